Source: an optimization exercise on an open RTL-to-GDS flow (aim: a short achievable clock period and few clock cycles). Production flows keep margins and buffers that such runs may drop.
Where RTL was checked, it was by simulation tests only, not by an equivalence proof against the original.
Order is by start time. A run may have started before the one above it ended, and the first run may already hold edits.
The series may have gaps, and a smaller design here may also do less where the tests do not look.
For runs 2 to 8, 10 to 13, 21 to 24, 26, 29 and 30, only the layout was checked, not whether the RTL still works.
Power is estimated from default activity; no workload was simulated.

File: flow/design.v
module SignExtension(
  In, 
  Out
);
input signed [15:0] In; 
output signed [31:0] Out;
assign Out = In;
endmodule  
module SevenSeg(OUT,IN);
input  [3:0] IN;
output [6:0] OUT;
assign OUT =
  (IN == 4'h0) ? 7'b1000000 :
  (IN == 4'h1) ? 7'b1111001 :
  (IN == 4'h2) ? 7'b0100100 :
  (IN == 4'h3) ? 7'b0110000 :
  (IN == 4'h4) ? 7'b0011001 :
  (IN == 4'h5) ? 7'b0010010 :
  (IN == 4'h6) ? 7'b0000010 :
  (IN == 4'h7) ? 7'b1111000 :
  (IN == 4'h8) ? 7'b0000000 :
  (IN == 4'h9) ? 7'b0010000 :
  (IN == 4'hA) ? 7'b0001000 :
  (IN == 4'hb) ? 7'b0000011 :
  (IN == 4'hc) ? 7'b1000110 :
  (IN == 4'hd) ? 7'b0100001 :
  (IN == 4'he) ? 7'b0000110 :
    7'b0001110 ;
endmodule
module Fetch(
  I_CLOCK,
  I_LOCK,
  I_BranchPC,
  I_BranchAddrSelect,
  I_BranchStallSignal,
  I_DepStallSignal,
  O_LOCK,
  O_PC,
  O_IR,
  O_FetchStall,
  O_IMemAddr,
  I_IMemData
);
input I_CLOCK;
input I_LOCK;
input [16-1:0] I_BranchPC;  
input[1:0] I_BranchAddrSelect;  
input I_BranchStallSignal;  
input I_DepStallSignal;  
output reg O_LOCK;
output reg [16-1:0] O_PC;
output reg [32-1:0] O_IR;
output reg O_FetchStall; 
output [9:0] O_IMemAddr;
input [32-1:0] I_IMemData;
reg[16-1:0] PC;  
reg branchwait;
assign O_IMemAddr = (I_LOCK == 1 && I_BranchAddrSelect == 1 && branchwait == 1) ?
  I_BranchPC[11:2] : PC[11:2];
always @(negedge I_CLOCK)
begin      
   O_LOCK <= I_LOCK;
   if (I_LOCK == 0)
   begin
      PC <= 0;
      branchwait <= 0;
      O_FetchStall <= 0;
      O_IR <= I_IMemData;
      O_PC <= 16'h4;
   end 
	else  
   begin
		  if(I_BranchAddrSelect == 1 && branchwait == 1) 
        begin
            O_FetchStall <= 0;
            PC <= I_BranchPC + 16'h4;
            O_IR <= I_IMemData;
            O_PC <= I_BranchPC;
            branchwait <= 0;
        end 
		  else if(I_BranchAddrSelect == 0 && branchwait == 1)  
        begin
            O_FetchStall <= 0;
            O_IR <= I_IMemData;
				PC <= PC + 16'h4;
            O_PC <= PC;
				branchwait <= 0;
        end 
		  else if(branchwait == 1)  
        begin
            O_FetchStall <= 1;  
        end 
		  else if(I_BranchStallSignal == 1'b1)  
        begin
            O_FetchStall <= 1;  
            branchwait <= 1;
        end 
		  else if(I_DepStallSignal == 1'b1)  
		  begin
        end 
		  else  
        begin
            O_FetchStall <= 0;
            O_IR <= I_IMemData;
            PC <= PC + 16'h4;
            O_PC <= PC;
        end
   end  
end  
endmodule  
module Decode(
  I_CLOCK,
  I_LOCK,
  I_PC,
  I_IR,
  I_FetchStall,
  I_WriteBackEnable,
  I_WriteBackRegIdx,
  I_WriteBackData,
  O_LOCK,
  O_PC,
  O_Opcode,
  O_Src1Value,
  O_Src2Value,
  O_DestRegIdx,
  O_DestValue,
  O_Imm,
  O_FetchStall,
  O_DepStall,
  O_BranchStallSignal,
  O_DepStallSignal
);
input I_CLOCK;
input I_LOCK;
input [16-1:0] I_PC;
input [32-1:0] I_IR;
input I_FetchStall;
input I_WriteBackEnable;
input [3:0] I_WriteBackRegIdx;
input [16-1:0] I_WriteBackData;
output reg O_LOCK;
output reg [16-1:0] O_PC;
output reg [8-1:0] O_Opcode;
output reg [16-1:0] O_Src1Value;
output reg [16-1:0] O_Src2Value;
output reg [3:0] O_DestRegIdx;
output reg [16-1:0] O_DestValue;
output reg [16-1:0] O_Imm;
output reg O_FetchStall;
output reg O_DepStall;  
output O_DepStallSignal;
output O_BranchStallSignal;
reg [16-1:0] RF[0:16-1];  
reg RF_VALID[0:16-1];  
wire [16-1:0] Imm32;  
reg [2:0] ConditionalCode;  
reg [3:0] counter; 
integer trav;
wire __DepStallSignal;
function RegBusy;
  input [3:0] idx;
  RegBusy = (RF_VALID[idx] != 1) && !((I_WriteBackEnable == 1) && (I_WriteBackRegIdx == idx));
endfunction
assign __DepStallSignal = 
  (I_LOCK == 1'b1) ? 
   ( (I_IR[31:24] == 8'b00000001    ) ? ((I_WriteBackEnable == 1) ? ((I_WriteBackRegIdx == I_IR[19:16]) ? (1'b0) : (RF_VALID[I_IR[19:16]] != 1)) : (RF_VALID[I_IR[19:16]] != 1)) || RegBusy(I_IR[23:20]) : 
	  (I_IR[31:24] == 8'b00001001    ) ? ((I_WriteBackEnable == 1) ? ((I_WriteBackRegIdx == I_IR[19:16]) ? (1'b0) : (RF_VALID[I_IR[19:16]] != 1)) : (RF_VALID[I_IR[19:16]] != 1)) || RegBusy(I_IR[23:20]) : 
     (I_IR[31:24] == 8'b00010000       ) ? (RegBusy(I_IR[11:8]) || RegBusy(I_IR[19:16])) : 
	  (I_IR[31:24] == 8'b00010001    ) ? (RegBusy(I_IR[19:16])) : 
	  (I_IR[31:24] == 8'b00000000     ) ? ((RF_VALID[I_IR[19:16]] == 1 && RF_VALID[I_IR[11:8]] == 1) ? (1'b0) : (1'b1)) || RegBusy(I_IR[23:20]) :
	  (I_IR[31:24] == 8'b00001000     ) ? ((RF_VALID[I_IR[19:16]] == 1 && RF_VALID[I_IR[11:8]] == 1) ? (1'b0) : (1'b1)) || RegBusy(I_IR[23:20]) :
     (I_IR[31:24] == 8'b11011100       ) ? (ConditionalCode != 3'b100) : 
	  (I_IR[31:24] == 8'b11011010       ) ? (ConditionalCode != 3'b010) : 
	  (I_IR[31:24] == 8'b11011001       ) ? (ConditionalCode != 3'b001) : 
	  (I_IR[31:24] == 8'b11011110      ) ? (ConditionalCode != 3'b110) : 
	  (I_IR[31:24] == 8'b11011101      ) ? (ConditionalCode != 3'b101) : 
	  (I_IR[31:24] == 8'b11011011      ) ? (ConditionalCode != 3'b011) : 
	  (I_IR[31:24] == 8'b11011111     ) ? (ConditionalCode != 3'b111) : 
	  (I_IR[31:24] == 8'b00101010       ) ? ((I_WriteBackEnable == 1) ? ((I_WriteBackRegIdx == I_IR[23:20]) ? (1'b0) : (RF_VALID[I_IR[23:20]] != 1)) : (RF_VALID[I_IR[23:20]] != 1)) || RegBusy(I_IR[19:16]) :
	  (I_IR[31:24] == 8'b00110010       ) ? ((RF_VALID[I_IR[19:16]] == 1 && RF_VALID[I_IR[23:20]] == 1) ? (1'b0) : (1'b1)) :
	  (I_IR[31:24] == 8'b11100000       ) ? ((I_WriteBackEnable == 1) ? ((I_WriteBackRegIdx == I_IR[19:16]) ? (1'b0) : (RF_VALID[I_IR[19:16]] != 1)) : (RF_VALID[I_IR[19:16]] != 1)) :
	  (I_IR[31:24] == 8'b11110000       ) ? (1'b0) :
	  (I_IR[31:24] == 8'b11111000      ) ? ((I_WriteBackEnable == 1) ? ((I_WriteBackRegIdx == I_IR[19:16]) ? (1'b0) : (RF_VALID[I_IR[19:16]] != 1)) : (RF_VALID[I_IR[19:16]] != 1)) :
     (1'b0)
    ) : (1'b0);
assign O_DepStallSignal = (__DepStallSignal);
wire IsJump = (I_IR[31:24] == 8'b11100000 || I_IR[31:24] == 8'b11110000 || I_IR[31:24] == 8'b11111000);
wire IsBranchOrJump = (I_IR[31:27] == 5'b11011) || IsJump;
assign O_BranchStallSignal = 
  (I_LOCK == 1'b1) ? 
    ((I_IR[31:24] == 8'b11011100  ) ? (1'b1) : 
     (I_IR[31:24] == 8'b11011010  ) ? (1'b1) : 
     (I_IR[31:24] == 8'b11011001  ) ? (1'b1) : 
     (I_IR[31:24] == 8'b11011110 ) ? (1'b1) : 
     (I_IR[31:24] == 8'b11011101 ) ? (1'b1) : 
     (I_IR[31:24] == 8'b11011011 ) ? (1'b1) : 
     (I_IR[31:24] == 8'b11011111) ? (1'b1) : 
     (I_IR[31:24] == 8'b11100000  ) ? (1'b1) : 
     (I_IR[31:24] == 8'b11110000  ) ? (1'b1) : 
     (I_IR[31:24] == 8'b11111000 ) ? (1'b1) : 
     (1'b0)
    ) : (1'b0);
always @(posedge I_CLOCK)
begin
  if (I_LOCK == 1'b1)
  begin
	 if(I_WriteBackEnable == 1)
	 begin
		RF[I_WriteBackRegIdx] <= I_WriteBackData;
		if($signed(I_WriteBackData) > 0)
		begin
			ConditionalCode <= 3'b001;
		end else
		if($signed(I_WriteBackData) == 0)
		begin
			ConditionalCode <= 3'b010;
		end else
		if($signed(I_WriteBackData) < 0)
		begin
			ConditionalCode <= 3'b100;
		end
	 end
  end  
  else
  begin
    for (trav = 0; trav < 16; trav = trav + 1)
      RF[trav] <= 0;
    ConditionalCode <= 0;
  end
end  
always @(negedge I_CLOCK)
begin
  O_LOCK <= I_LOCK;
  O_FetchStall <= I_FetchStall;
  O_DepStall <= I_LOCK;  
  if(counter == 0)
  begin
	O_PC <= I_PC;
  end
  else
  begin
  O_PC <= I_PC;
  end
  if (I_LOCK == 1'b1)
  begin
	  if(I_WriteBackEnable == 1)
	  begin
		RF_VALID[I_WriteBackRegIdx] <= 1'b1;
	  end
	  if(IsBranchOrJump || counter >= 1)
	  begin
		counter <= counter + 1'b1;
	  end
	  else
	  begin
		counter <= 0;
	  end
	  if(I_FetchStall && counter <= 2 && !((I_IR[31:24] == 8'b11100000 || I_IR[31:24] == 8'b11110000 || I_IR[31:24] == 8'b11111000) && !__DepStallSignal))
		  begin 
		  end
     else if((counter >= 4'b0100 && IsBranchOrJump && !(IsJump && __DepStallSignal)) || (!IsBranchOrJump && !__DepStallSignal))
     begin
	   O_Opcode <= I_IR[31:24];
	   counter <= 0;
		O_FetchStall <= 0;
		O_DepStall <= 0;
			 case(I_IR[31:24]) 
					8'b00000001:
						 begin
							  O_DestRegIdx <= I_IR[23:20];
							  O_DestValue <= RF[I_IR[23:20]];
							  RF_VALID[I_IR[23:20]] <= 1'b0;
							  O_Src1Value <= RF[I_IR[19:16]];
							  O_Imm <= Imm32;
						 end
					8'b00000000:
						 begin
							  O_DestRegIdx <= I_IR[23:20];
							  O_DestValue <= RF[I_IR[23:20]];
							  RF_VALID[I_IR[23:20]] <= 1'b0;
							  O_Src1Value <= RF[I_IR[19:16]];
							  O_Src2Value <= RF[I_IR[11:8]];
						 end
					8'b00001000:
						 begin
							  O_DestRegIdx <= I_IR[23:20];
							  O_DestValue <= RF[I_IR[23:20]];
							  RF_VALID[I_IR[23:20]] <= 1'b0;
							  O_Src1Value <= RF[I_IR[19:16]];
							  O_Src2Value <= RF[I_IR[11:8]];
						 end
					8'b00001001:
						 begin
							  O_DestRegIdx <= I_IR[23:20];
							  O_DestValue <= RF[I_IR[23:20]];
							  RF_VALID[I_IR[23:20]] <= 1'b0;
							  O_Src1Value <= RF[I_IR[19:16]];
							  O_Imm <= Imm32;
						 end
					8'b00010001:
						 begin
							  O_DestRegIdx <= I_IR[19:16];
							  O_Src1Value <= RF[I_IR[19:16]];
							  RF_VALID[I_IR[19:16]] <= 1'b0;
							  O_Imm <= Imm32;
						 end
					8'b00010000:
						 begin
							  O_DestRegIdx <= I_IR[19:16];
							  O_Src1Value <= RF[I_IR[19:16]];
							  RF_VALID[I_IR[19:16]] <= 1'b0;
							  O_Src2Value <= RF[I_IR[11:8]];
						 end
					8'b00101010:
						 begin
							  O_DestRegIdx <= I_IR[23:20];
							  O_DestValue <= RF[I_IR[23:20]];
							  RF_VALID[I_IR[23:20]] <= 1'b0;
							  O_Src1Value <= RF[I_IR[19:16]];
							  O_Imm <= Imm32;
						 end
					8'b00110010:
						 begin
							  O_DestValue <= RF[I_IR[23:20]];
							  O_Src1Value <= RF[I_IR[19:16]];
							  O_Imm <= Imm32;
						 end
					8'b11100000:
						 begin
							  O_Src1Value <= RF[I_IR[19:16]];
						 end
					8'b11110000:
						 begin
							  O_Imm <= Imm32;
						 end
					8'b11111000:
						 begin
							  O_DestRegIdx <= I_IR[19:16];
							  O_Src1Value <= RF[I_IR[19:16]];
						 end 
						 8'b11011100:
						 begin
							  O_Imm <= I_IR[15:0];
							  O_DestValue <= ConditionalCode;
						 end 
					8'b11011010:
						 begin
							  O_Imm <= I_IR[15:0];
							  O_DestValue <= ConditionalCode;
						 end
					8'b11011001:
						 begin
							  O_Imm <= I_IR[15:0];
							  O_DestValue <= ConditionalCode;
						 end
					8'b11011110:
						 begin
							  O_Imm <= I_IR[15:0];
							  O_DestValue <= ConditionalCode;
						 end
					8'b11011101:
						 begin
							  O_Imm <= I_IR[15:0];
							  O_DestValue <= ConditionalCode;
						 end
					8'b11011011:
						 begin
							  O_Imm <= I_IR[15:0];
							  O_DestValue <= ConditionalCode;
						 end
					8'b11011111:
						 begin
							  O_Imm <= I_IR[15:0];
							  O_DestValue <= ConditionalCode;
						 end
			  endcase
		  end    
  end  
  else
  begin
    for (trav = 0; trav < 16; trav = trav + 1)
      RF_VALID[trav] <= 1'b1;
    counter <= 0;
    O_Opcode <= 0;
  end
end  
SignExtension SE0(.In(I_IR[15:0]), .Out(Imm32));
endmodule  
module Execute(
  I_CLOCK,
  I_LOCK,
  I_PC,
  I_Opcode,
  I_Src1Value,
  I_Src2Value,
  I_DestRegIdx,
  I_Imm,
  I_DestValue,
  I_FetchStall,
  I_DepStall,
  O_LOCK,
  O_ALUOut,
  O_Opcode,
  O_DestRegIdx,
  O_DestValue,
  O_FetchStall,
  O_DepStall
);
input I_CLOCK;
input I_LOCK;
input [16-1:0] I_PC;
input [8-1:0] I_Opcode;
input [3:0] I_DestRegIdx;
input [16-1:0] I_Src1Value;
input [16-1:0] I_Src2Value;
input [16-1:0] I_Imm;
input [16-1:0] I_DestValue;
input I_FetchStall;
input I_DepStall;
output reg O_LOCK;
output reg [16-1:0] O_ALUOut;
output reg [8-1:0] O_Opcode;
output reg [3:0] O_DestRegIdx;
output reg [16-1:0] O_DestValue;
output reg O_FetchStall;
output reg O_DepStall;
always @(negedge I_CLOCK)
begin
  O_LOCK <= I_LOCK;
  if(I_LOCK == 1'b1) 
  begin
	  O_FetchStall <= I_FetchStall;
	  O_DepStall <= I_DepStall;
	  if(I_DepStall || I_FetchStall)
	  begin
	  end
	  else
	  begin
	  O_DestRegIdx <= I_DestRegIdx;
	  O_DestValue <= I_DestValue;
	  O_Opcode <= I_Opcode;
		case(I_Opcode)
			8'b00000000: O_ALUOut <= I_Src1Value + I_Src2Value;
			8'b00000001: O_ALUOut <= I_Src1Value + I_Imm;
			8'b00001000: O_ALUOut <= I_Src1Value & I_Src2Value;
			8'b00001001: O_ALUOut <= I_Src1Value & I_Imm;
			8'b00010000: O_ALUOut <= I_Src2Value;
			8'b00010001: O_ALUOut <= I_Imm;
			8'b00101010: O_ALUOut <= I_Src1Value + I_Imm;
			8'b00110010: O_ALUOut <= I_Src1Value + I_Imm;
			8'b11011100: O_ALUOut <=   I_PC + (I_Imm<<2) + 16'h4;
			8'b11011010: O_ALUOut <=   I_PC + (I_Imm<<2) + 16'h4;
			8'b11011001: O_ALUOut <=   I_PC + (I_Imm<<2) + 16'h4;
			8'b11011110: O_ALUOut <=  I_PC + (I_Imm<<2) + 16'h4;
			8'b11011101: O_ALUOut <=  I_PC + (I_Imm<<2) + 16'h4;
			8'b11011011: O_ALUOut <=  I_PC + (I_Imm<<2) + 16'h4;
			8'b11011111: O_ALUOut <= I_PC + (I_Imm<<2) + 16'h4;
			8'b11100000: O_ALUOut <= I_Src1Value;
			8'b11110000: 
			 begin
				O_DestValue <= (I_PC + 16'h4);
				O_ALUOut <= I_PC + (I_Imm<<2) + 16'h4;	
			 end
			8'b11111000: 
			 begin
				O_DestValue <= (I_PC + 16'h4);
				O_ALUOut <= I_PC + (I_Src1Value<<2) + 16'h4;
			 end
		 endcase
	  end
  end  
  else
  begin
    O_ALUOut <= 0;  
  end
end  
endmodule  
module Memory(
  I_CLOCK,
  I_LOCK,
  I_ALUOut,
  I_Opcode,
  I_DestRegIdx,
  I_DestValue,
  I_FetchStall,
  I_DepStall,
  O_LOCK,
  O_ALUOut,
  O_Opcode,
  O_MemOut,
  O_DestRegIdx,
  O_BranchPC,
  O_BranchAddrSelect,
  O_FetchStall,
  O_DepStall,
  O_LEDR,
  O_LEDG,
  O_HEX0,
  O_HEX1,
  O_HEX2,
  O_HEX3,
  O_DMemAddr,
  O_DMemWE,
  O_DMemWData,
  I_DMemRData
);
input I_CLOCK;
input I_LOCK;
input [16-1:0] I_ALUOut;
input [8-1:0] I_Opcode;
input [3:0] I_DestRegIdx;
input [16-1:0] I_DestValue;
input I_FetchStall;
input I_DepStall;
output reg O_LOCK;
output reg [16-1:0] O_ALUOut;
output reg [8-1:0] O_Opcode;
output reg [3:0] O_DestRegIdx;
output reg [16-1:0] O_MemOut;
output reg O_FetchStall;
output reg O_DepStall;
output reg [16-1:0] O_BranchPC;
output reg [1:0] O_BranchAddrSelect;
output [9:0] O_LEDR;
output [7:0] O_LEDG;
output [6:0] O_HEX0, O_HEX1, O_HEX2, O_HEX3;
output [9:0] O_DMemAddr;
output O_DMemWE;
output [16-1:0] O_DMemWData;
input [16-1:0] I_DMemRData;
assign O_DMemAddr = I_ALUOut[9:0];
assign O_DMemWE = (I_LOCK == 1'b1) && (I_FetchStall == 1'b0) && (I_DepStall == 1'b0) && (I_Opcode == 8'b00110010);
assign O_DMemWData = I_DestValue;
always @(negedge I_CLOCK)
begin
  O_LOCK <= I_LOCK;
  O_BranchAddrSelect <=2'b10;
  O_FetchStall <= I_FetchStall;
  O_DepStall <= I_DepStall;
  if (I_LOCK == 1'b1)
  begin
	 if(I_FetchStall || I_DepStall)
	 begin 
	 end
	 else
	 begin
	 O_ALUOut <= I_ALUOut;
	 O_Opcode <= I_Opcode;
	 O_DestRegIdx <= I_DestRegIdx;
		case(I_Opcode)
			8'b00101010:
				begin
					O_MemOut <= I_DMemRData;
				end
			8'b00110010:   
				begin
				end
			8'b11011100: 
				begin
					if(I_DestValue[2:0] == 3'b100)
					begin
						O_BranchAddrSelect <= 1'b1;
					end
					else
					begin
						O_BranchAddrSelect <= 1'b0;
					end
					O_BranchPC <= I_ALUOut;
				end
			8'b11011010: 
				begin
					if(I_DestValue[2:0] == 3'b010)
					begin
						O_BranchAddrSelect <= 1'b1;
					end
					else
					begin
						O_BranchAddrSelect <= 1'b0;
					end
					O_BranchPC <= I_ALUOut;
				end
			8'b11011001: 
				begin
					if(I_DestValue[2:0] == 3'b001)
					begin
						O_BranchAddrSelect <= 1'b1;
					end
					else
					begin
						O_BranchAddrSelect <= 1'b0;
					end
					O_BranchPC <= I_ALUOut;
				end
			8'b11011110: 
				begin
					if(I_DestValue[2:0] == 3'b100 || I_DestValue[2:0] == 3'b010)
					begin
						O_BranchAddrSelect <= 1'b1;
					end
					else
					begin
						O_BranchAddrSelect <= 1'b0;
					end
					O_BranchPC <= I_ALUOut;
				end
			8'b11011101: 
				begin
					if(I_DestValue[2:0] == 3'b100 || I_DestValue[2:0] == 3'b001)
					begin
						O_BranchAddrSelect <= 1'b1;
					end
					else
					begin
						O_BranchAddrSelect <= 1'b0;
					end
					O_BranchPC <= I_ALUOut;
				end
			8'b11011011: 
				begin
					if(I_DestValue[2:0] == 3'b010 || I_DestValue[2:0] == 3'b001)
					begin
						O_BranchAddrSelect <= 1'b1;
					end
					else
					begin
						O_BranchAddrSelect <= 1'b0;
					end
					O_BranchPC <= I_ALUOut;
				end	
			8'b11011111: 
				begin
					if(I_DestValue[2:0] == 3'b100 || I_DestValue[2:0] == 3'b010 || I_DestValue[2:0] == 3'b001)
					begin
						O_BranchAddrSelect <= 1'b1;
					end
					else
					begin
						O_BranchAddrSelect <= 1'b0;
					end
					O_BranchPC <= I_ALUOut;
				end	
			8'b11100000: 
				begin
					O_BranchAddrSelect <= 1'b1;
					O_BranchPC <= I_ALUOut;
				end	
			8'b11110000: 
				begin
					O_BranchAddrSelect <= 1'b1;
					O_BranchPC <= I_ALUOut;
					O_ALUOut <= I_DestValue;
				end	
			8'b11111000: 
				begin
					O_BranchAddrSelect <= 1'b1;
					O_BranchPC <= I_ALUOut;
					O_ALUOut <= I_DestValue;
				end	
		endcase
	end
  end 
  else  
  begin
    O_BranchAddrSelect <= 1'b0;
  end  
end  
reg [15:0] HexOut;
reg [9:0] LedROut;
reg [7:0] LedGOut;
always @(negedge I_CLOCK)
begin
	if (I_LOCK == 0) begin
		HexOut <= 16'hDEAD;
      LedGOut <= 8'b11111111;
      LedROut <= 10'b1111111111;
   end else begin  
		if ((I_FetchStall == 1'b0) && (I_DepStall == 1'b0)) begin
			if (I_Opcode == 8'b00110010) begin
				if (I_ALUOut[9:0] == 1022)
					HexOut <= I_DestValue;
				else if (I_ALUOut[9:0] == 1020)
					LedROut <= I_DestValue;
				else if (I_ALUOut[9:0] == 1021)
					LedGOut <= I_DestValue;
			end  
		end  
	end  
end  
SevenSeg sseg0(.OUT(O_HEX3), .IN(HexOut[15:12]));
SevenSeg sseg1(.OUT(O_HEX2), .IN(HexOut[11:8]));
SevenSeg sseg2(.OUT(O_HEX1), .IN(HexOut[7:4]));
SevenSeg sseg3(.OUT(O_HEX0), .IN(HexOut[3:0]));
assign O_LEDR = LedROut;
assign O_LEDG = LedGOut;
endmodule  
module Writeback(
  I_CLOCK,
  I_LOCK,
  I_Opcode,
  I_ALUOut,
  I_MemOut,
  I_DestRegIdx,
  I_FetchStall,
  I_DepStall,
  O_WriteBackEnable,
  O_WriteBackRegIdx,
  O_WriteBackData
);
input I_CLOCK;
input I_LOCK;
input I_FetchStall;
input [8-1:0] I_Opcode;
input [3:0] I_DestRegIdx;
input [16-1:0] I_ALUOut;
input [16-1:0] I_MemOut;
input I_DepStall;
output O_WriteBackEnable;
output [3:0] O_WriteBackRegIdx;
output [16-1:0] O_WriteBackData;
assign O_WriteBackEnable = 
  ((I_LOCK == 1'b1) && (I_FetchStall == 1'b0)) ? 
    ((I_DepStall == 1'b0) ?
      ((I_Opcode == 8'b00000000 ) ? (1'b1) :
       (I_Opcode == 8'b00000001) ? (1'b1) :
       (I_Opcode == 8'b00010001) ? (1'b1) :
		 (I_Opcode == 8'b00001000)  ? (1'b1) :
		 (I_Opcode == 8'b00001001) ? (1'b1) :
		 (I_Opcode == 8'b00010000)    ? (1'b1) :
       (I_Opcode == 8'b11111000  ) ? (1'b1) :   
		 (I_Opcode == 8'b11110000  )  ? (1'b1) :
		 (I_Opcode == 8'b00101010  )  ? (1'b1) : 	 
       (1'b0)
      ) : (1'b0)
    ) : (1'b0);
assign O_WriteBackRegIdx = 
  ((I_LOCK == 1'b1) && (I_FetchStall == 1'b0)) ? 
    ((I_DepStall == 1'b0) ?
      ((I_Opcode == 8'b00000000 ) ? (I_DestRegIdx) :
       (I_Opcode == 8'b00000001) ? (I_DestRegIdx) :
       (I_Opcode == 8'b00010001) ? (I_DestRegIdx) :
		 (I_Opcode == 8'b00001000)  ? (I_DestRegIdx) :
		 (I_Opcode == 8'b00001001) ? (I_DestRegIdx) :
		 (I_Opcode == 8'b00010000)    ? (I_DestRegIdx) :
		 (I_Opcode == 8'b00101010)    ? (I_DestRegIdx) : 
		 (I_Opcode == 8'b11111000)   ?(7) : 
		 (I_Opcode == 8'b11110000)    ? (7) : 
       (4'h0)
      ) : (1'b0)
    ) : (1'b0);
assign O_WriteBackData = 
  ((I_LOCK == 1'b1) && (I_FetchStall == 1'b0)) ? 
    ((I_DepStall == 1'b0) ?
      ((I_Opcode == 8'b00000000 ) ? (I_ALUOut) :
       (I_Opcode == 8'b00000001) ? (I_ALUOut) :
       (I_Opcode == 8'b00010001) ? (I_ALUOut) :
		 (I_Opcode == 8'b00001000)  ? (I_ALUOut) :
		 (I_Opcode == 8'b00001001) ? (I_ALUOut) :
		 (I_Opcode == 8'b00010000)    ? (I_ALUOut) :
		 (I_Opcode == 8'b11111000)   ? (I_ALUOut) :
		 (I_Opcode == 8'b11110000)    ? (I_ALUOut) :
		 (I_Opcode == 8'b00101010)    ? (I_MemOut) : 
       (16'h0000)
      ) : (1'b0)
    ) : (1'b0);
endmodule  
module hw5_cpu(
  clk,
  rst_n,
  imem_addr,
  imem_data,
  dmem_addr,
  dmem_we,
  dmem_wdata,
  dmem_rdata,
  LEDR, LEDG,
  HEX0, HEX1, HEX2, HEX3
);
input clk;
input rst_n;
output [9:0] imem_addr;
input [32-1:0] imem_data;
output [9:0] dmem_addr;
output dmem_we;
output [16-1:0] dmem_wdata;
input [16-1:0] dmem_rdata;
output [9:0] LEDR;
output [7:0] LEDG;
output [6:0] HEX0, HEX1, HEX2, HEX3;
wire LOCK_FD;
wire [16-1:0] PC_FD;
wire [32-1:0] IR_FD;
wire [16-1:0] BranchPC_FM;
wire [1:0] BranchAddrSelect_FM;
wire DepStallSignal_FD;
wire BranchStallSignal_FD;
wire FetchStall_FD;
Fetch Fetch0(
  .I_CLOCK(clk),
  .I_LOCK(rst_n),
  .I_BranchPC(BranchPC_FM),
  .I_BranchAddrSelect(BranchAddrSelect_FM),
  .I_BranchStallSignal(BranchStallSignal_FD),
  .I_DepStallSignal(DepStallSignal_FD),
  .O_LOCK(LOCK_FD),
  .O_FetchStall(FetchStall_FD),
  .O_PC(PC_FD),
  .O_IR(IR_FD),
  .O_IMemAddr(imem_addr),
  .I_IMemData(imem_data)
);
wire WritebackEnable_WD;
wire [3:0] WriteBackRegIdx_WD;
wire [16-1:0] WritebackData_WD;
wire LOCK_DE;
wire [16-1:0] PC_DE;
wire [8-1:0] Opcode_DE;
wire [16-1:0] Src1Value_DE;
wire [16-1:0] Src2Value_DE;
wire [3:0] DestRegIdx_DE;
wire [16-1:0] DestValue_DE;
wire [16-1:0] Imm_DE;
wire FetchStall_DE;
wire DepStall_DE;
Decode Decode0(
  .I_CLOCK(clk),
  .I_LOCK(LOCK_FD),
  .I_FetchStall(FetchStall_FD),
  .I_PC(PC_FD),
  .I_IR(IR_FD),
  .I_WriteBackEnable(WritebackEnable_WD),
  .I_WriteBackRegIdx(WriteBackRegIdx_WD),
  .I_WriteBackData(WritebackData_WD),
  .O_DepStallSignal(DepStallSignal_FD),
  .O_BranchStallSignal(BranchStallSignal_FD),
  .O_LOCK(LOCK_DE),
  .O_FetchStall(FetchStall_DE),
  .O_PC(PC_DE),
  .O_Opcode(Opcode_DE),
  .O_DepStall(DepStall_DE),
  .O_Src1Value(Src1Value_DE),
  .O_Src2Value(Src2Value_DE),
  .O_DestRegIdx(DestRegIdx_DE),
  .O_DestValue(DestValue_DE),
  .O_Imm(Imm_DE)
);
wire LOCK_EM;
wire [16-1:0] ALUOut_EM;
wire [8-1:0] Opcode_EM;
wire [3:0] DestRegIdx_EM;
wire [16-1:0] DestValue_EM;
wire FetchStall_EM;
wire DepStall_EM;
Execute Execute0(
  .I_CLOCK(clk),
  .I_LOCK(LOCK_DE),
  .I_FetchStall(FetchStall_DE),
  .I_PC(PC_DE),
  .I_Opcode(Opcode_DE),
  .I_Src1Value(Src1Value_DE),
  .I_Src2Value(Src2Value_DE),
  .I_DestRegIdx(DestRegIdx_DE),
  .I_DestValue(DestValue_DE),
  .I_Imm(Imm_DE),
  .I_DepStall(DepStall_DE),
  .O_LOCK(LOCK_EM),
  .O_FetchStall(FetchStall_EM),
  .O_ALUOut(ALUOut_EM),
  .O_Opcode(Opcode_EM),
  .O_DestRegIdx(DestRegIdx_EM),
  .O_DestValue(DestValue_EM),
  .O_DepStall(DepStall_EM)
);
wire LOCK_MW;
wire [16-1:0] ALUOut_MW;
wire [8-1:0] Opcode_MW;
wire [16-1:0] MemOut_MW;
wire [3:0] DestRegIdx_MW;
wire FetchStall_MW;
wire DepStall_MW;
Memory Memory0(
  .I_CLOCK(clk),
  .I_LOCK(LOCK_EM),
  .I_FetchStall(FetchStall_EM),
  .I_ALUOut(ALUOut_EM),
  .I_Opcode(Opcode_EM),
  .I_DestRegIdx(DestRegIdx_EM),
  .I_DestValue(DestValue_EM),
  .I_DepStall(DepStall_EM),
  .O_BranchPC(BranchPC_FM),
  .O_BranchAddrSelect(BranchAddrSelect_FM),
  .O_LOCK(LOCK_MW),
  .O_FetchStall(FetchStall_MW),
  .O_ALUOut(ALUOut_MW),
  .O_Opcode(Opcode_MW),
  .O_MemOut(MemOut_MW),
  .O_DestRegIdx(DestRegIdx_MW),
  .O_DepStall(DepStall_MW),
  .O_LEDR(LEDR),
  .O_LEDG(LEDG),
  .O_HEX0(HEX0),
  .O_HEX1(HEX1),
  .O_HEX2(HEX2),
  .O_HEX3(HEX3),
  .O_DMemAddr(dmem_addr),
  .O_DMemWE(dmem_we),
  .O_DMemWData(dmem_wdata),
  .I_DMemRData(dmem_rdata)
);
Writeback Writeback0(
  .I_CLOCK(clk),
  .I_LOCK(LOCK_MW),
  .I_FetchStall(FetchStall_MW),
  .I_ALUOut(ALUOut_MW),
  .I_Opcode(Opcode_MW),
  .I_MemOut(MemOut_MW),
  .I_DestRegIdx(DestRegIdx_MW),
  .I_DepStall(DepStall_MW),
  .O_WriteBackEnable(WritebackEnable_WD),
  .O_WriteBackRegIdx(WriteBackRegIdx_WD),
  .O_WriteBackData(WritebackData_WD)
);
endmodule  
File: flow/run.sh
#!/bin/bash
# synth_recipe.tcl (not shown) runs the flow's synth.tcl, then flattens the netlist and writes it again
# the make line also repeats each setting of config.mk as NAME=value (left out here)
make -C /OpenROAD-flow-scripts/flow DESIGN_CONFIG=/design/flow/config.mk WORK_HOME=/design/flow/orfs CLKGATE_MAP_FILE= SYNTH_SCRIPT=/design/flow/synth_recipe.tcl finish
File: flow/config.mk
export PLATFORM = sky130hd
export DESIGN_NAME = hw5_cpu
export DESIGN_NICKNAME = hw5_cpu
export VERILOG_FILES = /design/flow/design.v
export SDC_FILE = /design/flow/constraint.sdc
export NUM_CORES = 4
export LEC_CHECK = 0
export CAP_MARGIN = 20
export CORE_MARGIN = 2
export CORE_UTILIZATION = 40
export SLEW_MARGIN = 20
File: flow/constraint.sdc
create_clock -name core_clock -period 12.0 [get_ports {clk}]
set_input_delay 2.4000 -clock core_clock [delete_from_list [all_inputs] [get_ports {clk}]]
set_output_delay 2.4000 -clock core_clock [all_outputs]
set_load 0.01 [all_outputs]
==> results of run 1 <==
==> Yosys cell counts (6+ instances only) <==
| library cell | instances | share of area, % |
|---|---|---|
| buf_4 | 11 | 0.25 |
| buf_2 | 9 | 0.14 |
| o21bai_1 | 9 | 0.21 |
| edfxtp_1 | 190 | 18 |
| inv_1 | 51 | 0.59 |
| o31ai_1 | 17 | 0.39 |
| ha_1 | 70 | 2.7 |
| and3_1 | 18 | 0.35 |
| nand3_1 | 92 | 1.4 |
| buf_1 | 27 | 0.31 |
| and2_1 | 7 | 0.14 |
| xnor2_1 | 31 | 0.84 |
| mux2_2 | 67 | 2.3 |
| a221o_1 | 7 | 0.22 |
| o2111ai_1 | 9 | 0.24 |
| clkbuf_1 | 183 | 2.1 |
| xor2_1 | 33 | 0.89 |
| a21oi_1 | 270 | 4.2 |
| a21boi_0 | 14 | 0.32 |
| nand2_1 | 482 | 5.6 |
| or3_1 | 10 | 0.19 |
| nor3_1 | 39 | 0.60 |
| a21o_1 | 24 | 0.56 |
| a22oi_1 | 11 | 0.25 |
| nor4_1 | 14 | 0.27 |
| nand2b_1 | 32 | 0.62 |
| nor2_1 | 268 | 3.1 |
| nor3b_1 | 12 | 0.28 |
| mux4_2 | 254 | 18 |
| nor2b_1 | 31 | 0.60 |
| o21ai_0 | 77 | 1.2 |
| o211ai_1 | 13 | 0.30 |
| dfxtp_1 | 409 | 25 |
| a211oi_1 | 39 | 0.90 |
| nand4_1 | 9 | 0.17 |
| mux2i_1 | 102 | 3.2 |
| o22ai_1 | 15 | 0.29 |
| a31oi_1 | 27 | 0.52 |
| a221oi_1 | 11 | 0.30 |
| or2_2 | 11 | 0.21 |
| or3b_2 | 6 | 0.16 |
==> worst reg2reg max path: cells and delay by family (launching register included) <==
kind	cells	cell delay, ps
AO/OA/AOI/OAI	1	120
buffers and inverters	1	380
flip-flops	1	410
AND/OR/NAND/NOR	9	3210
==> worst min path at each step <==
| stage | from | end |
|---|---|---|
| finish | Fetch0.O_PC[1]$_SDFFE_NN0P_ | Decode0.O_PC[1]$_DFF_N_ |
| CTS | Fetch0.O_PC[1]$_SDFFE_NN0P_ | Decode0.O_PC[1]$_DFF_N_ |
| global placement | Fetch0.O_PC[9]$_SDFFE_NN0P_ | Decode0.O_PC[9]$_DFF_N_ |
| detailed placement | Fetch0.O_PC[1]$_SDFFE_NN0P_ | Decode0.O_PC[1]$_DFF_N_ |
| global route | Fetch0.O_PC[10]$_SDFFE_NN0P_ | Decode0.O_PC[10]$_DFF_N_ |
| floorplan | Fetch0.O_LOCK$_DFF_N_ | Decode0.O_LOCK$_DFF_N_ |
==> cells by family after synthesis <==
family | Yosys count
xor gates and xnor gates | 64
and+or+nand+nor | 1053
buffers and inverters | 284
muxes | 425
AOI/OAI and AO/OA | 600
adders and majority gates | 73
DFF | 599
==> layout make-up <==
type | instances | area (µm²)
tap | 1060 | 1330
inverter | 51 | 199
antenna | 2 | 5.00
fill | 7430 | 41800
sequential | 599 | 13900
timing repair buffer | 213 | 1950
clock buffer | 86 | 2000
clock inverter | 383 | 1770
multi-input combinational | 2215 | 17400
==> metrics by stage <==
stage / hold slack, ps / utilization, % / power [W]
3_5_place_dp: 338 / 43.2 / 0.00276
4_1_cts: 336 / 47.9 / 0.00537
6_report: 334 / 48.0 / 0.00533
2_1_floorplan: 329 / - / 0.00262
3_3_place_gp: 334 / 43.2 / 0.00276
5_1_grt: 342 / 48.0 / 0.00557
==> per-layer routing <==
| metal | GRT usage [%] | up-vias | share of wire [%] |
|---|---|---|---|
| li1 | - | 12270 | - |
| met1 | 32.9 | 13061 | 41 |
| met2 | 40.5 | 1349 | 47 |
| met3 | 5.66 | 283 | 8.5 |
| met4 | 11.8 | 2 | 4.4 |
| met5 | 0 | - | 0.011 |
==> power by group through the flow <==
stage,Combinational (W),Clock (W),Sequential (W)
finish,0.000359,0.00277,0.00220
detailed placement,0.000353,0.000170,0.00224
floorplan,0.000245,0.000170,0.00220
global route,0.000382,0.00299,0.00220
CTS,0.000355,0.00281,0.00220
global placement,0.000353,0.000170,0.00224
==> results.txt, run 1 <==
flop-to-flop setup slack 1710 ps; Critical Path AT 8680 ps; Clk pin slew, worst setup/hold paths 50 ps; CP Cell Sequence nor2b_1 -> and2_1 -> nand2_1 -> mux2_2 -> clkdlybuf4s50_1; CP Launch Type flip-flop; Int Power 0.00385 W; CTS Buffer Depth 3; hold buffers post-CTS 0; Starting Density 40.3%; Hold Path Class flip-flop to flip-flop; Post-Synth Adder-Cell Area 2.89%; IO Count 133; Leakage 15.0 nW; largest family of logic cells by synthesized area multiplexers; WP data required 9600 ps; EDFF count, synth 190; worst-path fanout max 11; Root Driver clkbuf_16; Synth cell types 85; Ys Warns 5; status no timing/DRC/antenna violations; clock sinks 599; Critical Path Start Fetch0.branchwait$_SDFF_NP0_; grt ovf 0; Comb pwr share 6.7%; Max Transition Viols Final 0; worst-margin pin slew 1180 ps; Die Wd 289 µm; die area 83300 µm²; via count 26965; sw frac 27.8%; Critical R2R Launch Memory0.O_Opcode[2]$_DFFE_NP_; cts bufs inserted 70; hold path depth 0; asr flop ratio synth 0%; Port Buffers 132; flops & latches, synth 599; Top reg by flops Decode0.RF; FF-to-FF path depth 11; drt first pass iters 8; Setup violations, final 0; post-route design area 38600 µm²; Row Count 104; sequential-to-total area share from yosys stat 42.9%; setup TNS 0 ps; detailed router's first-iteration violation count 2806; vias in the first global route 26028; maxcap violations 0; Regs by FF count Decode0.RF x256, Fetch0.O_IR x32; first-pass GRT wire length 160000 µm; H-tree levels 3; initial antenna violation count 4; post-synthesis mux area share 23.2%; Reg power frac 41.3%; Antenna Nets Post-Route 0; Critical path buffers and inverters 1; placed cells 4138; Layout Cells excl Fill 4609; Psw 0.00148 W; Clock Skews 65.5 ps; Mapped Cells 3098; Total GRT Usage 25.4%; Clock Latency Late Sink 670 ps; CTS tree done; pin count of the biggest net entering global routing 120; fraction of the mapped netlist area in simple logic gates 14.3%; Power per Cell Area 138 nW/µm²; slew margin rel. 20.9%; commonest non-fill, non-tap cell in the layout nand2_1; area share of xor/xnor cells in the synthesized design 1.73%; Post-CTS Setup Bufs 0; Fin. Hold Viols 0; CORE AREA 80400 µm²; Max IR drop VDD 0.0926 mV; routed wire length 108000 µm; unrepaired setup endpoints after global routing no; DRC Markers 0; Critical Path End imem_addr[5]; most frequent cells in the layout nand2_1 (481), dfxtp_1 (409), inv_1 (396); number of cells on the critical path 5; DP HPWL 70400 µm; CP Capture Type output pin; Clk pwr share 52.0%; Final #Nets 3613; pre-CTS setup slack 1600 ps; CP top delay family simple AND/OR/NAND/NOR gates; vias per inst 5.85; proportion of layout cells with a drive suffix above 1 15.9%; Die Height 289 µm; placer congestion estimate 0.918; dpl cell area 34800 µm²; compound-cell area share of the yosys netlist 11.5%; post-CTS sizing 0; Crit Path Category flip-flop to output pin; wire length per cell 23.3 µm; R2R Path End Decode0.ConditionalCode[1]$_SDFFE_PN0P_; Post-synth top flop dfxtp_1; Post-Synthesis Cell Area 32400 µm²; area delta synth->final 19.1%; Synth Area per Inst 10.5 µm²; CP max-delay cell clkdlybuf4s50_1; Largest register FFs 256; largest stage delay on the critical path 530 ps; PnR worst setup slack 923 ps
Testbench counts, summed over its fixed seeds: cycles 43,176.
==> inputs of run 2 (changes only) <==
==> flow/design.v (replaced) <==
module SignExtension(
  In, 
  Out
);
input signed [15:0] In; 
output signed [31:0] Out;
assign Out = In;
endmodule  
module SevenSeg(OUT,IN);
input  [3:0] IN;
output [6:0] OUT;
assign OUT =
  (IN == 4'h0) ? 7'b1000000 :
  (IN == 4'h1) ? 7'b1111001 :
  (IN == 4'h2) ? 7'b0100100 :
  (IN == 4'h3) ? 7'b0110000 :
  (IN == 4'h4) ? 7'b0011001 :
  (IN == 4'h5) ? 7'b0010010 :
  (IN == 4'h6) ? 7'b0000010 :
  (IN == 4'h7) ? 7'b1111000 :
  (IN == 4'h8) ? 7'b0000000 :
  (IN == 4'h9) ? 7'b0010000 :
  (IN == 4'hA) ? 7'b0001000 :
  (IN == 4'hb) ? 7'b0000011 :
  (IN == 4'hc) ? 7'b1000110 :
  (IN == 4'hd) ? 7'b0100001 :
  (IN == 4'he) ? 7'b0000110 :
    7'b0001110 ;
endmodule
module hw5_cpu(
  clk,
  rst_n,
  imem_addr,
  imem_data,
  dmem_addr,
  dmem_we,
  dmem_wdata,
  dmem_rdata,
  LEDR, LEDG,
  HEX0, HEX1, HEX2, HEX3
);
input clk;
input rst_n;
output [9:0] imem_addr;
input [32-1:0] imem_data;
output [9:0] dmem_addr;
output dmem_we;
output [16-1:0] dmem_wdata;
input [16-1:0] dmem_rdata;
output [9:0] LEDR;
output [7:0] LEDG;
output [6:0] HEX0, HEX1, HEX2, HEX3;
reg rst_q;
always @(posedge clk)
  rst_q <= rst_n;
reg [15:0] pc_f;
reg        x_v;
reg [31:0] x_ir;
reg [15:0] x_pc;
reg        m_wreg;
reg        m_load;
reg        m_we;
reg [3:0]  m_rd;
reg [15:0] m_res;
reg [15:0] m_sdata;
reg        w_wreg;
reg [3:0]  w_rd;
reg [15:0] w_res;
reg [15:0] rf [0:15];
reg [2:0]  cc;
reg [9:0]  ledr_q;
reg [7:0]  ledg_q;
reg [6:0]  hex0_q, hex1_q, hex2_q, hex3_q;
assign imem_addr  = pc_f[11:2];
assign dmem_addr  = m_res[9:0];
assign dmem_we    = m_we;
assign dmem_wdata = m_sdata;
assign LEDR = ledr_q;
assign LEDG = ledg_q;
assign HEX0 = hex0_q;
assign HEX1 = hex1_q;
assign HEX2 = hex2_q;
assign HEX3 = hex3_q;
wire [7:0]  op  = x_ir[31:24];
wire [3:0]  ra  = x_ir[23:20];
wire [3:0]  rb  = x_ir[19:16];
wire [3:0]  rc  = x_ir[11:8];
wire [15:0] imm = x_ir[15:0];
wire is_add  = (op == 8'b00000000);
wire is_addi = (op == 8'b00000001);
wire is_and  = (op == 8'b00001000);
wire is_andi = (op == 8'b00001001);
wire is_mov  = (op == 8'b00010000);
wire is_movi = (op == 8'b00010001);
wire is_ldw  = (op == 8'b00101010);
wire is_stw  = (op == 8'b00110010);
wire is_br   = (op[7:3] == 5'b11011);
wire is_jmp  = (op == 8'b11100000);
wire is_jsr  = (op == 8'b11110000);
wire is_jsrr = (op == 8'b11111000);
wire uses_b = is_add | is_addi | is_and | is_andi | is_ldw | is_stw | is_jmp | is_jsrr;
wire uses_c = is_add | is_and | is_mov;
wire wreg   = is_add | is_addi | is_and | is_andi | is_mov | is_movi | is_ldw | is_jsr | is_jsrr;
wire [3:0] rd = (is_mov | is_movi) ? rb : (is_jsr | is_jsrr) ? 4'd7 : ra;
wire hit_m_b = m_wreg && (m_rd == rb);
wire hit_m_c = m_wreg && (m_rd == rc);
wire hit_m_a = m_wreg && (m_rd == ra);
wire hit_w_b = w_wreg && (w_rd == rb);
wire hit_w_c = w_wreg && (w_rd == rc);
wire hit_w_a = w_wreg && (w_rd == ra);
wire [15:0] fb = hit_m_b ? m_res : hit_w_b ? w_res : rf[rb];
wire [15:0] fc = hit_m_c ? m_res : hit_w_c ? w_res : rf[rc];
wire [15:0] fa = hit_m_a ? m_res : hit_w_a ? w_res : rf[ra];
wire stall = x_v && m_load &&
  ((uses_b && m_rd == rb) || (uses_c && m_rd == rc) || (is_stw && m_rd == ra) || is_br);
wire [15:0] pc4 = x_pc + 16'h4;
wire [15:0] opb = (is_addi | is_andi | is_ldw | is_stw) ? imm : fc;
wire [15:0] sum = fb + opb;
wire [15:0] res = (is_and | is_andi) ? (fb & opb) :
                  is_mov ? fc :
                  is_movi ? imm :
                  (is_jsr | is_jsrr) ? pc4 :
                  sum;
function [2:0] ccof;
  input [15:0] v;
  ccof = v[15] ? 3'b100 : (v == 16'h0) ? 3'b010 : 3'b001;
endfunction
wire [2:0] cc_now = m_wreg ? ccof(m_res) : w_wreg ? ccof(w_res) : cc;
wire br_taken = is_br && ((op[2:0] & cc_now) != 3'b000);
wire redirect = x_v && !stall && (is_jmp || is_jsr || is_jsrr || br_taken);
wire [15:0] target = is_jmp ? fb : pc4 + {(is_jsrr ? fb[13:0] : imm[13:0]), 2'b00};
wire go = x_v && !stall;
always @(posedge clk)
begin
  if (!rst_n) begin
    pc_f <= 16'h0;
    x_v  <= 1'b0;
  end else if (redirect) begin
    pc_f <= target;
    x_v  <= 1'b0;
  end else if (!stall) begin
    pc_f <= pc_f + 16'h4;
    x_v  <= 1'b1;
    x_ir <= imem_data;
    x_pc <= pc_f;
  end
end
always @(posedge clk)
begin
  if (!rst_q) begin
    m_wreg <= 1'b0;
    m_load <= 1'b0;
    m_we   <= 1'b0;
    m_res  <= 16'h0;
  end else begin
    m_wreg <= go && wreg;
    m_load <= go && is_ldw;
    m_we   <= go && is_stw;
    m_res  <= res;
  end
  m_rd    <= rd;
  m_sdata <= fa;
end
always @(posedge clk)
begin
  if (!rst_q)
    w_wreg <= 1'b0;
  else
    w_wreg <= m_wreg;
  w_rd  <= m_rd;
  w_res <= m_load ? dmem_rdata : m_res;
end
integer i;
always @(posedge clk)
begin
  if (!rst_q) begin
    for (i = 0; i < 16; i = i + 1)
      rf[i] <= 16'h0;
    cc <= 3'b000;
  end else if (w_wreg) begin
    rf[w_rd] <= w_res;
    cc <= ccof(w_res);
  end
end
wire [6:0] seg0, seg1, seg2, seg3;
SevenSeg sseg0(.OUT(seg3), .IN(m_sdata[15:12]));
SevenSeg sseg1(.OUT(seg2), .IN(m_sdata[11:8]));
SevenSeg sseg2(.OUT(seg1), .IN(m_sdata[7:4]));
SevenSeg sseg3(.OUT(seg0), .IN(m_sdata[3:0]));
always @(posedge clk)
begin
  if (!rst_q) begin
    ledr_q <= 10'h3FF;
    ledg_q <= 8'hFF;
    hex3_q <= 7'b0100001;  
    hex2_q <= 7'b0000110;  
    hex1_q <= 7'b0001000;  
    hex0_q <= 7'b0100001;  
  end else if (m_we) begin
    if (m_res[9:0] == 1020)
      ledr_q <= m_sdata[9:0];
    if (m_res[9:0] == 1021)
      ledg_q <= m_sdata[7:0];
    if (m_res[9:0] == 1022) begin
      hex3_q <= seg3;
      hex2_q <= seg2;
      hex1_q <= seg1;
      hex0_q <= seg0;
    end
  end
end
endmodule  
==> results.txt, run 2 <==
fraction of the mapped netlist area in simple logic gates 14.8% (was 14.3%); post-CTS sizing 0 (unchanged); FMAX 0.170 GHz; Post-CTS Setup Bufs 0 (unchanged); flop-to-flop setup slack 6120 ps (was 1710 ps); EDFF count, synth 304 (was 190); Root Driver clkbuf_16 (unchanged); sequential-to-total area share from yosys stat 44.8% (was 42.9%); Clock Skews 26.9 ps (was 65.5 ps); Hold Path Class flip-flop to flip-flop (unchanged); first-pass GRT wire length 128000 µm (was 160000 µm); Hold Path Origin m_rd[0]$_DFF_P_ (was Fetch0.O_PC[1]$_SDFFE_NN0P_); IO Count 133 (unchanged); grt ovf 0 (unchanged); die area 68500 µm² (was 83300 µm²); vias in the first global route 18889 (was 26028); Fillers 5831 (was 7430); drt first pass iters 5 (was 8); Post-synth top flop edfxtp_1 (was dfxtp_1); commonest non-fill, non-tap cell in the layout edfxtp_1 (was nand2_1); Max Transition Viols Final 0 (unchanged); post-synth top area share 34.4% (was 25.3%); Starting Density 40.4% (was 40.3%); worst-margin pin slew 1250 ps (was 1180 ps); vias per inst 6.16 (was 5.85); via count 19154 (was 26965); Max IR drop VDD 0.112 mV (was 0.0926 mV); largest family of logic cells by synthesized area multiplexers (unchanged); Layout Cells excl Fill 3110 (was 4609); area delta synth->final 13.5% (was 19.1%); R2R Path End m_res[15]$_SDFF_PN0_ (was Decode0.ConditionalCode[1]$_SDFFE_PN0P_); Comb pwr share 18.1% (was 6.7%); Total GRT Usage 25.7% (was 25.4%); Post-Synth Adder-Cell Area 1.61% (was 2.89%); Mapped Cells 2187 (was 3098); CP Capture Type flip-flop (was output pin); hold buffers post-CTS 0 (unchanged); worst-path fanout max 43 (was 11); setup TNS 0 ps (unchanged); Leakage 10.9 nW (was 15.0 nW); Core Util, Final 45.9% (was 48.0%); Final #Nets 2290 (was 3613); Synth Area per Inst 12.1 µm² (was 10.5 µm²); CORE AREA 65700 µm² (was 80400 µm²); clock sinks 443 (was 599); Ys Warns 1 (was 5); CP Launch Type flip-flop (unchanged); Clk pin slew, worst setup/hold paths 70 ps (was 50 ps); Row Count 94 (was 104); Die Height 262 µm (was 289 µm); sw frac 30.1% (was 27.8%); compound-cell area share of the yosys netlist 7.55% (was 11.5%); DRC Markers 0 (unchanged); hold endpoint w_rd[0]$_DFF_P_ (was Decode0.O_PC[1]$_DFF_N_); placed cells 3018 (was 4138); detailed router's first-iteration violation count 1984 (was 2806); maxcap violations 0 (unchanged); Regs by FF count rf x256, x_ir x32 (was Decode0.RF x256, Fetch0.O_IR x32); FF-to-FF path depth 16 (was 11); Largest register FFs 256 (unchanged); wire length per cell 28.3 µm (was 23.3 µm); CTS Buffer Depth 3 (unchanged); pin count of the biggest net entering global routing 72 (was 120); Post-synth top cells edfxtp_1 (304), and2_1 (250), mux4_2 (238), nand2_1 (162), clkbuf_1 (141) (was nand2_1 (482), dfxtp_1 (409), a21oi_1 (270), nor2_1 (268), mux4_2 (254)); WP data required 12510 ps (was 9600 ps); Post-Synthesis Cell Area 26600 µm² (was 32400 µm²); leading post-synthesis cells by cell area edfxtp_1 (34%), mux4_2 (20%), dfxtp_1 (10%) (was dfxtp_1 (25%), mux4_2 (18%), edfxtp_1 (18%)); post-synthesis mux area share 25.2% (was 23.2%); Int Power 0.00306 W (was 0.00385 W); Hold WS 441 ps (was 334 ps); Clk pwr share 37.0% (was 52.0%); asr flop ratio synth 0% (unchanged); proportion of layout cells with a drive suffix above 1 20.4% (was 15.9%); CTS tree done (unchanged); initial antenna violation count 2 (was 4); top-count cell post-synth edfxtp_1 (was nand2_1); placer congestion estimate 0.958 (was 0.918); cts bufs inserted 50 (was 70); Power per Cell Area 145 nW/µm² (was 138 nW/µm²); Psw 0.00132 W (was 0.00148 W); Reg power frac 45.0% (was 41.3%); hold path depth 0 (unchanged); routed wire length 88100 µm (was 108000 µm); Tmin final 5880 ps; Fin. Hold Viols 0 (unchanged); post-synth top area cell edfxtp_1 (was dfxtp_1); Power Total 0.00438 W (was 0.00533 W); most frequent cells in the layout edfxtp_1 (304), and2_1 (250), mux4_2 (238) (was nand2_1 (481), dfxtp_1 (409), inv_1 (396)); flops & latches, synth 443 (was 599); Setup violations, final 0 (unchanged); unrepaired setup endpoints after global routing no (unchanged); Synth cell types 85 (unchanged); Clock Latency Late Sink 620 ps (was 670 ps); Port Buffers 132 (unchanged); Critical Path AT 6390 ps (was 8680 ps); Antenna Nets Post-Route 0 (unchanged); # diodes 0 (was 2); Die Wd 262 µm (was 289 µm); DP HPWL 58600 µm (was 70400 µm); Top reg by flops rf (was Decode0.RF); area share of xor/xnor cells in the synthesized design 2.04% (was 1.73%); final clock period utilization by the worst path 49.0%; slew margin rel. 16.8% (was 20.9%); H-tree levels 2 (was 3); Crit Path Category flip-flop to flip-flop (was flip-flop to output pin); status no timing/DRC/antenna violations (unchanged)
## run 2: how the worst max path moves through the flow
stage	from	endpoint	slack, ps	depth (start not counted)
final	flip-flop	m_res[15]$_SDFF_PN0_	6120	16
after global routing	flip-flop	m_res[15]$_SDFF_PN0_	5800	16
after CTS	flip-flop	m_res[15]$_SDFF_PN0_	6090	16
after detailed placement	flip-flop	m_res[15]$_SDFF_PN0_	6100	16
after global placement	flip-flop	m_res[15]$_SDFF_PN0_	6060	16
after floorplan	flip-flop	m_res[15]$_SDFF_PN0_	7210	18
## run 2: cell families (layout without fill, tap and decap cells)
kind of cell             count (synthesis)  after routing
XOR/XNOR                                62             62
flip-flops                             443            443
AO/OA/AOI/OAI                          313            313
multiplexers                           360            360
buffers and inverters                  230            289
AND/OR/NAND/NOR                        746            746
adder cells (fa/ha/maj)                 33             33
## run 2: through the flow
step | setup slack, ps | area [µm²]
floorplan | 7210 | 26600
global placement | 6060 | 28400
detailed placement | 6100 | 28400
CTS | 6090 | 30100
global route | 5800 | 30100
finish | 6120 | 30100
## run 2: per-layer routing
| metal | GRT usage, % | vias to the layer above | part of all wire (%) |
|---|---|---|---|
| met4 | 11.8 | 2 | 4.8 |
| li1 | - | 8320 | - |
| met2 | 42.3 | 943 | 48 |
| met3 | 4.21 | 226 | 8.5 |
| met5 | 0 | - | 0.012 |
| met1 | 33.3 | 9663 | 39 |
## run 2: power by group through the flow
stage / Sequential, W / Clock (W) / Combinational [W]
after floorplan: 0.00181 / 0 / 0.000640
after global placement: 0.00199 / 0 / 0.000776
after detailed placement: 0.00199 / 0 / 0.000778
after CTS: 0.00196 / 0.00164 / 0.000782
after global routing: 0.00199 / 0.00169 / 0.000841
final: 0.00197 / 0.00162 / 0.000791
## run 2: area by class of cell
class / instances / area (µm²) / share of cell area [%]
clock inverter: 23 / 236 / 0.784
multi-input combinational: 1514 / 13700 / 45.3
sequential: 443 / 11900 / 39.6
clock buffer: 68 / 1490 / 4.93
inverter: 18 / 67.6 / 0.224
timing repair buffer: 180 / 1690 / 5.59
tap: 864 / 1080 / 3.59
## run 2: critical path: stages, from the launching register on
cell and delay, ps:
dfxtp_4 640, buf_4 820, mux4_2 600, mux4_2 480
nor2b_1 150, a211oi_1 330, nor2_1 90, mux2_2 270
ha_1 240, or2_1 260, a21o_1 160, or4_4 520
a41oi_2 230, a211o_1 190, o21ai_1 100, or4_1 400
a32o_1 260
==> inputs of run 3 (changes only) <==
==> flow/flow/run.sh (new file) <==
#!/bin/bash
# The standard layout, with timing repair aimed below the design's period.
set -euo pipefail
bash standard.sh SETUP_SLACK_MARGIN=9 finish > flow.log 2>&1
==> flow/standard.sh (new file) <==
#!/bin/bash
# synth_recipe.tcl (not shown) runs the flow's synth.tcl, then flattens the netlist and writes it again
# the make line also repeats each setting of config.mk as NAME=value (left out here)
make -C /OpenROAD-flow-scripts/flow DESIGN_CONFIG=/design/flow/config.mk WORK_HOME=/design/flow/orfs CLKGATE_MAP_FILE= SYNTH_SCRIPT=/design/flow/synth_recipe.tcl "${@:-finish}"
removed: flow/run.sh
==> results.txt, run 3 <==
WP data required 12530 ps (was 12510 ps); CORE AREA 65700 µm² (unchanged); Starting Density 40.4% (unchanged); Power Total 0.00461 W (was 0.00438 W); worst-path fanout max 5 (was 43); CP Cell Sequence buf_12 -> buf_12 -> buf_16 -> mux4_2 -> mux4_2 -> mux2i_1 -> a21oi_1 -> mux2_4 -> ha_4 -> a21oi_4 -> and4b_1 -> or4_4 -> a41oi_2 -> a211o_1 -> o21ai_1 -> or4_1 -> a32o_1 (was buf_4 -> mux4_2 -> mux4_2 -> nor2b_1 -> a211oi_1 -> nor2_1 -> mux2_2 -> ha_1 -> or2_1 -> a21o_1 -> or4_4 -> a41oi_2 -> a211o_1 -> o21ai_1 -> or4_1 -> a32o_1); Regs by FF count rf x256, x_ir x32 (unchanged); setup TNS 0 ps (unchanged); die area 68500 µm² (unchanged); pin count of the biggest net entering global routing 65 (was 72); FMAX 0.212 GHz (was 0.170 GHz); Setup violations, final 0 (unchanged); Max Transition Viols Final 0 (unchanged); Crit Path Category flip-flop to flip-flop (unchanged); area of the multi-input gates 14600 µm² (was 13700 µm²); DP HPWL 59100 µm (was 58600 µm); Max Used Layer met4 (was met5); commonest non-fill, non-tap cell in the layout edfxtp_1 (unchanged); Row Count 94 (unchanged); Ys Warns 1 (unchanged); Fillers 5498 (was 5831); Clock Skews 38.5 ps (was 26.9 ps); asr flop ratio synth 0% (unchanged); EDFF count, synth 304 (unchanged); Hold Path Class flip-flop to flip-flop (unchanged); flops & latches, synth 443 (unchanged); drt first pass iters 6 (was 5); Top reg by flops rf (unchanged); first-pass GRT wire length 136000 µm (was 128000 µm); proportion of layout cells with a drive suffix above 1 38.9% (was 20.4%); Root Driver clkbuf_16 (unchanged); Power per Cell Area 138 nW/µm² (was 145 nW/µm²); CTS Buffer Depth 3 (unchanged); Max IR drop VDD 0.0965 mV (was 0.112 mV); CTS tree done (unchanged); Post-Synthesis Cell Area 26600 µm² (unchanged); flop-to-flop setup slack 7280 ps (was 6120 ps); via count 20457 (was 19154); met2 WL 46300 µm (was 42100 µm); worst-margin pin slew 1080 ps (was 1250 ps); Die Wd 262 µm (unchanged); initial antenna violation count 3 (was 2); status no timing/DRC/antenna violations (unchanged); IO Count 133 (unchanged); wire length per cell 28.8 µm (was 28.3 µm); vias in the first global route 19945 (was 18889); Port Buffers 132 (unchanged); Total GRT Usage 27.3% (was 25.7%); Clock Latency Late Sink 630 ps (was 620 ps); unrepaired setup endpoints after global routing yes (was no); Post-synth top cells edfxtp_1 (304), and2_1 (250), mux4_2 (238), nand2_1 (162), clkbuf_1 (141) (unchanged); Tmin final 4720 ps (was 5880 ps); Sequential Area 12100 µm² (was 11900 µm²); CP Launch Type flip-flop (unchanged); sequential-to-total area share from yosys stat 44.8% (unchanged); area delta synth->final 26.2% (was 13.5%); Clk pin slew, worst setup/hold paths 70 ps (about the same); post-synth top area cell edfxtp_1 (unchanged); routed wire length 95300 µm (was 88100 µm); Die Height 262 µm (unchanged); Antenna Nets Post-Route 0 (unchanged); Critical Path End m_res[15]$_SDFF_PN0_ (unchanged); maxcap violations 0 (unchanged); grt ovf 0 (unchanged); cts bufs inserted 50 (unchanged); placer congestion estimate 0.947 (was 0.958); Synth Area per Inst 12.1 µm² (unchanged); slew margin rel. 27.8% (was 16.8%); most frequent cells in the layout edfxtp_1 (304), and2_1 (249), mux4_2 (238) (was edfxtp_1 (304), and2_1 (250), mux4_2 (238)); Leakage 12.5 nW (was 10.9 nW); Largest register FFs 256 (unchanged); Synth cell types 85 (unchanged); Fin. Hold Viols 0 (unchanged); largest stage delay on the critical path 540 ps (was 820 ps); vias per inst 6.20 (was 6.16); FF-to-FF path depth 17 (was 16); met1 wire length 36800 µm (was 34300 µm); post-synth top area share 34.4% (unchanged); DRC Markers 0 (unchanged); leading post-synthesis cells by cell area edfxtp_1 (34%), mux4_2 (20%), dfxtp_1 (10%) (unchanged); CP Capture Type flip-flop (unchanged); detailed router's first-iteration violation count 2479 (was 1984); clock sinks 443 (unchanged); Final #Nets 2477 (was 2290); H-tree levels 2 (unchanged); final clock period utilization by the worst path 39.3% (was 49.0%); met3 wire length 7410 µm (was 7530 µm); top-count cell post-synth edfxtp_1 (unchanged); Critical Path AT 5240 ps (was 6390 ps); R2R Path End m_res[15]$_SDFF_PN0_ (unchanged); Mapped Cells 2187 (unchanged); Post-synth top flop edfxtp_1 (unchanged); CP max-delay cell or4_4 (was buf_4); Core Util, Final 51.0% (was 45.9%)
-- run 3: timing repair --
| action | 4_1_cts | 5_1_grt |
|---|---|---|
| hold endpoints to repair | 0 | 0 |
| hold buffers | 0 | 0 |
| pin swaps | 51 | 33 |
| gates resized for setup | 716 | 64 |
| buffers inserted | 125 | 46 |
| setup endpoints to repair | 297 | 222 |
| gates cloned | 15 | 4 |
-- run 3: worst min path at each step --
stage	start	end	slack, ps	depth (start not counted)
floorplan	m_rd[0]$_DFF_P_	w_rd[0]$_DFF_P_	400	0
finish	m_rd[0]$_DFF_P_	w_rd[0]$_DFF_P_	430	0
CTS	m_rd[1]$_DFF_P_	w_rd[1]$_DFF_P_	420	0
global placement	pc_f[0]$_SDFFE_PN0P_	x_pc[0]$_DFFE_PP_	410	0
global route	m_rd[0]$_DFF_P_	w_rd[0]$_DFF_P_	440	0
detailed placement	pc_f[0]$_SDFFE_PN0P_	x_pc[0]$_DFFE_PP_	420	0
-- run 3: final cells by class --
type,instances,share of cell area (%)
flip-flops and latches,443,36.2
clock buffers,62,3.99
inverters,18,0.209
diodes,3,0.0224
well taps,864,3.22
repair buffers,365,11.9
clock inverters,31,0.791
multi-input cells,1516,43.7
-- run 3: power by group --
part | internal, W | total [W] | switching, W
combinational | 0.000578 | 0.00114 | 0.000559
clock | 0.000875 | 0.00154 | 0.000664
sequential | 0.00173 | 0.00194 | 0.000205
-- run 3: metal layers --
metal  track usage (%)  vias up
li1                  -     8728
met1              34.2    10421
met2              45.6     1059
met3              5.76      249
met4              11.8        0
met5                 0        -
-- run 3: worst max-delay path, delay by kind of cell, from the launching register on --
| family | cells | cell delay, ps |
|---|---|---|
| buffers and inverters | 3 | 370 |
| adder cells (fa/ha/maj) | 1 | 180 |
| multiplexers | 4 | 1470 |
| AND/OR/NAND/NOR | 3 | 1190 |
| flip-flops | 1 | 430 |
| AO/OA/AOI/OAI | 6 | 950 |
-- run 3: cell families after synthesis --
group                      Yosys count  synth area share (%)
and+or+nand+nor                    746                  14.8
DFF                                443                  44.8
muxes                              360                  25.2
AOI/OAI and AO/OA                  313                  7.55
buffers and inverters              230                  3.97
xor gates and xnor gates            62                  2.04
adders and majority gates           33                  1.61
-- run 3: through the flow --
step / std cells / hold WS, ps / area (µm²) / setup slack [ps]
floorplan: 2187 / 395 / 26900 / 7590
global placement: 3016 / 410 / 28600 / 6320
detailed placement: 3016 / 417 / 28600 / 6250
CTS: 3249 / 419 / 32800 / 7330
global route: 3301 / 436 / 33500 / 7180
finish: 3302 / 428 / 33500 / 7280
==> inputs of run 4 (changes only) <==
==> flow/design.v (replaced) <==
module SignExtension(
  In, 
  Out
);
input signed [15:0] In; 
output signed [31:0] Out;
assign Out = In;
endmodule  
module SevenSeg(OUT,IN);
input  [3:0] IN;
output [6:0] OUT;
assign OUT =
  (IN == 4'h0) ? 7'b1000000 :
  (IN == 4'h1) ? 7'b1111001 :
  (IN == 4'h2) ? 7'b0100100 :
  (IN == 4'h3) ? 7'b0110000 :
  (IN == 4'h4) ? 7'b0011001 :
  (IN == 4'h5) ? 7'b0010010 :
  (IN == 4'h6) ? 7'b0000010 :
  (IN == 4'h7) ? 7'b1111000 :
  (IN == 4'h8) ? 7'b0000000 :
  (IN == 4'h9) ? 7'b0010000 :
  (IN == 4'hA) ? 7'b0001000 :
  (IN == 4'hb) ? 7'b0000011 :
  (IN == 4'hc) ? 7'b1000110 :
  (IN == 4'hd) ? 7'b0100001 :
  (IN == 4'he) ? 7'b0000110 :
    7'b0001110 ;
endmodule
module hw5_cpu(
  clk,
  rst_n,
  imem_addr,
  imem_data,
  dmem_addr,
  dmem_we,
  dmem_wdata,
  dmem_rdata,
  LEDR, LEDG,
  HEX0, HEX1, HEX2, HEX3
);
input clk;
input rst_n;
output [9:0] imem_addr;
input [32-1:0] imem_data;
output [9:0] dmem_addr;
output dmem_we;
output [16-1:0] dmem_wdata;
input [16-1:0] dmem_rdata;
output [9:0] LEDR;
output [7:0] LEDG;
output [6:0] HEX0, HEX1, HEX2, HEX3;
reg rst_q;
always @(posedge clk)
  rst_q <= rst_n;
reg [15:0] pc_f;
reg        x_v;
reg [15:0] x_pc4;                   
reg [15:0] x_tgt;                   
reg        x_sum, x_and, x_link;    
reg        x_wreg, x_load, x_store;
reg        x_br, x_jmp, x_jsr, x_jsrr;
reg [2:0]  x_nzp;
reg [3:0]  x_rd;
reg [15:0] x_b, x_c, x_a;           
reg        x_bm, x_bw, x_bv, x_bn;  
reg        x_cm, x_cw, x_cv, x_cn;
reg        x_am, x_aw, x_av, x_an;
reg        m_wreg;
reg        m_load;
reg        m_we;
reg [3:0]  m_rd;
reg [15:0] m_res;
reg [15:0] m_sdata;
reg        w_wreg;
reg [3:0]  w_rd;
reg [15:0] w_res;
reg        v_wreg;
reg [3:0]  v_rd;
reg [15:0] v_res;
reg [15:0] rf [0:15];
reg [2:0]  cc;
reg [9:0]  ledr_q;
reg [7:0]  ledg_q;
reg [6:0]  hex0_q, hex1_q, hex2_q, hex3_q;
assign imem_addr  = pc_f[11:2];
assign dmem_addr  = m_res[9:0];
assign dmem_we    = m_we;
assign dmem_wdata = m_sdata;
assign LEDR = ledr_q;
assign LEDG = ledg_q;
assign HEX0 = hex0_q;
assign HEX1 = hex1_q;
assign HEX2 = hex2_q;
assign HEX3 = hex3_q;
wire [7:0]  f_op  = imem_data[31:24];
wire [3:0]  f_ra  = imem_data[23:20];
wire [3:0]  f_rb  = imem_data[19:16];
wire [3:0]  f_rc  = imem_data[11:8];
wire [15:0] f_imm = imem_data[15:0];
wire f_add  = (f_op == 8'b00000000);
wire f_addi = (f_op == 8'b00000001);
wire f_and  = (f_op == 8'b00001000);
wire f_andi = (f_op == 8'b00001001);
wire f_mov  = (f_op == 8'b00010000);
wire f_movi = (f_op == 8'b00010001);
wire f_ldw  = (f_op == 8'b00101010);
wire f_stw  = (f_op == 8'b00110010);
wire f_br   = (f_op[7:3] == 5'b11011);
wire f_jmp  = (f_op == 8'b11100000);
wire f_jsr  = (f_op == 8'b11110000);
wire f_jsrr = (f_op == 8'b11111000);
wire f_immt   = f_addi | f_andi | f_ldw | f_stw | f_movi;
wire f_uses_b = f_add | f_addi | f_and | f_andi | f_ldw | f_stw | f_jmp | f_jsrr;
wire f_uses_c = f_add | f_and | f_mov;
wire f_wreg   = f_add | f_addi | f_and | f_andi | f_mov | f_movi | f_ldw | f_jsr | f_jsrr;
wire [3:0] f_rd = (f_mov | f_movi) ? f_rb : (f_jsr | f_jsrr) ? 4'd7 : f_ra;
wire xw = x_v && x_wreg;
wire b_m = xw     && (x_rd == f_rb);
wire b_w = m_wreg && (m_rd == f_rb);
wire b_v = w_wreg && (w_rd == f_rb);
wire c_m = xw     && (x_rd == f_rc);
wire c_w = m_wreg && (m_rd == f_rc);
wire c_v = w_wreg && (w_rd == f_rc);
wire a_m = xw     && (x_rd == f_ra);
wire a_w = m_wreg && (m_rd == f_ra);
wire a_v = w_wreg && (w_rd == f_ra);
wire f_stall = x_v && x_load &&
  ((f_uses_b && x_rd == f_rb) || (f_uses_c && x_rd == f_rc) || (f_stw && x_rd == f_ra) || f_br);
wire [15:0] pc4_f = pc_f + 16'h4;
wire [15:0] tgt_f = pc4_f + {f_imm[13:0], 2'b00};
wire [15:0] fb = ({16{x_bm}} & m_res) | ({16{x_bw}} & w_res) | ({16{x_bv}} & v_res) | ({16{x_bn}} & x_b);
wire [15:0] fc = ({16{x_cm}} & m_res) | ({16{x_cw}} & w_res) | ({16{x_cv}} & v_res) | ({16{x_cn}} & x_c);
wire [15:0] fa = ({16{x_am}} & m_res) | ({16{x_aw}} & w_res) | ({16{x_av}} & v_res) | ({16{x_an}} & x_a);
wire [15:0] sum = fb + fc;
wire [15:0] res = x_sum ? sum :
                  x_and ? (fb & fc) :
                  x_link ? x_pc4 :
                  fc;
function [2:0] ccof;
  input [15:0] v;
  ccof = v[15] ? 3'b100 : (v == 16'h0) ? 3'b010 : 3'b001;
endfunction
wire [2:0] cc_now = m_wreg ? ccof(m_res) : w_wreg ? ccof(w_res) : cc;
wire br_taken = x_br && ((x_nzp & cc_now) != 3'b000);
wire redirect = x_v && (x_jmp || x_jsr || x_jsrr || br_taken);
wire [15:0] target = x_jmp ? fb : x_jsrr ? (x_pc4 + {fb[13:0], 2'b00}) : x_tgt;
always @(posedge clk)
begin
  if (!rst_n) begin
    pc_f <= 16'h0;
    x_v  <= 1'b0;
  end else if (redirect) begin
    pc_f <= target;
    x_v  <= 1'b0;
  end else if (f_stall) begin
    x_v  <= 1'b0;
  end else begin
    pc_f <= pc4_f;
    x_v  <= 1'b1;
  end
  x_pc4   <= pc4_f;
  x_tgt   <= tgt_f;
  x_sum   <= f_add | f_addi | f_ldw | f_stw;
  x_and   <= f_and | f_andi;
  x_link  <= f_jsr | f_jsrr;
  x_wreg  <= f_wreg;
  x_load  <= f_ldw;
  x_store <= f_stw;
  x_br    <= f_br;
  x_jmp   <= f_jmp;
  x_jsr   <= f_jsr;
  x_jsrr  <= f_jsrr;
  x_nzp   <= f_op[2:0];
  x_rd    <= f_rd;
  x_b  <= rf[f_rb];
  x_bm <= b_m;
  x_bw <= !b_m && b_w;
  x_bv <= !b_m && !b_w && b_v;
  x_bn <= !b_m && !b_w && !b_v;
  x_c  <= f_immt ? f_imm : rf[f_rc];
  x_cm <= !f_immt && c_m;
  x_cw <= !f_immt && !c_m && c_w;
  x_cv <= !f_immt && !c_m && !c_w && c_v;
  x_cn <= f_immt || (!c_m && !c_w && !c_v);
  x_a  <= rf[f_ra];
  x_am <= a_m;
  x_aw <= !a_m && a_w;
  x_av <= !a_m && !a_w && a_v;
  x_an <= !a_m && !a_w && !a_v;
end
always @(posedge clk)
begin
  if (!rst_q) begin
    m_wreg <= 1'b0;
    m_load <= 1'b0;
    m_we   <= 1'b0;
    m_res  <= 16'h0;
  end else begin
    m_wreg <= x_v && x_wreg;
    m_load <= x_v && x_load;
    m_we   <= x_v && x_store;
    m_res  <= res;
  end
  m_rd    <= x_rd;
  m_sdata <= fa;
end
always @(posedge clk)
begin
  if (!rst_q) begin
    w_wreg <= 1'b0;
    v_wreg <= 1'b0;
  end else begin
    w_wreg <= m_wreg;
    v_wreg <= w_wreg;
  end
  w_rd  <= m_rd;
  w_res <= m_load ? dmem_rdata : m_res;
  v_rd  <= w_rd;
  v_res <= w_res;
end
integer i;
always @(posedge clk)
begin
  if (!rst_q) begin
    for (i = 0; i < 16; i = i + 1)
      rf[i] <= 16'h0;
    cc <= 3'b000;
  end else if (w_wreg) begin
    rf[w_rd] <= w_res;
    cc <= ccof(w_res);
  end
end
wire [6:0] seg0, seg1, seg2, seg3;
SevenSeg sseg0(.OUT(seg3), .IN(m_sdata[15:12]));
SevenSeg sseg1(.OUT(seg2), .IN(m_sdata[11:8]));
SevenSeg sseg2(.OUT(seg1), .IN(m_sdata[7:4]));
SevenSeg sseg3(.OUT(seg0), .IN(m_sdata[3:0]));
always @(posedge clk)
begin
  if (!rst_q) begin
    ledr_q <= 10'h3FF;
    ledg_q <= 8'hFF;
    hex3_q <= 7'b0100001;  
    hex2_q <= 7'b0000110;  
    hex1_q <= 7'b0001000;  
    hex0_q <= 7'b0100001;  
  end else if (m_we) begin
    if (m_res[9:0] == 1020)
      ledr_q <= m_sdata[9:0];
    if (m_res[9:0] == 1021)
      ledg_q <= m_sdata[7:0];
    if (m_res[9:0] == 1022) begin
      hex3_q <= seg3;
      hex2_q <= seg2;
      hex1_q <= seg1;
      hex0_q <= seg0;
    end
  end
end
endmodule  
==> flow/run.sh (new file) <==
#!/bin/bash
# synth_recipe.tcl (not shown) runs the flow's synth.tcl, then flattens the netlist and writes it again
# the make line also repeats each setting of config.mk as NAME=value (left out here)
make -C /OpenROAD-flow-scripts/flow DESIGN_CONFIG=/design/flow/config.mk WORK_HOME=/design/flow/orfs CLKGATE_MAP_FILE= SYNTH_SCRIPT=/design/flow/synth_recipe.tcl finish
removed: flow/flow/run.sh
removed: flow/standard.sh
==> results.txt, run 4 <==
initial antenna violation count 5 (was 3); CP top delay family simple AND/OR/NAND/NOR gates (was multiplexers); IO Count 133 (unchanged); via count 20049 (was 20457); grt ovf 0 (unchanged); Critical Path AT 5810 ps (was 5240 ps); most frequent cells in the layout and2_1 (265), edfxtp_1 (256), dfxtp_1 (249) (was edfxtp_1 (304), and2_1 (249), mux4_2 (238)); placer congestion estimate 0.891 (was 0.947); Setup violations, final 0 (unchanged); CTS Buffer Depth 3 (unchanged); Max Transition Viols Final 0 (unchanged); Post-synth top cells and2_1 (265), edfxtp_1 (256), dfxtp_1 (250), mux4_2 (238), nand2_1 (180) (was edfxtp_1 (304), and2_1 (250), mux4_2 (238), nand2_1 (162), clkbuf_1 (141)); WP data required 12500 ps (was 12530 ps); EDFF count, synth 256 (was 304); post-CTS sizing 0 (was 716); proportion of layout cells with a drive suffix above 1 20.1% (was 38.9%); CTS tree done (unchanged); Post-synth top flop edfxtp_1 (unchanged); asr flop ratio synth 0% (unchanged); Synth cell types 79 (was 85); setup TNS 0 ps (unchanged); Tmin final 5310 ps (was 4720 ps); Critical path buffers and inverters 2 (was 3); met2 WL 42000 µm (was 46300 µm); commonest non-fill, non-tap cell in the layout and2_1 (was edfxtp_1); wire length per cell 27.3 µm (was 28.8 µm); worst-path fanout max 23 (was 5); Largest register FFs 256 (unchanged); Max IR drop VDD 0.0993 mV (was 0.0965 mV); pin count of the biggest net entering global routing 74 (was 65); first-pass GRT wire length 132000 µm (was 136000 µm); Die Wd 268 µm (was 262 µm); slew margin rel. 21.1% (was 27.8%); met3 wire length 8680 µm (was 7410 µm); Clk pin slew, worst setup/hold paths 60 ps (was 70 ps); vias per inst 6.08 (was 6.20); Root Driver clkbuf_16 (unchanged); CP dominant cell by count o211ai_1; CP Launch Type input pin (was flip-flop); final clock period utilization by the worst path 44.2% (was 39.3%); clock sinks 506 (was 443); Port Buffers 132 (unchanged); Die Height 268 µm (was 262 µm); Crit Path Category input pin to flip-flop (was flip-flop to flip-flop); Clock Skews 18.4 ps (was 38.5 ps); drt first pass iters 6 (unchanged); CORE AREA 68700 µm² (was 65700 µm²); detailed router's first-iteration violation count 2393 (was 2479); CP max-delay cell nor2_2 (was or4_4); DP HPWL 59000 µm (was 59100 µm); worst-margin pin slew 1180 ps (was 1080 ps); post-synth top area share 27.6% (was 34.4%); unrepaired setup endpoints after global routing no (was yes); top-count cell post-synth and2_1 (was edfxtp_1); FMAX 0.188 GHz (was 0.212 GHz); maxcap violations 0 (unchanged); post-synth top area cell edfxtp_1 (unchanged); Leakage 11.9 nW (was 12.5 nW); Starting Density 40.5% (was 40.4%); CP Cell Sequence clkdlybuf4s50_1 -> buf_4 -> xor2_1 -> nor4_1 -> o211ai_1 -> nand2_1 -> o211ai_1 -> nor2_2 -> or4b_4 -> a41oi_2 (was buf_12 -> buf_12 -> buf_16 -> mux4_2 -> mux4_2 -> mux2i_1 -> a21oi_1 -> mux2_4 -> ha_4 -> a21oi_4 -> and4b_1 -> or4_4 -> a41oi_2 -> a211o_1 -> o21ai_1 -> or4_1 -> a32o_1); routed wire length 90100 µm (was 95300 µm); leading post-synthesis cells by cell area edfxtp_1 (28%), mux4_2 (19%), dfxtp_1 (18%) (was edfxtp_1 (34%), mux4_2 (20%), dfxtp_1 (10%)); dpl cell area 29800 µm² (was 28600 µm²); DRC Markers 0 (unchanged); hold buffers post-CTS 0 (unchanged); Synth Area per Inst 12.0 µm² (was 12.1 µm²); area delta synth->final 14.4% (was 26.2%); H-tree levels 2 (unchanged); CP Capture Type flip-flop (unchanged); Ys Warns 1 (unchanged); Clock Latency Late Sink 630 ps (about the same); Total GRT Usage 25.2% (was 27.3%); Antenna Nets Post-Route 0 (unchanged); Hold Path Class flip-flop to flip-flop (unchanged); largest stage delay on the critical path 810 ps (was 540 ps); Row Count 96 (was 94); Max Used Layer met5 (was met4); status no timing/DRC/antenna violations (unchanged); die area 71600 µm² (was 68500 µm²); vias in the first global route 19725 (was 19945); post-route design area 31800 µm² (was 33500 µm²); sequential-to-total area share from yosys stat 45.6% (was 44.8%); Final #Nets 2417 (was 2477); flops & latches, synth 506 (was 443); Post-Synthesis Cell Area 27800 µm² (was 26600 µm²); Fin. Hold Viols 0 (unchanged); Top reg by flops rf (unchanged); cts bufs inserted 55 (was 50); Power per Cell Area 139 nW/µm² (was 138 nW/µm²); met1 wire length 35400 µm (was 36800 µm); Post-CTS Setup Bufs 0 (was 125); Mapped Cells 2311 (was 2187)
[run 4: cell count changes after synthesis, moves of 12 or more]
cell / change
mux2i_1: -41
a21oi_1: -44
nand2_1: +18
clkbuf_1: +18
and2_1: +15
ha_1: +13
xor2_1: +15
edfxtp_1: -48
a22oi_1: +96
nor2_1: -43
buf_1: +12
o211a_1: +19
dfxtp_1: +111
[run 4: layout make-up]
class                   instances  area [µm²]
multi-input cells            1557       14300
clock inverters                29         335
fillers                      6112       36900
diodes                          2        5.00
clock buffers                  75        1620
repair buffers                174        1610
well taps                     931        1160
flip-flops and latches        506       12700
inverters                      26        97.6
[run 4: cell families after synthesis]
family / after synthesis / share of synthesized area [%]
simple gates: 740 / 14.4
flops: 506 / 45.6
compound gates: 379 / 9.41
mux: 304 / 21.8
buf+inv: 248 / 3.76
xor+xnor: 87 / 2.74
fa+ha+maj: 47 / 2.20
[run 4: final timing paths]
check / cells past startpoint / to / slack (ps) / start
setup reg to reg: 12 / m_res[13]$_SDFF_PN0_ / 7630 / w_res[1]$_DFF_P_
hold / removal: 0 / x_tgt[1]$_DFF_P_ / 360 / pc_f[1]$_SDFFE_PN0P_
hold reg to reg: 0 / x_tgt[1]$_DFF_P_ / 360 / pc_f[1]$_SDFFE_PN0P_
setup / recovery: 10 / pc_f[15]$_SDFFE_PN0P_ / 6690 / imem_data[22]
[run 4: through the flow]
stage	cells	power (W)	worst slack, ps	hold slack [ps]	utilization (%)
2_1_floorplan	2311	0.00241	7510	331	-
3_3_place_gp	3194	0.00261	6150	337	43.4
3_5_place_dp	3194	0.00263	6060	346	43.4
4_1_cts	3298	0.00443	6730	361	46.3
5_1_grt	3299	0.00455	6510	379	46.3
6_report	3300	0.00442	6690	359	46.3
[run 4: layer usage]
layer  GRT usage, %  up-vias
li1               -     8714
met1           33.0     9999
met2           40.1     1119
met3           6.05      215
met4           10.3        2
met5              0        -
[run 4: report_power, final]
group / internal (W) / total (W) / switching (W)
clock: 0.00108 / 0.00182 / 0.000743
combinational: 0.000271 / 0.000579 / 0.000308
sequential: 0.00190 / 0.00202 / 0.000125
==> inputs of run 5 (changes only) <==
--- a/flow/design.v
+++ b/flow/design.v
@@ -56,11 +56,11 @@
 reg [15:0] pc_f;
 reg        x_v;
 reg [15:0] x_pc4;                   
-reg [15:0] x_tgt;                   
 reg        x_sum, x_and, x_link;    
 reg        x_wreg, x_load, x_store;
-reg        x_br, x_jmp, x_jsr, x_jsrr;
-reg [2:0]  x_nzp;
+reg        x_jmp, x_jsrr, x_movi;
+reg        x_pv;                    
+reg [15:0] x_pval;                  
 reg [3:0]  x_rd;
 reg [15:0] x_b, x_c, x_a;           
 reg        x_bm, x_bw, x_bv, x_bn;  
@@ -78,6 +78,7 @@
 reg        v_wreg;
 reg [3:0]  v_rd;
 reg [15:0] v_res;
+reg [15:0] lr;                      
 reg [15:0] rf [0:15];
 reg [2:0]  cc;
 reg [9:0]  ledr_q;
@@ -129,22 +130,32 @@
   ((f_uses_b && x_rd == f_rb) || (f_uses_c && x_rd == f_rc) || (f_stw && x_rd == f_ra) || f_br);
 wire [15:0] pc4_f = pc_f + 16'h4;
 wire [15:0] tgt_f = pc4_f + {f_imm[13:0], 2'b00};
+wire movi_hit = x_v && x_movi && (x_rd == f_rb);
+wire [15:0] jmp_pval = movi_hit ? x_c : (f_rb == 4'd7) ? lr : pc4_f;
+wire [15:0] jsrr_pf  = pc4_f + {x_c[13:0], 2'b00};
 wire [15:0] fb = ({16{x_bm}} & m_res) | ({16{x_bw}} & w_res) | ({16{x_bv}} & v_res) | ({16{x_bn}} & x_b);
 wire [15:0] fc = ({16{x_cm}} & m_res) | ({16{x_cw}} & w_res) | ({16{x_cv}} & v_res) | ({16{x_cn}} & x_c);
 wire [15:0] fa = ({16{x_am}} & m_res) | ({16{x_aw}} & w_res) | ({16{x_av}} & v_res) | ({16{x_an}} & x_a);
 wire [15:0] sum = fb + fc;
 wire [15:0] res = x_sum ? sum :
-                  x_and ? (fb & fc) :
+                  x_and ? andv :
                   x_link ? x_pc4 :
                   fc;
 function [2:0] ccof;
   input [15:0] v;
   ccof = v[15] ? 3'b100 : (v == 16'h0) ? 3'b010 : 3'b001;
 endfunction
-wire [2:0] cc_now = m_wreg ? ccof(m_res) : w_wreg ? ccof(w_res) : cc;
-wire br_taken = x_br && ((x_nzp & cc_now) != 3'b000);
-wire redirect = x_v && (x_jmp || x_jsr || x_jsrr || br_taken);
-wire [15:0] target = x_jmp ? fb : x_jsrr ? (x_pc4 + {fb[13:0], 2'b00}) : x_tgt;
+wire [15:0] andv = fb & fc;
+wire sum_zero = ((fb ^ fc) == {fb[14:0] | fc[14:0], 1'b0});
+wire [2:0] cc_sum = sum[15] ? 3'b100 : sum_zero ? 3'b010 : 3'b001;
+wire [2:0] cc_x = x_sum ? cc_sum : x_and ? ccof(andv) : x_link ? ccof(x_pc4) : ccof(fc);
+wire [2:0] cc_m = m_load ? ccof(dmem_rdata) : ccof(m_res);
+wire [2:0] cc_now = m_wreg ? cc_m : w_wreg ? ccof(w_res) : cc;
+wire [2:0] cc_live = (x_v && x_wreg) ? cc_x : cc_now;
+wire f_take = f_jsr || (f_br && ((f_op[2:0] & cc_live) != 3'b000));
+wire pred_ok = x_pv && (fb == x_pval);
+wire redirect = x_v && (x_jmp || x_jsrr) && !pred_ok;
+wire [15:0] target = x_jmp ? fb : (x_pc4 + {fb[13:0], 2'b00});
 always @(posedge clk)
 begin
   if (!rst_n) begin
@@ -156,22 +167,32 @@
   end else if (f_stall) begin
     x_v  <= 1'b0;
   end else begin
-    pc_f <= pc4_f;
+    if (f_take)
+      pc_f <= tgt_f;
+    else if (f_jmp)
+      pc_f <= jmp_pval;
+    else if (f_jsrr && movi_hit)
+      pc_f <= jsrr_pf;
+    else
+      pc_f <= pc4_f;
     x_v  <= 1'b1;
   end
+  if (!rst_q)
+    lr <= 16'h0;
+  else if (!redirect && !f_stall && (f_jsr || f_jsrr))
+    lr <= pc4_f;
   x_pc4   <= pc4_f;
-  x_tgt   <= tgt_f;
   x_sum   <= f_add | f_addi | f_ldw | f_stw;
   x_and   <= f_and | f_andi;
   x_link  <= f_jsr | f_jsrr;
   x_wreg  <= f_wreg;
   x_load  <= f_ldw;
   x_store <= f_stw;
-  x_br    <= f_br;
   x_jmp   <= f_jmp;
-  x_jsr   <= f_jsr;
   x_jsrr  <= f_jsrr;
-  x_nzp   <= f_op[2:0];
+  x_movi  <= f_movi;
+  x_pv    <= f_jmp || movi_hit;
+  x_pval  <= f_jmp ? jmp_pval : x_c;
   x_rd    <= f_rd;
   x_b  <= rf[f_rb];
   x_bm <= b_m;
==> flow/flow/run.sh (new file) <==
#!/bin/bash
# The standard layout, with timing repair aimed below the design's period.
set -euo pipefail
bash standard.sh SETUP_SLACK_MARGIN=9 finish > flow.log 2>&1
==> flow/standard.sh (new file) <==
#!/bin/bash
# synth_recipe.tcl (not shown) runs the flow's synth.tcl, then flattens the netlist and writes it again
# the make line also repeats each setting of config.mk as NAME=value (left out here)
make -C /OpenROAD-flow-scripts/flow DESIGN_CONFIG=/design/flow/config.mk WORK_HOME=/design/flow/orfs CLKGATE_MAP_FILE= SYNTH_SCRIPT=/design/flow/synth_recipe.tcl "${@:-finish}"
removed: flow/run.sh
==> results.txt, run 5 <==
status no timing/DRC/antenna violations (unchanged); final clock period utilization by the worst path 36.1% (was 44.2%); FMAX 0.231 GHz (was 0.188 GHz); Starting Density 40.3% (was 40.5%); Die Height 280 µm (was 268 µm); top-count cell post-synth dfxtp_1 (was and2_1); flops & latches, synth 521 (was 506); DRC Markers 0 (unchanged); IO Count 133 (unchanged); area delta synth->final 33.0% (was 14.4%); clock sinks 521 (was 506); Synth cell types 80 (was 79); hold buffers post-CTS 0 (unchanged); leading post-synthesis cells by cell area edfxtp_1 (25%), dfxtp_1 (17%), mux4_2 (14%) (was edfxtp_1 (28%), mux4_2 (19%), dfxtp_1 (18%)); Mapped Cells 2804 (was 2311); setup TNS 0 ps (unchanged); Leakage 15.8 nW (was 11.9 nW); pin count of the biggest net entering global routing 49 (was 74); wire length per cell 31.4 µm (was 27.3 µm); die area 78600 µm² (was 71600 µm²); Clock Latency Late Sink 680 ps (was 630 ps); Critical Path AT 4870 ps (was 5810 ps); Top reg by flops rf (unchanged); Crit Path Category input pin to flip-flop (unchanged); post-synth top area share 25.1% (was 27.6%); CP Launch Type input pin (unchanged); WP data required 12530 ps (was 12500 ps); vias per inst 6.44 (was 6.08); proportion of layout cells with a drive suffix above 1 37.7% (was 20.1%); Clk pin slew, worst setup/hold paths 60 ps (about the same); Hold WS 436 ps (was 359 ps); Root Driver clkbuf_16 (unchanged); most frequent cells in the layout edfxtp_1 (256), and2_1 (250), buf_4 (192) (was and2_1 (265), edfxtp_1 (256), dfxtp_1 (249)); CTS tree done (unchanged); worst-path fanout max 3 (was 23); Fillers 6215 (was 6112); first-pass GRT wire length 184000 µm (was 132000 µm); routed wire length 129000 µm (was 90100 µm); sequential-to-total area share from yosys stat 42.5% (was 45.6%); Row Count 101 (was 96); slew margin rel. 15.1% (was 21.1%); met3 usage 6.93% (was 6.05%); grt ovf 0 (unchanged); initial antenna violation count 7 (was 5); Fin. Hold Viols 0 (unchanged); placer congestion estimate 0.966 (was 0.891); Port Buffers 132 (unchanged); Max Transition Viols Final 0 (unchanged); CTS Buffer Depth 3 (unchanged); DP HPWL 75700 µm (was 59000 µm); drt first pass iters 6 (unchanged); Ys Warns 1 (unchanged); Tmin final 4340 ps (was 5310 ps); asr flop ratio synth 0% (unchanged); CP Capture Type flip-flop (unchanged); EDFF count, synth 256 (unchanged); detailed router's first-iteration violation count 3678 (was 2393); Die Wd 280 µm (was 268 µm); Setup violations, final 0 (unchanged); Max IR drop VDD 0.146 mV (was 0.0993 mV); Layout Cells excl Fill 4120 (was 3300); cts bufs inserted 60 (was 55); Power per Cell Area 125 nW/µm² (was 139 nW/µm²); CORE AREA 75800 µm² (was 68700 µm²); vias in the first global route 26091 (was 19725); H-tree levels 2 (unchanged); GR Util met1 39.0% (was 33.0%); Largest register FFs 256 (unchanged); Total GRT Usage 32.4% (was 25.2%); Clock Skews 42.8 ps (was 18.4 ps); Post-synth top cells dfxtp_1 (265), edfxtp_1 (256), and2_1 (252), nand2_1 (199), mux4_2 (190) (was and2_1 (265), edfxtp_1 (256), dfxtp_1 (250), mux4_2 (238), nand2_1 (180)); post-synth top area cell edfxtp_1 (unchanged); via count 26532 (was 20049); Post-synth top flop dfxtp_1 (was edfxtp_1); Hold Path Class flip-flop to flip-flop (unchanged); commonest non-fill, non-tap cell in the layout edfxtp_1 (was and2_1); met2 usage 50.9% (was 40.1%); unrepaired setup endpoints after global routing yes (was no); Final #Nets 3216 (was 2417); Antenna Nets Post-Route 0 (unchanged); Synth Area per Inst 10.9 µm² (was 12.0 µm²); Post-Synthesis Cell Area 30600 µm² (was 27800 µm²); GR peak layer met2 (unchanged); placed cells 3715 (was 3194); maxcap violations 0 (unchanged); worst-margin pin slew 1270 ps (was 1180 ps)
run 5: logic make-up after synthesis:
group	share of synthesized area, %
adder cells (fa/ha/maj)	3.17
AO/OA/AOI/OAI	11.9
buffers and inverters	4.38
AND/OR/NAND/NOR	14.5
flip-flops	42.5
XOR/XNOR	3.70
multiplexers	19.8
run 5: stage by stage:
step | util [%] | power [W] | cell area (µm²) | worst slack [ps]
detailed placement | 43.4 | 0.00290 | 32900 | 5620
CTS | 52.4 | 0.00501 | 39800 | 7680
global placement | 43.3 | 0.00289 | 32800 | 5680
finish | 53.6 | 0.00509 | 40700 | 7660
floorplan | - | 0.00261 | 31500 | 7520
global route | 53.6 | 0.00521 | 40700 | 7560
run 5: metal layers:
layer	vias up	routed length (µm)
li1	11040	-
met1	12944	45900
met2	1968	58500
met3	578	13300
met4	2	11700
met5	-	12
run 5: area by class of cell:
class | instances | area [µm²] | area share [%]
multi-input combinational | 1974 | 18000 | 44.2
sequential | 521 | 13200 | 32.5
timing repair buffer | 471 | 5920 | 14.6
clock buffer | 68 | 1530 | 3.77
tap | 978 | 1220 | 3.01
clock inverter | 43 | 492 | 1.21
inverter | 61 | 246 | 0.606
timing repair inverter | 2 | 25.0 | 0.0616
antenna | 2 | 5.00 | 0.0123
run 5: worst paths after layout:
path	start	endpoint	slack (ps)	cells past startpoint
worst max register to register	w_res[3]$_DFF_P_	pc_f[6]$_SDFFE_PN0P_	7930	18
worst min register to register	m_rd[0]$_DFF_P_	w_rd[0]$_DFF_P_	440	0
worst max-delay path	imem_data[3]	pc_f[15]$_SDFFE_PN0P_	7660	11
worst min-delay path	m_rd[0]$_DFF_P_	w_rd[0]$_DFF_P_	440	0
run 5: worst max-delay path: stages:
cell and delay [ps]:
clkdlybuf4s50_1 550, ha_4 240, o21ai_2 80, o21ai_1 100, a31oi_2 230, nor2b_1 70, o21a_1 210, o41ai_4 370
buf_4 200, o211ai_1 140, o2111a_1 290
run 5: what timing repair did:
item,in CTS,in global routing
setup buffers,196,43
setup endpoints to repair,299,223
gates resized for setup,1094,126
cloned,50,3
pin swaps,104,55
run 5: where the power goes:
part / internal [W] / leakage (nW) / switching, W
registers: 0.00195 / 4.85 / 0.000142
clock network: 0.00110 / 0.969 / 0.000823
logic: 0.000503 / 9.93 / 0.000569
total: 0.00355 / 15.8 / 0.00153
==> inputs of run 6 (changes only) <==
--- a/flow/design.v
+++ b/flow/design.v
@@ -27,6 +27,50 @@
   (IN == 4'he) ? 7'b0000110 :
     7'b0001110 ;
 endmodule
+module Add16(
+  A,
+  B,
+  S
+);
+input  [15:0] A;
+input  [15:0] B;
+output [15:0] S;
+wire [15:0] p0 = A ^ B;
+wire [15:0] g0 = A & B;
+wire [15:0] g1, p1, g2, p2, g3, p3, g4;
+genvar i;
+generate
+  for (i = 0; i < 16; i = i + 1) begin : lv
+    if (i >= 1) begin : l1
+      assign g1[i] = g0[i] | (p0[i] & g0[i-1]);
+      assign p1[i] = p0[i] & p0[i-1];
+    end else begin : l1n
+      assign g1[i] = g0[i];
+      assign p1[i] = p0[i];
+    end
+    if (i >= 2) begin : l2
+      assign g2[i] = g1[i] | (p1[i] & g1[i-2]);
+      assign p2[i] = p1[i] & p1[i-2];
+    end else begin : l2n
+      assign g2[i] = g1[i];
+      assign p2[i] = p1[i];
+    end
+    if (i >= 4) begin : l3
+      assign g3[i] = g2[i] | (p2[i] & g2[i-4]);
+      assign p3[i] = p2[i] & p2[i-4];
+    end else begin : l3n
+      assign g3[i] = g2[i];
+      assign p3[i] = p2[i];
+    end
+    if (i >= 8) begin : l4
+      assign g4[i] = g3[i] | (p3[i] & g3[i-8]);
+    end else begin : l4n
+      assign g4[i] = g3[i];
+    end
+  end
+endgenerate
+assign S = p0 ^ {g4[14:0], 1'b0};
+endmodule  
 module hw5_cpu(
   clk,
   rst_n,
@@ -129,14 +173,17 @@
 wire f_stall = x_v && x_load &&
   ((f_uses_b && x_rd == f_rb) || (f_uses_c && x_rd == f_rc) || (f_stw && x_rd == f_ra) || f_br);
 wire [15:0] pc4_f = pc_f + 16'h4;
-wire [15:0] tgt_f = pc4_f + {f_imm[13:0], 2'b00};
+wire [15:0] tgt_f;
+Add16 add_tgt(.A(pc4_f), .B({f_imm[13:0], 2'b00}), .S(tgt_f));
 wire movi_hit = x_v && x_movi && (x_rd == f_rb);
 wire [15:0] jmp_pval = movi_hit ? x_c : (f_rb == 4'd7) ? lr : pc4_f;
-wire [15:0] jsrr_pf  = pc4_f + {x_c[13:0], 2'b00};
+wire [15:0] jsrr_pf;
+Add16 add_jsrr(.A(pc4_f), .B({x_c[13:0], 2'b00}), .S(jsrr_pf));
 wire [15:0] fb = ({16{x_bm}} & m_res) | ({16{x_bw}} & w_res) | ({16{x_bv}} & v_res) | ({16{x_bn}} & x_b);
 wire [15:0] fc = ({16{x_cm}} & m_res) | ({16{x_cw}} & w_res) | ({16{x_cv}} & v_res) | ({16{x_cn}} & x_c);
 wire [15:0] fa = ({16{x_am}} & m_res) | ({16{x_aw}} & w_res) | ({16{x_av}} & v_res) | ({16{x_an}} & x_a);
-wire [15:0] sum = fb + fc;
+wire [15:0] sum;
+Add16 add_alu(.A(fb), .B(fc), .S(sum));
 wire [15:0] res = x_sum ? sum :
                   x_and ? andv :
                   x_link ? x_pc4 :
@@ -155,7 +202,9 @@
 wire f_take = f_jsr || (f_br && ((f_op[2:0] & cc_live) != 3'b000));
 wire pred_ok = x_pv && (fb == x_pval);
 wire redirect = x_v && (x_jmp || x_jsrr) && !pred_ok;
-wire [15:0] target = x_jmp ? fb : (x_pc4 + {fb[13:0], 2'b00});
+wire [15:0] jsrr_x;
+Add16 add_jsrx(.A(x_pc4), .B({fb[13:0], 2'b00}), .S(jsrr_x));
+wire [15:0] target = x_jmp ? fb : jsrr_x;
 always @(posedge clk)
 begin
   if (!rst_n) begin
==> results.txt, run 6 <==
Post-Synth Adder-Cell Area 3.21% (was 3.17%); Max Transition Viols Final 0 (unchanged); top-count cell post-synth and2_1 (was dfxtp_1); Root Driver clkbuf_16 (unchanged); detailed router's first-iteration violation count 3161 (was 3678); Row Count 100 (was 101); CTS tree done (unchanged); wire length per cell 30.7 µm (was 31.4 µm); final clock period utilization by the worst path 38.3% (was 36.1%); Top reg by flops rf (unchanged); vias in the first global route 24563 (was 26091); post-synth top area cell edfxtp_1 (unchanged); Ys Warns 1 (unchanged); placed cells 3555 (was 3715); Critical Path AT 5120 ps (was 4870 ps); FMAX 0.218 GHz (was 0.231 GHz); initial antenna violation count 6 (was 7); vias per inst 6.34 (was 6.44); Die Wd 279 µm (was 280 µm); worst-margin pin slew 1110 ps (was 1270 ps); drt first pass iters 6 (unchanged); placer congestion estimate 0.927 (was 0.966); die area 77700 µm² (was 78600 µm²); compound-cell area share of the yosys netlist 10.3% (was 11.9%); Clock Skews 26.3 ps (was 42.8 ps); worst-path fanout max 7 (was 3); Crit Path Category input pin to flip-flop (unchanged); proportion of layout cells with a drive suffix above 1 36.2% (was 37.7%); via count 24772 (was 26532); Fin. Hold Viols 0 (unchanged); post-synth top area share 25.5% (was 25.1%); Port Buffers 132 (unchanged); Clock Latency Late Sink 640 ps (was 680 ps); Largest register FFs 256 (unchanged); Post-synth top cells and2_1 (272), dfxtp_1 (265), edfxtp_1 (256), mux4_2 (238), nand2_1 (186) (was dfxtp_1 (265), edfxtp_1 (256), and2_1 (252), nand2_1 (199), mux4_2 (190)); first-pass GRT wire length 171000 µm (was 184000 µm); Die Height 279 µm (was 280 µm); Power per Cell Area 126 nW/µm² (was 125 nW/µm²); Synth cell types 79 (was 80); CORE AREA 74600 µm² (was 75800 µm²); fraction of the mapped netlist area in simple logic gates 13.8% (was 14.5%); CP Capture Type flip-flop (unchanged); asr flop ratio synth 0% (unchanged); Synth Area per Inst 11.4 µm² (was 10.9 µm²); DP HPWL 71900 µm (was 75700 µm); hold buffers post-CTS 0 (unchanged); area share of xor/xnor cells in the synthesized design 3.66% (was 3.70%); grt ovf 0 (unchanged); pin count of the biggest net entering global routing 54 (was 49); Starting Density 40.5% (was 40.3%); Final #Nets 3010 (was 3216); Max IR drop VDD 0.109 mV (was 0.146 mV); Hold Path Class flip-flop to flip-flop (unchanged); Layout Cells excl Fill 3907 (was 4120); unrepaired setup endpoints after global routing yes (unchanged); maxcap violations 0 (unchanged); CP Launch Type input pin (unchanged); cts bufs inserted 58 (was 60); most frequent cells in the layout and2_1 (269), edfxtp_1 (256), mux4_2 (238) (was edfxtp_1 (256), and2_1 (250), buf_4 (192)); Post-synth top flop dfxtp_1 (unchanged); Post-Synthesis Cell Area 30200 µm² (was 30600 µm²); Antenna Nets Post-Route 0 (unchanged); clock sinks 521 (unchanged); Clk pin slew, worst setup/hold paths 60 ps (about the same); Tmin final 4590 ps (was 4340 ps); CTS Buffer Depth 3 (unchanged); largest family of logic cells by synthesized area multiplexers (unchanged); EDFF count, synth 256 (unchanged); slew margin rel. 25.6% (was 15.1%); flop-to-flop setup slack 8000 ps (was 7930 ps); status no timing/DRC/antenna violations (unchanged); post-synthesis mux area share 21.9% (was 19.8%); setup TNS 0 ps (unchanged); area delta synth->final 29.7% (was 33.0%); IO Count 133 (unchanged); H-tree levels 2 (unchanged); leading post-synthesis cells by cell area edfxtp_1 (25%), mux4_2 (18%), dfxtp_1 (18%) (was edfxtp_1 (25%), dfxtp_1 (17%), mux4_2 (14%)); routed wire length 120000 µm (was 129000 µm); Mapped Cells 2645 (was 2804); Setup violations, final 0 (unchanged); sequential-to-total area share from yosys stat 43.0% (was 42.5%); WP data required 12520 ps (was 12530 ps); DRC Markers 0 (unchanged); flops & latches, synth 521 (unchanged); Leakage 15.2 nW (was 15.8 nW); Total GRT Usage 30.4% (was 32.4%); commonest non-fill, non-tap cell in the layout and2_1 (was edfxtp_1)
[run 6: cell types whose count changed in the layout (fill, tap and decap cells not counted), sizes merged, moves of 12 or more]
| cell | before | now |
|---|---|---|
| mux2 | 49 | 36 |
| mux2i | 123 | 85 |
| mux4 | 190 | 238 |
| and2 | 252 | 272 |
| nor3 | 66 | 49 |
| clkbuf | 74 | 86 |
| buf | 438 | 373 |
| a221oi | 28 | 7 |
| nand2 | 204 | 188 |
| nand3 | 42 | 20 |
| o21ai | 137 | 118 |
[run 6: final cells by class]
| type | count | area (µm²) |
|---|---|---|
| antenna | 4 | 10.0 |
| clock buffer | 79 | 1670 |
| clock inverter | 30 | 348 |
| fill | 6174 | 35400 |
| inverter | 63 | 272 |
| multi-input combinational | 1833 | 17200 |
| sequential | 521 | 13200 |
| tap | 969 | 1210 |
| timing repair buffer | 405 | 5210 |
| timing repair inverter | 3 | 38.8 |
[run 6: what timing repair did]
action                                  CTS  global route
pin swaps                                63            49
buffers inserted                        149            39
gates resized for setup                 966           110
cloned                                   47             4
endpoints found under the setup margin  365           236
[run 6: layer usage]
metal,track usage (%),vias up,part of all wire [%]
met1,36.0,12169,35
met5,0,-,0.033
met3,6.89,522,10
met4,22.7,6,9.0
met2,48.5,1661,46
li1,-,10414,-
[run 6: critical path, cell delays in order]
cell and delay (ps):
buf_6 90, or4_4 540, o41ai_4 460, a21boi_1 160, o31ai_2 310, mux2i_1 130, mux2i_1 270, a221oi_4 80
buf_6 160, buf_16 140, mux2i_2 150, a32o_1 230
[run 6: path summary, 6_finish.rpt]
check / from / endpoint / cells past startpoint
max: dmem_rdata[7] / pc_f[13]$_SDFFE_PN0P_ / 12
min: m_rd[1]$_DFF_P_ / w_rd[1]$_DFF_P_ / 0
min reg2reg: m_rd[1]$_DFF_P_ / w_rd[1]$_DFF_P_ / 0
max reg2reg: pc_f[3]$_SDFFE_PN0P_ / pc_f[15]$_SDFFE_PN0P_ / 13
[run 6: metrics by stage]
step	util (%)	total power, W	instance area, µm²	setup WS, ps	hold slack [ps]
6_report	52.5	0.00495	39200	7410	428
5_1_grt	52.5	0.00509	39200	7380	440
4_1_cts	51.4	0.00489	38300	7440	418
3_5_place_dp	43.5	0.00286	32400	5820	407
3_3_place_gp	43.4	0.00285	32400	5930	416
2_1_floorplan	-	0.00258	30900	7230	349
[run 6: kinds of logic (layout without fill, tap and decap cells)]
kind of cell             count (synthesis)  after routing
multiplexers                           359            359
other                                    0              4
adder cells (fa/ha/maj)                 75             75
AO/OA/AOI/OAI                          457            458
XOR/XNOR                               126            126
flip-flops                             521            521
buffers and inverters                  294            580
AND/OR/NAND/NOR                        813            815
[run 6: power breakdown]
| group | switching (W) | leakage [nW] | internal (W) |
|---|---|---|---|
| Clock | 0.000766 | 0.993 | 0.00113 |
| Sequential | 0.000140 | 4.85 | 0.00195 |
| Combinational | 0.000508 | 9.31 | 0.000458 |
==> inputs of run 7 (changes only) <==
--- a/flow/design.v
+++ b/flow/design.v
@@ -27,50 +27,6 @@
   (IN == 4'he) ? 7'b0000110 :
     7'b0001110 ;
 endmodule
-module Add16(
-  A,
-  B,
-  S
-);
-input  [15:0] A;
-input  [15:0] B;
-output [15:0] S;
-wire [15:0] p0 = A ^ B;
-wire [15:0] g0 = A & B;
-wire [15:0] g1, p1, g2, p2, g3, p3, g4;
-genvar i;
-generate
-  for (i = 0; i < 16; i = i + 1) begin : lv
-    if (i >= 1) begin : l1
-      assign g1[i] = g0[i] | (p0[i] & g0[i-1]);
-      assign p1[i] = p0[i] & p0[i-1];
-    end else begin : l1n
-      assign g1[i] = g0[i];
-      assign p1[i] = p0[i];
-    end
-    if (i >= 2) begin : l2
-      assign g2[i] = g1[i] | (p1[i] & g1[i-2]);
-      assign p2[i] = p1[i] & p1[i-2];
-    end else begin : l2n
-      assign g2[i] = g1[i];
-      assign p2[i] = p1[i];
-    end
-    if (i >= 4) begin : l3
-      assign g3[i] = g2[i] | (p2[i] & g2[i-4]);
-      assign p3[i] = p2[i] & p2[i-4];
-    end else begin : l3n
-      assign g3[i] = g2[i];
-      assign p3[i] = p2[i];
-    end
-    if (i >= 8) begin : l4
-      assign g4[i] = g3[i] | (p3[i] & g3[i-8]);
-    end else begin : l4n
-      assign g4[i] = g3[i];
-    end
-  end
-endgenerate
-assign S = p0 ^ {g4[14:0], 1'b0};
-endmodule  
 module hw5_cpu(
   clk,
   rst_n,
@@ -107,9 +63,7 @@
 reg [15:0] x_pval;                  
 reg [3:0]  x_rd;
 reg [15:0] x_b, x_c, x_a;           
-reg        x_bm, x_bw, x_bv, x_bn;  
-reg        x_cm, x_cw, x_cv, x_cn;
-reg        x_am, x_aw, x_av, x_an;
+reg        x_bm, x_cm, x_am;        
 reg        m_wreg;
 reg        m_load;
 reg        m_we;
@@ -119,9 +73,6 @@
 reg        w_wreg;
 reg [3:0]  w_rd;
 reg [15:0] w_res;
-reg        v_wreg;
-reg [3:0]  v_rd;
-reg [15:0] v_res;
 reg [15:0] lr;                      
 reg [15:0] rf [0:15];
 reg [2:0]  cc;
@@ -170,20 +121,22 @@
 wire a_m = xw     && (x_rd == f_ra);
 wire a_w = m_wreg && (m_rd == f_ra);
 wire a_v = w_wreg && (w_rd == f_ra);
-wire f_stall = x_v && x_load &&
-  ((f_uses_b && x_rd == f_rb) || (f_uses_c && x_rd == f_rc) || (f_stw && x_rd == f_ra) || f_br);
+wire [15:0] w_next = m_load ? dmem_rdata : m_res;
+wire [15:0] f_bval = b_w ? w_next : b_v ? w_res : rf[f_rb];
+wire [15:0] f_cval = c_w ? w_next : c_v ? w_res : rf[f_rc];
+wire [15:0] f_aval = a_w ? w_next : a_v ? w_res : rf[f_ra];
+wire f_stall = (x_v && x_load &&
+  ((f_uses_b && x_rd == f_rb) || (f_uses_c && x_rd == f_rc) || (f_stw && x_rd == f_ra) || f_br)) ||
+  (f_br && !xw && m_load);
 wire [15:0] pc4_f = pc_f + 16'h4;
-wire [15:0] tgt_f;
-Add16 add_tgt(.A(pc4_f), .B({f_imm[13:0], 2'b00}), .S(tgt_f));
+wire [15:0] tgt_f = pc4_f + {f_imm[13:0], 2'b00};
 wire movi_hit = x_v && x_movi && (x_rd == f_rb);
 wire [15:0] jmp_pval = movi_hit ? x_c : (f_rb == 4'd7) ? lr : pc4_f;
-wire [15:0] jsrr_pf;
-Add16 add_jsrr(.A(pc4_f), .B({x_c[13:0], 2'b00}), .S(jsrr_pf));
-wire [15:0] fb = ({16{x_bm}} & m_res) | ({16{x_bw}} & w_res) | ({16{x_bv}} & v_res) | ({16{x_bn}} & x_b);
-wire [15:0] fc = ({16{x_cm}} & m_res) | ({16{x_cw}} & w_res) | ({16{x_cv}} & v_res) | ({16{x_cn}} & x_c);
-wire [15:0] fa = ({16{x_am}} & m_res) | ({16{x_aw}} & w_res) | ({16{x_av}} & v_res) | ({16{x_an}} & x_a);
-wire [15:0] sum;
-Add16 add_alu(.A(fb), .B(fc), .S(sum));
+wire [15:0] jsrr_pf  = pc4_f + {x_c[13:0], 2'b00};
+wire [15:0] fb = x_bm ? m_res : x_b;
+wire [15:0] fc = x_cm ? m_res : x_c;
+wire [15:0] fa = x_am ? m_res : x_a;
+wire [15:0] sum = fb + fc;
 wire [15:0] res = x_sum ? sum :
                   x_and ? andv :
                   x_link ? x_pc4 :
@@ -196,14 +149,12 @@
 wire sum_zero = ((fb ^ fc) == {fb[14:0] | fc[14:0], 1'b0});
 wire [2:0] cc_sum = sum[15] ? 3'b100 : sum_zero ? 3'b010 : 3'b001;
 wire [2:0] cc_x = x_sum ? cc_sum : x_and ? ccof(andv) : x_link ? ccof(x_pc4) : ccof(fc);
-wire [2:0] cc_m = m_load ? ccof(dmem_rdata) : ccof(m_res);
-wire [2:0] cc_now = m_wreg ? cc_m : w_wreg ? ccof(w_res) : cc;
+wire [2:0] cc_now = m_wreg ? ccof(m_res) : w_wreg ? ccof(w_res) : cc;
 wire [2:0] cc_live = (x_v && x_wreg) ? cc_x : cc_now;
 wire f_take = f_jsr || (f_br && ((f_op[2:0] & cc_live) != 3'b000));
 wire pred_ok = x_pv && (fb == x_pval);
 wire redirect = x_v && (x_jmp || x_jsrr) && !pred_ok;
-wire [15:0] jsrr_x;
-Add16 add_jsrx(.A(x_pc4), .B({fb[13:0], 2'b00}), .S(jsrr_x));
+wire [15:0] jsrr_x = x_pc4 + {fb[13:0], 2'b00};
 wire [15:0] target = x_jmp ? fb : jsrr_x;
 always @(posedge clk)
 begin
@@ -243,21 +194,12 @@
   x_pv    <= f_jmp || movi_hit;
   x_pval  <= f_jmp ? jmp_pval : x_c;
   x_rd    <= f_rd;
-  x_b  <= rf[f_rb];
+  x_b  <= f_bval;
   x_bm <= b_m;
-  x_bw <= !b_m && b_w;
-  x_bv <= !b_m && !b_w && b_v;
-  x_bn <= !b_m && !b_w && !b_v;
-  x_c  <= f_immt ? f_imm : rf[f_rc];
+  x_c  <= f_immt ? f_imm : f_cval;
   x_cm <= !f_immt && c_m;
-  x_cw <= !f_immt && !c_m && c_w;
-  x_cv <= !f_immt && !c_m && !c_w && c_v;
-  x_cn <= f_immt || (!c_m && !c_w && !c_v);
-  x_a  <= rf[f_ra];
+  x_a  <= f_aval;
   x_am <= a_m;
-  x_aw <= !a_m && a_w;
-  x_av <= !a_m && !a_w && a_v;
-  x_an <= !a_m && !a_w && !a_v;
 end
 always @(posedge clk)
 begin
@@ -277,17 +219,12 @@
 end
 always @(posedge clk)
 begin
-  if (!rst_q) begin
+  if (!rst_q)
     w_wreg <= 1'b0;
-    v_wreg <= 1'b0;
-  end else begin
+  else
     w_wreg <= m_wreg;
-    v_wreg <= w_wreg;
-  end
   w_rd  <= m_rd;
-  w_res <= m_load ? dmem_rdata : m_res;
-  v_rd  <= w_rd;
-  v_res <= w_res;
+  w_res <= w_next;
 end
 integer i;
 always @(posedge clk)
==> results.txt, run 7 <==
CP dominant cell by count o21ai_2; detailed router's first-iteration violation count 3079 (was 3161); Clock Skews 25.5 ps (was 26.3 ps); Max IR drop VDD 0.110 mV (was 0.109 mV); Clk pwr share 37.5% (was 38.2%); CP max-delay cell fa_2 (was or4_4); CTS Buffer Depth 3 (unchanged); initial antenna violation count 8 (was 6); FMAX 0.247 GHz (was 0.218 GHz); Fin. Hold Viols 0 (unchanged); Clock Latency Late Sink 640 ps (about the same); hold buffers post-CTS 0 (unchanged); post-synth top area share 25.5% (about the same); vias per inst 6.28 (was 6.34); Total GRT Usage 30.2% (was 30.4%); Critical Path AT 4590 ps (was 5120 ps); die area 77600 µm² (was 77700 µm²); Reg power frac 41.3% (was 42.3%); top-count cell post-synth and2_1 (unchanged); Die Height 279 µm (about the same); Hold Path Class flip-flop to flip-flop (unchanged); Crit Path Category input pin to flip-flop (unchanged); setup TNS 0 ps (unchanged); proportion of layout cells with a drive suffix above 1 38.7% (was 36.2%); Power per Cell Area 121 nW/µm² (was 126 nW/µm²); Synth Area per Inst 11.2 µm² (was 11.4 µm²); CORE AREA 74600 µm² (unchanged); most frequent cells in the layout and2_1 (259), edfxtp_1 (256), mux4_2 (240) (was and2_1 (269), edfxtp_1 (256), mux4_2 (238)); first-pass GRT wire length 170000 µm (was 171000 µm); Setup violations, final 0 (unchanged); Top reg by flops rf (unchanged); DRC Markers 0 (unchanged); Port Buffers 132 (unchanged); Leakage 15.0 nW (was 15.2 nW); Row Count 100 (unchanged); sw frac 29.4% (was 28.6%); Int Power 0.00341 W (was 0.00354 W); final clock period utilization by the worst path 33.8% (was 38.3%); Ys Warns 1 (unchanged); Post-synth top cells and2_1 (260), edfxtp_1 (256), dfxtp_1 (240), mux4_2 (240), nand2_1 (191) (was and2_1 (272), dfxtp_1 (265), edfxtp_1 (256), mux4_2 (238), nand2_1 (186)); clock sinks 496 (was 521); Post-Synthesis Cell Area 30100 µm² (was 30200 µm²); Die Wd 279 µm (about the same); Max Transition Viols Final 0 (unchanged); Clk pin slew, worst setup/hold paths 60 ps (about the same); Power Total 0.00483 W (was 0.00495 W); Post-synth top flop edfxtp_1 (was dfxtp_1); post-synth top area cell edfxtp_1 (unchanged); via count 25095 (was 24772); CP Cell Sequence buf_8 -> ha_4 -> fa_2 -> a21o_1 -> a21oi_2 -> o21ai_2 -> a31oi_2 -> nor2b_1 -> o21ai_2 -> nor2b_4 -> xnor2_2 -> mux2i_1 -> o22ai_1 (was buf_6 -> or4_4 -> o41ai_4 -> a21boi_1 -> o31ai_2 -> mux2i_1 -> mux2i_1 -> a221oi_4 -> buf_6 -> buf_16 -> mux2i_2 -> a32o_1); Fillers 6238 (was 6174); IO Count 133 (unchanged); pin count of the biggest net entering global routing 49 (was 54); CP Launch Type input pin (unchanged); Final #Nets 3103 (was 3010); placer congestion estimate 0.948 (was 0.927); sequential-to-total area share from yosys stat 41.4% (was 43.0%); Core Util, Final 53.4% (was 52.5%); Antenna Nets Post-Route 0 (unchanged); Mapped Cells 2696 (was 2645); EDFF count, synth 256 (unchanged); H-tree levels 2 (unchanged); leading post-synthesis cells by cell area edfxtp_1 (26%), mux4_2 (18%), dfxtp_1 (16%) (was edfxtp_1 (25%), mux4_2 (18%), dfxtp_1 (18%)); Synth cell types 78 (was 79); slew margin rel. 21.3% (was 25.6%); Root Driver clkbuf_16 (unchanged); wire length per cell 30.3 µm (was 30.7 µm); Psw 0.00142 W (was 0.00141 W); drt first pass iters 5 (was 6); commonest non-fill, non-tap cell in the layout and2_1 (unchanged); routed wire length 121000 µm (was 120000 µm); asr flop ratio synth 0% (unchanged); vias in the first global route 24367 (was 24563); unrepaired setup endpoints after global routing yes (unchanged); area delta synth->final 32.0% (was 29.7%); CP Capture Type flip-flop (unchanged); worst-margin pin slew 1180 ps (was 1110 ps); Starting Density 40.4% (was 40.5%); cts bufs inserted 55 (was 58); flops & latches, synth 496 (was 521); WP data required 12540 ps (was 12520 ps); Largest register FFs 256 (unchanged); Tmin final 4050 ps (was 4590 ps); largest stage delay on the critical path 350 ps (was 540 ps); Comb pwr share 21.2% (was 19.5%); worst-path fanout max 2 (was 7); DP HPWL 73700 µm (was 71900 µm); status no timing/DRC/antenna violations (unchanged); CTS tree done (unchanged); grt ovf 0 (unchanged); maxcap violations 0 (unchanged)
## run 7: cell count changes after synthesis, moves of 19 or more
cell,before,now
dfxtp_1,265,240
a211oi_1,31,50
a21oi_1,81,113
a22oi_1,87,9
nand3_1,19,44
nor2_1,164,185
## run 7: cells by family after synthesis
logic type	Yosys count	synth area share (%)
and+or+nand+nor	865	14.8
DFF	496	41.4
AOI/OAI and AO/OA	436	9.12
muxes	397	23.4
buffers and inverters	299	4.23
xor gates and xnor gates	128	3.72
adders and majority gates	75	3.21
## run 7: power groups by stage
stage	clock (W)	sequential (W)	combinational, W
3_5_place_dp	0	0.00204	0.000766
5_1_grt	0.00188	0.00200	0.00107
3_3_place_gp	0	0.00203	0.000763
2_1_floorplan	0	0.00195	0.000572
4_1_cts	0.00182	0.00198	0.000961
6_report	0.00181	0.00199	0.00103
## run 7: worst paths after layout
| path | from | end | slack (ps) | cells past startpoint |
|---|---|---|---|---|
| worst max-delay path | imem_data[0] | pc_f[12]$_SDFFE_PN0P_ | 7950 | 13 |
| worst min-delay path | x_rd[0]$_DFF_P_ | m_rd[0]$_DFF_P_ | 420 | 0 |
| worst max register to register | pc_f[2]$_SDFFE_PN0P_ | pc_f[15]$_SDFFE_PN0P_ | 8090 | 14 |
| worst min register to register | x_rd[0]$_DFF_P_ | m_rd[0]$_DFF_P_ | 420 | 0 |
## run 7: area by class of cell
| cell class | count | area, µm² | share of cell area [%] |
|---|---|---|---|
| inverters | 63 | 265 | 0.666 |
| diodes | 4 | 10.0 | 0.0251 |
| clock buffers | 74 | 1560 | 3.92 |
| repair inverters | 1 | 16.3 | 0.0409 |
| repair buffers | 456 | 5800 | 14.6 |
| flip-flops and latches | 496 | 12700 | 31.9 |
| well taps | 969 | 1210 | 3.05 |
| multi-input cells | 1905 | 17900 | 45.0 |
| clock inverters | 27 | 332 | 0.833 |
## run 7: routing by layer
layer  global-route usage, %  up-vias  share of wire (%)
met5                   0.750        -               0.10
met4                    14.8        8                5.9
met3                    7.26      394                 10
met2                    48.0     1565                 46
met1                    38.5    12530                 38
li1                        -    10598                  -
## run 7: what timing repair did
action	in CTS	in global routing
pin swaps	93	75
gates cloned	46	6
endpoints found under the setup margin	255	214
buffers inserted	159	73
resized for setup	984	141
## run 7: through the flow
stage	hold slack (ps)	instance area, µm²	instances	setup WS [ps]
floorplan	364	30700	2696	7650
global placement	396	32300	3606	6060
detailed placement	407	32300	3606	6020
CTS	412	38500	3912	7960
global route	424	39800	3994	7870
finish	420	39800	3995	7950
## run 7: critical path: cells and delay by family
kind	cells	cell delay, ps
buffers and inverters	1	100
adder cells (fa/ha/maj)	2	500
multiplexers	1	120
XOR/XNOR	1	150
AO/OA/AOI/OAI	6	1040
AND/OR/NAND/NOR	2	280
==> inputs of run 8 (changes only) <==
--- a/flow/design.v
+++ b/flow/design.v
@@ -27,6 +27,50 @@
   (IN == 4'he) ? 7'b0000110 :
     7'b0001110 ;
 endmodule
+module Add16(
+  A,
+  B,
+  S
+);
+input  [15:0] A;
+input  [15:0] B;
+output [15:0] S;
+wire [15:0] p0 = A ^ B;
+wire [15:0] g0 = A & B;
+wire [15:0] g1, p1, g2, p2, g3, p3, g4;
+genvar i;
+generate
+  for (i = 0; i < 16; i = i + 1) begin : lv
+    if (i >= 1) begin : l1
+      assign g1[i] = g0[i] | (p0[i] & g0[i-1]);
+      assign p1[i] = p0[i] & p0[i-1];
+    end else begin : l1n
+      assign g1[i] = g0[i];
+      assign p1[i] = p0[i];
+    end
+    if (i >= 2) begin : l2
+      assign g2[i] = g1[i] | (p1[i] & g1[i-2]);
+      assign p2[i] = p1[i] & p1[i-2];
+    end else begin : l2n
+      assign g2[i] = g1[i];
+      assign p2[i] = p1[i];
+    end
+    if (i >= 4) begin : l3
+      assign g3[i] = g2[i] | (p2[i] & g2[i-4]);
+      assign p3[i] = p2[i] & p2[i-4];
+    end else begin : l3n
+      assign g3[i] = g2[i];
+      assign p3[i] = p2[i];
+    end
+    if (i >= 8) begin : l4
+      assign g4[i] = g3[i] | (p3[i] & g3[i-8]);
+    end else begin : l4n
+      assign g4[i] = g3[i];
+    end
+  end
+endgenerate
+assign S = p0 ^ {g4[14:0], 1'b0};
+endmodule  
 module hw5_cpu(
   clk,
   rst_n,
@@ -129,14 +173,17 @@
   ((f_uses_b && x_rd == f_rb) || (f_uses_c && x_rd == f_rc) || (f_stw && x_rd == f_ra) || f_br)) ||
   (f_br && !xw && m_load);
 wire [15:0] pc4_f = pc_f + 16'h4;
-wire [15:0] tgt_f = pc4_f + {f_imm[13:0], 2'b00};
+wire [15:0] tgt_f;
+Add16 add_tgt(.A(pc4_f), .B({f_imm[13:0], 2'b00}), .S(tgt_f));
 wire movi_hit = x_v && x_movi && (x_rd == f_rb);
 wire [15:0] jmp_pval = movi_hit ? x_c : (f_rb == 4'd7) ? lr : pc4_f;
-wire [15:0] jsrr_pf  = pc4_f + {x_c[13:0], 2'b00};
+wire [15:0] jsrr_pf;
+Add16 add_jsrr(.A(pc4_f), .B({x_c[13:0], 2'b00}), .S(jsrr_pf));
 wire [15:0] fb = x_bm ? m_res : x_b;
 wire [15:0] fc = x_cm ? m_res : x_c;
 wire [15:0] fa = x_am ? m_res : x_a;
-wire [15:0] sum = fb + fc;
+wire [15:0] sum;
+Add16 add_alu(.A(fb), .B(fc), .S(sum));
 wire [15:0] res = x_sum ? sum :
                   x_and ? andv :
                   x_link ? x_pc4 :
@@ -154,7 +201,8 @@
 wire f_take = f_jsr || (f_br && ((f_op[2:0] & cc_live) != 3'b000));
 wire pred_ok = x_pv && (fb == x_pval);
 wire redirect = x_v && (x_jmp || x_jsrr) && !pred_ok;
-wire [15:0] jsrr_x = x_pc4 + {fb[13:0], 2'b00};
+wire [15:0] jsrr_x;
+Add16 add_jsrx(.A(x_pc4), .B({fb[13:0], 2'b00}), .S(jsrr_x));
 wire [15:0] target = x_jmp ? fb : jsrr_x;
 always @(posedge clk)
 begin
==> results.txt, run 8 <==
worst-margin pin slew 1200 ps (was 1180 ps); Row Count 100 (unchanged); Top reg by flops rf (unchanged); initial antenna violation count 6 (was 8); Clk pin slew, worst setup/hold paths 60 ps (about the same); WP data required 12560 ps (was 12540 ps); Core Util, Final 53.6% (was 53.4%); FF-to-FF path depth 15 (was 14); Setup violations, final 0 (unchanged); area delta synth->final 32.7% (was 32.0%); most frequent cells in the layout and2_1 (262), edfxtp_1 (256), mux4_2 (241) (was and2_1 (259), edfxtp_1 (256), mux4_2 (240)); flops & latches, synth 496 (unchanged); CTS tree done (unchanged); Mapped Cells 2690 (was 2696); Fillers 6179 (was 6238); Synth cell types 76 (was 78); Hold Path Class flip-flop to flip-flop (unchanged); status no timing/DRC/antenna violations (unchanged); CTS Buffer Depth 3 (unchanged); number of cells on the critical path 13 (unchanged); slew margin rel. 20.1% (was 21.3%); setup TNS 0 ps (unchanged); via count 24633 (was 25095); top-count cell post-synth and2_1 (unchanged); proportion of layout cells with a drive suffix above 1 39.0% (was 38.7%); vias per inst 6.15 (was 6.28); routed wire length 119000 µm (was 121000 µm); Post-Synthesis Cell Area 30100 µm² (about the same); Critical Path End pc_f[14]$_SDFFE_PN0P_ (was pc_f[12]$_SDFFE_PN0P_); asr flop ratio synth 0% (unchanged); IO Count 133 (unchanged); Post-synth top flop edfxtp_1 (unchanged); DP HPWL 71900 µm (was 73700 µm); Port Buffers 132 (unchanged); detailed router's first-iteration violation count 3010 (was 3079); placer congestion estimate 0.953 (was 0.948); Starting Density 40.4% (about the same); Critical path buffers and inverters 1 (unchanged); H-tree levels 2 (unchanged); first-pass GRT wire length 169000 µm (was 170000 µm); CP max-delay cell fa_2 (unchanged); hold buffers post-CTS 0 (unchanged); post-synth top area share 25.6% (was 25.5%); Ys Warns 1 (unchanged); Leakage 15.2 nW (was 15.0 nW); die area 77400 µm² (was 77600 µm²); Die Height 278 µm (was 279 µm); cts bufs inserted 56 (was 55); Clock Latency Late Sink 630 ps (was 640 ps); Fin. Hold Viols 0 (unchanged); Die Wd 278 µm (was 279 µm); Power per Cell Area 121 nW/µm² (about the same); unrepaired setup endpoints after global routing yes (unchanged); wire length per cell 29.8 µm (was 30.3 µm); Critical Path Start imem_data[0] (unchanged); final clock period utilization by the worst path 34.9% (was 33.8%); Final #Nets 3106 (was 3103); area of the multi-input gates 18000 µm² (was 17900 µm²); Antenna Nets Post-Route 0 (unchanged); Crit Path Category input pin to flip-flop (unchanged); post-synth top area cell edfxtp_1 (unchanged); CP Launch Type input pin (unchanged); worst-path fanout max 2 (unchanged); CP Cell Sequence buf_8 -> ha_4 -> fa_2 -> a21o_1 -> a21oi_2 -> o21bai_1 -> a21o_1 -> a21oi_2 -> o21ai_2 -> o41ai_2 -> xnor2_1 -> mux2i_1 -> o2bb2ai_1 (was buf_8 -> ha_4 -> fa_2 -> a21o_1 -> a21oi_2 -> o21ai_2 -> a31oi_2 -> nor2b_1 -> o21ai_2 -> nor2b_4 -> xnor2_2 -> mux2i_1 -> o22ai_1); Post-synth top cells and2_1 (265), edfxtp_1 (256), mux4_2 (241), dfxtp_1 (240), nand2_1 (190) (was and2_1 (260), edfxtp_1 (256), dfxtp_1 (240), mux4_2 (240), nand2_1 (191)); Clock Skews 20.7 ps (was 25.5 ps); flop-to-flop setup slack 8070 ps (was 8090 ps); CP top delay family compound AO/OA/AOI/OAI gates (unchanged); Sequential Area 12700 µm² (about the same); vias in the first global route 24340 (was 24367); Total GRT Usage 30.0% (was 30.2%); CORE AREA 74400 µm² (was 74600 µm²); EDFF count, synth 256 (unchanged); Tmin final 4190 ps (was 4050 ps); drt first pass iters 5 (unchanged); pin count of the biggest net entering global routing 49 (unchanged); maxcap violations 0 (unchanged); Critical R2R Launch pc_f[2]$_SDFFE_PN0P_ (unchanged); commonest non-fill, non-tap cell in the layout and2_1 (unchanged); clock sinks 496 (unchanged); CP Capture Type flip-flop (unchanged); grt ovf 0 (unchanged); sequential-to-total area share from yosys stat 41.5% (was 41.4%); Root Driver clkbuf_16 (unchanged); DRC Markers 0 (unchanged); R2R Path End pc_f[15]$_SDFFE_PN0P_ (unchanged); FMAX 0.239 GHz (was 0.247 GHz); largest stage delay on the critical path 360 ps (was 350 ps); Synth Area per Inst 11.2 µm² (about the same); leading post-synthesis cells by cell area edfxtp_1 (26%), mux4_2 (18%), dfxtp_1 (16%) (unchanged); Largest register FFs 256 (unchanged); Critical Path AT 4750 ps (was 4590 ps); Max Transition Viols Final 0 (unchanged); Max IR drop VDD 0.103 mV (was 0.110 mV)
[run 8: cell types whose count changed after synthesis, moves of 6 or more]
cell,delta
mux2i_1,+26
o21ai_0,+15
a22oi_1,-9
nand3_1,-9
o221ai_1,-9
xor2_1,+9
a21oi_1,-8
xnor2_1,-8
a211oi_2,-7
a21o_1,+6
nor3_1,+6
[run 8: layout make-up]
class,count,share of cell area (%)
Multi-Input combinational cell,1905,45.1
Clock buffer,67,3.90
Tap cell,969,3.04
Sequential cell,496,31.8
Timing Repair Buffer,459,14.5
Inverter,61,0.624
Timing Repair inverter,2,0.0627
Antenna cell,6,0.0376
Clock inverter,39,0.940
[run 8: per-layer routing]
layer  vias to the layer above  global-route usage (%)  wire (µm)
li1                      10573                       -          -
met1                     12044                    35.5      42200
met2                      1543                    49.1      56200
met3                       473                    5.58      10700
met4                         0                    21.7      10300
met5                         -                       0          0
[run 8: worst min path at each step]
stage,from,endpoint,slack (ps),depth (start not counted)
final,pc_f[0]$_SDFFE_PN0P_,x_pc4[0]$_DFF_P_,410,0
after global routing,pc_f[0]$_SDFFE_PN0P_,x_pc4[0]$_DFF_P_,420,0
after CTS,pc_f[1]$_SDFFE_PN0P_,x_pc4[1]$_DFF_P_,400,0
after detailed placement,pc_f[1]$_SDFFE_PN0P_,x_pc4[1]$_DFF_P_,390,0
after global placement,pc_f[0]$_SDFFE_PN0P_,x_pc4[0]$_DFF_P_,380,0
after floorplan,pc_f[0]$_SDFFE_PN0P_,x_pc4[0]$_DFF_P_,360,0
[run 8: logic make-up after synthesis]
kind of cell / count (synthesis) / share of synthesized area, %
AO/OA/AOI/OAI: 422 / 8.75
buffers and inverters: 297 / 4.12
flip-flops: 496 / 41.5
XOR/XNOR: 129 / 3.76
multiplexers: 415 / 24.0
adder cells (fa/ha/maj): 75 / 3.22
AND/OR/NAND/NOR: 856 / 14.6
[run 8: where the power goes]
part	internal [W]	switching [W]
combinational	0.000492	0.000536
clock	0.00105	0.000753
sequential	0.00186	0.000119
total	0.00341	0.00141
[run 8: metrics by stage]
| step | power, W | instance area [µm²] | std cells | worst slack, ps | hold WS, ps |
|---|---|---|---|---|---|
| 6_report | 0.00482 | 39900 | 4004 | 7810 | 412 |
| 5_1_grt | 0.00495 | 39900 | 4001 | 7680 | 417 |
| 4_1_cts | 0.00476 | 38800 | 3927 | 7880 | 401 |
| 3_5_place_dp | 0.00279 | 32400 | 3607 | 6060 | 388 |
| 3_3_place_gp | 0.00278 | 32400 | 3606 | 6090 | 384 |
| 2_1_floorplan | 0.00251 | 30900 | 2690 | 7570 | 363 |
[run 8: worst register-to-register path: cells and delay by family (launching register included)]
| kind | cells | cell delay, ps |
|---|---|---|
| simple gates | 3 | 260 |
| xor+xnor | 3 | 890 |
| compound gates | 6 | 1290 |
| fa+ha+maj | 2 | 680 |
| buf+inv | 1 | 360 |
| flops | 1 | 360 |
[run 8: what timing repair did]
action | CTS | global route
buffers inserted | 166 | 65
pin swaps | 85 | 69
resized for setup | 972 | 125
gates cloned | 48 | 5
endpoints found under the setup margin | 247 | 311
==> inputs of run 9 (changes only) <==
--- a/flow/design.v
+++ b/flow/design.v
@@ -27,49 +27,37 @@
   (IN == 4'he) ? 7'b0000110 :
     7'b0001110 ;
 endmodule
-module Add16(
+module AddKS(
   A,
   B,
+  CI,
   S
 );
-input  [15:0] A;
-input  [15:0] B;
-output [15:0] S;
-wire [15:0] p0 = A ^ B;
-wire [15:0] g0 = A & B;
-wire [15:0] g1, p1, g2, p2, g3, p3, g4;
-genvar i;
+parameter W = 16;
+input  [W-1:0] A;
+input  [W-1:0] B;
+input          CI;
+output [W-1:0] S;
+wire [W-1:0] p = A ^ B;
+wire [6*W-1:0] g;
+wire [6*W-1:0] t;
+assign g[W-1:0] = (A & B) | {{(W-1){1'b0}}, p[0] & CI};
+assign t[W-1:0] = p;
+genvar l, i;
 generate
-  for (i = 0; i < 16; i = i + 1) begin : lv
-    if (i >= 1) begin : l1
-      assign g1[i] = g0[i] | (p0[i] & g0[i-1]);
-      assign p1[i] = p0[i] & p0[i-1];
-    end else begin : l1n
-      assign g1[i] = g0[i];
-      assign p1[i] = p0[i];
-    end
-    if (i >= 2) begin : l2
-      assign g2[i] = g1[i] | (p1[i] & g1[i-2]);
-      assign p2[i] = p1[i] & p1[i-2];
-    end else begin : l2n
-      assign g2[i] = g1[i];
-      assign p2[i] = p1[i];
-    end
-    if (i >= 4) begin : l3
-      assign g3[i] = g2[i] | (p2[i] & g2[i-4]);
-      assign p3[i] = p2[i] & p2[i-4];
-    end else begin : l3n
-      assign g3[i] = g2[i];
-      assign p3[i] = p2[i];
-    end
-    if (i >= 8) begin : l4
-      assign g4[i] = g3[i] | (p3[i] & g3[i-8]);
-    end else begin : l4n
-      assign g4[i] = g3[i];
+  for (l = 0; l < 5; l = l + 1) begin : lvl
+    for (i = 0; i < W; i = i + 1) begin : pos
+      if (i >= (1 << l)) begin : comb
+        assign g[(l+1)*W+i] = g[l*W+i] | (t[l*W+i] & g[l*W+i-(1<<l)]);
+        assign t[(l+1)*W+i] = t[l*W+i] & t[l*W+i-(1<<l)];
+      end else begin : pass
+        assign g[(l+1)*W+i] = g[l*W+i];
+        assign t[(l+1)*W+i] = t[l*W+i];
+      end
     end
   end
 endgenerate
-assign S = p0 ^ {g4[14:0], 1'b0};
+assign S = p ^ {g[5*W +: W-1], CI};
 endmodule  
 module hw5_cpu(
   clk,
@@ -173,17 +161,19 @@
   ((f_uses_b && x_rd == f_rb) || (f_uses_c && x_rd == f_rc) || (f_stw && x_rd == f_ra) || f_br)) ||
   (f_br && !xw && m_load);
 wire [15:0] pc4_f = pc_f + 16'h4;
-wire [15:0] tgt_f;
-Add16 add_tgt(.A(pc4_f), .B({f_imm[13:0], 2'b00}), .S(tgt_f));
+wire [13:0] tgt_hi;
+AddKS #(.W(14)) add_tgt(.A(pc_f[15:2]), .B(f_imm[13:0]), .CI(1'b1), .S(tgt_hi));
+wire [15:0] tgt_f = {tgt_hi, pc_f[1:0]};
 wire movi_hit = x_v && x_movi && (x_rd == f_rb);
 wire [15:0] jmp_pval = movi_hit ? x_c : (f_rb == 4'd7) ? lr : pc4_f;
-wire [15:0] jsrr_pf;
-Add16 add_jsrr(.A(pc4_f), .B({x_c[13:0], 2'b00}), .S(jsrr_pf));
+wire [13:0] jsrr_hi;
+AddKS #(.W(14)) add_jsrr(.A(pc_f[15:2]), .B(x_c[13:0]), .CI(1'b1), .S(jsrr_hi));
+wire [15:0] jsrr_pf  = {jsrr_hi, pc_f[1:0]};
 wire [15:0] fb = x_bm ? m_res : x_b;
 wire [15:0] fc = x_cm ? m_res : x_c;
 wire [15:0] fa = x_am ? m_res : x_a;
 wire [15:0] sum;
-Add16 add_alu(.A(fb), .B(fc), .S(sum));
+AddKS #(.W(16)) add_alu(.A(fb), .B(fc), .CI(1'b0), .S(sum));
 wire [15:0] res = x_sum ? sum :
                   x_and ? andv :
                   x_link ? x_pc4 :
@@ -201,8 +191,9 @@
 wire f_take = f_jsr || (f_br && ((f_op[2:0] & cc_live) != 3'b000));
 wire pred_ok = x_pv && (fb == x_pval);
 wire redirect = x_v && (x_jmp || x_jsrr) && !pred_ok;
-wire [15:0] jsrr_x;
-Add16 add_jsrx(.A(x_pc4), .B({fb[13:0], 2'b00}), .S(jsrr_x));
+wire [13:0] jsrx_hi;
+AddKS #(.W(14)) add_jsrx(.A(x_pc4[15:2]), .B(fb[13:0]), .CI(1'b0), .S(jsrx_hi));
+wire [15:0] jsrr_x = {jsrx_hi, x_pc4[1:0]};
 wire [15:0] target = x_jmp ? fb : jsrr_x;
 always @(posedge clk)
 begin
@@ -227,7 +218,7 @@
   end
   if (!rst_q)
     lr <= 16'h0;
-  else if (!redirect && !f_stall && (f_jsr || f_jsrr))
+  else if (f_jsr || f_jsrr)
     lr <= pc4_f;
   x_pc4   <= pc4_f;
   x_sum   <= f_add | f_addi | f_ldw | f_stw;
@@ -274,12 +265,12 @@
   w_rd  <= m_rd;
   w_res <= w_next;
 end
-integer i;
+integer k;
 always @(posedge clk)
 begin
   if (!rst_q) begin
-    for (i = 0; i < 16; i = i + 1)
-      rf[i] <= 16'h0;
+    for (k = 0; k < 16; k = k + 1)
+      rf[k] <= 16'h0;
     cc <= 3'b000;
   end else if (w_wreg) begin
     rf[w_rd] <= w_res;
==> results.txt, run 9 <==
# diodes 0 (was 6); Critical Path Start imem_data[8] (was imem_data[0]); routed wire length 121000 µm (was 119000 µm); initial antenna violation count 4 (was 6); Tmin final 4030 ps (was 4190 ps); detailed router's first-iteration violation count 2899 (was 3010); Ys Warns 1 (unchanged); Total GRT Usage 30.2% (was 30.0%); first-pass GRT wire length 172000 µm (was 169000 µm); Top reg by flops rf (unchanged); worst-path fanout max 8 (was 2); vias in the first global route 24907 (was 24340); FF-to-FF path depth 13 (was 15); FMAX 0.248 GHz (was 0.239 GHz); H-tree levels 2 (unchanged); sequential-to-total area share from yosys stat 41.4% (was 41.5%); placer congestion estimate 0.949 (was 0.953); worst-margin pin slew 1200 ps (about the same); CTS tree done (unchanged); Fillers 6171 (was 6179); Row Count 100 (unchanged); CTS Buffer Depth 3 (unchanged); Sequential Area 12700 µm² (about the same); Critical R2R Launch x_c[5]$_DFF_P_ (was pc_f[2]$_SDFFE_PN0P_); wire length per cell 29.9 µm (was 29.8 µm); Post-synth top flop edfxtp_1 (unchanged); DP HPWL 71700 µm (was 71900 µm); Synth Area per Inst 11.0 µm² (was 11.2 µm²); Clock Skews 31.8 ps (was 20.7 ps); CP max-delay cell o41a_4 (was fa_2); Post-Synthesis Cell Area 30200 µm² (was 30100 µm²); Crit Path Category input pin to flip-flop (unchanged); Die Height 279 µm (was 278 µm); cts bufs inserted 56 (unchanged); pin count of the biggest net entering global routing 49 (unchanged); CP Capture Type flip-flop (unchanged); maxcap violations 0 (unchanged); Antenna Nets Post-Route 0 (unchanged); proportion of layout cells with a drive suffix above 1 37.3% (was 39.0%); post-route design area 39900 µm² (about the same); drt first pass iters 6 (was 5); clock sinks 496 (unchanged); dpl cell area 32400 µm² (about the same); most frequent cells in the layout edfxtp_1 (256), and2_1 (250), mux4_2 (240) (was and2_1 (262), edfxtp_1 (256), mux4_2 (241)); flop-to-flop setup slack 8100 ps (was 8070 ps); flops & latches, synth 496 (unchanged); Die Wd 279 µm (was 278 µm); largest stage delay on the critical path 570 ps (was 360 ps); Leakage 15.2 nW (about the same); Root Driver clkbuf_16 (unchanged); Critical Path End pc_f[14]$_SDFFE_PN0N_ (was pc_f[14]$_SDFFE_PN0P_); Mapped Cells 2735 (was 2690); grt ovf 0 (unchanged); status no timing/DRC/antenna violations (unchanged); via count 25299 (was 24633); asr flop ratio synth 0% (unchanged); Starting Density 40.5% (was 40.4%); post-synth top area cell edfxtp_1 (unchanged); Port Buffers 132 (unchanged); Largest register FFs 256 (unchanged); vias per inst 6.26 (was 6.15); Clock Latency Late Sink 640 ps (was 630 ps); commonest non-fill, non-tap cell in the layout edfxtp_1 (was and2_1); CP Launch Type input pin (unchanged); Max Transition Viols Final 0 (unchanged); Hold Path Class flip-flop to flip-flop (unchanged); EDFF count, synth 256 (unchanged); CORE AREA 74600 µm² (was 74400 µm²); Clk pin slew, worst setup/hold paths 60 ps (about the same); Post-synth top cells edfxtp_1 (256), and2_1 (250), dfxtp_1 (240), mux4_2 (240), nand2_1 (206) (was and2_1 (265), edfxtp_1 (256), mux4_2 (241), dfxtp_1 (240), nand2_1 (190)); CP dominant cell by count buf_16; setup TNS 0 ps (unchanged); Fin. Hold Viols 0 (unchanged); Critical Path AT 4550 ps (was 4750 ps); Synth cell types 84 (was 76); post-synth top area share 25.5% (was 25.6%); final clock period utilization by the worst path 33.6% (was 34.9%); Setup violations, final 0 (unchanged); area of the multi-input gates 17800 µm² (was 18000 µm²); Final #Nets 3151 (was 3106); IO Count 133 (unchanged); top-count cell post-synth edfxtp_1 (was and2_1); CP Cell Sequence buf_16 -> buf_16 -> buf_12 -> xnor2_4 -> nand4_1 -> nor3_2 -> o41a_4 -> nor2_4 -> nand2_4 -> nand4bb_1 -> o311ai_1 (was buf_8 -> ha_4 -> fa_2 -> a21o_1 -> a21oi_2 -> o21bai_1 -> a21o_1 -> a21oi_2 -> o21ai_2 -> o41ai_2 -> xnor2_1 -> mux2i_1 -> o2bb2ai_1); leading post-synthesis cells by cell area edfxtp_1 (25%), mux4_2 (18%), dfxtp_1 (16%) (was edfxtp_1 (26%), mux4_2 (18%), dfxtp_1 (16%)); R2R Path End pc_f[15]$_SDFFE_PN0N_ (was pc_f[15]$_SDFFE_PN0P_); DRC Markers 0 (unchanged); area delta synth->final 32.1% (was 32.7%); WP data required 12520 ps (was 12560 ps); unrepaired setup endpoints after global routing yes (unchanged); Power per Cell Area 121 nW/µm² (about the same); Max IR drop VDD 0.107 mV (was 0.103 mV); slew margin rel. 20.1% (about the same); die area 77700 µm² (was 77400 µm²)
-- run 9: changes by cell type after synthesis, sizes merged, moves of 14 or more --
cell / before / now
nand2: 191 / 207
nor3: 44 / 60
and2: 265 / 250
clkbuf: 168 / 183
mux2i: 125 / 111
xnor2: 75 / 61
-- run 9: worst min path at each step --
stage	end	startpoint	depth (start not counted)
final	x_pc4[1]$_DFF_P_	pc_f[1]$_SDFFE_PN0P_	0
after global routing	x_pc4[1]$_DFF_P_	pc_f[1]$_SDFFE_PN0P_	0
after CTS	x_pc4[1]$_DFF_P_	pc_f[1]$_SDFFE_PN0P_	0
after floorplan	x_pc4[0]$_DFF_P_	pc_f[0]$_SDFFE_PN0P_	0
after global placement	x_pc4[1]$_DFF_P_	pc_f[1]$_SDFFE_PN0P_	0
after detailed placement	x_pc4[1]$_DFF_P_	pc_f[1]$_SDFFE_PN0P_	0
-- run 9: power by group --
| group | switching (W) | internal (W) |
|---|---|---|
| Clock | 0.000754 | 0.00107 |
| Combinational | 0.000533 | 0.000471 |
| Sequential | 0.000133 | 0.00187 |
-- run 9: cell families after synthesis --
logic type / after synthesis / synth area share, %
AO/OA/AOI/OAI: 446 / 9.31
adder cells (fa/ha/maj): 75 / 3.21
XOR/XNOR: 125 / 3.62
flip-flops: 496 / 41.4
multiplexers: 400 / 23.4
AND/OR/NAND/NOR: 879 / 14.8
buffers and inverters: 314 / 4.30
-- run 9: critical path: cells and delay by family --
family / cells / cell delay, ps
AND/OR/NAND/NOR: 5 / 950
XOR/XNOR: 1 / 120
buffers and inverters: 3 / 410
AO/OA/AOI/OAI: 2 / 660
-- run 9: metal layers --
layer	GRT usage, %	vias to the layer above	share of wire, %
met4	19.2	6	7.9
met5	0	-	0.035
met2	50.1	1537	47
met1	36.5	12543	36
li1	-	10752	-
met3	5.17	461	8.8
-- run 9: cell type report --
| class | count | area share (%) |
|---|---|---|
| Clock buffer | 66 | 3.68 |
| Clock inverter | 39 | 1.16 |
| Inverter | 73 | 0.740 |
| Multi-Input combinational cell | 1931 | 44.6 |
| Sequential cell | 496 | 31.8 |
| Tap cell | 969 | 3.04 |
| Timing Repair Buffer | 468 | 15.0 |
-- run 9: timing repair --
item / in CTS / in global routing
endpoints found under the setup margin: 252 / 196
resized for setup: 982 / 105
buffers inserted: 180 / 58
gates cloned: 44 / 7
pin swaps: 88 / 59
hold buffers: 0 / 0
-- run 9: stage by stage --
stage | power, W | cells | util, % | hold WS [ps] | worst slack, ps
global route | 0.00496 | 4042 | 53.5 | 395 | 7890
global placement | 0.00279 | 3648 | 43.4 | 385 | 6140
detailed placement | 0.00280 | 3648 | 43.4 | 387 | 6100
CTS | 0.00477 | 3977 | 52.0 | 388 | 7950
floorplan | 0.00252 | 2735 | - | 363 | 7730
finish | 0.00483 | 4042 | 53.5 | 400 | 7970
Testbench counts for the RTL of run 9, summed over its fixed seeds: cycles 19,565.
==> inputs of run 10 (changes only) <==
--- a/flow/design.v
+++ b/flow/design.v
@@ -87,7 +87,11 @@
   rst_q <= rst_n;
 reg [15:0] pc_f;
 reg        x_v;
+reg [15:0] x_pc;                    
 reg [15:0] x_pc4;                   
+reg        x_rp;                    
+reg        x_lt;                    
+reg [2:0]  x_lcc;                   
 reg        x_sum, x_and, x_link;    
 reg        x_wreg, x_load, x_store;
 reg        x_jmp, x_jsrr, x_movi;
@@ -101,10 +105,8 @@
 reg        m_we;
 reg [3:0]  m_rd;
 reg [15:0] m_res;
-reg [15:0] m_sdata;
-reg        w_wreg;
-reg [3:0]  w_rd;
-reg [15:0] w_res;
+reg [9:0]  m_addr;                  
+reg [15:0] m_sdata;                 
 reg [15:0] lr;                      
 reg [15:0] rf [0:15];
 reg [2:0]  cc;
@@ -112,7 +114,7 @@
 reg [7:0]  ledg_q;
 reg [6:0]  hex0_q, hex1_q, hex2_q, hex3_q;
 assign imem_addr  = pc_f[11:2];
-assign dmem_addr  = m_res[9:0];
+assign dmem_addr  = m_addr;
 assign dmem_we    = m_we;
 assign dmem_wdata = m_sdata;
 assign LEDR = ledr_q;
@@ -121,6 +123,10 @@
 assign HEX1 = hex1_q;
 assign HEX2 = hex2_q;
 assign HEX3 = hex3_q;
+function [2:0] ccof;
+  input [15:0] v;
+  ccof = v[15] ? 3'b100 : (v == 16'h0) ? 3'b010 : 3'b001;
+endfunction
 wire [7:0]  f_op  = imem_data[31:24];
 wire [3:0]  f_ra  = imem_data[23:20];
 wire [3:0]  f_rb  = imem_data[19:16];
@@ -138,7 +144,7 @@
 wire f_jmp  = (f_op == 8'b11100000);
 wire f_jsr  = (f_op == 8'b11110000);
 wire f_jsrr = (f_op == 8'b11111000);
-wire f_immt   = f_addi | f_andi | f_ldw | f_stw | f_movi;
+wire f_immt   = f_addi | f_andi | f_ldw | f_stw | f_movi | f_br | f_jsr;
 wire f_uses_b = f_add | f_addi | f_and | f_andi | f_ldw | f_stw | f_jmp | f_jsrr;
 wire f_uses_c = f_add | f_and | f_mov;
 wire f_wreg   = f_add | f_addi | f_and | f_andi | f_mov | f_movi | f_ldw | f_jsr | f_jsrr;
@@ -146,24 +152,29 @@
 wire xw = x_v && x_wreg;
 wire b_m = xw     && (x_rd == f_rb);
 wire b_w = m_wreg && (m_rd == f_rb);
-wire b_v = w_wreg && (w_rd == f_rb);
 wire c_m = xw     && (x_rd == f_rc);
 wire c_w = m_wreg && (m_rd == f_rc);
-wire c_v = w_wreg && (w_rd == f_rc);
 wire a_m = xw     && (x_rd == f_ra);
 wire a_w = m_wreg && (m_rd == f_ra);
-wire a_v = w_wreg && (w_rd == f_ra);
-wire [15:0] w_next = m_load ? dmem_rdata : m_res;
-wire [15:0] f_bval = b_w ? w_next : b_v ? w_res : rf[f_rb];
-wire [15:0] f_cval = c_w ? w_next : c_v ? w_res : rf[f_rc];
-wire [15:0] f_aval = a_w ? w_next : a_v ? w_res : rf[f_ra];
-wire f_stall = (x_v && x_load &&
-  ((f_uses_b && x_rd == f_rb) || (f_uses_c && x_rd == f_rc) || (f_stw && x_rd == f_ra) || f_br)) ||
-  (f_br && !xw && m_load);
+wire [15:0] m_val = m_load ? dmem_rdata : m_res;
+wire [15:0] f_bval = b_w ? m_val : rf[f_rb];
+wire [15:0] f_cval = c_w ? m_val : rf[f_rc];
+wire [15:0] f_aval = a_w ? m_val : rf[f_ra];
+wire f_ldep = x_v && x_load &&
+  ((f_uses_b && x_rd == f_rb) || (f_uses_c && x_rd == f_rc) || (f_stw && x_rd == f_ra));
+wire f_stall = f_br && ((x_v && x_load) || (!xw && m_load));
 wire [15:0] pc4_f = pc_f + 16'h4;
-wire [13:0] tgt_hi;
-AddKS #(.W(14)) add_tgt(.A(pc_f[15:2]), .B(f_imm[13:0]), .CI(1'b1), .S(tgt_hi));
-wire [15:0] tgt_f = {tgt_hi, pc_f[1:0]};
+wire [4:0] tgt_lo = {1'b0, pc_f[5:2]} + {1'b0, f_imm[3:0]} + 5'd1;
+wire imm_pos = (f_imm[13:4] == 10'h000);
+wire imm_neg = (f_imm[13:4] == 10'h3FF);
+wire f_short = imm_pos || imm_neg;
+wire [9:0] pch_inc = pc_f[15:6] + 10'd1;
+wire [9:0] pch_dec = pc_f[15:6] - 10'd1;
+wire hi_inc = imm_pos && tgt_lo[4];
+wire hi_dec = imm_neg && !tgt_lo[4];
+wire [9:0] tgt_hi = ({10{hi_inc}} & pch_inc) | ({10{hi_dec}} & pch_dec) |
+                    ({10{!hi_inc && !hi_dec}} & pc_f[15:6]);
+wire [15:0] tgt_f = {tgt_hi, tgt_lo[3:0], pc_f[1:0]};
 wire movi_hit = x_v && x_movi && (x_rd == f_rb);
 wire [15:0] jmp_pval = movi_hit ? x_c : (f_rb == 4'd7) ? lr : pc4_f;
 wire [13:0] jsrr_hi;
@@ -174,53 +185,80 @@
 wire [15:0] fa = x_am ? m_res : x_a;
 wire [15:0] sum;
 AddKS #(.W(16)) add_alu(.A(fb), .B(fc), .CI(1'b0), .S(sum));
+wire [15:0] andv = fb & fc;
 wire [15:0] res = x_sum ? sum :
                   x_and ? andv :
                   x_link ? x_pc4 :
                   fc;
-function [2:0] ccof;
-  input [15:0] v;
-  ccof = v[15] ? 3'b100 : (v == 16'h0) ? 3'b010 : 3'b001;
+function zsum;    
+  input [15:0] a;
+  input [15:0] b;
+  zsum = ((a ^ b) == {a[14:0] | b[14:0], 1'b0});
 endfunction
-wire [15:0] andv = fb & fc;
-wire sum_zero = ((fb ^ fc) == {fb[14:0] | fc[14:0], 1'b0});
-wire [2:0] cc_sum = sum[15] ? 3'b100 : sum_zero ? 3'b010 : 3'b001;
-wire [2:0] cc_x = x_sum ? cc_sum : x_and ? ccof(andv) : x_link ? ccof(x_pc4) : ccof(fc);
-wire [2:0] cc_now = m_wreg ? ccof(m_res) : w_wreg ? ccof(w_res) : cc;
-wire [2:0] cc_live = (x_v && x_wreg) ? cc_x : cc_now;
+wire [15:0] s_bc, s_bm, s_mc, s_mm;
+AddKS #(.W(16)) add_sbc(.A(x_b),   .B(x_c),   .CI(1'b0), .S(s_bc));
+AddKS #(.W(16)) add_sbm(.A(x_b),   .B(m_res), .CI(1'b0), .S(s_bm));
+AddKS #(.W(16)) add_smc(.A(m_res), .B(x_c),   .CI(1'b0), .S(s_mc));
+AddKS #(.W(16)) add_smm(.A(m_res), .B(m_res), .CI(1'b0), .S(s_mm));
+wire n_sum = (x_bm && x_cm && s_mm[15]) || (x_bm && !x_cm && s_mc[15]) ||
+             (!x_bm && x_cm && s_bm[15]) || (!x_bm && !x_cm && s_bc[15]);
+wire z_sum = x_bm ? (x_cm ? zsum(m_res, m_res) : zsum(m_res, x_c)) :
+                    (x_cm ? zsum(x_b, m_res)   : zsum(x_b, x_c));
+wire n_and = fb[15] & fc[15];
+wire z_and = x_bm ? (x_cm ? (m_res == 16'h0) : ((m_res & x_c) == 16'h0)) :
+                    (x_cm ? ((x_b & m_res) == 16'h0) : ((x_b & x_c) == 16'h0));
+wire n_pass = fc[15];
+wire z_pass = x_cm ? (m_res == 16'h0) : (x_c == 16'h0);
+wire n_x = x_sum ? n_sum : x_and ? n_and : x_link ? x_lcc[2] : n_pass;
+wire z_x = x_sum ? z_sum : x_and ? z_and : x_link ? x_lcc[1] : z_pass;
+wire [2:0] cc_x = {n_x, !n_x && z_x, !n_x && !z_x};
+wire [2:0] cc_now = m_wreg ? ccof(m_res) : cc;
+wire [2:0] cc_live = xw ? cc_x : cc_now;
 wire f_take = f_jsr || (f_br && ((f_op[2:0] & cc_live) != 3'b000));
-wire pred_ok = x_pv && (fb == x_pval);
-wire redirect = x_v && (x_jmp || x_jsrr) && !pred_ok;
-wire [13:0] jsrx_hi;
-AddKS #(.W(14)) add_jsrx(.A(x_pc4[15:2]), .B(fb[13:0]), .CI(1'b0), .S(jsrx_hi));
-wire [15:0] jsrr_x = {jsrx_hi, x_pc4[1:0]};
-wire [15:0] target = x_jmp ? fb : jsrr_x;
+wire pred_ok = x_pv && (x_bm ? (m_res == x_pval) : (x_b == x_pval));
+wire redirect = x_v && (x_rp || x_lt || ((x_jmp || x_jsrr) && !pred_ok));
+wire go = x_v && !x_rp;
+wire [13:0] jsrb_hi, jsrm_hi, far_hi;
+AddKS #(.W(14)) add_jsrb(.A(x_pc4[15:2]), .B(x_b[13:0]),   .CI(1'b0), .S(jsrb_hi));
+AddKS #(.W(14)) add_jsrm(.A(x_pc4[15:2]), .B(m_res[13:0]), .CI(1'b0), .S(jsrm_hi));
+AddKS #(.W(14)) add_far(.A(x_pc4[15:2]),  .B(x_c[13:0]),   .CI(1'b0), .S(far_hi));
+wire t_rp  = x_rp;
+wire t_far = !x_rp && x_lt;
+wire t_jmp = !x_rp && !x_lt && x_jmp;
+wire t_jrb = !x_rp && !x_lt && !x_jmp && !x_bm;
+wire t_jrm = !x_rp && !x_lt && !x_jmp && x_bm;
+wire [15:0] target = ({16{t_rp}} & x_pc) | ({16{t_jmp}} & fb) |
+                     ({16{t_far}} & {far_hi, x_pc4[1:0]}) |
+                     ({16{t_jrb}} & {jsrb_hi, x_pc4[1:0]}) |
+                     ({16{t_jrm}} & {jsrm_hi, x_pc4[1:0]});
+wire p_red  = redirect;
+wire p_hold = !redirect && f_stall;
+wire p_go   = !redirect && !f_stall;
+wire p_tgt  = p_go && f_take && f_short;
+wire p_jmp  = p_go && f_jmp;
+wire p_jsrr = p_go && f_jsrr && movi_hit;
+wire p_seq  = p_go && !(f_take && f_short) && !f_jmp && !(f_jsrr && movi_hit);
+wire [15:0] pc_next = ({16{p_red}} & target) | ({16{p_hold}} & pc_f) |
+                      ({16{p_tgt}} & tgt_f) | ({16{p_jmp}} & jmp_pval) |
+                      ({16{p_jsrr}} & jsrr_pf) | ({16{p_seq}} & pc4_f);
 always @(posedge clk)
 begin
   if (!rst_n) begin
     pc_f <= 16'h0;
     x_v  <= 1'b0;
-  end else if (redirect) begin
-    pc_f <= target;
-    x_v  <= 1'b0;
-  end else if (f_stall) begin
-    x_v  <= 1'b0;
   end else begin
-    if (f_take)
-      pc_f <= tgt_f;
-    else if (f_jmp)
-      pc_f <= jmp_pval;
-    else if (f_jsrr && movi_hit)
-      pc_f <= jsrr_pf;
-    else
-      pc_f <= pc4_f;
-    x_v  <= 1'b1;
+    pc_f <= pc_next;
+    x_v  <= !redirect && !f_stall;
   end
   if (!rst_q)
     lr <= 16'h0;
   else if (f_jsr || f_jsrr)
     lr <= pc4_f;
+  x_pc    <= pc_f;
   x_pc4   <= pc4_f;
+  x_rp    <= f_ldep;
+  x_lt    <= f_take && !f_short;
+  x_lcc   <= ccof(pc4_f);
   x_sum   <= f_add | f_addi | f_ldw | f_stw;
   x_and   <= f_and | f_andi;
   x_link  <= f_jsr | f_jsrr;
@@ -247,23 +285,18 @@
     m_load <= 1'b0;
     m_we   <= 1'b0;
     m_res  <= 16'h0;
+    m_addr <= 10'h0;
   end else begin
-    m_wreg <= x_v && x_wreg;
-    m_load <= x_v && x_load;
-    m_we   <= x_v && x_store;
+    m_wreg <= go && x_wreg;
+    m_load <= go && x_load;
+    m_we   <= go && x_store;
     m_res  <= res;
+    if (go && (x_load || x_store))
+      m_addr <= sum[9:0];
   end
   m_rd    <= x_rd;
-  m_sdata <= fa;
-end
-always @(posedge clk)
-begin
-  if (!rst_q)
-    w_wreg <= 1'b0;
-  else
-    w_wreg <= m_wreg;
-  w_rd  <= m_rd;
-  w_res <= w_next;
+  if (go && x_store)
+    m_sdata <= fa;
 end
 integer k;
 always @(posedge clk)
@@ -272,9 +305,9 @@
     for (k = 0; k < 16; k = k + 1)
       rf[k] <= 16'h0;
     cc <= 3'b000;
-  end else if (w_wreg) begin
-    rf[w_rd] <= w_res;
-    cc <= ccof(w_res);
+  end else if (m_wreg) begin
+    rf[m_rd] <= m_val;
+    cc <= ccof(m_val);
   end
 end
 wire [6:0] seg0, seg1, seg2, seg3;
@@ -292,11 +325,11 @@
     hex1_q <= 7'b0001000;  
     hex0_q <= 7'b0100001;  
   end else if (m_we) begin
-    if (m_res[9:0] == 1020)
+    if (m_addr == 1020)
       ledr_q <= m_sdata[9:0];
-    if (m_res[9:0] == 1021)
+    if (m_addr == 1021)
       ledg_q <= m_sdata[7:0];
-    if (m_res[9:0] == 1022) begin
+    if (m_addr == 1022) begin
       hex3_q <= seg3;
       hex2_q <= seg2;
       hex1_q <= seg1;
==> results.txt, run 10 <==
status no timing/DRC/antenna violations (unchanged); pin count of the biggest net entering global routing 56 (was 49); Tmin final 4130 ps (was 4030 ps); Max IR drop VDD 0.131 mV (was 0.107 mV); worst-path fanout max 3 (was 8); CTS tree done (unchanged); vias per inst 6.47 (was 6.26); post-synth top area cell edfxtp_1 (unchanged); Total GRT Usage 33.4% (was 30.2%); setup TNS 0 ps (unchanged); Critical Path AT 4650 ps (was 4550 ps); grt ovf 0 (unchanged); Final #Nets 3632 (was 3151); area delta synth->final 33.4% (was 32.1%); unrepaired setup endpoints after global routing yes (unchanged); die area 83300 µm² (was 77700 µm²); Synth Area per Inst 10.6 µm² (was 11.0 µm²); flops & latches, synth 503 (was 496); Port Buffers 132 (unchanged); Root Driver clkbuf_16 (unchanged); Ys Warns 1 (unchanged); hold path depth 0 (unchanged); Comb pwr share 23.5% (was 20.8%); Antenna Nets Post-Route 0 (unchanged); CORE AREA 80400 µm² (was 74600 µm²); Clk pin slew, worst setup/hold paths 70 ps (was 60 ps); first-pass GRT wire length 199000 µm (was 172000 µm); pre-CTS setup slack 6000 ps (was 6100 ps); placer congestion estimate 0.957 (was 0.949); H-tree levels 2 (unchanged); most frequent cells in the layout nor2_1 (432), edfxtp_1 (272), mux4_2 (240) (was edfxtp_1 (256), and2_1 (250), mux4_2 (240)); Row Count 104 (was 100); Starting Density 40.3% (was 40.5%); DP HPWL 83000 µm (was 71700 µm); Post-synth top cells nor2_1 (453), edfxtp_1 (272), mux4_2 (240), nand2_1 (240), dfxtp_1 (231) (was edfxtp_1 (256), and2_1 (250), dfxtp_1 (240), mux4_2 (240), nand2_1 (206)); sequential-to-total area share from yosys stat 39.5% (was 41.4%); EDFF count, synth 272 (was 256); CTS Buffer Depth 3 (unchanged); post-route design area 43200 µm² (was 39900 µm²); cts bufs inserted 56 (unchanged); FMAX 0.242 GHz (was 0.248 GHz); Clk pwr share 36.4% (was 37.8%); Int Power 0.00346 W (was 0.00341 W); # diodes 0 (unchanged); PnR worst setup slack 7870 ps (was 7970 ps); Top reg by flops rf (unchanged); Die Wd 289 µm (was 279 µm); proportion of layout cells with a drive suffix above 1 36.3% (was 37.3%); vias in the first global route 28309 (was 24907); maxcap violations 0 (unchanged); Power per Cell Area 116 nW/µm² (was 121 nW/µm²); CP Capture Type flip-flop (unchanged); Hold Path Class flip-flop to flip-flop (unchanged); Post-Synthesis Cell Area 32400 µm² (was 30200 µm²); Layout Cells excl Fill 4514 (was 4042); detailed router's first-iteration violation count 3925 (was 2899); Psw 0.00156 W (was 0.00142 W); Crit Path Category input pin to flip-flop (unchanged); placed cells 4091 (was 3648); Post-synth top flop edfxtp_1 (unchanged); Die Height 289 µm (was 279 µm); worst-margin pin slew 955 ps (was 1200 ps); Clock Skews 51.6 ps (was 31.8 ps); drt first pass iters 8 (was 6); leading post-synthesis cells by cell area edfxtp_1 (25%), mux4_2 (17%), dfxtp_1 (14%) (was edfxtp_1 (25%), mux4_2 (18%), dfxtp_1 (16%)); slew margin rel. 36.2% (was 20.1%); sw frac 31.1% (was 29.4%); Reg power frac 40.1% (was 41.4%); IO Count 133 (unchanged); post-synth top area share 25.2% (was 25.5%); routed wire length 143000 µm (was 121000 µm); DRC Markers 0 (unchanged); final clock period utilization by the worst path 34.4% (was 33.6%); Mapped Cells 3057 (was 2735); Max Transition Viols Final 0 (unchanged); FF-to-FF path depth 12 (was 13); Fillers 6837 (was 6171); Leakage 16.9 nW (was 15.2 nW); wire length per cell 31.6 µm (was 29.9 µm); clock sinks 503 (was 496); via count 29184 (was 25299); WP data required 12520 ps (about the same); Fin. Hold Viols 0 (unchanged); commonest non-fill, non-tap cell in the layout nor2_1 (was edfxtp_1); Clock Latency Late Sink 680 ps (was 640 ps); top-count cell post-synth nor2_1 (was edfxtp_1); CP Launch Type input pin (unchanged); Synth cell types 85 (was 84); initial antenna violation count 3 (was 4); asr flop ratio synth 0% (unchanged); Largest register FFs 256 (unchanged); dpl cell area 35100 µm² (was 32400 µm²); Setup violations, final 0 (unchanged)
## run 10: cell types whose count changed in the layout (fill, tap and decap cells not counted), sizes merged, moves of 18 or more
cell / change
o21a: +21
nor2: +268
nand4: +23
buf: +56
xnor2: +34
and3: +18
clkdlybuf4s50: -19
and2: -235
nand2: +30
a21oi: +20
ha: +98
inv: +35
mux2i: -31
## run 10: cell type report
cell class              instances  area [µm²]  area share, %
multi-input cells            2219       19900           46.1
flip-flops and latches        503       13000           30.0
repair buffers                516        6610           15.3
clock buffers                  68        1450           3.35
well taps                    1060        1330           3.07
inverters                     109         469           1.09
clock inverters                37         463           1.07
repair inverters                2        36.3         0.0839
## run 10: per-stage QoR
step / total power [W] / util, % / hold WS (ps)
6_report: 0.00503 / 53.7 / 405
5_1_grt: 0.00514 / 53.7 / 415
4_1_cts: 0.00491 / 52.3 / 398
3_5_place_dp: 0.00294 / 43.6 / 387
3_3_place_gp: 0.00294 / 43.6 / 385
2_1_floorplan: 0.00264 / - / 354
## run 10: critical path, cell delays in order
cell and delay, ps:
buf_6 70, nand4_1 430, nor3_4 440, and3_4 280, nand4_1 130, or3_1 330, o21ai_1 100, xor2_1 90
nand2_1 90, mux2i_1 60, o31a_1 230
## run 10: power by group through the flow
stage / Sequential, W / Clock, W / Combinational (W)
after floorplan: 0.00197 / 0 / 0.000671
after global placement: 0.00204 / 0 / 0.000899
after detailed placement: 0.00204 / 0 / 0.000900
after CTS: 0.00200 / 0.00181 / 0.00109
after global routing: 0.00201 / 0.00189 / 0.00123
final: 0.00202 / 0.00183 / 0.00118
## run 10: routing by layer
metal  share of wire, %  up-vias  global-route usage, %
li1                   -    12057                      -
met1                 34    14140                   40.1
met2                 45     2246                   51.3
met3                 12      735                   9.68
met4                9.0        6                   24.2
met5              0.030        -                      0
## run 10: logic make-up (layout without fill, tap and decap cells)
family	count (synthesis)	in the layout	synth area share, %
and+or+nand+nor	992	993	13.6
muxes	382	382	21.3
AOI/OAI and AO/OA	501	501	9.98
adders and majority gates	175	175	6.89
DFF	503	503	39.5
xor gates and xnor gates	168	168	4.54
buffers and inverters	336	732	4.17
## run 10: repair_timing
| item | CTS | global route |
|---|---|---|
| hold buffers | 0 | 0 |
| hold endpoints to repair | 0 | 0 |
| resized for setup | 1096 | 169 |
| gates cloned | 60 | 2 |
| endpoints found under the setup margin | 582 | 323 |
| setup buffers | 199 | 57 |
| pin swaps | 90 | 97 |
## run 10: final timing paths
kind                  startpoint  slack [ps]                   to
max                imem_data[13]        7870  pc_f[14]$_SDFF_PN0_
min           pc_f[1]$_SDFF_PN0_         410     x_pc4[1]$_DFF_P_
max reg2reg  m_res[0]$_SDFF_PN0_        8150  pc_f[14]$_SDFF_PN0_
min reg2reg   pc_f[1]$_SDFF_PN0_         410     x_pc4[1]$_DFF_P_
==> inputs of run 11 (changes only) <==
--- a/flow/design.v
+++ b/flow/design.v
@@ -163,13 +163,16 @@
 wire f_ldep = x_v && x_load &&
   ((f_uses_b && x_rd == f_rb) || (f_uses_c && x_rd == f_rc) || (f_stw && x_rd == f_ra));
 wire f_stall = f_br && ((x_v && x_load) || (!xw && m_load));
-wire [15:0] pc4_f = pc_f + 16'h4;
+wire [13:0] pc4_hi;
+AddKS #(.W(14)) add_pc4(.A(pc_f[15:2]), .B(14'h0), .CI(1'b1), .S(pc4_hi));
+wire [15:0] pc4_f = {pc4_hi, pc_f[1:0]};
 wire [4:0] tgt_lo = {1'b0, pc_f[5:2]} + {1'b0, f_imm[3:0]} + 5'd1;
 wire imm_pos = (f_imm[13:4] == 10'h000);
 wire imm_neg = (f_imm[13:4] == 10'h3FF);
 wire f_short = imm_pos || imm_neg;
-wire [9:0] pch_inc = pc_f[15:6] + 10'd1;
-wire [9:0] pch_dec = pc_f[15:6] - 10'd1;
+wire [9:0] pch_inc, pch_dec;
+AddKS #(.W(10)) add_pinc(.A(pc_f[15:6]), .B(10'h000), .CI(1'b1), .S(pch_inc));
+AddKS #(.W(10)) add_pdec(.A(pc_f[15:6]), .B(10'h3FF), .CI(1'b0), .S(pch_dec));
 wire hi_inc = imm_pos && tgt_lo[4];
 wire hi_dec = imm_neg && !tgt_lo[4];
 wire [9:0] tgt_hi = ({10{hi_inc}} & pch_inc) | ({10{hi_dec}} & pch_dec) |
==> results.txt, run 11 <==
area delta synth->final 31.8% (was 33.4%); Starting Density 40.3% (about the same); Hold WS 453 ps (was 405 ps); IO Count 133 (unchanged); grt ovf 0 (unchanged); Total GRT Usage 32.7% (was 33.4%); wire length per cell 31.0 µm (was 31.6 µm); Hold Path Class flip-flop to flip-flop (unchanged); Leakage 16.5 nW (was 16.9 nW); CP dominant cell by count buf_4 (was nand4_1); drt first pass iters 7 (was 8); status no timing/DRC/antenna violations (unchanged); WP data required 12530 ps (was 12520 ps); Die Height 289 µm (about the same); Row Count 104 (unchanged); Comb pwr share 22.7% (was 23.5%); placer congestion estimate 0.982 (was 0.957); Clock Latency Late Sink 700 ps (was 680 ps); slew margin rel. 32.4% (was 36.2%); sw frac 30.7% (was 31.1%); proportion of layout cells with a drive suffix above 1 35.1% (was 36.3%); CP Capture Type flip-flop (unchanged); pre-CTS setup slack 6360 ps (was 6000 ps); Reg power frac 39.6% (was 40.1%); vias per inst 6.46 (was 6.47); Synth cell types 78 (was 85); detailed router's first-iteration violation count 3864 (was 3925); Ys Warns 1 (unchanged); post-synth top area share 25.2% (about the same); CORE AREA 80400 µm² (unchanged); first-pass GRT wire length 197000 µm (was 199000 µm); DRC Markers 0 (unchanged); Fillers 6770 (was 6837); Critical Path AT 4690 ps (was 4650 ps); Clk pin slew, worst setup/hold paths 60 ps (was 70 ps); unrepaired setup endpoints after global routing yes (unchanged); cts bufs inserted 57 (was 56); initial antenna violation count 2 (was 3); leading post-synthesis cells by cell area edfxtp_1 (25%), mux4_2 (17%), dfxtp_1 (14%) (unchanged); Clock Skews 80.3 ps (was 51.6 ps); Max Transition Viols Final 0 (unchanged); clock sinks 503 (unchanged); vias in the first global route 28643 (was 28309); Die Wd 289 µm (about the same); Mapped Cells 3048 (was 3057); Power Total 0.00510 W (was 0.00503 W); CP max-delay cell nor4_4 (was nor3_4); most frequent cells in the layout nor2_1 (413), edfxtp_1 (272), mux4_2 (240) (was nor2_1 (432), edfxtp_1 (272), mux4_2 (240)); CP Launch Type input pin (unchanged); Post-synth top cells nor2_1 (430), edfxtp_1 (272), mux4_2 (240), nand2_1 (236), dfxtp_1 (231) (was nor2_1 (453), edfxtp_1 (272), mux4_2 (240), nand2_1 (240), dfxtp_1 (231)); FMAX 0.241 GHz (was 0.242 GHz); worst-path fanout max 4 (was 3); top-count cell post-synth nor2_1 (unchanged); largest stage delay on the critical path 450 ps (was 440 ps); die area 83400 µm² (was 83300 µm²); Max IR drop VDD 0.112 mV (was 0.131 mV); CTS Buffer Depth 3 (unchanged); final clock period utilization by the worst path 34.6% (was 34.4%); CP Cell Sequence buf_8 -> buf_4 -> nor4_4 -> buf_4 -> nand3_2 -> buf_6 -> a21oi_4 -> nor2b_4 -> buf_4 -> a21oi_2 -> xor2_1 -> nor4_2 -> a311o_1 (was buf_6 -> nand4_1 -> nor3_4 -> and3_4 -> nand4_1 -> or3_1 -> o21ai_1 -> xor2_1 -> nand2_1 -> mux2i_1 -> o31a_1); Setup violations, final 0 (unchanged); Post-synth top flop edfxtp_1 (unchanged); worst-margin pin slew 1010 ps (was 955 ps); H-tree levels 2 (unchanged); pin count of the biggest net entering global routing 54 (was 56); commonest non-fill, non-tap cell in the layout nor2_1 (unchanged); via count 28909 (was 29184); PnR worst setup slack 7840 ps (was 7870 ps); Psw 0.00156 W (about the same); Power per Cell Area 119 nW/µm² (was 116 nW/µm²); sequential-to-total area share from yosys stat 39.5% (about the same); Int Power 0.00354 W (was 0.00346 W); DP HPWL 86600 µm (was 83000 µm); Top reg by flops rf (unchanged); asr flop ratio synth 0% (unchanged); Tmin final 4160 ps (was 4130 ps); post-synth top area cell edfxtp_1 (unchanged); Clk pwr share 37.7% (was 36.4%); Synth Area per Inst 10.6 µm² (about the same); EDFF count, synth 272 (unchanged); Post-Synthesis Cell Area 32400 µm² (about the same); Antenna Nets Post-Route 0 (unchanged); Root Driver clkbuf_16 (unchanged); CTS tree done (unchanged); setup TNS 0 ps (unchanged); # diodes 0 (unchanged); Port Buffers 132 (unchanged); maxcap violations 0 (unchanged); flops & latches, synth 503 (unchanged); Largest register FFs 256 (unchanged); Final #Nets 3595 (was 3632); routed wire length 139000 µm (was 143000 µm); Fin. Hold Viols 0 (unchanged); Crit Path Category input pin to flip-flop (unchanged)
[run 11: cell types whose count changed in the layout (fill, tap and decap cells not counted), sizes merged, moves of 7 or more]
cell / change
a221o: -10
a21o: +8
a221oi: +7
o211ai: +7
xor2: +17
and3: -7
a211oi: +13
nor2: -22
o21ai: -14
o22ai: +7
nand3: +10
xnor2: -19
buf: -25
[run 11: worst max-delay path: cells and delay by family]
family	cells	cell delay, ps
and+or+nand+nor	4	770
buffers and inverters	5	740
AOI/OAI and AO/OA	3	560
xor gates and xnor gates	1	200
[run 11: power groups by stage]
stage	Combinational [W]	Clock (W)	Sequential (W)
detailed placement	0.000929	0	0.00205
floorplan	0.000676	0	0.00197
global route	0.00121	0.00200	0.00202
finish	0.00116	0.00192	0.00202
global placement	0.000912	0	0.00204
CTS	0.00109	0.00192	0.00201
[run 11: layout make-up]
| class | instances | area [µm²] | area share [%] |
|---|---|---|---|
| Clock buffer | 66 | 1480 | 3.47 |
| Clock inverter | 41 | 562 | 1.32 |
| Timing Repair Buffer | 483 | 5910 | 13.8 |
| Sequential cell | 503 | 13000 | 30.3 |
| Timing Repair inverter | 2 | 28.8 | 0.0674 |
| Tap cell | 1060 | 1330 | 3.10 |
| Multi-Input combinational cell | 2213 | 19900 | 46.7 |
| Inverter | 110 | 498 | 1.17 |
[run 11: repair_timing]
action / CTS / global route
setup endpoints to repair: 477 / 232
resized for setup: 1070 / 116
endpoints found under the hold margin: 0 / 0
pin swaps: 80 / 67
gates cloned: 48 / 2
hold buffers: 0 / 0
setup buffers: 191 / 42
[run 11: layer usage]
metal	GRT usage [%]	routed length, µm
met1	39.7	49000
met4	20.3	10100
met2	52.2	64300
met5	0	26
met3	8.25	15500
[run 11: cells by family (layout without fill, tap and decap cells)]
group           Yosys count  in the layout  share of synthesized area, %
simple gates            966            969                          13.3
compound gates          524            524                          10.6
flops                   503            503                          39.5
mux                     379            379                          21.2
buf+inv                 335            702                          4.12
fa+ha+maj               175            175                          6.89
xor+xnor                166            166                          4.48
[run 11: worst paths after layout]
check / from / end / slack (ps) / cells after the start
max: imem_data[6] / pc_f[9]$_SDFF_PN0_ / 7840 / 13
min: x_rp$_DFF_P_ / m_wreg$_SDFF_PN0_ / 450 / 1
max reg2reg: x_c[13]$_DFF_P_ / pc_f[8]$_SDFF_PN0_ / 8160 / 13
min reg2reg: x_rp$_DFF_P_ / m_wreg$_SDFF_PN0_ / 450 / 1
[run 11: stage by stage]
step / instances / area [µm²] / utilization [%]
after floorplan: 3048 / 33700 / -
after global placement: 4082 / 35100 / 43.6
after detailed placement: 4087 / 35200 / 43.8
after CTS: 4433 / 41900 / 52.1
after global routing: 4478 / 42700 / 53.1
final: 4478 / 42700 / 53.1
==> inputs of run 12 (changes only) <==
--- a/flow/config.mk
+++ b/flow/config.mk
@@ -9,3 +9,4 @@
 export CORE_MARGIN = 2
 export CORE_UTILIZATION = 40
 export SLEW_MARGIN = 20
+export SYNTH_HIERARCHICAL = 1
==> results.txt, run 12 <==
placer congestion estimate 0.933 (was 0.982); Final #Nets 3926 (was 3595); drt first pass iters 5 (was 7); cts bufs inserted 56 (was 57); die area 91200 µm² (was 83400 µm²); Critical Path AT 4580 ps (was 4690 ps); CORE AREA 88200 µm² (was 80400 µm²); Crit Path Category input pin to flip-flop (unchanged); area of the multi-input gates 23000 µm² (was 19900 µm²); hold endpoint m_rd[0]$_DFF_P_ (was m_wreg$_SDFF_PN0_); Post-Synthesis Cell Area 35500 µm² (was 32400 µm²); H-tree levels 2 (unchanged); slew margin rel. 29.1% (was 32.4%); Clock Skews 73.6 ps (was 80.3 ps); pin count of the biggest net entering global routing 69 (was 54); Tmin final 4070 ps (was 4160 ps); Psw 0.00244 W (was 0.00156 W); Critical R2R Launch x_c[7]$_DFF_P_ (was x_c[13]$_DFF_P_); PnR worst setup slack 7930 ps (was 7840 ps); CTS tree done (unchanged); final clock period utilization by the worst path 34.0% (was 34.6%); vias in the first global route 29218 (was 28643); clock sinks 503 (unchanged); detailed router's first-iteration violation count 3872 (was 3864); DP HPWL 87000 µm (was 86600 µm); Max IR drop VDD 0.166 mV (was 0.112 mV); sw frac 37.2% (was 30.7%); initial antenna violation count 4 (was 2); CTS Buffer Depth 3 (unchanged); CP Capture Type flip-flop (unchanged); first-pass GRT wire length 200000 µm (was 197000 µm); Row Count 109 (was 104); Comb pwr share 38.6% (was 22.7%); flop-to-flop setup slack 7940 ps (was 8160 ps); FF-to-FF path depth 15 (was 13); commonest non-fill, non-tap cell in the layout nor2_1 (unchanged); maxcap violations 0 (unchanged); proportion of layout cells with a drive suffix above 1 32.8% (was 35.1%); R2R Path End pc_f[14]$_SDFF_PN0_ (was pc_f[8]$_SDFF_PN0_); wire length per cell 29.1 µm (was 31.0 µm); Die Height 302 µm (was 289 µm); WP data required 12500 ps (was 12530 ps); Clock Latency Late Sink 680 ps (was 700 ps); Largest register FFs 256 (unchanged); grt ovf 0 (unchanged); DRC Markers 0 (unchanged); Power per Cell Area 145 nW/µm² (was 119 nW/µm²); Port Buffers 132 (unchanged); Hold Path Origin x_rd[0]$_DFF_P_ (was x_rp$_DFF_P_); status no timing/DRC/antenna violations (unchanged); Total GRT Usage 30.2% (was 32.7%); Fin. Hold Viols 0 (unchanged); Starting Density 40.2% (was 40.3%); Sequential Area 13000 µm² (about the same); Reg power frac 33.1% (was 39.6%); CP Launch Type input pin (unchanged); Critical Path Start imem_data[19] (was imem_data[6]); Layout Cells excl Fill 4827 (was 4478); Die Wd 302 µm (was 289 µm); setup TNS 0 ps (unchanged); most frequent cells in the layout nor2_1 (356), nand2_1 (275), edfxtp_1 (272) (was nor2_1 (413), edfxtp_1 (272), mux4_2 (240)); Hold WS 440 ps (was 453 ps); Top reg by flops rf (unchanged); pre-CTS setup slack 5750 ps (was 6360 ps); Fillers 7680 (was 6770); Clk pwr share 28.3% (was 37.7%); worst-path fanout max 14 (was 4); Ys Warns 7 (was 1); Setup violations, final 0 (unchanged); hold buffers post-CTS 0 (unchanged); Leakage 17.9 nW (was 16.5 nW); IO Count 133 (unchanged); Clk pin slew, worst setup/hold paths 60 ps (about the same); Root Driver clkbuf_16 (unchanged); unrepaired setup endpoints after global routing yes (unchanged); hold path depth 0 (was 1); Antenna Nets Post-Route 0 (unchanged); Synth Area per Inst 10.8 µm² (was 10.6 µm²); Mapped Cells 3288 (was 3048); routed wire length 141000 µm (was 139000 µm); Int Power 0.00413 W (was 0.00354 W); worst-margin pin slew 1060 ps (was 1010 ps); vias per inst 6.28 (was 6.46); Hold Path Class flip-flop to flip-flop (unchanged); area delta synth->final 27.7% (was 31.8%); placed cells 4469 (was 4087); Max Transition Viols Final 0 (unchanged); FMAX 0.245 GHz (was 0.241 GHz); via count 30330 (was 28909)
[run 12: power by group through the flow]
stage | registers [W] | logic, W | clock network (W)
after floorplan | 0.00210 | 0.00163 | 0
after global placement | 0.00222 | 0.00215 | 0
after detailed placement | 0.00222 | 0.00215 | 0
after CTS | 0.00217 | 0.00242 | 0.00187
after global routing | 0.00218 | 0.00273 | 0.00193
final | 0.00218 | 0.00254 | 0.00186
[run 12: cell type report]
class                      instances  share of cell area (%)
clock inverter                    38                    1.05
sequential                       503                    28.7
tap                             1165                    3.21
timing repair buffer             457                    12.2
inverter                          83                   0.770
clock buffer                      68                    3.28
antenna                            2                  0.0110
multi-input combinational       2511                    50.7
[run 12: metal layers]
metal	vias up	wire [µm]	GRT usage [%]
met5	-	92	0.569
met4	4	10400	18.9
met3	529	16200	7.05
met2	2056	62900	47.0
met1	14747	51000	37.9
li1	12994	-	-
[run 12: timing repair]
item                       CTS  global route
pin swaps                   39            26
setup buffers              169            37
resized for setup          999           126
setup endpoints to repair  487           237
cloned                      40             3
[run 12: worst max-delay path by stage]
stage | to | slack, ps | depth (start not counted)
6_report | pc_f[8]$_SDFF_PN0_ | 7930 | 12
5_1_grt | pc_f[14]$_SDFF_PN0_ | 7830 | 14
4_1_cts | pc_f[14]$_SDFF_PN0_ | 8040 | 14
3_5_place_dp | pc_f[11]$_SDFF_PN0_ | 5750 | 10
3_3_place_gp | pc_f[13]$_SDFF_PN0_ | 5760 | 10
2_1_floorplan | pc_f[13]$_SDFF_PN0_ | 7830 | 9
[run 12: critical path, stage by stage]
cell and delay, ps:
buf_8 100, buf_12 130, xor2_4 180, nor4_4 430, nand3_4 190, buf_12 190, nor3_4 170, nor2_1 70
nand3_1 140, a31oi_4 50, buf_12 160, a221o_1 340
[run 12: through the flow]
stage / instance area, µm² / power, W / util [%]
final: 45300 / 0.00657 / 51.4
after global routing: 45300 / 0.00684 / 51.4
after CTS: 44400 / 0.00645 / 50.4
after detailed placement: 38300 / 0.00437 / 43.4
after global placement: 38200 / 0.00437 / 43.3
after floorplan: 36900 / 0.00373 / -
==> inputs of run 13 (changes only) <==
--- a/flow/design.v
+++ b/flow/design.v
@@ -90,7 +90,6 @@
 reg [15:0] x_pc;                    
 reg [15:0] x_pc4;                   
 reg        x_rp;                    
-reg        x_lt;                    
 reg [2:0]  x_lcc;                   
 reg        x_sum, x_and, x_link;    
 reg        x_wreg, x_load, x_store;
@@ -107,6 +106,9 @@
 reg [15:0] m_res;
 reg [9:0]  m_addr;                  
 reg [15:0] m_sdata;                 
+reg        w_wreg;
+reg [3:0]  w_rd;
+reg [15:0] w_res;
 reg [15:0] lr;                      
 reg [15:0] rf [0:15];
 reg [2:0]  cc;
@@ -123,10 +125,6 @@
 assign HEX1 = hex1_q;
 assign HEX2 = hex2_q;
 assign HEX3 = hex3_q;
-function [2:0] ccof;
-  input [15:0] v;
-  ccof = v[15] ? 3'b100 : (v == 16'h0) ? 3'b010 : 3'b001;
-endfunction
 wire [7:0]  f_op  = imem_data[31:24];
 wire [3:0]  f_ra  = imem_data[23:20];
 wire [3:0]  f_rb  = imem_data[19:16];
@@ -144,7 +142,7 @@
 wire f_jmp  = (f_op == 8'b11100000);
 wire f_jsr  = (f_op == 8'b11110000);
 wire f_jsrr = (f_op == 8'b11111000);
-wire f_immt   = f_addi | f_andi | f_ldw | f_stw | f_movi | f_br | f_jsr;
+wire f_immt   = f_addi | f_andi | f_ldw | f_stw | f_movi;
 wire f_uses_b = f_add | f_addi | f_and | f_andi | f_ldw | f_stw | f_jmp | f_jsrr;
 wire f_uses_c = f_add | f_and | f_mov;
 wire f_wreg   = f_add | f_addi | f_and | f_andi | f_mov | f_movi | f_ldw | f_jsr | f_jsrr;
@@ -152,32 +150,24 @@
 wire xw = x_v && x_wreg;
 wire b_m = xw     && (x_rd == f_rb);
 wire b_w = m_wreg && (m_rd == f_rb);
+wire b_v = w_wreg && (w_rd == f_rb);
 wire c_m = xw     && (x_rd == f_rc);
 wire c_w = m_wreg && (m_rd == f_rc);
+wire c_v = w_wreg && (w_rd == f_rc);
 wire a_m = xw     && (x_rd == f_ra);
 wire a_w = m_wreg && (m_rd == f_ra);
-wire [15:0] m_val = m_load ? dmem_rdata : m_res;
-wire [15:0] f_bval = b_w ? m_val : rf[f_rb];
-wire [15:0] f_cval = c_w ? m_val : rf[f_rc];
-wire [15:0] f_aval = a_w ? m_val : rf[f_ra];
+wire a_v = w_wreg && (w_rd == f_ra);
+wire [15:0] w_next = m_load ? dmem_rdata : m_res;
+wire [15:0] f_bval = b_w ? w_next : b_v ? w_res : rf[f_rb];
+wire [15:0] f_cval = c_w ? w_next : c_v ? w_res : rf[f_rc];
+wire [15:0] f_aval = a_w ? w_next : a_v ? w_res : rf[f_ra];
 wire f_ldep = x_v && x_load &&
   ((f_uses_b && x_rd == f_rb) || (f_uses_c && x_rd == f_rc) || (f_stw && x_rd == f_ra));
 wire f_stall = f_br && ((x_v && x_load) || (!xw && m_load));
-wire [13:0] pc4_hi;
-AddKS #(.W(14)) add_pc4(.A(pc_f[15:2]), .B(14'h0), .CI(1'b1), .S(pc4_hi));
-wire [15:0] pc4_f = {pc4_hi, pc_f[1:0]};
-wire [4:0] tgt_lo = {1'b0, pc_f[5:2]} + {1'b0, f_imm[3:0]} + 5'd1;
-wire imm_pos = (f_imm[13:4] == 10'h000);
-wire imm_neg = (f_imm[13:4] == 10'h3FF);
-wire f_short = imm_pos || imm_neg;
-wire [9:0] pch_inc, pch_dec;
-AddKS #(.W(10)) add_pinc(.A(pc_f[15:6]), .B(10'h000), .CI(1'b1), .S(pch_inc));
-AddKS #(.W(10)) add_pdec(.A(pc_f[15:6]), .B(10'h3FF), .CI(1'b0), .S(pch_dec));
-wire hi_inc = imm_pos && tgt_lo[4];
-wire hi_dec = imm_neg && !tgt_lo[4];
-wire [9:0] tgt_hi = ({10{hi_inc}} & pch_inc) | ({10{hi_dec}} & pch_dec) |
-                    ({10{!hi_inc && !hi_dec}} & pc_f[15:6]);
-wire [15:0] tgt_f = {tgt_hi, tgt_lo[3:0], pc_f[1:0]};
+wire [15:0] pc4_f = pc_f + 16'h4;
+wire [13:0] tgt_hi;
+AddKS #(.W(14)) add_tgt(.A(pc_f[15:2]), .B(f_imm[13:0]), .CI(1'b1), .S(tgt_hi));
+wire [15:0] tgt_f = {tgt_hi, pc_f[1:0]};
 wire movi_hit = x_v && x_movi && (x_rd == f_rb);
 wire [15:0] jmp_pval = movi_hit ? x_c : (f_rb == 4'd7) ? lr : pc4_f;
 wire [13:0] jsrr_hi;
@@ -188,11 +178,14 @@
 wire [15:0] fa = x_am ? m_res : x_a;
 wire [15:0] sum;
 AddKS #(.W(16)) add_alu(.A(fb), .B(fc), .CI(1'b0), .S(sum));
-wire [15:0] andv = fb & fc;
 wire [15:0] res = x_sum ? sum :
                   x_and ? andv :
                   x_link ? x_pc4 :
                   fc;
+function [2:0] ccof;
+  input [15:0] v;
+  ccof = v[15] ? 3'b100 : (v == 16'h0) ? 3'b010 : 3'b001;
+endfunction
 function zsum;    
   input [15:0] a;
   input [15:0] b;
@@ -203,8 +196,7 @@
 AddKS #(.W(16)) add_sbm(.A(x_b),   .B(m_res), .CI(1'b0), .S(s_bm));
 AddKS #(.W(16)) add_smc(.A(m_res), .B(x_c),   .CI(1'b0), .S(s_mc));
 AddKS #(.W(16)) add_smm(.A(m_res), .B(m_res), .CI(1'b0), .S(s_mm));
-wire n_sum = (x_bm && x_cm && s_mm[15]) || (x_bm && !x_cm && s_mc[15]) ||
-             (!x_bm && x_cm && s_bm[15]) || (!x_bm && !x_cm && s_bc[15]);
+wire n_sum = x_bm ? (x_cm ? s_mm[15] : s_mc[15]) : (x_cm ? s_bm[15] : s_bc[15]);
 wire z_sum = x_bm ? (x_cm ? zsum(m_res, m_res) : zsum(m_res, x_c)) :
                     (x_cm ? zsum(x_b, m_res)   : zsum(x_b, x_c));
 wire n_and = fb[15] & fc[15];
@@ -215,43 +207,37 @@
 wire n_x = x_sum ? n_sum : x_and ? n_and : x_link ? x_lcc[2] : n_pass;
 wire z_x = x_sum ? z_sum : x_and ? z_and : x_link ? x_lcc[1] : z_pass;
 wire [2:0] cc_x = {n_x, !n_x && z_x, !n_x && !z_x};
-wire [2:0] cc_now = m_wreg ? ccof(m_res) : cc;
-wire [2:0] cc_live = xw ? cc_x : cc_now;
+wire [15:0] andv = fb & fc;
+wire [2:0] cc_now = m_wreg ? ccof(m_res) : w_wreg ? ccof(w_res) : cc;
+wire [2:0] cc_live = (x_v && x_wreg) ? cc_x : cc_now;
 wire f_take = f_jsr || (f_br && ((f_op[2:0] & cc_live) != 3'b000));
-wire pred_ok = x_pv && (x_bm ? (m_res == x_pval) : (x_b == x_pval));
-wire redirect = x_v && (x_rp || x_lt || ((x_jmp || x_jsrr) && !pred_ok));
+wire pred_ok = x_pv && (fb == x_pval);
+wire redirect = x_v && (x_rp || ((x_jmp || x_jsrr) && !pred_ok));
 wire go = x_v && !x_rp;
-wire [13:0] jsrb_hi, jsrm_hi, far_hi;
-AddKS #(.W(14)) add_jsrb(.A(x_pc4[15:2]), .B(x_b[13:0]),   .CI(1'b0), .S(jsrb_hi));
-AddKS #(.W(14)) add_jsrm(.A(x_pc4[15:2]), .B(m_res[13:0]), .CI(1'b0), .S(jsrm_hi));
-AddKS #(.W(14)) add_far(.A(x_pc4[15:2]),  .B(x_c[13:0]),   .CI(1'b0), .S(far_hi));
-wire t_rp  = x_rp;
-wire t_far = !x_rp && x_lt;
-wire t_jmp = !x_rp && !x_lt && x_jmp;
-wire t_jrb = !x_rp && !x_lt && !x_jmp && !x_bm;
-wire t_jrm = !x_rp && !x_lt && !x_jmp && x_bm;
-wire [15:0] target = ({16{t_rp}} & x_pc) | ({16{t_jmp}} & fb) |
-                     ({16{t_far}} & {far_hi, x_pc4[1:0]}) |
-                     ({16{t_jrb}} & {jsrb_hi, x_pc4[1:0]}) |
-                     ({16{t_jrm}} & {jsrm_hi, x_pc4[1:0]});
-wire p_red  = redirect;
-wire p_hold = !redirect && f_stall;
-wire p_go   = !redirect && !f_stall;
-wire p_tgt  = p_go && f_take && f_short;
-wire p_jmp  = p_go && f_jmp;
-wire p_jsrr = p_go && f_jsrr && movi_hit;
-wire p_seq  = p_go && !(f_take && f_short) && !f_jmp && !(f_jsrr && movi_hit);
-wire [15:0] pc_next = ({16{p_red}} & target) | ({16{p_hold}} & pc_f) |
-                      ({16{p_tgt}} & tgt_f) | ({16{p_jmp}} & jmp_pval) |
-                      ({16{p_jsrr}} & jsrr_pf) | ({16{p_seq}} & pc4_f);
+wire [13:0] jsrx_hi;
+AddKS #(.W(14)) add_jsrx(.A(x_pc4[15:2]), .B(fb[13:0]), .CI(1'b0), .S(jsrx_hi));
+wire [15:0] jsrr_x = {jsrx_hi, x_pc4[1:0]};
+wire [15:0] target = x_rp ? x_pc : x_jmp ? fb : jsrr_x;
 always @(posedge clk)
 begin
   if (!rst_n) begin
     pc_f <= 16'h0;
     x_v  <= 1'b0;
+  end else if (redirect) begin
+    pc_f <= target;
+    x_v  <= 1'b0;
+  end else if (f_stall) begin
+    x_v  <= 1'b0;
   end else begin
-    pc_f <= pc_next;
-    x_v  <= !redirect && !f_stall;
+    if (f_take)
+      pc_f <= tgt_f;
+    else if (f_jmp)
+      pc_f <= jmp_pval;
+    else if (f_jsrr && movi_hit)
+      pc_f <= jsrr_pf;
+    else
+      pc_f <= pc4_f;
+    x_v  <= 1'b1;
   end
   if (!rst_q)
     lr <= 16'h0;
@@ -260,7 +246,6 @@
   x_pc    <= pc_f;
   x_pc4   <= pc4_f;
   x_rp    <= f_ldep;
-  x_lt    <= f_take && !f_short;
   x_lcc   <= ccof(pc4_f);
   x_sum   <= f_add | f_addi | f_ldw | f_stw;
   x_and   <= f_and | f_andi;
@@ -301,6 +286,15 @@
   if (go && x_store)
     m_sdata <= fa;
 end
+always @(posedge clk)
+begin
+  if (!rst_q)
+    w_wreg <= 1'b0;
+  else
+    w_wreg <= m_wreg;
+  w_rd  <= m_rd;
+  w_res <= w_next;
+end
 integer k;
 always @(posedge clk)
 begin
@@ -308,9 +302,9 @@
     for (k = 0; k < 16; k = k + 1)
       rf[k] <= 16'h0;
     cc <= 3'b000;
-  end else if (m_wreg) begin
-    rf[m_rd] <= m_val;
-    cc <= ccof(m_val);
+  end else if (w_wreg) begin
+    rf[w_rd] <= w_res;
+    cc <= ccof(w_res);
   end
 end
 wire [6:0] seg0, seg1, seg2, seg3;
--- a/flow/config.mk
+++ b/flow/config.mk
@@ -9,4 +9,3 @@
 export CORE_MARGIN = 2
 export CORE_UTILIZATION = 40
 export SLEW_MARGIN = 20
-export SYNTH_HIERARCHICAL = 1
==> results.txt, run 13 <==
status no timing/DRC/antenna violations (unchanged); Core Util, Final 52.1% (was 51.4%); drt first pass iters 6 (was 5); leading post-synthesis cells by cell area edfxtp_1 (25%), mux4_2 (17%), dfxtp_1 (15%); proportion of layout cells with a drive suffix above 1 33.7% (was 32.8%); Clock Latency Late Sink 670 ps (was 680 ps); sw frac 29.9% (was 37.2%); CORE AREA 80800 µm² (was 88200 µm²); Top reg by flops rf (unchanged); vias per inst 6.23 (was 6.28); hold path depth 0 (unchanged); FMAX 0.244 GHz (was 0.245 GHz); Critical R2R Launch x_bm$_DFF_P_ (was x_c[7]$_DFF_P_); Clk pin slew, worst setup/hold paths 70 ps (was 60 ps); DRC Markers 0 (unchanged); CTS Buffer Depth 3 (unchanged); CP Capture Type flip-flop (unchanged); detailed router's first-iteration violation count 3443 (was 3872); Mapped Cells 2990 (was 3288); Hold Path Origin m_rd[0]$_DFF_P_ (was x_rd[0]$_DFF_P_); post-synth top area share 25.0%; Hold WS 437 ps (was 440 ps); post-synth top area cell edfxtp_1; Total GRT Usage 30.2% (about the same); pin count of the biggest net entering global routing 52 (was 69); Psw 0.00151 W (was 0.00244 W); first-pass GRT wire length 187000 µm (was 200000 µm); asr flop ratio synth 0%; Row Count 104 (was 109); EDFF count, synth 272; Critical Path AT 4630 ps (was 4580 ps); Reg power frac 41.3% (was 33.1%); H-tree levels 2 (unchanged); DP HPWL 83000 µm (was 87000 µm); Ys Warns 1 (was 7); vias in the first global route 26850 (was 29218); Post-Synthesis Cell Area 32700 µm² (was 35500 µm²); Int Power 0.00354 W (was 0.00413 W); Synth Area per Inst 10.9 µm² (was 10.8 µm²); FF-to-FF path depth 16 (was 15); grt ovf 0 (unchanged); area delta synth->final 28.8% (was 27.7%); placer congestion estimate 0.967 (was 0.933); cts bufs inserted 60 (was 56); Synth cell types 85; Die Wd 290 µm (was 302 µm); Power per Cell Area 120 nW/µm² (was 145 nW/µm²); Final #Nets 3474 (was 3926); worst-path fanout max 4 (was 14); flop-to-flop setup slack 8110 ps (was 7940 ps); Setup violations, final 0 (unchanged); IO Count 133 (unchanged); Max Transition Viols Final 0 (unchanged); Die Height 290 µm (was 302 µm); R2R Path End pc_f[14]$_SDFFE_PN0N_ (was pc_f[14]$_SDFF_PN0_); routed wire length 131000 µm (was 141000 µm); via count 27296 (was 30330); Leakage 16.2 nW (was 17.9 nW); final clock period utilization by the worst path 34.1% (was 34.0%); top-count cell post-synth edfxtp_1; clock sinks 523 (was 503); slew margin rel. 16.5% (was 29.1%); Port Buffers 132 (unchanged); Post-synth top cells edfxtp_1 (272), and2_1 (264), dfxtp_1 (251), mux4_2 (240), nand2_1 (221); Root Driver clkbuf_16 (unchanged); most frequent cells in the layout edfxtp_1 (272), and2_1 (264), mux4_2 (240) (was nor2_1 (356), nand2_1 (275), edfxtp_1 (272)); Comb pwr share 21.2% (was 38.6%); Hold Path Class flip-flop to flip-flop (unchanged); Crit Path Category input pin to flip-flop (unchanged); maxcap violations 0 (unchanged); worst-margin pin slew 1250 ps (was 1060 ps); flops & latches, synth 523; die area 84100 µm² (was 91200 µm²); Clock Skews 40.6 ps (was 73.6 ps); initial antenna violation count 3 (was 4); commonest non-fill, non-tap cell in the layout edfxtp_1 (was nor2_1); hold endpoint w_rd[0]$_DFF_P_ (was m_rd[0]$_DFF_P_); Clk pwr share 37.5% (was 28.3%); Largest register FFs 256 (unchanged); Tmin final 4090 ps (was 4070 ps); Max IR drop VDD 0.0947 mV (was 0.166 mV); WP data required 12540 ps (was 12500 ps); placed cells 4019 (was 4469); Layout Cells excl Fill 4379 (was 4827); sequential-to-total area share from yosys stat 40.3%; Antenna Nets Post-Route 0 (unchanged); Starting Density 40.5% (was 40.2%); CTS tree done (unchanged); CP Launch Type input pin (unchanged); Fin. Hold Viols 0 (unchanged); unrepaired setup endpoints after global routing yes (unchanged); wire length per cell 30.0 µm (was 29.1 µm); setup TNS 0 ps (unchanged); Post-synth top flop edfxtp_1
run 13: stage by stage:
| step | cell area (µm²) | total power [W] | setup slack (ps) |
|---|---|---|---|
| final | 42100 | 0.00505 | 7910 |
| after global routing | 42100 | 0.00518 | 7760 |
| after CTS | 41000 | 0.00499 | 7800 |
| after floorplan | 33600 | 0.00266 | 7540 |
| after detailed placement | 35400 | 0.00298 | 5780 |
| after global placement | 35400 | 0.00297 | 5790 |
run 13: timing repair:
action | 4_1_cts | 5_1_grt
gates cloned | 38 | 9
resized for setup | 852 | 129
pin swaps | 67 | 66
setup endpoints to repair | 255 | 229
hold buffers | 0 | 0
setup buffers | 160 | 42
run 13: metal layers:
layer,routed length [µm],vias to the layer above,GRT usage (%)
li1,-,11667,-
met1,49100,13516,38.1
met2,61300,1691,48.9
met3,12200,422,5.23
met4,8780,0,17.8
met5,0,-,0
run 13: worst max-delay path by stage:
| stage | end | slack (ps) | startpoint | cells after the start |
|---|---|---|---|---|
| after global routing | pc_f[14]$_SDFFE_PN0N_ | 7760 | imem_data[0] | 15 |
| after detailed placement | pc_f[3]$_SDFFE_PN0N_ | 5780 | imem_data[18] | 10 |
| final | pc_f[13]$_SDFFE_PN0N_ | 7910 | imem_data[6] | 10 |
| after floorplan | pc_f[14]$_SDFFE_PN0N_ | 7540 | imem_data[0] | 14 |
| after CTS | pc_f[15]$_SDFFE_PN0N_ | 7800 | imem_data[5] | 10 |
| after global placement | pc_f[3]$_SDFFE_PN0N_ | 5790 | imem_data[18] | 10 |
run 13: logic make-up (layout without fill, tap and decap cells):
logic type | after synthesis | in the layout | synth area share (%)
simple gates | 954 | 959 | 14.8
xor+xnor | 154 | 154 | 4.12
fa+ha+maj | 154 | 154 | 5.98
other cells | 0 | 3 | 0
buf+inv | 321 | 642 | 3.96
compound gates | 504 | 504 | 9.80
flops | 523 | 523 | 40.3
mux | 380 | 380 | 21.0
run 13: worst max-delay path: stages:
cell	delay [ps]
clkdlybuf4s50_1	440
ha_1	240
and2_1	170
o21ai_0	330
o21ai_4	130
o41ai_2	210
buf_4	200
xor2_4	170
a211oi_1	80
a211o_1	250
run 13: power by group through the flow:
stage	sequential (W)	combinational, W	clock (W)
after floorplan	0.00204	0.000613	0
after global placement	0.00211	0.000859	0
after detailed placement	0.00212	0.000867	0
after CTS	0.00208	0.00102	0.00190
after global routing	0.00209	0.00113	0.00196
final	0.00208	0.00107	0.00189
run 13: final cells by class:
type,count,area (µm²)
fill,6910,38700
multi-input combinational,2151,19700
sequential,523,13300
timing repair buffer,433,5250
clock buffer,78,1620
tap,1060,1330
inverter,99,463
clock inverter,30,350
timing repair inverter,2,36.3
antenna,3,7.51
==> inputs of run 14 (changes only) <==
==> flow/design.v: back to that of run 9 <==
--- a/flow/config.mk
+++ b/flow/config.mk
@@ -9,3 +9,4 @@
 export CORE_MARGIN = 2
 export CORE_UTILIZATION = 40
 export SLEW_MARGIN = 20
+export TNS_END_PERCENT = 10
==> results.txt, run 14 <==
status no timing/DRC/antenna violations (unchanged); Power Total 0.00479 W (was 0.00505 W); post-synth top area share 25.5% (was 25.0%); Fin. Hold Viols 0 (unchanged); Clk pwr share 38.6% (was 37.5%); Comb pwr share 19.3% (was 21.2%); hold path depth 0 (unchanged); EDFF count, synth 256 (was 272); routed wire length 119000 µm (was 131000 µm); worst-margin pin slew 1240 ps (was 1250 ps); Largest register FFs 256 (unchanged); Post-synth top flop edfxtp_1 (unchanged); Critical R2R Launch rst_q$_DFF_P_ (was x_bm$_DFF_P_); proportion of layout cells with a drive suffix above 1 28.4% (was 33.7%); Leakage 14.3 nW (was 16.2 nW); Layout Cells excl Fill 3931 (was 4379); vias per inst 6.24 (was 6.23); drt first pass iters 7 (was 6); pre-CTS setup slack 5830 ps (was 5780 ps); Final #Nets 3036 (was 3474); FMAX 0.250 GHz (was 0.244 GHz); area delta synth->final 25.1% (was 28.8%); FF-to-FF path depth 5 (was 16); Total GRT Usage 30.2% (about the same); hold endpoint x_pc4[1]$_DFF_P_ (was w_rd[0]$_DFF_P_); placed cells 3644 (was 4019); commonest non-fill, non-tap cell in the layout edfxtp_1 (unchanged); clock sinks 496 (was 523); sequential-to-total area share from yosys stat 41.4% (was 40.3%); vias in the first global route 24324 (was 26850); IO Count 133 (unchanged); wire length per cell 30.3 µm (was 30.0 µm); post-synth top area cell edfxtp_1 (unchanged); Port Buffers 132 (unchanged); worst-path fanout max 3 (was 4); Mapped Cells 2735 (was 2990); die area 77700 µm² (was 84100 µm²); final clock period utilization by the worst path 33.3% (was 34.1%); Int Power 0.00337 W (was 0.00354 W); Antenna Nets Post-Route 0 (unchanged); setup TNS 0 ps (unchanged); Max Transition Viols Final 0 (unchanged); DRC Markers 0 (unchanged); pin count of the biggest net entering global routing 40 (was 52); DP HPWL 74200 µm (was 83000 µm); Synth cell types 84 (was 85); Die Height 279 µm (was 290 µm); slew margin rel. 17.4% (was 16.5%); Max IR drop VDD 0.113 mV (was 0.0947 mV); CTS tree done (unchanged); CTS Buffer Depth 3 (unchanged); post-route design area 37800 µm² (was 42100 µm²); flops & latches, synth 496 (was 523); CP Capture Type flip-flop (unchanged); Synth Area per Inst 11.0 µm² (was 10.9 µm²); leading post-synthesis cells by cell area edfxtp_1 (25%), mux4_2 (18%), dfxtp_1 (16%) (was edfxtp_1 (25%), mux4_2 (17%), dfxtp_1 (15%)); Hold Path Origin pc_f[1]$_SDFFE_PN0P_ (was m_rd[0]$_DFF_P_); Top reg by flops rf (unchanged); initial antenna violation count 7 (was 3); asr flop ratio synth 0% (unchanged); Tmin final 4000 ps (was 4090 ps); dpl cell area 32400 µm² (was 35400 µm²); Die Wd 279 µm (was 290 µm); unrepaired setup endpoints after global routing yes (unchanged); Ys Warns 1 (unchanged); Critical Path AT 4540 ps (was 4630 ps); first-pass GRT wire length 171000 µm (was 187000 µm); Psw 0.00142 W (was 0.00151 W); maxcap violations 0 (unchanged); Power per Cell Area 127 nW/µm² (was 120 nW/µm²); Setup violations, final 0 (unchanged); Clk pin slew, worst setup/hold paths 60 ps (was 70 ps); R2R Path End rf[0][10]$_SDFFCE_PN0P_ (was pc_f[14]$_SDFFE_PN0N_); Post-Synthesis Cell Area 30200 µm² (was 32700 µm²); WP data required 12540 ps (about the same); Root Driver clkbuf_16 (unchanged); Crit Path Category input pin to flip-flop (unchanged); H-tree levels 2 (unchanged); top-count cell post-synth edfxtp_1 (unchanged); PnR worst setup slack 8000 ps (was 7910 ps); via count 24511 (was 27296); Hold Path Class flip-flop to flip-flop (unchanged); Reg power frac 42.1% (was 41.3%); Critical Path Start imem_data[0] (was imem_data[6]); Clock Skews 32.6 ps (was 40.6 ps); Post-synth top cells edfxtp_1 (256), and2_1 (250), dfxtp_1 (240), mux4_2 (240), nand2_1 (206) (was edfxtp_1 (272), and2_1 (264), dfxtp_1 (251), mux4_2 (240), nand2_1 (221)); Row Count 100 (was 104); Clock Latency Late Sink 660 ps (was 670 ps); detailed router's first-iteration violation count 2788 (was 3443); CORE AREA 74600 µm² (was 80800 µm²); most frequent cells in the layout edfxtp_1 (256), and2_1 (250), mux4_2 (240) (was edfxtp_1 (272), and2_1 (264), mux4_2 (240)); flop-to-flop setup slack 8040 ps (was 8110 ps); Starting Density 40.5% (about the same); grt ovf 0 (unchanged); sw frac 29.7% (was 29.9%); cts bufs inserted 55 (was 60); CP Launch Type input pin (unchanged); placer congestion estimate 0.945 (was 0.967)
[run 14: changes by cell type after synthesis, moves of 11 or more]
cell / change
a21oi_1: -31
and2_1: -14
dfxtp_1: -11
edfxtp_1: -16
ha_1: -79
inv_1: -21
mux2_2: +16
nand2_1: -15
nand4_1: -19
nor2_1: -31
o21ai_0: -26
xor2_1: -23
[run 14: metal layers]
metal	vias up	track usage [%]	wire, µm	share of wire [%]
li1	10539	-	-	-
met1	12156	35.8	43000	36
met2	1388	50.4	57700	48
met3	426	5.25	9220	7.7
met4	2	20.4	9230	7.7
met5	-	0	12	0.010
[run 14: power by group through the flow]
stage	sequential, W	clock [W]	combinational, W
after floorplan	0.00195	0	0.000566
after global placement	0.00204	0	0.000763
after detailed placement	0.00204	0	0.000769
after CTS	0.00201	0.00186	0.000883
after global routing	0.00202	0.00193	0.000973
final	0.00201	0.00185	0.000923
[run 14: kinds of logic (layout without fill, tap and decap cells)]
family	Yosys count	after routing	synth area share (%)
and+or+nand+nor	879	883	14.8
DFF	496	496	41.4
AOI/OAI and AO/OA	446	446	9.31
muxes	400	400	23.4
buffers and inverters	314	533	4.30
xor gates and xnor gates	125	125	3.62
adders and majority gates	75	75	3.21
other	0	4	0
[run 14: final cells by class]
type	count	area, µm²
Inverter	73	293
Antenna cell	4	10.0
Clock inverter	39	480
Sequential cell	496	12600
Timing Repair inverter	1	5.00
Timing Repair Buffer	355	4270
Clock buffer	65	1460
Multi-Input combinational cell	1929	17400
Tap cell	969	1210
Fill cell	6386	36800
[run 14: how the worst max path moves through the flow]
stage	end	slack [ps]	depth (start not counted)
CTS	pc_f[12]$_SDFFE_PN0N_	7940	14
global route	pc_f[12]$_SDFFE_PN0N_	7920	14
detailed placement	pc_f[13]$_SDFFE_PN0N_	5830	10
finish	pc_f[12]$_SDFFE_PN0N_	8000	14
floorplan	pc_f[12]$_SDFFE_PN0N_	7730	13
global placement	pc_f[13]$_SDFFE_PN0N_	5940	10
[run 14: stage by stage]
stage | util (%) | hold slack [ps]
finish | 50.7 | 404
global route | 50.7 | 418
CTS | 49.8 | 402
detailed placement | 43.4 | 389
global placement | 43.4 | 384
floorplan | - | 363
[run 14: repair_timing]
item	4_1_cts	5_1_grt
gates cloned	33	1
pin swaps	46	22
buffers inserted	98	47
endpoints found under the setup margin	386	492
hold buffers	0	0
gates resized for setup	386	132
[run 14: critical path, stage by stage]
cell and delay (ps):
buf_12 110, inv_12 40, ha_4 120, inv_2 40, fa_2 350, a21o_1 180, a21oi_2 190, o21bai_1 80
a21o_1 190, a21oi_4 190, o21bai_1 110, a21oi_2 190, xnor2_2 100, a311oi_1 240
Testbench counts for the RTL of run 14, summed over its fixed seeds: cycles 19,565.
==> inputs of run 15 (changes only) <==
==> flow/flow/run.sh (replaced) <==
#!/bin/bash
# The standard layout, with timing repair aimed below the design's period.
set -euo pipefail
bash standard.sh SETUP_SLACK_MARGIN=8.5 finish > flow.log 2>&1
==> results.txt, run 15 <==
status no timing/DRC/antenna violations (unchanged); Die Wd 279 µm (unchanged); EDFF count, synth 256 (unchanged); Fin. Hold Viols 0 (unchanged); Max Transition Viols Final 0 (unchanged); H-tree levels 2 (unchanged); Starting Density 40.5% (unchanged); detailed router's first-iteration violation count 2540 (was 2788); Power Total 0.00483 W (was 0.00479 W); leading post-synthesis cells by cell area edfxtp_1 (25%), mux4_2 (18%), dfxtp_1 (16%) (unchanged); via count 23987 (was 24511); compound-cell area share of the yosys netlist 9.31% (unchanged); Tmin final 3950 ps (was 4000 ps); worst-path fanout max 3 (unchanged); Synth cell types 84 (unchanged); post-synth top area share 25.5% (unchanged); setup TNS 0 ps (unchanged); routed wire length 115000 µm (was 119000 µm); CP Launch Type input pin (unchanged); die area 77700 µm² (unchanged); Crit Path Category input pin to flip-flop (unchanged); pin count of the biggest net entering global routing 52 (was 40); Post-Synth Adder-Cell Area 3.21% (unchanged); fraction of the mapped netlist area in simple logic gates 14.8% (unchanged); Psw 0.00140 W (was 0.00142 W); area share of xor/xnor cells in the synthesized design 3.62% (unchanged); unrepaired setup endpoints after global routing yes (unchanged); Clock Latency Late Sink 660 ps (about the same); post-synthesis mux area share 23.4% (unchanged); CORE AREA 74600 µm² (unchanged); Root Driver clkbuf_16 (unchanged); CP Capture Type flip-flop (unchanged); CP top delay family compound AO/OA/AOI/OAI gates (unchanged); CP Cell Sequence buf_12 -> inv_12 -> ha_4 -> inv_2 -> fa_2 -> a21o_1 -> a21oi_2 -> o21bai_1 -> a21o_1 -> a21oi_4 -> o21bai_1 -> a21oi_1 -> xnor2_1 -> a311oi_1 (was buf_12 -> inv_12 -> ha_4 -> inv_2 -> fa_2 -> a21o_1 -> a21oi_2 -> o21bai_1 -> a21o_1 -> a21oi_4 -> o21bai_1 -> a21oi_2 -> xnor2_2 -> a311oi_1); CTS tree done (unchanged); Leakage 13.9 nW (was 14.3 nW); placer congestion estimate 0.957 (was 0.945); CP max-delay cell fa_2 (unchanged); FF-to-FF path depth 15 (was 5); most frequent cells in the layout edfxtp_1 (256), and2_1 (250), mux4_2 (240) (unchanged); Post-Synthesis Cell Area 30200 µm² (unchanged); FMAX 0.253 GHz (was 0.250 GHz); sequential-to-total area share from yosys stat 41.4% (unchanged); clock sinks 496 (unchanged); Ys Warns 1 (unchanged); final clock period utilization by the worst path 32.9% (was 33.3%); worst-margin pin slew 1210 ps (was 1240 ps); CTS Buffer Depth 3 (unchanged); asr flop ratio synth 0% (unchanged); Post-synth top cells edfxtp_1 (256), and2_1 (250), dfxtp_1 (240), mux4_2 (240), nand2_1 (206) (unchanged); Clk pwr share 40.4% (was 38.6%); Post-synth top flop edfxtp_1 (unchanged); Port Buffers 132 (unchanged); drt first pass iters 6 (was 7); slew margin rel. 19.1% (was 17.4%); Clk pin slew, worst setup/hold paths 60 ps (about the same); Int Power 0.00344 W (was 0.00337 W); WP data required 12500 ps (was 12540 ps); Max IR drop VDD 0.115 mV (was 0.113 mV); IO Count 133 (unchanged); DP HPWL 73400 µm (was 74200 µm); flops & latches, synth 496 (unchanged); Total GRT Usage 29.3% (was 30.2%); number of cells on the critical path 14 (unchanged); Critical path buffers and inverters 3 (unchanged); wire length per cell 29.6 µm (was 30.3 µm); Die Height 279 µm (unchanged); grt ovf 0 (unchanged); top-count cell post-synth edfxtp_1 (unchanged); Setup violations, final 0 (unchanged); maxcap violations 0 (unchanged); Clock Skews 37.6 ps (was 32.6 ps); Row Count 100 (unchanged); vias per inst 6.19 (was 6.24); Antenna Nets Post-Route 0 (unchanged); area delta synth->final 22.3% (was 25.1%); hold buffers post-CTS 0 (unchanged); Synth Area per Inst 11.0 µm² (unchanged); Top reg by flops rf (unchanged); Hold Path Class flip-flop to flip-flop (unchanged); cts bufs inserted 56 (was 55); largest family of logic cells by synthesized area multiplexers (unchanged); post-synth top area cell edfxtp_1 (unchanged); commonest non-fill, non-tap cell in the layout edfxtp_1 (unchanged); Reg power frac 41.7% (was 42.1%); initial antenna violation count 10 (was 7); DRC Markers 0 (unchanged); vias in the first global route 24082 (was 24324); Final #Nets 2974 (was 3036); Critical Path AT 4450 ps (was 4540 ps); Mapped Cells 2735 (unchanged); proportion of layout cells with a drive suffix above 1 26.0% (was 28.4%); first-pass GRT wire length 167000 µm (was 171000 µm); Power per Cell Area 131 nW/µm² (was 127 nW/µm²); hold path depth 0 (unchanged); sw frac 28.9% (was 29.7%); Largest register FFs 256 (unchanged); Comb pwr share 17.9% (was 19.3%); largest stage delay on the critical path 330 ps (was 350 ps); Core Util, Final 49.5% (was 50.7%)
## run 15: cell count changes in the layout (fill, tap and decap cells not counted), moves of 11 or more
cell and delta:
buf_4 -39, dlygate4sd2_1 +31, buf_6 -22, o21ai_0 +15
clkdlybuf4s50_1 -13, mux2i_1 +13, mux2i_4 -11, o21ai_1 -11
## run 15: cells by family (layout without fill, tap and decap cells)
family,count (synthesis),count (layout)
AO/OA/AOI/OAI,446,446
XOR/XNOR,125,125
adder cells (fa/ha/maj),75,75
buffers and inverters,314,472
flip-flops,496,496
multiplexers,400,400
other,0,7
AND/OR/NAND/NOR,879,883
## run 15: final cells by class
type	instances	area, µm²
antenna	7	17.5
inverter	73	295
sequential	496	12600
clock buffer	70	1540
tap	969	1210
multi-input combinational	1929	17200
timing repair buffer	293	3470
clock inverter	36	572
fill	6471	37600
## run 15: timing repair
item                                    CTS  global route
setup buffers                            81             7
pin swaps                                52            17
resized for setup                       388            33
cloned                                   24             0
endpoints found under the setup margin  217           197
## run 15: path summary, 6_finish.rpt
path	slack, ps	from	to
worst max register to register	8220	x_bm$_DFF_P_	pc_f[14]$_SDFFE_PN0N_
worst min-delay path	400	pc_f[1]$_SDFFE_PN0P_	x_pc4[1]$_DFF_P_
worst min register to register	400	pc_f[1]$_SDFFE_PN0P_	x_pc4[1]$_DFF_P_
worst max-delay path	8050	imem_data[0]	pc_f[12]$_SDFFE_PN0N_
## run 15: routing by layer
| metal | vias up | GRT usage [%] | wire [µm] |
|---|---|---|---|
| met2 | 1260 | 49.0 | 55100 |
| met5 | - | 0 | 61 |
| met4 | 10 | 18.9 | 8380 |
| met1 | 11911 | 34.4 | 41900 |
| li1 | 10380 | - | - |
| met3 | 426 | 6.28 | 9270 |
## run 15: power by group through the flow
stage | clock, W | combinational, W | sequential (W)
floorplan | 0 | 0.000562 | 0.00195
global placement | 0 | 0.000754 | 0.00204
detailed placement | 0 | 0.000760 | 0.00205
CTS | 0.00197 | 0.000844 | 0.00201
global route | 0.00203 | 0.000916 | 0.00203
finish | 0.00195 | 0.000865 | 0.00202
## run 15: through the flow
stage                     setup slack (ps)  area (µm²)  instances  hold WS [ps]
after floorplan                       7730       30600       2735           363
after global placement                5900       32400       3648           384
after detailed placement              5860       32400       3648           388
after CTS                             8030       36800       3859           399
after global routing                  7970       36900       3870           414
final                                 8050       36900       3873           401
==> inputs of run 16 (changes only) <==
--- a/flow/design.v
+++ b/flow/design.v
@@ -101,7 +101,8 @@
 reg        m_we;
 reg [3:0]  m_rd;
 reg [15:0] m_res;
-reg [15:0] m_sdata;
+reg [9:0]  m_addr;                  
+reg [15:0] m_sdata;                 
 reg        w_wreg;
 reg [3:0]  w_rd;
 reg [15:0] w_res;
@@ -112,7 +113,7 @@
 reg [7:0]  ledg_q;
 reg [6:0]  hex0_q, hex1_q, hex2_q, hex3_q;
 assign imem_addr  = pc_f[11:2];
-assign dmem_addr  = m_res[9:0];
+assign dmem_addr  = m_addr;
 assign dmem_we    = m_we;
 assign dmem_wdata = m_sdata;
 assign LEDR = ledr_q;
@@ -164,8 +165,8 @@
 wire [13:0] tgt_hi;
 AddKS #(.W(14)) add_tgt(.A(pc_f[15:2]), .B(f_imm[13:0]), .CI(1'b1), .S(tgt_hi));
 wire [15:0] tgt_f = {tgt_hi, pc_f[1:0]};
-wire movi_hit = x_v && x_movi && (x_rd == f_rb);
-wire [15:0] jmp_pval = movi_hit ? x_c : (f_rb == 4'd7) ? lr : pc4_f;
+wire movi_hit = x_v && x_movi;
+wire [15:0] jmp_pval = (f_rb == 4'd7) ? lr : movi_hit ? x_c : pc4_f;
 wire [13:0] jsrr_hi;
 AddKS #(.W(14)) add_jsrr(.A(pc_f[15:2]), .B(x_c[13:0]), .CI(1'b1), .S(jsrr_hi));
 wire [15:0] jsrr_pf  = {jsrr_hi, pc_f[1:0]};
@@ -247,14 +248,17 @@
     m_load <= 1'b0;
     m_we   <= 1'b0;
     m_res  <= 16'h0;
+    m_addr <= 10'h0;
+    m_sdata <= 16'h0;
   end else begin
     m_wreg <= x_v && x_wreg;
     m_load <= x_v && x_load;
     m_we   <= x_v && x_store;
     m_res  <= res;
+    m_addr <= (x_v && (x_load || x_store)) ? sum[9:0] : 10'h0;
+    m_sdata <= (x_v && x_store) ? fa : 16'h0;
   end
   m_rd    <= x_rd;
-  m_sdata <= fa;
 end
 always @(posedge clk)
 begin
@@ -282,6 +286,9 @@
 SevenSeg sseg1(.OUT(seg2), .IN(m_sdata[11:8]));
 SevenSeg sseg2(.OUT(seg1), .IN(m_sdata[7:4]));
 SevenSeg sseg3(.OUT(seg0), .IN(m_sdata[3:0]));
+wire ld_r = m_we && (m_addr == 1020);
+wire ld_g = m_we && (m_addr == 1021);
+wire ld_h = m_we && (m_addr == 1022);
 always @(posedge clk)
 begin
   if (!rst_q) begin
@@ -291,17 +298,13 @@
     hex2_q <= 7'b0000110;  
     hex1_q <= 7'b0001000;  
     hex0_q <= 7'b0100001;  
-  end else if (m_we) begin
-    if (m_res[9:0] == 1020)
-      ledr_q <= m_sdata[9:0];
-    if (m_res[9:0] == 1021)
-      ledg_q <= m_sdata[7:0];
-    if (m_res[9:0] == 1022) begin
-      hex3_q <= seg3;
-      hex2_q <= seg2;
-      hex1_q <= seg1;
-      hex0_q <= seg0;
-    end
+  end else begin
+    ledr_q <= ({10{ld_r}} & m_sdata[9:0]) | ({10{!ld_r}} & ledr_q);
+    ledg_q <= ({8{ld_g}} & m_sdata[7:0]) | ({8{!ld_g}} & ledg_q);
+    hex3_q <= ({7{ld_h}} & seg3) | ({7{!ld_h}} & hex3_q);
+    hex2_q <= ({7{ld_h}} & seg2) | ({7{!ld_h}} & hex2_q);
+    hex1_q <= ({7{ld_h}} & seg1) | ({7{!ld_h}} & hex1_q);
+    hex0_q <= ({7{ld_h}} & seg0) | ({7{!ld_h}} & hex0_q);
   end
 end
 endmodule  
==> results.txt, run 16 <==
status no timing/DRC/antenna violations (unchanged); worst-path fanout max 3 (unchanged); Port Buffers 132 (unchanged); most frequent cells in the layout and2_1 (261), edfxtp_1 (256), mux4_2 (240) (was edfxtp_1 (256), and2_1 (250), mux4_2 (240)); CP max-delay cell fa_2 (unchanged); CP Launch Type input pin (unchanged); sequential-to-total area share from yosys stat 41.8% (was 41.4%); Die Wd 280 µm (was 279 µm); grt ovf 0 (unchanged); met1 wire length 44800 µm (was 41900 µm); DP HPWL 75900 µm (was 73400 µm); CP dominant cell by count o211ai_1; largest family of logic cells by synthesized area multiplexers (unchanged); drt first pass iters 7 (was 6); H-tree levels 2 (unchanged); Critical Path AT 4670 ps (was 4450 ps); FMAX 0.241 GHz (was 0.253 GHz); Clock Skews 25.4 ps (was 37.6 ps); placer congestion estimate 0.979 (was 0.957); maxcap violations 0 (unchanged); Ys Warns 1 (unchanged); IO Count 133 (unchanged); Top reg by flops rf (unchanged); Post-synth top flop edfxtp_1 (unchanged); flops & latches, synth 506 (was 496); Reg power frac 43.2% (was 41.7%); pin count of the biggest net entering global routing 47 (was 52); Mapped Cells 2719 (was 2735); largest stage delay on the critical path 360 ps (was 330 ps); Psw 0.00132 W (was 0.00140 W); Int Power 0.00332 W (was 0.00344 W); vias per inst 6.20 (was 6.19); slew margin rel. 23.3% (was 19.1%); cts bufs inserted 58 (was 56); sw frac 28.4% (was 28.9%); Starting Density 40.2% (was 40.5%); FF-to-FF path depth 13 (was 15); Tmin final 4150 ps (was 3950 ps); Post-synth top cells and2_1 (262), edfxtp_1 (256), dfxtp_1 (250), mux4_2 (240), nor2_1 (215) (was edfxtp_1 (256), and2_1 (250), dfxtp_1 (240), mux4_2 (240), nand2_1 (206)); Comb pwr share 17.1% (was 17.9%); compound-cell area share of the yosys netlist 8.93% (was 9.31%); Clock Latency Late Sink 630 ps (was 660 ps); Hold Path Class flip-flop to flip-flop (unchanged); CORE AREA 75600 µm² (was 74600 µm²); clock sinks 506 (was 496); Post-Synth Adder-Cell Area 3.19% (was 3.21%); first-pass GRT wire length 162000 µm (was 167000 µm); final clock period utilization by the worst path 34.6% (was 32.9%); post-synth top area share 25.3% (was 25.5%); Largest register FFs 256 (unchanged); met3 wire length 10600 µm (was 9270 µm); Power per Cell Area 127 nW/µm² (was 131 nW/µm²); CP Cell Sequence buf_6 -> inv_4 -> ha_4 -> inv_2 -> fa_2 -> a21oi_4 -> o211ai_1 -> a31oi_1 -> nor2b_1 -> o21a_1 -> o41ai_4 -> xnor2_2 -> o211ai_1 -> o311ai_1 (was buf_12 -> inv_12 -> ha_4 -> inv_2 -> fa_2 -> a21o_1 -> a21oi_2 -> o21bai_1 -> a21o_1 -> a21oi_4 -> o21bai_1 -> a21oi_1 -> xnor2_1 -> a311oi_1); leading post-synthesis cells by cell area edfxtp_1 (25%), mux4_2 (18%), dfxtp_1 (16%) (unchanged); WP data required 12520 ps (was 12500 ps); Layout Cells excl Fill 3867 (was 3873); Critical R2R Launch x_bm$_DFF_P_ (unchanged); Post-Synthesis Cell Area 30400 µm² (was 30200 µm²); met2 WL 52900 µm (was 55100 µm); routed wire length 115000 µm (about the same); hold buffers post-CTS 0 (unchanged); Row Count 101 (was 100); CP Capture Type flip-flop (unchanged); EDFF count, synth 256 (unchanged); Max Transition Viols Final 0 (unchanged); Synth Area per Inst 11.2 µm² (was 11.0 µm²); area share of xor/xnor cells in the synthesized design 3.72% (was 3.62%); CTS tree done (unchanged); top-count cell post-synth and2_1 (was edfxtp_1); Clk pwr share 39.7% (was 40.4%); unrepaired setup endpoints after global routing yes (unchanged); post-synth top area cell edfxtp_1 (unchanged); placed cells 3650 (was 3648); area delta synth->final 20.6% (was 22.3%); worst-margin pin slew 1150 ps (was 1210 ps); Total GRT Usage 28.4% (was 29.3%); commonest non-fill, non-tap cell in the layout and2_1 (was edfxtp_1); Leakage 13.4 nW (was 13.9 nW); flop-to-flop setup slack 7960 ps (was 8220 ps); via count 23988 (was 23987); Crit Path Category input pin to flip-flop (unchanged); setup TNS 0 ps (unchanged); R2R Path End pc_f[12]$_SDFFE_PN0N_ (was pc_f[14]$_SDFFE_PN0N_); post-synthesis mux area share 23.7% (was 23.4%); die area 78200 µm² (was 77700 µm²); Hold Path Origin pc_f[1]$_SDFFE_PN0P_ (unchanged); Setup violations, final 0 (unchanged); Root Driver clkbuf_16 (unchanged); detailed router's first-iteration violation count 2722 (was 2540); Synth cell types 75 (was 84); Fin. Hold Viols 0 (unchanged); initial antenna violation count 4 (was 10); hold path depth 0 (unchanged); proportion of layout cells with a drive suffix above 1 24.7% (was 26.0%); CTS Buffer Depth 3 (unchanged); hold endpoint x_pc4[1]$_DFF_P_ (unchanged); Clk pin slew, worst setup/hold paths 60 ps (about the same); asr flop ratio synth 0% (unchanged); Max Used Layer met5 (unchanged); Final #Nets 2967 (was 2974); # diodes 0 (was 7); Antenna Nets Post-Route 0 (unchanged); Max IR drop VDD 0.114 mV (was 0.115 mV); vias in the first global route 23467 (was 24082); DRC Markers 0 (unchanged); fraction of the mapped netlist area in simple logic gates 14.8% (about the same); wire length per cell 29.7 µm (was 29.6 µm); Die Height 280 µm (was 279 µm)
==> run 16: area by class of cell <==
cell class                 instances  area, µm²
multi-input combinational       1925      17200
clock buffer                      72       1620
fill                            6661      38900
inverter                          68        268
sequential                       506      12800
timing repair buffer             281       3260
tap                              978       1220
timing repair inverter             2       10.0
clock inverter                    35        344
==> run 16: routing by layer <==
layer  GRT usage [%]  vias up
li1                -    10356
met1            37.0    11947
met2            45.4     1383
met3            5.99      300
met4            13.5        2
met5               0        -
==> run 16: kinds of logic (layout without fill, tap and decap cells) <==
group                    count (synthesis)  after routing
adder cells (fa/ha/maj)                 75             75
multiplexers                           409            409
AND/OR/NAND/NOR                        889            889
XOR/XNOR                               129            129
flip-flops                             506            506
buffers and inverters                  288            458
AO/OA/AOI/OAI                          423            423
==> run 16: how the worst max path moves through the flow <==
stage                  start                     to  slack (ps)
2_1_floorplan  imem_data[30]   pc_f[9]$_SDFFE_PN0N_        7570
3_3_place_gp   imem_data[24]   pc_f[9]$_SDFFE_PN0N_        5900
3_5_place_dp   imem_data[24]   pc_f[9]$_SDFFE_PN0N_        5850
4_1_cts         imem_data[0]  pc_f[14]$_SDFFE_PN0N_        7830
5_1_grt         imem_data[0]  pc_f[14]$_SDFFE_PN0N_        7780
6_report        imem_data[0]  pc_f[14]$_SDFFE_PN0N_        7850
==> run 16: power by group through the flow <==
| stage | clock network, W | registers (W) | logic (W) |
|---|---|---|---|
| floorplan | 0 | 0.00196 | 0.000501 |
| global placement | 0 | 0.00203 | 0.000696 |
| detailed placement | 0 | 0.00204 | 0.000701 |
| CTS | 0.00186 | 0.00200 | 0.000755 |
| global route | 0.00193 | 0.00201 | 0.000834 |
| finish | 0.00184 | 0.00201 | 0.000794 |
==> run 16: timing repair <==
item	4_1_cts	5_1_grt
setup endpoints to repair	230	226
cloned	12	11
gates resized for setup	237	94
pin swaps	34	15
setup buffers	47	40
==> run 16: worst max-delay path, delay by kind of cell <==
kind | cells | cell delay, ps
adder cells (fa/ha/maj) | 2 | 490
buffers and inverters | 3 | 190
AND/OR/NAND/NOR | 1 | 100
AO/OA/AOI/OAI | 7 | 1290
XOR/XNOR | 1 | 200
==> run 16: stage by stage <==
stage	instance area, µm²	hold slack, ps	utilization [%]	worst slack [ps]	power [W]
floorplan	30600	364	-	7570	0.00247
global placement	32500	394	43.0	5900	0.00273
detailed placement	32600	374	43.1	5850	0.00274
CTS	35900	396	47.5	7830	0.00461
global route	36600	407	48.5	7780	0.00478
finish	36600	403	48.5	7850	0.00464
Testbench counts for the RTL of run 16, summed over its fixed seeds: cycles 19,565.
==> inputs of run 17 (changes only) <==
==> flow/design.v: back to that of run 9 <==
--- a/flow/config.mk
+++ b/flow/config.mk
@@ -7,6 +7,6 @@
 export LEC_CHECK = 0
 export CAP_MARGIN = 20
 export CORE_MARGIN = 2
-export CORE_UTILIZATION = 40
+export CORE_UTILIZATION = 50
 export SLEW_MARGIN = 20
 export TNS_END_PERCENT = 10
==> results.txt, run 17 <==
Mapped Cells 2735 (was 2719); placed cells 3454 (was 3650); Power per Cell Area 128 nW/µm² (was 127 nW/µm²); Largest register FFs 256 (unchanged); CP top delay family buffers and inverters (was compound AO/OA/AOI/OAI gates); Synth Area per Inst 11.0 µm² (was 11.2 µm²); Max IR drop VDD 0.114 mV (about the same); Fillers 4754 (was 6661); CTS Buffer Depth 3 (unchanged); asr flop ratio synth 0% (unchanged); dpl cell area 32100 µm² (was 32600 µm²); Post-Synthesis Cell Area 30200 µm² (was 30400 µm²); Row Count 90 (was 101); Critical path buffers and inverters 1 (was 3); slew margin rel. 17.4% (was 23.3%); WP data required 9600 ps (was 12520 ps); routed wire length 113000 µm (was 115000 µm); Hold Path Class flip-flop to flip-flop (unchanged); unrepaired setup endpoints after global routing yes (unchanged); IO Count 133 (unchanged); Starting Density 50.3% (was 40.2%); status no timing/DRC/antenna violations (unchanged); initial antenna violation count 5 (was 4); hold buffers post-CTS 0 (unchanged); Fin. Hold Viols 0 (unchanged); CP max-delay cell clkdlybuf4s50_1 (was fa_2); Setup violations, final 0 (unchanged); drt first pass iters 6 (was 7); leading post-synthesis cells by cell area edfxtp_1 (25%), mux4_2 (18%), dfxtp_1 (16%) (unchanged); Post-synth top cells edfxtp_1 (256), and2_1 (250), dfxtp_1 (240), mux4_2 (240), nand2_1 (206) (was and2_1 (262), edfxtp_1 (256), dfxtp_1 (250), mux4_2 (240), nor2_1 (215)); worst-margin pin slew 1240 ps (was 1150 ps); first-pass GRT wire length 164000 µm (was 162000 µm); largest stage delay on the critical path 580 ps (was 360 ps); post-synth top area share 25.5% (was 25.3%); setup TNS 0 ps (unchanged); vias per inst 6.52 (was 6.20); pin count of the biggest net entering global routing 48 (was 47); detailed router's first-iteration violation count 3131 (was 2722); post-route design area 36900 µm² (was 36600 µm²); clock sinks 496 (was 506); most frequent cells in the layout edfxtp_1 (256), and2_1 (250), mux4_2 (240) (was and2_1 (261), edfxtp_1 (256), mux4_2 (240)); sequential-to-total area share from yosys stat 41.4% (was 41.8%); Critical Path AT 1670 ps (was 4670 ps); Max Transition Viols Final 0 (unchanged); worst-path fanout max 6 (was 3); Port Buffers 132 (unchanged); H-tree levels 2 (unchanged); Synth cell types 84 (was 75); Root Driver clkbuf_16 (unchanged); maxcap violations 0 (unchanged); CORE AREA 60000 µm² (was 75600 µm²); commonest non-fill, non-tap cell in the layout edfxtp_1 (was and2_1); Clock Latency Late Sink 640 ps (was 630 ps); Hold WS 395 ps (was 403 ps); Top reg by flops rf (unchanged); Clk pin slew, worst setup/hold paths 70 ps (was 60 ps); DRC Markers 0 (unchanged); CP Capture Type output pin (was flip-flop); wire length per cell 30.6 µm (was 29.7 µm); Antenna Nets Post-Route 0 (unchanged); die area 62400 µm² (was 78200 µm²); Total GRT Usage 36.1% (was 28.4%); DP HPWL 70300 µm (was 75900 µm); flops & latches, synth 496 (was 506); Leakage 13.9 nW (was 13.4 nW); final clock period utilization by the worst path 33.9% (was 34.6%); Layout Cells excl Fill 3699 (was 3867); CTS tree done (unchanged); grt ovf 0 (unchanged); CP Cell Sequence clkdlybuf4s50_1 (was buf_6 -> inv_4 -> ha_4 -> inv_2 -> fa_2 -> a21oi_4 -> o211ai_1 -> a31oi_1 -> nor2b_1 -> o21a_1 -> o41ai_4 -> xnor2_2 -> o211ai_1 -> o311ai_1); Crit Path Category flip-flop to output pin (was input pin to flip-flop); via count 24131 (was 23988); cts bufs inserted 56 (was 58); Power Total 0.00472 W (was 0.00464 W); Post-synth top flop edfxtp_1 (unchanged); Final #Nets 2995 (was 2967); post-synth top area cell edfxtp_1 (unchanged); Ys Warns 1 (unchanged); Tmin final 4070 ps (was 4150 ps); vias in the first global route 23642 (was 23467); Clock Skews 27.7 ps (was 25.4 ps); area delta synth->final 22.0% (was 20.6%); CP Launch Type flip-flop (was input pin); EDFF count, synth 256 (unchanged); top-count cell post-synth edfxtp_1 (was and2_1); proportion of layout cells with a drive suffix above 1 26.8% (was 24.7%); Die Wd 250 µm (was 280 µm); placer congestion estimate 0.960 (was 0.979); FMAX 0.246 GHz (was 0.241 GHz); Die Height 250 µm (was 280 µm)
-- run 17: cell count changes in the layout (fill, tap and decap cells not counted), sizes merged, moves of 9 or more --
cell,previous run,this run
nor2,217,185
o21ai,133,146
xnor2,89,61
and2,263,250
clkbuf,80,68
buf,158,196
a21oi,85,94
xor2,40,64
clkdlybuf4s50,96,87
nand2,194,209
a31oi,7,16
nand3,29,44
dfxtp,250,240
-- run 17: where the power goes --
group	internal (W)	switching, W	leakage [nW]
logic	0.000409	0.000478	8.29
registers	0.00187	0.000150	4.64
clock network	0.00106	0.000761	0.928
-- run 17: kinds of logic (layout without fill, tap and decap cells) --
kind of cell             after synthesis  after routing  synth area share (%)
other                                  0              1                     0
XOR/XNOR                             125            125                  3.62
flip-flops                           496            496                  41.4
multiplexers                         400            400                  23.4
buffers and inverters                314            489                  4.30
AND/OR/NAND/NOR                      879            885                  14.8
AO/OA/AOI/OAI                        446            446                  9.31
adder cells (fa/ha/maj)               75             75                  3.21
-- run 17: cell type report --
cell class | instances | area (µm²) | share of cell area, %
Clock inverter | 39 | 442 | 1.20
Tap cell | 782 | 978 | 2.65
Clock buffer | 65 | 1480 | 4.01
Antenna cell | 1 | 2.50 | 0.00679
Timing Repair Buffer | 312 | 3700 | 10.0
Inverter | 73 | 293 | 0.794
Sequential cell | 496 | 12600 | 34.2
Multi-Input combinational cell | 1931 | 17400 | 47.1
-- run 17: metal layers --
layer | GRT usage (%) | wire length (µm) | vias up
li1 | - | - | 10447
met1 | 46.1 | 42400 | 11921
met2 | 57.5 | 53100 | 1396
met3 | 6.81 | 10500 | 367
met4 | 21.2 | 7330 | 0
met5 | 0 | 0 | -
-- run 17: worst paths after layout --
path | depth (start not counted) | to | slack (ps) | start
min reg2reg | 0 | x_pc4[1]$_DFF_P_ | 400 | pc_f[1]$_SDFFE_PN0P_
max | 1 | imem_addr[5] | 7930 | pc_f[7]$_SDFFE_PN0N_
max reg2reg | 14 | pc_f[13]$_SDFFE_PN0N_ | 8170 | x_bm$_DFF_P_
min | 0 | x_pc4[1]$_DFF_P_ | 400 | pc_f[1]$_SDFFE_PN0P_
-- run 17: per-stage QoR --
| step | utilization (%) | setup WS, ps |
|---|---|---|
| 6_report | 61.4 | 7930 |
| 5_1_grt | 61.4 | 7850 |
| 4_1_cts | 60.7 | 7920 |
| 3_5_place_dp | 53.5 | 5820 |
| 3_3_place_gp | 53.5 | 5910 |
| 2_1_floorplan | - | 7730 |
-- run 17: repair_timing --
action	4_1_cts	5_1_grt
buffers inserted	81	30
pin swaps	54	15
resized for setup	335	90
setup endpoints to repair	197	185
cloned	29	0
Testbench counts for the RTL of run 17, summed over its fixed seeds: cycles 19,565.
==> inputs of run 18 (changes only) <==
==> flow/flow/run.sh (replaced) <==
#!/bin/bash
# The standard layout, with timing repair aimed below the design's period.
set -euo pipefail
bash standard.sh SETUP_SLACK_MARGIN=8.0 finish > flow.log 2>&1
--- a/flow/config.mk
+++ b/flow/config.mk
@@ -7,6 +7,6 @@
 export LEC_CHECK = 0
 export CAP_MARGIN = 20
 export CORE_MARGIN = 2
-export CORE_UTILIZATION = 50
+export CORE_UTILIZATION = 40
 export SLEW_MARGIN = 20
 export TNS_END_PERCENT = 10
==> results.txt, run 18 <==
status no timing/DRC/antenna violations (unchanged); top-count cell post-synth edfxtp_1 (unchanged); worst-path fanout max 6 (unchanged); worst-margin pin slew 1250 ps (was 1240 ps); Hold Path Class flip-flop to flip-flop (unchanged); Psw 0.00138 W (was 0.00139 W); vias in the first global route 23309 (was 23642); H-tree levels 2 (unchanged); unrepaired setup endpoints after global routing yes (unchanged); hold path depth 0 (unchanged); clock sinks 496 (unchanged); first-pass GRT wire length 157000 µm (was 164000 µm); cts bufs inserted 57 (was 56); IO Count 133 (unchanged); pin count of the biggest net entering global routing 52 (was 48); Fin. Hold Viols 0 (unchanged); CP max-delay cell clkdlybuf4s50_1 (unchanged); CTS Buffer Depth 3 (unchanged); post-synth top area share 25.5% (unchanged); Clock Skews 56.0 ps (was 27.7 ps); vias per inst 6.12 (was 6.52); WP data required 9600 ps (about the same); Row Count 100 (was 90); die area 77700 µm² (was 62400 µm²); Int Power 0.00322 W (was 0.00333 W); initial antenna violation count 7 (was 5); Tmin final 4200 ps (was 4070 ps); Post-synth top flop edfxtp_1 (unchanged); Critical R2R Launch x_cm$_DFF_P_ (was x_bm$_DFF_P_); CORE AREA 74600 µm² (was 60000 µm²); via count 23371 (was 24131); CTS tree done (unchanged); asr flop ratio synth 0% (unchanged); Total GRT Usage 27.4% (was 36.1%); Port Buffers 132 (unchanged); area of the multi-input gates 17000 µm² (was 17400 µm²); setup TNS 0 ps (unchanged); Fillers 6619 (was 4754); Power per Cell Area 129 nW/µm² (was 128 nW/µm²); R2R Path End pc_f[2]$_SDFFE_PN0N_ (was pc_f[13]$_SDFFE_PN0N_); Reg power frac 43.8% (was 42.7%); Clk pwr share 38.4% (was 38.5%); routed wire length 109000 µm (was 113000 µm); flops & latches, synth 496 (unchanged); slew margin rel. 16.7% (was 17.4%); Critical Path AT 1800 ps (was 1670 ps); Leakage 13.1 nW (was 13.9 nW); Post-Synthesis Cell Area 30200 µm² (unchanged); Die Height 279 µm (was 250 µm); DP HPWL 72400 µm (was 70300 µm); CP Launch Type flip-flop (unchanged); sw frac 30.0% (was 29.4%); placer congestion estimate 0.942 (was 0.960); Clk pin slew, worst setup/hold paths 60 ps (was 70 ps); post-synth top area cell edfxtp_1 (unchanged); detailed router's first-iteration violation count 2208 (was 3131); Synth Area per Inst 11.0 µm² (unchanged); maxcap violations 0 (unchanged); Core Util, Final 47.8% (was 61.4%); Starting Density 40.5% (was 50.3%); hold buffers post-CTS 0 (unchanged); CP Capture Type output pin (unchanged); Hold WS 404 ps (was 395 ps); Sequential Area 12500 µm² (was 12600 µm²); hold endpoint x_pc4[1]$_DFF_P_ (unchanged); Critical path buffers and inverters 2 (was 1); FMAX 0.238 GHz (was 0.246 GHz); drt first pass iters 6 (unchanged); grt ovf 0 (unchanged); Final #Nets 2921 (was 2995); sequential-to-total area share from yosys stat 41.4% (unchanged); Synth cell types 84 (unchanged); wire length per cell 28.7 µm (was 30.6 µm); CP Cell Sequence buf_4 -> clkdlybuf4s50_1 (was clkdlybuf4s50_1); Antenna Nets Post-Route 0 (unchanged); DRC Markers 0 (unchanged); Top reg by flops rf (unchanged); EDFF count, synth 256 (unchanged); commonest non-fill, non-tap cell in the layout edfxtp_1 (unchanged); Crit Path Category flip-flop to output pin (unchanged); area delta synth->final 18.0% (was 22.0%); CP top delay family buffers and inverters (unchanged); Clock Latency Late Sink 670 ps (was 640 ps); Hold Path Origin pc_f[1]$_SDFFE_PN0P_ (unchanged); Root Driver clkbuf_16 (unchanged); leading post-synthesis cells by cell area edfxtp_1 (25%), mux4_2 (18%), dfxtp_1 (16%) (unchanged); Ys Warns 1 (unchanged); Largest register FFs 256 (unchanged); Max IR drop VDD 0.124 mV (was 0.114 mV); flop-to-flop setup slack 8090 ps (was 8170 ps); largest stage delay on the critical path 550 ps (was 580 ps); Setup violations, final 0 (unchanged); FF-to-FF path depth 12 (was 14); proportion of layout cells with a drive suffix above 1 22.5% (was 26.8%); Post-synth top cells edfxtp_1 (256), and2_1 (250), dfxtp_1 (240), mux4_2 (240), nand2_1 (206) (unchanged); Die Wd 279 µm (was 250 µm); Max Transition Viols Final 0 (unchanged); Comb pwr share 17.8% (was 18.8%); Mapped Cells 2735 (unchanged); final clock period utilization by the worst path 35.0% (was 33.9%); most frequent cells in the layout edfxtp_1 (256), and2_1 (250), mux4_2 (240) (unchanged)
[run 18: cell types whose count changed in the layout (fill, tap and decap cells not counted), sizes merged]
cell,before,now
or2,4,3
diode,1,5
dlygate4sd2,7,6
clkdlybuf4s50,87,102
bufinv,8,2
clkbuf,68,84
clkinvlp,6,5
nand2,209,207
bufbuf,16,6
clkdlybuf4s15,0,6
buf,196,109
clkinv,24,23
[run 18: cell type report]
class,instances,share of cell area [%]
multi-input combinational,1928,47.8
sequential,496,35.2
timing repair buffer,240,7.47
clock buffer,76,4.49
tap,969,3.40
clock inverter,31,0.836
inverter,73,0.815
antenna,5,0.0351
[run 18: worst max-delay path by stage]
stage | startpoint | to | slack, ps | depth (start not counted)
2_1_floorplan | imem_data[0] | pc_f[12]$_SDFFE_PN0N_ | 7730 | 13
4_1_cts | imem_data[20] | x_a[13]$_DFF_P_ | 7770 | 6
6_report | m_res[6]$_SDFF_PN0_ | dmem_addr[6] | 7800 | 2
3_5_place_dp | imem_data[18] | pc_f[13]$_SDFFE_PN0N_ | 5930 | 10
5_1_grt | m_sdata[11]$_DFF_P_ | dmem_wdata[11] | 7750 | 1
3_3_place_gp | imem_data[18] | pc_f[13]$_SDFFE_PN0N_ | 5980 | 10
[run 18: power by group through the flow]
| stage | clock network [W] | registers, W | logic (W) |
|---|---|---|---|
| after CTS | 0.00179 | 0.00201 | 0.000796 |
| final | 0.00177 | 0.00202 | 0.000818 |
| after floorplan | 0 | 0.00195 | 0.000562 |
| after global placement | 0 | 0.00204 | 0.000758 |
| after global routing | 0.00186 | 0.00203 | 0.000868 |
| after detailed placement | 0 | 0.00204 | 0.000764 |
[run 18: timing repair]
item,4_1_cts,5_1_grt
cloned,7,7
endpoints found under the setup margin,144,108
gates resized for setup,164,46
setup buffers,25,20
hold endpoints to repair,0,0
pin swaps,21,19
[run 18: through the flow]
stage | total power [W] | cells | cell area (µm²) | setup WS, ps
floorplan | 0.00251 | 2735 | 30600 | 7730
global placement | 0.00280 | 3647 | 32400 | 5980
detailed placement | 0.00281 | 3647 | 32400 | 5930
CTS | 0.00459 | 3786 | 35100 | 7770
global route | 0.00475 | 3817 | 35600 | 7750
finish | 0.00460 | 3818 | 35600 | 7800
[run 18: layer usage]
layer	up-vias	GRT usage, %	wire (µm)	share of wire (%)
met5	-	0	13	0.012
met4	2	14.6	6390	5.8
met3	331	4.07	8610	7.9
met2	1181	46.9	53400	49
met1	11590	33.6	41000	37
li1	10267	-	-	-
[run 18: logic make-up after synthesis]
logic type	after synthesis	synth area share [%]
compound gates	446	9.31
xor+xnor	125	3.62
fa+ha+maj	75	3.21
buf+inv	314	4.30
flops	496	41.4
mux	400	23.4
simple gates	879	14.8
[run 18: worst register-to-register path, cell delays in order (launching register included)]
cell      delay, ps
dfxtp_4         480
mux2_2          400
inv_1            60
ha_1            310
xnor2_1         190
or4_4           540
nor4_4          340
a311oi_1         90
o211a_1         280
o211ai_4        380
nand3_4         210
o311ai_1        350
a31oi_1         120
==> inputs of run 19 (changes only) <==
==> flow/flow/run.sh (replaced) <==
#!/bin/bash
# The standard layout, with timing repair aimed below the design's period.
set -euo pipefail
bash standard.sh SETUP_SLACK_MARGIN=8.5 MATCH_CELL_FOOTPRINT=0 finish > flow.log 2>&1
==> results.txt, run 19 <==
status no timing/DRC/antenna violations (unchanged); Tmin final 4040 ps (was 4200 ps); maxcap violations 0 (unchanged); Ys Warns 1 (unchanged); Post-synth top flop edfxtp_1 (unchanged); sequential-to-total area share from yosys stat 41.4% (unchanged); hold buffers post-CTS 0 (unchanged); Critical Path End imem_addr[2] (was dmem_addr[6]); post-synth top area share 25.5% (unchanged); EDFF count, synth 256 (unchanged); Top reg by flops rf (unchanged); Setup violations, final 0 (unchanged); CP Launch Type flip-flop (unchanged); Critical path buffers and inverters 1 (was 2); CP Capture Type output pin (unchanged); cts bufs inserted 58 (was 57); slew margin rel. 27.3% (was 16.7%); drt first pass iters 9 (was 6); Power per Cell Area 129 nW/µm² (about the same); pin count of the biggest net entering global routing 41 (was 52); clock sinks 496 (unchanged); Max Transition Viols Final 0 (unchanged); flop-to-flop setup slack 8180 ps (was 8090 ps); Clock Skews 51.2 ps (was 56.0 ps); WP data required 9600 ps (about the same); R2R Path End m_res[12]$_SDFF_PN0_ (was pc_f[2]$_SDFFE_PN0N_); detailed router's first-iteration violation count 2714 (was 2208); unrepaired setup endpoints after global routing yes (unchanged); worst-path fanout max 9 (was 6); commonest non-fill, non-tap cell in the layout edfxtp_1 (unchanged); largest stage delay on the critical path 570 ps (was 550 ps); Core Util, Final 49.4% (was 47.8%); Antenna Nets Post-Route 0 (unchanged); post-synth top area cell edfxtp_1 (unchanged); Critical Path Start pc_f[4]$_SDFFE_PN0N_ (was m_res[6]$_SDFF_PN0_); CTS Buffer Depth 3 (unchanged); CP max-delay cell clkdlybuf4s50_1 (unchanged); Clock Latency Late Sink 660 ps (was 670 ps); Critical R2R Launch x_bm$_DFF_P_ (was x_cm$_DFF_P_); leading post-synthesis cells by cell area edfxtp_1 (25%), mux4_2 (18%), dfxtp_1 (16%) (unchanged); Hold Path Class flip-flop to flip-flop (unchanged); Mapped Cells 2735 (unchanged); Largest register FFs 256 (unchanged); asr flop ratio synth 0% (unchanged); CP Cell Sequence clkdlybuf4s50_1 (was buf_4 -> clkdlybuf4s50_1); vias per inst 6.18 (was 6.12); Crit Path Category flip-flop to output pin (unchanged); Total GRT Usage 28.8% (was 27.4%); area delta synth->final 21.9% (was 18.0%); worst-margin pin slew 1090 ps (was 1250 ps); Post-Synthesis Cell Area 30200 µm² (unchanged); Synth Area per Inst 11.0 µm² (unchanged); first-pass GRT wire length 164000 µm (was 157000 µm); Die Height 279 µm (unchanged); FMAX 0.248 GHz (was 0.238 GHz); Fin. Hold Viols 0 (unchanged); Die Wd 279 µm (unchanged); wire length per cell 28.9 µm (was 28.7 µm); DP HPWL 73300 µm (was 72400 µm); CP top delay family buffers and inverters (unchanged); DRC Markers 0 (unchanged); flops & latches, synth 496 (unchanged); Leakage 14.0 nW (was 13.1 nW); IO Count 133 (unchanged); most frequent cells in the layout edfxtp_1 (256), and2_1 (250), mux4_2 (240) (unchanged); Clk pin slew, worst setup/hold paths 60 ps (about the same); initial antenna violation count 3 (was 7); H-tree levels 2 (unchanged); die area 77700 µm² (unchanged); Post-synth top cells edfxtp_1 (256), and2_1 (250), dfxtp_1 (240), mux4_2 (240), nand2_1 (206) (unchanged); Root Driver clkbuf_16 (unchanged); Hold Path Origin pc_f[1]$_SDFFE_PN0P_ (unchanged); top-count cell post-synth edfxtp_1 (unchanged); Row Count 100 (unchanged); Starting Density 40.5% (unchanged); number of cells on the critical path 1 (was 2); setup TNS 0 ps (unchanged); Synth cell types 84 (unchanged); CORE AREA 74600 µm² (unchanged); Critical Path AT 1640 ps (was 1800 ps); via count 24177 (was 23371); routed wire length 113000 µm (was 109000 µm); Max IR drop VDD 0.118 mV (was 0.124 mV); vias in the first global route 23942 (was 23309); proportion of layout cells with a drive suffix above 1 26.5% (was 22.5%); Final #Nets 3018 (was 2921); grt ovf 0 (unchanged); FF-to-FF path depth 15 (was 12); Port Buffers 132 (unchanged); final clock period utilization by the worst path 33.7% (was 35.0%); CTS tree done (unchanged); placer congestion estimate 0.970 (was 0.942)
-- run 19: what timing repair did --
item | in CTS | in global routing
gates cloned | 19 | 0
buffers inserted | 89 | 44
endpoints found under the setup margin | 202 | 211
pin swaps | 49 | 11
gates resized for setup | 330 | 81
-- run 19: worst min path at each step --
| stage | endpoint | slack (ps) | cells after the start |
|---|---|---|---|
| floorplan | x_pc4[0]$_DFF_P_ | 360 | 0 |
| global placement | x_pc4[1]$_DFF_P_ | 380 | 0 |
| detailed placement | x_pc4[0]$_DFF_P_ | 380 | 0 |
| CTS | x_pc4[0]$_DFF_P_ | 390 | 0 |
| global route | x_pc4[0]$_DFF_P_ | 400 | 0 |
| finish | x_pc4[1]$_DFF_P_ | 400 | 0 |
-- run 19: cell type report --
| class | count | area [µm²] |
|---|---|---|
| well taps | 969 | 1210 |
| diodes | 1 | 2.50 |
| clock buffers | 71 | 1560 |
| clock inverters | 36 | 418 |
| inverters | 73 | 280 |
| repair buffers | 335 | 3640 |
| multi-input cells | 1929 | 17100 |
| flip-flops and latches | 496 | 12600 |
| fillers | 6496 | 37800 |
-- run 19: routing by layer --
metal  vias to the layer above  track usage [%]  part of all wire, %
li1                      10464                -                    -
met1                     11988             35.2                   37
met2                      1358             48.3                   48
met3                       365             4.76                  8.4
met4                         2             16.8                  6.9
met5                         -                0                0.015
-- run 19: through the flow --
stage	total power [W]	hold WS (ps)	instance area [µm²]	worst slack, ps	cells
after detailed placement	0.00281	382	32400	6220	3650
final	0.00474	397	36800	7960	3910
after global placement	0.00280	382	32300	6260	3649
after global routing	0.00487	404	36800	7910	3909
after CTS	0.00470	392	36400	7910	3865
after floorplan	0.00251	363	30500	7720	2735
-- run 19: where the power goes --
part / switching (W) / internal, W / total (W)
combinational: 0.000481 / 0.000403 / 0.000884
sequential: 0.000143 / 0.00187 / 0.00201
clock: 0.000766 / 0.00108 / 0.00184
-- run 19: logic make-up (layout without fill, tap and decap cells) --
group,count (synthesis),in the layout,synth area share [%]
xor+xnor,125,125,3.62
other cells,0,1,0
flops,496,496,41.4
fa+ha+maj,75,75,3.21
compound gates,446,446,9.31
mux,400,400,23.4
simple gates,879,883,14.8
buf+inv,314,515,4.30
==> inputs of run 20 (changes only) <==
==> flow/flow/run.sh (replaced) <==
#!/bin/bash
# The standard layout, with timing repair aimed below the design's period.
set -euo pipefail
bash standard.sh SETUP_SLACK_MARGIN=9 MATCH_CELL_FOOTPRINT=0 finish > flow.log 2>&1
==> results.txt, run 20 <==
CP Cell Sequence buf_12 -> buf_12 -> xnor2_2 -> nand4_1 -> buf_6 -> buf_6 -> a211oi_2 -> o41a_4 -> nor2_4 -> buf_4 -> buf_6 -> nor4b_4 -> a311oi_2 (was clkdlybuf4s50_1); Post-Synthesis Cell Area 30200 µm² (unchanged); final clock period utilization by the worst path 33.2% (was 33.7%); Post-synth top flop edfxtp_1 (unchanged); Starting Density 40.5% (unchanged); Reg power frac 43.7% (was 42.4%); Leakage 14.3 nW (was 14.0 nW); clock sinks 496 (unchanged); unrepaired setup endpoints after global routing yes (unchanged); maxcap violations 0 (unchanged); Critical Path AT 4480 ps (was 1640 ps); CP Launch Type input pin (was flip-flop); Ys Warns 1 (unchanged); die area 77700 µm² (unchanged); EDFF count, synth 256 (unchanged); initial antenna violation count 4 (was 3); worst-margin pin slew 1280 ps (was 1090 ps); IO Count 133 (unchanged); Synth cell types 84 (unchanged); Clock Skews 33.0 ps (was 51.2 ps); Top reg by flops rf (unchanged); Clock Latency Late Sink 650 ps (was 660 ps); Tmin final 3980 ps (was 4040 ps); vias in the first global route 24025 (was 23942); Power per Cell Area 122 nW/µm² (was 129 nW/µm²); slew margin rel. 14.6% (was 27.3%); commonest non-fill, non-tap cell in the layout edfxtp_1 (unchanged); Power Total 0.00458 W (was 0.00474 W); Psw 0.00137 W (was 0.00139 W); cts bufs inserted 54 (was 58); drt first pass iters 8 (was 9); CP Capture Type flip-flop (was output pin); CP dominant cell by count buf_6; routed wire length 117000 µm (was 113000 µm); Row Count 100 (unchanged); met1 wire length 41800 µm (about the same); Core Util, Final 50.5% (was 49.4%); post-synth top area cell edfxtp_1 (unchanged); top-count cell post-synth edfxtp_1 (unchanged); hold path depth 0 (unchanged); Total GRT Usage 29.2% (was 28.8%); FF-to-FF path depth 13 (was 15); Crit Path Category input pin to flip-flop (was flip-flop to output pin); Synth Area per Inst 11.0 µm² (unchanged); Largest register FFs 256 (unchanged); hold buffers post-CTS 0 (unchanged); flops & latches, synth 496 (unchanged); CORE AREA 74600 µm² (unchanged); Final #Nets 3054 (was 3018); Mapped Cells 2735 (unchanged); Max Transition Viols Final 0 (unchanged); Port Buffers 132 (unchanged); post-synth top area share 25.5% (unchanged); area delta synth->final 24.7% (was 21.9%); Die Height 279 µm (unchanged); CP max-delay cell o41a_4 (was clkdlybuf4s50_1); Clk pin slew, worst setup/hold paths 60 ps (about the same); Antenna Nets Post-Route 0 (unchanged); Max IR drop VDD 0.119 mV (was 0.118 mV); asr flop ratio synth 0% (unchanged); Fin. Hold Viols 0 (unchanged); status no timing/DRC/antenna violations (unchanged); Root Driver clkbuf_16 (unchanged); pin count of the biggest net entering global routing 57 (was 41); Clk pwr share 35.9% (was 38.9%); Hold Path Class flip-flop to flip-flop (unchanged); flop-to-flop setup slack 8080 ps (was 8180 ps); met2 WL 55500 µm (was 54000 µm); first-pass GRT wire length 166000 µm (was 164000 µm); via count 24556 (was 24177); Setup violations, final 0 (unchanged); DRC Markers 0 (unchanged); CTS Buffer Depth 3 (unchanged); most frequent cells in the layout edfxtp_1 (256), and2_1 (250), mux4_2 (240) (unchanged); Comb pwr share 20.5% (was 18.7%); H-tree levels 2 (unchanged); FMAX 0.251 GHz (was 0.248 GHz); placer congestion estimate 0.945 (was 0.970); Max Used Layer met4 (was met5); proportion of layout cells with a drive suffix above 1 29.3% (was 26.5%); sequential-to-total area share from yosys stat 41.4% (unchanged); worst-path fanout max 5 (was 9); grt ovf 0 (unchanged); wire length per cell 29.7 µm (was 28.9 µm); met3 wire length 10600 µm (was 9480 µm); Die Wd 279 µm (unchanged); leading post-synthesis cells by cell area edfxtp_1 (25%), mux4_2 (18%), dfxtp_1 (16%) (unchanged); vias per inst 6.23 (was 6.18); Int Power 0.00322 W (was 0.00335 W); CTS tree done (unchanged); Post-synth top cells edfxtp_1 (256), and2_1 (250), dfxtp_1 (240), mux4_2 (240), nand2_1 (206) (unchanged); detailed router's first-iteration violation count 2667 (was 2714); WP data required 12490 ps (was 9600 ps); largest stage delay on the critical path 510 ps (was 570 ps); sw frac 29.8% (was 29.4%); DP HPWL 72100 µm (was 73300 µm); setup TNS 0 ps (unchanged)
run 20: cell counts after synthesis:
Identical to the previous run, type by type.
run 20: power by group through the flow:
stage	sequential, W	combinational [W]	clock, W
finish	0.00200	0.000937	0.00164
global route	0.00201	0.000984	0.00172
CTS	0.00201	0.000853	0.00165
detailed placement	0.00204	0.000764	0
global placement	0.00203	0.000757	0
floorplan	0.00195	0.000563	0
run 20: worst max-delay path: cells and delay by family:
family	cells	cell delay (ps)
buffers and inverters	6	750
XOR/XNOR	1	120
AO/OA/AOI/OAI	3	610
AND/OR/NAND/NOR	3	580
run 20: path summary, 6_finish.rpt:
check	endpoint	from
max	pc_f[13]$_SDFFE_PN0N_	imem_data[18]
min	x_pc4[0]$_DFF_P_	pc_f[0]$_SDFFE_PN0P_
max reg2reg	pc_f[2]$_SDFFE_PN0N_	x_c[4]$_DFF_P_
min reg2reg	x_pc4[0]$_DFF_P_	pc_f[0]$_SDFFE_PN0P_
run 20: per-stage QoR:
stage               worst slack [ps]  instances  hold slack (ps)  area [µm²]
finish                          8020       3940              402       37700
floorplan                       7720       2735              363       30600
global placement                5540       3647              378       32300
detailed placement              5460       3648              389       32300
global route                    7910       3939              408       37700
CTS                             7900       3858              395       36400
run 20: logic make-up (layout without fill, tap and decap cells):
group	after synthesis	in the layout	share of synthesized area [%]
and+or+nand+nor	879	885	14.8
buffers and inverters	314	541	4.30
other	0	3	0
xor gates and xnor gates	125	125	3.62
AOI/OAI and AO/OA	446	446	9.31
adders and majority gates	75	75	3.21
muxes	400	400	23.4
DFF	496	496	41.4
run 20: layer usage:
metal | track usage, % | vias to the layer above
li1 | - | 10532
met1 | 35.0 | 12140
met2 | 48.1 | 1462
met3 | 5.22 | 422
met4 | 19.6 | 0
met5 | 0 | -
run 20: area by class of cell:
cell class / count / area (µm²)
Timing Repair inverter: 1 / 7.51
Tap cell: 969 / 1210
Timing Repair Buffer: 372 / 4420
Antenna cell: 3 / 7.51
Multi-Input combinational cell: 1931 / 17400
Inverter: 73 / 283
Sequential cell: 496 / 12600
Fill cell: 6461 / 36900
Clock inverter: 19 / 166
Clock buffer: 76 / 1520
run 20: timing repair:
item | in CTS | in global routing
setup endpoints to repair | 406 | 503
cloned | 40 | 4
pin swaps | 38 | 46
gates resized for setup | 325 | 262
buffers inserted | 75 | 75
==> inputs of run 21 (changes only) <==
--- a/flow/design.v
+++ b/flow/design.v
@@ -282,6 +282,9 @@
 SevenSeg sseg1(.OUT(seg2), .IN(m_sdata[11:8]));
 SevenSeg sseg2(.OUT(seg1), .IN(m_sdata[7:4]));
 SevenSeg sseg3(.OUT(seg0), .IN(m_sdata[3:0]));
+wire ld_r = m_we && (m_res[9:0] == 1020);
+wire ld_g = m_we && (m_res[9:0] == 1021);
+wire ld_h = m_we && (m_res[9:0] == 1022);
 always @(posedge clk)
 begin
   if (!rst_q) begin
@@ -291,17 +294,13 @@
     hex2_q <= 7'b0000110;  
     hex1_q <= 7'b0001000;  
     hex0_q <= 7'b0100001;  
-  end else if (m_we) begin
-    if (m_res[9:0] == 1020)
-      ledr_q <= m_sdata[9:0];
-    if (m_res[9:0] == 1021)
-      ledg_q <= m_sdata[7:0];
-    if (m_res[9:0] == 1022) begin
-      hex3_q <= seg3;
-      hex2_q <= seg2;
-      hex1_q <= seg1;
-      hex0_q <= seg0;
-    end
+  end else begin
+    ledr_q <= ({10{ld_r}} & m_sdata[9:0]) | ({10{!ld_r}} & ledr_q);
+    ledg_q <= ({8{ld_g}} & m_sdata[7:0]) | ({8{!ld_g}} & ledg_q);
+    hex3_q <= ({7{ld_h}} & seg3) | ({7{!ld_h}} & hex3_q);
+    hex2_q <= ({7{ld_h}} & seg2) | ({7{!ld_h}} & hex2_q);
+    hex1_q <= ({7{ld_h}} & seg1) | ({7{!ld_h}} & hex1_q);
+    hex0_q <= ({7{ld_h}} & seg0) | ({7{!ld_h}} & hex0_q);
   end
 end
 endmodule  
==> flow/flow/run.sh (replaced) <==
#!/bin/bash
# The standard layout, with timing repair aimed below the design's period.
set -euo pipefail
bash standard.sh SETUP_SLACK_MARGIN=9 finish > flow.log 2>&1
==> results.txt, run 21 <==
status no timing/DRC/antenna violations (unchanged); Setup violations, final 0 (unchanged); Crit Path Category input pin to flip-flop (unchanged); setup TNS 0 ps (unchanged); WP data required 12510 ps (was 12490 ps); CP Cell Sequence buf_8 -> ha_4 -> nor2b_4 -> o31a_1 -> o211a_1 -> o21a_1 -> o21a_1 -> o41a_1 -> mux2i_2 -> nor4_2 -> a211o_1 (was buf_12 -> buf_12 -> xnor2_2 -> nand4_1 -> buf_6 -> buf_6 -> a211oi_2 -> o41a_4 -> nor2_4 -> buf_4 -> buf_6 -> nor4b_4 -> a311oi_2); Clock Latency Late Sink 640 ps (was 650 ps); detailed router's first-iteration violation count 2657 (was 2667); vias in the first global route 23828 (was 24025); Hold Path Class flip-flop to flip-flop (unchanged); Leakage 13.7 nW (was 14.3 nW); drt first pass iters 5 (was 8); Post-synth top cells and2_1 (260), edfxtp_1 (256), dfxtp_1 (240), mux4_2 (240), nand2_1 (196) (was edfxtp_1 (256), and2_1 (250), dfxtp_1 (240), mux4_2 (240), nand2_1 (206)); Largest register FFs 256 (unchanged); pin count of the biggest net entering global routing 65 (was 57); Fillers 6490 (was 6461); Tmin final 4110 ps (was 3980 ps); unrepaired setup endpoints after global routing yes (unchanged); dpl cell area 32400 µm² (was 32300 µm²); Mapped Cells 2721 (was 2735); IO Count 133 (unchanged); sequential-to-total area share from yosys stat 41.2% (was 41.4%); top-count cell post-synth and2_1 (was edfxtp_1); area delta synth->final 22.1% (was 24.7%); commonest non-fill, non-tap cell in the layout and2_1 (was edfxtp_1); final clock period utilization by the worst path 34.2% (was 33.2%); FMAX 0.243 GHz (was 0.251 GHz); worst-margin pin slew 1220 ps (was 1280 ps); Power per Cell Area 127 nW/µm² (was 122 nW/µm²); CORE AREA 74700 µm² (was 74600 µm²); Critical Path Start imem_data[1] (was imem_data[18]); DP HPWL 73000 µm (was 72100 µm); maxcap violations 0 (unchanged); Core Util, Final 49.5% (was 50.5%); CP Launch Type input pin (unchanged); EDFF count, synth 256 (unchanged); CTS tree done (unchanged); cts bufs inserted 55 (was 54); Total GRT Usage 28.7% (was 29.2%); die area 77900 µm² (was 77700 µm²); Hold Path Origin pc_f[0]$_SDFFE_PN0P_ (unchanged); Fin. Hold Viols 0 (unchanged); Max IR drop VDD 0.110 mV (was 0.119 mV); Die Height 279 µm (about the same); Port Buffers 132 (unchanged); Clk pin slew, worst setup/hold paths 60 ps (about the same); asr flop ratio synth 0% (unchanged); post-synth top area share 25.4% (was 25.5%); Critical Path AT 4620 ps (was 4480 ps); CP Capture Type flip-flop (unchanged); vias per inst 6.20 (was 6.23); Root Driver clkbuf_16 (unchanged); placer congestion estimate 0.948 (was 0.945); most frequent cells in the layout and2_1 (260), edfxtp_1 (256), mux4_2 (240) (was edfxtp_1 (256), and2_1 (250), mux4_2 (240)); Antenna Nets Post-Route 0 (unchanged); DRC Markers 0 (unchanged); Critical R2R Launch x_bm$_DFF_P_ (was x_c[4]$_DFF_P_); Final #Nets 2984 (was 3054); Post-Synthesis Cell Area 30300 µm² (was 30200 µm²); Top reg by flops rf (unchanged); CP dominant cell by count o21a_1 (was buf_6); Power Total 0.00470 W (was 0.00458 W); flop-to-flop setup slack 8100 ps (was 8080 ps); proportion of layout cells with a drive suffix above 1 26.9% (was 29.3%); Clock Skews 25.4 ps (was 33.0 ps); routed wire length 114000 µm (was 117000 µm); worst-path fanout max 3 (was 5); post-route design area 37000 µm² (was 37700 µm²); H-tree levels 2 (unchanged); leading post-synthesis cells by cell area edfxtp_1 (25%), mux4_2 (18%), dfxtp_1 (16%) (unchanged); Row Count 100 (unchanged); Starting Density 40.5% (about the same); slew margin rel. 18.8% (was 14.6%); wire length per cell 29.3 µm (was 29.7 µm); Synth Area per Inst 11.1 µm² (was 11.0 µm²); flops & latches, synth 496 (unchanged); Max Transition Viols Final 0 (unchanged); Post-synth top flop edfxtp_1 (unchanged); Synth cell types 91 (was 84); first-pass GRT wire length 163000 µm (was 166000 µm); largest stage delay on the critical path 360 ps (was 510 ps); CTS Buffer Depth 3 (unchanged); clock sinks 496 (unchanged); Ys Warns 1 (unchanged); via count 24047 (was 24556); Die Wd 279 µm (about the same); post-synth top area cell edfxtp_1 (unchanged); CP max-delay cell o41a_1 (was o41a_4); initial antenna violation count 4 (unchanged); grt ovf 0 (unchanged)
run 21: cell count changes in the layout (fill, tap and decap cells not counted), moves of 11 or more:
| cell | delta |
|---|---|
| clkbuf_16 | -30 |
| bufbuf_16 | +11 |
| buf_16 | +12 |
| buf_4 | -24 |
| buf_2 | +11 |
| dlymetal6s2s_1 | -14 |
| buf_12 | -14 |
| buf_6 | -45 |
| a21oi_1 | +19 |
| xor2_1 | -29 |
| o211ai_1 | -11 |
| xnor2_1 | +28 |
| clkdlybuf4s50_1 | +22 |
run 21: metrics by stage:
step	std cells	worst slack (ps)	hold slack, ps
final	3876	7890	379
after global routing	3876	7810	390
after CTS	3840	7920	377
after detailed placement	3645	5950	370
after global placement	3645	5990	369
after floorplan	2721	7480	351
run 21: path summary, 6_finish.rpt:
kind	depth (start not counted)	endpoint
max	11	pc_f[15]$_SDFFE_PN0N_
min	0	x_pc4[0]$_DFF_P_
max reg2reg	15	pc_f[4]$_SDFFE_PN0N_
min reg2reg	0	x_pc4[0]$_DFF_P_
run 21: timing repair:
action / in CTS / in global routing
buffers inserted: 66 / 33
gates resized for setup: 361 / 81
gates cloned: 26 / 1
pin swaps: 48 / 17
endpoints found under the setup margin: 222 / 231
endpoints found under the hold margin: 0 / 0
hold buffers: 0 / 0
run 21: area by class of cell:
type / instances / area (µm²) / share of cell area (%)
multi-input combinational: 1922 / 17400 / 46.9
sequential: 496 / 12600 / 34.1
clock inverter: 31 / 404 / 1.09
clock buffer: 72 / 1510 / 4.09
inverter: 75 / 295 / 0.798
tap: 969 / 1210 / 3.28
timing repair buffer: 308 / 3590 / 9.69
timing repair inverter: 1 / 7.51 / 0.0203
antenna: 2 / 5.00 / 0.0135
run 21: cell families after synthesis:
kind of cell / share of synthesized area (%)
simple gates: 15.2
buf+inv: 4.26
flops: 41.2
xor+xnor: 3.50
fa+ha+maj: 3.20
compound gates: 9.28
mux: 23.3
run 21: critical path: cells and delay by family:
kind,cells,cell delay [ps]
AOI/OAI and AO/OA,6,1520
muxes,1,210
adders and majority gates,1,190
and+or+nand+nor,2,190
buffers and inverters,1,100
run 21: power breakdown:
part	leakage, nW	switching, W	internal (W)
registers	4.64	0.000138	0.00187
clock network	0.933	0.000739	0.00106
logic	8.09	0.000479	0.000417
total	13.7	0.00136	0.00335
run 21: metal layers:
| metal | up-vias | global-route usage (%) | part of all wire, % |
|---|---|---|---|
| met1 | 11940 | 34.5 | 37 |
| met3 | 369 | 4.83 | 8.2 |
| li1 | 10408 | - | - |
| met4 | 2 | 17.1 | 6.8 |
| met2 | 1328 | 48.3 | 48 |
| met5 | - | 0 | 0.011 |
==> inputs of run 22 (changes only) <==
==> flow/flow/run.sh (replaced) <==
#!/bin/bash
# The standard layout, with timing repair aimed below the design's period.
set -euo pipefail
bash standard.sh SETUP_SLACK_MARGIN=8.5 finish > flow.log 2>&1
==> results.txt, run 22 <==
status no timing/DRC/antenna violations (unchanged); area share of xor/xnor cells in the synthesized design 3.50% (unchanged); post-synth top area share 25.4% (unchanged); leading post-synthesis cells by cell area edfxtp_1 (25%), mux4_2 (18%), dfxtp_1 (16%) (unchanged); Hold Path Class flip-flop to flip-flop (unchanged); Synth cell types 91 (unchanged); final clock period utilization by the worst path 33.8% (was 34.2%); Final #Nets 2983 (was 2984); vias per inst 6.18 (was 6.20); Tmin final 4060 ps (was 4110 ps); vias in the first global route 23729 (was 23828); area delta synth->final 21.9% (was 22.1%); cts bufs inserted 55 (unchanged); Reg power frac 41.9% (was 42.6%); hold buffers post-CTS 0 (unchanged); proportion of layout cells with a drive suffix above 1 27.1% (was 26.9%); slew margin rel. 17.2% (was 18.8%); most frequent cells in the layout and2_1 (260), edfxtp_1 (256), mux4_2 (240) (unchanged); Max IR drop VDD 0.122 mV (was 0.110 mV); Setup violations, final 0 (unchanged); Comb pwr share 18.7% (was 19.1%); Largest register FFs 256 (unchanged); WP data required 12520 ps (was 12510 ps); Clock Skews 35.2 ps (was 25.4 ps); Ys Warns 1 (unchanged); Die Wd 279 µm (unchanged); wire length per cell 29.4 µm (was 29.3 µm); worst-margin pin slew 1240 ps (was 1220 ps); flops & latches, synth 496 (unchanged); met2 WL 55200 µm (was 55000 µm); grt ovf 0 (unchanged); CP dominant cell by count o21a_1 (unchanged); unrepaired setup endpoints after global routing yes (unchanged); post-synthesis mux area share 23.3% (unchanged); initial antenna violation count 5 (was 4); Max Transition Viols Final 0 (unchanged); CP Cell Sequence buf_6 -> ha_4 -> nor2b_4 -> o31a_1 -> o211a_1 -> o21a_1 -> o21a_1 -> o41a_1 -> mux2i_1 -> nor4_1 -> a211o_1 (was buf_8 -> ha_4 -> nor2b_4 -> o31a_1 -> o211a_1 -> o21a_1 -> o21a_1 -> o41a_1 -> mux2i_2 -> nor4_2 -> a211o_1); top-count cell post-synth and2_1 (unchanged); Post-Synth Adder-Cell Area 3.20% (unchanged); CP Capture Type flip-flop (unchanged); Psw 0.00136 W (about the same); setup TNS 0 ps (unchanged); Synth Area per Inst 11.1 µm² (unchanged); sw frac 28.3% (was 28.8%); routed wire length 114000 µm (about the same); sequential-to-total area share from yosys stat 41.2% (unchanged); via count 23944 (was 24047); CP Launch Type input pin (unchanged); Clk pin slew, worst setup/hold paths 60 ps (about the same); Max Used Layer met5 (unchanged); pin count of the biggest net entering global routing 53 (was 65); met3 wire length 9040 µm (was 9280 µm); Antenna Nets Post-Route 0 (unchanged); Post-Synthesis Cell Area 30300 µm² (unchanged); Mapped Cells 2721 (unchanged); Int Power 0.00343 W (was 0.00335 W); largest stage delay on the critical path 360 ps (about the same); Leakage 13.7 nW (about the same); placer congestion estimate 0.952 (was 0.948); Crit Path Category input pin to flip-flop (unchanged); drt first pass iters 6 (was 5); Port Buffers 132 (unchanged); CP max-delay cell o41a_1 (unchanged); Total GRT Usage 28.9% (was 28.7%); Die Height 279 µm (unchanged); worst-path fanout max 3 (unchanged); met1 wire length 42500 µm (was 41600 µm); Hold WS 383 ps (was 379 ps); Critical Path AT 4570 ps (was 4620 ps); H-tree levels 2 (unchanged); Power per Cell Area 130 nW/µm² (was 127 nW/µm²); Starting Density 40.5% (unchanged); Row Count 100 (unchanged); commonest non-fill, non-tap cell in the layout and2_1 (unchanged); clock sinks 496 (unchanged); post-synth top area cell edfxtp_1 (unchanged); CORE AREA 74700 µm² (unchanged); IO Count 133 (unchanged); CTS tree done (unchanged); EDFF count, synth 256 (unchanged); Clk pwr share 39.4% (was 38.3%); DP HPWL 73300 µm (was 73000 µm); first-pass GRT wire length 164000 µm (was 163000 µm); fraction of the mapped netlist area in simple logic gates 15.2% (unchanged); Top reg by flops rf (unchanged); compound-cell area share of the yosys netlist 9.28% (unchanged); Power Total 0.00479 W (was 0.00470 W); asr flop ratio synth 0% (unchanged); Post-synth top cells and2_1 (260), edfxtp_1 (256), dfxtp_1 (240), mux4_2 (240), nand2_1 (196) (unchanged); CTS Buffer Depth 3 (unchanged); DRC Markers 0 (unchanged); die area 77900 µm² (unchanged); FMAX 0.246 GHz (was 0.243 GHz); maxcap violations 0 (unchanged); Root Driver clkbuf_16 (unchanged); Post-synth top flop edfxtp_1 (unchanged); detailed router's first-iteration violation count 2468 (was 2657); Clock Latency Late Sink 630 ps (was 640 ps); largest family of logic cells by synthesized area multiplexers (unchanged); Fin. Hold Viols 0 (unchanged)
==> run 22: changes by cell type in the layout (fill, tap and decap cells not counted), sizes merged, moves of 2 or more <==
cell / previous run / this run
bufbuf: 11 / 16
clkbuf: 72 / 77
clkinv: 18 / 10
bufinv: 8 / 10
buf: 201 / 194
==> run 22: path summary, 6_finish.rpt <==
path	start	to	cells past startpoint	slack (ps)
min	pc_f[0]$_SDFFE_PN0P_	x_pc4[0]$_DFF_P_	0	380
max reg2reg	x_bm$_DFF_P_	pc_f[4]$_SDFFE_PN0N_	14	8150
max	imem_data[1]	pc_f[15]$_SDFFE_PN0N_	11	7940
min reg2reg	pc_f[0]$_SDFFE_PN0P_	x_pc4[0]$_DFF_P_	0	380
==> run 22: cells by family (layout without fill, tap and decap cells) <==
family | Yosys count | in the layout
simple gates | 890 | 892
flops | 496 | 496
other cells | 0 | 1
mux | 396 | 396
xor+xnor | 121 | 121
compound gates | 438 | 438
fa+ha+maj | 75 | 75
buf+inv | 305 | 485
==> run 22: area by class of cell <==
class / count / area (µm²)
multi-input combinational: 1922 / 17400
sequential: 496 / 12600
timing repair buffer: 308 / 3390
tap: 969 / 1210
clock buffer: 76 / 1610
fill: 6508 / 37800
inverter: 75 / 293
clock inverter: 26 / 413
antenna: 1 / 2.50
==> run 22: through the flow <==
step	std cells	setup slack, ps	instance area (µm²)	utilization, %
2_1_floorplan	2721	7480	30500	-
5_1_grt	3873	7820	36900	49.4
6_report	3873	7940	36900	49.4
4_1_cts	3835	7940	36500	48.9
3_5_place_dp	3644	5910	32400	43.4
3_3_place_gp	3644	5980	32400	43.4
==> run 22: timing repair <==
action                                  CTS  global route
gates resized for setup                 351            72
endpoints found under the setup margin  196           192
cloned                                   19             0
pin swaps                                45            24
buffers inserted                         70            37
==> run 22: layer usage <==
metal	vias up	global-route usage, %
li1	10380	-
met1	11867	35.3
met2	1325	48.4
met3	370	4.77
met4	2	16.8
met5	-	0
==> run 22: critical path: cells and delay by family <==
family	cells	cell delay, ps
AO/OA/AOI/OAI	6	1480
AND/OR/NAND/NOR	2	190
buffers and inverters	1	110
multiplexers	1	190
adder cells (fa/ha/maj)	1	200
==> run 22: power groups by stage <==
stage	clock, W	combinational [W]	sequential, W
floorplan	0	0.000562	0.00195
global placement	0	0.000765	0.00204
detailed placement	0	0.000769	0.00204
CTS	0.00191	0.000858	0.00201
global route	0.00197	0.000944	0.00201
finish	0.00189	0.000894	0.00201
==> inputs of run 23 (changes only) <==
--- a/flow/design.v
+++ b/flow/design.v
@@ -158,8 +158,7 @@
 wire [15:0] f_cval = c_w ? w_next : c_v ? w_res : rf[f_rc];
 wire [15:0] f_aval = a_w ? w_next : a_v ? w_res : rf[f_ra];
 wire f_stall = (x_v && x_load &&
-  ((f_uses_b && x_rd == f_rb) || (f_uses_c && x_rd == f_rc) || (f_stw && x_rd == f_ra) || f_br)) ||
-  (f_br && !xw && m_load);
+  ((f_uses_b && x_rd == f_rb) || (f_uses_c && x_rd == f_rc) || (f_stw && x_rd == f_ra) || f_br));
 wire [15:0] pc4_f = pc_f + 16'h4;
 wire [13:0] tgt_hi;
 AddKS #(.W(14)) add_tgt(.A(pc_f[15:2]), .B(f_imm[13:0]), .CI(1'b1), .S(tgt_hi));
@@ -186,7 +185,7 @@
 wire sum_zero = ((fb ^ fc) == {fb[14:0] | fc[14:0], 1'b0});
 wire [2:0] cc_sum = sum[15] ? 3'b100 : sum_zero ? 3'b010 : 3'b001;
 wire [2:0] cc_x = x_sum ? cc_sum : x_and ? ccof(andv) : x_link ? ccof(x_pc4) : ccof(fc);
-wire [2:0] cc_now = m_wreg ? ccof(m_res) : w_wreg ? ccof(w_res) : cc;
+wire [2:0] cc_now = m_wreg ? (m_load ? ccof(dmem_rdata) : ccof(m_res)) : w_wreg ? ccof(w_res) : cc;
 wire [2:0] cc_live = (x_v && x_wreg) ? cc_x : cc_now;
 wire f_take = f_jsr || (f_br && ((f_op[2:0] & cc_live) != 3'b000));
 wire pred_ok = x_pv && (fb == x_pval);
==> flow/flow/run.sh (replaced) <==
#!/bin/bash
# The standard layout, with timing repair aimed below the design's period.
set -euo pipefail
bash standard.sh SETUP_SLACK_MARGIN=9 finish > flow.log 2>&1
==> results.txt, run 23 <==
status no timing/DRC/antenna violations (unchanged); PnR worst setup slack 7850 ps (was 7940 ps); Critical R2R Launch x_bm$_DFF_P_ (unchanged); CP Capture Type flip-flop (unchanged); setup TNS 0 ps (unchanged); Port Buffers 132 (unchanged); wire length per cell 28.8 µm (was 29.4 µm); Critical Path Start dmem_rdata[6] (was imem_data[1]); Largest register FFs 256 (unchanged); Total GRT Usage 28.7% (was 28.9%); Top reg by flops rf (unchanged); final clock period utilization by the worst path 34.6% (was 33.8%); first-pass GRT wire length 163000 µm (was 164000 µm); Row Count 100 (unchanged); Die Height 278 µm (was 279 µm); leading post-synthesis cells by cell area edfxtp_1 (26%), mux4_2 (18%), dfxtp_1 (16%) (was edfxtp_1 (25%), mux4_2 (18%), dfxtp_1 (16%)); Ys Warns 1 (unchanged); pre-CTS setup slack 6020 ps (was 5910 ps); maxcap violations 0 (unchanged); placed cells 3621 (was 3644); Post-synth top cells edfxtp_1 (256), and2_1 (250), dfxtp_1 (240), mux4_2 (240), nand2_1 (212) (was and2_1 (260), edfxtp_1 (256), dfxtp_1 (240), mux4_2 (240), nand2_1 (196)); Clock Latency Late Sink 660 ps (was 630 ps); DP HPWL 72300 µm (was 73300 µm); die area 77300 µm² (was 77900 µm²); post-synth top area share 25.6% (was 25.4%); worst-path fanout max 6 (was 3); initial antenna violation count 4 (was 5); vias per inst 6.12 (was 6.18); most frequent cells in the layout edfxtp_1 (256), and2_1 (246), mux4_2 (240) (was and2_1 (260), edfxtp_1 (256), mux4_2 (240)); flops & latches, synth 496 (unchanged); commonest non-fill, non-tap cell in the layout edfxtp_1 (was and2_1); DRC Markers 0 (unchanged); cts bufs inserted 56 (was 55); worst-margin pin slew 1120 ps (was 1240 ps); CTS Buffer Depth 3 (unchanged); Tmin final 4150 ps (was 4060 ps); Max Transition Viols Final 0 (unchanged); Synth cell types 81 (was 91); slew margin rel. 25.2% (was 17.2%); CORE AREA 74400 µm² (was 74700 µm²); via count 23856 (was 23944); Final #Nets 3008 (was 2983); asr flop ratio synth 0% (unchanged); Power per Cell Area 124 nW/µm² (was 130 nW/µm²); Root Driver clkbuf_16 (unchanged); Clock Skews 39.3 ps (was 35.2 ps); Mapped Cells 2708 (was 2721); IO Count 133 (unchanged); vias in the first global route 23996 (was 23729); Setup violations, final 0 (unchanged); Hold Path Origin m_rd[3]$_DFF_P_ (was pc_f[0]$_SDFFE_PN0P_); Critical Path AT 4700 ps (was 4570 ps); routed wire length 112000 µm (was 114000 µm); Leakage 14.0 nW (was 13.7 nW); drt first pass iters 6 (unchanged); Post-synth top flop edfxtp_1 (unchanged); detailed router's first-iteration violation count 2487 (was 2468); Starting Density 40.3% (was 40.5%); grt ovf 0 (unchanged); unrepaired setup endpoints after global routing yes (unchanged); area delta synth->final 24.2% (was 21.9%); Fin. Hold Viols 0 (unchanged); Crit Path Category input pin to flip-flop (unchanged); Synth Area per Inst 11.1 µm² (about the same); hold buffers post-CTS 0 (unchanged); EDFF count, synth 256 (unchanged); FMAX 0.241 GHz (was 0.246 GHz); Die Wd 278 µm (was 279 µm); Hold Path Class flip-flop to flip-flop (unchanged); placer congestion estimate 0.993 (was 0.952); Max IR drop VDD 0.132 mV (was 0.122 mV); H-tree levels 2 (unchanged); WP data required 12550 ps (was 12520 ps); proportion of layout cells with a drive suffix above 1 30.5% (was 27.1%); Clk pin slew, worst setup/hold paths 70 ps (was 60 ps); CP Launch Type input pin (unchanged); pin count of the biggest net entering global routing 56 (was 53); post-synth top area cell edfxtp_1 (unchanged); clock sinks 496 (unchanged); Layout Cells excl Fill 3901 (was 3873); Post-Synthesis Cell Area 30000 µm² (was 30300 µm²); sequential-to-total area share from yosys stat 41.6% (was 41.2%); Antenna Nets Post-Route 0 (unchanged); CTS tree done (unchanged); top-count cell post-synth edfxtp_1 (was and2_1)
[run 23: path summary, 6_finish.rpt]
path,slack (ps),cells after the start,to
worst max-delay path,7850,13,pc_f[14]$_SDFFE_PN0N_
worst min-delay path,400,0,w_rd[3]$_DFF_P_
worst max register to register,7960,16,pc_f[4]$_SDFFE_PN0N_
worst min register to register,400,0,w_rd[3]$_DFF_P_
[run 23: cell families (layout without fill, tap and decap cells)]
group | Yosys count | after routing | synth area share (%)
and+or+nand+nor | 879 | 880 | 14.8
DFF | 496 | 496 | 41.6
AOI/OAI and AO/OA | 431 | 433 | 8.94
muxes | 400 | 400 | 23.5
buffers and inverters | 297 | 515 | 4.07
xor gates and xnor gates | 130 | 130 | 3.79
adders and majority gates | 75 | 75 | 3.22
other | 0 | 3 | 0
[run 23: area by class of cell]
type / count / area (µm²)
multi-input combinational: 1918 / 17400
sequential: 496 / 12600
tap: 969 / 1210
clock buffer: 66 / 1470
clock inverter: 38 / 372
inverter: 62 / 259
fill: 6490 / 37100
timing repair buffer: 348 / 3990
antenna: 3 / 7.51
timing repair inverter: 1 / 6.26
[run 23: stage by stage]
| stage | hold slack [ps] | total power [W] | cell area, µm² | util, % |
|---|---|---|---|---|
| after floorplan | 363 | 0.00249 | 30400 | - |
| after global placement | 391 | 0.00276 | 32100 | 43.2 |
| after detailed placement | 397 | 0.00277 | 32100 | 43.2 |
| after CTS | 409 | 0.00459 | 36500 | 49.0 |
| after global routing | 410 | 0.00476 | 37300 | 50.1 |
| final | 405 | 0.00463 | 37300 | 50.1 |
[run 23: where the power goes]
part	internal, W	switching [W]	total (W)
clock	0.000987	0.000760	0.00175
sequential	0.00186	0.000137	0.00200
combinational	0.000412	0.000470	0.000882
[run 23: worst max-delay path, stage by stage]
cell and delay (ps):
buf_12 110, nor4_4 340, nand4_1 180, buf_6 180, nor2_4 120, o311ai_4 100
or2_1 270, a211oi_2 280, nor3_4 90, buf_12 160, buf_6 110, mux2i_1 110
a211oi_1 240
[run 23: metal layers]
layer / global-route usage [%] / vias to the layer above / routed length [µm]
li1: - / 10420 / -
met1: 33.4 / 11926 / 40900
met2: 49.7 / 1143 / 56100
met3: 5.26 / 365 / 8040
met4: 16.5 / 2 / 7390
met5: 0 / - / 14
[run 23: timing repair]
item                       CTS  global route
hold endpoints to repair     0             0
pin swaps                   63            41
setup endpoints to repair  442           450
gates cloned                30             0
setup buffers               82            61
resized for setup          454           211
==> inputs of run 24 (changes only) <==
==> flow/flow/run.sh (replaced) <==
#!/bin/bash
# The standard layout, with timing repair aimed below the design's period.
set -euo pipefail
bash standard.sh SETUP_SLACK_MARGIN=8.5 finish > flow.log 2>&1
==> results.txt, run 24 <==
Critical Path Start dmem_rdata[10] (was dmem_rdata[6]); CP Capture Type flip-flop (unchanged); met2 WL 54500 µm (was 56100 µm); Psw 0.00134 W (was 0.00137 W); die area 77300 µm² (unchanged); cts bufs inserted 56 (unchanged); initial antenna violation count 8 (was 4); Post-synth top flop edfxtp_1 (unchanged); CP Launch Type input pin (unchanged); Comb pwr share 17.4% (was 19.1%); hold buffers post-CTS 0 (unchanged); flop-to-flop setup slack 7960 ps (about the same); Hold Path Origin pc_f[1]$_SDFFE_PN0P_ (was m_rd[3]$_DFF_P_); worst-margin pin slew 1100 ps (was 1120 ps); CTS tree done (unchanged); vias in the first global route 23366 (was 23996); unrepaired setup endpoints after global routing yes (unchanged); status no timing/DRC/antenna violations (unchanged); Leakage 13.4 nW (was 14.0 nW); Port Buffers 132 (unchanged); Root Driver clkbuf_16 (unchanged); most frequent cells in the layout edfxtp_1 (256), and2_1 (246), mux4_2 (240) (unchanged); Synth cell types 81 (unchanged); routed wire length 110000 µm (was 112000 µm); post-synth top area share 25.6% (unchanged); Crit Path Category input pin to flip-flop (unchanged); Row Count 100 (unchanged); post-route design area 36400 µm² (was 37300 µm²); sw frac 28.2% (was 29.5%); slew margin rel. 26.7% (was 25.2%); leading post-synthesis cells by cell area edfxtp_1 (26%), mux4_2 (18%), dfxtp_1 (16%) (unchanged); Max Transition Viols Final 0 (unchanged); WP data required 12490 ps (was 12550 ps); DRC Markers 0 (unchanged); Int Power 0.00343 W (was 0.00326 W); Synth Area per Inst 11.1 µm² (unchanged); Largest register FFs 256 (unchanged); Fin. Hold Viols 0 (unchanged); Total GRT Usage 28.0% (was 28.7%); placer congestion estimate 0.976 (was 0.993); Critical Path AT 4630 ps (was 4700 ps); H-tree levels 2 (unchanged); Clk pwr share 40.5% (was 37.7%); maxcap violations 0 (unchanged); Clock Latency Late Sink 640 ps (was 660 ps); dpl cell area 32100 µm² (about the same); Mapped Cells 2708 (unchanged); Sequential Area 12600 µm² (about the same); grt ovf 0 (unchanged); Post-synth top cells edfxtp_1 (256), and2_1 (250), dfxtp_1 (240), mux4_2 (240), nand2_1 (212) (unchanged); sequential-to-total area share from yosys stat 41.6% (unchanged); Hold Path Class flip-flop to flip-flop (unchanged); vias per inst 6.14 (was 6.12); detailed router's first-iteration violation count 2532 (was 2487); Starting Density 40.3% (unchanged); Hold WS 418 ps (was 405 ps); wire length per cell 28.7 µm (was 28.8 µm); commonest non-fill, non-tap cell in the layout edfxtp_1 (unchanged); met3 wire length 8900 µm (was 8040 µm); Ys Warns 1 (unchanged); worst-path fanout max 6 (unchanged); flops & latches, synth 496 (unchanged); first-pass GRT wire length 160000 µm (was 163000 µm); Max Used Layer met5 (unchanged); EDFF count, synth 256 (unchanged); Power per Cell Area 131 nW/µm² (was 124 nW/µm²); Setup violations, final 0 (unchanged); Clk pin slew, worst setup/hold paths 60 ps (was 70 ps); Top reg by flops rf (unchanged); Clock Skews 21.6 ps (was 39.3 ps); post-synth top area cell edfxtp_1 (unchanged); Tmin final 4140 ps (was 4150 ps); proportion of layout cells with a drive suffix above 1 26.1% (was 30.5%); Antenna Nets Post-Route 0 (unchanged); setup TNS 0 ps (unchanged); met1 wire length 40400 µm (was 40900 µm); CTS Buffer Depth 3 (unchanged); Final #Nets 2942 (was 3008); FMAX 0.241 GHz (about the same); via count 23527 (was 23856); Max IR drop VDD 0.123 mV (was 0.132 mV); Reg power frac 42.1% (was 43.2%); Fillers 6487 (was 6490); final clock period utilization by the worst path 34.5% (was 34.6%); area of the multi-input gates 17100 µm² (was 17400 µm²); asr flop ratio synth 0% (unchanged); DP HPWL 72400 µm (was 72300 µm); pre-CTS setup slack 5930 ps (was 6020 ps); top-count cell post-synth edfxtp_1 (unchanged); IO Count 133 (unchanged); CORE AREA 74400 µm² (unchanged); Critical R2R Launch x_bm$_DFF_P_ (unchanged); Core Util, Final 48.8% (was 50.1%); drt first pass iters 5 (was 6); Die Height 278 µm (unchanged); PnR worst setup slack 7860 ps (was 7850 ps); clock sinks 496 (unchanged); pin count of the biggest net entering global routing 71 (was 56); area delta synth->final 21.1% (was 24.2%); Post-Synthesis Cell Area 30000 µm² (unchanged); Die Wd 278 µm (unchanged)
run 24: critical path, stage by stage:
cell	delay, ps
buf_6	100
nor4_4	350
nand4_1	220
nor2_2	240
o311ai_2	120
or2_1	280
a211oi_2	290
nor3_4	80
buf_12	150
buf_12	140
o311ai_4	90
o311ai_4	150
run 24: path summary, 6_finish.rpt:
kind / endpoint / cells after the start
min: x_pc4[1]$_DFF_P_ / 0
min reg2reg: x_pc4[1]$_DFF_P_ / 0
max: pc_f[2]$_SDFFE_PN0N_ / 12
max reg2reg: pc_f[15]$_SDFFE_PN0N_ / 15
run 24: logic make-up after synthesis:
family,synth area share (%)
compound gates,8.94
simple gates,14.8
fa+ha+maj,3.22
flops,41.6
xor+xnor,3.79
mux,23.5
buf+inv,4.07
run 24: final cells by class:
class | instances | share of cell area (%)
multi-input cells | 1917 | 47.1
flip-flops and latches | 496 | 34.6
repair buffers | 283 | 8.57
clock buffers | 63 | 4.04
well taps | 969 | 3.33
clock inverters | 39 | 1.60
inverters | 62 | 0.719
repair inverters | 1 | 0.0241
diodes | 3 | 0.0206
run 24: stage by stage:
stage	power [W]	cells
finish	0.00477	3833
global route	0.00491	3833
CTS	0.00475	3807
detailed placement	0.00277	3624
global placement	0.00277	3624
floorplan	0.00249	2708
run 24: power groups by stage:
| stage | combinational, W | clock (W) | sequential, W |
|---|---|---|---|
| floorplan | 0.000545 | 0 | 0.00195 |
| global placement | 0.000738 | 0 | 0.00203 |
| detailed placement | 0.000742 | 0 | 0.00203 |
| CTS | 0.000799 | 0.00195 | 0.00200 |
| global route | 0.000880 | 0.00201 | 0.00202 |
| finish | 0.000830 | 0.00193 | 0.00201 |
run 24: layer usage:
layer	vias up	GRT usage [%]
li1	10290	-
met1	11721	34.0
met2	1197	48.9
met3	315	4.37
met4	4	13.0
met5	-	0
run 24: timing repair:
action | CTS | global route
hold endpoints to repair | 0 | 0
endpoints found under the setup margin | 199 | 171
pin swaps | 60 | 28
buffers inserted | 65 | 20
gates resized for setup | 370 | 51
cloned | 16 | 3
==> inputs of run 25 (changes only) <==
--- a/flow/design.v
+++ b/flow/design.v
@@ -158,7 +158,8 @@
 wire [15:0] f_cval = c_w ? w_next : c_v ? w_res : rf[f_rc];
 wire [15:0] f_aval = a_w ? w_next : a_v ? w_res : rf[f_ra];
 wire f_stall = (x_v && x_load &&
-  ((f_uses_b && x_rd == f_rb) || (f_uses_c && x_rd == f_rc) || (f_stw && x_rd == f_ra) || f_br));
+  ((f_uses_b && x_rd == f_rb) || (f_uses_c && x_rd == f_rc) || (f_stw && x_rd == f_ra) || f_br)) ||
+  (f_br && !xw && m_load);
 wire [15:0] pc4_f = pc_f + 16'h4;
 wire [13:0] tgt_hi;
 AddKS #(.W(14)) add_tgt(.A(pc_f[15:2]), .B(f_imm[13:0]), .CI(1'b1), .S(tgt_hi));
@@ -185,7 +186,7 @@
 wire sum_zero = ((fb ^ fc) == {fb[14:0] | fc[14:0], 1'b0});
 wire [2:0] cc_sum = sum[15] ? 3'b100 : sum_zero ? 3'b010 : 3'b001;
 wire [2:0] cc_x = x_sum ? cc_sum : x_and ? ccof(andv) : x_link ? ccof(x_pc4) : ccof(fc);
-wire [2:0] cc_now = m_wreg ? (m_load ? ccof(dmem_rdata) : ccof(m_res)) : w_wreg ? ccof(w_res) : cc;
+wire [2:0] cc_now = m_wreg ? ccof(m_res) : w_wreg ? ccof(w_res) : cc;
 wire [2:0] cc_live = (x_v && x_wreg) ? cc_x : cc_now;
 wire f_take = f_jsr || (f_br && ((f_op[2:0] & cc_live) != 3'b000));
 wire pred_ok = x_pv && (fb == x_pval);
@@ -281,9 +282,6 @@
 SevenSeg sseg1(.OUT(seg2), .IN(m_sdata[11:8]));
 SevenSeg sseg2(.OUT(seg1), .IN(m_sdata[7:4]));
 SevenSeg sseg3(.OUT(seg0), .IN(m_sdata[3:0]));
-wire ld_r = m_we && (m_res[9:0] == 1020);
-wire ld_g = m_we && (m_res[9:0] == 1021);
-wire ld_h = m_we && (m_res[9:0] == 1022);
 always @(posedge clk)
 begin
   if (!rst_q) begin
@@ -293,13 +291,17 @@
     hex2_q <= 7'b0000110;  
     hex1_q <= 7'b0001000;  
     hex0_q <= 7'b0100001;  
-  end else begin
-    ledr_q <= ({10{ld_r}} & m_sdata[9:0]) | ({10{!ld_r}} & ledr_q);
-    ledg_q <= ({8{ld_g}} & m_sdata[7:0]) | ({8{!ld_g}} & ledg_q);
-    hex3_q <= ({7{ld_h}} & seg3) | ({7{!ld_h}} & hex3_q);
-    hex2_q <= ({7{ld_h}} & seg2) | ({7{!ld_h}} & hex2_q);
-    hex1_q <= ({7{ld_h}} & seg1) | ({7{!ld_h}} & hex1_q);
-    hex0_q <= ({7{ld_h}} & seg0) | ({7{!ld_h}} & hex0_q);
+  end else if (m_we) begin
+    if (m_res[9:0] == 1020)
+      ledr_q <= m_sdata[9:0];
+    if (m_res[9:0] == 1021)
+      ledg_q <= m_sdata[7:0];
+    if (m_res[9:0] == 1022) begin
+      hex3_q <= seg3;
+      hex2_q <= seg2;
+      hex1_q <= seg1;
+      hex0_q <= seg0;
+    end
   end
 end
 endmodule  
==> flow/flow/run.sh (replaced) <==
#!/bin/bash
# The standard layout, with timing repair aimed below the design's period.
# The standard synthesis runs first, unchanged; the layout after it also
# keeps the delay cells out, so that port buffers are not delay cells.
set -euo pipefail
bash standard.sh synth > synth.log 2>&1
bash standard.sh SETUP_SLACK_MARGIN=8.5 "DONT_USE_CELLS=sky130_fd_sc_hd__probe_p_8 sky130_fd_sc_hd__probec_p_8 sky130_fd_sc_hd__lpflow_bleeder_1 sky130_fd_sc_hd__lpflow_clkbufkapwr_1 sky130_fd_sc_hd__lpflow_clkbufkapwr_16 sky130_fd_sc_hd__lpflow_clkbufkapwr_2 sky130_fd_sc_hd__lpflow_clkbufkapwr_4 sky130_fd_sc_hd__lpflow_clkbufkapwr_8 sky130_fd_sc_hd__lpflow_clkinvkapwr_1 sky130_fd_sc_hd__lpflow_clkinvkapwr_16 sky130_fd_sc_hd__lpflow_clkinvkapwr_2 sky130_fd_sc_hd__lpflow_clkinvkapwr_4 sky130_fd_sc_hd__lpflow_clkinvkapwr_8 sky130_fd_sc_hd__lpflow_decapkapwr_12 sky130_fd_sc_hd__lpflow_decapkapwr_3 sky130_fd_sc_hd__lpflow_decapkapwr_4 sky130_fd_sc_hd__lpflow_decapkapwr_6 sky130_fd_sc_hd__lpflow_decapkapwr_8 sky130_fd_sc_hd__lpflow_inputiso0n_1 sky130_fd_sc_hd__lpflow_inputiso0p_1 sky130_fd_sc_hd__lpflow_inputiso1n_1 sky130_fd_sc_hd__lpflow_inputiso1p_1 sky130_fd_sc_hd__lpflow_inputisolatch_1 sky130_fd_sc_hd__lpflow_isobufsrc_1 sky130_fd_sc_hd__lpflow_isobufsrc_16 sky130_fd_sc_hd__lpflow_isobufsrc_2 sky130_fd_sc_hd__lpflow_isobufsrc_4 sky130_fd_sc_hd__lpflow_isobufsrc_8 sky130_fd_sc_hd__lpflow_isobufsrckapwr_16 sky130_fd_sc_hd__lpflow_lsbuf_lh_hl_isowell_tap_1 sky130_fd_sc_hd__lpflow_lsbuf_lh_hl_isowell_tap_2 sky130_fd_sc_hd__lpflow_lsbuf_lh_hl_isowell_tap_4 sky130_fd_sc_hd__lpflow_lsbuf_lh_isowell_4 sky130_fd_sc_hd__lpflow_lsbuf_lh_isowell_tap_1 sky130_fd_sc_hd__lpflow_lsbuf_lh_isowell_tap_2 sky130_fd_sc_hd__lpflow_lsbuf_lh_isowell_tap_4 sky130_fd_sc_hd__clkdlybuf4s15_1 sky130_fd_sc_hd__clkdlybuf4s15_2 sky130_fd_sc_hd__clkdlybuf4s18_1 sky130_fd_sc_hd__clkdlybuf4s18_2 sky130_fd_sc_hd__clkdlybuf4s25_1 sky130_fd_sc_hd__clkdlybuf4s25_2 sky130_fd_sc_hd__clkdlybuf4s50_1 sky130_fd_sc_hd__clkdlybuf4s50_2 sky130_fd_sc_hd__dlygate4sd1_1 sky130_fd_sc_hd__dlygate4sd2_1 sky130_fd_sc_hd__dlygate4sd3_1 sky130_fd_sc_hd__dlymetal6s2s_1 sky130_fd_sc_hd__dlymetal6s4s_1 sky130_fd_sc_hd__dlymetal6s6s_1 " finish > flow.log 2>&1
==> results.txt, run 25 <==
status no timing/DRC/antenna violations (unchanged); Final #Nets 3023 (was 2942); Power per Cell Area 130 nW/µm² (was 131 nW/µm²); met3 usage 5.72% (was 4.37%); DRC Markers 0 (unchanged); Clk pin slew, worst setup/hold paths 60 ps (about the same); flops & latches, synth 496 (unchanged); worst-margin pin slew 1240 ps (was 1100 ps); Synth Area per Inst 11.0 µm² (was 11.1 µm²); post-route design area 35800 µm² (was 36400 µm²); Largest register FFs 256 (unchanged); WP data required 12570 ps (was 12490 ps); CP Launch Type input pin (unchanged); proportion of layout cells with a drive suffix above 1 23.1% (was 26.1%); post-synth top area cell edfxtp_1 (unchanged); CTS Buffer Depth 3 (unchanged); Total GRT Usage 28.9% (was 28.0%); CP Capture Type flip-flop (unchanged); commonest non-fill, non-tap cell in the layout edfxtp_1 (unchanged); Clock Skews 33.8 ps (was 21.6 ps); routed wire length 115000 µm (was 110000 µm); pin count of the biggest net entering global routing 42 (was 71); DP HPWL 75000 µm (was 72400 µm); CTS tree done (unchanged); via count 24576 (was 23527); hold buffers post-CTS 0 (unchanged); Tmin final 3980 ps (was 4140 ps); Post-synth top flop edfxtp_1 (unchanged); area of the multi-input gates 17200 µm² (was 17100 µm²); Critical Path AT 4550 ps (was 4630 ps); Fin. Hold Viols 0 (unchanged); Top reg by flops rf (unchanged); drt first pass iters 8 (was 5); Setup violations, final 0 (unchanged); most frequent cells in the layout edfxtp_1 (256), and2_1 (250), mux4_2 (240) (was edfxtp_1 (256), and2_1 (246), mux4_2 (240)); slew margin rel. 17.2% (was 26.7%); maxcap violations 0 (unchanged); initial antenna violation count 8 (unchanged); GR peak layer met2 (unchanged); Die Wd 279 µm (was 278 µm); final clock period utilization by the worst path 33.2% (was 34.5%); first-pass GRT wire length 165000 µm (was 160000 µm); Ys Warns 1 (unchanged); Hold Path Class flip-flop to flip-flop (unchanged); wire length per cell 29.3 µm (was 28.7 µm); H-tree levels 2 (unchanged); FMAX 0.251 GHz (was 0.241 GHz); Port Buffers 132 (unchanged); vias in the first global route 24108 (was 23366); Synth cell types 84 (was 81); unrepaired setup endpoints after global routing yes (unchanged); Mapped Cells 2735 (was 2708); dpl cell area 31500 µm² (was 32100 µm²); Antenna Nets Post-Route 0 (unchanged); Leakage 13.1 nW (was 13.4 nW); Post-Synthesis Cell Area 30200 µm² (was 30000 µm²); sequential-to-total area share from yosys stat 41.4% (was 41.6%); Max IR drop VDD 0.119 mV (was 0.123 mV); cts bufs inserted 57 (was 56); Root Driver clkbuf_16 (unchanged); Post-synth top cells edfxtp_1 (256), and2_1 (250), dfxtp_1 (240), mux4_2 (240), nand2_1 (206) (was edfxtp_1 (256), and2_1 (250), dfxtp_1 (240), mux4_2 (240), nand2_1 (212)); detailed router's first-iteration violation count 2854 (was 2532); Max Transition Viols Final 0 (unchanged); asr flop ratio synth 0% (unchanged); Starting Density 40.5% (was 40.3%); leading post-synthesis cells by cell area edfxtp_1 (25%), mux4_2 (18%), dfxtp_1 (16%) (was edfxtp_1 (26%), mux4_2 (18%), dfxtp_1 (16%)); CORE AREA 74600 µm² (was 74400 µm²); vias per inst 6.28 (was 6.14); Hold WS 393 ps (was 418 ps); grt ovf 0 (unchanged); Row Count 100 (unchanged); Crit Path Category input pin to flip-flop (unchanged); Die Height 279 µm (was 278 µm); Power Total 0.00464 W (was 0.00477 W); placer congestion estimate 0.971 (was 0.976); EDFF count, synth 256 (unchanged); area delta synth->final 18.5% (was 21.1%); die area 77700 µm² (was 77300 µm²); clock sinks 496 (unchanged); Sequential Area 12500 µm² (was 12600 µm²); top-count cell post-synth edfxtp_1 (unchanged); setup TNS 0 ps (unchanged); Clock Latency Late Sink 640 ps (about the same); IO Count 133 (unchanged); GR Util met1 34.3% (was 34.0%); post-synth top area share 25.5% (was 25.6%); Fillers 6630 (was 6487); met2 usage 47.6% (was 48.9%); worst-path fanout max 3 (was 6)
==> run 25: cell families (layout without fill, tap and decap cells) <==
logic type,count (synthesis),count (layout),synth area share (%)
fa+ha+maj,75,75,3.21
mux,400,400,23.4
flops,496,496,41.4
xor+xnor,125,125,3.62
compound gates,446,447,9.31
buf+inv,314,514,4.30
other cells,0,2,0
simple gates,879,883,14.8
==> run 25: final cells by class <==
class	instances	area share, %
repair buffers	340	7.38
inverters	73	0.815
clock buffers	76	4.42
well taps	969	3.39
clock inverters	25	0.769
flip-flops and latches	496	35.0
multi-input cells	1930	48.2
diodes	2	0.0140
==> run 25: metal layers <==
layer,up-vias,share of wire (%)
li1,10488,-
met1,12046,35
met2,1560,47
met3,474,9.9
met4,8,7.9
met5,-,0.044
==> run 25: worst paths after layout <==
path	startpoint	endpoint	slack, ps	depth (start not counted)
worst max-delay path	imem_data[0]	pc_f[10]$_SDFFE_PN0N_	8020	15
worst min-delay path	pc_f[1]$_SDFFE_PN0P_	x_pc4[1]$_DFF_P_	390	0
worst max register to register	x_bm$_DFF_P_	pc_f[5]$_SDFFE_PN0N_	8170	15
worst min register to register	pc_f[1]$_SDFFE_PN0P_	x_pc4[1]$_DFF_P_	390	0
==> run 25: critical path, stage by stage <==
cell       delay [ps]
buf_12            120
inv_12             40
ha_4              140
inv_2              40
fa_2              330
a21o_1            170
a21oi_2           140
o21bai_1           90
a21o_1            180
a21oi_2           200
buf_2             140
o21bai_1           70
xor2_1            210
mux2i_1           110
o2bb2ai_1         150
==> run 25: timing repair <==
item	CTS	global route
cloned	21	6
resized for setup	250	64
endpoints found under the setup margin	271	265
setup buffers	91	39
pin swaps	57	20
==> run 25: through the flow <==
step	util (%)	std cells	worst slack (ps)
floorplan	-	2735	7730
global placement	42.2	3649	5460
detailed placement	42.2	3651	5450
CTS	47.3	3864	8060
global route	48.0	3910	7920
finish	48.0	3911	8020
==> run 25: power breakdown <==
group / total (W) / internal, W / leakage, nW / switching [W]
Sequential: 0.00203 / 0.00187 / 4.62 / 0.000163
Combinational: 0.000840 / 0.000367 / 7.64 / 0.000473
Clock: 0.00177 / 0.00103 / 0.880 / 0.000747
Testbench counts for the RTL of run 25, summed over its fixed seeds: cycles 19,565.
==> inputs of run 26 (changes only) <==
--- a/flow/design.v
+++ b/flow/design.v
@@ -282,6 +282,9 @@
 SevenSeg sseg1(.OUT(seg2), .IN(m_sdata[11:8]));
 SevenSeg sseg2(.OUT(seg1), .IN(m_sdata[7:4]));
 SevenSeg sseg3(.OUT(seg0), .IN(m_sdata[3:0]));
+wire ld_r = m_we && (m_res[9:0] == 1020);
+wire ld_g = m_we && (m_res[9:0] == 1021);
+wire ld_h = m_we && (m_res[9:0] == 1022);
 always @(posedge clk)
 begin
   if (!rst_q) begin
@@ -291,17 +294,13 @@
     hex2_q <= 7'b0000110;  
     hex1_q <= 7'b0001000;  
     hex0_q <= 7'b0100001;  
-  end else if (m_we) begin
-    if (m_res[9:0] == 1020)
-      ledr_q <= m_sdata[9:0];
-    if (m_res[9:0] == 1021)
-      ledg_q <= m_sdata[7:0];
-    if (m_res[9:0] == 1022) begin
-      hex3_q <= seg3;
-      hex2_q <= seg2;
-      hex1_q <= seg1;
-      hex0_q <= seg0;
-    end
+  end else begin
+    ledr_q <= ({10{ld_r}} & m_sdata[9:0]) | ({10{!ld_r}} & ledr_q);
+    ledg_q <= ({8{ld_g}} & m_sdata[7:0]) | ({8{!ld_g}} & ledg_q);
+    hex3_q <= ({7{ld_h}} & seg3) | ({7{!ld_h}} & hex3_q);
+    hex2_q <= ({7{ld_h}} & seg2) | ({7{!ld_h}} & hex2_q);
+    hex1_q <= ({7{ld_h}} & seg1) | ({7{!ld_h}} & hex1_q);
+    hex0_q <= ({7{ld_h}} & seg0) | ({7{!ld_h}} & hex0_q);
   end
 end
 endmodule  
==> results.txt, run 26 <==
via count 24042 (was 24576); Critical path buffers and inverters 1 (was 4); FF-to-FF path depth 6 (was 15); first-pass GRT wire length 159000 µm (was 165000 µm); Antenna Nets Post-Route 0 (unchanged); Clock Skews 31.0 ps (was 33.8 ps); DRC Markers 0 (unchanged); placer congestion estimate 0.956 (was 0.971); grt ovf 0 (unchanged); Setup violations, final 0 (unchanged); Largest register FFs 256 (unchanged); Top reg by flops rf (unchanged); CP max-delay cell o41a_1 (was fa_2); routed wire length 112000 µm (was 115000 µm); asr flop ratio synth 0% (unchanged); Row Count 100 (unchanged); CP top delay family compound AO/OA/AOI/OAI gates (unchanged); Post-synth top cells and2_1 (260), edfxtp_1 (256), dfxtp_1 (240), mux4_2 (240), nand2_1 (196) (was edfxtp_1 (256), and2_1 (250), dfxtp_1 (240), mux4_2 (240), nand2_1 (206)); FMAX 0.242 GHz (was 0.251 GHz); Fin. Hold Viols 0 (unchanged); Crit Path Category input pin to flip-flop (unchanged); top-count cell post-synth and2_1 (was edfxtp_1); Mapped Cells 2721 (was 2735); commonest non-fill, non-tap cell in the layout and2_1 (was edfxtp_1); largest stage delay on the critical path 360 ps (was 330 ps); worst-margin pin slew 1220 ps (was 1240 ps); CP Cell Sequence buf_12 -> ha_4 -> nor2b_4 -> o31a_1 -> o211a_1 -> o21a_1 -> o21a_1 -> o41a_1 -> mux2i_1 -> nor4_1 -> a211o_1 (was buf_12 -> inv_12 -> ha_4 -> inv_2 -> fa_2 -> a21o_1 -> a21oi_2 -> o21bai_1 -> a21o_1 -> a21oi_2 -> buf_2 -> o21bai_1 -> xor2_1 -> mux2i_1 -> o2bb2ai_1); Clock Latency Late Sink 640 ps (about the same); CP Launch Type input pin (unchanged); final clock period utilization by the worst path 34.5% (was 33.2%); Die Height 279 µm (about the same); Starting Density 40.5% (about the same); Total GRT Usage 27.6% (was 28.9%); Critical Path AT 4650 ps (was 4550 ps); pre-CTS setup slack 5570 ps (was 5450 ps); Max IR drop VDD 0.121 mV (was 0.119 mV); flops & latches, synth 496 (unchanged); flop-to-flop setup slack 8120 ps (was 8170 ps); Clk pin slew, worst setup/hold paths 60 ps (about the same); vias in the first global route 23230 (was 24108); maxcap violations 0 (unchanged); die area 77900 µm² (was 77700 µm²); worst-path fanout max 2 (was 3); Power per Cell Area 131 nW/µm² (was 130 nW/µm²); EDFF count, synth 256 (unchanged); detailed router's first-iteration violation count 2858 (was 2854); Post-synth top flop edfxtp_1 (unchanged); CP Capture Type flip-flop (unchanged); leading post-synthesis cells by cell area edfxtp_1 (25%), mux4_2 (18%), dfxtp_1 (16%) (unchanged); Root Driver clkbuf_16 (unchanged); number of cells on the critical path 11 (was 15); slew margin rel. 18.6% (was 17.2%); initial antenna violation count 6 (was 8); Tmin final 4140 ps (was 3980 ps); setup TNS 0 ps (unchanged); unrepaired setup endpoints after global routing yes (unchanged); IO Count 133 (unchanged); CORE AREA 74700 µm² (was 74600 µm²); clock sinks 496 (unchanged); WP data required 12510 ps (was 12570 ps); pin count of the biggest net entering global routing 56 (was 42); CTS Buffer Depth 3 (unchanged); post-synth top area share 25.4% (was 25.5%); hold buffers post-CTS 0 (unchanged); post-synth top area cell edfxtp_1 (unchanged); area delta synth->final 17.2% (was 18.5%); drt first pass iters 8 (unchanged); hold path depth 0 (unchanged); CP dominant cell by count o21a_1; cts bufs inserted 55 (was 57); proportion of layout cells with a drive suffix above 1 22.8% (was 23.1%); most frequent cells in the layout and2_1 (260), edfxtp_1 (256), mux4_2 (240) (was edfxtp_1 (256), and2_1 (250), mux4_2 (240)); Max Transition Viols Final 0 (unchanged); vias per inst 6.23 (was 6.28); CTS tree done (unchanged); Synth cell types 91 (was 84); wire length per cell 29.0 µm (was 29.3 µm); PnR worst setup slack 7860 ps (was 8020 ps); Port Buffers 132 (unchanged); sequential-to-total area share from yosys stat 41.2% (was 41.4%); Die Wd 279 µm (about the same); Leakage 12.9 nW (was 13.1 nW); Ys Warns 1 (unchanged); status no timing/DRC/antenna violations (unchanged); H-tree levels 2 (unchanged); Synth Area per Inst 11.1 µm² (was 11.0 µm²); Final #Nets 2972 (was 3023); DP HPWL 72400 µm (was 75000 µm); Hold Path Class flip-flop to flip-flop (unchanged); Post-Synthesis Cell Area 30300 µm² (was 30200 µm²)
[run 26: cell count changes after synthesis, moves of 7 or more]
cell | before | now
and2_1 | 250 | 260
o221ai_1 | 9 | 17
xor2_1 | 64 | 36
buf_2 | 14 | 27
nand2_1 | 206 | 196
xnor2_1 | 61 | 85
clkbuf_1 | 183 | 158
mux2i_1 | 111 | 94
o21ai_0 | 145 | 138
a31oi_1 | 16 | 5
o211ai_1 | 25 | 14
mux2i_2 | 0 | 8
a21oi_1 | 94 | 104
[run 26: power breakdown]
group | internal, W | leakage (nW) | switching [W]
Combinational | 0.000366 | 7.33 | 0.000449
Clock | 0.00106 | 0.933 | 0.000743
Sequential | 0.00186 | 4.62 | 0.000154
Total | 0.00329 | 12.9 | 0.00135
[run 26: cell families (layout without fill, tap and decap cells)]
| logic type | Yosys count | count (layout) | synth area share [%] |
|---|---|---|---|
| and+or+nand+nor | 890 | 892 | 15.2 |
| DFF | 496 | 496 | 41.2 |
| AOI/OAI and AO/OA | 438 | 439 | 9.28 |
| muxes | 396 | 396 | 23.3 |
| buffers and inverters | 305 | 472 | 4.26 |
| xor gates and xnor gates | 121 | 121 | 3.50 |
| adders and majority gates | 75 | 75 | 3.20 |
| other | 0 | 2 | 0 |
[run 26: layout make-up]
class                           instances  area [µm²]
Antenna cell                            2        5.00
Clock buffer                           72        1540
Clock inverter                         29         350
Fill cell                            6623       39200
Inverter                               75         298
Multi-Input combinational cell       1923       17300
Sequential cell                       496       12500
Tap cell                              969        1210
Timing Repair Buffer                  296        2270
[run 26: stage by stage]
step	instances	util, %	total power [W]	hold slack, ps	instance area (µm²)
floorplan	2721	-	0.00251	351	30500
global placement	3638	42.1	0.00276	371	31400
detailed placement	3638	42.1	0.00277	377	31400
CTS	3810	46.3	0.00459	387	34600
global route	3862	47.5	0.00476	402	35500
finish	3862	47.5	0.00463	392	35500
[run 26: worst paths after layout]
kind                        startpoint                       to
setup / recovery          imem_data[1]    pc_f[15]$_SDFFE_PN0N_
hold / removal    pc_f[0]$_SDFFE_PN0P_         x_pc4[0]$_DFF_P_
setup reg to reg         rst_q$_DFF_P_  rf[2][13]$_SDFFCE_PN0P_
hold reg to reg   pc_f[0]$_SDFFE_PN0P_         x_pc4[0]$_DFF_P_
[run 26: layer usage]
layer | share of wire, % | GRT usage (%) | vias to the layer above
met5 | 0.030 | 0 | -
met4 | 6.4 | 15.2 | 6
met2 | 48 | 45.1 | 1365
li1 | - | - | 10374
met1 | 37 | 34.4 | 11944
met3 | 8.7 | 5.53 | 353
[run 26: worst reg2reg max path: cells and delay by family, from the launching register on]
| kind | cells | cell delay (ps) |
|---|---|---|
| DFF | 1 | 770 |
| buffers and inverters | 1 | 760 |
| and+or+nand+nor | 5 | 1960 |
[run 26: timing repair]
action,in CTS,in global routing
endpoints found under the setup margin,211,211
endpoints found under the hold margin,0,0
pin swaps,24,21
cloned,13,14
resized for setup,175,119
buffers inserted,58,36
==> inputs of run 27 (changes only) <==
--- a/flow/design.v
+++ b/flow/design.v
@@ -282,9 +282,6 @@
 SevenSeg sseg1(.OUT(seg2), .IN(m_sdata[11:8]));
 SevenSeg sseg2(.OUT(seg1), .IN(m_sdata[7:4]));
 SevenSeg sseg3(.OUT(seg0), .IN(m_sdata[3:0]));
-wire ld_r = m_we && (m_res[9:0] == 1020);
-wire ld_g = m_we && (m_res[9:0] == 1021);
-wire ld_h = m_we && (m_res[9:0] == 1022);
 always @(posedge clk)
 begin
   if (!rst_q) begin
@@ -294,13 +291,17 @@
     hex2_q <= 7'b0000110;  
     hex1_q <= 7'b0001000;  
     hex0_q <= 7'b0100001;  
-  end else begin
-    ledr_q <= ({10{ld_r}} & m_sdata[9:0]) | ({10{!ld_r}} & ledr_q);
-    ledg_q <= ({8{ld_g}} & m_sdata[7:0]) | ({8{!ld_g}} & ledg_q);
-    hex3_q <= ({7{ld_h}} & seg3) | ({7{!ld_h}} & hex3_q);
-    hex2_q <= ({7{ld_h}} & seg2) | ({7{!ld_h}} & hex2_q);
-    hex1_q <= ({7{ld_h}} & seg1) | ({7{!ld_h}} & hex1_q);
-    hex0_q <= ({7{ld_h}} & seg0) | ({7{!ld_h}} & hex0_q);
+  end else if (m_we) begin
+    if (m_res[9:0] == 1020)
+      ledr_q <= m_sdata[9:0];
+    if (m_res[9:0] == 1021)
+      ledg_q <= m_sdata[7:0];
+    if (m_res[9:0] == 1022) begin
+      hex3_q <= seg3;
+      hex2_q <= seg2;
+      hex1_q <= seg1;
+      hex0_q <= seg0;
+    end
   end
 end
 endmodule  
==> flow/flow/run.sh (replaced) <==
#!/bin/bash
# The standard layout, with timing repair aimed below the design's period.
set -euo pipefail
bash standard.sh SETUP_SLACK_MARGIN=8.5 finish > flow.log 2>&1
--- a/flow/config.mk
+++ b/flow/config.mk
@@ -8,5 +8,6 @@
 export CAP_MARGIN = 20
 export CORE_MARGIN = 2
 export CORE_UTILIZATION = 40
+export PLACE_DENSITY = 0.75
 export SLEW_MARGIN = 20
 export TNS_END_PERCENT = 10
==> results.txt, run 27 <==
post-synth top area cell edfxtp_1 (unchanged); Setup violations, final 0 (unchanged); CP max-delay cell fa_2 (was o41a_1); met2 WL 49600 µm (was 53300 µm); R2R Path End pc_f[13]$_SDFFE_PN0N_ (was rf[2][13]$_SDFFCE_PN0P_); grt ovf 0 (unchanged); Critical R2R Launch x_bm$_DFF_P_ (was rst_q$_DFF_P_); top-count cell post-synth edfxtp_1 (was and2_1); Critical Path Start imem_data[0] (was imem_data[1]); Top reg by flops rf (unchanged); post-synth top area share 25.5% (was 25.4%); DRC Markers 0 (unchanged); most frequent cells in the layout edfxtp_1 (256), and2_1 (250), mux4_2 (240) (was and2_1 (260), edfxtp_1 (256), mux4_2 (240)); cts bufs inserted 54 (was 55); Max IR drop VDD 0.107 mV (was 0.121 mV); Power per Cell Area 126 nW/µm² (was 131 nW/µm²); DP HPWL 67100 µm (was 72400 µm); CTS Buffer Depth 3 (unchanged); Hold Path Class flip-flop to flip-flop (unchanged); commonest non-fill, non-tap cell in the layout edfxtp_1 (was and2_1); Clock Latency Late Sink 630 ps (was 640 ps); worst-margin pin slew 1210 ps (was 1220 ps); Critical Path AT 4620 ps (was 4650 ps); Post-synth top flop edfxtp_1 (unchanged); # diodes 0 (was 2); hold buffers post-CTS 0 (unchanged); Port Buffers 132 (unchanged); unrepaired setup endpoints after global routing yes (unchanged); Max Used Layer met5 (unchanged); asr flop ratio synth 0% (unchanged); setup TNS 0 ps (unchanged); Root Driver clkbuf_16 (unchanged); drt first pass iters 6 (was 8); status no timing/DRC/antenna violations (unchanged); leading post-synthesis cells by cell area edfxtp_1 (25%), mux4_2 (18%), dfxtp_1 (16%) (unchanged); CP Launch Type input pin (unchanged); clock sinks 496 (unchanged); sequential-to-total area share from yosys stat 41.4% (was 41.2%); Leakage 13.8 nW (was 12.9 nW); detailed router's first-iteration violation count 3217 (was 2858); vias per inst 6.38 (was 6.23); vias in the first global route 24005 (was 23230); via count 24823 (was 24042); Starting Density 40.5% (about the same); Largest register FFs 256 (unchanged); H-tree levels 2 (unchanged); routed wire length 110000 µm (was 112000 µm); Synth cell types 84 (was 91); met3 wire length 14700 µm (was 9760 µm); CTS tree done (unchanged); initial antenna violation count 4 (was 6); final clock period utilization by the worst path 34.1% (was 34.5%); CP Cell Sequence buf_12 -> inv_12 -> ha_4 -> inv_2 -> fa_2 -> a21o_1 -> a21oi_2 -> o21bai_1 -> a21o_1 -> a21oi_2 -> o21bai_1 -> a21oi_1 -> xnor2_1 -> a311oi_1 (was buf_12 -> ha_4 -> nor2b_4 -> o31a_1 -> o211a_1 -> o21a_1 -> o21a_1 -> o41a_1 -> mux2i_1 -> nor4_1 -> a211o_1); FF-to-FF path depth 15 (was 6); Antenna Nets Post-Route 0 (unchanged); Post-synth top cells edfxtp_1 (256), and2_1 (250), dfxtp_1 (240), mux4_2 (240), nand2_1 (206) (was and2_1 (260), edfxtp_1 (256), dfxtp_1 (240), mux4_2 (240), nand2_1 (196)); Tmin final 4090 ps (was 4140 ps); Fin. Hold Viols 0 (unchanged); Final #Nets 3006 (was 2972); Clock Skews 26.0 ps (was 31.0 ps); placer congestion estimate 0.971 (was 0.956); area delta synth->final 21.9% (was 17.2%); EDFF count, synth 256 (unchanged); IO Count 133 (unchanged); flop-to-flop setup slack 8200 ps (was 8120 ps); first-pass GRT wire length 159000 µm (about the same); Core Util, Final 49.4% (was 47.5%); met1 wire length 38200 µm (was 41700 µm); worst-path fanout max 3 (was 2); Post-Synthesis Cell Area 30200 µm² (was 30300 µm²); CORE AREA 74600 µm² (was 74700 µm²); WP data required 12530 ps (was 12510 ps); Die Wd 279 µm (about the same); CP Capture Type flip-flop (unchanged); largest stage delay on the critical path 370 ps (was 360 ps); Row Count 100 (unchanged); Ys Warns 1 (unchanged); slew margin rel. 19.3% (was 18.6%); proportion of layout cells with a drive suffix above 1 27.0% (was 22.8%); wire length per cell 28.2 µm (was 29.0 µm); Critical Path End pc_f[12]$_SDFFE_PN0N_ (was pc_f[15]$_SDFFE_PN0N_); Clk pin slew, worst setup/hold paths 60 ps (about the same); Mapped Cells 2735 (was 2721); flops & latches, synth 496 (unchanged); die area 77700 µm² (was 77900 µm²); Total GRT Usage 27.5% (was 27.6%); Die Height 279 µm (about the same); Crit Path Category input pin to flip-flop (unchanged); FMAX 0.245 GHz (was 0.242 GHz); pin count of the biggest net entering global routing 49 (was 56); Max Transition Viols Final 0 (unchanged); maxcap violations 0 (unchanged); Synth Area per Inst 11.0 µm² (was 11.1 µm²)
==> run 27: cell count changes after synthesis, moves of 7 or more <==
| cell | previous run | this run |
|---|---|---|
| a21oi_1 | 104 | 94 |
| a31oi_1 | 5 | 16 |
| and2_1 | 260 | 250 |
| buf_2 | 27 | 14 |
| clkbuf_1 | 158 | 183 |
| mux2i_1 | 94 | 111 |
| mux2i_2 | 8 | 0 |
| nand2_1 | 196 | 206 |
| o211ai_1 | 14 | 25 |
| o21ai_0 | 138 | 145 |
| o221ai_1 | 17 | 9 |
| xnor2_1 | 85 | 61 |
| xor2_1 | 36 | 64 |
==> run 27: worst min path at each step <==
| stage | from | end | cells past startpoint |
|---|---|---|---|
| after CTS | pc_f[1]$_SDFFE_PN0P_ | x_pc4[1]$_DFF_P_ | 0 |
| after global routing | pc_f[1]$_SDFFE_PN0P_ | x_pc4[1]$_DFF_P_ | 0 |
| final | pc_f[0]$_SDFFE_PN0P_ | x_pc4[0]$_DFF_P_ | 0 |
| after global placement | pc_f[1]$_SDFFE_PN0P_ | x_pc4[1]$_DFF_P_ | 0 |
| after detailed placement | pc_f[1]$_SDFFE_PN0P_ | x_pc4[1]$_DFF_P_ | 0 |
| after floorplan | pc_f[0]$_SDFFE_PN0P_ | x_pc4[0]$_DFF_P_ | 0 |
==> run 27: report_power, final <==
| part | total, W | switching, W | internal, W |
|---|---|---|---|
| registers | 0.00202 | 0.000153 | 0.00187 |
| logic | 0.000886 | 0.000471 | 0.000415 |
| clock network | 0.00173 | 0.000742 | 0.000983 |
| total | 0.00463 | 0.00137 | 0.00327 |
==> run 27: through the flow <==
step                instance area [µm²]  cells  worst slack, ps  hold slack, ps  power (W)
floorplan                         30600   2735             7730             363    0.00251
global placement                  32300   3648             6030             388    0.00278
detailed placement                32300   3648             5940             385    0.00279
CTS                               36200   3842             7930             403    0.00456
global route                      36800   3891             7850             415    0.00474
finish                            36800   3891             7910             411    0.00463
==> run 27: worst max-delay path, delay by kind of cell <==
kind / cells / cell delay, ps
AOI/OAI and AO/OA: 8 / 1360
adders and majority gates: 2 / 510
xor gates and xnor gates: 1 / 150
buffers and inverters: 3 / 210
==> run 27: cell families after synthesis <==
logic type               count (synthesis)  share of synthesized area [%]
AND/OR/NAND/NOR                        879                           14.8
flip-flops                             496                           41.4
AO/OA/AOI/OAI                          446                           9.31
multiplexers                           400                           23.4
buffers and inverters                  314                           4.30
XOR/XNOR                               125                           3.62
adder cells (fa/ha/maj)                 75                           3.21
==> run 27: area by class of cell <==
cell class                      count  area [µm²]
Fill cell                        6400       37700
Multi-Input combinational cell   1929       17200
Sequential cell                   496       12600
Timing Repair Buffer              327        3720
Clock buffer                       68        1520
Tap cell                          969        1210
Inverter                           73         293
Clock inverter                     29         279
==> run 27: per-layer routing <==
layer | track usage [%] | vias up
li1 | - | 10446
met1 | 33.9 | 11956
met2 | 42.6 | 1954
met3 | 8.55 | 463
met4 | 15.9 | 4
met5 | 0 | -
==> run 27: repair_timing <==
action	4_1_cts	5_1_grt
endpoints found under the setup margin	199	186
cloned	21	2
resized for setup	317	79
buffers inserted	76	47
pin swaps	45	33
Testbench counts for the RTL of run 27, summed over its fixed seeds: cycles 19,565.
==> inputs of run 28 (changes only) <==
--- a/flow/config.mk
+++ b/flow/config.mk
@@ -7,7 +7,6 @@
 export LEC_CHECK = 0
 export CAP_MARGIN = 20
 export CORE_MARGIN = 2
-export CORE_UTILIZATION = 40
-export PLACE_DENSITY = 0.75
+export CORE_UTILIZATION = 30
 export SLEW_MARGIN = 20
 export TNS_END_PERCENT = 10
==> results.txt, run 28 <==
Starting Density 30.2% (was 40.5%); leading post-synthesis cells by cell area edfxtp_1 (25%), mux4_2 (18%), dfxtp_1 (16%) (unchanged); Post-synth top flop edfxtp_1 (unchanged); proportion of layout cells with a drive suffix above 1 27.2% (was 27.0%); flops & latches, synth 496 (unchanged); placed cells 3974 (was 3648); Post-synth top cells edfxtp_1 (256), and2_1 (250), dfxtp_1 (240), mux4_2 (240), nand2_1 (206) (unchanged); first-pass GRT wire length 159000 µm (about the same); asr flop ratio synth 0% (unchanged); Synth cell types 84 (unchanged); CP Capture Type output pin (was flip-flop); vias per inst 5.70 (was 6.38); DRC Markers 0 (unchanged); FF-to-FF path depth 14 (was 15); H-tree levels 2 (unchanged); detailed router's first-iteration violation count 3169 (was 3217); CP Cell Sequence clkdlybuf4s50_1 (was buf_12 -> inv_12 -> ha_4 -> inv_2 -> fa_2 -> a21o_1 -> a21oi_2 -> o21bai_1 -> a21o_1 -> a21oi_2 -> o21bai_1 -> a21oi_1 -> xnor2_1 -> a311oi_1); Row Count 116 (was 100); pin count of the biggest net entering global routing 57 (was 49); post-synth top area share 25.5% (unchanged); Final #Nets 3008 (was 3006); worst-path fanout max 7 (was 3); Clock Skews 24.4 ps (was 26.0 ps); Hold Path Class flip-flop to flip-flop (unchanged); Largest register FFs 256 (unchanged); R2R Path End pc_f[13]$_SDFFE_PN0N_ (unchanged); Die Wd 321 µm (was 279 µm); grt ovf 0 (unchanged); via count 24111 (was 24823); Leakage 13.9 nW (was 13.8 nW); IO Count 133 (unchanged); Crit Path Category flip-flop to output pin (was input pin to flip-flop); status no timing/DRC/antenna violations (unchanged); DP HPWL 72600 µm (was 67100 µm); number of cells on the critical path 1 (was 14); sw frac 29.9% (was 29.5%); Mapped Cells 2735 (unchanged); most frequent cells in the layout edfxtp_1 (256), and2_1 (250), mux4_2 (240) (unchanged); final clock period utilization by the worst path 33.8% (was 34.1%); Hold Path Origin pc_f[0]$_SDFFE_PN0P_ (unchanged); Max Transition Viols Final 0 (unchanged); Clk pwr share 37.1% (was 37.3%); die area 103000 µm² (was 77700 µm²); hold endpoint x_pc4[0]$_DFF_P_ (unchanged); vias in the first global route 22662 (was 24005); routed wire length 115000 µm (was 110000 µm); CORE AREA 100000 µm² (was 74600 µm²); clock sinks 496 (unchanged); largest stage delay on the critical path 580 ps (was 370 ps); Psw 0.00139 W (was 0.00137 W); Critical path buffers and inverters 1 (was 3); Setup violations, final 0 (unchanged); Ys Warns 1 (unchanged); CTS tree done (unchanged); flop-to-flop setup slack 8230 ps (was 8200 ps); sequential-to-total area share from yosys stat 41.4% (unchanged); Top reg by flops rf (unchanged); Port Buffers 132 (unchanged); initial antenna violation count 6 (was 4); drt first pass iters 6 (unchanged); CP max-delay cell clkdlybuf4s50_1 (was fa_2); area delta synth->final 24.6% (was 21.9%); placer congestion estimate 0.960 (was 0.971); Tmin final 4060 ps (was 4090 ps); worst-margin pin slew 1180 ps (was 1210 ps); EDFF count, synth 256 (unchanged); hold path depth 0 (unchanged); cts bufs inserted 55 (was 54); WP data required 9600 ps (was 12530 ps); area of the multi-input gates 17300 µm² (was 17200 µm²); FMAX 0.246 GHz (was 0.245 GHz); Die Height 321 µm (was 279 µm); wire length per cell 27.2 µm (was 28.2 µm); Critical Path AT 1660 ps (was 4620 ps); Critical R2R Launch x_bm$_DFF_P_ (unchanged); commonest non-fill, non-tap cell in the layout edfxtp_1 (unchanged); Power per Cell Area 123 nW/µm² (was 126 nW/µm²); CTS Buffer Depth 3 (unchanged); top-count cell post-synth edfxtp_1 (unchanged); Layout Cells excl Fill 4228 (was 3891); Total GRT Usage 21.0% (was 27.5%); Post-Synthesis Cell Area 30200 µm² (unchanged); post-synth top area cell edfxtp_1 (unchanged); Comb pwr share 19.3% (was 19.1%); CP Launch Type flip-flop (was input pin); Clk pin slew, worst setup/hold paths 60 ps (about the same); slew margin rel. 21.1% (was 19.3%); Synth Area per Inst 11.0 µm² (unchanged); Fillers 9523 (was 6400); Int Power 0.00325 W (was 0.00327 W); Antenna Nets Post-Route 0 (unchanged); setup TNS 0 ps (unchanged); maxcap violations 0 (unchanged); Sequential Area 12600 µm² (about the same); Root Driver clkbuf_16 (unchanged); CP top delay family buffers and inverters (was compound AO/OA/AOI/OAI gates); unrepaired setup endpoints after global routing yes (unchanged); Clock Latency Late Sink 640 ps (was 630 ps); Reg power frac 43.6% (about the same); Fin. Hold Viols 0 (unchanged); Max IR drop VDD 0.107 mV (about the same)
==> run 28: cell counts after synthesis <==
No cell type changed its count.
==> run 28: how the worst max path moves through the flow <==
stage                     slack (ps)                 from                    end
after floorplan                 7730         imem_data[0]  pc_f[12]$_SDFFE_PN0N_
after CTS                       7940         imem_data[0]  pc_f[14]$_SDFFE_PN0N_
after global routing            7860         imem_data[0]  pc_f[12]$_SDFFE_PN0N_
after global placement          6150        imem_data[18]  pc_f[12]$_SDFFE_PN0N_
after detailed placement        6110        imem_data[18]  pc_f[12]$_SDFFE_PN0N_
final                           7940  m_res[7]$_SDFF_PN0_           dmem_addr[7]
==> run 28: per-stage QoR <==
stage | power [W] | utilization [%] | hold slack [ps] | setup WS, ps | area, µm²
2_1_floorplan | 0.00251 | - | 363 | 7730 | 30600
3_3_place_gp | 0.00280 | 32.7 | 382 | 6150 | 32700
3_5_place_dp | 0.00281 | 32.7 | 383 | 6110 | 32700
4_1_cts | 0.00456 | 36.1 | 393 | 7940 | 36100
5_1_grt | 0.00477 | 37.6 | 410 | 7860 | 37600
6_report | 0.00464 | 37.6 | 402 | 7940 | 37600
==> run 28: routing by layer <==
layer  up-vias  GRT usage, %  routed length [µm]
li1      10451             -                   -
met1     11935          28.2               44900
met2      1447          32.9               51900
met3       270          4.99               13200
met4         8          7.89                4730
met5         -             0                  41
==> run 28: power by group through the flow <==
stage | clock network (W) | logic (W) | registers [W]
floorplan | 0 | 0.000562 | 0.00195
global placement | 0 | 0.000757 | 0.00205
detailed placement | 0 | 0.000760 | 0.00205
CTS | 0.00173 | 0.000819 | 0.00201
global route | 0.00179 | 0.000951 | 0.00203
finish | 0.00172 | 0.000898 | 0.00202
==> run 28: kinds of logic after synthesis <==
logic type,count (synthesis),share of synthesized area [%]
AO/OA/AOI/OAI,446,9.31
XOR/XNOR,125,3.62
adder cells (fa/ha/maj),75,3.21
buffers and inverters,314,4.30
flip-flops,496,41.4
multiplexers,400,23.4
AND/OR/NAND/NOR,879,14.8
==> run 28: cell type report <==
type | count | area share [%]
clock inverters | 38 | 0.821
repair buffers | 329 | 10.6
flip-flops and latches | 496 | 33.5
well taps | 1298 | 4.32
multi-input cells | 1928 | 46.1
diodes | 1 | 0.00665
clock buffers | 65 | 3.95
inverters | 73 | 0.788
==> run 28: repair_timing <==
action | 4_1_cts | 5_1_grt
hold buffers | 0 | 0
resized for setup | 262 | 176
hold endpoints to repair | 0 | 0
pin swaps | 25 | 50
buffers inserted | 44 | 74
setup endpoints to repair | 212 | 206
gates cloned | 20 | 12
==> inputs of run 29 (changes only) <==
--- a/flow/design.v
+++ b/flow/design.v
@@ -158,8 +158,7 @@
 wire [15:0] f_cval = c_w ? w_next : c_v ? w_res : rf[f_rc];
 wire [15:0] f_aval = a_w ? w_next : a_v ? w_res : rf[f_ra];
 wire f_stall = (x_v && x_load &&
-  ((f_uses_b && x_rd == f_rb) || (f_uses_c && x_rd == f_rc) || (f_stw && x_rd == f_ra) || f_br)) ||
-  (f_br && !xw && m_load);
+  ((f_uses_b && x_rd == f_rb) || (f_uses_c && x_rd == f_rc) || (f_stw && x_rd == f_ra) || f_br));
 wire [15:0] pc4_f = pc_f + 16'h4;
 wire [13:0] tgt_hi;
 AddKS #(.W(14)) add_tgt(.A(pc_f[15:2]), .B(f_imm[13:0]), .CI(1'b1), .S(tgt_hi));
@@ -186,7 +185,7 @@
 wire sum_zero = ((fb ^ fc) == {fb[14:0] | fc[14:0], 1'b0});
 wire [2:0] cc_sum = sum[15] ? 3'b100 : sum_zero ? 3'b010 : 3'b001;
 wire [2:0] cc_x = x_sum ? cc_sum : x_and ? ccof(andv) : x_link ? ccof(x_pc4) : ccof(fc);
-wire [2:0] cc_now = m_wreg ? ccof(m_res) : w_wreg ? ccof(w_res) : cc;
+wire [2:0] cc_now = m_wreg ? (m_load ? ccof(dmem_rdata) : ccof(m_res)) : w_wreg ? ccof(w_res) : cc;
 wire [2:0] cc_live = (x_v && x_wreg) ? cc_x : cc_now;
 wire f_take = f_jsr || (f_br && ((f_op[2:0] & cc_live) != 3'b000));
 wire pred_ok = x_pv && (fb == x_pval);
@@ -282,6 +281,9 @@
 SevenSeg sseg1(.OUT(seg2), .IN(m_sdata[11:8]));
 SevenSeg sseg2(.OUT(seg1), .IN(m_sdata[7:4]));
 SevenSeg sseg3(.OUT(seg0), .IN(m_sdata[3:0]));
+wire ld_r = m_we && (m_res[9:0] == 1020);
+wire ld_g = m_we && (m_res[9:0] == 1021);
+wire ld_h = m_we && (m_res[9:0] == 1022);
 always @(posedge clk)
 begin
   if (!rst_q) begin
@@ -291,17 +293,13 @@
     hex2_q <= 7'b0000110;  
     hex1_q <= 7'b0001000;  
     hex0_q <= 7'b0100001;  
-  end else if (m_we) begin
-    if (m_res[9:0] == 1020)
-      ledr_q <= m_sdata[9:0];
-    if (m_res[9:0] == 1021)
-      ledg_q <= m_sdata[7:0];
-    if (m_res[9:0] == 1022) begin
-      hex3_q <= seg3;
-      hex2_q <= seg2;
-      hex1_q <= seg1;
-      hex0_q <= seg0;
-    end
+  end else begin
+    ledr_q <= ({10{ld_r}} & m_sdata[9:0]) | ({10{!ld_r}} & ledr_q);
+    ledg_q <= ({8{ld_g}} & m_sdata[7:0]) | ({8{!ld_g}} & ledg_q);
+    hex3_q <= ({7{ld_h}} & seg3) | ({7{!ld_h}} & hex3_q);
+    hex2_q <= ({7{ld_h}} & seg2) | ({7{!ld_h}} & hex2_q);
+    hex1_q <= ({7{ld_h}} & seg1) | ({7{!ld_h}} & hex1_q);
+    hex0_q <= ({7{ld_h}} & seg0) | ({7{!ld_h}} & hex0_q);
   end
 end
 endmodule  
--- a/flow/config.mk
+++ b/flow/config.mk
@@ -7,6 +7,6 @@
 export LEC_CHECK = 0
 export CAP_MARGIN = 20
 export CORE_MARGIN = 2
-export CORE_UTILIZATION = 30
+export CORE_UTILIZATION = 40
 export SLEW_MARGIN = 20
-export TNS_END_PERCENT = 10
+export TNS_END_PERCENT = 20
==> results.txt, run 29 <==
Starting Density 40.3% (was 30.2%); CTS Buffer Depth 3 (unchanged); vias per inst 6.19 (was 5.70); DRC Markers 0 (unchanged); CP Capture Type flip-flop (was output pin); commonest non-fill, non-tap cell in the layout edfxtp_1 (unchanged); placer congestion estimate 0.989 (was 0.960); Total GRT Usage 28.5% (was 21.0%); Max Transition Viols Final 0 (unchanged); placed cells 3619 (was 3974); top-count cell post-synth edfxtp_1 (unchanged); most frequent cells in the layout edfxtp_1 (256), and2_1 (247), mux4_2 (240) (was edfxtp_1 (256), and2_1 (250), mux4_2 (240)); post-synth top area share 25.6% (was 25.5%); H-tree levels 2 (unchanged); Clock Latency Late Sink 640 ps (about the same); Largest register FFs 256 (unchanged); CORE AREA 74400 µm² (was 100000 µm²); hold buffers post-CTS 0 (unchanged); Max IR drop VDD 0.106 mV (was 0.107 mV); Crit Path Category input pin to flip-flop (was flip-flop to output pin); flops & latches, synth 496 (unchanged); Post-synth top flop edfxtp_1 (unchanged); flop-to-flop setup slack 7960 ps (was 8230 ps); Leakage 14.1 nW (was 13.9 nW); CTS tree done (unchanged); Hold WS 403 ps (was 402 ps); Mapped Cells 2708 (was 2735); unrepaired setup endpoints after global routing yes (unchanged); DP HPWL 71600 µm (was 72600 µm); detailed router's first-iteration violation count 2494 (was 3169); routed wire length 112000 µm (was 115000 µm); cts bufs inserted 54 (was 55); Top reg by flops rf (unchanged); CP dominant cell by count buf_12; die area 77300 µm² (was 103000 µm²); Fin. Hold Viols 0 (unchanged); Row Count 100 (was 116); IO Count 133 (unchanged); Hold Path Class flip-flop to flip-flop (unchanged); Synth cell types 81 (was 84); sequential-to-total area share from yosys stat 41.6% (was 41.4%); Post-Synthesis Cell Area 30000 µm² (was 30200 µm²); setup TNS 0 ps (unchanged); proportion of layout cells with a drive suffix above 1 30.0% (was 27.2%); Die Wd 278 µm (was 321 µm); Critical Path AT 4630 ps (was 1660 ps); leading post-synthesis cells by cell area edfxtp_1 (26%), mux4_2 (18%), dfxtp_1 (16%) (was edfxtp_1 (25%), mux4_2 (18%), dfxtp_1 (16%)); worst-path fanout max 7 (unchanged); Final #Nets 3031 (was 3008); wire length per cell 28.6 µm (was 27.2 µm); Die Height 278 µm (was 321 µm); Setup violations, final 0 (unchanged); post-synth top area cell edfxtp_1 (unchanged); Post-synth top cells edfxtp_1 (256), and2_1 (250), dfxtp_1 (240), mux4_2 (240), nand2_1 (212) (was edfxtp_1 (256), and2_1 (250), dfxtp_1 (240), mux4_2 (240), nand2_1 (206)); Root Driver clkbuf_16 (unchanged); Antenna Nets Post-Route 0 (unchanged); post-route design area 37400 µm² (was 37600 µm²); FMAX 0.245 GHz (was 0.246 GHz); CP Launch Type input pin (was flip-flop); WP data required 12550 ps (was 9600 ps); CP Cell Sequence buf_8 -> nor4_4 -> nand4_1 -> nor2_1 -> o311ai_2 -> or2_1 -> a211oi_2 -> nor3_4 -> buf_12 -> buf_12 -> mux2i_2 -> a21boi_1 (was clkdlybuf4s50_1); slew margin rel. 21.3% (was 21.1%); Clk pin slew, worst setup/hold paths 60 ps (about the same); final clock period utilization by the worst path 34.1% (was 33.8%); Layout Cells excl Fill 3917 (was 4228); largest stage delay on the critical path 360 ps (was 580 ps); Core Util, Final 50.3% (was 37.6%); clock sinks 496 (unchanged); dpl cell area 32100 µm² (was 32700 µm²); maxcap violations 0 (unchanged); status no timing/DRC/antenna violations (unchanged); grt ovf 0 (unchanged); Port Buffers 132 (unchanged); asr flop ratio synth 0% (unchanged); via count 24241 (was 24111); pin count of the biggest net entering global routing 50 (was 57); Power per Cell Area 122 nW/µm² (was 123 nW/µm²); vias in the first global route 23962 (was 22662); EDFF count, synth 256 (unchanged); Tmin final 4090 ps (was 4060 ps); initial antenna violation count 3 (was 6); area delta synth->final 24.6% (about the same); CP max-delay cell nor4_4 (was clkdlybuf4s50_1); Synth Area per Inst 11.1 µm² (was 11.0 µm²); worst-margin pin slew 1180 ps (about the same); drt first pass iters 6 (unchanged); first-pass GRT wire length 162000 µm (was 159000 µm); Ys Warns 1 (unchanged); Clock Skews 25.8 ps (was 24.4 ps)
## run 29: critical path: cells and delay by family
kind / cells / cell delay, ps
AOI/OAI and AO/OA: 3 / 580
buffers and inverters: 3 / 390
and+or+nand+nor: 5 / 1100
muxes: 1 / 140
## run 29: power by group
group          switching (W)  total (W)  internal [W]
Combinational       0.000483   0.000913      0.000430
Clock               0.000736    0.00166      0.000922
Sequential          0.000131    0.00199       0.00186
## run 29: per-stage QoR
step           worst slack (ps)  total power [W]
2_1_floorplan              7630          0.00250
3_3_place_gp               5250          0.00276
3_5_place_dp               5140          0.00277
4_1_cts                    7930          0.00451
5_1_grt                    7850          0.00470
6_report                   7910          0.00457
## run 29: timing repair
| item | CTS | global route |
|---|---|---|
| resized for setup | 455 | 157 |
| pin swaps | 75 | 36 |
| endpoints found under the setup margin | 229 | 217 |
| setup buffers | 90 | 77 |
| cloned | 33 | 0 |
## run 29: path summary, 6_finish.rpt
kind / start / to / cells after the start
setup / recovery: dmem_rdata[13] / pc_f[7]$_SDFFE_PN0N_ / 12
hold / removal: pc_f[1]$_SDFFE_PN0P_ / x_pc4[1]$_DFF_P_ / 0
setup reg to reg: x_bm$_DFF_P_ / pc_f[7]$_SDFFE_PN0N_ / 17
hold reg to reg: pc_f[1]$_SDFFE_PN0P_ / x_pc4[1]$_DFF_P_ / 0
## run 29: layout make-up
cell class	count	area, µm²
Fill cell	6332	37000
Multi-Input combinational cell	1918	17300
Sequential cell	496	12600
Timing Repair Buffer	374	4270
Clock buffer	64	1400
Tap cell	969	1210
Clock inverter	33	309
Inverter	62	278
Antenna cell	1	2.50
## run 29: logic make-up (layout without fill, tap and decap cells)
group / after synthesis / after routing / share of synthesized area (%)
adders and majority gates: 75 / 75 / 3.22
and+or+nand+nor: 879 / 881 / 14.8
DFF: 496 / 496 / 41.6
buffers and inverters: 297 / 533 / 4.07
muxes: 400 / 400 / 23.5
other: 0 / 1 / 0
AOI/OAI and AO/OA: 431 / 432 / 8.94
xor gates and xnor gates: 130 / 130 / 3.79
## run 29: layer usage
| layer | share of wire [%] | global-route usage (%) |
|---|---|---|
| met5 | 0.024 | 0 |
| met4 | 7.7 | 19.2 |
| met3 | 7.8 | 5.02 |
| met2 | 49 | 48.8 |
| met1 | 35 | 32.7 |
==> inputs of run 30 (changes only) <==
--- a/flow/design.v
+++ b/flow/design.v
@@ -158,7 +158,8 @@
 wire [15:0] f_cval = c_w ? w_next : c_v ? w_res : rf[f_rc];
 wire [15:0] f_aval = a_w ? w_next : a_v ? w_res : rf[f_ra];
 wire f_stall = (x_v && x_load &&
-  ((f_uses_b && x_rd == f_rb) || (f_uses_c && x_rd == f_rc) || (f_stw && x_rd == f_ra) || f_br));
+  ((f_uses_b && x_rd == f_rb) || (f_uses_c && x_rd == f_rc) || (f_stw && x_rd == f_ra) || f_br)) ||
+  (f_br && !xw && m_load);
 wire [15:0] pc4_f = pc_f + 16'h4;
 wire [13:0] tgt_hi;
 AddKS #(.W(14)) add_tgt(.A(pc_f[15:2]), .B(f_imm[13:0]), .CI(1'b1), .S(tgt_hi));
@@ -185,7 +186,7 @@
 wire sum_zero = ((fb ^ fc) == {fb[14:0] | fc[14:0], 1'b0});
 wire [2:0] cc_sum = sum[15] ? 3'b100 : sum_zero ? 3'b010 : 3'b001;
 wire [2:0] cc_x = x_sum ? cc_sum : x_and ? ccof(andv) : x_link ? ccof(x_pc4) : ccof(fc);
-wire [2:0] cc_now = m_wreg ? (m_load ? ccof(dmem_rdata) : ccof(m_res)) : w_wreg ? ccof(w_res) : cc;
+wire [2:0] cc_now = m_wreg ? ccof(m_res) : w_wreg ? ccof(w_res) : cc;
 wire [2:0] cc_live = (x_v && x_wreg) ? cc_x : cc_now;
 wire f_take = f_jsr || (f_br && ((f_op[2:0] & cc_live) != 3'b000));
 wire pred_ok = x_pv && (fb == x_pval);
==> results.txt, run 30 <==
status no timing/DRC/antenna violations (unchanged); sequential-to-total area share from yosys stat 41.2% (was 41.6%); hold path depth 0 (unchanged); pin count of the biggest net entering global routing 56 (was 50); PnR worst setup slack 7920 ps (was 7910 ps); initial antenna violation count 7 (was 3); CTS Buffer Depth 3 (unchanged); hold buffers post-CTS 0 (unchanged); Top reg by flops rf (unchanged); Clock Skews 38.2 ps (was 25.8 ps); Synth cell types 91 (was 81); Row Count 100 (unchanged); Post-Synthesis Cell Area 30300 µm² (was 30000 µm²); Setup violations, final 0 (unchanged); placer congestion estimate 0.946 (was 0.989); commonest non-fill, non-tap cell in the layout and2_1 (was edfxtp_1); routed wire length 117000 µm (was 112000 µm); top-count cell post-synth and2_1 (was edfxtp_1); post-synth top area share 25.4% (was 25.6%); Power per Cell Area 126 nW/µm² (was 122 nW/µm²); CORE AREA 74700 µm² (was 74400 µm²); asr flop ratio synth 0% (unchanged); via count 24535 (was 24241); Comb pwr share 19.7% (was 20.0%); WP data required 12590 ps (was 12550 ps); leading post-synthesis cells by cell area edfxtp_1 (25%), mux4_2 (18%), dfxtp_1 (16%) (was edfxtp_1 (26%), mux4_2 (18%), dfxtp_1 (16%)); Port Buffers 132 (unchanged); Int Power 0.00338 W (was 0.00322 W); flops & latches, synth 496 (unchanged); drt first pass iters 5 (was 6); FF-to-FF path depth 13 (was 17); Hold Path Class flip-flop to flip-flop (unchanged); final clock period utilization by the worst path 34.0% (was 34.1%); grt ovf 0 (unchanged); Psw 0.00141 W (was 0.00135 W); Mapped Cells 2721 (was 2708); hold endpoint x_pc4[0]$_DFF_P_ (was x_pc4[1]$_DFF_P_); worst-path fanout max 6 (was 7); post-synth top area cell edfxtp_1 (unchanged); Starting Density 40.5% (was 40.3%); IO Count 133 (unchanged); Max IR drop VDD 0.120 mV (was 0.106 mV); unrepaired setup endpoints after global routing yes (unchanged); clock sinks 496 (unchanged); R2R Path End pc_f[13]$_SDFFE_PN0N_ (was pc_f[7]$_SDFFE_PN0N_); DRC Markers 0 (unchanged); CP dominant cell by count nand2b_4 (was buf_12); vias in the first global route 23840 (was 23962); area delta synth->final 25.9% (was 24.6%); Root Driver clkbuf_16 (unchanged); Tmin final 4080 ps (was 4090 ps); CP Capture Type flip-flop (unchanged); cts bufs inserted 55 (was 54); pre-CTS setup slack 5940 ps (was 5140 ps); Largest register FFs 256 (unchanged); Hold WS 378 ps (was 403 ps); H-tree levels 2 (unchanged); slew margin rel. 24.2% (was 21.3%); Fin. Hold Viols 0 (unchanged); vias per inst 6.18 (was 6.19); Clk pin slew, worst setup/hold paths 70 ps (was 60 ps); wire length per cell 29.5 µm (was 28.6 µm); CP Launch Type input pin (unchanged); EDFF count, synth 256 (unchanged); area of the multi-input gates 17500 µm² (was 17300 µm²); Critical Path AT 4680 ps (was 4630 ps); CP max-delay cell o41a_4 (was nor4_4); Max Transition Viols Final 0 (unchanged); DP HPWL 72800 µm (was 71600 µm); flop-to-flop setup slack 8080 ps (was 7960 ps); Power Total 0.00479 W (was 0.00457 W); Crit Path Category input pin to flip-flop (unchanged); Clk pwr share 38.5% (was 36.3%); die area 77900 µm² (was 77300 µm²); setup TNS 0 ps (unchanged); Ys Warns 1 (unchanged); Post-synth top cells and2_1 (260), edfxtp_1 (256), dfxtp_1 (240), mux4_2 (240), nand2_1 (196) (was edfxtp_1 (256), and2_1 (250), dfxtp_1 (240), mux4_2 (240), nand2_1 (212)); Fillers 6376 (was 6332); Clock Latency Late Sink 650 ps (was 640 ps); Hold Path Origin pc_f[0]$_SDFFE_PN0P_ (was pc_f[1]$_SDFFE_PN0P_); Critical R2R Launch x_c[2]$_DFF_P_ (was x_bm$_DFF_P_); CTS tree done (unchanged); proportion of layout cells with a drive suffix above 1 30.2% (was 30.0%); maxcap violations 0 (unchanged); FMAX 0.245 GHz (about the same); CP Cell Sequence buf_2 -> buf_12 -> xnor2_1 -> nand4_1 -> buf_6 -> nor3_1 -> o41a_4 -> nand2b_4 -> nand2b_4 -> buf_4 -> nor4_2 -> a211o_1 (was buf_8 -> nor4_4 -> nand4_1 -> nor2_1 -> o311ai_2 -> or2_1 -> a211oi_2 -> nor3_4 -> buf_12 -> buf_12 -> mux2i_2 -> a21boi_1); Leakage 14.3 nW (was 14.1 nW); largest stage delay on the critical path 530 ps (was 360 ps); worst-margin pin slew 1140 ps (was 1180 ps); Reg power frac 41.8% (was 43.7%); Die Wd 279 µm (was 278 µm); first-pass GRT wire length 166000 µm (was 162000 µm); Antenna Nets Post-Route 0 (unchanged); Sequential Area 12600 µm² (about the same); Synth Area per Inst 11.1 µm² (about the same); detailed router's first-iteration violation count 2860 (was 2494); Final #Nets 3077 (was 3031); Post-synth top flop edfxtp_1 (unchanged); Total GRT Usage 29.2% (was 28.5%); most frequent cells in the layout and2_1 (260), edfxtp_1 (256), mux4_2 (240) (was edfxtp_1 (256), and2_1 (247), mux4_2 (240)); sw frac 29.4% (was 29.6%); Die Height 279 µm (was 278 µm)
-- run 30: cell types whose count changed in the layout (fill, tap and decap cells not counted), sizes merged, moves of 11 or more --
| cell | delta |
|---|---|
| inv | +14 |
| nor2 | +12 |
| nand2 | -15 |
| xor2 | -16 |
| clkdlybuf4s50 | +25 |
| o21ai | -11 |
-- run 30: worst max path at each step --
stage / from / end / cells after the start
after floorplan: imem_data[1] / pc_f[15]$_SDFFE_PN0N_ / 10
after global placement: imem_data[18] / pc_f[7]$_SDFFE_PN0N_ / 11
after detailed placement: imem_data[18] / pc_f[7]$_SDFFE_PN0N_ / 11
after CTS: m_res[5]$_SDFF_PN0_ / dmem_addr[5] / 1
after global routing: imem_data[1] / pc_f[15]$_SDFFE_PN0N_ / 11
final: imem_data[23] / pc_f[15]$_SDFFE_PN0N_ / 12
-- run 30: worst max-delay path: cells and delay by family --
family	cells	cell delay, ps
AOI/OAI and AO/OA	2	660
and+or+nand+nor	5	850
xor gates and xnor gates	1	110
buffers and inverters	4	640
-- run 30: logic make-up (layout without fill, tap and decap cells) --
| group | Yosys count | count (layout) | synth area share (%) |
|---|---|---|---|
| buffers and inverters | 305 | 581 | 4.26 |
| and+or+nand+nor | 890 | 892 | 15.2 |
| AOI/OAI and AO/OA | 438 | 438 | 9.28 |
| xor gates and xnor gates | 121 | 121 | 3.50 |
| DFF | 496 | 496 | 41.2 |
| other | 0 | 3 | 0 |
| muxes | 396 | 396 | 23.3 |
| adders and majority gates | 75 | 75 | 3.20 |
-- run 30: timing repair --
item                                    4_1_cts  5_1_grt
setup buffers                                83      101
cloned                                       30        5
gates resized for setup                     379      134
endpoints found under the setup margin      195      186
pin swaps                                    43       28
-- run 30: final cells by class --
cell class	instances	area share (%)
multi-input combinational	1922	45.9
tap	969	3.18
sequential	496	33.1
clock buffer	58	3.64
clock inverter	46	1.46
inverter	75	0.775
timing repair buffer	402	12.0
antenna	3	0.0197
-- run 30: power groups by stage --
| stage | logic, W | registers [W] | clock network (W) |
|---|---|---|---|
| final | 0.000944 | 0.00200 | 0.00184 |
| after CTS | 0.000871 | 0.00200 | 0.00186 |
| after detailed placement | 0.000767 | 0.00204 | 0 |
| after global routing | 0.000992 | 0.00201 | 0.00192 |
| after global placement | 0.000760 | 0.00203 | 0 |
| after floorplan | 0.000565 | 0.00195 | 0 |
-- run 30: per-layer routing --
metal / up-vias / global-route usage [%] / share of wire [%]
li1: 10584 / - / -
met1: 12033 / 35.2 / 36
met2: 1509 / 48.6 / 48
met3: 407 / 5.34 / 9.2
met4: 2 / 17.5 / 7.1
met5: - / 0 / 0.011
-- run 30: per-stage QoR --
stage	cells	util (%)	instance area, µm²
after floorplan	2721	-	30600
after global placement	3643	43.3	32400
after detailed placement	3645	43.4	32400
after CTS	3862	49.3	36900
after global routing	3971	51.0	38100
final	3971	51.0	38100

## static timing again, ports no longer ideal
In the flow no input, the clock included, has a driving cell. The finished layouts below were timed again as built, in two steps. Step 1 (the two cells are an assumption about what drives the block):
set clk [get_ports {clk}]
set_driving_cell -lib_cell sky130_fd_sc_hd__clkbuf_16 $clk
set_driving_cell -lib_cell sky130_fd_sc_hd__buf_2 [delete_from_list [all_inputs] $clk]
Step 2, shift: input delay + t, output delay - t, t = (earliest + latest rising clock arrival at the registers) / 2. This alone moves slack from input paths to output paths. Slacks: no drivers / after step 1 / after step 2; pairs: no drivers / after step 1.
run | t (ns) | setup WS [ns] | worst setup path after step 2
run 2 | 0.665 | 6.119 / 6.119 / 6.119 | register to register
run 3 | 0.681 | 7.282 / 7.282 / 7.282 | register to register
run 4 | 0.689 | 6.692 / 6.732 / 6.043 | input to register
run 5 | 0.730 | 7.663 / 7.688 / 6.958 | input to register
run 6 | 0.690 | 7.406 / 7.437 / 6.747 | input to register
run 7 | 0.684 | 7.947 / 7.725 / 7.041 | input to register
run 8 | 0.682 | 7.814 / 7.840 / 7.157 | input to register
run 9 | 0.696 | 7.965 / 7.978 / 7.282 | input to register
run 10 | 0.718 | 7.870 / 7.871 / 7.153 | input to register
run 11 | 0.723 | 7.844 / 7.862 / 7.140 | input to register
run 12 | 0.712 | 7.926 / 7.937 / 7.236 | input to register
run 13 | 0.709 | 7.908 / 7.929 / 7.220 | input to register
run 14 | 0.705 | 8.002 / 7.914 / 7.209 | input to register
run 15 | 0.714 | 8.054 / 7.973 / 7.259 | input to register
run 16 | 0.680 | 7.854 / 7.795 / 7.204 | input to register
run 17 | 0.691 | 7.932 / 7.868 / 7.273 | input to register
run 18 | 0.702 | 7.795 / 7.736 / 7.168 | input to register
run 19 | 0.697 | 7.961 / 7.900 / 7.255 | input to register
run 20 | 0.684 | 8.015 / 7.851 / 7.167 | input to register
run 21 | 0.688 | 7.893 / 7.868 / 7.180 | input to register
run 22 | 0.683 | 7.943 / 7.871 / 7.187 | input to register
run 23 | 0.703 | 7.853 / 7.868 / 7.165 | input to register
run 24 | 0.686 | 7.859 / 7.843 / 7.171 | input to register
run 25 | 0.693 | 8.015 / 7.982 / 7.289 | input to register
run 26 | 0.686 | 7.865 / 7.871 / 7.185 | input to register
run 27 | 0.683 | 7.910 / 7.802 / 7.119 | input to register
run 28 | 0.686 | 7.941 / 7.878 / 7.207 | input to register
run 29 | 0.688 | 7.914 / 7.907 / 7.220 | input to register
run 30 | 0.692 | 7.917 / 7.804 / 7.112 | input to register
After both steps every run listed still meets setup and hold. For run 7, which loses most, drivers alone change the setup slack by -0.222 ns; drivers and shift together by -0.906 ns.
